From an optimization exercise on the open Yosys and OpenROAD flow, aimed at small area; shortcuts taken in it are not production practice.
RTL that was checked went through simulation tests only; none was proved equivalent to the original.
Runs are listed by start time; runs that overlapped did not see each other's results, and the first one shown may already differ from the original design.
Not every run is shown, and edits may drop behaviour that the tests do not exercise.
Function not checked in run 8: the RTL went through the layout flow alone.

--- flow/design.v ---
module qam_transmitter (
    input clk,
    input reset,
    input [1:0] syms_in_i,
    input [1:0] syms_in_q,
    output sym_ready,
    output signed [17:0] transmitter_out
);
reg [3:0] c;
always @(posedge clk)
    if (reset) c <= 4'd0;
    else c <= c + 4'd1;
assign sym_ready = (c == 4'd0);
reg [3:0] hold;
always @(posedge clk)
    if (c == 4'd0) hold <= {syms_in_i[1], syms_in_i[1] ~^ syms_in_i[0], syms_in_q[1], syms_in_q[1] ~^ syms_in_q[0]};
wire xfer = (c == 4'd6);
reg [5:0] nv;
always @(posedge clk)
    if (reset) nv <= 6'd0;
    else if (xfer && !nv[5]) nv <= nv + 6'd1;
reg [3:0] R0_0, R0_1, R0_2, R0_3, R1_0, R1_1, R1_2, R1_3, R2_0, R2_1, R2_2, R2_3, R3_0, R3_1, R3_2, R3_3, R4_0, R4_1, R4_2, R4_3, R5_0, R5_1, R5_2, R5_3, R6_0, R6_1, R6_2, R6_3, R7_0, R7_1, R7_2, R7_3;
always @(posedge clk) begin
    R0_0 <= xfer ? hold : R0_1;
    R0_1 <= xfer ? R0_1 : R0_2;
    R0_2 <= xfer ? R1_0 : R0_3;
    R0_3 <= xfer ? R0_3 : R0_0;
    R1_0 <= xfer ? R0_2 : R1_1;
    R1_1 <= xfer ? R1_1 : R1_2;
    R1_2 <= xfer ? R2_0 : R1_3;
    R1_3 <= xfer ? R1_3 : R1_0;
    R2_0 <= xfer ? R1_2 : R2_1;
    R2_1 <= xfer ? R2_1 : R2_2;
    R2_2 <= xfer ? R3_0 : R2_3;
    R2_3 <= xfer ? R2_3 : R2_0;
    R3_0 <= xfer ? R2_2 : R3_1;
    R3_1 <= xfer ? R4_0 : R3_2;
    R3_2 <= xfer ? R3_2 : R3_3;
    R3_3 <= xfer ? R3_3 : R3_0;
    R4_0 <= xfer ? R3_1 : R4_1;
    R4_1 <= xfer ? R4_1 : R4_2;
    R4_2 <= xfer ? R4_2 : R4_3;
    R4_3 <= xfer ? R5_0 : R4_0;
    R5_0 <= xfer ? R4_3 : R5_1;
    R5_1 <= xfer ? R5_1 : R5_2;
    R5_2 <= xfer ? R6_0 : R5_3;
    R5_3 <= xfer ? R5_3 : R5_0;
    R6_0 <= xfer ? R5_2 : R6_1;
    R6_1 <= xfer ? R6_1 : R6_2;
    R6_2 <= xfer ? R7_0 : R6_3;
    R6_3 <= xfer ? R6_3 : R6_0;
    R7_0 <= xfer ? R6_2 : R7_1;
    R7_1 <= xfer ? R7_1 : R7_2;
    R7_2 <= xfer ? R7_2 : R7_3;
    R7_3 <= xfer ? R7_3 : R7_0;
end
wire [3:0] u = c + 4'd1;
wire [1:0] r = u[1:0];    
reg signed [6:0] pa0, pb0;
always @* case (u)
    4'd1: begin pa0 = -10; pb0 = -3; end
    4'd2: begin pa0 = -56; pb0 = -19; end
    4'd3: begin pa0 = 40; pb0 = 13; end
    4'd4: begin pa0 = -19; pb0 = -6; end
    4'd5: begin pa0 = 46; pb0 = 15; end
    4'd6: begin pa0 = -19; pb0 = -6; end
    4'd7: begin pa0 = 0; pb0 = 0; end
    4'd8: begin pa0 = 40; pb0 = 13; end
    4'd9: begin pa0 = -56; pb0 = -19; end
    4'd10: begin pa0 = -10; pb0 = -3; end
    4'd11: begin pa0 = 28; pb0 = 9; end
    4'd12: begin pa0 = 53; pb0 = 18; end
    4'd13: begin pa0 = -54; pb0 = -18; end
    4'd14: begin pa0 = -54; pb0 = -18; end
    4'd15: begin pa0 = 53; pb0 = 18; end
    4'd0: begin pa0 = 28; pb0 = 9; end
endcase
reg v0;
always @* case (r) 2'd0: v0 = nv > 6'd0; 2'd1: v0 = nv > 6'd1; 2'd2: v0 = nv > 6'd30; 2'd3: v0 = nv > 6'd31; endcase
wire signed [6:0] ga0 = v0 ? pa0 : 7'sd0;
wire signed [6:0] gb0 = v0 ? pb0 : 7'sd0;
wire [1:0] si0 = R0_0[3:2];
wire signed [6:0] mi0 = si0[0] ? ga0 : gb0;
wire [6:0] ti0 = mi0 ^ {7{~si0[1]}};
wire [1:0] sq0 = R0_0[1:0];
wire signed [6:0] mq0 = sq0[0] ? ga0 : gb0;
wire [6:0] tq0 = mq0 ^ {7{~sq0[1]}};
reg signed [7:0] pa1, pb1;
always @* case (u)
    4'd1: begin pa1 = 72; pb1 = 24; end
    4'd2: begin pa1 = -86; pb1 = -29; end
    4'd3: begin pa1 = 72; pb1 = 24; end
    4'd4: begin pa1 = -82; pb1 = -27; end
    4'd5: begin pa1 = 127; pb1 = 42; end
    4'd6: begin pa1 = -82; pb1 = -27; end
    4'd7: begin pa1 = 46; pb1 = 15; end
    4'd8: begin pa1 = 72; pb1 = 24; end
    4'd9: begin pa1 = -86; pb1 = -29; end
    4'd10: begin pa1 = 72; pb1 = 24; end
    4'd11: begin pa1 = -22; pb1 = -7; end
    4'd12: begin pa1 = 45; pb1 = 15; end
    4'd13: begin pa1 = -22; pb1 = -7; end
    4'd14: begin pa1 = -22; pb1 = -7; end
    4'd15: begin pa1 = 45; pb1 = 15; end
    4'd0: begin pa1 = -22; pb1 = -7; end
endcase
reg v1;
always @* case (r) 2'd0: v1 = nv > 6'd2; 2'd1: v1 = nv > 6'd3; 2'd2: v1 = nv > 6'd28; 2'd3: v1 = nv > 6'd29; endcase
wire signed [7:0] ga1 = v1 ? pa1 : 8'sd0;
wire signed [7:0] gb1 = v1 ? pb1 : 8'sd0;
wire [1:0] si1 = R1_0[3:2];
wire signed [7:0] mi1 = si1[0] ? ga1 : gb1;
wire [7:0] ti1 = mi1 ^ {8{~si1[1]}};
wire [1:0] sq1 = R1_0[1:0];
wire signed [7:0] mq1 = sq1[0] ? ga1 : gb1;
wire [7:0] tq1 = mq1 ^ {8{~sq1[1]}};
reg signed [8:0] pa2, pb2;
always @* case (u)
    4'd1: begin pa2 = 239; pb2 = 80; end
    4'd2: begin pa2 = -90; pb2 = -30; end
    4'd3: begin pa2 = 93; pb2 = 31; end
    4'd4: begin pa2 = -182; pb2 = -61; end
    4'd5: begin pa2 = 244; pb2 = 81; end
    4'd6: begin pa2 = -182; pb2 = -61; end
    4'd7: begin pa2 = 127; pb2 = 42; end
    4'd8: begin pa2 = 93; pb2 = 31; end
    4'd9: begin pa2 = -90; pb2 = -30; end
    4'd10: begin pa2 = 239; pb2 = 80; end
    4'd11: begin pa2 = -143; pb2 = -48; end
    4'd12: begin pa2 = -21; pb2 = -7; end
    4'd13: begin pa2 = 89; pb2 = 30; end
    4'd14: begin pa2 = 89; pb2 = 30; end
    4'd15: begin pa2 = -21; pb2 = -7; end
    4'd0: begin pa2 = -143; pb2 = -48; end
endcase
reg v2;
always @* case (r) 2'd0: v2 = nv > 6'd4; 2'd1: v2 = nv > 6'd5; 2'd2: v2 = nv > 6'd26; 2'd3: v2 = nv > 6'd27; endcase
wire signed [8:0] ga2 = v2 ? pa2 : 9'sd0;
wire signed [8:0] gb2 = v2 ? pb2 : 9'sd0;
wire [1:0] si2 = R2_0[3:2];
wire signed [8:0] mi2 = si2[0] ? ga2 : gb2;
wire [8:0] ti2 = mi2 ^ {9{~si2[1]}};
wire [1:0] sq2 = R2_0[1:0];
wire signed [8:0] mq2 = sq2[0] ? ga2 : gb2;
wire [8:0] tq2 = mq2 ^ {9{~sq2[1]}};
reg signed [10:0] pa3, pb3;
always @* case (u)
    4'd1: begin pa3 = -49; pb3 = -16; end
    4'd2: begin pa3 = -27; pb3 = -9; end
    4'd3: begin pa3 = 70; pb3 = 23; end
    4'd4: begin pa3 = -313; pb3 = -104; end
    4'd5: begin pa3 = 387; pb3 = 129; end
    4'd6: begin pa3 = -313; pb3 = -104; end
    4'd7: begin pa3 = 244; pb3 = 81; end
    4'd8: begin pa3 = 70; pb3 = 23; end
    4'd9: begin pa3 = -730; pb3 = -243; end
    4'd10: begin pa3 = 527; pb3 = 176; end
    4'd11: begin pa3 = -366; pb3 = -122; end
    4'd12: begin pa3 = -190; pb3 = -63; end
    4'd13: begin pa3 = -530; pb3 = -177; end
    4'd14: begin pa3 = 333; pb3 = 111; end
    4'd15: begin pa3 = -190; pb3 = -63; end
    4'd0: begin pa3 = -366; pb3 = -122; end
endcase
reg v3;
always @* case (r) 2'd0: v3 = nv > 6'd6; 2'd1: v3 = nv > 6'd23; 2'd2: v3 = nv > 6'd24; 2'd3: v3 = nv > 6'd25; endcase
wire signed [10:0] ga3 = v3 ? pa3 : 11'sd0;
wire signed [10:0] gb3 = v3 ? pb3 : 11'sd0;
wire [1:0] si3 = R3_0[3:2];
wire signed [10:0] mi3 = si3[0] ? ga3 : gb3;
wire [10:0] ti3 = mi3 ^ {11{~si3[1]}};
wire [1:0] sq3 = R3_0[1:0];
wire signed [10:0] mq3 = sq3[0] ? ga3 : gb3;
wire [10:0] tq3 = mq3 ^ {11{~sq3[1]}};
reg signed [10:0] pa4, pb4;
always @* case (u)
    4'd1: begin pa4 = -730; pb4 = -243; end
    4'd2: begin pa4 = 988; pb4 = 329; end
    4'd3: begin pa4 = 170; pb4 = 57; end
    4'd4: begin pa4 = 387; pb4 = 129; end
    4'd5: begin pa4 = -463; pb4 = -154; end
    4'd6: begin pa4 = 537; pb4 = 179; end
    4'd7: begin pa4 = -463; pb4 = -154; end
    4'd8: begin pa4 = -27; pb4 = -9; end
    4'd9: begin pa4 = -49; pb4 = -16; end
    4'd10: begin pa4 = 170; pb4 = 57; end
    4'd11: begin pa4 = 988; pb4 = 329; end
    4'd12: begin pa4 = 333; pb4 = 111; end
    4'd13: begin pa4 = -530; pb4 = -177; end
    4'd14: begin pa4 = 797; pb4 = 266; end
    4'd15: begin pa4 = 797; pb4 = 266; end
    4'd0: begin pa4 = 527; pb4 = 176; end
endcase
reg v4;
always @* case (r) 2'd0: v4 = nv > 6'd7; 2'd1: v4 = nv > 6'd8; 2'd2: v4 = nv > 6'd9; 2'd3: v4 = nv > 6'd22; endcase
wire signed [10:0] ga4 = v4 ? pa4 : 11'sd0;
wire signed [10:0] gb4 = v4 ? pb4 : 11'sd0;
wire [1:0] si4 = R4_0[3:2];
wire signed [10:0] mi4 = si4[0] ? ga4 : gb4;
wire [10:0] ti4 = mi4 ^ {11{~si4[1]}};
wire [1:0] sq4 = R4_0[1:0];
wire signed [10:0] mq4 = sq4[0] ? ga4 : gb4;
wire [10:0] tq4 = mq4 ^ {11{~sq4[1]}};
reg signed [11:0] pa5, pb5;
always @* case (u)
    4'd1: begin pa5 = 1762; pb5 = 587; end
    4'd2: begin pa5 = 639; pb5 = 213; end
    4'd3: begin pa5 = -356; pb5 = -119; end
    4'd4: begin pa5 = -608; pb5 = -203; end
    4'd5: begin pa5 = 671; pb5 = 224; end
    4'd6: begin pa5 = -608; pb5 = -203; end
    4'd7: begin pa5 = 537; pb5 = 179; end
    4'd8: begin pa5 = -356; pb5 = -119; end
    4'd9: begin pa5 = 639; pb5 = 213; end
    4'd10: begin pa5 = 1762; pb5 = 587; end
    4'd11: begin pa5 = -1318; pb5 = -439; end
    4'd12: begin pa5 = -1162; pb5 = -387; end
    4'd13: begin pa5 = 1675; pb5 = 558; end
    4'd14: begin pa5 = 1675; pb5 = 558; end
    4'd15: begin pa5 = -1162; pb5 = -387; end
    4'd0: begin pa5 = -1318; pb5 = -439; end
endcase
reg v5;
always @* case (r) 2'd0: v5 = nv > 6'd10; 2'd1: v5 = nv > 6'd11; 2'd2: v5 = nv > 6'd20; 2'd3: v5 = nv > 6'd21; endcase
wire signed [11:0] ga5 = v5 ? pa5 : 12'sd0;
wire signed [11:0] gb5 = v5 ? pb5 : 12'sd0;
wire [1:0] si5 = R5_0[3:2];
wire signed [11:0] mi5 = si5[0] ? ga5 : gb5;
wire [11:0] ti5 = mi5 ^ {12{~si5[1]}};
wire [1:0] sq5 = R5_0[1:0];
wire signed [11:0] mq5 = sq5[0] ? ga5 : gb5;
wire [11:0] tq5 = mq5 ^ {12{~sq5[1]}};
reg signed [12:0] pa6, pb6;
always @* case (u)
    4'd1: begin pa6 = 3533; pb6 = 1178; end
    4'd2: begin pa6 = 1844; pb6 = 615; end
    4'd3: begin pa6 = -1084; pb6 = -361; end
    4'd4: begin pa6 = -723; pb6 = -241; end
    4'd5: begin pa6 = 763; pb6 = 254; end
    4'd6: begin pa6 = -723; pb6 = -241; end
    4'd7: begin pa6 = 671; pb6 = 224; end
    4'd8: begin pa6 = -1084; pb6 = -361; end
    4'd9: begin pa6 = 1844; pb6 = 615; end
    4'd10: begin pa6 = 3533; pb6 = 1178; end
    4'd11: begin pa6 = -2413; pb6 = -804; end
    4'd12: begin pa6 = -2444; pb6 = -815; end
    4'd13: begin pa6 = 3751; pb6 = 1250; end
    4'd14: begin pa6 = 3751; pb6 = 1250; end
    4'd15: begin pa6 = -2444; pb6 = -815; end
    4'd0: begin pa6 = -2413; pb6 = -804; end
endcase
reg v6;
always @* case (r) 2'd0: v6 = nv > 6'd12; 2'd1: v6 = nv > 6'd13; 2'd2: v6 = nv > 6'd18; 2'd3: v6 = nv > 6'd19; endcase
wire signed [12:0] ga6 = v6 ? pa6 : 13'sd0;
wire signed [12:0] gb6 = v6 ? pb6 : 13'sd0;
wire [1:0] si6 = R6_0[3:2];
wire signed [12:0] mi6 = si6[0] ? ga6 : gb6;
wire [12:0] ti6 = mi6 ^ {13{~si6[1]}};
wire [1:0] sq6 = R6_0[1:0];
wire signed [12:0] mq6 = sq6[0] ? ga6 : gb6;
wire [12:0] tq6 = mq6 ^ {13{~sq6[1]}};
reg signed [16:0] pa7, pb7;
always @* case (u)
    4'd1: begin pa7 = 29655; pb7 = 9885; end
    4'd2: begin pa7 = 9067; pb7 = 3022; end
    4'd3: begin pa7 = -3430; pb7 = -1143; end
    4'd4: begin pa7 = -787; pb7 = -262; end
    4'd5: begin pa7 = 33140; pb7 = 11047; end
    4'd6: begin pa7 = -787; pb7 = -262; end
    4'd7: begin pa7 = 763; pb7 = 254; end
    4'd8: begin pa7 = -3430; pb7 = -1143; end
    4'd9: begin pa7 = 9067; pb7 = 3022; end
    4'd10: begin pa7 = 29655; pb7 = 9885; end
    4'd11: begin pa7 = -6244; pb7 = -2081; end
    4'd12: begin pa7 = -6638; pb7 = -2213; end
    4'd13: begin pa7 = 20515; pb7 = 6838; end
    4'd14: begin pa7 = 20515; pb7 = 6838; end
    4'd15: begin pa7 = -6638; pb7 = -2213; end
    4'd0: begin pa7 = -6244; pb7 = -2081; end
endcase
reg v7;
always @* case (r) 2'd0: v7 = nv > 6'd14; 2'd1: v7 = nv > 6'd15; 2'd2: v7 = nv > 6'd16; 2'd3: v7 = nv > 6'd17; endcase
wire signed [16:0] ga7 = v7 ? pa7 : 17'sd0;
wire signed [16:0] gb7 = v7 ? pb7 : 17'sd0;
wire [1:0] si7 = R7_0[3:2];
wire signed [16:0] mi7 = si7[0] ? ga7 : gb7;
wire [16:0] ti7 = mi7 ^ {17{~si7[1]}};
wire [1:0] sq7 = R7_0[1:0];
wire signed [16:0] mq7 = sq7[0] ? ga7 : gb7;
wire [16:0] tq7 = mq7 ^ {17{~sq7[1]}};
reg [17:0] acc_i;
wire [17:0] acc0_i = (r == 2'd0) ? 18'd0 : acc_i;
wire psi_1, psi_2;
FA psi_1_u (.a(~si7[1]), .b(ti7[0]), .c(~si6[1]), .s(psi_1), .co(psi_2));
wire psi_3, psi_4;
FA psi_3_u (.a(ti6[0]), .b(~si5[1]), .c(ti5[0]), .s(psi_3), .co(psi_4));
wire psi_5, psi_6;
FA psi_5_u (.a(~si4[1]), .b(ti4[0]), .c(~si3[1]), .s(psi_5), .co(psi_6));
wire psi_7, psi_8;
FA psi_7_u (.a(ti3[0]), .b(~si2[1]), .c(ti2[0]), .s(psi_7), .co(psi_8));
wire psi_9, psi_10;
FA psi_9_u (.a(ti7[1]), .b(ti6[1]), .c(ti5[1]), .s(psi_9), .co(psi_10));
wire psi_11, psi_12;
FA psi_11_u (.a(ti4[1]), .b(ti3[1]), .c(ti2[1]), .s(psi_11), .co(psi_12));
wire psi_13, psi_14;
FA psi_13_u (.a(ti7[2]), .b(ti6[2]), .c(ti5[2]), .s(psi_13), .co(psi_14));
wire psi_15, psi_16;
HA psi_15_u (.a(ti7[3]), .b(ti6[3]), .s(psi_15), .co(psi_16));
wire psi_17, psi_18;
HA psi_17_u (.a(ti7[4]), .b(ti6[4]), .s(psi_17), .co(psi_18));
wire psi_19, psi_20;
HA psi_19_u (.a(ti7[5]), .b(ti6[5]), .s(psi_19), .co(psi_20));
wire psi_21 = ~(ti7[6] ^ ti6[6]);
wire psi_22 = ti7[6] | ti6[6];
wire psi_23, psi_24;
FA psi_23_u (.a(~si1[1]), .b(ti1[0]), .c(~si0[1]), .s(psi_23), .co(psi_24));
wire psi_25, psi_26;
HA psi_25_u (.a(ti0[0]), .b(acc0_i[0]), .s(psi_25), .co(psi_26));
wire psi_27, psi_28;
FA psi_27_u (.a(ti1[1]), .b(ti0[1]), .c(acc0_i[1]), .s(psi_27), .co(psi_28));
wire psi_29, psi_30;
FA psi_29_u (.a(psi_4), .b(psi_2), .c(psi_11), .s(psi_29), .co(psi_30));
wire psi_31, psi_32;
HA psi_31_u (.a(psi_9), .b(psi_8), .s(psi_31), .co(psi_32));
wire psi_33, psi_34;
FA psi_33_u (.a(ti4[2]), .b(ti3[2]), .c(ti2[2]), .s(psi_33), .co(psi_34));
wire psi_35, psi_36;
FA psi_35_u (.a(ti1[2]), .b(ti0[2]), .c(acc0_i[2]), .s(psi_35), .co(psi_36));
wire psi_37, psi_38;
FA psi_37_u (.a(psi_13), .b(psi_12), .c(psi_10), .s(psi_37), .co(psi_38));
wire psi_39, psi_40;
FA psi_39_u (.a(ti5[3]), .b(ti4[3]), .c(ti3[3]), .s(psi_39), .co(psi_40));
wire psi_41, psi_42;
FA psi_41_u (.a(ti2[3]), .b(ti1[3]), .c(ti0[3]), .s(psi_41), .co(psi_42));
wire psi_43, psi_44;
FA psi_43_u (.a(acc0_i[3]), .b(psi_15), .c(psi_14), .s(psi_43), .co(psi_44));
wire psi_45, psi_46;
FA psi_45_u (.a(ti5[4]), .b(ti4[4]), .c(ti3[4]), .s(psi_45), .co(psi_46));
wire psi_47, psi_48;
FA psi_47_u (.a(ti2[4]), .b(ti1[4]), .c(ti0[4]), .s(psi_47), .co(psi_48));
wire psi_49, psi_50;
FA psi_49_u (.a(acc0_i[4]), .b(psi_17), .c(psi_16), .s(psi_49), .co(psi_50));
wire psi_51, psi_52;
FA psi_51_u (.a(ti5[5]), .b(ti4[5]), .c(ti3[5]), .s(psi_51), .co(psi_52));
wire psi_53, psi_54;
FA psi_53_u (.a(ti2[5]), .b(ti1[5]), .c(ti0[5]), .s(psi_53), .co(psi_54));
wire psi_55, psi_56;
FA psi_55_u (.a(acc0_i[5]), .b(psi_19), .c(psi_18), .s(psi_55), .co(psi_56));
wire psi_57, psi_58;
FA psi_57_u (.a(ti5[6]), .b(ti4[6]), .c(ti3[6]), .s(psi_57), .co(psi_58));
wire psi_59, psi_60;
FA psi_59_u (.a(ti2[6]), .b(ti1[6]), .c(~ti0[6]), .s(psi_59), .co(psi_60));
wire psi_61, psi_62;
FA psi_61_u (.a(acc0_i[6]), .b(psi_21), .c(psi_20), .s(psi_61), .co(psi_62));
wire psi_63, psi_64;
FA psi_63_u (.a(ti7[7]), .b(ti6[7]), .c(ti5[7]), .s(psi_63), .co(psi_64));
wire psi_65, psi_66;
FA psi_65_u (.a(ti4[7]), .b(ti3[7]), .c(ti2[7]), .s(psi_65), .co(psi_66));
wire psi_67, psi_68;
FA psi_67_u (.a(~ti1[7]), .b(acc0_i[7]), .c(psi_22), .s(psi_67), .co(psi_68));
wire psi_69, psi_70;
FA psi_69_u (.a(ti7[8]), .b(ti6[8]), .c(ti5[8]), .s(psi_69), .co(psi_70));
wire psi_71, psi_72;
FA psi_71_u (.a(ti4[8]), .b(ti3[8]), .c(~ti2[8]), .s(psi_71), .co(psi_72));
wire psi_73 = ~(ti7[9] ^ ti6[9]);
wire psi_74 = ti7[9] | ti6[9];
wire psi_75, psi_76;
HA psi_75_u (.a(ti5[9]), .b(ti4[9]), .s(psi_75), .co(psi_76));
wire psi_77 = ~(ti7[10] ^ ti6[10]);
wire psi_78 = ti7[10] | ti6[10];
wire psi_79, psi_80;
HA psi_79_u (.a(ti5[10]), .b(~ti4[10]), .s(psi_79), .co(psi_80));
wire psi_81 = ~ti7[11];
wire psi_82 = ti7[11];
wire psi_83, psi_84;
FA psi_83_u (.a(psi_3), .b(psi_1), .c(psi_7), .s(psi_83), .co(psi_84));
wire psi_85, psi_86;
FA psi_85_u (.a(psi_6), .b(psi_31), .c(psi_29), .s(psi_85), .co(psi_86));
wire psi_87, psi_88;
HA psi_87_u (.a(psi_27), .b(psi_26), .s(psi_87), .co(psi_88));
wire psi_89, psi_90;
FA psi_89_u (.a(psi_37), .b(psi_35), .c(psi_33), .s(psi_89), .co(psi_90));
wire psi_91, psi_92;
FA psi_91_u (.a(psi_32), .b(psi_30), .c(psi_28), .s(psi_91), .co(psi_92));
wire psi_93, psi_94;
FA psi_93_u (.a(psi_43), .b(psi_41), .c(psi_39), .s(psi_93), .co(psi_94));
wire psi_95, psi_96;
FA psi_95_u (.a(psi_38), .b(psi_36), .c(psi_34), .s(psi_95), .co(psi_96));
wire psi_97, psi_98;
FA psi_97_u (.a(psi_49), .b(psi_47), .c(psi_45), .s(psi_97), .co(psi_98));
wire psi_99, psi_100;
FA psi_99_u (.a(psi_44), .b(psi_42), .c(psi_40), .s(psi_99), .co(psi_100));
wire psi_101, psi_102;
FA psi_101_u (.a(psi_55), .b(psi_53), .c(psi_51), .s(psi_101), .co(psi_102));
wire psi_103, psi_104;
FA psi_103_u (.a(psi_50), .b(psi_48), .c(psi_46), .s(psi_103), .co(psi_104));
wire psi_105, psi_106;
FA psi_105_u (.a(psi_61), .b(psi_59), .c(psi_57), .s(psi_105), .co(psi_106));
wire psi_107, psi_108;
FA psi_107_u (.a(psi_56), .b(psi_54), .c(psi_52), .s(psi_107), .co(psi_108));
wire psi_109, psi_110;
FA psi_109_u (.a(psi_67), .b(psi_65), .c(psi_63), .s(psi_109), .co(psi_110));
wire psi_111, psi_112;
FA psi_111_u (.a(psi_62), .b(psi_60), .c(psi_58), .s(psi_111), .co(psi_112));
wire psi_113, psi_114;
FA psi_113_u (.a(acc0_i[8]), .b(psi_71), .c(psi_69), .s(psi_113), .co(psi_114));
wire psi_115, psi_116;
FA psi_115_u (.a(psi_68), .b(psi_66), .c(psi_64), .s(psi_115), .co(psi_116));
wire psi_117, psi_118;
FA psi_117_u (.a(ti3[9]), .b(acc0_i[9]), .c(psi_75), .s(psi_117), .co(psi_118));
wire psi_119, psi_120;
FA psi_119_u (.a(psi_73), .b(psi_72), .c(psi_70), .s(psi_119), .co(psi_120));
wire psi_121, psi_122;
FA psi_121_u (.a(~ti3[10]), .b(acc0_i[10]), .c(psi_79), .s(psi_121), .co(psi_122));
wire psi_123, psi_124;
FA psi_123_u (.a(psi_77), .b(psi_76), .c(psi_74), .s(psi_123), .co(psi_124));
wire psi_125, psi_126;
FA psi_125_u (.a(ti6[11]), .b(~ti5[11]), .c(acc0_i[11]), .s(psi_125), .co(psi_126));
wire psi_127, psi_128;
FA psi_127_u (.a(psi_81), .b(psi_80), .c(psi_78), .s(psi_127), .co(psi_128));
wire psi_129 = ~(ti7[12] ^ ~ti6[12]);
wire psi_130 = ti7[12] | ~ti6[12];
wire psi_131, psi_132;
HA psi_131_u (.a(acc0_i[12]), .b(psi_82), .s(psi_131), .co(psi_132));
wire psi_133, psi_134;
HA psi_133_u (.a(psi_5), .b(psi_25), .s(psi_133), .co(psi_134));
wire psi_135, psi_136;
FA psi_135_u (.a(psi_24), .b(psi_87), .c(psi_85), .s(psi_135), .co(psi_136));
wire psi_137, psi_138;
FA psi_137_u (.a(psi_91), .b(psi_89), .c(psi_88), .s(psi_137), .co(psi_138));
wire psi_139, psi_140;
FA psi_139_u (.a(psi_95), .b(psi_93), .c(psi_92), .s(psi_139), .co(psi_140));
wire psi_141, psi_142;
FA psi_141_u (.a(psi_99), .b(psi_97), .c(psi_96), .s(psi_141), .co(psi_142));
wire psi_143, psi_144;
FA psi_143_u (.a(psi_103), .b(psi_101), .c(psi_100), .s(psi_143), .co(psi_144));
wire psi_145, psi_146;
FA psi_145_u (.a(psi_107), .b(psi_105), .c(psi_104), .s(psi_145), .co(psi_146));
wire psi_147, psi_148;
FA psi_147_u (.a(psi_111), .b(psi_109), .c(psi_108), .s(psi_147), .co(psi_148));
wire psi_149, psi_150;
FA psi_149_u (.a(psi_115), .b(psi_113), .c(psi_112), .s(psi_149), .co(psi_150));
wire psi_151, psi_152;
FA psi_151_u (.a(psi_119), .b(psi_117), .c(psi_116), .s(psi_151), .co(psi_152));
wire psi_153, psi_154;
FA psi_153_u (.a(psi_123), .b(psi_121), .c(psi_120), .s(psi_153), .co(psi_154));
wire psi_155, psi_156;
FA psi_155_u (.a(psi_127), .b(psi_125), .c(psi_124), .s(psi_155), .co(psi_156));
wire psi_157, psi_158;
FA psi_157_u (.a(psi_131), .b(psi_129), .c(psi_128), .s(psi_157), .co(psi_158));
wire psi_159, psi_160;
FA psi_159_u (.a(ti7[13]), .b(acc0_i[13]), .c(psi_132), .s(psi_159), .co(psi_160));
wire psi_161 = ~ti7[14];
wire psi_162 = ti7[14];
wire psi_163 = ~ti7[15];
wire psi_164 = ti7[15];
wire psi_165, psi_166;
HA psi_165_u (.a(psi_23), .b(psi_83), .s(psi_165), .co(psi_166));
wire psi_167, psi_168;
FA psi_167_u (.a(psi_84), .b(psi_135), .c(psi_134), .s(psi_167), .co(psi_168));
wire psi_169, psi_170;
FA psi_169_u (.a(psi_86), .b(psi_137), .c(psi_136), .s(psi_169), .co(psi_170));
wire psi_171, psi_172;
FA psi_171_u (.a(psi_90), .b(psi_139), .c(psi_138), .s(psi_171), .co(psi_172));
wire psi_173, psi_174;
FA psi_173_u (.a(psi_94), .b(psi_141), .c(psi_140), .s(psi_173), .co(psi_174));
wire psi_175, psi_176;
FA psi_175_u (.a(psi_98), .b(psi_143), .c(psi_142), .s(psi_175), .co(psi_176));
wire psi_177, psi_178;
FA psi_177_u (.a(psi_102), .b(psi_145), .c(psi_144), .s(psi_177), .co(psi_178));
wire psi_179, psi_180;
FA psi_179_u (.a(psi_106), .b(psi_147), .c(psi_146), .s(psi_179), .co(psi_180));
wire psi_181, psi_182;
FA psi_181_u (.a(psi_110), .b(psi_149), .c(psi_148), .s(psi_181), .co(psi_182));
wire psi_183, psi_184;
FA psi_183_u (.a(psi_114), .b(psi_151), .c(psi_150), .s(psi_183), .co(psi_184));
wire psi_185, psi_186;
FA psi_185_u (.a(psi_118), .b(psi_153), .c(psi_152), .s(psi_185), .co(psi_186));
wire psi_187, psi_188;
FA psi_187_u (.a(psi_122), .b(psi_155), .c(psi_154), .s(psi_187), .co(psi_188));
wire psi_189, psi_190;
FA psi_189_u (.a(psi_126), .b(psi_157), .c(psi_156), .s(psi_189), .co(psi_190));
wire psi_191, psi_192;
FA psi_191_u (.a(psi_130), .b(psi_159), .c(psi_158), .s(psi_191), .co(psi_192));
wire psi_193, psi_194;
FA psi_193_u (.a(acc0_i[14]), .b(psi_161), .c(psi_160), .s(psi_193), .co(psi_194));
wire psi_195, psi_196;
FA psi_195_u (.a(acc0_i[15]), .b(psi_163), .c(psi_162), .s(psi_195), .co(psi_196));
wire psi_197, psi_198;
FA psi_197_u (.a(~ti7[16]), .b(acc0_i[16]), .c(psi_164), .s(psi_197), .co(psi_198));
wire psi_199 = ~acc0_i[17];
wire psi_200 = acc0_i[17];
wire psi_201, psi_202;
HA psi_201_u (.a(psi_165), .b(psi_133), .s(psi_201), .co(psi_202));
wire psi_203, psi_204;
FA psi_203_u (.a(psi_166), .b(psi_167), .c(psi_202), .s(psi_203), .co(psi_204));
wire psi_205, psi_206;
FA psi_205_u (.a(psi_168), .b(psi_169), .c(psi_204), .s(psi_205), .co(psi_206));
wire psi_207, psi_208;
FA psi_207_u (.a(psi_170), .b(psi_171), .c(psi_206), .s(psi_207), .co(psi_208));
wire psi_209, psi_210;
FA psi_209_u (.a(psi_172), .b(psi_173), .c(psi_208), .s(psi_209), .co(psi_210));
wire psi_211, psi_212;
FA psi_211_u (.a(psi_174), .b(psi_175), .c(psi_210), .s(psi_211), .co(psi_212));
wire psi_213, psi_214;
FA psi_213_u (.a(psi_176), .b(psi_177), .c(psi_212), .s(psi_213), .co(psi_214));
wire psi_215, psi_216;
FA psi_215_u (.a(psi_178), .b(psi_179), .c(psi_214), .s(psi_215), .co(psi_216));
wire psi_217, psi_218;
FA psi_217_u (.a(psi_180), .b(psi_181), .c(psi_216), .s(psi_217), .co(psi_218));
wire psi_219, psi_220;
FA psi_219_u (.a(psi_182), .b(psi_183), .c(psi_218), .s(psi_219), .co(psi_220));
wire psi_221, psi_222;
FA psi_221_u (.a(psi_184), .b(psi_185), .c(psi_220), .s(psi_221), .co(psi_222));
wire psi_223, psi_224;
FA psi_223_u (.a(psi_186), .b(psi_187), .c(psi_222), .s(psi_223), .co(psi_224));
wire psi_225, psi_226;
FA psi_225_u (.a(psi_188), .b(psi_189), .c(psi_224), .s(psi_225), .co(psi_226));
wire psi_227, psi_228;
FA psi_227_u (.a(psi_190), .b(psi_191), .c(psi_226), .s(psi_227), .co(psi_228));
wire psi_229, psi_230;
FA psi_229_u (.a(psi_192), .b(psi_193), .c(psi_228), .s(psi_229), .co(psi_230));
wire psi_231, psi_232;
FA psi_231_u (.a(psi_194), .b(psi_195), .c(psi_230), .s(psi_231), .co(psi_232));
wire psi_233, psi_234;
FA psi_233_u (.a(psi_196), .b(psi_197), .c(psi_232), .s(psi_233), .co(psi_234));
wire psi_235, psi_236;
FA psi_235_u (.a(psi_198), .b(psi_199), .c(psi_234), .s(psi_235), .co(psi_236));
wire [17:0] sum_i = {psi_235, psi_233, psi_231, psi_229, psi_227, psi_225, psi_223, psi_221, psi_219, psi_217, psi_215, psi_213, psi_211, psi_209, psi_207, psi_205, psi_203, psi_201};
always @(posedge clk) acc_i <= reset ? 18'd0 : sum_i;
reg [17:0] acc_q;
wire [17:0] acc0_q = (r == 2'd0) ? 18'd0 : acc_q;
wire psq_1, psq_2;
FA psq_1_u (.a(~sq7[1]), .b(tq7[0]), .c(~sq6[1]), .s(psq_1), .co(psq_2));
wire psq_3, psq_4;
FA psq_3_u (.a(tq6[0]), .b(~sq5[1]), .c(tq5[0]), .s(psq_3), .co(psq_4));
wire psq_5, psq_6;
FA psq_5_u (.a(~sq4[1]), .b(tq4[0]), .c(~sq3[1]), .s(psq_5), .co(psq_6));
wire psq_7, psq_8;
FA psq_7_u (.a(tq3[0]), .b(~sq2[1]), .c(tq2[0]), .s(psq_7), .co(psq_8));
wire psq_9, psq_10;
FA psq_9_u (.a(tq7[1]), .b(tq6[1]), .c(tq5[1]), .s(psq_9), .co(psq_10));
wire psq_11, psq_12;
FA psq_11_u (.a(tq4[1]), .b(tq3[1]), .c(tq2[1]), .s(psq_11), .co(psq_12));
wire psq_13, psq_14;
FA psq_13_u (.a(tq7[2]), .b(tq6[2]), .c(tq5[2]), .s(psq_13), .co(psq_14));
wire psq_15, psq_16;
HA psq_15_u (.a(tq7[3]), .b(tq6[3]), .s(psq_15), .co(psq_16));
wire psq_17, psq_18;
HA psq_17_u (.a(tq7[4]), .b(tq6[4]), .s(psq_17), .co(psq_18));
wire psq_19, psq_20;
HA psq_19_u (.a(tq7[5]), .b(tq6[5]), .s(psq_19), .co(psq_20));
wire psq_21 = ~(tq7[6] ^ tq6[6]);
wire psq_22 = tq7[6] | tq6[6];
wire psq_23, psq_24;
FA psq_23_u (.a(~sq1[1]), .b(tq1[0]), .c(~sq0[1]), .s(psq_23), .co(psq_24));
wire psq_25, psq_26;
HA psq_25_u (.a(tq0[0]), .b(acc0_q[0]), .s(psq_25), .co(psq_26));
wire psq_27, psq_28;
FA psq_27_u (.a(tq1[1]), .b(tq0[1]), .c(acc0_q[1]), .s(psq_27), .co(psq_28));
wire psq_29, psq_30;
FA psq_29_u (.a(psq_4), .b(psq_2), .c(psq_11), .s(psq_29), .co(psq_30));
wire psq_31, psq_32;
HA psq_31_u (.a(psq_9), .b(psq_8), .s(psq_31), .co(psq_32));
wire psq_33, psq_34;
FA psq_33_u (.a(tq4[2]), .b(tq3[2]), .c(tq2[2]), .s(psq_33), .co(psq_34));
wire psq_35, psq_36;
FA psq_35_u (.a(tq1[2]), .b(tq0[2]), .c(acc0_q[2]), .s(psq_35), .co(psq_36));
wire psq_37, psq_38;
FA psq_37_u (.a(psq_13), .b(psq_12), .c(psq_10), .s(psq_37), .co(psq_38));
wire psq_39, psq_40;
FA psq_39_u (.a(tq5[3]), .b(tq4[3]), .c(tq3[3]), .s(psq_39), .co(psq_40));
wire psq_41, psq_42;
FA psq_41_u (.a(tq2[3]), .b(tq1[3]), .c(tq0[3]), .s(psq_41), .co(psq_42));
wire psq_43, psq_44;
FA psq_43_u (.a(acc0_q[3]), .b(psq_15), .c(psq_14), .s(psq_43), .co(psq_44));
wire psq_45, psq_46;
FA psq_45_u (.a(tq5[4]), .b(tq4[4]), .c(tq3[4]), .s(psq_45), .co(psq_46));
wire psq_47, psq_48;
FA psq_47_u (.a(tq2[4]), .b(tq1[4]), .c(tq0[4]), .s(psq_47), .co(psq_48));
wire psq_49, psq_50;
FA psq_49_u (.a(acc0_q[4]), .b(psq_17), .c(psq_16), .s(psq_49), .co(psq_50));
wire psq_51, psq_52;
FA psq_51_u (.a(tq5[5]), .b(tq4[5]), .c(tq3[5]), .s(psq_51), .co(psq_52));
wire psq_53, psq_54;
FA psq_53_u (.a(tq2[5]), .b(tq1[5]), .c(tq0[5]), .s(psq_53), .co(psq_54));
wire psq_55, psq_56;
FA psq_55_u (.a(acc0_q[5]), .b(psq_19), .c(psq_18), .s(psq_55), .co(psq_56));
wire psq_57, psq_58;
FA psq_57_u (.a(tq5[6]), .b(tq4[6]), .c(tq3[6]), .s(psq_57), .co(psq_58));
wire psq_59, psq_60;
FA psq_59_u (.a(tq2[6]), .b(tq1[6]), .c(~tq0[6]), .s(psq_59), .co(psq_60));
wire psq_61, psq_62;
FA psq_61_u (.a(acc0_q[6]), .b(psq_21), .c(psq_20), .s(psq_61), .co(psq_62));
wire psq_63, psq_64;
FA psq_63_u (.a(tq7[7]), .b(tq6[7]), .c(tq5[7]), .s(psq_63), .co(psq_64));
wire psq_65, psq_66;
FA psq_65_u (.a(tq4[7]), .b(tq3[7]), .c(tq2[7]), .s(psq_65), .co(psq_66));
wire psq_67, psq_68;
FA psq_67_u (.a(~tq1[7]), .b(acc0_q[7]), .c(psq_22), .s(psq_67), .co(psq_68));
wire psq_69, psq_70;
FA psq_69_u (.a(tq7[8]), .b(tq6[8]), .c(tq5[8]), .s(psq_69), .co(psq_70));
wire psq_71, psq_72;
FA psq_71_u (.a(tq4[8]), .b(tq3[8]), .c(~tq2[8]), .s(psq_71), .co(psq_72));
wire psq_73 = ~(tq7[9] ^ tq6[9]);
wire psq_74 = tq7[9] | tq6[9];
wire psq_75, psq_76;
HA psq_75_u (.a(tq5[9]), .b(tq4[9]), .s(psq_75), .co(psq_76));
wire psq_77 = ~(tq7[10] ^ tq6[10]);
wire psq_78 = tq7[10] | tq6[10];
wire psq_79, psq_80;
HA psq_79_u (.a(tq5[10]), .b(~tq4[10]), .s(psq_79), .co(psq_80));
wire psq_81 = ~tq7[11];
wire psq_82 = tq7[11];
wire psq_83, psq_84;
FA psq_83_u (.a(psq_3), .b(psq_1), .c(psq_7), .s(psq_83), .co(psq_84));
wire psq_85, psq_86;
FA psq_85_u (.a(psq_6), .b(psq_31), .c(psq_29), .s(psq_85), .co(psq_86));
wire psq_87, psq_88;
HA psq_87_u (.a(psq_27), .b(psq_26), .s(psq_87), .co(psq_88));
wire psq_89, psq_90;
FA psq_89_u (.a(psq_37), .b(psq_35), .c(psq_33), .s(psq_89), .co(psq_90));
wire psq_91, psq_92;
FA psq_91_u (.a(psq_32), .b(psq_30), .c(psq_28), .s(psq_91), .co(psq_92));
wire psq_93, psq_94;
FA psq_93_u (.a(psq_43), .b(psq_41), .c(psq_39), .s(psq_93), .co(psq_94));
wire psq_95, psq_96;
FA psq_95_u (.a(psq_38), .b(psq_36), .c(psq_34), .s(psq_95), .co(psq_96));
wire psq_97, psq_98;
FA psq_97_u (.a(psq_49), .b(psq_47), .c(psq_45), .s(psq_97), .co(psq_98));
wire psq_99, psq_100;
FA psq_99_u (.a(psq_44), .b(psq_42), .c(psq_40), .s(psq_99), .co(psq_100));
wire psq_101, psq_102;
FA psq_101_u (.a(psq_55), .b(psq_53), .c(psq_51), .s(psq_101), .co(psq_102));
wire psq_103, psq_104;
FA psq_103_u (.a(psq_50), .b(psq_48), .c(psq_46), .s(psq_103), .co(psq_104));
wire psq_105, psq_106;
FA psq_105_u (.a(psq_61), .b(psq_59), .c(psq_57), .s(psq_105), .co(psq_106));
wire psq_107, psq_108;
FA psq_107_u (.a(psq_56), .b(psq_54), .c(psq_52), .s(psq_107), .co(psq_108));
wire psq_109, psq_110;
FA psq_109_u (.a(psq_67), .b(psq_65), .c(psq_63), .s(psq_109), .co(psq_110));
wire psq_111, psq_112;
FA psq_111_u (.a(psq_62), .b(psq_60), .c(psq_58), .s(psq_111), .co(psq_112));
wire psq_113, psq_114;
FA psq_113_u (.a(acc0_q[8]), .b(psq_71), .c(psq_69), .s(psq_113), .co(psq_114));
wire psq_115, psq_116;
FA psq_115_u (.a(psq_68), .b(psq_66), .c(psq_64), .s(psq_115), .co(psq_116));
wire psq_117, psq_118;
FA psq_117_u (.a(tq3[9]), .b(acc0_q[9]), .c(psq_75), .s(psq_117), .co(psq_118));
wire psq_119, psq_120;
FA psq_119_u (.a(psq_73), .b(psq_72), .c(psq_70), .s(psq_119), .co(psq_120));
wire psq_121, psq_122;
FA psq_121_u (.a(~tq3[10]), .b(acc0_q[10]), .c(psq_79), .s(psq_121), .co(psq_122));
wire psq_123, psq_124;
FA psq_123_u (.a(psq_77), .b(psq_76), .c(psq_74), .s(psq_123), .co(psq_124));
wire psq_125, psq_126;
FA psq_125_u (.a(tq6[11]), .b(~tq5[11]), .c(acc0_q[11]), .s(psq_125), .co(psq_126));
wire psq_127, psq_128;
FA psq_127_u (.a(psq_81), .b(psq_80), .c(psq_78), .s(psq_127), .co(psq_128));
wire psq_129 = ~(tq7[12] ^ ~tq6[12]);
wire psq_130 = tq7[12] | ~tq6[12];
wire psq_131, psq_132;
HA psq_131_u (.a(acc0_q[12]), .b(psq_82), .s(psq_131), .co(psq_132));
wire psq_133, psq_134;
HA psq_133_u (.a(psq_5), .b(psq_25), .s(psq_133), .co(psq_134));
wire psq_135, psq_136;
FA psq_135_u (.a(psq_24), .b(psq_87), .c(psq_85), .s(psq_135), .co(psq_136));
wire psq_137, psq_138;
FA psq_137_u (.a(psq_91), .b(psq_89), .c(psq_88), .s(psq_137), .co(psq_138));
wire psq_139, psq_140;
FA psq_139_u (.a(psq_95), .b(psq_93), .c(psq_92), .s(psq_139), .co(psq_140));
wire psq_141, psq_142;
FA psq_141_u (.a(psq_99), .b(psq_97), .c(psq_96), .s(psq_141), .co(psq_142));
wire psq_143, psq_144;
FA psq_143_u (.a(psq_103), .b(psq_101), .c(psq_100), .s(psq_143), .co(psq_144));
wire psq_145, psq_146;
FA psq_145_u (.a(psq_107), .b(psq_105), .c(psq_104), .s(psq_145), .co(psq_146));
wire psq_147, psq_148;
FA psq_147_u (.a(psq_111), .b(psq_109), .c(psq_108), .s(psq_147), .co(psq_148));
wire psq_149, psq_150;
FA psq_149_u (.a(psq_115), .b(psq_113), .c(psq_112), .s(psq_149), .co(psq_150));
wire psq_151, psq_152;
FA psq_151_u (.a(psq_119), .b(psq_117), .c(psq_116), .s(psq_151), .co(psq_152));
wire psq_153, psq_154;
FA psq_153_u (.a(psq_123), .b(psq_121), .c(psq_120), .s(psq_153), .co(psq_154));
wire psq_155, psq_156;
FA psq_155_u (.a(psq_127), .b(psq_125), .c(psq_124), .s(psq_155), .co(psq_156));
wire psq_157, psq_158;
FA psq_157_u (.a(psq_131), .b(psq_129), .c(psq_128), .s(psq_157), .co(psq_158));
wire psq_159, psq_160;
FA psq_159_u (.a(tq7[13]), .b(acc0_q[13]), .c(psq_132), .s(psq_159), .co(psq_160));
wire psq_161 = ~tq7[14];
wire psq_162 = tq7[14];
wire psq_163 = ~tq7[15];
wire psq_164 = tq7[15];
wire psq_165, psq_166;
HA psq_165_u (.a(psq_23), .b(psq_83), .s(psq_165), .co(psq_166));
wire psq_167, psq_168;
FA psq_167_u (.a(psq_84), .b(psq_135), .c(psq_134), .s(psq_167), .co(psq_168));
wire psq_169, psq_170;
FA psq_169_u (.a(psq_86), .b(psq_137), .c(psq_136), .s(psq_169), .co(psq_170));
wire psq_171, psq_172;
FA psq_171_u (.a(psq_90), .b(psq_139), .c(psq_138), .s(psq_171), .co(psq_172));
wire psq_173, psq_174;
FA psq_173_u (.a(psq_94), .b(psq_141), .c(psq_140), .s(psq_173), .co(psq_174));
wire psq_175, psq_176;
FA psq_175_u (.a(psq_98), .b(psq_143), .c(psq_142), .s(psq_175), .co(psq_176));
wire psq_177, psq_178;
FA psq_177_u (.a(psq_102), .b(psq_145), .c(psq_144), .s(psq_177), .co(psq_178));
wire psq_179, psq_180;
FA psq_179_u (.a(psq_106), .b(psq_147), .c(psq_146), .s(psq_179), .co(psq_180));
wire psq_181, psq_182;
FA psq_181_u (.a(psq_110), .b(psq_149), .c(psq_148), .s(psq_181), .co(psq_182));
wire psq_183, psq_184;
FA psq_183_u (.a(psq_114), .b(psq_151), .c(psq_150), .s(psq_183), .co(psq_184));
wire psq_185, psq_186;
FA psq_185_u (.a(psq_118), .b(psq_153), .c(psq_152), .s(psq_185), .co(psq_186));
wire psq_187, psq_188;
FA psq_187_u (.a(psq_122), .b(psq_155), .c(psq_154), .s(psq_187), .co(psq_188));
wire psq_189, psq_190;
FA psq_189_u (.a(psq_126), .b(psq_157), .c(psq_156), .s(psq_189), .co(psq_190));
wire psq_191, psq_192;
FA psq_191_u (.a(psq_130), .b(psq_159), .c(psq_158), .s(psq_191), .co(psq_192));
wire psq_193, psq_194;
FA psq_193_u (.a(acc0_q[14]), .b(psq_161), .c(psq_160), .s(psq_193), .co(psq_194));
wire psq_195, psq_196;
FA psq_195_u (.a(acc0_q[15]), .b(psq_163), .c(psq_162), .s(psq_195), .co(psq_196));
wire psq_197, psq_198;
FA psq_197_u (.a(~tq7[16]), .b(acc0_q[16]), .c(psq_164), .s(psq_197), .co(psq_198));
wire psq_199 = ~acc0_q[17];
wire psq_200 = acc0_q[17];
wire psq_201, psq_202;
HA psq_201_u (.a(psq_165), .b(psq_133), .s(psq_201), .co(psq_202));
wire psq_203, psq_204;
FA psq_203_u (.a(psq_166), .b(psq_167), .c(psq_202), .s(psq_203), .co(psq_204));
wire psq_205, psq_206;
FA psq_205_u (.a(psq_168), .b(psq_169), .c(psq_204), .s(psq_205), .co(psq_206));
wire psq_207, psq_208;
FA psq_207_u (.a(psq_170), .b(psq_171), .c(psq_206), .s(psq_207), .co(psq_208));
wire psq_209, psq_210;
FA psq_209_u (.a(psq_172), .b(psq_173), .c(psq_208), .s(psq_209), .co(psq_210));
wire psq_211, psq_212;
FA psq_211_u (.a(psq_174), .b(psq_175), .c(psq_210), .s(psq_211), .co(psq_212));
wire psq_213, psq_214;
FA psq_213_u (.a(psq_176), .b(psq_177), .c(psq_212), .s(psq_213), .co(psq_214));
wire psq_215, psq_216;
FA psq_215_u (.a(psq_178), .b(psq_179), .c(psq_214), .s(psq_215), .co(psq_216));
wire psq_217, psq_218;
FA psq_217_u (.a(psq_180), .b(psq_181), .c(psq_216), .s(psq_217), .co(psq_218));
wire psq_219, psq_220;
FA psq_219_u (.a(psq_182), .b(psq_183), .c(psq_218), .s(psq_219), .co(psq_220));
wire psq_221, psq_222;
FA psq_221_u (.a(psq_184), .b(psq_185), .c(psq_220), .s(psq_221), .co(psq_222));
wire psq_223, psq_224;
FA psq_223_u (.a(psq_186), .b(psq_187), .c(psq_222), .s(psq_223), .co(psq_224));
wire psq_225, psq_226;
FA psq_225_u (.a(psq_188), .b(psq_189), .c(psq_224), .s(psq_225), .co(psq_226));
wire psq_227, psq_228;
FA psq_227_u (.a(psq_190), .b(psq_191), .c(psq_226), .s(psq_227), .co(psq_228));
wire psq_229, psq_230;
FA psq_229_u (.a(psq_192), .b(psq_193), .c(psq_228), .s(psq_229), .co(psq_230));
wire psq_231, psq_232;
FA psq_231_u (.a(psq_194), .b(psq_195), .c(psq_230), .s(psq_231), .co(psq_232));
wire psq_233, psq_234;
FA psq_233_u (.a(psq_196), .b(psq_197), .c(psq_232), .s(psq_233), .co(psq_234));
wire psq_235, psq_236;
FA psq_235_u (.a(psq_198), .b(psq_199), .c(psq_234), .s(psq_235), .co(psq_236));
wire [17:0] sum_q = {psq_235, psq_233, psq_231, psq_229, psq_227, psq_225, psq_223, psq_221, psq_219, psq_217, psq_215, psq_213, psq_211, psq_209, psq_207, psq_205, psq_203, psq_201};
always @(posedge clk) acc_q <= reset ? 18'd0 : sum_q;
wire shift = (c[1:0] == 2'd2);
reg [17:0] L0, L1, L2, L3, L4, N0, N1, N2, N3, N4;
always @(posedge clk) begin
    L0 <= reset ? 18'd0 : shift ? sum_q : N1;
    L1 <= reset ? 18'd0 : shift ? N1 : N0;
    L2 <= reset ? 18'd0 : shift ? N0 : N2;
    L3 <= reset ? 18'd0 : shift ? N2 : N3;
    L4 <= reset ? 18'd0 : shift ? N3 : N4;
    N0 <= reset ? 18'd0 : shift ? L1 : L0;
    N1 <= reset ? 18'd0 : shift ? L2 : L1;
    N2 <= reset ? 18'd0 : shift ? L3 : L2;
    N3 <= reset ? 18'd0 : shift ? L4 : L3;
    N4 <= reset ? 18'd0 : shift ? sum_i : L4;
end
wire [1:0] p = c[1:0] + 2'd1;    
wire [17:0] yo0 = L0 ^ 18'h20000;
reg [17:0] r0_0;
always @* case (p)
    2'd0: r0_0 = ~{18'd0, yo0};
    2'd1: r0_0 = ~{18'd0, yo0};
    2'd2: r0_0 = ~{18'd0, yo0};
    2'd3: r0_0 = ~{18'd0, yo0};
endcase
reg [17:0] r0_1;
always @* case (p)
    2'd0: r0_1 = {18'd0, yo0};
    2'd1: r0_1 = {18'd0, yo0};
    2'd2: r0_1 = {18'd0, yo0};
    2'd3: r0_1 = {18'd0, yo0};
endcase
reg [18:0] r0_2;
always @* case (p)
    2'd0: r0_2 = ~{19'd0, yo0};
    2'd1: r0_2 = ~({19'd0, yo0} << 1);
    2'd2: r0_2 = ~({19'd0, yo0} << 1);
    2'd3: r0_2 = ~{19'd0, yo0};
endcase
reg [17:0] r0_3;
always @* case (p)
    2'd0: r0_3 = 18'd0;
    2'd1: r0_3 = {18'd0, yo0};
    2'd2: r0_3 = {18'd0, yo0};
    2'd3: r0_3 = 18'd0;
endcase
reg [17:0] r0_4;
always @* case (p)
    2'd0: r0_4 = 18'd0;
    2'd1: r0_4 = ~{18'd0, yo0};
    2'd2: r0_4 = ~{18'd0, yo0};
    2'd3: r0_4 = 18'd0;
endcase
wire [17:0] yo1 = L1 ^ 18'h20000;
reg [17:0] r1_0;
always @* case (p)
    2'd0: r1_0 = ~{18'd0, yo1};
    2'd1: r1_0 = {18'd0, yo1};
    2'd2: r1_0 = {18'd0, yo1};
    2'd3: r1_0 = ~{18'd0, yo1};
endcase
reg [17:0] r1_1;
always @* case (p)
    2'd0: r1_1 = ~{18'd0, yo1};
    2'd1: r1_1 = ~{18'd0, yo1};
    2'd2: r1_1 = ~{18'd0, yo1};
    2'd3: r1_1 = ~{18'd0, yo1};
endcase
reg [17:0] r1_2;
always @* case (p)
    2'd0: r1_2 = {18'd0, yo1};
    2'd1: r1_2 = {18'd0, yo1};
    2'd2: r1_2 = {18'd0, yo1};
    2'd3: r1_2 = {18'd0, yo1};
endcase
reg [21:0] r1_3;
always @* case (p)
    2'd0: r1_3 = ~{22'd0, yo1};
    2'd1: r1_3 = ~({22'd0, yo1} << 4);
    2'd2: r1_3 = ~({22'd0, yo1} << 4);
    2'd3: r1_3 = ~{22'd0, yo1};
endcase
reg [21:0] r1_4;
always @* case (p)
    2'd0: r1_4 = ~({22'd0, yo1} << 4);
    2'd1: r1_4 = ~{22'd0, yo1};
    2'd2: r1_4 = ~{22'd0, yo1};
    2'd3: r1_4 = ~({22'd0, yo1} << 4);
endcase
wire [17:0] yo2 = L2 ^ 18'h20000;
reg [17:0] r2_0;
always @* case (p)
    2'd0: r2_0 = {18'd0, yo2};
    2'd1: r2_0 = ~{18'd0, yo2};
    2'd2: r2_0 = ~{18'd0, yo2};
    2'd3: r2_0 = {18'd0, yo2};
endcase
reg [17:0] r2_1;
always @* case (p)
    2'd0: r2_1 = {18'd0, yo2};
    2'd1: r2_1 = {18'd0, yo2};
    2'd2: r2_1 = {18'd0, yo2};
    2'd3: r2_1 = {18'd0, yo2};
endcase
reg [18:0] r2_2;
always @* case (p)
    2'd0: r2_2 = ~({19'd0, yo2} << 1);
    2'd1: r2_2 = {19'd0, yo2};
    2'd2: r2_2 = {19'd0, yo2};
    2'd3: r2_2 = ~({19'd0, yo2} << 1);
endcase
reg [19:0] r2_3;
always @* case (p)
    2'd0: r2_3 = ({20'd0, yo2} << 2);
    2'd1: r2_3 = {20'd0, yo2};
    2'd2: r2_3 = {20'd0, yo2};
    2'd3: r2_3 = ({20'd0, yo2} << 2);
endcase
reg [19:0] r2_4;
always @* case (p)
    2'd0: r2_4 = {20'd0, yo2};
    2'd1: r2_4 = ({20'd0, yo2} << 2);
    2'd2: r2_4 = ({20'd0, yo2} << 2);
    2'd3: r2_4 = {20'd0, yo2};
endcase
reg [17:0] r2_5;
always @* case (p)
    2'd0: r2_5 = ~{18'd0, yo2};
    2'd1: r2_5 = 18'd0;
    2'd2: r2_5 = 18'd0;
    2'd3: r2_5 = ~{18'd0, yo2};
endcase
wire [17:0] yo3 = L3 ^ 18'h20000;
reg [17:0] r3_0;
always @* case (p)
    2'd0: r3_0 = ~{18'd0, yo3};
    2'd1: r3_0 = ~{18'd0, yo3};
    2'd2: r3_0 = ~{18'd0, yo3};
    2'd3: r3_0 = ~{18'd0, yo3};
endcase
reg [17:0] r3_1;
always @* case (p)
    2'd0: r3_1 = {18'd0, yo3};
    2'd1: r3_1 = {18'd0, yo3};
    2'd2: r3_1 = {18'd0, yo3};
    2'd3: r3_1 = {18'd0, yo3};
endcase
reg [17:0] r3_2;
always @* case (p)
    2'd0: r3_2 = {18'd0, yo3};
    2'd1: r3_2 = ~{18'd0, yo3};
    2'd2: r3_2 = ~{18'd0, yo3};
    2'd3: r3_2 = {18'd0, yo3};
endcase
reg [21:0] r3_3;
always @* case (p)
    2'd0: r3_3 = {22'd0, yo3};
    2'd1: r3_3 = ~({22'd0, yo3} << 4);
    2'd2: r3_3 = ~({22'd0, yo3} << 4);
    2'd3: r3_3 = {22'd0, yo3};
endcase
reg [18:0] r3_4;
always @* case (p)
    2'd0: r3_4 = {19'd0, yo3};
    2'd1: r3_4 = ~({19'd0, yo3} << 1);
    2'd2: r3_4 = ~({19'd0, yo3} << 1);
    2'd3: r3_4 = {19'd0, yo3};
endcase
reg [18:0] r3_5;
always @* case (p)
    2'd0: r3_5 = {19'd0, yo3};
    2'd1: r3_5 = ({19'd0, yo3} << 1);
    2'd2: r3_5 = ({19'd0, yo3} << 1);
    2'd3: r3_5 = {19'd0, yo3};
endcase
wire [17:0] yo4 = L4 ^ 18'h20000;
reg [17:0] r4_0;
always @* case (p)
    2'd0: r4_0 = {18'd0, yo4};
    2'd1: r4_0 = {18'd0, yo4};
    2'd2: r4_0 = {18'd0, yo4};
    2'd3: r4_0 = {18'd0, yo4};
endcase
reg [17:0] r4_1;
always @* case (p)
    2'd0: r4_1 = {18'd0, yo4};
    2'd1: r4_1 = {18'd0, yo4};
    2'd2: r4_1 = {18'd0, yo4};
    2'd3: r4_1 = {18'd0, yo4};
endcase
reg [17:0] r4_2;
always @* case (p)
    2'd0: r4_2 = ~{18'd0, yo4};
    2'd1: r4_2 = {18'd0, yo4};
    2'd2: r4_2 = {18'd0, yo4};
    2'd3: r4_2 = ~{18'd0, yo4};
endcase
reg [18:0] r4_3;
always @* case (p)
    2'd0: r4_3 = ({19'd0, yo4} << 1);
    2'd1: r4_3 = ~{19'd0, yo4};
    2'd2: r4_3 = ~{19'd0, yo4};
    2'd3: r4_3 = ({19'd0, yo4} << 1);
endcase
reg [32:0] kc;
always @* case (p)
    2'd0: kc = 33'd908206909;
    2'd1: kc = 33'd644228659;
    2'd2: kc = 33'd644097587;
    2'd3: kc = 33'd908075837;
endcase
wire ups_1 = ~r4_3[8];
wire ups_2 = r4_3[8];
wire ups_3, ups_4;
FA ups_3_u (.a(r4_3[9]), .b(r4_2[1]), .c(r4_1[5]), .s(ups_3), .co(ups_4));
wire ups_5, ups_6;
FA ups_5_u (.a(r4_0[6]), .b(r3_4[2]), .c(r3_3[8]), .s(ups_5), .co(ups_6));
wire ups_7, ups_8;
HA ups_7_u (.a(r3_1[7]), .b(r3_0[10]), .s(ups_7), .co(ups_8));
wire ups_9, ups_10;
FA ups_9_u (.a(r4_3[10]), .b(r4_2[2]), .c(r4_1[6]), .s(ups_9), .co(ups_10));
wire ups_11, ups_12;
FA ups_11_u (.a(r4_0[7]), .b(r3_5[0]), .c(r3_4[3]), .s(ups_11), .co(ups_12));
wire ups_13, ups_14;
FA ups_13_u (.a(r3_3[9]), .b(r3_1[8]), .c(r3_0[11]), .s(ups_13), .co(ups_14));
wire ups_15, ups_16;
HA ups_15_u (.a(r2_4[1]), .b(r2_3[5]), .s(ups_15), .co(ups_16));
wire ups_17, ups_18;
FA ups_17_u (.a(r4_3[11]), .b(r4_2[3]), .c(r4_1[7]), .s(ups_17), .co(ups_18));
wire ups_19, ups_20;
FA ups_19_u (.a(r4_0[8]), .b(r3_5[1]), .c(r3_4[4]), .s(ups_19), .co(ups_20));
wire ups_21, ups_22;
FA ups_21_u (.a(r3_3[10]), .b(r3_1[9]), .c(r3_0[12]), .s(ups_21), .co(ups_22));
wire ups_23, ups_24;
FA ups_23_u (.a(r2_4[2]), .b(r2_3[6]), .c(r2_2[8]), .s(ups_23), .co(ups_24));
wire ups_25 = ~(r4_3[12] ^ r4_2[4]);
wire ups_26 = r4_3[12] | r4_2[4];
wire ups_27, ups_28;
FA ups_27_u (.a(r4_1[8]), .b(r4_0[9]), .c(r3_5[2]), .s(ups_27), .co(ups_28));
wire ups_29, ups_30;
FA ups_29_u (.a(r3_4[5]), .b(r3_3[11]), .c(r3_2[0]), .s(ups_29), .co(ups_30));
wire ups_31, ups_32;
FA ups_31_u (.a(r3_1[10]), .b(r3_0[13]), .c(r2_5[0]), .s(ups_31), .co(ups_32));
wire ups_33, ups_34;
FA ups_33_u (.a(r2_4[3]), .b(r2_3[7]), .c(r2_2[9]), .s(ups_33), .co(ups_34));
wire ups_35, ups_36;
HA ups_35_u (.a(r2_0[12]), .b(r1_4[5]), .s(ups_35), .co(ups_36));
wire ups_37, ups_38;
FA ups_37_u (.a(r4_3[13]), .b(r4_2[5]), .c(r4_1[9]), .s(ups_37), .co(ups_38));
wire ups_39, ups_40;
FA ups_39_u (.a(r4_0[10]), .b(r3_5[3]), .c(r3_4[6]), .s(ups_39), .co(ups_40));
wire ups_41, ups_42;
FA ups_41_u (.a(r3_3[12]), .b(r3_2[1]), .c(r3_1[11]), .s(ups_41), .co(ups_42));
wire ups_43, ups_44;
FA ups_43_u (.a(r3_0[14]), .b(r2_5[1]), .c(r2_4[4]), .s(ups_43), .co(ups_44));
wire ups_45, ups_46;
FA ups_45_u (.a(r2_3[8]), .b(r2_2[10]), .c(r2_0[13]), .s(ups_45), .co(ups_46));
wire ups_47, ups_48;
FA ups_47_u (.a(r1_4[6]), .b(r1_3[14]), .c(r1_2[4]), .s(ups_47), .co(ups_48));
wire ups_49, ups_50;
FA ups_49_u (.a(r4_3[14]), .b(r4_2[6]), .c(r4_1[10]), .s(ups_49), .co(ups_50));
wire ups_51, ups_52;
FA ups_51_u (.a(r4_0[11]), .b(r3_5[4]), .c(r3_4[7]), .s(ups_51), .co(ups_52));
wire ups_53, ups_54;
FA ups_53_u (.a(r3_3[13]), .b(r3_2[2]), .c(r3_1[12]), .s(ups_53), .co(ups_54));
wire ups_55, ups_56;
FA ups_55_u (.a(r3_0[15]), .b(r2_5[2]), .c(r2_4[5]), .s(ups_55), .co(ups_56));
wire ups_57, ups_58;
FA ups_57_u (.a(r2_3[9]), .b(r2_2[11]), .c(r2_1[0]), .s(ups_57), .co(ups_58));
wire ups_59, ups_60;
FA ups_59_u (.a(r2_0[14]), .b(r1_4[7]), .c(r1_3[15]), .s(ups_59), .co(ups_60));
wire ups_61, ups_62;
HA ups_61_u (.a(r1_2[5]), .b(r1_1[10]), .s(ups_61), .co(ups_62));
wire ups_63, ups_64;
FA ups_63_u (.a(r4_3[15]), .b(r4_2[7]), .c(r4_1[11]), .s(ups_63), .co(ups_64));
wire ups_65, ups_66;
FA ups_65_u (.a(r4_0[12]), .b(r3_5[5]), .c(r3_4[8]), .s(ups_65), .co(ups_66));
wire ups_67, ups_68;
FA ups_67_u (.a(r3_3[14]), .b(r3_2[3]), .c(r3_1[13]), .s(ups_67), .co(ups_68));
wire ups_69, ups_70;
FA ups_69_u (.a(r3_0[16]), .b(r2_5[3]), .c(r2_4[6]), .s(ups_69), .co(ups_70));
wire ups_71, ups_72;
FA ups_71_u (.a(r2_3[10]), .b(r2_2[12]), .c(r2_1[1]), .s(ups_71), .co(ups_72));
wire ups_73, ups_74;
FA ups_73_u (.a(r2_0[15]), .b(r1_4[8]), .c(r1_3[16]), .s(ups_73), .co(ups_74));
wire ups_75, ups_76;
FA ups_75_u (.a(r1_2[6]), .b(r1_1[11]), .c(r1_0[15]), .s(ups_75), .co(ups_76));
wire ups_77, ups_78;
FA ups_77_u (.a(r4_3[16]), .b(r4_2[8]), .c(r4_1[12]), .s(ups_77), .co(ups_78));
wire ups_79, ups_80;
FA ups_79_u (.a(r4_0[13]), .b(r3_5[6]), .c(r3_4[9]), .s(ups_79), .co(ups_80));
wire ups_81, ups_82;
FA ups_81_u (.a(r3_3[15]), .b(r3_2[4]), .c(r3_1[14]), .s(ups_81), .co(ups_82));
wire ups_83, ups_84;
FA ups_83_u (.a(r3_0[17]), .b(r2_5[4]), .c(r2_4[7]), .s(ups_83), .co(ups_84));
wire ups_85, ups_86;
FA ups_85_u (.a(r2_3[11]), .b(r2_2[13]), .c(r2_1[2]), .s(ups_85), .co(ups_86));
wire ups_87, ups_88;
FA ups_87_u (.a(r2_0[16]), .b(r1_4[9]), .c(r1_3[17]), .s(ups_87), .co(ups_88));
wire ups_89, ups_90;
FA ups_89_u (.a(r1_2[7]), .b(r1_1[12]), .c(r1_0[16]), .s(ups_89), .co(ups_90));
wire ups_91, ups_92;
HA ups_91_u (.a(r0_4[7]), .b(r0_3[10]), .s(ups_91), .co(ups_92));
wire ups_93, ups_94;
FA ups_93_u (.a(r4_3[17]), .b(r4_2[9]), .c(r4_1[13]), .s(ups_93), .co(ups_94));
wire ups_95, ups_96;
FA ups_95_u (.a(r4_0[14]), .b(r3_5[7]), .c(r3_4[10]), .s(ups_95), .co(ups_96));
wire ups_97, ups_98;
FA ups_97_u (.a(r3_3[16]), .b(r3_2[5]), .c(r3_1[15]), .s(ups_97), .co(ups_98));
wire ups_99, ups_100;
FA ups_99_u (.a(r2_5[5]), .b(r2_4[8]), .c(r2_3[12]), .s(ups_99), .co(ups_100));
wire ups_101, ups_102;
FA ups_101_u (.a(r2_2[14]), .b(r2_1[3]), .c(r2_0[17]), .s(ups_101), .co(ups_102));
wire ups_103, ups_104;
FA ups_103_u (.a(r1_4[10]), .b(r1_3[18]), .c(r1_2[8]), .s(ups_103), .co(ups_104));
wire ups_105, ups_106;
FA ups_105_u (.a(r1_1[13]), .b(r1_0[17]), .c(r0_4[8]), .s(ups_105), .co(ups_106));
wire ups_107, ups_108;
HA ups_107_u (.a(r0_3[11]), .b(r0_2[18]), .s(ups_107), .co(ups_108));
wire ups_109, ups_110;
FA ups_109_u (.a(r4_3[18]), .b(r4_2[10]), .c(r4_1[14]), .s(ups_109), .co(ups_110));
wire ups_111, ups_112;
FA ups_111_u (.a(r4_0[15]), .b(r3_5[8]), .c(r3_4[11]), .s(ups_111), .co(ups_112));
wire ups_113, ups_114;
FA ups_113_u (.a(r3_3[17]), .b(r3_2[6]), .c(r3_1[16]), .s(ups_113), .co(ups_114));
wire ups_115, ups_116;
FA ups_115_u (.a(r2_5[6]), .b(r2_4[9]), .c(r2_3[13]), .s(ups_115), .co(ups_116));
wire ups_117, ups_118;
FA ups_117_u (.a(r2_2[15]), .b(r2_1[4]), .c(r1_4[11]), .s(ups_117), .co(ups_118));
wire ups_119, ups_120;
HA ups_119_u (.a(r1_3[19]), .b(r1_2[9]), .s(ups_119), .co(ups_120));
wire ups_121, ups_122;
FA ups_121_u (.a(r4_2[11]), .b(r4_1[15]), .c(r4_0[16]), .s(ups_121), .co(ups_122));
wire ups_123, ups_124;
FA ups_123_u (.a(r3_5[9]), .b(r3_4[12]), .c(r3_3[18]), .s(ups_123), .co(ups_124));
wire ups_125, ups_126;
FA ups_125_u (.a(r3_2[7]), .b(r3_1[17]), .c(r2_5[7]), .s(ups_125), .co(ups_126));
wire ups_127, ups_128;
FA ups_127_u (.a(r2_4[10]), .b(r2_3[14]), .c(r2_2[16]), .s(ups_127), .co(ups_128));
wire ups_129 = ~(r4_2[12] ^ r4_1[16]);
wire ups_130 = r4_2[12] | r4_1[16];
wire ups_131, ups_132;
FA ups_131_u (.a(r4_0[17]), .b(r3_5[10]), .c(r3_4[13]), .s(ups_131), .co(ups_132));
wire ups_133, ups_134;
HA ups_133_u (.a(r3_3[19]), .b(r3_2[8]), .s(ups_133), .co(ups_134));
wire ups_135, ups_136;
FA ups_135_u (.a(r4_2[13]), .b(r4_1[17]), .c(r3_5[11]), .s(ups_135), .co(ups_136));
wire ups_137 = ~r4_3[4];
wire ups_138 = r4_3[4];
wire ups_139, ups_140;
FA ups_139_u (.a(r4_3[5]), .b(r4_1[1]), .c(r4_0[2]), .s(ups_139), .co(ups_140));
wire ups_141, ups_142;
HA ups_141_u (.a(r3_3[4]), .b(r3_1[3]), .s(ups_141), .co(ups_142));
wire ups_143, ups_144;
FA ups_143_u (.a(r4_3[6]), .b(r4_1[2]), .c(r4_0[3]), .s(ups_143), .co(ups_144));
wire ups_145, ups_146;
FA ups_145_u (.a(r3_3[5]), .b(r3_1[4]), .c(r3_0[7]), .s(ups_145), .co(ups_146));
wire ups_147, ups_148;
HA ups_147_u (.a(r2_3[1]), .b(r2_2[3]), .s(ups_147), .co(ups_148));
wire ups_149, ups_150;
FA ups_149_u (.a(r4_3[7]), .b(r4_1[3]), .c(r4_0[4]), .s(ups_149), .co(ups_150));
wire ups_151, ups_152;
FA ups_151_u (.a(r3_4[0]), .b(r3_3[6]), .c(r3_1[5]), .s(ups_151), .co(ups_152));
wire ups_153, ups_154;
FA ups_153_u (.a(r3_0[8]), .b(r2_3[2]), .c(r2_2[4]), .s(ups_153), .co(ups_154));
wire ups_155, ups_156;
FA ups_155_u (.a(r2_0[7]), .b(r1_4[0]), .c(r1_3[8]), .s(ups_155), .co(ups_156));
wire ups_157, ups_158;
HA ups_157_u (.a(r1_1[3]), .b(r1_0[7]), .s(ups_157), .co(ups_158));
wire ups_159, ups_160;
FA ups_159_u (.a(r4_2[0]), .b(r4_1[4]), .c(r4_0[5]), .s(ups_159), .co(ups_160));
wire ups_161, ups_162;
FA ups_161_u (.a(r3_4[1]), .b(r3_3[7]), .c(r3_1[6]), .s(ups_161), .co(ups_162));
wire ups_163, ups_164;
FA ups_163_u (.a(r3_0[9]), .b(r2_3[3]), .c(r2_2[5]), .s(ups_163), .co(ups_164));
wire ups_165, ups_166;
FA ups_165_u (.a(r2_0[8]), .b(r1_4[1]), .c(r1_3[9]), .s(ups_165), .co(ups_166));
wire ups_167, ups_168;
FA ups_167_u (.a(r1_1[4]), .b(r1_0[8]), .c(r0_3[2]), .s(ups_167), .co(ups_168));
wire ups_169, ups_170;
HA ups_169_u (.a(r0_2[9]), .b(r0_1[3]), .s(ups_169), .co(ups_170));
wire ups_171, ups_172;
FA ups_171_u (.a(r2_4[0]), .b(r2_3[4]), .c(r2_2[6]), .s(ups_171), .co(ups_172));
wire ups_173, ups_174;
FA ups_173_u (.a(r2_0[9]), .b(r1_4[2]), .c(r1_3[10]), .s(ups_173), .co(ups_174));
wire ups_175, ups_176;
FA ups_175_u (.a(r1_2[0]), .b(r1_1[5]), .c(r1_0[9]), .s(ups_175), .co(ups_176));
wire ups_177, ups_178;
FA ups_177_u (.a(r0_4[0]), .b(r0_3[3]), .c(r0_2[10]), .s(ups_177), .co(ups_178));
wire ups_179, ups_180;
FA ups_179_u (.a(r0_1[4]), .b(r0_0[7]), .c(kc[10]), .s(ups_179), .co(ups_180));
wire ups_181, ups_182;
FA ups_181_u (.a(ups_7), .b(ups_5), .c(ups_3), .s(ups_181), .co(ups_182));
wire ups_183, ups_184;
FA ups_183_u (.a(r2_2[7]), .b(r2_0[10]), .c(r1_4[3]), .s(ups_183), .co(ups_184));
wire ups_185, ups_186;
FA ups_185_u (.a(r1_3[11]), .b(r1_2[1]), .c(r1_1[6]), .s(ups_185), .co(ups_186));
wire ups_187, ups_188;
FA ups_187_u (.a(r1_0[10]), .b(r0_4[1]), .c(r0_3[4]), .s(ups_187), .co(ups_188));
wire ups_189, ups_190;
FA ups_189_u (.a(r0_2[11]), .b(r0_1[5]), .c(r0_0[8]), .s(ups_189), .co(ups_190));
wire ups_191, ups_192;
FA ups_191_u (.a(ups_15), .b(ups_13), .c(ups_11), .s(ups_191), .co(ups_192));
wire ups_193, ups_194;
FA ups_193_u (.a(ups_9), .b(ups_8), .c(ups_6), .s(ups_193), .co(ups_194));
wire ups_195, ups_196;
FA ups_195_u (.a(r2_0[11]), .b(r1_4[4]), .c(r1_3[12]), .s(ups_195), .co(ups_196));
wire ups_197, ups_198;
FA ups_197_u (.a(r1_2[2]), .b(r1_1[7]), .c(r1_0[11]), .s(ups_197), .co(ups_198));
wire ups_199, ups_200;
FA ups_199_u (.a(r0_4[2]), .b(r0_3[5]), .c(r0_2[12]), .s(ups_199), .co(ups_200));
wire ups_201, ups_202;
FA ups_201_u (.a(r0_1[6]), .b(r0_0[9]), .c(ups_23), .s(ups_201), .co(ups_202));
wire ups_203, ups_204;
FA ups_203_u (.a(ups_21), .b(ups_19), .c(ups_17), .s(ups_203), .co(ups_204));
wire ups_205, ups_206;
FA ups_205_u (.a(ups_16), .b(ups_14), .c(ups_12), .s(ups_205), .co(ups_206));
wire ups_207, ups_208;
FA ups_207_u (.a(r1_3[13]), .b(r1_2[3]), .c(r1_1[8]), .s(ups_207), .co(ups_208));
wire ups_209, ups_210;
FA ups_209_u (.a(r1_0[12]), .b(r0_4[3]), .c(r0_3[6]), .s(ups_209), .co(ups_210));
wire ups_211, ups_212;
FA ups_211_u (.a(r0_2[13]), .b(r0_1[7]), .c(r0_0[10]), .s(ups_211), .co(ups_212));
wire ups_213, ups_214;
FA ups_213_u (.a(ups_35), .b(ups_33), .c(ups_31), .s(ups_213), .co(ups_214));
wire ups_215, ups_216;
FA ups_215_u (.a(ups_29), .b(ups_27), .c(ups_25), .s(ups_215), .co(ups_216));
wire ups_217, ups_218;
FA ups_217_u (.a(ups_24), .b(ups_22), .c(ups_20), .s(ups_217), .co(ups_218));
wire ups_219, ups_220;
FA ups_219_u (.a(r1_1[9]), .b(r1_0[13]), .c(r0_4[4]), .s(ups_219), .co(ups_220));
wire ups_221, ups_222;
FA ups_221_u (.a(r0_3[7]), .b(r0_2[14]), .c(r0_1[8]), .s(ups_221), .co(ups_222));
wire ups_223, ups_224;
FA ups_223_u (.a(r0_0[11]), .b(ups_47), .c(ups_45), .s(ups_223), .co(ups_224));
wire ups_225, ups_226;
FA ups_225_u (.a(ups_43), .b(ups_41), .c(ups_39), .s(ups_225), .co(ups_226));
wire ups_227, ups_228;
FA ups_227_u (.a(ups_37), .b(ups_36), .c(ups_34), .s(ups_227), .co(ups_228));
wire ups_229, ups_230;
FA ups_229_u (.a(ups_32), .b(ups_30), .c(ups_28), .s(ups_229), .co(ups_230));
wire ups_231, ups_232;
FA ups_231_u (.a(r1_0[14]), .b(r0_4[5]), .c(r0_3[8]), .s(ups_231), .co(ups_232));
wire ups_233, ups_234;
FA ups_233_u (.a(r0_2[15]), .b(r0_1[9]), .c(r0_0[12]), .s(ups_233), .co(ups_234));
wire ups_235, ups_236;
FA ups_235_u (.a(ups_61), .b(ups_59), .c(ups_57), .s(ups_235), .co(ups_236));
wire ups_237, ups_238;
FA ups_237_u (.a(ups_55), .b(ups_53), .c(ups_51), .s(ups_237), .co(ups_238));
wire ups_239, ups_240;
FA ups_239_u (.a(ups_49), .b(ups_48), .c(ups_46), .s(ups_239), .co(ups_240));
wire ups_241, ups_242;
FA ups_241_u (.a(ups_44), .b(ups_42), .c(ups_40), .s(ups_241), .co(ups_242));
wire ups_243, ups_244;
FA ups_243_u (.a(r0_4[6]), .b(r0_3[9]), .c(r0_2[16]), .s(ups_243), .co(ups_244));
wire ups_245, ups_246;
FA ups_245_u (.a(r0_1[10]), .b(r0_0[13]), .c(ups_75), .s(ups_245), .co(ups_246));
wire ups_247, ups_248;
FA ups_247_u (.a(ups_73), .b(ups_71), .c(ups_69), .s(ups_247), .co(ups_248));
wire ups_249, ups_250;
FA ups_249_u (.a(ups_67), .b(ups_65), .c(ups_63), .s(ups_249), .co(ups_250));
wire ups_251, ups_252;
FA ups_251_u (.a(ups_62), .b(ups_60), .c(ups_58), .s(ups_251), .co(ups_252));
wire ups_253, ups_254;
FA ups_253_u (.a(ups_56), .b(ups_54), .c(ups_52), .s(ups_253), .co(ups_254));
wire ups_255, ups_256;
FA ups_255_u (.a(r0_2[17]), .b(r0_1[11]), .c(r0_0[14]), .s(ups_255), .co(ups_256));
wire ups_257, ups_258;
FA ups_257_u (.a(kc[17]), .b(ups_91), .c(ups_89), .s(ups_257), .co(ups_258));
wire ups_259, ups_260;
FA ups_259_u (.a(ups_87), .b(ups_85), .c(ups_83), .s(ups_259), .co(ups_260));
wire ups_261, ups_262;
FA ups_261_u (.a(ups_81), .b(ups_79), .c(ups_77), .s(ups_261), .co(ups_262));
wire ups_263, ups_264;
FA ups_263_u (.a(ups_76), .b(ups_74), .c(ups_72), .s(ups_263), .co(ups_264));
wire ups_265, ups_266;
FA ups_265_u (.a(ups_70), .b(ups_68), .c(ups_66), .s(ups_265), .co(ups_266));
wire ups_267, ups_268;
FA ups_267_u (.a(r0_1[12]), .b(r0_0[15]), .c(kc[18]), .s(ups_267), .co(ups_268));
wire ups_269, ups_270;
FA ups_269_u (.a(ups_107), .b(ups_105), .c(ups_103), .s(ups_269), .co(ups_270));
wire ups_271, ups_272;
FA ups_271_u (.a(ups_101), .b(ups_99), .c(ups_97), .s(ups_271), .co(ups_272));
wire ups_273, ups_274;
FA ups_273_u (.a(ups_95), .b(ups_93), .c(ups_92), .s(ups_273), .co(ups_274));
wire ups_275, ups_276;
FA ups_275_u (.a(ups_90), .b(ups_88), .c(ups_86), .s(ups_275), .co(ups_276));
wire ups_277, ups_278;
FA ups_277_u (.a(ups_84), .b(ups_82), .c(ups_80), .s(ups_277), .co(ups_278));
wire ups_279, ups_280;
FA ups_279_u (.a(r1_1[14]), .b(r0_4[9]), .c(r0_3[12]), .s(ups_279), .co(ups_280));
wire ups_281, ups_282;
FA ups_281_u (.a(r0_1[13]), .b(r0_0[16]), .c(ups_119), .s(ups_281), .co(ups_282));
wire ups_283, ups_284;
FA ups_283_u (.a(ups_117), .b(ups_115), .c(ups_113), .s(ups_283), .co(ups_284));
wire ups_285, ups_286;
FA ups_285_u (.a(ups_111), .b(ups_109), .c(ups_108), .s(ups_285), .co(ups_286));
wire ups_287, ups_288;
FA ups_287_u (.a(ups_106), .b(ups_104), .c(ups_102), .s(ups_287), .co(ups_288));
wire ups_289, ups_290;
FA ups_289_u (.a(ups_100), .b(ups_98), .c(ups_96), .s(ups_289), .co(ups_290));
wire ups_291, ups_292;
FA ups_291_u (.a(r2_1[5]), .b(r1_4[12]), .c(r1_3[20]), .s(ups_291), .co(ups_292));
wire ups_293, ups_294;
FA ups_293_u (.a(r1_2[10]), .b(r1_1[15]), .c(r0_4[10]), .s(ups_293), .co(ups_294));
wire ups_295, ups_296;
FA ups_295_u (.a(r0_3[13]), .b(r0_1[14]), .c(r0_0[17]), .s(ups_295), .co(ups_296));
wire ups_297, ups_298;
FA ups_297_u (.a(ups_127), .b(ups_125), .c(ups_123), .s(ups_297), .co(ups_298));
wire ups_299, ups_300;
FA ups_299_u (.a(ups_121), .b(ups_120), .c(ups_118), .s(ups_299), .co(ups_300));
wire ups_301, ups_302;
FA ups_301_u (.a(ups_116), .b(ups_114), .c(ups_112), .s(ups_301), .co(ups_302));
wire ups_303, ups_304;
FA ups_303_u (.a(r2_5[8]), .b(r2_4[11]), .c(r2_3[15]), .s(ups_303), .co(ups_304));
wire ups_305, ups_306;
FA ups_305_u (.a(r2_2[17]), .b(r2_1[6]), .c(r1_4[13]), .s(ups_305), .co(ups_306));
wire ups_307, ups_308;
FA ups_307_u (.a(r1_3[21]), .b(r1_2[11]), .c(r1_1[16]), .s(ups_307), .co(ups_308));
wire ups_309, ups_310;
FA ups_309_u (.a(r0_4[11]), .b(r0_3[14]), .c(r0_1[15]), .s(ups_309), .co(ups_310));
wire ups_311, ups_312;
FA ups_311_u (.a(ups_133), .b(ups_131), .c(ups_129), .s(ups_311), .co(ups_312));
wire ups_313, ups_314;
FA ups_313_u (.a(ups_128), .b(ups_126), .c(ups_124), .s(ups_313), .co(ups_314));
wire ups_315, ups_316;
FA ups_315_u (.a(r3_4[14]), .b(r3_3[20]), .c(r3_2[9]), .s(ups_315), .co(ups_316));
wire ups_317, ups_318;
FA ups_317_u (.a(r2_5[9]), .b(r2_4[12]), .c(r2_3[16]), .s(ups_317), .co(ups_318));
wire ups_319, ups_320;
FA ups_319_u (.a(r2_2[18]), .b(r2_1[7]), .c(r1_4[14]), .s(ups_319), .co(ups_320));
wire ups_321, ups_322;
FA ups_321_u (.a(r1_2[12]), .b(r1_1[17]), .c(r0_4[12]), .s(ups_321), .co(ups_322));
wire ups_323, ups_324;
FA ups_323_u (.a(r0_3[15]), .b(r0_1[16]), .c(kc[22]), .s(ups_323), .co(ups_324));
wire ups_325, ups_326;
FA ups_325_u (.a(ups_135), .b(ups_134), .c(ups_132), .s(ups_325), .co(ups_326));
wire ups_327, ups_328;
FA ups_327_u (.a(r4_2[14]), .b(r3_5[12]), .c(r3_4[15]), .s(ups_327), .co(ups_328));
wire ups_329, ups_330;
FA ups_329_u (.a(r3_3[21]), .b(r3_2[10]), .c(r2_5[10]), .s(ups_329), .co(ups_330));
wire ups_331, ups_332;
FA ups_331_u (.a(r2_4[13]), .b(r2_3[17]), .c(r2_1[8]), .s(ups_331), .co(ups_332));
wire ups_333, ups_334;
FA ups_333_u (.a(r1_4[15]), .b(r1_2[13]), .c(r0_4[13]), .s(ups_333), .co(ups_334));
wire ups_335, ups_336;
FA ups_335_u (.a(r4_2[15]), .b(r3_5[13]), .c(r3_4[16]), .s(ups_335), .co(ups_336));
wire ups_337, ups_338;
HA ups_337_u (.a(r3_2[11]), .b(r2_5[11]), .s(ups_337), .co(ups_338));
wire ups_339 = ~r4_2[16];
wire ups_340 = r4_2[16];
wire ups_341, ups_342;
HA ups_341_u (.a(r4_3[2]), .b(r3_3[1]), .s(ups_341), .co(ups_342));
wire ups_343 = ~(r4_3[3] ^ r4_0[0]);
wire ups_344 = r4_3[3] | r4_0[0];
wire ups_345, ups_346;
FA ups_345_u (.a(r3_3[2]), .b(r3_1[1]), .c(r3_0[4]), .s(ups_345), .co(ups_346));
wire ups_347, ups_348;
FA ups_347_u (.a(r4_1[0]), .b(r4_0[1]), .c(r3_3[3]), .s(ups_347), .co(ups_348));
wire ups_349, ups_350;
FA ups_349_u (.a(r3_1[2]), .b(r3_0[5]), .c(r2_2[1]), .s(ups_349), .co(ups_350));
wire ups_351, ups_352;
FA ups_351_u (.a(r2_0[4]), .b(r1_3[5]), .c(r1_1[0]), .s(ups_351), .co(ups_352));
wire ups_353, ups_354;
FA ups_353_u (.a(r3_0[6]), .b(r2_3[0]), .c(r2_2[2]), .s(ups_353), .co(ups_354));
wire ups_355, ups_356;
FA ups_355_u (.a(r2_0[5]), .b(r1_3[6]), .c(r1_1[1]), .s(ups_355), .co(ups_356));
wire ups_357, ups_358;
FA ups_357_u (.a(r1_0[5]), .b(r0_2[6]), .c(r0_1[0]), .s(ups_357), .co(ups_358));
wire ups_359, ups_360;
HA ups_359_u (.a(r0_0[3]), .b(ups_141), .s(ups_359), .co(ups_360));
wire ups_361, ups_362;
FA ups_361_u (.a(r2_0[6]), .b(r1_3[7]), .c(r1_1[2]), .s(ups_361), .co(ups_362));
wire ups_363, ups_364;
FA ups_363_u (.a(r1_0[6]), .b(r0_3[0]), .c(r0_2[7]), .s(ups_363), .co(ups_364));
wire ups_365, ups_366;
FA ups_365_u (.a(r0_1[1]), .b(r0_0[4]), .c(ups_147), .s(ups_365), .co(ups_366));
wire ups_367, ups_368;
FA ups_367_u (.a(ups_145), .b(ups_143), .c(ups_142), .s(ups_367), .co(ups_368));
wire ups_369, ups_370;
FA ups_369_u (.a(r0_3[1]), .b(r0_2[8]), .c(r0_1[2]), .s(ups_369), .co(ups_370));
wire ups_371, ups_372;
FA ups_371_u (.a(r0_0[5]), .b(kc[8]), .c(ups_157), .s(ups_371), .co(ups_372));
wire ups_373, ups_374;
FA ups_373_u (.a(ups_155), .b(ups_153), .c(ups_151), .s(ups_373), .co(ups_374));
wire ups_375, ups_376;
FA ups_375_u (.a(ups_149), .b(ups_148), .c(ups_146), .s(ups_375), .co(ups_376));
wire ups_377, ups_378;
FA ups_377_u (.a(r0_0[6]), .b(ups_1), .c(ups_169), .s(ups_377), .co(ups_378));
wire ups_379, ups_380;
FA ups_379_u (.a(ups_167), .b(ups_165), .c(ups_163), .s(ups_379), .co(ups_380));
wire ups_381, ups_382;
FA ups_381_u (.a(ups_161), .b(ups_159), .c(ups_158), .s(ups_381), .co(ups_382));
wire ups_383, ups_384;
FA ups_383_u (.a(ups_156), .b(ups_154), .c(ups_152), .s(ups_383), .co(ups_384));
wire ups_385, ups_386;
FA ups_385_u (.a(ups_2), .b(ups_181), .c(ups_179), .s(ups_385), .co(ups_386));
wire ups_387, ups_388;
FA ups_387_u (.a(ups_177), .b(ups_175), .c(ups_173), .s(ups_387), .co(ups_388));
wire ups_389, ups_390;
FA ups_389_u (.a(ups_171), .b(ups_170), .c(ups_168), .s(ups_389), .co(ups_390));
wire ups_391, ups_392;
FA ups_391_u (.a(ups_166), .b(ups_164), .c(ups_162), .s(ups_391), .co(ups_392));
wire ups_393, ups_394;
FA ups_393_u (.a(ups_4), .b(ups_193), .c(ups_191), .s(ups_393), .co(ups_394));
wire ups_395, ups_396;
FA ups_395_u (.a(ups_189), .b(ups_187), .c(ups_185), .s(ups_395), .co(ups_396));
wire ups_397, ups_398;
FA ups_397_u (.a(ups_183), .b(ups_182), .c(ups_180), .s(ups_397), .co(ups_398));
wire ups_399, ups_400;
FA ups_399_u (.a(ups_178), .b(ups_176), .c(ups_174), .s(ups_399), .co(ups_400));
wire ups_401, ups_402;
FA ups_401_u (.a(ups_10), .b(ups_205), .c(ups_203), .s(ups_401), .co(ups_402));
wire ups_403, ups_404;
FA ups_403_u (.a(ups_201), .b(ups_199), .c(ups_197), .s(ups_403), .co(ups_404));
wire ups_405, ups_406;
FA ups_405_u (.a(ups_195), .b(ups_194), .c(ups_192), .s(ups_405), .co(ups_406));
wire ups_407, ups_408;
FA ups_407_u (.a(ups_190), .b(ups_188), .c(ups_186), .s(ups_407), .co(ups_408));
wire ups_409, ups_410;
FA ups_409_u (.a(ups_18), .b(ups_217), .c(ups_215), .s(ups_409), .co(ups_410));
wire ups_411, ups_412;
FA ups_411_u (.a(ups_213), .b(ups_211), .c(ups_209), .s(ups_411), .co(ups_412));
wire ups_413, ups_414;
FA ups_413_u (.a(ups_207), .b(ups_206), .c(ups_204), .s(ups_413), .co(ups_414));
wire ups_415, ups_416;
FA ups_415_u (.a(ups_202), .b(ups_200), .c(ups_198), .s(ups_415), .co(ups_416));
wire ups_417, ups_418;
FA ups_417_u (.a(ups_26), .b(ups_229), .c(ups_227), .s(ups_417), .co(ups_418));
wire ups_419, ups_420;
FA ups_419_u (.a(ups_225), .b(ups_223), .c(ups_221), .s(ups_419), .co(ups_420));
wire ups_421, ups_422;
FA ups_421_u (.a(ups_219), .b(ups_218), .c(ups_216), .s(ups_421), .co(ups_422));
wire ups_423, ups_424;
FA ups_423_u (.a(ups_214), .b(ups_212), .c(ups_210), .s(ups_423), .co(ups_424));
wire ups_425, ups_426;
FA ups_425_u (.a(ups_38), .b(ups_241), .c(ups_239), .s(ups_425), .co(ups_426));
wire ups_427, ups_428;
FA ups_427_u (.a(ups_237), .b(ups_235), .c(ups_233), .s(ups_427), .co(ups_428));
wire ups_429, ups_430;
FA ups_429_u (.a(ups_231), .b(ups_230), .c(ups_228), .s(ups_429), .co(ups_430));
wire ups_431, ups_432;
FA ups_431_u (.a(ups_226), .b(ups_224), .c(ups_222), .s(ups_431), .co(ups_432));
wire ups_433, ups_434;
FA ups_433_u (.a(ups_50), .b(ups_253), .c(ups_251), .s(ups_433), .co(ups_434));
wire ups_435, ups_436;
FA ups_435_u (.a(ups_249), .b(ups_247), .c(ups_245), .s(ups_435), .co(ups_436));
wire ups_437, ups_438;
FA ups_437_u (.a(ups_243), .b(ups_242), .c(ups_240), .s(ups_437), .co(ups_438));
wire ups_439, ups_440;
FA ups_439_u (.a(ups_238), .b(ups_236), .c(ups_234), .s(ups_439), .co(ups_440));
wire ups_441, ups_442;
FA ups_441_u (.a(ups_64), .b(ups_265), .c(ups_263), .s(ups_441), .co(ups_442));
wire ups_443, ups_444;
FA ups_443_u (.a(ups_261), .b(ups_259), .c(ups_257), .s(ups_443), .co(ups_444));
wire ups_445, ups_446;
FA ups_445_u (.a(ups_255), .b(ups_254), .c(ups_252), .s(ups_445), .co(ups_446));
wire ups_447, ups_448;
FA ups_447_u (.a(ups_250), .b(ups_248), .c(ups_246), .s(ups_447), .co(ups_448));
wire ups_449, ups_450;
FA ups_449_u (.a(ups_78), .b(ups_277), .c(ups_275), .s(ups_449), .co(ups_450));
wire ups_451, ups_452;
FA ups_451_u (.a(ups_273), .b(ups_271), .c(ups_269), .s(ups_451), .co(ups_452));
wire ups_453, ups_454;
FA ups_453_u (.a(ups_267), .b(ups_266), .c(ups_264), .s(ups_453), .co(ups_454));
wire ups_455, ups_456;
FA ups_455_u (.a(ups_262), .b(ups_260), .c(ups_258), .s(ups_455), .co(ups_456));
wire ups_457, ups_458;
FA ups_457_u (.a(ups_94), .b(ups_289), .c(ups_287), .s(ups_457), .co(ups_458));
wire ups_459, ups_460;
FA ups_459_u (.a(ups_285), .b(ups_283), .c(ups_281), .s(ups_459), .co(ups_460));
wire ups_461, ups_462;
FA ups_461_u (.a(ups_279), .b(ups_278), .c(ups_276), .s(ups_461), .co(ups_462));
wire ups_463, ups_464;
FA ups_463_u (.a(ups_274), .b(ups_272), .c(ups_270), .s(ups_463), .co(ups_464));
wire ups_465, ups_466;
FA ups_465_u (.a(ups_110), .b(ups_301), .c(ups_299), .s(ups_465), .co(ups_466));
wire ups_467, ups_468;
FA ups_467_u (.a(ups_297), .b(ups_295), .c(ups_293), .s(ups_467), .co(ups_468));
wire ups_469, ups_470;
FA ups_469_u (.a(ups_291), .b(ups_290), .c(ups_288), .s(ups_469), .co(ups_470));
wire ups_471, ups_472;
FA ups_471_u (.a(ups_286), .b(ups_284), .c(ups_282), .s(ups_471), .co(ups_472));
wire ups_473, ups_474;
FA ups_473_u (.a(ups_122), .b(ups_313), .c(ups_311), .s(ups_473), .co(ups_474));
wire ups_475, ups_476;
FA ups_475_u (.a(ups_309), .b(ups_307), .c(ups_305), .s(ups_475), .co(ups_476));
wire ups_477, ups_478;
FA ups_477_u (.a(ups_303), .b(ups_302), .c(ups_300), .s(ups_477), .co(ups_478));
wire ups_479, ups_480;
FA ups_479_u (.a(ups_298), .b(ups_296), .c(ups_294), .s(ups_479), .co(ups_480));
wire ups_481, ups_482;
FA ups_481_u (.a(ups_130), .b(ups_325), .c(ups_323), .s(ups_481), .co(ups_482));
wire ups_483, ups_484;
FA ups_483_u (.a(ups_321), .b(ups_319), .c(ups_317), .s(ups_483), .co(ups_484));
wire ups_485, ups_486;
FA ups_485_u (.a(ups_315), .b(ups_314), .c(ups_312), .s(ups_485), .co(ups_486));
wire ups_487, ups_488;
FA ups_487_u (.a(ups_310), .b(ups_308), .c(ups_306), .s(ups_487), .co(ups_488));
wire ups_489, ups_490;
FA ups_489_u (.a(r0_3[16]), .b(r0_1[17]), .c(ups_136), .s(ups_489), .co(ups_490));
wire ups_491, ups_492;
FA ups_491_u (.a(ups_333), .b(ups_331), .c(ups_329), .s(ups_491), .co(ups_492));
wire ups_493, ups_494;
FA ups_493_u (.a(ups_327), .b(ups_326), .c(ups_324), .s(ups_493), .co(ups_494));
wire ups_495, ups_496;
FA ups_495_u (.a(ups_322), .b(ups_320), .c(ups_318), .s(ups_495), .co(ups_496));
wire ups_497, ups_498;
FA ups_497_u (.a(r2_4[14]), .b(r2_3[18]), .c(r2_1[9]), .s(ups_497), .co(ups_498));
wire ups_499, ups_500;
FA ups_499_u (.a(r1_4[16]), .b(r1_2[14]), .c(r0_4[14]), .s(ups_499), .co(ups_500));
wire ups_501, ups_502;
FA ups_501_u (.a(r0_3[17]), .b(ups_337), .c(ups_335), .s(ups_501), .co(ups_502));
wire ups_503, ups_504;
FA ups_503_u (.a(ups_334), .b(ups_332), .c(ups_330), .s(ups_503), .co(ups_504));
wire ups_505, ups_506;
FA ups_505_u (.a(r3_5[14]), .b(r3_4[17]), .c(r3_2[12]), .s(ups_505), .co(ups_506));
wire ups_507, ups_508;
FA ups_507_u (.a(r2_5[12]), .b(r2_4[15]), .c(r2_3[19]), .s(ups_507), .co(ups_508));
wire ups_509, ups_510;
FA ups_509_u (.a(r2_1[10]), .b(r1_4[17]), .c(r1_2[15]), .s(ups_509), .co(ups_510));
wire ups_511, ups_512;
FA ups_511_u (.a(r0_4[15]), .b(ups_339), .c(ups_338), .s(ups_511), .co(ups_512));
wire ups_513 = ~(r4_2[17] ^ r3_5[15]);
wire ups_514 = r4_2[17] | r3_5[15];
wire ups_515, ups_516;
FA ups_515_u (.a(r3_4[18]), .b(r3_2[13]), .c(r2_5[13]), .s(ups_515), .co(ups_516));
wire ups_517, ups_518;
FA ups_517_u (.a(r2_4[16]), .b(r2_1[11]), .c(r1_4[18]), .s(ups_517), .co(ups_518));
wire ups_519, ups_520;
HA ups_519_u (.a(r1_2[16]), .b(r0_4[16]), .s(ups_519), .co(ups_520));
wire ups_521, ups_522;
FA ups_521_u (.a(r3_5[16]), .b(r3_2[14]), .c(r2_5[14]), .s(ups_521), .co(ups_522));
wire ups_523, ups_524;
HA ups_523_u (.a(r2_4[17]), .b(r2_1[12]), .s(ups_523), .co(ups_524));
wire ups_525, ups_526;
HA ups_525_u (.a(r4_3[0]), .b(r3_0[1]), .s(ups_525), .co(ups_526));
wire ups_527, ups_528;
FA ups_527_u (.a(r4_3[1]), .b(r3_3[0]), .c(r3_0[2]), .s(ups_527), .co(ups_528));
wire ups_529, ups_530;
HA ups_529_u (.a(r2_0[1]), .b(r1_3[2]), .s(ups_529), .co(ups_530));
wire ups_531, ups_532;
FA ups_531_u (.a(r3_1[0]), .b(r3_0[3]), .c(r2_0[2]), .s(ups_531), .co(ups_532));
wire ups_533, ups_534;
FA ups_533_u (.a(r1_3[3]), .b(r1_0[2]), .c(r0_2[3]), .s(ups_533), .co(ups_534));
wire ups_535, ups_536;
HA ups_535_u (.a(r0_0[0]), .b(kc[3]), .s(ups_535), .co(ups_536));
wire ups_537, ups_538;
FA ups_537_u (.a(r2_2[0]), .b(r2_0[3]), .c(r1_3[4]), .s(ups_537), .co(ups_538));
wire ups_539, ups_540;
FA ups_539_u (.a(r1_0[3]), .b(r0_2[4]), .c(r0_0[1]), .s(ups_539), .co(ups_540));
wire ups_541, ups_542;
FA ups_541_u (.a(ups_345), .b(ups_343), .c(ups_342), .s(ups_541), .co(ups_542));
wire ups_543, ups_544;
FA ups_543_u (.a(r1_0[4]), .b(r0_2[5]), .c(r0_0[2]), .s(ups_543), .co(ups_544));
wire ups_545, ups_546;
FA ups_545_u (.a(ups_137), .b(ups_351), .c(ups_349), .s(ups_545), .co(ups_546));
wire ups_547, ups_548;
FA ups_547_u (.a(ups_347), .b(ups_346), .c(ups_344), .s(ups_547), .co(ups_548));
wire ups_549, ups_550;
FA ups_549_u (.a(ups_139), .b(ups_138), .c(ups_359), .s(ups_549), .co(ups_550));
wire ups_551, ups_552;
FA ups_551_u (.a(ups_357), .b(ups_355), .c(ups_353), .s(ups_551), .co(ups_552));
wire ups_553, ups_554;
FA ups_553_u (.a(ups_352), .b(ups_350), .c(ups_348), .s(ups_553), .co(ups_554));
wire ups_555, ups_556;
FA ups_555_u (.a(ups_140), .b(ups_367), .c(ups_365), .s(ups_555), .co(ups_556));
wire ups_557, ups_558;
FA ups_557_u (.a(ups_363), .b(ups_361), .c(ups_360), .s(ups_557), .co(ups_558));
wire ups_559, ups_560;
FA ups_559_u (.a(ups_358), .b(ups_356), .c(ups_354), .s(ups_559), .co(ups_560));
wire ups_561, ups_562;
FA ups_561_u (.a(ups_144), .b(ups_375), .c(ups_373), .s(ups_561), .co(ups_562));
wire ups_563, ups_564;
FA ups_563_u (.a(ups_371), .b(ups_369), .c(ups_368), .s(ups_563), .co(ups_564));
wire ups_565, ups_566;
FA ups_565_u (.a(ups_366), .b(ups_364), .c(ups_362), .s(ups_565), .co(ups_566));
wire ups_567, ups_568;
FA ups_567_u (.a(ups_150), .b(ups_383), .c(ups_381), .s(ups_567), .co(ups_568));
wire ups_569, ups_570;
FA ups_569_u (.a(ups_379), .b(ups_377), .c(ups_376), .s(ups_569), .co(ups_570));
wire ups_571, ups_572;
FA ups_571_u (.a(ups_374), .b(ups_372), .c(ups_370), .s(ups_571), .co(ups_572));
wire ups_573, ups_574;
FA ups_573_u (.a(ups_160), .b(ups_391), .c(ups_389), .s(ups_573), .co(ups_574));
wire ups_575, ups_576;
FA ups_575_u (.a(ups_387), .b(ups_385), .c(ups_384), .s(ups_575), .co(ups_576));
wire ups_577, ups_578;
FA ups_577_u (.a(ups_382), .b(ups_380), .c(ups_378), .s(ups_577), .co(ups_578));
wire ups_579, ups_580;
FA ups_579_u (.a(ups_172), .b(ups_399), .c(ups_397), .s(ups_579), .co(ups_580));
wire ups_581, ups_582;
FA ups_581_u (.a(ups_395), .b(ups_393), .c(ups_392), .s(ups_581), .co(ups_582));
wire ups_583, ups_584;
FA ups_583_u (.a(ups_390), .b(ups_388), .c(ups_386), .s(ups_583), .co(ups_584));
wire ups_585, ups_586;
FA ups_585_u (.a(ups_184), .b(ups_407), .c(ups_405), .s(ups_585), .co(ups_586));
wire ups_587, ups_588;
FA ups_587_u (.a(ups_403), .b(ups_401), .c(ups_400), .s(ups_587), .co(ups_588));
wire ups_589, ups_590;
FA ups_589_u (.a(ups_398), .b(ups_396), .c(ups_394), .s(ups_589), .co(ups_590));
wire ups_591, ups_592;
FA ups_591_u (.a(ups_196), .b(ups_415), .c(ups_413), .s(ups_591), .co(ups_592));
wire ups_593, ups_594;
FA ups_593_u (.a(ups_411), .b(ups_409), .c(ups_408), .s(ups_593), .co(ups_594));
wire ups_595, ups_596;
FA ups_595_u (.a(ups_406), .b(ups_404), .c(ups_402), .s(ups_595), .co(ups_596));
wire ups_597, ups_598;
FA ups_597_u (.a(ups_208), .b(ups_423), .c(ups_421), .s(ups_597), .co(ups_598));
wire ups_599, ups_600;
FA ups_599_u (.a(ups_419), .b(ups_417), .c(ups_416), .s(ups_599), .co(ups_600));
wire ups_601, ups_602;
FA ups_601_u (.a(ups_414), .b(ups_412), .c(ups_410), .s(ups_601), .co(ups_602));
wire ups_603, ups_604;
FA ups_603_u (.a(ups_220), .b(ups_431), .c(ups_429), .s(ups_603), .co(ups_604));
wire ups_605, ups_606;
FA ups_605_u (.a(ups_427), .b(ups_425), .c(ups_424), .s(ups_605), .co(ups_606));
wire ups_607, ups_608;
FA ups_607_u (.a(ups_422), .b(ups_420), .c(ups_418), .s(ups_607), .co(ups_608));
wire ups_609, ups_610;
FA ups_609_u (.a(ups_232), .b(ups_439), .c(ups_437), .s(ups_609), .co(ups_610));
wire ups_611, ups_612;
FA ups_611_u (.a(ups_435), .b(ups_433), .c(ups_432), .s(ups_611), .co(ups_612));
wire ups_613, ups_614;
FA ups_613_u (.a(ups_430), .b(ups_428), .c(ups_426), .s(ups_613), .co(ups_614));
wire ups_615, ups_616;
FA ups_615_u (.a(ups_244), .b(ups_447), .c(ups_445), .s(ups_615), .co(ups_616));
wire ups_617, ups_618;
FA ups_617_u (.a(ups_443), .b(ups_441), .c(ups_440), .s(ups_617), .co(ups_618));
wire ups_619, ups_620;
FA ups_619_u (.a(ups_438), .b(ups_436), .c(ups_434), .s(ups_619), .co(ups_620));
wire ups_621, ups_622;
FA ups_621_u (.a(ups_256), .b(ups_455), .c(ups_453), .s(ups_621), .co(ups_622));
wire ups_623, ups_624;
FA ups_623_u (.a(ups_451), .b(ups_449), .c(ups_448), .s(ups_623), .co(ups_624));
wire ups_625, ups_626;
FA ups_625_u (.a(ups_446), .b(ups_444), .c(ups_442), .s(ups_625), .co(ups_626));
wire ups_627, ups_628;
FA ups_627_u (.a(ups_268), .b(ups_463), .c(ups_461), .s(ups_627), .co(ups_628));
wire ups_629, ups_630;
FA ups_629_u (.a(ups_459), .b(ups_457), .c(ups_456), .s(ups_629), .co(ups_630));
wire ups_631, ups_632;
FA ups_631_u (.a(ups_454), .b(ups_452), .c(ups_450), .s(ups_631), .co(ups_632));
wire ups_633, ups_634;
FA ups_633_u (.a(ups_280), .b(ups_471), .c(ups_469), .s(ups_633), .co(ups_634));
wire ups_635, ups_636;
FA ups_635_u (.a(ups_467), .b(ups_465), .c(ups_464), .s(ups_635), .co(ups_636));
wire ups_637, ups_638;
FA ups_637_u (.a(ups_462), .b(ups_460), .c(ups_458), .s(ups_637), .co(ups_638));
wire ups_639, ups_640;
FA ups_639_u (.a(ups_292), .b(ups_479), .c(ups_477), .s(ups_639), .co(ups_640));
wire ups_641, ups_642;
FA ups_641_u (.a(ups_475), .b(ups_473), .c(ups_472), .s(ups_641), .co(ups_642));
wire ups_643, ups_644;
FA ups_643_u (.a(ups_470), .b(ups_468), .c(ups_466), .s(ups_643), .co(ups_644));
wire ups_645, ups_646;
FA ups_645_u (.a(ups_304), .b(ups_487), .c(ups_485), .s(ups_645), .co(ups_646));
wire ups_647, ups_648;
FA ups_647_u (.a(ups_483), .b(ups_481), .c(ups_480), .s(ups_647), .co(ups_648));
wire ups_649, ups_650;
FA ups_649_u (.a(ups_478), .b(ups_476), .c(ups_474), .s(ups_649), .co(ups_650));
wire ups_651, ups_652;
FA ups_651_u (.a(ups_316), .b(ups_495), .c(ups_493), .s(ups_651), .co(ups_652));
wire ups_653, ups_654;
FA ups_653_u (.a(ups_491), .b(ups_489), .c(ups_488), .s(ups_653), .co(ups_654));
wire ups_655, ups_656;
FA ups_655_u (.a(ups_486), .b(ups_484), .c(ups_482), .s(ups_655), .co(ups_656));
wire ups_657, ups_658;
FA ups_657_u (.a(ups_328), .b(ups_503), .c(ups_501), .s(ups_657), .co(ups_658));
wire ups_659, ups_660;
FA ups_659_u (.a(ups_499), .b(ups_497), .c(ups_496), .s(ups_659), .co(ups_660));
wire ups_661, ups_662;
FA ups_661_u (.a(ups_494), .b(ups_492), .c(ups_490), .s(ups_661), .co(ups_662));
wire ups_663, ups_664;
FA ups_663_u (.a(ups_336), .b(ups_511), .c(ups_509), .s(ups_663), .co(ups_664));
wire ups_665, ups_666;
FA ups_665_u (.a(ups_507), .b(ups_505), .c(ups_504), .s(ups_665), .co(ups_666));
wire ups_667, ups_668;
FA ups_667_u (.a(ups_502), .b(ups_500), .c(ups_498), .s(ups_667), .co(ups_668));
wire ups_669, ups_670;
FA ups_669_u (.a(ups_340), .b(ups_519), .c(ups_517), .s(ups_669), .co(ups_670));
wire ups_671, ups_672;
FA ups_671_u (.a(ups_515), .b(ups_513), .c(ups_512), .s(ups_671), .co(ups_672));
wire ups_673, ups_674;
FA ups_673_u (.a(ups_510), .b(ups_508), .c(ups_506), .s(ups_673), .co(ups_674));
wire ups_675, ups_676;
FA ups_675_u (.a(r1_4[19]), .b(r1_2[17]), .c(r0_4[17]), .s(ups_675), .co(ups_676));
wire ups_677, ups_678;
FA ups_677_u (.a(ups_523), .b(ups_521), .c(ups_520), .s(ups_677), .co(ups_678));
wire ups_679, ups_680;
FA ups_679_u (.a(ups_518), .b(ups_516), .c(ups_514), .s(ups_679), .co(ups_680));
wire ups_681, ups_682;
FA ups_681_u (.a(r3_5[17]), .b(r3_2[15]), .c(r2_5[15]), .s(ups_681), .co(ups_682));
wire ups_683, ups_684;
FA ups_683_u (.a(r2_4[18]), .b(r2_1[13]), .c(r1_4[20]), .s(ups_683), .co(ups_684));
wire ups_685, ups_686;
FA ups_685_u (.a(kc[28]), .b(ups_524), .c(ups_522), .s(ups_685), .co(ups_686));
wire ups_687 = ~(r3_5[18] ^ r3_2[16]);
wire ups_688 = r3_5[18] | r3_2[16];
wire ups_689, ups_690;
FA ups_689_u (.a(r2_5[16]), .b(r2_4[19]), .c(r2_1[14]), .s(ups_689), .co(ups_690));
wire ups_691, ups_692;
FA ups_691_u (.a(r2_0[0]), .b(r1_3[1]), .c(r1_0[0]), .s(ups_691), .co(ups_692));
wire ups_693, ups_694;
FA ups_693_u (.a(r1_0[1]), .b(r0_2[2]), .c(kc[2]), .s(ups_693), .co(ups_694));
wire ups_695, ups_696;
HA ups_695_u (.a(ups_529), .b(ups_527), .s(ups_695), .co(ups_696));
wire ups_697, ups_698;
FA ups_697_u (.a(ups_341), .b(ups_535), .c(ups_533), .s(ups_697), .co(ups_698));
wire ups_699, ups_700;
FA ups_699_u (.a(ups_531), .b(ups_530), .c(ups_528), .s(ups_699), .co(ups_700));
wire ups_701, ups_702;
FA ups_701_u (.a(ups_541), .b(ups_539), .c(ups_537), .s(ups_701), .co(ups_702));
wire ups_703, ups_704;
FA ups_703_u (.a(ups_536), .b(ups_534), .c(ups_532), .s(ups_703), .co(ups_704));
wire ups_705, ups_706;
FA ups_705_u (.a(ups_547), .b(ups_545), .c(ups_543), .s(ups_705), .co(ups_706));
wire ups_707, ups_708;
FA ups_707_u (.a(ups_542), .b(ups_540), .c(ups_538), .s(ups_707), .co(ups_708));
wire ups_709, ups_710;
FA ups_709_u (.a(ups_553), .b(ups_551), .c(ups_549), .s(ups_709), .co(ups_710));
wire ups_711, ups_712;
FA ups_711_u (.a(ups_548), .b(ups_546), .c(ups_544), .s(ups_711), .co(ups_712));
wire ups_713, ups_714;
FA ups_713_u (.a(ups_559), .b(ups_557), .c(ups_555), .s(ups_713), .co(ups_714));
wire ups_715, ups_716;
FA ups_715_u (.a(ups_554), .b(ups_552), .c(ups_550), .s(ups_715), .co(ups_716));
wire ups_717, ups_718;
FA ups_717_u (.a(ups_565), .b(ups_563), .c(ups_561), .s(ups_717), .co(ups_718));
wire ups_719, ups_720;
FA ups_719_u (.a(ups_560), .b(ups_558), .c(ups_556), .s(ups_719), .co(ups_720));
wire ups_721, ups_722;
FA ups_721_u (.a(ups_571), .b(ups_569), .c(ups_567), .s(ups_721), .co(ups_722));
wire ups_723, ups_724;
FA ups_723_u (.a(ups_566), .b(ups_564), .c(ups_562), .s(ups_723), .co(ups_724));
wire ups_725, ups_726;
FA ups_725_u (.a(ups_577), .b(ups_575), .c(ups_573), .s(ups_725), .co(ups_726));
wire ups_727, ups_728;
FA ups_727_u (.a(ups_572), .b(ups_570), .c(ups_568), .s(ups_727), .co(ups_728));
wire ups_729, ups_730;
FA ups_729_u (.a(ups_583), .b(ups_581), .c(ups_579), .s(ups_729), .co(ups_730));
wire ups_731, ups_732;
FA ups_731_u (.a(ups_578), .b(ups_576), .c(ups_574), .s(ups_731), .co(ups_732));
wire ups_733, ups_734;
FA ups_733_u (.a(ups_589), .b(ups_587), .c(ups_585), .s(ups_733), .co(ups_734));
wire ups_735, ups_736;
FA ups_735_u (.a(ups_584), .b(ups_582), .c(ups_580), .s(ups_735), .co(ups_736));
wire ups_737, ups_738;
FA ups_737_u (.a(ups_595), .b(ups_593), .c(ups_591), .s(ups_737), .co(ups_738));
wire ups_739, ups_740;
FA ups_739_u (.a(ups_590), .b(ups_588), .c(ups_586), .s(ups_739), .co(ups_740));
wire ups_741, ups_742;
FA ups_741_u (.a(ups_601), .b(ups_599), .c(ups_597), .s(ups_741), .co(ups_742));
wire ups_743, ups_744;
FA ups_743_u (.a(ups_596), .b(ups_594), .c(ups_592), .s(ups_743), .co(ups_744));
wire ups_745, ups_746;
FA ups_745_u (.a(ups_607), .b(ups_605), .c(ups_603), .s(ups_745), .co(ups_746));
wire ups_747, ups_748;
FA ups_747_u (.a(ups_602), .b(ups_600), .c(ups_598), .s(ups_747), .co(ups_748));
wire ups_749, ups_750;
FA ups_749_u (.a(ups_613), .b(ups_611), .c(ups_609), .s(ups_749), .co(ups_750));
wire ups_751, ups_752;
FA ups_751_u (.a(ups_608), .b(ups_606), .c(ups_604), .s(ups_751), .co(ups_752));
wire ups_753, ups_754;
FA ups_753_u (.a(ups_619), .b(ups_617), .c(ups_615), .s(ups_753), .co(ups_754));
wire ups_755, ups_756;
FA ups_755_u (.a(ups_614), .b(ups_612), .c(ups_610), .s(ups_755), .co(ups_756));
wire ups_757, ups_758;
FA ups_757_u (.a(ups_625), .b(ups_623), .c(ups_621), .s(ups_757), .co(ups_758));
wire ups_759, ups_760;
FA ups_759_u (.a(ups_620), .b(ups_618), .c(ups_616), .s(ups_759), .co(ups_760));
wire ups_761, ups_762;
FA ups_761_u (.a(ups_631), .b(ups_629), .c(ups_627), .s(ups_761), .co(ups_762));
wire ups_763, ups_764;
FA ups_763_u (.a(ups_626), .b(ups_624), .c(ups_622), .s(ups_763), .co(ups_764));
wire ups_765, ups_766;
FA ups_765_u (.a(ups_637), .b(ups_635), .c(ups_633), .s(ups_765), .co(ups_766));
wire ups_767, ups_768;
FA ups_767_u (.a(ups_632), .b(ups_630), .c(ups_628), .s(ups_767), .co(ups_768));
wire ups_769, ups_770;
FA ups_769_u (.a(ups_643), .b(ups_641), .c(ups_639), .s(ups_769), .co(ups_770));
wire ups_771, ups_772;
FA ups_771_u (.a(ups_638), .b(ups_636), .c(ups_634), .s(ups_771), .co(ups_772));
wire ups_773, ups_774;
FA ups_773_u (.a(ups_649), .b(ups_647), .c(ups_645), .s(ups_773), .co(ups_774));
wire ups_775, ups_776;
FA ups_775_u (.a(ups_644), .b(ups_642), .c(ups_640), .s(ups_775), .co(ups_776));
wire ups_777, ups_778;
FA ups_777_u (.a(ups_655), .b(ups_653), .c(ups_651), .s(ups_777), .co(ups_778));
wire ups_779, ups_780;
FA ups_779_u (.a(ups_650), .b(ups_648), .c(ups_646), .s(ups_779), .co(ups_780));
wire ups_781, ups_782;
FA ups_781_u (.a(ups_661), .b(ups_659), .c(ups_657), .s(ups_781), .co(ups_782));
wire ups_783, ups_784;
FA ups_783_u (.a(ups_656), .b(ups_654), .c(ups_652), .s(ups_783), .co(ups_784));
wire ups_785, ups_786;
FA ups_785_u (.a(ups_667), .b(ups_665), .c(ups_663), .s(ups_785), .co(ups_786));
wire ups_787, ups_788;
FA ups_787_u (.a(ups_662), .b(ups_660), .c(ups_658), .s(ups_787), .co(ups_788));
wire ups_789, ups_790;
FA ups_789_u (.a(ups_673), .b(ups_671), .c(ups_669), .s(ups_789), .co(ups_790));
wire ups_791, ups_792;
FA ups_791_u (.a(ups_668), .b(ups_666), .c(ups_664), .s(ups_791), .co(ups_792));
wire ups_793, ups_794;
FA ups_793_u (.a(ups_679), .b(ups_677), .c(ups_675), .s(ups_793), .co(ups_794));
wire ups_795, ups_796;
FA ups_795_u (.a(ups_674), .b(ups_672), .c(ups_670), .s(ups_795), .co(ups_796));
wire ups_797, ups_798;
FA ups_797_u (.a(ups_685), .b(ups_683), .c(ups_681), .s(ups_797), .co(ups_798));
wire ups_799, ups_800;
FA ups_799_u (.a(ups_680), .b(ups_678), .c(ups_676), .s(ups_799), .co(ups_800));
wire ups_801, ups_802;
FA ups_801_u (.a(r1_4[21]), .b(ups_689), .c(ups_687), .s(ups_801), .co(ups_802));
wire ups_803, ups_804;
FA ups_803_u (.a(ups_686), .b(ups_684), .c(ups_682), .s(ups_803), .co(ups_804));
wire ups_805, ups_806;
FA ups_805_u (.a(r3_2[17]), .b(r2_5[17]), .c(r2_1[15]), .s(ups_805), .co(ups_806));
wire ups_807, ups_808;
HA ups_807_u (.a(ups_690), .b(ups_688), .s(ups_807), .co(ups_808));
wire ups_809 = ~r3_0[0];
wire ups_810 = r3_0[0];
wire ups_811, ups_812;
FA ups_811_u (.a(r0_2[1]), .b(kc[1]), .c(ups_525), .s(ups_811), .co(ups_812));
wire ups_813, ups_814;
FA ups_813_u (.a(ups_526), .b(ups_695), .c(ups_693), .s(ups_813), .co(ups_814));
wire ups_815, ups_816;
FA ups_815_u (.a(ups_699), .b(ups_697), .c(ups_696), .s(ups_815), .co(ups_816));
wire ups_817, ups_818;
FA ups_817_u (.a(ups_703), .b(ups_701), .c(ups_700), .s(ups_817), .co(ups_818));
wire ups_819, ups_820;
FA ups_819_u (.a(ups_707), .b(ups_705), .c(ups_704), .s(ups_819), .co(ups_820));
wire ups_821, ups_822;
FA ups_821_u (.a(ups_711), .b(ups_709), .c(ups_708), .s(ups_821), .co(ups_822));
wire ups_823, ups_824;
FA ups_823_u (.a(ups_715), .b(ups_713), .c(ups_712), .s(ups_823), .co(ups_824));
wire ups_825, ups_826;
FA ups_825_u (.a(ups_719), .b(ups_717), .c(ups_716), .s(ups_825), .co(ups_826));
wire ups_827, ups_828;
FA ups_827_u (.a(ups_723), .b(ups_721), .c(ups_720), .s(ups_827), .co(ups_828));
wire ups_829, ups_830;
FA ups_829_u (.a(ups_727), .b(ups_725), .c(ups_724), .s(ups_829), .co(ups_830));
wire ups_831, ups_832;
FA ups_831_u (.a(ups_731), .b(ups_729), .c(ups_728), .s(ups_831), .co(ups_832));
wire ups_833, ups_834;
FA ups_833_u (.a(ups_735), .b(ups_733), .c(ups_732), .s(ups_833), .co(ups_834));
wire ups_835, ups_836;
FA ups_835_u (.a(ups_739), .b(ups_737), .c(ups_736), .s(ups_835), .co(ups_836));
wire ups_837, ups_838;
FA ups_837_u (.a(ups_743), .b(ups_741), .c(ups_740), .s(ups_837), .co(ups_838));
wire ups_839, ups_840;
FA ups_839_u (.a(ups_747), .b(ups_745), .c(ups_744), .s(ups_839), .co(ups_840));
wire ups_841, ups_842;
FA ups_841_u (.a(ups_751), .b(ups_749), .c(ups_748), .s(ups_841), .co(ups_842));
wire ups_843, ups_844;
FA ups_843_u (.a(ups_755), .b(ups_753), .c(ups_752), .s(ups_843), .co(ups_844));
wire ups_845, ups_846;
FA ups_845_u (.a(ups_759), .b(ups_757), .c(ups_756), .s(ups_845), .co(ups_846));
wire ups_847, ups_848;
FA ups_847_u (.a(ups_763), .b(ups_761), .c(ups_760), .s(ups_847), .co(ups_848));
wire ups_849, ups_850;
FA ups_849_u (.a(ups_767), .b(ups_765), .c(ups_764), .s(ups_849), .co(ups_850));
wire ups_851, ups_852;
FA ups_851_u (.a(ups_771), .b(ups_769), .c(ups_768), .s(ups_851), .co(ups_852));
wire ups_853, ups_854;
FA ups_853_u (.a(ups_775), .b(ups_773), .c(ups_772), .s(ups_853), .co(ups_854));
wire ups_855, ups_856;
FA ups_855_u (.a(ups_779), .b(ups_777), .c(ups_776), .s(ups_855), .co(ups_856));
wire ups_857, ups_858;
FA ups_857_u (.a(ups_783), .b(ups_781), .c(ups_780), .s(ups_857), .co(ups_858));
wire ups_859, ups_860;
FA ups_859_u (.a(ups_787), .b(ups_785), .c(ups_784), .s(ups_859), .co(ups_860));
wire ups_861, ups_862;
FA ups_861_u (.a(ups_791), .b(ups_789), .c(ups_788), .s(ups_861), .co(ups_862));
wire ups_863, ups_864;
FA ups_863_u (.a(ups_795), .b(ups_793), .c(ups_792), .s(ups_863), .co(ups_864));
wire ups_865, ups_866;
FA ups_865_u (.a(ups_799), .b(ups_797), .c(ups_796), .s(ups_865), .co(ups_866));
wire ups_867, ups_868;
FA ups_867_u (.a(ups_803), .b(ups_801), .c(ups_800), .s(ups_867), .co(ups_868));
wire ups_869, ups_870;
FA ups_869_u (.a(ups_807), .b(ups_805), .c(ups_804), .s(ups_869), .co(ups_870));
wire ups_871, ups_872;
HA ups_871_u (.a(r2_1[16]), .b(ups_808), .s(ups_871), .co(ups_872));
wire ups_873, ups_874;
HA ups_873_u (.a(r1_3[0]), .b(r0_2[0]), .s(ups_873), .co(ups_874));
wire ups_875, ups_876;
FA ups_875_u (.a(ups_691), .b(ups_811), .c(ups_810), .s(ups_875), .co(ups_876));
wire ups_877, ups_878;
FA ups_877_u (.a(ups_692), .b(ups_813), .c(ups_812), .s(ups_877), .co(ups_878));
wire ups_879, ups_880;
FA ups_879_u (.a(ups_694), .b(ups_815), .c(ups_814), .s(ups_879), .co(ups_880));
wire ups_881, ups_882;
FA ups_881_u (.a(ups_698), .b(ups_817), .c(ups_816), .s(ups_881), .co(ups_882));
wire ups_883, ups_884;
FA ups_883_u (.a(ups_702), .b(ups_819), .c(ups_818), .s(ups_883), .co(ups_884));
wire ups_885, ups_886;
FA ups_885_u (.a(ups_706), .b(ups_821), .c(ups_820), .s(ups_885), .co(ups_886));
wire ups_887, ups_888;
FA ups_887_u (.a(ups_710), .b(ups_823), .c(ups_822), .s(ups_887), .co(ups_888));
wire ups_889, ups_890;
FA ups_889_u (.a(ups_714), .b(ups_825), .c(ups_824), .s(ups_889), .co(ups_890));
wire ups_891, ups_892;
FA ups_891_u (.a(ups_718), .b(ups_827), .c(ups_826), .s(ups_891), .co(ups_892));
wire ups_893, ups_894;
FA ups_893_u (.a(ups_722), .b(ups_829), .c(ups_828), .s(ups_893), .co(ups_894));
wire ups_895, ups_896;
FA ups_895_u (.a(ups_726), .b(ups_831), .c(ups_830), .s(ups_895), .co(ups_896));
wire ups_897, ups_898;
FA ups_897_u (.a(ups_730), .b(ups_833), .c(ups_832), .s(ups_897), .co(ups_898));
wire ups_899, ups_900;
FA ups_899_u (.a(ups_734), .b(ups_835), .c(ups_834), .s(ups_899), .co(ups_900));
wire ups_901, ups_902;
FA ups_901_u (.a(ups_738), .b(ups_837), .c(ups_836), .s(ups_901), .co(ups_902));
wire ups_903, ups_904;
FA ups_903_u (.a(ups_742), .b(ups_839), .c(ups_838), .s(ups_903), .co(ups_904));
wire ups_905, ups_906;
FA ups_905_u (.a(ups_746), .b(ups_841), .c(ups_840), .s(ups_905), .co(ups_906));
wire ups_907, ups_908;
FA ups_907_u (.a(ups_750), .b(ups_843), .c(ups_842), .s(ups_907), .co(ups_908));
wire ups_909, ups_910;
FA ups_909_u (.a(ups_754), .b(ups_845), .c(ups_844), .s(ups_909), .co(ups_910));
wire ups_911, ups_912;
FA ups_911_u (.a(ups_758), .b(ups_847), .c(ups_846), .s(ups_911), .co(ups_912));
wire ups_913, ups_914;
FA ups_913_u (.a(ups_762), .b(ups_849), .c(ups_848), .s(ups_913), .co(ups_914));
wire ups_915, ups_916;
FA ups_915_u (.a(ups_766), .b(ups_851), .c(ups_850), .s(ups_915), .co(ups_916));
wire ups_917, ups_918;
FA ups_917_u (.a(ups_770), .b(ups_853), .c(ups_852), .s(ups_917), .co(ups_918));
wire ups_919, ups_920;
FA ups_919_u (.a(ups_774), .b(ups_855), .c(ups_854), .s(ups_919), .co(ups_920));
wire ups_921, ups_922;
FA ups_921_u (.a(ups_778), .b(ups_857), .c(ups_856), .s(ups_921), .co(ups_922));
wire ups_923, ups_924;
FA ups_923_u (.a(ups_782), .b(ups_859), .c(ups_858), .s(ups_923), .co(ups_924));
wire ups_925, ups_926;
FA ups_925_u (.a(ups_786), .b(ups_861), .c(ups_860), .s(ups_925), .co(ups_926));
wire ups_927, ups_928;
FA ups_927_u (.a(ups_790), .b(ups_863), .c(ups_862), .s(ups_927), .co(ups_928));
wire ups_929, ups_930;
FA ups_929_u (.a(ups_794), .b(ups_865), .c(ups_864), .s(ups_929), .co(ups_930));
wire ups_931, ups_932;
FA ups_931_u (.a(ups_798), .b(ups_867), .c(ups_866), .s(ups_931), .co(ups_932));
wire ups_933, ups_934;
FA ups_933_u (.a(ups_802), .b(ups_869), .c(ups_868), .s(ups_933), .co(ups_934));
wire ups_935, ups_936;
FA ups_935_u (.a(ups_806), .b(ups_871), .c(ups_870), .s(ups_935), .co(ups_936));
wire ups_937, ups_938;
HA ups_937_u (.a(r2_1[17]), .b(ups_872), .s(ups_937), .co(ups_938));
wire ups_939 = ups_873 & ups_809;
wire ups_940 = (ups_874 & ups_875) | (ups_939 & (ups_874 | ups_875));
wire ups_941 = (ups_876 & ups_877) | (ups_940 & (ups_876 | ups_877));
wire ups_942 = (ups_878 & ups_879) | (ups_941 & (ups_878 | ups_879));
wire ups_943 = (ups_880 & ups_881) | (ups_942 & (ups_880 | ups_881));
wire ups_944 = (ups_882 & ups_883) | (ups_943 & (ups_882 | ups_883));
wire ups_945 = (ups_884 & ups_885) | (ups_944 & (ups_884 | ups_885));
wire ups_946 = (ups_886 & ups_887) | (ups_945 & (ups_886 | ups_887));
wire ups_947 = (ups_888 & ups_889) | (ups_946 & (ups_888 | ups_889));
wire ups_948 = (ups_890 & ups_891) | (ups_947 & (ups_890 | ups_891));
wire ups_949 = (ups_892 & ups_893) | (ups_948 & (ups_892 | ups_893));
wire ups_950 = (ups_894 & ups_895) | (ups_949 & (ups_894 | ups_895));
wire ups_951 = (ups_896 & ups_897) | (ups_950 & (ups_896 | ups_897));
wire ups_952 = (ups_898 & ups_899) | (ups_951 & (ups_898 | ups_899));
wire ups_953 = (ups_900 & ups_901) | (ups_952 & (ups_900 | ups_901));
wire ups_954 = (ups_902 & ups_903) | (ups_953 & (ups_902 | ups_903));
wire ups_955 = (ups_904 & ups_905) | (ups_954 & (ups_904 | ups_905));
wire ups_956, ups_957;
FA ups_956_u (.a(ups_906), .b(ups_907), .c(ups_955), .s(ups_956), .co(ups_957));
wire ups_958, ups_959;
FA ups_958_u (.a(ups_908), .b(ups_909), .c(ups_957), .s(ups_958), .co(ups_959));
wire ups_960, ups_961;
FA ups_960_u (.a(ups_910), .b(ups_911), .c(ups_959), .s(ups_960), .co(ups_961));
wire ups_962, ups_963;
FA ups_962_u (.a(ups_912), .b(ups_913), .c(ups_961), .s(ups_962), .co(ups_963));
wire ups_964, ups_965;
FA ups_964_u (.a(ups_914), .b(ups_915), .c(ups_963), .s(ups_964), .co(ups_965));
wire ups_966, ups_967;
FA ups_966_u (.a(ups_916), .b(ups_917), .c(ups_965), .s(ups_966), .co(ups_967));
wire ups_968, ups_969;
FA ups_968_u (.a(ups_918), .b(ups_919), .c(ups_967), .s(ups_968), .co(ups_969));
wire ups_970, ups_971;
FA ups_970_u (.a(ups_920), .b(ups_921), .c(ups_969), .s(ups_970), .co(ups_971));
wire ups_972, ups_973;
FA ups_972_u (.a(ups_922), .b(ups_923), .c(ups_971), .s(ups_972), .co(ups_973));
wire ups_974, ups_975;
FA ups_974_u (.a(ups_924), .b(ups_925), .c(ups_973), .s(ups_974), .co(ups_975));
wire ups_976, ups_977;
FA ups_976_u (.a(ups_926), .b(ups_927), .c(ups_975), .s(ups_976), .co(ups_977));
wire ups_978, ups_979;
FA ups_978_u (.a(ups_928), .b(ups_929), .c(ups_977), .s(ups_978), .co(ups_979));
wire ups_980, ups_981;
FA ups_980_u (.a(ups_930), .b(ups_931), .c(ups_979), .s(ups_980), .co(ups_981));
wire ups_982, ups_983;
FA ups_982_u (.a(ups_932), .b(ups_933), .c(ups_981), .s(ups_982), .co(ups_983));
wire ups_984, ups_985;
FA ups_984_u (.a(ups_934), .b(ups_935), .c(ups_983), .s(ups_984), .co(ups_985));
wire ups_986, ups_987;
FA ups_986_u (.a(ups_936), .b(ups_937), .c(ups_985), .s(ups_986), .co(ups_987));
wire [32:0] tot = {ups_986, ups_984, ups_982, ups_980, ups_978, ups_976, ups_974, ups_972, ups_970, ups_968, ups_966, ups_964, ups_962, ups_960, ups_958, ups_956, 1'b0, 1'b0, 1'b0, 1'b0, 1'b0, 1'b0, 1'b0, 1'b0, 1'b0, 1'b0, 1'b0, 1'b0, 1'b0, 1'b0, 1'b0, 1'b0, 1'b0};
reg [15:0] yo;
always @(posedge clk) yo <= tot[32:17] ^ {16{p[1]}};
assign transmitter_out = {{2{yo[15]}}, yo};
endmodule
module FA (input a, input b, input c, output s, output co);
assign s = a ^ b ^ c;
assign co = (a & b) | (c & (a ^ b));
endmodule
module HA (input a, input b, output s, output co);
assign s = a ^ b;
assign co = a & b;
endmodule
--- flow/run.sh ---
#!/bin/bash
# synth_recipe.tcl (not shown) runs the flow's synth.tcl, then flattens the netlist and writes it again
# the make line also repeats each setting of config.mk as NAME=value (left out here)
make -C /OpenROAD-flow-scripts/flow DESIGN_CONFIG=/design/flow/config.mk WORK_HOME=/design/flow/orfs CLKGATE_MAP_FILE= SYNTH_SCRIPT=/design/flow/synth_recipe.tcl finish
--- flow/config.mk ---
export PLATFORM = sky130hd
export DESIGN_NAME = qam_transmitter
export DESIGN_NICKNAME = qam_transmitter
export VERILOG_FILES = /design/flow/design.v
export SDC_FILE = /design/flow/constraint.sdc
export NUM_CORES = 4
export LEC_CHECK = 0
export ABC_AREA = 1
export CAP_MARGIN = 20
export CELL_PAD_IN_SITES_DETAIL_PLACEMENT = 1
export CELL_PAD_IN_SITES_GLOBAL_PLACEMENT = 2
export CORE_MARGIN = 2
export CORE_UTILIZATION = 40
export CTS_BUF_LIST = sky130_fd_sc_hd__clkbuf_4 sky130_fd_sc_hd__clkbuf_8
export GPL_ROUTABILITY_DRIVEN = 1
export GPL_TIMING_DRIVEN = 0
export SLEW_MARGIN = 20
export SYNTH_HIERARCHICAL = 1
export SYNTH_MINIMUM_KEEP_SIZE = 0
--- flow/constraint.sdc ---
create_clock -name core_clock -period 16.0 [get_ports {clk}]
set_input_delay 3.2000 -clock core_clock [delete_from_list [all_inputs] [get_ports {clk}]]
set_output_delay 3.2000 -clock core_clock [all_outputs]
set_load 0.01 [all_outputs]
==> out/results.ini, run 1 <==
[place]
place_congestion = 1.074
dp_hpwl_um = 145000
place_ws_ns = 0.7352
place_area_um2 = 36900
io_buffers = 24

[logic_synthesis]
syn_area_um2 = 35120
synth_edf_count = 72
ys_seq_area_share_pct = 23.37
synth_top_cells_by_count = 650 x nand2_1, 647 x fa_1, 414 x o21ai_0
synth.top_cell.area_share_pct = 36.88
synthCells = 3766
async_flop_share_pct = 0
yosysTopAreaCell = fa_1
synth.distinct_cells = 51
synth.most_common_cell = nand2_1
synth.avg_cell_area_um2 = 9.327
synthTopCellsByArea = fa_1 37%, dfxtp_1 17%, nand2_1 6.9%
ys_seq_elements = 374
synth_ff_type = dfxtp_1
yosys_warnings = 7

[final_layout]
fin_nets = 4657
regArea_um2 = 8209
drive_above_1_share_pct = 6.307
areaGrowthSynthToFinish_pct = 9.540
multi_input_area_um2 = 24730
fillCellCount = 9966
design_area_um2 = 38470

[sta]
fmax_mhz = 64.52
maxSlewViolCount = 0
rsz0062_at_grt = false
timing.slew.headroom_pct = 20.96
finalWorstSetupSlack_ns = 0.5012
finalSetupViolCount = 0
whs_ns = 0.4255
final.setup_skew_ns = 0.05580
hold_viol = 0
setup_tns_ns = 0
worst_pin_slew_ns = 1.173
finalCritPeriodShare_pct = 96.87
period_needed_ns = 15.50

[worst_setup_path]
end_kind = register
worstSetupStartpointType = register
critPathArrivalTime_ns = 16.03
worstSetupPathType = reg2reg
max_stage_delay_ns = 0.73
crit_slowest_cell = clkbuf_2
path_common_cell = fa_1
worstPathRequired_ns = 16.54
critical_path.max_fanout = 28

[routing]
avgViaCountPerCell = 5.728
vias = 29070
wl_um = 169500
drt-wirelength-per-cell_um = 33.40
drtPass1Iterations = 5
ant_nets = 0
drt_iter0_drc = 3046
drc = 0

[cts]
clock_path_buffers = 3
numCtsBuffers = 70
clk_latency_ns = 0.69
postCtsHoldBufs = 0
cts_setup_buffers = 0
cts_tree = yes
cts_root_buf = clkbuf_8
clkTransAtPathRegs_ns = 0.07
cts_resized = 0
htree_levels = 3
cts_sinks = 374

[min_path]
hold_path_class = reg2reg

[floorplanning]
die_y_um = 300.3
core_um2 = 86890
die_area_um2 = 90200
ioPinCount = 25
dieWidth_um = 300.3
initial_core_util_pct = 40.42
fp-row-count = 108

[grt]
top_usage_layer = met1
antenna_found_initial = 10
grt_pass1_wl_um = 238200
grt_use_met3_pct = 14.88
grt_max_degree = 52
grtUsageMet1_pct = 55.93
grtUsageMet2_pct = 52.53
grt_use_total_pct = 38.34
grt_pass1_vias = 31290
grt-ovfl-total = 0

[outcome]
status = finished clean

[flow_run]
cap_violations = 0

[cells by family after synthesis]
logic type / after synthesis / synth area share, %
flops: 374 / 23.37
buf+inv: 556 / 6.273
mux: 2 / 0.05700
simple gates: 1161 / 13.14
fa+ha+maj: 785 / 41.79
xor+xnor: 203 / 5.062
compound gates: 685 / 10.30
[critical path, delay by kind of cell (launching register included)]
family	cells	cell delay (ns)
fa+ha+maj	25	11.12
flops	1	0.60
buf+inv	5	2.39
compound gates	1	0.13
xor+xnor	1	0.16
simple gates	5	0.94
[layout by cell type (no fill, tap or decap), drive strengths merged, types with 3 or more instances in the layout]
master         instances
nand2                656
fa                   647
o21ai                464
nor2                 398
inv                  372
dfxtp                302
clkbuf               237
xor2                 201
a21oi                170
ha                   138
edfxtp                72
nand3                 68
buf                   52
clkdlybuf4s50         24
nor3                  19
o211ai                17
clkinv                12
nand4                 10
o31ai                  8
or2                    6
bufinv                 5
diode                  4
nand3b                 4
a31oi                  4
clkinvlp               4
a211oi                 4
o21a                   3
o21bai                 3
o2111ai                3
[final cells by class]
cell class              count  share of cell area [%]
inverters                 375                   3.665
flip-flops and latches    374                   21.34
clock inverters            18                  0.7317
clock buffers             104                   3.330
diodes                      4                 0.02602
multi-input cells        2836                   64.27
repair buffers             28                  0.8065
well taps                1155                   3.756
plain buffers             181                   2.081
[per-module statistics from Yosys (local to each module, per instance)]
module	times used	area, um^2	cells inside	flip-flops and latches
qam_transmitter	1	21560	3070	374
FA	647	20.02	1	0
HA	49	12.51	1	0
[stage by stage]
stage / instances / utilization (%)
finish: 5075 / 44.28
global route: 5073 / 44.27
CTS: 5071 / 44.26
detailed placement: 4949 / 42.46
global placement: 4945 / 42.36
floorplan: 3766 / -
[registers in the layout, indices dropped and copies added (netlist names), 6 cells and up]
| register | cells |
|---|---|
| L2 | 18 |
| nv | 6 |
| acc_i | 18 |
| N1 | 18 |
| N2 | 18 |
| L1 | 18 |
| L3 | 18 |
| yo | 16 |
| acc_q | 18 |
| N3 | 18 |
| N4 | 18 |
| N0 | 18 |
| L4 | 18 |
| L0 | 18 |
[path summary, 6_finish.rpt]
kind	slack (ns)	cells past startpoint	endpoint	startpoint
min	0.43	0	R4_1[3]$_DFFE_PN_	R4_2[3]$_DFFE_PN_
max reg2reg	0.50	37	yo[15]$_DFF_P_	c[0]$_SDFF_PP0_
min reg2reg	0.43	0	R4_1[3]$_DFFE_PN_	R4_2[3]$_DFFE_PN_
max	0.50	37	yo[15]$_DFF_P_	c[0]$_SDFF_PP0_
[routing by layer]
layer	up-vias	routed length [um]
met4	2	4858
met1	15310	76030
li1	12090	-
met2	1460	68050
met3	212	20540
met5	-	7
Power of run 1 is left out: the tool's default activity adds up to more than one toggle a clock period on the data nets, which glitch-free logic cannot reach.
==> run 2: changes to the inputs <==
--- a/flow/config.mk
+++ b/flow/config.mk
@@ -11,7 +11,9 @@
 export CELL_PAD_IN_SITES_GLOBAL_PLACEMENT = 2
 export CORE_MARGIN = 2
 export CORE_UTILIZATION = 40
-export CTS_BUF_LIST = sky130_fd_sc_hd__clkbuf_4 sky130_fd_sc_hd__clkbuf_8
+export CTS_BUF_LIST = sky130_fd_sc_hd__clkbuf_8 sky130_fd_sc_hd__clkbuf_16
+export CTS_CLUSTER_DIAMETER = 50
+export CTS_CLUSTER_SIZE = 12
 export GPL_ROUTABILITY_DRIVEN = 1
 export GPL_TIMING_DRIVEN = 0
 export SLEW_MARGIN = 20
==> run 2 against run 1 <==
Against the previous run: clock skew down 0.035 ns; synthesized cell count unchanged; final cell count down 0.49%; critical path depth did not move; die area stayed put; register-to-register slack worse by 0.11 ns.
==> out/results.ini, run 2 <==
[outcome]
status = finished clean

[logic_synthesis]
ys_seq_area_share_pct = 23.37  ; unchanged
synth-compound-area-share_pct = 10.30  ; unchanged
ys_seq_elements = 374  ; unchanged
yosysTopAreaCell = fa_1
syn_area_um2 = 35120  ; unchanged
synth.distinct_cells = 51  ; unchanged
synth_simple_gate_area_share_pct = 13.14  ; unchanged
async_flop_share_pct = 0  ; unchanged
synth_xor_area_share_pct = 5.062  ; unchanged
synth.most_common_cell = nand2_1
synthAdderAreaFrac_pct = 41.79  ; unchanged
synth_top_family_by_area = adder cells
synth_top_cells_by_count = 650 x nand2_1, 647 x fa_1, 414 x o21ai_0
synth_ff_type = dfxtp_1
synthCells = 3766  ; unchanged
synth.top_cell.area_share_pct = 36.88  ; unchanged
synthMuxAreaShare_pct = 0.05700  ; unchanged
synth.avg_cell_area_um2 = 9.327  ; unchanged
yosys_warnings = 7  ; unchanged
synth_edf_count = 72  ; unchanged
synthTopCellsByArea = fa_1 37%, dfxtp_1 17%, nand2_1 6.9%

[sta]
maxSlewViolCount = 0  ; unchanged
fmax_mhz = 64.07  ; -0.69%
rsz0062_at_grt = false
finalSetupViolCount = 0  ; unchanged
finalCritPeriodShare_pct = 97.54  ; +0.68 points
worst_pin_slew_ns = 1.179  ; +0.005289 ns
hold_viol = 0  ; unchanged
timing.slew.headroom_pct = 21.43  ; +0.47 points
final.setup_skew_ns = 0.02107  ; -0.03474 ns
period_needed_ns = 15.61  ; +0.1083 ns

[cts]
numCtsBuffers = 52  ; -26%
cts_root_buf = clkbuf_16
cts_setup_buffers = 0  ; unchanged
cts_tree = yes
htree_levels = 2  ; -1
cts_resized = 0  ; unchanged
clk_latency_ns = 0.65  ; -0.04 ns
clock_path_buffers = 3  ; unchanged
clkTransAtPathRegs_ns = 0.06  ; about the same
cts_sinks = 374  ; unchanged
postCtsHoldBufs = 0  ; unchanged

[grt]
antenna_found_initial = 6  ; -4
grt_pass1_vias = 31230  ; -0.19%
grt_pass1_wl_um = 239000  ; +0.32%
grt_use_total_pct = 38.41  ; +0.066 points
grt_max_degree = 52  ; unchanged
grt-ovfl-total = 0  ; unchanged

[routing]
drt-wirelength-per-cell_um = 33.63  ; +0.68%
ant_nets = 0  ; unchanged
drt_iter0_drc = 3295  ; +8.2%
drtPass1Iterations = 5  ; unchanged
vias = 29260  ; +0.66%
drc = 0  ; unchanged
avgViaCountPerCell = 5.795  ; +1.2%
wl_um = 169800  ; +0.19%

[final_layout]
final_cell_mix = 650 x nand2_1, 647 x fa_1, 413 x o21ai_0, 388 x nor2_1, 340 x inv_1
fillCellCount = 9944  ; -0.22%
multi_input_area_um2 = 24730  ; unchanged
fin_nets = 4639  ; -0.39%
areaGrowthSynthToFinish_pct = 10.34
drive_above_1_share_pct = 5.551  ; -0.76 points
design_area_um2 = 38760  ; +0.74%
regArea_um2 = 8209  ; unchanged
final_common_cell = nand2_1
final_util_pct = 44.61  ; +0.33 points

[worst_setup_path]
end_kind = register
critical_path.max_fanout = 28  ; unchanged
worst-path-stages = 37  ; unchanged
worstSetupStartpointType = register
max_stage_delay_ns = 0.73  ; about the same
crit_buf_inv = 5  ; unchanged
crit_end = yo[15]$_DFF_P_
path_common_cell = fa_1
critPathArrivalTime_ns = 16.12  ; +0.09 ns
worstSetupPathType = reg2reg
cp-startpoint = c[0]$_SDFF_PP0_
crit_slowest_cell = clkbuf_2
critical_path.top_delay_family = adder cells
worstPathRequired_ns = 16.51  ; -0.03 ns
worstReg2RegEnd = yo[15]$_DFF_P_
ff2ff_setup_slack_ns = 0.39  ; -0.11 ns
r2r-start = c[0]$_SDFF_PP0_
reg2reg_depth = 37  ; unchanged

[floorplanning]
core_um2 = 86890  ; unchanged
die_y_um = 300.3  ; unchanged
dieWidth_um = 300.3  ; unchanged
fp-row-count = 108  ; unchanged
ioPinCount = 25  ; unchanged
die_area_um2 = 90200  ; unchanged
initial_core_util_pct = 40.42  ; unchanged

[place]
place_area_um2 = 36900  ; unchanged
io_buffers = 24  ; unchanged
dp_hpwl_um = 145000  ; unchanged
place_congestion = 1.074  ; unchanged

[min_path]
hold_path_class = reg2reg

[flow_run]
cap_violations = 0  ; unchanged

-- run 2: worst min path at each step --
stage,cells after the start,end,from
after floorplan,0,R3_2[0]$_DFFE_PN_,R3_3[0]$_DFFE_PN_
final,0,R7_1[2]$_DFFE_PN_,R7_2[2]$_DFFE_PN_
after global placement,0,R3_2[3]$_DFFE_PN_,R3_3[3]$_DFFE_PN_
after global routing,0,R2_1[2]$_DFFE_PN_,R2_2[2]$_DFF_P_
after CTS,0,R4_1[3]$_DFFE_PN_,R4_2[3]$_DFFE_PN_
after detailed placement,0,R7_2[2]$_DFFE_PN_,R7_3[2]$_DFFE_PN_
-- run 2: metal layers --
layer  vias to the layer above  part of all wire [%]  wire [um]  track usage (%)
met1                     15490                    45      76350            56.72
met2                      1491                    41      68800            53.21
met5                         -                     0          0                0
li1                      12060                     -          -                -
met3                       220                    12      20080            13.46
met4                         0                   2.7       4579            9.762
-- run 2: kinds of logic after synthesis --
logic type / count (synthesis)
simple gates: 1161
fa+ha+maj: 785
compound gates: 685
buf+inv: 556
flops: 374
xor+xnor: 203
mux: 2
-- run 2: per-stage QoR --
stage               TNS [ns]  cells  worst slack, ns  hold WS (ns)
detailed placement         0   4949           0.7352        0.4077
global placement     -0.3496   4945          -0.3496        0.4028
finish                     0   5050           0.3929        0.4206
global route               0   5046           0.2305        0.4340
CTS                        0   5046           0.6523        0.4249
floorplan                  0   3766            2.775        0.4003
-- run 2: cell type report --
class                   count  area share, %
flip-flops and latches    374          21.18
plain buffers             181          2.069
inverters                 375          3.638
multi-input cells        2836          63.80
clock inverters            41          1.259
diodes                      4        0.02583
repair buffers             28         0.8006
clock buffers              56          3.499
well taps                1155          3.729
-- run 2: Yosys stat by module (local to each module, per instance) --
module,flip-flops and latches,cells
FA,0,1
HA,0,1
qam_transmitter,374,3070
Power of run 2 is left out for the same reason.
==> run 3: changes to the inputs <==
--- a/flow/config.mk
+++ b/flow/config.mk
@@ -11,9 +11,9 @@
 export CELL_PAD_IN_SITES_GLOBAL_PLACEMENT = 2
 export CORE_MARGIN = 2
 export CORE_UTILIZATION = 40
-export CTS_BUF_LIST = sky130_fd_sc_hd__clkbuf_8 sky130_fd_sc_hd__clkbuf_16
-export CTS_CLUSTER_DIAMETER = 50
-export CTS_CLUSTER_SIZE = 12
+export CTS_BUF_LIST = sky130_fd_sc_hd__clkbuf_4 sky130_fd_sc_hd__clkbuf_8
+export CTS_CLUSTER_DIAMETER = 60
+export CTS_CLUSTER_SIZE = 10
 export GPL_ROUTABILITY_DRIVEN = 1
 export GPL_TIMING_DRIVEN = 0
 export SLEW_MARGIN = 20
==> run 3 against run 2 <==
Against the previous run: critical endpoint unchanged; utilization shrank 0.94 points; non-clock buffer count grew 1; synthesized cell count is the same.
==> out/results.ini, run 3 <==
[outcome]
status = finished clean

[worst_setup_path]
crit_buf_inv = 5  ; unchanged
path_common_cell = fa_1
end_kind = register
r2r-start = c[0]$_SDFF_PP0_
worstPathRequired_ns = 16.56  ; +0.05 ns
reg2reg_depth = 37  ; unchanged
ff2ff_setup_slack_ns = 0.45  ; +0.06 ns
critical_path.max_fanout = 28  ; unchanged
worstReg2RegEnd = yo[15]$_DFF_P_
worstSetupStartpointType = register
max_stage_delay_ns = 0.75  ; +0.02 ns
crit_slowest_cell = clkbuf_2
critPathArrivalTime_ns = 16.11  ; about the same
worstSetupPathType = reg2reg
critical_path.top_delay_family = adder cells

[logic_synthesis]
yosysTopAreaCell = fa_1
synth-compound-area-share_pct = 10.30  ; unchanged
synth_top_cells_by_count = 650 x nand2_1, 647 x fa_1, 414 x o21ai_0
synth.avg_cell_area_um2 = 9.327  ; unchanged
synthAdderAreaFrac_pct = 41.79  ; unchanged
synth_ff_type = dfxtp_1
synth.distinct_cells = 51  ; unchanged
ys_seq_elements = 374  ; unchanged
synth_xor_area_share_pct = 5.062  ; unchanged
async_flop_share_pct = 0  ; unchanged
synth_simple_gate_area_share_pct = 13.14  ; unchanged
synthCells = 3766  ; unchanged
synthMuxAreaShare_pct = 0.05700  ; unchanged
synth.top_cell.area_share_pct = 36.88  ; unchanged
ys_seq_area_share_pct = 23.37  ; unchanged
yosys_warnings = 7  ; unchanged
synth_edf_count = 72  ; unchanged
synth_top_family_by_area = adder cells
synthTopCellsByArea = fa_1 37%, dfxtp_1 17%, nand2_1 6.9%
syn_area_um2 = 35120  ; unchanged
synth.most_common_cell = nand2_1

[sta]
fmax_mhz = 64.32  ; +0.38%
period_needed_ns = 15.55  ; -0.05957 ns
whs_ns = 0.4244  ; +0.003816 ns
timing.slew.headroom_pct = 18.96  ; -2.5 points
finalCritPeriodShare_pct = 97.17  ; -0.37 points
hold_viol = 0  ; unchanged
final.setup_skew_ns = 0.05808  ; +0.03702 ns
worst_pin_slew_ns = 1.216  ; +0.03709 ns
finalSetupViolCount = 0  ; unchanged
rsz0062_at_grt = false
maxSlewViolCount = 0  ; unchanged

[place]
place_area_um2 = 36900  ; unchanged
dp_hpwl_um = 145000  ; unchanged
place_congestion = 1.074  ; unchanged
dp_cells = 4949  ; unchanged
io_buffers = 24  ; unchanged

[final_layout]
design_area_um2 = 37940  ; -2.1%
drive_above_1_share_pct = 5.292  ; -0.26 points
final_common_cell = nand2_1
fillCellCount = 9978  ; +0.34%
fin_nets = 4637  ; -0.043%
final_cell_mix = 650 x nand2_1, 647 x fa_1, 413 x o21ai_0, 388 x nor2_1, 334 x inv_1
layout.cells.non_filler = 5033  ; -0.34%
areaGrowthSynthToFinish_pct = 8.008

[grt]
grt_pass1_vias = 31000  ; -0.73%
grt-ovfl-total = 0  ; unchanged
grt_use_total_pct = 38.17  ; -0.23 points
grt_pass1_wl_um = 237700  ; -0.53%
antenna_found_initial = 9  ; +3
grt_max_degree = 52  ; unchanged

[routing]
avgViaCountPerCell = 5.790  ; about the same
vias = 29140  ; -0.41%
drtPass1Iterations = 6  ; +1
drc = 0  ; unchanged
wl_um = 169000  ; -0.49%
drt-wirelength-per-cell_um = 33.57  ; -0.16%
ant_nets = 0  ; unchanged
drt_iter0_drc = 3226  ; -2.1%

[floorplanning]
die_area_um2 = 90200  ; unchanged
ioPinCount = 25  ; unchanged
core_um2 = 86890  ; unchanged
die_y_um = 300.3  ; unchanged
initial_core_util_pct = 40.42  ; unchanged
dieWidth_um = 300.3  ; unchanged
fp-row-count = 108  ; unchanged

[cts]
clk_latency_ns = 0.74  ; +0.09 ns
cts_tree = yes
postCtsHoldBufs = 0  ; unchanged
cts_setup_buffers = 0  ; unchanged
cts_root_buf = clkbuf_8
cts_resized = 0  ; unchanged
clkTransAtPathRegs_ns = 0.08  ; +0.02 ns
clock_path_buffers = 3  ; unchanged
htree_levels = 2  ; unchanged
numCtsBuffers = 49  ; -5.8%
cts_sinks = 374  ; unchanged

[min_path]
hold_depth = 0  ; unchanged
hold_path_class = reg2reg
min_to = R7_1[3]$_DFFE_PN_
min_from = R7_2[3]$_DFFE_PN_

[flow_run]
cap_violations = 0  ; unchanged

[run 3: cell counts after synthesis]
Identical to the previous run, type by type.
[run 3: worst max-delay path by stage]
stage	cells past startpoint	slack, ns	from	endpoint
floorplan	37	2.78	c[0]$_SDFF_PP0_	yo[15]$_DFF_P_
global placement	37	-0.35	c[0]$_SDFF_PP0_	yo[15]$_DFF_P_
detailed placement	37	0.74	c[0]$_SDFF_PP0_	yo[15]$_DFF_P_
CTS	37	0.71	c[0]$_SDFF_PP0_	yo[15]$_DFF_P_
global route	37	0.28	c[0]$_SDFF_PP0_	yo[15]$_DFF_P_
finish	37	0.45	c[0]$_SDFF_PP0_	yo[15]$_DFF_P_
[run 3: cell type report]
class	count	area [um^2]	share of cell area (%)
multi-input cells	2836	24730	65.18
flip-flops and latches	374	8209	21.64
clock inverters	14	212.7	0.5607
diodes	4	10.01	0.02639
repair buffers	29	321.6	0.8476
inverters	375	1410	3.717
clock buffers	65	800.8	2.111
well taps	1155	1445	3.809
plain buffers	181	800.8	2.111
[run 3: cells by family (layout without fill, tap and decap cells)]
logic type               after synthesis  count (layout)
adder cells (fa/ha/maj)              785             785
multiplexers                           2               2
buffers and inverters                556             664
AO/OA/AOI/OAI                        685             685
AND/OR/NAND/NOR                     1161            1161
XOR/XNOR                             203             203
flip-flops                           374             374
other                                  0               4
[run 3: metal layers]
metal / up-vias / part of all wire, % / GRT usage (%)
met1: 15400 / 45 / 56.94
met3: 195 / 12 / 13.03
li1: 12040 / - / -
met5: - / 0 / 0
met2: 1509 / 41 / 52.73
met4: 0 / 2.6 / 9.190
[run 3: metrics by stage]
step	worst slack [ns]	setup TNS [ns]	utilization [%]
floorplan	2.775	0	-
global placement	-0.3496	-0.3496	42.36
detailed placement	0.7352	0	42.46
CTS	0.7126	0	43.63
global route	0.2793	0	43.66
finish	0.4525	0	43.66
[run 3: Yosys stat by module, one instance, submodules excluded]
module | area, um^2 | flip-flops and latches | cells
HA | 12.51 | 0 | 1
FA | 20.02 | 0 | 1
qam_transmitter | 21560 | 374 | 3070
Power of run 3 is left out for the same reason.
==> run 4: changes to the inputs <==
--- a/flow/config.mk
+++ b/flow/config.mk
@@ -11,9 +11,9 @@
 export CELL_PAD_IN_SITES_GLOBAL_PLACEMENT = 2
 export CORE_MARGIN = 2
 export CORE_UTILIZATION = 40
-export CTS_BUF_LIST = sky130_fd_sc_hd__clkbuf_4 sky130_fd_sc_hd__clkbuf_8
+export CTS_BUF_LIST = sky130_fd_sc_hd__clkbuf_2 sky130_fd_sc_hd__clkbuf_4 sky130_fd_sc_hd__clkbuf_8
 export CTS_CLUSTER_DIAMETER = 60
-export CTS_CLUSTER_SIZE = 10
+export CTS_CLUSTER_SIZE = 12
 export GPL_ROUTABILITY_DRIVEN = 1
 export GPL_TIMING_DRIVEN = 0
 export SLEW_MARGIN = 20
==> run 4 against run 3 <==
Against the previous run: still clean on timing, DRC and antenna; first-iteration DRC count shrank 0.74%; design area shrank 0.12%; routed wire length is 0.22% lower; critical path depth unchanged; die area did not move; hold slack got worse by 0.0019 ns; critical path type unchanged; critical endpoint unchanged; largest cell class unchanged; highest routed layer unchanged.
==> out/results.ini, run 4 <==
[cts]
htree_levels = 2  ; unchanged
cts_resized = 0  ; unchanged
cts_root_buf = clkbuf_8
postCtsHoldBufs = 0  ; unchanged
numCtsBuffers = 44  ; -10%
clk_latency_ns = 0.72  ; -0.02 ns
cts_sinks = 374  ; unchanged
cts_setup_buffers = 0  ; unchanged
clkTransAtPathRegs_ns = 0.08  ; about the same
cts_tree = yes
clock_path_buffers = 3  ; unchanged

[sta]
finalCritPeriodShare_pct = 96.55  ; -0.62 points
fmax_mhz = 64.73  ; +0.64%
final.setup_skew_ns = 0.07276  ; +0.01468 ns
worst_pin_slew_ns = 1.201  ; -0.01442 ns
timing.slew.headroom_pct = 19.07  ; +0.11 points
finalSetupViolCount = 0  ; unchanged
hold_viol = 0  ; unchanged
period_needed_ns = 15.45  ; -0.09954 ns
rsz0062_at_grt = false
maxSlewViolCount = 0  ; unchanged

[place]
place_congestion = 1.074  ; unchanged
io_buffers = 24  ; unchanged
place_area_um2 = 36900  ; unchanged
dp_hpwl_um = 145000  ; unchanged

[outcome]
status = finished clean

[floorplanning]
die_area_um2 = 90200  ; unchanged
die_y_um = 300.3  ; unchanged
dieWidth_um = 300.3  ; unchanged
ioPinCount = 25  ; unchanged
fp-row-count = 108  ; unchanged
initial_core_util_pct = 40.42  ; unchanged
core_um2 = 86890  ; unchanged

[routing]
drc = 0  ; unchanged
drt-wirelength-per-cell_um = 33.51  ; -0.18%
drtPass1Iterations = 6  ; unchanged
drt_iter0_drc = 3202  ; -0.74%
vias = 29110  ; -0.11%
wl_um = 168600  ; -0.22%
avgViaCountPerCell = 5.787  ; about the same
ant_nets = 0  ; unchanged

[worst_setup_path]
worstSetupStartpointType = register
critPathArrivalTime_ns = 16.05  ; -0.06 ns
path_common_cell = fa_1
worstSetupPathType = reg2reg
crit_slowest_cell = clkbuf_2
worstPathRequired_ns = 16.60  ; +0.04 ns
end_kind = register
critical_path.max_fanout = 28  ; unchanged
max_stage_delay_ns = 0.73  ; -0.02 ns

[final_layout]
final_common_cell = nand2_1
fin_nets = 4631  ; -0.13%
fillCellCount = 10000  ; +0.26%
drive_above_1_share_pct = 5.218  ; -0.073 points
design_area_um2 = 37890  ; -0.12%
areaGrowthSynthToFinish_pct = 7.876
final_cell_mix = 650 x nand2_1, 647 x fa_1, 413 x o21ai_0, 388 x nor2_1, 334 x inv_1

[grt]
grt_pass1_vias = 30990  ; -0.035%
grtUsageMet2_pct = 52.46  ; -0.26 points
grt_max_degree = 52  ; unchanged
grt_pass1_wl_um = 237300  ; -0.18%
grtUsageMet1_pct = 56.79  ; -0.15 points
grt_use_met3_pct = 13.11  ; +0.079 points
top_usage_layer = met1
antenna_found_initial = 9  ; unchanged
grt-ovfl-total = 0  ; unchanged
grt_use_total_pct = 38.09  ; -0.078 points

[logic_synthesis]
synth_ff_type = dfxtp_1
synth.distinct_cells = 51  ; unchanged
synth.top_cell.area_share_pct = 36.88  ; unchanged
synthCells = 3766  ; unchanged
synth.most_common_cell = nand2_1
yosys_warnings = 7  ; unchanged
synth.avg_cell_area_um2 = 9.327  ; unchanged
yosysTopAreaCell = fa_1
synth_top_cells_by_count = 650 x nand2_1, 647 x fa_1, 414 x o21ai_0
synthTopCellsByArea = fa_1 37%, dfxtp_1 17%, nand2_1 6.9%
async_flop_share_pct = 0  ; unchanged
syn_area_um2 = 35120  ; unchanged
ys_seq_elements = 374  ; unchanged
synth_edf_count = 72  ; unchanged
ys_seq_area_share_pct = 23.37  ; unchanged

[min_path]
hold_path_class = reg2reg

[flow_run]
cap_violations = 0  ; unchanged

-- run 4: cell type report --
type | count | area [um^2] | area share [%]
multi-input cells | 2836 | 24730 | 65.26
flip-flops and latches | 374 | 8209 | 21.67
well taps | 1155 | 1445 | 3.814
inverters | 375 | 1410 | 3.722
plain buffers | 181 | 800.8 | 2.113
clock buffers | 61 | 764.5 | 2.018
repair buffers | 28 | 310.3 | 0.8189
clock inverters | 16 | 211.5 | 0.5581
diodes | 5 | 12.51 | 0.03302
-- run 4: worst max-delay path, delay by kind of cell (launching register included) --
kind                     cells  cell delay [ns]
adder cells (fa/ha/maj)     25            11.11
buffers and inverters        5             2.38
AO/OA/AOI/OAI                1             0.13
AND/OR/NAND/NOR              5             0.93
flip-flops                   1             0.60
XOR/XNOR                     1             0.16
-- run 4: worst paths after layout --
check                    start                end  slack (ns)  cells past startpoint
max            c[0]$_SDFF_PP0_     yo[15]$_DFF_P_        0.55                     37
min          R7_2[2]$_DFFE_PN_  R7_1[2]$_DFFE_PN_        0.42                      0
max reg2reg    c[0]$_SDFF_PP0_     yo[15]$_DFF_P_        0.55                     37
min reg2reg  R7_2[2]$_DFFE_PN_  R7_1[2]$_DFFE_PN_        0.42                      0
-- run 4: cell families after synthesis --
family | share of synthesized area (%)
buffers and inverters | 6.273
AND/OR/NAND/NOR | 13.14
flip-flops | 23.37
multiplexers | 0.05700
AO/OA/AOI/OAI | 10.30
adder cells (fa/ha/maj) | 41.79
XOR/XNOR | 5.062
-- run 4: Yosys stat by module (local to each module, per instance) --
module / cells / area, um^2 / flip-flops and latches
HA: 1 / 12.51 / 0
FA: 1 / 20.02 / 0
qam_transmitter: 3070 / 21560 / 374
-- run 4: routing by layer --
layer / vias up / share of wire [%]
met3: 227 / 12
met2: 1540 / 40
met5: - / 0
met4: 0 / 2.9
li1: 12020 / -
met1: 15320 / 45
-- run 4: through the flow --
stage	hold WS [ns]	utilization (%)	TNS, ns	instances	worst slack (ns)
6_report	0.4226	43.61	0	5031	0.5520
2_1_floorplan	0.4003	-	0	3766	2.775
5_1_grt	0.4378	43.60	0	5028	0.3509
3_5_place_dp	0.4077	42.46	0	4949	0.7352
3_3_place_gp	0.4028	42.36	-0.3496	4945	-0.3496
4_1_cts	0.4224	43.59	0	5026	0.7733
Power of run 4 is left out for the same reason.
==> run 5: changes to the inputs <==
--- a/flow/config.mk
+++ b/flow/config.mk
@@ -11,9 +11,9 @@
 export CELL_PAD_IN_SITES_GLOBAL_PLACEMENT = 2
 export CORE_MARGIN = 2
 export CORE_UTILIZATION = 40
-export CTS_BUF_LIST = sky130_fd_sc_hd__clkbuf_2 sky130_fd_sc_hd__clkbuf_4 sky130_fd_sc_hd__clkbuf_8
-export CTS_CLUSTER_DIAMETER = 60
-export CTS_CLUSTER_SIZE = 12
+export CTS_BUF_LIST = sky130_fd_sc_hd__clkbuf_4 sky130_fd_sc_hd__clkbuf_8
+export CTS_CLUSTER_DIAMETER = 70
+export CTS_CLUSTER_SIZE = 14
 export GPL_ROUTABILITY_DRIVEN = 1
 export GPL_TIMING_DRIVEN = 0
 export SLEW_MARGIN = 20
==> run 5 against run 4 <==
Against the previous run: clock skew shrank 0.031 ns; clock-buffer cell count shrank 16; global-route usage shrank 0.069 points; sequential cell count is the same; final cell count shrank 0.34%; routed wire length is essentially flat; sequential share of layout area grew 0.14 points; area after synthesis is the same; hold slack gained 0.0027 ns; utilization shrank 0.29 points; critical path depth is the same; synthesized cell count is the same; critical path type unchanged; critical endpoint unchanged; largest cell class unchanged; highest routed layer is now met5.
==> out/results.ini, run 5 <==
[floorplanning]
die_y_um = 300.3  ; unchanged
core_um2 = 86890  ; unchanged
fp-row-count = 108  ; unchanged
ioPinCount = 25  ; unchanged
dieWidth_um = 300.3  ; unchanged
die_area_um2 = 90200  ; unchanged
initial_core_util_pct = 40.42  ; unchanged

[min_path]
hold_path_class = reg2reg
min_from = R7_2[2]$_DFFE_PN_
hold_depth = 0  ; unchanged
min_to = R7_1[2]$_DFFE_PN_

[logic_synthesis]
synth_top_cells_by_count = 650 x nand2_1, 647 x fa_1, 414 x o21ai_0
synth.avg_cell_area_um2 = 9.327  ; unchanged
ys_seq_elements = 374  ; unchanged
async_flop_share_pct = 0  ; unchanged
yosysTopAreaCell = fa_1
syn_area_um2 = 35120  ; unchanged
synth_xor_area_share_pct = 5.062  ; unchanged
synthAdderAreaFrac_pct = 41.79  ; unchanged
synth_ff_type = dfxtp_1
synthCells = 3766  ; unchanged
synth-compound-area-share_pct = 10.30  ; unchanged
synth.distinct_cells = 51  ; unchanged
yosys_warnings = 7  ; unchanged
ys_seq_area_share_pct = 23.37  ; unchanged
synth.top_cell.area_share_pct = 36.88  ; unchanged
synth_top_family_by_area = adder cells
synthTopCellsByArea = fa_1 37%, dfxtp_1 17%, nand2_1 6.9%
synthMuxAreaShare_pct = 0.05700  ; unchanged
synth_simple_gate_area_share_pct = 13.14  ; unchanged
synth.most_common_cell = nand2_1
synth_edf_count = 72  ; unchanged

[worst_setup_path]
path_common_cell = fa_1
ff2ff_setup_slack_ns = 0.48  ; -0.07 ns
r2r-start = c[0]$_SDFF_PP0_
worstSetupStartpointType = register
worstPathRequired_ns = 16.57  ; -0.03 ns
critPathArrivalTime_ns = 16.09  ; +0.04 ns
max_stage_delay_ns = 0.73  ; about the same
end_kind = register
worstReg2RegEnd = yo[15]$_DFF_P_
reg2reg_depth = 37  ; unchanged
critical_path.max_fanout = 28  ; unchanged
crit_slowest_cell = clkbuf_2
worstSetupPathType = reg2reg

[sta]
hold_viol = 0  ; unchanged
period_needed_ns = 15.52  ; +0.06910 ns
finalCritPeriodShare_pct = 96.98  ; +0.43 points
timing.slew.headroom_pct = 18.75  ; -0.32 points
fmax_mhz = 64.45  ; -0.45%
finalSetupViolCount = 0  ; unchanged
worst_pin_slew_ns = 1.219  ; +0.01745 ns
maxSlewViolCount = 0  ; unchanged
rsz0062_at_grt = false
final.setup_skew_ns = 0.04128  ; -0.03148 ns

[final_layout]
final_common_cell = nand2_1
drive_above_1_share_pct = 4.751  ; -0.47 points
fin_nets = 4624  ; -0.15%
final_util_pct = 43.32  ; -0.29 points
areaGrowthSynthToFinish_pct = 7.160
multi_input_area_um2 = 24730  ; unchanged
regArea_um2 = 8209  ; unchanged
final_cell_mix = 650 x nand2_1, 647 x fa_1, 413 x o21ai_0, 388 x nor2_1, 334 x inv_1
fillCellCount = 9998  ; -0.060%

[routing]
wl_um = 168600  ; about the same
avgViaCountPerCell = 5.805  ; +0.31%
drtPass1Iterations = 5  ; -1
vias = 29110  ; -0.024%
drc = 0  ; unchanged
ant_nets = 0  ; unchanged
drt-wirelength-per-cell_um = 33.62  ; +0.31%
drt_iter0_drc = 3173  ; -0.91%

[cts]
cts_root_buf = clkbuf_8
cts_setup_buffers = 0  ; unchanged
cts_sinks = 374  ; unchanged
htree_levels = 2  ; unchanged
cts_tree = yes
clock_path_buffers = 3  ; unchanged
clkTransAtPathRegs_ns = 0.09  ; about the same
cts_resized = 0  ; unchanged
numCtsBuffers = 37  ; -16%
postCtsHoldBufs = 0  ; unchanged
clk_latency_ns = 0.69  ; -0.03 ns

[grt]
grt_max_degree = 52  ; unchanged
grt_pass1_vias = 30750  ; -0.79%
antenna_found_initial = 10  ; +1
grt_pass1_wl_um = 236500  ; -0.34%
grt_use_total_pct = 38.03  ; -0.069 points
grt-ovfl-total = 0  ; unchanged

[place]
place_congestion = 1.074  ; unchanged
dp_hpwl_um = 145000  ; unchanged
io_buffers = 24  ; unchanged

[flow_run]
cap_violations = 0  ; unchanged

[outcome]
status = finished clean

## run 5: cell count changes in the layout (fill, tap and decap cells not counted), moves of 2 or more
cell       change
inv_8          -4
clkinv_2       +2
inv_4          -2
bufinv_16      -2
diode_2        +2
clkbuf_4       -5
clkinv_8       +3
clkbuf_8      -11
## run 5: cells by family (layout without fill, tap and decap cells)
group           count (synthesis)  count (layout)
buf+inv                       556             642
compound gates                685             685
other cells                     0               7
flops                         374             374
mux                             2               2
simple gates                 1161            1161
fa+ha+maj                     785             785
xor+xnor                      203             203
## run 5: worst max-delay path, delay by kind of cell (launching register included)
kind,cells,cell delay [ns]
XOR/XNOR,1,0.16
flip-flops,1,0.60
AO/OA/AOI/OAI,1,0.12
AND/OR/NAND/NOR,5,0.93
buffers and inverters,5,2.40
adder cells (fa/ha/maj),25,11.14
## run 5: metal layers
layer | GRT usage [%] | share of wire [%]
met2 | 52.30 | 40
met1 | 56.87 | 45
met5 | 0.3704 | 0.027
met3 | 12.79 | 12
met4 | 9.500 | 2.6
## run 5: how the worst max path moves through the flow
stage / from / end / depth (start not counted)
after global placement: c[0]$_SDFF_PP0_ / yo[15]$_DFF_P_ / 37
after CTS: c[0]$_SDFF_PP0_ / yo[15]$_DFF_P_ / 37
after global routing: c[0]$_SDFF_PP0_ / yo[15]$_DFF_P_ / 37
final: c[0]$_SDFF_PP0_ / yo[15]$_DFF_P_ / 37
after floorplan: c[0]$_SDFF_PP0_ / yo[15]$_DFF_P_ / 37
after detailed placement: c[0]$_SDFF_PP0_ / yo[15]$_DFF_P_ / 37
## run 5: per-stage QoR
step / setup WS, ns / instances / hold WS (ns) / area [um^2] / TNS [ns]
finish: 0.4829 / 5014 / 0.4252 / 37640 / 0
detailed placement: 0.7352 / 4949 / 0.4077 / 36900 / 0
CTS: 0.7406 / 5007 / 0.4270 / 37620 / 0
global placement: -0.3496 / 4945 / 0.4028 / 36810 / -0.3496
global route: 0.3089 / 5008 / 0.4228 / 37620 / 0
floorplan: 2.775 / 3766 / 0.4003 / 35120 / 0
## run 5: final cells by class
class / count / share of cell area (%)
clock inverters: 13 / 0.3823
well taps: 1155 / 3.840
multi-input cells: 2836 / 65.69
diodes: 7 / 0.04654
flip-flops and latches: 374 / 21.81
plain buffers: 181 / 2.128
repair buffers: 28 / 0.8244
clock buffers: 45 / 1.529
inverters: 375 / 3.746
## run 5: Yosys stat by module, one instance, submodules excluded
module | flip-flops and latches | cells | copies in the design
qam_transmitter | 374 | 3070 | 1
FA | 0 | 1 | 647
HA | 0 | 1 | 49
Power of run 5 is left out for the same reason.
==> run 6: changes to the inputs <==
==> flow/flow/run.sh (new file) <==
#!/bin/bash
# Layout flow: the standard flow (standard.sh), with two changes:
#  - synthesis maps logic with an area-only ABC script (flow/abc_area.script)
#    instead of ORFS's abc_area.script; every other ORFS script is used
#    unchanged from a copy of $FLOW_HOME/scripts;
#  - clock tree synthesis runs without dummy loads.
# Each tool's output goes to standard.log (and ORFS's own logs under orfs/).
set -euo pipefail
rm -rf scripts
cp -r "$FLOW_HOME/scripts" scripts
cp flow/abc_area.script scripts/abc_area.script
CTS="-sink_clustering_enable -repair_clock_nets -sink_clustering_size 14 -sink_clustering_max_diameter 70 -buf_list {sky130_fd_sc_hd__clkbuf_4 sky130_fd_sc_hd__clkbuf_8} -dont_use_dummy_load"
bash standard.sh "SCRIPTS_DIR=$PWD/scripts" "CTS_ARGS=$CTS" finish > standard.log 2>&1
==> flow/flow/abc_area.script (new file) <==
strash
dch
map -a -B 0
topo
dnsize -c
==> flow/standard.sh (new file) <==
#!/bin/bash
# synth_recipe.tcl (not shown) runs the flow's synth.tcl, then flattens the netlist and writes it again
# the make line also repeats each setting of config.mk as NAME=value (left out here)
make -C /OpenROAD-flow-scripts/flow DESIGN_CONFIG=/design/flow/config.mk WORK_HOME=/design/flow/orfs CLKGATE_MAP_FILE= SYNTH_SCRIPT=/design/flow/synth_recipe.tcl "${@:-finish}"
removed: flow/run.sh
==> run 6 against run 5 <==
Against the previous run: clock-buffer cell count down 7; final cell count down 6.9%; maximum frequency up 1.3%; via count down 11%; hold slack worse by 0.037 ns; area after synthesis down 3.7%; utilization up 0.71 points; first-iteration DRC count down 45%; sequential share of layout area up 0.48 points; non-clock buffer count down 157.
==> out/results.ini, run 6 <==
[floorplanning]
initial_core_util_pct = 40.40  ; about the same
core_um2 = 83690  ; -3.7%
dieWidth_um = 294.7  ; -1.9%
fp-row-count = 106  ; -1.9%
die_area_um2 = 86870  ; -3.7%
ioPinCount = 25  ; unchanged
die_y_um = 294.7  ; -1.9%

[worst_setup_path]
reg2reg_depth = 38  ; +2.7%
critPathArrivalTime_ns = 15.91  ; -0.18 ns
max_stage_delay_ns = 0.93  ; +0.20 ns
worstPathRequired_ns = 16.59  ; +0.02 ns
crit_slowest_cell = ha_2
path_common_cell = fa_2
critical_path.max_fanout = 41  ; +46%
end_kind = register
worstSetupPathType = reg2reg
worstSetupStartpointType = register

[sta]
maxSlewViolCount = 0  ; unchanged
finalWorstSetupSlack_ns = 0.6812  ; +0.1983 ns
finalCritPeriodShare_pct = 95.74  ; -1.2 points
worst_pin_slew_ns = 1.082  ; -0.1368 ns
period_needed_ns = 15.32  ; -0.1983 ns
final.setup_skew_ns = 0.07638  ; +0.03510 ns
timing.slew.headroom_pct = 27.11  ; +8.4 points
rsz0062_at_grt = false
setup_tns_ns = 0  ; unchanged
hold_viol = 0  ; unchanged
fmax_mhz = 65.28  ; +1.3%
finalSetupViolCount = 0  ; unchanged

[logic_synthesis]
synthTopCellsByArea = fa_1 38%, dfxtp_1 18%, edfxtp_1 6.4%
syn_area_um2 = 33810  ; -3.7%
synth.top_cell.area_share_pct = 38.31  ; +1.4 points
synth.distinct_cells = 32  ; -37%
yosys_warnings = 7  ; unchanged
synthCells = 3440  ; -8.7%
synth.avg_cell_area_um2 = 9.829  ; +5.4%
ys_seq_area_share_pct = 24.27  ; +0.91 points
synth_ff_type = dfxtp_1
synth.most_common_cell = fa_1
synth_top_cells_by_count = 647 x fa_1, 457 x nand2_1, 420 x o21ai_0
async_flop_share_pct = 0  ; unchanged
synth_edf_count = 72  ; unchanged
ys_seq_elements = 374  ; unchanged
yosysTopAreaCell = fa_1

[grt]
grt_use_total_pct = 33.09  ; -4.9 points
grt_pass1_wl_um = 203600  ; -14%
antenna_found_initial = 2  ; -8
grt_max_degree = 123  ; +140%
grt_pass1_vias = 28650  ; -6.8%
grt-ovfl-total = 0  ; unchanged

[place]
io_buffers = 24  ; unchanged
place_ws_ns = -0.3711  ; -1.106 ns
place_congestion = 0.9808  ; -8.7%
dp_cells = 4623  ; -6.6%
dp_hpwl_um = 118200  ; -18%

[routing]
drtPass1Iterations = 5  ; unchanged
ant_nets = 0  ; unchanged
drt-wirelength-per-cell_um = 30.21  ; -10%
drc = 0  ; unchanged
avgViaCountPerCell = 5.557  ; -4.3%
drt_iter0_drc = 1757  ; -45%
vias = 25930  ; -11%
wl_um = 141000  ; -16%

[final_layout]
multi_input_area_um2 = 24460  ; -1.1%
drive_above_1_share_pct = 4.366  ; -0.38 points
areaGrowthSynthToFinish_pct = 8.966
fin_nets = 4320  ; -6.6%
final_common_cell = fa_1
fillCellCount = 9389  ; -6.1%
final_cell_mix = 598 x fa_1, 457 x nand2_1, 419 x o21ai_0, 375 x clkinv_1, 344 x a21oi_1
layout.cells.non_filler = 4667  ; -6.9%
regArea_um2 = 8213  ; about the same

[cts]
numCtsBuffers = 38  ; +2.7%
clkTransAtPathRegs_ns = 0.09  ; about the same
clk_latency_ns = 0.67  ; -0.02 ns
cts_root_buf = clkbuf_8
cts_setup_buffers = 0  ; unchanged
cts_resized = 1  ; +1
htree_levels = 2  ; unchanged
clock_path_buffers = 3  ; unchanged
postCtsHoldBufs = 0  ; unchanged
cts_sinks = 374  ; unchanged
cts_tree = yes

[flow_run]
cap_violations = 0  ; unchanged

[min_path]
hold_path_class = reg2reg
hold_depth = 2  ; +2

[outcome]
status = finished clean

-- run 6: per-module statistics from Yosys, one instance, submodules excluded --
module           cells inside  flops+latches  copies in the design  cell area [um^2]
qam_transmitter          2744            374                     1             20250
HA                          1              0                    49             12.51
FA                          1              0                   647             20.02
-- run 6: path summary, 6_finish.rpt --
check	slack, ns	endpoint	start
hold / removal	0.39	R0_0[3]$_DFF_P_	R0_1[3]$_DFFE_PN_
hold reg to reg	0.39	R0_0[3]$_DFF_P_	R0_1[3]$_DFFE_PN_
setup reg to reg	0.68	L0[17]$_SDFF_PP0_	c[1]$_SDFF_PP0_
setup / recovery	0.68	L0[17]$_SDFF_PP0_	c[1]$_SDFF_PP0_
-- run 6: kinds of logic (layout without fill, tap and decap cells) --
logic type | Yosys count | count (layout) | share of synthesized area [%]
buffers and inverters | 388 | 475 | 4.329
and+or+nand+nor | 851 | 851 | 9.751
xor gates and xnor gates | 206 | 206 | 5.336
AOI/OAI and AO/OA | 836 | 836 | 12.90
DFF | 374 | 374 | 24.27
adders and majority gates | 785 | 785 | 43.41
other | 0 | 6 | 0
-- run 6: critical path: cells and delay by family (launching register included) --
family / cells / cell delay, ns
flip-flops: 1 / 0.77
buffers and inverters: 5 / 1.83
adder cells (fa/ha/maj): 24 / 10.33
AO/OA/AOI/OAI: 2 / 0.30
AND/OR/NAND/NOR: 6 / 1.78
XOR/XNOR: 1 / 0.12
-- run 6: final cells by class --
| type | instances | area share, % |
|---|---|---|
| Antenna cell | 6 | 0.04075 |
| Buffer | 3 | 0.08150 |
| Clock buffer | 38 | 1.420 |
| Inverter | 385 | 4.007 |
| Multi-Input combinational cell | 2678 | 66.40 |
| Sequential cell | 374 | 22.29 |
| Tap cell | 1134 | 3.851 |
| Timing Repair Buffer | 49 | 1.909 |
-- run 6: layer usage --
metal	vias to the layer above	global-route usage, %	part of all wire [%]	wire length, um
met3	261	3.220	4.2	5859
met4	0	15.42	5.5	7810
met1	13500	42.49	42	59110
met5	-	0	0	0
met2	771	56.35	48	68190
li1	11400	-	-	-
-- run 6: per-stage QoR --
step	area [um^2]	hold slack (ns)	utilization [%]
6_report	36840	0.3882	44.03
5_1_grt	36840	0.4257	44.02
4_1_cts	36820	0.3893	44.00
3_5_place_dp	36300	0.4068	43.38
3_3_place_gp	35760	0.4045	42.72
2_1_floorplan	34100	0.4003	-
Power of run 6 is left out for the same reason.
==> run 7: changes to the inputs <==
--- a/flow/config.mk
+++ b/flow/config.mk
@@ -6,7 +6,7 @@
 export NUM_CORES = 4
 export LEC_CHECK = 0
 export ABC_AREA = 1
-export CAP_MARGIN = 20
+export CAP_MARGIN = 5
 export CELL_PAD_IN_SITES_DETAIL_PLACEMENT = 1
 export CELL_PAD_IN_SITES_GLOBAL_PLACEMENT = 2
 export CORE_MARGIN = 2
@@ -16,6 +16,6 @@
 export CTS_CLUSTER_SIZE = 14
 export GPL_ROUTABILITY_DRIVEN = 1
 export GPL_TIMING_DRIVEN = 0
-export SLEW_MARGIN = 20
+export SLEW_MARGIN = 5
 export SYNTH_HIERARCHICAL = 1
 export SYNTH_MINIMUM_KEEP_SIZE = 0
==> run 7 against run 6 <==
Against the previous run: still clean on timing, DRC and antenna; hold slack better by 0.0025 ns; non-clock buffer count down 6; synthesized cell count unchanged; die area unchanged; sequential share of layout area up 0.072 points.
==> out/results.ini, run 7 <==
[cts]
clk_latency_ns = 0.67  ; about the same
postCtsHoldBufs = 0  ; unchanged
numCtsBuffers = 37  ; -2.6%
clkTransAtPathRegs_ns = 0.09  ; about the same
clock_path_buffers = 3  ; unchanged
htree_levels = 2  ; unchanged
cts_sinks = 374  ; unchanged
cts_root_buf = clkbuf_8
cts_tree = yes

[place]
dp_hpwl_um = 117700  ; -0.44%
place_congestion = 0.9808  ; unchanged
io_buffers = 24  ; unchanged

[worst_setup_path]
max_stage_delay_ns = 0.93  ; about the same
crit_slowest_cell = ha_2
worstReg2RegEnd = L0[17]$_SDFF_PP0_
ff2ff_setup_slack_ns = 0.50  ; -0.18 ns
worstPathRequired_ns = 16.59  ; about the same
worstSetupPathType = reg2reg
reg2reg_depth = 37  ; -2.6%
critPathArrivalTime_ns = 16.08  ; +0.17 ns
path_common_cell = fa_2
r2r-start = c[1]$_SDFF_PP0_
end_kind = register
cp-startpoint = c[1]$_SDFF_PP0_
worstSetupStartpointType = register
critical_path.max_fanout = 49  ; +20%

[floorplanning]
ioPinCount = 25  ; unchanged
core_um2 = 83690  ; unchanged
fp-row-count = 106  ; unchanged
initial_core_util_pct = 40.40  ; unchanged
die_y_um = 294.7  ; unchanged
die_area_um2 = 86870  ; unchanged
dieWidth_um = 294.7  ; unchanged

[logic_synthesis]
synthCells = 3440  ; unchanged
syn_area_um2 = 33810  ; unchanged
yosys_warnings = 7  ; unchanged
synth.most_common_cell = fa_1
synth_edf_count = 72  ; unchanged
synth.top_cell.area_share_pct = 38.31  ; unchanged
async_flop_share_pct = 0  ; unchanged
synth.distinct_cells = 32  ; unchanged
ys_seq_area_share_pct = 24.27  ; unchanged
synth_top_cells_by_count = 647 x fa_1, 457 x nand2_1, 420 x o21ai_0
yosysTopAreaCell = fa_1
synthTopCellsByArea = fa_1 38%, dfxtp_1 18%, edfxtp_1 6.4%
synth_ff_type = dfxtp_1
synth.avg_cell_area_um2 = 9.829  ; unchanged
ys_seq_elements = 374  ; unchanged

[grt]
grt-ovfl-total = 0  ; unchanged
grt_pass1_wl_um = 203600  ; about the same
grt_use_total_pct = 33.09  ; about the same
antenna_found_initial = 3  ; +1
grt_max_degree = 148  ; +20%
grt_pass1_vias = 28670  ; +0.052%

[final_layout]
final_common_cell = fa_1
fillCellCount = 9410  ; +0.22%
multi_input_area_um2 = 24450  ; about the same
drive_above_1_share_pct = 4.091  ; -0.28 points
fin_nets = 4313  ; -0.16%
final_util_pct = 43.88  ; -0.14 points
areaGrowthSynthToFinish_pct = 8.614
regArea_um2 = 8213  ; unchanged
final_cell_mix = 598 x fa_1, 457 x nand2_1, 419 x o21ai_0, 375 x clkinv_1, 344 x a21oi_1

[routing]
drt_iter0_drc = 1726  ; -1.8%
vias = 25930  ; -0.012%
drc = 0  ; unchanged
drt-wirelength-per-cell_um = 30.35  ; +0.48%
wl_um = 141400  ; +0.30%
drtPass1Iterations = 5  ; unchanged
avgViaCountPerCell = 5.566  ; +0.16%
ant_nets = 0  ; unchanged

[sta]
timing.slew.headroom_pct = 10.70  ; -16 points
hold_viol = 0  ; unchanged
worst_pin_slew_ns = 1.329  ; +0.2474 ns
fmax_mhz = 64.52  ; -1.2%
rsz0062_at_grt = false
maxSlewViolCount = 0  ; unchanged
finalSetupViolCount = 0  ; unchanged
final.setup_skew_ns = 0.09822  ; +0.02185 ns
period_needed_ns = 15.50  ; +0.1808 ns
finalCritPeriodShare_pct = 96.87  ; +1.1 points

[min_path]
hold_path_class = reg2reg
min_from = N0[8]$_SDFF_PP0_
min_to = L2[8]$_SDFF_PP0_
hold_depth = 2  ; unchanged

[flow_run]
cap_violations = 0  ; unchanged

[outcome]
status = finished clean

-- run 7: worst max-delay path, delay by kind of cell, from the launching register on --
| family | cells | cell delay, ns |
|---|---|---|
| flip-flops | 1 | 0.82 |
| AO/OA/AOI/OAI | 3 | 0.67 |
| AND/OR/NAND/NOR | 4 | 1.70 |
| XOR/XNOR | 1 | 0.20 |
| adder cells (fa/ha/maj) | 24 | 10.26 |
| buffers and inverters | 5 | 1.75 |
-- run 7: what timing repair did --
action	in CTS	in global routing
setup endpoints to repair	9	4
resized for setup	2	0
endpoints found under the hold margin	0	0
buffers inserted	0	1
-- run 7: Yosys stat by module (local to each module, per instance) --
module / copies in the design / flops+latches / cells / cell area, um^2
qam_transmitter: 1 / 374 / 2744 / 20250
FA: 647 / 0 / 1 / 20.02
HA: 49 / 0 / 1 / 12.51
-- run 7: worst max path at each step --
stage                              to  slack (ns)
finish              L0[17]$_SDFF_PP0_        0.50
detailed placement  L0[17]$_SDFF_PP0_       -0.62
global route        L0[17]$_SDFF_PP0_        0.03
global placement       yo[15]$_DFF_P_       -7.78
floorplan              yo[15]$_DFF_P_       -0.59
CTS                 L0[17]$_SDFF_PP0_        0.22
-- run 7: logic make-up after synthesis --
logic type / count (synthesis) / share of synthesized area, %
AND/OR/NAND/NOR: 851 / 9.751
AO/OA/AOI/OAI: 836 / 12.90
adder cells (fa/ha/maj): 785 / 43.41
buffers and inverters: 388 / 4.329
flip-flops: 374 / 24.27
XOR/XNOR: 206 / 5.336
-- run 7: final cells by class --
cell class,count,share of cell area (%)
inverters,385,4.020
diodes,5,0.03407
clock buffers,37,1.387
multi-input cells,2678,66.59
flip-flops and latches,374,22.36
well taps,1134,3.863
repair buffers,43,1.666
plain buffers,3,0.08177
-- run 7: per-layer routing --
layer	share of wire, %	wire length [um]	GRT usage, %
met3	3.9	5522	3.160
met2	48	68410	56.10
met5	0.0092	13	0
met4	5.8	8207	16.20
met1	42	59240	42.43
-- run 7: metrics by stage --
step                      setup slack (ns)  area, um^2  hold slack, ns  instances  setup TNS [ns]
after floorplan                    -0.5895       34100          0.4003       3440          -1.164
after global placement              -7.779       35760          0.4045       4598         -998.32
after detailed placement           -0.6181       36170          0.4068       4616          -3.215
after CTS                           0.2215       36690          0.3917       4653               0
after global routing               0.03232       36720          0.4320       4658               0
final                               0.5004       36730          0.3908       4659               0
Power of run 7 is left out for the same reason.
==> run 8: changes to the inputs <==
--- a/flow/design.v
+++ b/flow/design.v
@@ -56,25 +56,8 @@
 end
 wire [3:0] u = c + 4'd1;
 wire [1:0] r = u[1:0];    
-reg signed [6:0] pa0, pb0;
-always @* case (u)
-    4'd1: begin pa0 = -10; pb0 = -3; end
-    4'd2: begin pa0 = -56; pb0 = -19; end
-    4'd3: begin pa0 = 40; pb0 = 13; end
-    4'd4: begin pa0 = -19; pb0 = -6; end
-    4'd5: begin pa0 = 46; pb0 = 15; end
-    4'd6: begin pa0 = -19; pb0 = -6; end
-    4'd7: begin pa0 = 0; pb0 = 0; end
-    4'd8: begin pa0 = 40; pb0 = 13; end
-    4'd9: begin pa0 = -56; pb0 = -19; end
-    4'd10: begin pa0 = -10; pb0 = -3; end
-    4'd11: begin pa0 = 28; pb0 = 9; end
-    4'd12: begin pa0 = 53; pb0 = 18; end
-    4'd13: begin pa0 = -54; pb0 = -18; end
-    4'd14: begin pa0 = -54; pb0 = -18; end
-    4'd15: begin pa0 = 53; pb0 = 18; end
-    4'd0: begin pa0 = 28; pb0 = 9; end
-endcase
+wire signed [6:0] pa0 = (c == 4'd15) ? 7'sd28 : (c == 4'd14) ? 7'sd53 : (c == 4'd13) ? -7'sd54 : (c == 4'd12) ? -7'sd54 : (c == 4'd11) ? 7'sd53 : (c == 4'd10) ? 7'sd28 : (c == 4'd9) ? -7'sd10 : (c == 4'd8) ? -7'sd56 : (c == 4'd7) ? 7'sd40 : (c == 4'd6) ? 7'sd0 : (c == 4'd5) ? -7'sd19 : (c == 4'd4) ? 7'sd46 : (c == 4'd3) ? -7'sd19 : (c == 4'd2) ? 7'sd40 : (c == 4'd1) ? -7'sd56 : -7'sd10;
+wire signed [6:0] pb0 = (c == 4'd15) ? 7'sd9 : (c == 4'd14) ? 7'sd18 : (c == 4'd13) ? -7'sd18 : (c == 4'd12) ? -7'sd18 : (c == 4'd11) ? 7'sd18 : (c == 4'd10) ? 7'sd9 : (c == 4'd9) ? -7'sd3 : (c == 4'd8) ? -7'sd19 : (c == 4'd7) ? 7'sd13 : (c == 4'd6) ? 7'sd0 : (c == 4'd5) ? -7'sd6 : (c == 4'd4) ? 7'sd15 : (c == 4'd3) ? -7'sd6 : (c == 4'd2) ? 7'sd13 : (c == 4'd1) ? -7'sd19 : -7'sd3;
 reg v0;
 always @* case (r) 2'd0: v0 = nv > 6'd0; 2'd1: v0 = nv > 6'd1; 2'd2: v0 = nv > 6'd30; 2'd3: v0 = nv > 6'd31; endcase
 wire signed [6:0] ga0 = v0 ? pa0 : 7'sd0;
@@ -85,25 +68,8 @@
 wire [1:0] sq0 = R0_0[1:0];
 wire signed [6:0] mq0 = sq0[0] ? ga0 : gb0;
 wire [6:0] tq0 = mq0 ^ {7{~sq0[1]}};
-reg signed [7:0] pa1, pb1;
-always @* case (u)
-    4'd1: begin pa1 = 72; pb1 = 24; end
-    4'd2: begin pa1 = -86; pb1 = -29; end
-    4'd3: begin pa1 = 72; pb1 = 24; end
-    4'd4: begin pa1 = -82; pb1 = -27; end
-    4'd5: begin pa1 = 127; pb1 = 42; end
-    4'd6: begin pa1 = -82; pb1 = -27; end
-    4'd7: begin pa1 = 46; pb1 = 15; end
-    4'd8: begin pa1 = 72; pb1 = 24; end
-    4'd9: begin pa1 = -86; pb1 = -29; end
-    4'd10: begin pa1 = 72; pb1 = 24; end
-    4'd11: begin pa1 = -22; pb1 = -7; end
-    4'd12: begin pa1 = 45; pb1 = 15; end
-    4'd13: begin pa1 = -22; pb1 = -7; end
-    4'd14: begin pa1 = -22; pb1 = -7; end
-    4'd15: begin pa1 = 45; pb1 = 15; end
-    4'd0: begin pa1 = -22; pb1 = -7; end
-endcase
+wire signed [7:0] pa1 = (c == 4'd15) ? -8'sd22 : (c == 4'd14) ? 8'sd45 : (c == 4'd13) ? -8'sd22 : (c == 4'd12) ? -8'sd22 : (c == 4'd11) ? 8'sd45 : (c == 4'd10) ? -8'sd22 : (c == 4'd9) ? 8'sd72 : (c == 4'd8) ? -8'sd86 : (c == 4'd7) ? 8'sd72 : (c == 4'd6) ? 8'sd46 : (c == 4'd5) ? -8'sd82 : (c == 4'd4) ? 8'sd127 : (c == 4'd3) ? -8'sd82 : (c == 4'd2) ? 8'sd72 : (c == 4'd1) ? -8'sd86 : 8'sd72;
+wire signed [7:0] pb1 = (c == 4'd15) ? -8'sd7 : (c == 4'd14) ? 8'sd15 : (c == 4'd13) ? -8'sd7 : (c == 4'd12) ? -8'sd7 : (c == 4'd11) ? 8'sd15 : (c == 4'd10) ? -8'sd7 : (c == 4'd9) ? 8'sd24 : (c == 4'd8) ? -8'sd29 : (c == 4'd7) ? 8'sd24 : (c == 4'd6) ? 8'sd15 : (c == 4'd5) ? -8'sd27 : (c == 4'd4) ? 8'sd42 : (c == 4'd3) ? -8'sd27 : (c == 4'd2) ? 8'sd24 : (c == 4'd1) ? -8'sd29 : 8'sd24;
 reg v1;
 always @* case (r) 2'd0: v1 = nv > 6'd2; 2'd1: v1 = nv > 6'd3; 2'd2: v1 = nv > 6'd28; 2'd3: v1 = nv > 6'd29; endcase
 wire signed [7:0] ga1 = v1 ? pa1 : 8'sd0;
@@ -114,25 +80,8 @@
 wire [1:0] sq1 = R1_0[1:0];
 wire signed [7:0] mq1 = sq1[0] ? ga1 : gb1;
 wire [7:0] tq1 = mq1 ^ {8{~sq1[1]}};
-reg signed [8:0] pa2, pb2;
-always @* case (u)
-    4'd1: begin pa2 = 239; pb2 = 80; end
-    4'd2: begin pa2 = -90; pb2 = -30; end
-    4'd3: begin pa2 = 93; pb2 = 31; end
-    4'd4: begin pa2 = -182; pb2 = -61; end
-    4'd5: begin pa2 = 244; pb2 = 81; end
-    4'd6: begin pa2 = -182; pb2 = -61; end
-    4'd7: begin pa2 = 127; pb2 = 42; end
-    4'd8: begin pa2 = 93; pb2 = 31; end
-    4'd9: begin pa2 = -90; pb2 = -30; end
-    4'd10: begin pa2 = 239; pb2 = 80; end
-    4'd11: begin pa2 = -143; pb2 = -48; end
-    4'd12: begin pa2 = -21; pb2 = -7; end
-    4'd13: begin pa2 = 89; pb2 = 30; end
-    4'd14: begin pa2 = 89; pb2 = 30; end
-    4'd15: begin pa2 = -21; pb2 = -7; end
-    4'd0: begin pa2 = -143; pb2 = -48; end
-endcase
+wire signed [8:0] pa2 = (c == 4'd15) ? -9'sd143 : (c == 4'd14) ? -9'sd21 : (c == 4'd13) ? 9'sd89 : (c == 4'd12) ? 9'sd89 : (c == 4'd11) ? -9'sd21 : (c == 4'd10) ? -9'sd143 : (c == 4'd9) ? 9'sd239 : (c == 4'd8) ? -9'sd90 : (c == 4'd7) ? 9'sd93 : (c == 4'd6) ? 9'sd127 : (c == 4'd5) ? -9'sd182 : (c == 4'd4) ? 9'sd244 : (c == 4'd3) ? -9'sd182 : (c == 4'd2) ? 9'sd93 : (c == 4'd1) ? -9'sd90 : 9'sd239;
+wire signed [8:0] pb2 = (c == 4'd15) ? -9'sd48 : (c == 4'd14) ? -9'sd7 : (c == 4'd13) ? 9'sd30 : (c == 4'd12) ? 9'sd30 : (c == 4'd11) ? -9'sd7 : (c == 4'd10) ? -9'sd48 : (c == 4'd9) ? 9'sd80 : (c == 4'd8) ? -9'sd30 : (c == 4'd7) ? 9'sd31 : (c == 4'd6) ? 9'sd42 : (c == 4'd5) ? -9'sd61 : (c == 4'd4) ? 9'sd81 : (c == 4'd3) ? -9'sd61 : (c == 4'd2) ? 9'sd31 : (c == 4'd1) ? -9'sd30 : 9'sd80;
 reg v2;
 always @* case (r) 2'd0: v2 = nv > 6'd4; 2'd1: v2 = nv > 6'd5; 2'd2: v2 = nv > 6'd26; 2'd3: v2 = nv > 6'd27; endcase
 wire signed [8:0] ga2 = v2 ? pa2 : 9'sd0;
@@ -143,25 +92,8 @@
 wire [1:0] sq2 = R2_0[1:0];
 wire signed [8:0] mq2 = sq2[0] ? ga2 : gb2;
 wire [8:0] tq2 = mq2 ^ {9{~sq2[1]}};
-reg signed [10:0] pa3, pb3;
-always @* case (u)
-    4'd1: begin pa3 = -49; pb3 = -16; end
-    4'd2: begin pa3 = -27; pb3 = -9; end
-    4'd3: begin pa3 = 70; pb3 = 23; end
-    4'd4: begin pa3 = -313; pb3 = -104; end
-    4'd5: begin pa3 = 387; pb3 = 129; end
-    4'd6: begin pa3 = -313; pb3 = -104; end
-    4'd7: begin pa3 = 244; pb3 = 81; end
-    4'd8: begin pa3 = 70; pb3 = 23; end
-    4'd9: begin pa3 = -730; pb3 = -243; end
-    4'd10: begin pa3 = 527; pb3 = 176; end
-    4'd11: begin pa3 = -366; pb3 = -122; end
-    4'd12: begin pa3 = -190; pb3 = -63; end
-    4'd13: begin pa3 = -530; pb3 = -177; end
-    4'd14: begin pa3 = 333; pb3 = 111; end
-    4'd15: begin pa3 = -190; pb3 = -63; end
-    4'd0: begin pa3 = -366; pb3 = -122; end
-endcase
+wire signed [10:0] pa3 = (c == 4'd15) ? -11'sd366 : (c == 4'd14) ? -11'sd190 : (c == 4'd13) ? 11'sd333 : (c == 4'd12) ? -11'sd530 : (c == 4'd11) ? -11'sd190 : (c == 4'd10) ? -11'sd366 : (c == 4'd9) ? 11'sd527 : (c == 4'd8) ? -11'sd730 : (c == 4'd7) ? 11'sd70 : (c == 4'd6) ? 11'sd244 : (c == 4'd5) ? -11'sd313 : (c == 4'd4) ? 11'sd387 : (c == 4'd3) ? -11'sd313 : (c == 4'd2) ? 11'sd70 : (c == 4'd1) ? -11'sd27 : -11'sd49;
+wire signed [10:0] pb3 = (c == 4'd15) ? -11'sd122 : (c == 4'd14) ? -11'sd63 : (c == 4'd13) ? 11'sd111 : (c == 4'd12) ? -11'sd177 : (c == 4'd11) ? -11'sd63 : (c == 4'd10) ? -11'sd122 : (c == 4'd9) ? 11'sd176 : (c == 4'd8) ? -11'sd243 : (c == 4'd7) ? 11'sd23 : (c == 4'd6) ? 11'sd81 : (c == 4'd5) ? -11'sd104 : (c == 4'd4) ? 11'sd129 : (c == 4'd3) ? -11'sd104 : (c == 4'd2) ? 11'sd23 : (c == 4'd1) ? -11'sd9 : -11'sd16;
 reg v3;
 always @* case (r) 2'd0: v3 = nv > 6'd6; 2'd1: v3 = nv > 6'd23; 2'd2: v3 = nv > 6'd24; 2'd3: v3 = nv > 6'd25; endcase
 wire signed [10:0] ga3 = v3 ? pa3 : 11'sd0;
@@ -172,25 +104,8 @@
 wire [1:0] sq3 = R3_0[1:0];
 wire signed [10:0] mq3 = sq3[0] ? ga3 : gb3;
 wire [10:0] tq3 = mq3 ^ {11{~sq3[1]}};
-reg signed [10:0] pa4, pb4;
-always @* case (u)
-    4'd1: begin pa4 = -730; pb4 = -243; end
-    4'd2: begin pa4 = 988; pb4 = 329; end
-    4'd3: begin pa4 = 170; pb4 = 57; end
-    4'd4: begin pa4 = 387; pb4 = 129; end
-    4'd5: begin pa4 = -463; pb4 = -154; end
-    4'd6: begin pa4 = 537; pb4 = 179; end
-    4'd7: begin pa4 = -463; pb4 = -154; end
-    4'd8: begin pa4 = -27; pb4 = -9; end
-    4'd9: begin pa4 = -49; pb4 = -16; end
-    4'd10: begin pa4 = 170; pb4 = 57; end
-    4'd11: begin pa4 = 988; pb4 = 329; end
-    4'd12: begin pa4 = 333; pb4 = 111; end
-    4'd13: begin pa4 = -530; pb4 = -177; end
-    4'd14: begin pa4 = 797; pb4 = 266; end
-    4'd15: begin pa4 = 797; pb4 = 266; end
-    4'd0: begin pa4 = 527; pb4 = 176; end
-endcase
+wire signed [10:0] pa4 = (c == 4'd15) ? 11'sd527 : (c == 4'd14) ? 11'sd797 : (c == 4'd13) ? 11'sd797 : (c == 4'd12) ? -11'sd530 : (c == 4'd11) ? 11'sd333 : (c == 4'd10) ? 11'sd988 : (c == 4'd9) ? 11'sd170 : (c == 4'd8) ? -11'sd49 : (c == 4'd7) ? -11'sd27 : (c == 4'd6) ? -11'sd463 : (c == 4'd5) ? 11'sd537 : (c == 4'd4) ? -11'sd463 : (c == 4'd3) ? 11'sd387 : (c == 4'd2) ? 11'sd170 : (c == 4'd1) ? 11'sd988 : -11'sd730;
+wire signed [10:0] pb4 = (c == 4'd15) ? 11'sd176 : (c == 4'd14) ? 11'sd266 : (c == 4'd13) ? 11'sd266 : (c == 4'd12) ? -11'sd177 : (c == 4'd11) ? 11'sd111 : (c == 4'd10) ? 11'sd329 : (c == 4'd9) ? 11'sd57 : (c == 4'd8) ? -11'sd16 : (c == 4'd7) ? -11'sd9 : (c == 4'd6) ? -11'sd154 : (c == 4'd5) ? 11'sd179 : (c == 4'd4) ? -11'sd154 : (c == 4'd3) ? 11'sd129 : (c == 4'd2) ? 11'sd57 : (c == 4'd1) ? 11'sd329 : -11'sd243;
 reg v4;
 always @* case (r) 2'd0: v4 = nv > 6'd7; 2'd1: v4 = nv > 6'd8; 2'd2: v4 = nv > 6'd9; 2'd3: v4 = nv > 6'd22; endcase
 wire signed [10:0] ga4 = v4 ? pa4 : 11'sd0;
@@ -201,25 +116,8 @@
 wire [1:0] sq4 = R4_0[1:0];
 wire signed [10:0] mq4 = sq4[0] ? ga4 : gb4;
 wire [10:0] tq4 = mq4 ^ {11{~sq4[1]}};
-reg signed [11:0] pa5, pb5;
-always @* case (u)
-    4'd1: begin pa5 = 1762; pb5 = 587; end
-    4'd2: begin pa5 = 639; pb5 = 213; end
-    4'd3: begin pa5 = -356; pb5 = -119; end
-    4'd4: begin pa5 = -608; pb5 = -203; end
-    4'd5: begin pa5 = 671; pb5 = 224; end
-    4'd6: begin pa5 = -608; pb5 = -203; end
-    4'd7: begin pa5 = 537; pb5 = 179; end
-    4'd8: begin pa5 = -356; pb5 = -119; end
-    4'd9: begin pa5 = 639; pb5 = 213; end
-    4'd10: begin pa5 = 1762; pb5 = 587; end
-    4'd11: begin pa5 = -1318; pb5 = -439; end
-    4'd12: begin pa5 = -1162; pb5 = -387; end
-    4'd13: begin pa5 = 1675; pb5 = 558; end
-    4'd14: begin pa5 = 1675; pb5 = 558; end
-    4'd15: begin pa5 = -1162; pb5 = -387; end
-    4'd0: begin pa5 = -1318; pb5 = -439; end
-endcase
+wire signed [11:0] pa5 = (c == 4'd15) ? -12'sd1318 : (c == 4'd14) ? -12'sd1162 : (c == 4'd13) ? 12'sd1675 : (c == 4'd12) ? 12'sd1675 : (c == 4'd11) ? -12'sd1162 : (c == 4'd10) ? -12'sd1318 : (c == 4'd9) ? 12'sd1762 : (c == 4'd8) ? 12'sd639 : (c == 4'd7) ? -12'sd356 : (c == 4'd6) ? 12'sd537 : (c == 4'd5) ? -12'sd608 : (c == 4'd4) ? 12'sd671 : (c == 4'd3) ? -12'sd608 : (c == 4'd2) ? -12'sd356 : (c == 4'd1) ? 12'sd639 : 12'sd1762;
+wire signed [11:0] pb5 = (c == 4'd15) ? -12'sd439 : (c == 4'd14) ? -12'sd387 : (c == 4'd13) ? 12'sd558 : (c == 4'd12) ? 12'sd558 : (c == 4'd11) ? -12'sd387 : (c == 4'd10) ? -12'sd439 : (c == 4'd9) ? 12'sd587 : (c == 4'd8) ? 12'sd213 : (c == 4'd7) ? -12'sd119 : (c == 4'd6) ? 12'sd179 : (c == 4'd5) ? -12'sd203 : (c == 4'd4) ? 12'sd224 : (c == 4'd3) ? -12'sd203 : (c == 4'd2) ? -12'sd119 : (c == 4'd1) ? 12'sd213 : 12'sd587;
 reg v5;
 always @* case (r) 2'd0: v5 = nv > 6'd10; 2'd1: v5 = nv > 6'd11; 2'd2: v5 = nv > 6'd20; 2'd3: v5 = nv > 6'd21; endcase
 wire signed [11:0] ga5 = v5 ? pa5 : 12'sd0;
@@ -230,25 +128,8 @@
 wire [1:0] sq5 = R5_0[1:0];
 wire signed [11:0] mq5 = sq5[0] ? ga5 : gb5;
 wire [11:0] tq5 = mq5 ^ {12{~sq5[1]}};
-reg signed [12:0] pa6, pb6;
-always @* case (u)
-    4'd1: begin pa6 = 3533; pb6 = 1178; end
-    4'd2: begin pa6 = 1844; pb6 = 615; end
-    4'd3: begin pa6 = -1084; pb6 = -361; end
-    4'd4: begin pa6 = -723; pb6 = -241; end
-    4'd5: begin pa6 = 763; pb6 = 254; end
-    4'd6: begin pa6 = -723; pb6 = -241; end
-    4'd7: begin pa6 = 671; pb6 = 224; end
-    4'd8: begin pa6 = -1084; pb6 = -361; end
-    4'd9: begin pa6 = 1844; pb6 = 615; end
-    4'd10: begin pa6 = 3533; pb6 = 1178; end
-    4'd11: begin pa6 = -2413; pb6 = -804; end
-    4'd12: begin pa6 = -2444; pb6 = -815; end
-    4'd13: begin pa6 = 3751; pb6 = 1250; end
-    4'd14: begin pa6 = 3751; pb6 = 1250; end
-    4'd15: begin pa6 = -2444; pb6 = -815; end
-    4'd0: begin pa6 = -2413; pb6 = -804; end
-endcase
+wire signed [12:0] pa6 = (c == 4'd15) ? -13'sd2413 : (c == 4'd14) ? -13'sd2444 : (c == 4'd13) ? 13'sd3751 : (c == 4'd12) ? 13'sd3751 : (c == 4'd11) ? -13'sd2444 : (c == 4'd10) ? -13'sd2413 : (c == 4'd9) ? 13'sd3533 : (c == 4'd8) ? 13'sd1844 : (c == 4'd7) ? -13'sd1084 : (c == 4'd6) ? 13'sd671 : (c == 4'd5) ? -13'sd723 : (c == 4'd4) ? 13'sd763 : (c == 4'd3) ? -13'sd723 : (c == 4'd2) ? -13'sd1084 : (c == 4'd1) ? 13'sd1844 : 13'sd3533;
+wire signed [12:0] pb6 = (c == 4'd15) ? -13'sd804 : (c == 4'd14) ? -13'sd815 : (c == 4'd13) ? 13'sd1250 : (c == 4'd12) ? 13'sd1250 : (c == 4'd11) ? -13'sd815 : (c == 4'd10) ? -13'sd804 : (c == 4'd9) ? 13'sd1178 : (c == 4'd8) ? 13'sd615 : (c == 4'd7) ? -13'sd361 : (c == 4'd6) ? 13'sd224 : (c == 4'd5) ? -13'sd241 : (c == 4'd4) ? 13'sd254 : (c == 4'd3) ? -13'sd241 : (c == 4'd2) ? -13'sd361 : (c == 4'd1) ? 13'sd615 : 13'sd1178;
 reg v6;
 always @* case (r) 2'd0: v6 = nv > 6'd12; 2'd1: v6 = nv > 6'd13; 2'd2: v6 = nv > 6'd18; 2'd3: v6 = nv > 6'd19; endcase
 wire signed [12:0] ga6 = v6 ? pa6 : 13'sd0;
@@ -259,25 +140,8 @@
 wire [1:0] sq6 = R6_0[1:0];
 wire signed [12:0] mq6 = sq6[0] ? ga6 : gb6;
 wire [12:0] tq6 = mq6 ^ {13{~sq6[1]}};
-reg signed [16:0] pa7, pb7;
-always @* case (u)
-    4'd1: begin pa7 = 29655; pb7 = 9885; end
-    4'd2: begin pa7 = 9067; pb7 = 3022; end
-    4'd3: begin pa7 = -3430; pb7 = -1143; end
-    4'd4: begin pa7 = -787; pb7 = -262; end
-    4'd5: begin pa7 = 33140; pb7 = 11047; end
-    4'd6: begin pa7 = -787; pb7 = -262; end
-    4'd7: begin pa7 = 763; pb7 = 254; end
-    4'd8: begin pa7 = -3430; pb7 = -1143; end
-    4'd9: begin pa7 = 9067; pb7 = 3022; end
-    4'd10: begin pa7 = 29655; pb7 = 9885; end
-    4'd11: begin pa7 = -6244; pb7 = -2081; end
-    4'd12: begin pa7 = -6638; pb7 = -2213; end
-    4'd13: begin pa7 = 20515; pb7 = 6838; end
-    4'd14: begin pa7 = 20515; pb7 = 6838; end
-    4'd15: begin pa7 = -6638; pb7 = -2213; end
-    4'd0: begin pa7 = -6244; pb7 = -2081; end
-endcase
+wire signed [16:0] pa7 = (c == 4'd15) ? -17'sd6244 : (c == 4'd14) ? -17'sd6638 : (c == 4'd13) ? 17'sd20515 : (c == 4'd12) ? 17'sd20515 : (c == 4'd11) ? -17'sd6638 : (c == 4'd10) ? -17'sd6244 : (c == 4'd9) ? 17'sd29655 : (c == 4'd8) ? 17'sd9067 : (c == 4'd7) ? -17'sd3430 : (c == 4'd6) ? 17'sd763 : (c == 4'd5) ? -17'sd787 : (c == 4'd4) ? 17'sd33140 : (c == 4'd3) ? -17'sd787 : (c == 4'd2) ? -17'sd3430 : (c == 4'd1) ? 17'sd9067 : 17'sd29655;
+wire signed [16:0] pb7 = (c == 4'd15) ? -17'sd2081 : (c == 4'd14) ? -17'sd2213 : (c == 4'd13) ? 17'sd6838 : (c == 4'd12) ? 17'sd6838 : (c == 4'd11) ? -17'sd2213 : (c == 4'd10) ? -17'sd2081 : (c == 4'd9) ? 17'sd9885 : (c == 4'd8) ? 17'sd3022 : (c == 4'd7) ? -17'sd1143 : (c == 4'd6) ? 17'sd254 : (c == 4'd5) ? -17'sd262 : (c == 4'd4) ? 17'sd11047 : (c == 4'd3) ? -17'sd262 : (c == 4'd2) ? -17'sd1143 : (c == 4'd1) ? 17'sd3022 : 17'sd9885;
 reg v7;
 always @* case (r) 2'd0: v7 = nv > 6'd14; 2'd1: v7 = nv > 6'd15; 2'd2: v7 = nv > 6'd16; 2'd3: v7 = nv > 6'd17; endcase
 wire signed [16:0] ga7 = v7 ? pa7 : 17'sd0;
--- a/flow/config.mk
+++ b/flow/config.mk
@@ -6,7 +6,7 @@
 export NUM_CORES = 4
 export LEC_CHECK = 0
 export ABC_AREA = 1
-export CAP_MARGIN = 5
+export CAP_MARGIN = 20
 export CELL_PAD_IN_SITES_DETAIL_PLACEMENT = 1
 export CELL_PAD_IN_SITES_GLOBAL_PLACEMENT = 2
 export CORE_MARGIN = 2
@@ -16,6 +16,6 @@
 export CTS_CLUSTER_SIZE = 14
 export GPL_ROUTABILITY_DRIVEN = 1
 export GPL_TIMING_DRIVEN = 0
-export SLEW_MARGIN = 5
+export SLEW_MARGIN = 20
 export SYNTH_HIERARCHICAL = 1
 export SYNTH_MINIMUM_KEEP_SIZE = 0
==> run 8 against run 7 <==
Against the previous run: critical path depth increased by 3; area after synthesis increased by 0.88%; routed wire length about the same; clock-buffer cell count increased by 4; first-iteration DRC count increased by 8.0%; die area increased by 0.87%; register-to-register slack improved by 0.23 ns; sequential cell count unchanged; final cell count increased by 2.8%.
==> out/results.ini, run 8 <==
[cts]
cts_tree = yes
cts_sinks = 374  ; unchanged
cts_root_buf = clkbuf_8
clock_path_buffers = 3  ; unchanged
postCtsHoldBufs = 0  ; unchanged
htree_levels = 2  ; unchanged
numCtsBuffers = 41  ; +11%
clk_latency_ns = 0.70  ; +0.03 ns
cts_resized = 0  ; -2
cts_setup_buffers = 0  ; unchanged
clkTransAtPathRegs_ns = 0.10  ; about the same

[sta]
timing.slew.headroom_pct = 24.94  ; +14 points
finalCritPeriodShare_pct = 95.45  ; -1.4 points
finalSetupViolCount = 0  ; unchanged
maxSlewViolCount = 0  ; unchanged
worst_pin_slew_ns = 1.122  ; -0.2075 ns
period_needed_ns = 15.27  ; -0.2283 ns
setup_tns_ns = 0  ; unchanged
final.setup_skew_ns = 0.09810  ; -0.0001226 ns
hold_viol = 0  ; unchanged
fmax_mhz = 65.48  ; +1.5%
rsz0062_at_grt = false

[worst_setup_path]
max_stage_delay_ns = 0.92  ; about the same
worstSetupStartpointType = register
worstSetupPathType = reg2reg
worstReg2RegEnd = N4[17]$_SDFF_PP0_
end_kind = register
ff2ff_setup_slack_ns = 0.73  ; +0.23 ns
critPathArrivalTime_ns = 15.88  ; -0.20 ns
critical_path.max_fanout = 162  ; +230%
crit_slowest_cell = nor3_1
r2r-start = c[0]$_SDFF_PP0_
path_common_cell = fa_1
reg2reg_depth = 40  ; +8.1%
worstPathRequired_ns = 16.61  ; +0.02 ns

[min_path]
min_from = R7_3[3]$_DFFE_PN_
hold_path_class = reg2reg
hold_depth = 0  ; -2
min_to = R7_2[3]$_DFFE_PN_

[routing]
ant_nets = 0  ; unchanged
vias = 26880  ; +3.6%
drc = 0  ; unchanged
avgViaCountPerCell = 5.609  ; +0.78%
drt_iter0_drc = 1864  ; +8.0%
wl_um = 141400  ; about the same
drtPass1Iterations = 6  ; +1
drt-wirelength-per-cell_um = 29.51  ; -2.8%

[logic_synthesis]
ys_seq_elements = 374  ; unchanged
synth.top_cell.area_share_pct = 37.97  ; -0.34 points
synth_top_cells_by_count = 647 x fa_1, 557 x nand2_1, 470 x o21ai_0
synth.most_common_cell = fa_1
syn_area_um2 = 34110  ; +0.88%
yosys_warnings = 7  ; unchanged
synth_ff_type = dfxtp_1
synthTopCellsByArea = fa_1 38%, dfxtp_1 18%, o21ai_0 6.9%
synthCells = 3556  ; +3.4%
yosysTopAreaCell = fa_1
synth.distinct_cells = 34  ; +6.3%
async_flop_share_pct = 0  ; unchanged
synth_edf_count = 72  ; unchanged
ys_seq_area_share_pct = 24.06  ; -0.21 points
synth.avg_cell_area_um2 = 9.593  ; -2.4%

[grt]
grt-ovfl-total = 0  ; unchanged
antenna_found_initial = 2  ; -1
grt_pass1_vias = 29270  ; +2.1%
grt_use_total_pct = 32.81  ; -0.28 points
grt_pass1_wl_um = 205100  ; +0.76%
grt_max_degree = 163  ; +10%

[floorplanning]
initial_core_util_pct = 40.19  ; -0.21 points
ioPinCount = 25  ; unchanged
core_um2 = 84880  ; +1.4%
dieWidth_um = 296.0  ; +0.44%
die_y_um = 296.0  ; +0.44%
fp-row-count = 107  ; +0.94%
die_area_um2 = 87630  ; +0.87%

[flow_run]
cap_violations = 0  ; unchanged

[place]
place_congestion = 0.9968  ; +1.6%
dp_hpwl_um = 116700  ; -0.84%
io_buffers = 24  ; unchanged

[final_layout]
drive_above_1_share_pct = 2.936  ; -1.2 points
final_common_cell = fa_1
fin_nets = 4426  ; +2.6%
final_cell_mix = 632 x fa_1, 557 x nand2_1, 467 x o21ai_0, 388 x clkinv_1, 351 x a21oi_1
fillCellCount = 9733  ; +3.4%
areaGrowthSynthToFinish_pct = 8.634  ; about the same

[outcome]
status = finished clean

-- run 8: worst max path at each step --
stage / slack (ns) / start / endpoint / cells after the start
floorplan: -0.28 / c[0]$_SDFF_PP0_ / yo[15]$_DFF_P_ / 35
global placement: -6.00 / c[1]$_SDFF_PP0_ / yo[15]$_DFF_P_ / 37
detailed placement: 0.73 / c[0]$_SDFF_PP0_ / L0[17]$_SDFF_PP0_ / 40
CTS: 0.74 / c[0]$_SDFF_PP0_ / N4[17]$_SDFF_PP0_ / 40
global route: 0.21 / c[0]$_SDFF_PP0_ / L0[17]$_SDFF_PP0_ / 40
finish: 0.73 / c[0]$_SDFF_PP0_ / N4[17]$_SDFF_PP0_ / 40
-- run 8: per-module statistics from Yosys, one instance, submodules excluded --
module | flip-flops and latches | cells | area, um^2 | times used
FA | 0 | 1 | 20.02 | 647
HA | 0 | 1 | 12.51 | 49
qam_transmitter | 374 | 2860 | 20550 | 1
-- run 8: per-layer routing --
| layer | share of wire, % | track usage, % | vias up |
|---|---|---|---|
| met5 | 0 | 0 | - |
| li1 | - | - | 11760 |
| met4 | 5.4 | 15.72 | 0 |
| met1 | 42 | 42.68 | 14050 |
| met2 | 48 | 55.05 | 811 |
| met3 | 4.2 | 3.335 | 255 |
-- run 8: logic make-up after synthesis --
| kind of cell | after synthesis | synth area share [%] |
|---|---|---|
| adders and majority gates | 773 | 42.59 |
| AOI/OAI and AO/OA | 878 | 13.29 |
| xor gates and xnor gates | 195 | 5.007 |
| buffers and inverters | 396 | 4.380 |
| DFF | 374 | 24.06 |
| muxes | 2 | 0.05869 |
| and+or+nand+nor | 938 | 10.61 |
-- run 8: through the flow --
stage / hold slack [ns] / util, % / worst slack, ns / cells / area [um^2]
finish: 0.4166 / 43.66 / 0.7288 / 4791 / 37060
global route: 0.4168 / 43.66 / 0.2131 / 4791 / 37060
CTS: 0.4210 / 43.65 / 0.7399 / 4789 / 37050
detailed placement: 0.4059 / 42.99 / 0.7316 / 4748 / 36490
global placement: 0.4016 / 42.26 / -5.998 / 4724 / 35870
floorplan: 0.4003 / - / -0.2792 / 3556 / 34200
-- run 8: critical path, delay by kind of cell, from the launching register on --
kind / cells / cell delay (ns)
adders and majority gates: 23 / 9.73
and+or+nand+nor: 6 / 2.55
buffers and inverters: 7 / 1.40
AOI/OAI and AO/OA: 3 / 0.81
DFF: 1 / 0.47
xor gates and xnor gates: 1 / 0.20
-- run 8: layout make-up --
class                   count  area [um^2]  area share (%)
flip-flops and latches    374         8212           22.16
well taps                1144         1431           3.863
plain buffers               3        18.77         0.05065
diodes                      2        5.005         0.01351
repair buffers             48        779.5           2.104
clock buffers              41        564.3           1.523
multi-input cells        2786        24540           66.22
inverters                 393         1508           4.069
Power of run 8 is left out for the same reason.
==> run 9: changes to the inputs <==
--- a/flow/design.v
+++ b/flow/design.v
@@ -13,7 +13,7 @@
 assign sym_ready = (c == 4'd0);
 reg [3:0] hold;
 always @(posedge clk)
-    if (c == 4'd0) hold <= {syms_in_i[1], syms_in_i[1] ~^ syms_in_i[0], syms_in_q[1], syms_in_q[1] ~^ syms_in_q[0]};
+    if (c == 4'd0) hold <= {~syms_in_i[1], syms_in_i[1] ~^ syms_in_i[0], ~syms_in_q[1], syms_in_q[1] ~^ syms_in_q[0]};    
 wire xfer = (c == 4'd6);
 reg [5:0] nv;
 always @(posedge clk)
@@ -56,112 +56,248 @@
 end
 wire [3:0] u = c + 4'd1;
 wire [1:0] r = u[1:0];    
-wire signed [6:0] pa0 = (c == 4'd15) ? 7'sd28 : (c == 4'd14) ? 7'sd53 : (c == 4'd13) ? -7'sd54 : (c == 4'd12) ? -7'sd54 : (c == 4'd11) ? 7'sd53 : (c == 4'd10) ? 7'sd28 : (c == 4'd9) ? -7'sd10 : (c == 4'd8) ? -7'sd56 : (c == 4'd7) ? 7'sd40 : (c == 4'd6) ? 7'sd0 : (c == 4'd5) ? -7'sd19 : (c == 4'd4) ? 7'sd46 : (c == 4'd3) ? -7'sd19 : (c == 4'd2) ? 7'sd40 : (c == 4'd1) ? -7'sd56 : -7'sd10;
-wire signed [6:0] pb0 = (c == 4'd15) ? 7'sd9 : (c == 4'd14) ? 7'sd18 : (c == 4'd13) ? -7'sd18 : (c == 4'd12) ? -7'sd18 : (c == 4'd11) ? 7'sd18 : (c == 4'd10) ? 7'sd9 : (c == 4'd9) ? -7'sd3 : (c == 4'd8) ? -7'sd19 : (c == 4'd7) ? 7'sd13 : (c == 4'd6) ? 7'sd0 : (c == 4'd5) ? -7'sd6 : (c == 4'd4) ? 7'sd15 : (c == 4'd3) ? -7'sd6 : (c == 4'd2) ? 7'sd13 : (c == 4'd1) ? -7'sd19 : -7'sd3;
+reg signed [6:0] pa0, pb0;
+always @* case (u)
+    4'd1: begin pa0 = -10; pb0 = -3; end
+    4'd2: begin pa0 = -56; pb0 = -19; end
+    4'd3: begin pa0 = 40; pb0 = 13; end
+    4'd4: begin pa0 = -19; pb0 = -6; end
+    4'd5: begin pa0 = 46; pb0 = 15; end
+    4'd6: begin pa0 = -19; pb0 = -6; end
+    4'd7: begin pa0 = 0; pb0 = 0; end
+    4'd8: begin pa0 = 40; pb0 = 13; end
+    4'd9: begin pa0 = -56; pb0 = -19; end
+    4'd10: begin pa0 = -10; pb0 = -3; end
+    4'd11: begin pa0 = 28; pb0 = 9; end
+    4'd12: begin pa0 = 53; pb0 = 18; end
+    4'd13: begin pa0 = -54; pb0 = -18; end
+    4'd14: begin pa0 = -54; pb0 = -18; end
+    4'd15: begin pa0 = 53; pb0 = 18; end
+    4'd0: begin pa0 = 28; pb0 = 9; end
+endcase
 reg v0;
 always @* case (r) 2'd0: v0 = nv > 6'd0; 2'd1: v0 = nv > 6'd1; 2'd2: v0 = nv > 6'd30; 2'd3: v0 = nv > 6'd31; endcase
 wire signed [6:0] ga0 = v0 ? pa0 : 7'sd0;
 wire signed [6:0] gb0 = v0 ? pb0 : 7'sd0;
 wire [1:0] si0 = R0_0[3:2];
 wire signed [6:0] mi0 = si0[0] ? ga0 : gb0;
-wire [6:0] ti0 = mi0 ^ {7{~si0[1]}};
+wire [6:0] ti0 = mi0 ^ {7{si0[1]}};
 wire [1:0] sq0 = R0_0[1:0];
 wire signed [6:0] mq0 = sq0[0] ? ga0 : gb0;
-wire [6:0] tq0 = mq0 ^ {7{~sq0[1]}};
-wire signed [7:0] pa1 = (c == 4'd15) ? -8'sd22 : (c == 4'd14) ? 8'sd45 : (c == 4'd13) ? -8'sd22 : (c == 4'd12) ? -8'sd22 : (c == 4'd11) ? 8'sd45 : (c == 4'd10) ? -8'sd22 : (c == 4'd9) ? 8'sd72 : (c == 4'd8) ? -8'sd86 : (c == 4'd7) ? 8'sd72 : (c == 4'd6) ? 8'sd46 : (c == 4'd5) ? -8'sd82 : (c == 4'd4) ? 8'sd127 : (c == 4'd3) ? -8'sd82 : (c == 4'd2) ? 8'sd72 : (c == 4'd1) ? -8'sd86 : 8'sd72;
-wire signed [7:0] pb1 = (c == 4'd15) ? -8'sd7 : (c == 4'd14) ? 8'sd15 : (c == 4'd13) ? -8'sd7 : (c == 4'd12) ? -8'sd7 : (c == 4'd11) ? 8'sd15 : (c == 4'd10) ? -8'sd7 : (c == 4'd9) ? 8'sd24 : (c == 4'd8) ? -8'sd29 : (c == 4'd7) ? 8'sd24 : (c == 4'd6) ? 8'sd15 : (c == 4'd5) ? -8'sd27 : (c == 4'd4) ? 8'sd42 : (c == 4'd3) ? -8'sd27 : (c == 4'd2) ? 8'sd24 : (c == 4'd1) ? -8'sd29 : 8'sd24;
+wire [6:0] tq0 = mq0 ^ {7{sq0[1]}};
+reg signed [7:0] pa1, pb1;
+always @* case (u)
+    4'd1: begin pa1 = 72; pb1 = 24; end
+    4'd2: begin pa1 = -86; pb1 = -29; end
+    4'd3: begin pa1 = 72; pb1 = 24; end
+    4'd4: begin pa1 = -82; pb1 = -27; end
+    4'd5: begin pa1 = 127; pb1 = 42; end
+    4'd6: begin pa1 = -82; pb1 = -27; end
+    4'd7: begin pa1 = 46; pb1 = 15; end
+    4'd8: begin pa1 = 72; pb1 = 24; end
+    4'd9: begin pa1 = -86; pb1 = -29; end
+    4'd10: begin pa1 = 72; pb1 = 24; end
+    4'd11: begin pa1 = -22; pb1 = -7; end
+    4'd12: begin pa1 = 45; pb1 = 15; end
+    4'd13: begin pa1 = -22; pb1 = -7; end
+    4'd14: begin pa1 = -22; pb1 = -7; end
+    4'd15: begin pa1 = 45; pb1 = 15; end
+    4'd0: begin pa1 = -22; pb1 = -7; end
+endcase
 reg v1;
 always @* case (r) 2'd0: v1 = nv > 6'd2; 2'd1: v1 = nv > 6'd3; 2'd2: v1 = nv > 6'd28; 2'd3: v1 = nv > 6'd29; endcase
 wire signed [7:0] ga1 = v1 ? pa1 : 8'sd0;
 wire signed [7:0] gb1 = v1 ? pb1 : 8'sd0;
 wire [1:0] si1 = R1_0[3:2];
 wire signed [7:0] mi1 = si1[0] ? ga1 : gb1;
-wire [7:0] ti1 = mi1 ^ {8{~si1[1]}};
+wire [7:0] ti1 = mi1 ^ {8{si1[1]}};
 wire [1:0] sq1 = R1_0[1:0];
 wire signed [7:0] mq1 = sq1[0] ? ga1 : gb1;
-wire [7:0] tq1 = mq1 ^ {8{~sq1[1]}};
-wire signed [8:0] pa2 = (c == 4'd15) ? -9'sd143 : (c == 4'd14) ? -9'sd21 : (c == 4'd13) ? 9'sd89 : (c == 4'd12) ? 9'sd89 : (c == 4'd11) ? -9'sd21 : (c == 4'd10) ? -9'sd143 : (c == 4'd9) ? 9'sd239 : (c == 4'd8) ? -9'sd90 : (c == 4'd7) ? 9'sd93 : (c == 4'd6) ? 9'sd127 : (c == 4'd5) ? -9'sd182 : (c == 4'd4) ? 9'sd244 : (c == 4'd3) ? -9'sd182 : (c == 4'd2) ? 9'sd93 : (c == 4'd1) ? -9'sd90 : 9'sd239;
-wire signed [8:0] pb2 = (c == 4'd15) ? -9'sd48 : (c == 4'd14) ? -9'sd7 : (c == 4'd13) ? 9'sd30 : (c == 4'd12) ? 9'sd30 : (c == 4'd11) ? -9'sd7 : (c == 4'd10) ? -9'sd48 : (c == 4'd9) ? 9'sd80 : (c == 4'd8) ? -9'sd30 : (c == 4'd7) ? 9'sd31 : (c == 4'd6) ? 9'sd42 : (c == 4'd5) ? -9'sd61 : (c == 4'd4) ? 9'sd81 : (c == 4'd3) ? -9'sd61 : (c == 4'd2) ? 9'sd31 : (c == 4'd1) ? -9'sd30 : 9'sd80;
+wire [7:0] tq1 = mq1 ^ {8{sq1[1]}};
+reg signed [8:0] pa2, pb2;
+always @* case (u)
+    4'd1: begin pa2 = 239; pb2 = 80; end
+    4'd2: begin pa2 = -90; pb2 = -30; end
+    4'd3: begin pa2 = 93; pb2 = 31; end
+    4'd4: begin pa2 = -182; pb2 = -61; end
+    4'd5: begin pa2 = 244; pb2 = 81; end
+    4'd6: begin pa2 = -182; pb2 = -61; end
+    4'd7: begin pa2 = 127; pb2 = 42; end
+    4'd8: begin pa2 = 93; pb2 = 31; end
+    4'd9: begin pa2 = -90; pb2 = -30; end
+    4'd10: begin pa2 = 239; pb2 = 80; end
+    4'd11: begin pa2 = -143; pb2 = -48; end
+    4'd12: begin pa2 = -21; pb2 = -7; end
+    4'd13: begin pa2 = 89; pb2 = 30; end
+    4'd14: begin pa2 = 89; pb2 = 30; end
+    4'd15: begin pa2 = -21; pb2 = -7; end
+    4'd0: begin pa2 = -143; pb2 = -48; end
+endcase
 reg v2;
 always @* case (r) 2'd0: v2 = nv > 6'd4; 2'd1: v2 = nv > 6'd5; 2'd2: v2 = nv > 6'd26; 2'd3: v2 = nv > 6'd27; endcase
 wire signed [8:0] ga2 = v2 ? pa2 : 9'sd0;
 wire signed [8:0] gb2 = v2 ? pb2 : 9'sd0;
 wire [1:0] si2 = R2_0[3:2];
 wire signed [8:0] mi2 = si2[0] ? ga2 : gb2;
-wire [8:0] ti2 = mi2 ^ {9{~si2[1]}};
+wire [8:0] ti2 = mi2 ^ {9{si2[1]}};
 wire [1:0] sq2 = R2_0[1:0];
 wire signed [8:0] mq2 = sq2[0] ? ga2 : gb2;
-wire [8:0] tq2 = mq2 ^ {9{~sq2[1]}};
-wire signed [10:0] pa3 = (c == 4'd15) ? -11'sd366 : (c == 4'd14) ? -11'sd190 : (c == 4'd13) ? 11'sd333 : (c == 4'd12) ? -11'sd530 : (c == 4'd11) ? -11'sd190 : (c == 4'd10) ? -11'sd366 : (c == 4'd9) ? 11'sd527 : (c == 4'd8) ? -11'sd730 : (c == 4'd7) ? 11'sd70 : (c == 4'd6) ? 11'sd244 : (c == 4'd5) ? -11'sd313 : (c == 4'd4) ? 11'sd387 : (c == 4'd3) ? -11'sd313 : (c == 4'd2) ? 11'sd70 : (c == 4'd1) ? -11'sd27 : -11'sd49;
-wire signed [10:0] pb3 = (c == 4'd15) ? -11'sd122 : (c == 4'd14) ? -11'sd63 : (c == 4'd13) ? 11'sd111 : (c == 4'd12) ? -11'sd177 : (c == 4'd11) ? -11'sd63 : (c == 4'd10) ? -11'sd122 : (c == 4'd9) ? 11'sd176 : (c == 4'd8) ? -11'sd243 : (c == 4'd7) ? 11'sd23 : (c == 4'd6) ? 11'sd81 : (c == 4'd5) ? -11'sd104 : (c == 4'd4) ? 11'sd129 : (c == 4'd3) ? -11'sd104 : (c == 4'd2) ? 11'sd23 : (c == 4'd1) ? -11'sd9 : -11'sd16;
+wire [8:0] tq2 = mq2 ^ {9{sq2[1]}};
+reg signed [10:0] pa3, pb3;
+always @* case (u)
+    4'd1: begin pa3 = -49; pb3 = -16; end
+    4'd2: begin pa3 = -27; pb3 = -9; end
+    4'd3: begin pa3 = 70; pb3 = 23; end
+    4'd4: begin pa3 = -313; pb3 = -104; end
+    4'd5: begin pa3 = 387; pb3 = 129; end
+    4'd6: begin pa3 = -313; pb3 = -104; end
+    4'd7: begin pa3 = 244; pb3 = 81; end
+    4'd8: begin pa3 = 70; pb3 = 23; end
+    4'd9: begin pa3 = -730; pb3 = -243; end
+    4'd10: begin pa3 = 527; pb3 = 176; end
+    4'd11: begin pa3 = -366; pb3 = -122; end
+    4'd12: begin pa3 = -190; pb3 = -63; end
+    4'd13: begin pa3 = -530; pb3 = -177; end
+    4'd14: begin pa3 = 333; pb3 = 111; end
+    4'd15: begin pa3 = -190; pb3 = -63; end
+    4'd0: begin pa3 = -366; pb3 = -122; end
+endcase
 reg v3;
 always @* case (r) 2'd0: v3 = nv > 6'd6; 2'd1: v3 = nv > 6'd23; 2'd2: v3 = nv > 6'd24; 2'd3: v3 = nv > 6'd25; endcase
 wire signed [10:0] ga3 = v3 ? pa3 : 11'sd0;
 wire signed [10:0] gb3 = v3 ? pb3 : 11'sd0;
 wire [1:0] si3 = R3_0[3:2];
 wire signed [10:0] mi3 = si3[0] ? ga3 : gb3;
-wire [10:0] ti3 = mi3 ^ {11{~si3[1]}};
+wire [10:0] ti3 = mi3 ^ {11{si3[1]}};
 wire [1:0] sq3 = R3_0[1:0];
 wire signed [10:0] mq3 = sq3[0] ? ga3 : gb3;
-wire [10:0] tq3 = mq3 ^ {11{~sq3[1]}};
-wire signed [10:0] pa4 = (c == 4'd15) ? 11'sd527 : (c == 4'd14) ? 11'sd797 : (c == 4'd13) ? 11'sd797 : (c == 4'd12) ? -11'sd530 : (c == 4'd11) ? 11'sd333 : (c == 4'd10) ? 11'sd988 : (c == 4'd9) ? 11'sd170 : (c == 4'd8) ? -11'sd49 : (c == 4'd7) ? -11'sd27 : (c == 4'd6) ? -11'sd463 : (c == 4'd5) ? 11'sd537 : (c == 4'd4) ? -11'sd463 : (c == 4'd3) ? 11'sd387 : (c == 4'd2) ? 11'sd170 : (c == 4'd1) ? 11'sd988 : -11'sd730;
-wire signed [10:0] pb4 = (c == 4'd15) ? 11'sd176 : (c == 4'd14) ? 11'sd266 : (c == 4'd13) ? 11'sd266 : (c == 4'd12) ? -11'sd177 : (c == 4'd11) ? 11'sd111 : (c == 4'd10) ? 11'sd329 : (c == 4'd9) ? 11'sd57 : (c == 4'd8) ? -11'sd16 : (c == 4'd7) ? -11'sd9 : (c == 4'd6) ? -11'sd154 : (c == 4'd5) ? 11'sd179 : (c == 4'd4) ? -11'sd154 : (c == 4'd3) ? 11'sd129 : (c == 4'd2) ? 11'sd57 : (c == 4'd1) ? 11'sd329 : -11'sd243;
+wire [10:0] tq3 = mq3 ^ {11{sq3[1]}};
+reg signed [10:0] pa4, pb4;
+always @* case (u)
+    4'd1: begin pa4 = -730; pb4 = -243; end
+    4'd2: begin pa4 = 988; pb4 = 329; end
+    4'd3: begin pa4 = 170; pb4 = 57; end
+    4'd4: begin pa4 = 387; pb4 = 129; end
+    4'd5: begin pa4 = -463; pb4 = -154; end
+    4'd6: begin pa4 = 537; pb4 = 179; end
+    4'd7: begin pa4 = -463; pb4 = -154; end
+    4'd8: begin pa4 = -27; pb4 = -9; end
+    4'd9: begin pa4 = -49; pb4 = -16; end
+    4'd10: begin pa4 = 170; pb4 = 57; end
+    4'd11: begin pa4 = 988; pb4 = 329; end
+    4'd12: begin pa4 = 333; pb4 = 111; end
+    4'd13: begin pa4 = -530; pb4 = -177; end
+    4'd14: begin pa4 = 797; pb4 = 266; end
+    4'd15: begin pa4 = 797; pb4 = 266; end
+    4'd0: begin pa4 = 527; pb4 = 176; end
+endcase
 reg v4;
 always @* case (r) 2'd0: v4 = nv > 6'd7; 2'd1: v4 = nv > 6'd8; 2'd2: v4 = nv > 6'd9; 2'd3: v4 = nv > 6'd22; endcase
 wire signed [10:0] ga4 = v4 ? pa4 : 11'sd0;
 wire signed [10:0] gb4 = v4 ? pb4 : 11'sd0;
 wire [1:0] si4 = R4_0[3:2];
 wire signed [10:0] mi4 = si4[0] ? ga4 : gb4;
-wire [10:0] ti4 = mi4 ^ {11{~si4[1]}};
+wire [10:0] ti4 = mi4 ^ {11{si4[1]}};
 wire [1:0] sq4 = R4_0[1:0];
 wire signed [10:0] mq4 = sq4[0] ? ga4 : gb4;
-wire [10:0] tq4 = mq4 ^ {11{~sq4[1]}};
-wire signed [11:0] pa5 = (c == 4'd15) ? -12'sd1318 : (c == 4'd14) ? -12'sd1162 : (c == 4'd13) ? 12'sd1675 : (c == 4'd12) ? 12'sd1675 : (c == 4'd11) ? -12'sd1162 : (c == 4'd10) ? -12'sd1318 : (c == 4'd9) ? 12'sd1762 : (c == 4'd8) ? 12'sd639 : (c == 4'd7) ? -12'sd356 : (c == 4'd6) ? 12'sd537 : (c == 4'd5) ? -12'sd608 : (c == 4'd4) ? 12'sd671 : (c == 4'd3) ? -12'sd608 : (c == 4'd2) ? -12'sd356 : (c == 4'd1) ? 12'sd639 : 12'sd1762;
-wire signed [11:0] pb5 = (c == 4'd15) ? -12'sd439 : (c == 4'd14) ? -12'sd387 : (c == 4'd13) ? 12'sd558 : (c == 4'd12) ? 12'sd558 : (c == 4'd11) ? -12'sd387 : (c == 4'd10) ? -12'sd439 : (c == 4'd9) ? 12'sd587 : (c == 4'd8) ? 12'sd213 : (c == 4'd7) ? -12'sd119 : (c == 4'd6) ? 12'sd179 : (c == 4'd5) ? -12'sd203 : (c == 4'd4) ? 12'sd224 : (c == 4'd3) ? -12'sd203 : (c == 4'd2) ? -12'sd119 : (c == 4'd1) ? 12'sd213 : 12'sd587;
+wire [10:0] tq4 = mq4 ^ {11{sq4[1]}};
+reg signed [11:0] pa5, pb5;
+always @* case (u)
+    4'd1: begin pa5 = 1762; pb5 = 587; end
+    4'd2: begin pa5 = 639; pb5 = 213; end
+    4'd3: begin pa5 = -356; pb5 = -119; end
+    4'd4: begin pa5 = -608; pb5 = -203; end
+    4'd5: begin pa5 = 671; pb5 = 224; end
+    4'd6: begin pa5 = -608; pb5 = -203; end
+    4'd7: begin pa5 = 537; pb5 = 179; end
+    4'd8: begin pa5 = -356; pb5 = -119; end
+    4'd9: begin pa5 = 639; pb5 = 213; end
+    4'd10: begin pa5 = 1762; pb5 = 587; end
+    4'd11: begin pa5 = -1318; pb5 = -439; end
+    4'd12: begin pa5 = -1162; pb5 = -387; end
+    4'd13: begin pa5 = 1675; pb5 = 558; end
+    4'd14: begin pa5 = 1675; pb5 = 558; end
+    4'd15: begin pa5 = -1162; pb5 = -387; end
+    4'd0: begin pa5 = -1318; pb5 = -439; end
+endcase
 reg v5;
 always @* case (r) 2'd0: v5 = nv > 6'd10; 2'd1: v5 = nv > 6'd11; 2'd2: v5 = nv > 6'd20; 2'd3: v5 = nv > 6'd21; endcase
 wire signed [11:0] ga5 = v5 ? pa5 : 12'sd0;
 wire signed [11:0] gb5 = v5 ? pb5 : 12'sd0;
 wire [1:0] si5 = R5_0[3:2];
 wire signed [11:0] mi5 = si5[0] ? ga5 : gb5;
-wire [11:0] ti5 = mi5 ^ {12{~si5[1]}};
+wire [11:0] ti5 = mi5 ^ {12{si5[1]}};
 wire [1:0] sq5 = R5_0[1:0];
 wire signed [11:0] mq5 = sq5[0] ? ga5 : gb5;
-wire [11:0] tq5 = mq5 ^ {12{~sq5[1]}};
-wire signed [12:0] pa6 = (c == 4'd15) ? -13'sd2413 : (c == 4'd14) ? -13'sd2444 : (c == 4'd13) ? 13'sd3751 : (c == 4'd12) ? 13'sd3751 : (c == 4'd11) ? -13'sd2444 : (c == 4'd10) ? -13'sd2413 : (c == 4'd9) ? 13'sd3533 : (c == 4'd8) ? 13'sd1844 : (c == 4'd7) ? -13'sd1084 : (c == 4'd6) ? 13'sd671 : (c == 4'd5) ? -13'sd723 : (c == 4'd4) ? 13'sd763 : (c == 4'd3) ? -13'sd723 : (c == 4'd2) ? -13'sd1084 : (c == 4'd1) ? 13'sd1844 : 13'sd3533;
-wire signed [12:0] pb6 = (c == 4'd15) ? -13'sd804 : (c == 4'd14) ? -13'sd815 : (c == 4'd13) ? 13'sd1250 : (c == 4'd12) ? 13'sd1250 : (c == 4'd11) ? -13'sd815 : (c == 4'd10) ? -13'sd804 : (c == 4'd9) ? 13'sd1178 : (c == 4'd8) ? 13'sd615 : (c == 4'd7) ? -13'sd361 : (c == 4'd6) ? 13'sd224 : (c == 4'd5) ? -13'sd241 : (c == 4'd4) ? 13'sd254 : (c == 4'd3) ? -13'sd241 : (c == 4'd2) ? -13'sd361 : (c == 4'd1) ? 13'sd615 : 13'sd1178;
+wire [11:0] tq5 = mq5 ^ {12{sq5[1]}};
+reg signed [12:0] pa6, pb6;
+always @* case (u)
+    4'd1: begin pa6 = 3533; pb6 = 1178; end
+    4'd2: begin pa6 = 1844; pb6 = 615; end
+    4'd3: begin pa6 = -1084; pb6 = -361; end
+    4'd4: begin pa6 = -723; pb6 = -241; end
+    4'd5: begin pa6 = 763; pb6 = 254; end
+    4'd6: begin pa6 = -723; pb6 = -241; end
+    4'd7: begin pa6 = 671; pb6 = 224; end
+    4'd8: begin pa6 = -1084; pb6 = -361; end
+    4'd9: begin pa6 = 1844; pb6 = 615; end
+    4'd10: begin pa6 = 3533; pb6 = 1178; end
+    4'd11: begin pa6 = -2413; pb6 = -804; end
+    4'd12: begin pa6 = -2444; pb6 = -815; end
+    4'd13: begin pa6 = 3751; pb6 = 1250; end
+    4'd14: begin pa6 = 3751; pb6 = 1250; end
+    4'd15: begin pa6 = -2444; pb6 = -815; end
+    4'd0: begin pa6 = -2413; pb6 = -804; end
+endcase
 reg v6;
 always @* case (r) 2'd0: v6 = nv > 6'd12; 2'd1: v6 = nv > 6'd13; 2'd2: v6 = nv > 6'd18; 2'd3: v6 = nv > 6'd19; endcase
 wire signed [12:0] ga6 = v6 ? pa6 : 13'sd0;
 wire signed [12:0] gb6 = v6 ? pb6 : 13'sd0;
 wire [1:0] si6 = R6_0[3:2];
 wire signed [12:0] mi6 = si6[0] ? ga6 : gb6;
-wire [12:0] ti6 = mi6 ^ {13{~si6[1]}};
+wire [12:0] ti6 = mi6 ^ {13{si6[1]}};
 wire [1:0] sq6 = R6_0[1:0];
 wire signed [12:0] mq6 = sq6[0] ? ga6 : gb6;
-wire [12:0] tq6 = mq6 ^ {13{~sq6[1]}};
-wire signed [16:0] pa7 = (c == 4'd15) ? -17'sd6244 : (c == 4'd14) ? -17'sd6638 : (c == 4'd13) ? 17'sd20515 : (c == 4'd12) ? 17'sd20515 : (c == 4'd11) ? -17'sd6638 : (c == 4'd10) ? -17'sd6244 : (c == 4'd9) ? 17'sd29655 : (c == 4'd8) ? 17'sd9067 : (c == 4'd7) ? -17'sd3430 : (c == 4'd6) ? 17'sd763 : (c == 4'd5) ? -17'sd787 : (c == 4'd4) ? 17'sd33140 : (c == 4'd3) ? -17'sd787 : (c == 4'd2) ? -17'sd3430 : (c == 4'd1) ? 17'sd9067 : 17'sd29655;
-wire signed [16:0] pb7 = (c == 4'd15) ? -17'sd2081 : (c == 4'd14) ? -17'sd2213 : (c == 4'd13) ? 17'sd6838 : (c == 4'd12) ? 17'sd6838 : (c == 4'd11) ? -17'sd2213 : (c == 4'd10) ? -17'sd2081 : (c == 4'd9) ? 17'sd9885 : (c == 4'd8) ? 17'sd3022 : (c == 4'd7) ? -17'sd1143 : (c == 4'd6) ? 17'sd254 : (c == 4'd5) ? -17'sd262 : (c == 4'd4) ? 17'sd11047 : (c == 4'd3) ? -17'sd262 : (c == 4'd2) ? -17'sd1143 : (c == 4'd1) ? 17'sd3022 : 17'sd9885;
+wire [12:0] tq6 = mq6 ^ {13{sq6[1]}};
+reg signed [16:0] pa7, pb7;
+always @* case (u)
+    4'd1: begin pa7 = 29655; pb7 = 9885; end
+    4'd2: begin pa7 = 9067; pb7 = 3022; end
+    4'd3: begin pa7 = -3430; pb7 = -1143; end
+    4'd4: begin pa7 = -787; pb7 = -262; end
+    4'd5: begin pa7 = 33140; pb7 = 11047; end
+    4'd6: begin pa7 = -787; pb7 = -262; end
+    4'd7: begin pa7 = 763; pb7 = 254; end
+    4'd8: begin pa7 = -3430; pb7 = -1143; end
+    4'd9: begin pa7 = 9067; pb7 = 3022; end
+    4'd10: begin pa7 = 29655; pb7 = 9885; end
+    4'd11: begin pa7 = -6244; pb7 = -2081; end
+    4'd12: begin pa7 = -6638; pb7 = -2213; end
+    4'd13: begin pa7 = 20515; pb7 = 6838; end
+    4'd14: begin pa7 = 20515; pb7 = 6838; end
+    4'd15: begin pa7 = -6638; pb7 = -2213; end
+    4'd0: begin pa7 = -6244; pb7 = -2081; end
+endcase
 reg v7;
 always @* case (r) 2'd0: v7 = nv > 6'd14; 2'd1: v7 = nv > 6'd15; 2'd2: v7 = nv > 6'd16; 2'd3: v7 = nv > 6'd17; endcase
 wire signed [16:0] ga7 = v7 ? pa7 : 17'sd0;
 wire signed [16:0] gb7 = v7 ? pb7 : 17'sd0;
 wire [1:0] si7 = R7_0[3:2];
 wire signed [16:0] mi7 = si7[0] ? ga7 : gb7;
-wire [16:0] ti7 = mi7 ^ {17{~si7[1]}};
+wire [16:0] ti7 = mi7 ^ {17{si7[1]}};
 wire [1:0] sq7 = R7_0[1:0];
 wire signed [16:0] mq7 = sq7[0] ? ga7 : gb7;
-wire [16:0] tq7 = mq7 ^ {17{~sq7[1]}};
-reg [17:0] acc_i;
-wire [17:0] acc0_i = (r == 2'd0) ? 18'd0 : acc_i;
+wire [16:0] tq7 = mq7 ^ {17{sq7[1]}};
+reg [17:0] nacc_i;    
+wire [17:0] acc0_i = (r == 2'd0) ? 18'd0 : ~nacc_i;
 wire psi_1, psi_2;
-FA psi_1_u (.a(~si7[1]), .b(ti7[0]), .c(~si6[1]), .s(psi_1), .co(psi_2));
+FA psi_1_u (.a(si7[1]), .b(ti7[0]), .c(si6[1]), .s(psi_1), .co(psi_2));
 wire psi_3, psi_4;
-FA psi_3_u (.a(ti6[0]), .b(~si5[1]), .c(ti5[0]), .s(psi_3), .co(psi_4));
+FA psi_3_u (.a(ti6[0]), .b(si5[1]), .c(ti5[0]), .s(psi_3), .co(psi_4));
 wire psi_5, psi_6;
-FA psi_5_u (.a(~si4[1]), .b(ti4[0]), .c(~si3[1]), .s(psi_5), .co(psi_6));
+FA psi_5_u (.a(si4[1]), .b(ti4[0]), .c(si3[1]), .s(psi_5), .co(psi_6));
 wire psi_7, psi_8;
-FA psi_7_u (.a(ti3[0]), .b(~si2[1]), .c(ti2[0]), .s(psi_7), .co(psi_8));
+FA psi_7_u (.a(ti3[0]), .b(si2[1]), .c(ti2[0]), .s(psi_7), .co(psi_8));
 wire psi_9, psi_10;
 FA psi_9_u (.a(ti7[1]), .b(ti6[1]), .c(ti5[1]), .s(psi_9), .co(psi_10));
 wire psi_11, psi_12;
@@ -177,7 +313,7 @@
 wire psi_21 = ~(ti7[6] ^ ti6[6]);
 wire psi_22 = ti7[6] | ti6[6];
 wire psi_23, psi_24;
-FA psi_23_u (.a(~si1[1]), .b(ti1[0]), .c(~si0[1]), .s(psi_23), .co(psi_24));
+FA psi_23_u (.a(si1[1]), .b(ti1[0]), .c(si0[1]), .s(psi_23), .co(psi_24));
 wire psi_25, psi_26;
 HA psi_25_u (.a(ti0[0]), .b(acc0_i[0]), .s(psi_25), .co(psi_26));
 wire psi_27, psi_28;
@@ -391,17 +527,17 @@
 wire psi_235, psi_236;
 FA psi_235_u (.a(psi_198), .b(psi_199), .c(psi_234), .s(psi_235), .co(psi_236));
 wire [17:0] sum_i = {psi_235, psi_233, psi_231, psi_229, psi_227, psi_225, psi_223, psi_221, psi_219, psi_217, psi_215, psi_213, psi_211, psi_209, psi_207, psi_205, psi_203, psi_201};
-always @(posedge clk) acc_i <= reset ? 18'd0 : sum_i;
-reg [17:0] acc_q;
-wire [17:0] acc0_q = (r == 2'd0) ? 18'd0 : acc_q;
+always @(posedge clk) nacc_i <= reset ? 18'h3ffff : ~sum_i;
+reg [17:0] nacc_q;    
+wire [17:0] acc0_q = (r == 2'd0) ? 18'd0 : ~nacc_q;
 wire psq_1, psq_2;
-FA psq_1_u (.a(~sq7[1]), .b(tq7[0]), .c(~sq6[1]), .s(psq_1), .co(psq_2));
+FA psq_1_u (.a(sq7[1]), .b(tq7[0]), .c(sq6[1]), .s(psq_1), .co(psq_2));
 wire psq_3, psq_4;
-FA psq_3_u (.a(tq6[0]), .b(~sq5[1]), .c(tq5[0]), .s(psq_3), .co(psq_4));
+FA psq_3_u (.a(tq6[0]), .b(sq5[1]), .c(tq5[0]), .s(psq_3), .co(psq_4));
 wire psq_5, psq_6;
-FA psq_5_u (.a(~sq4[1]), .b(tq4[0]), .c(~sq3[1]), .s(psq_5), .co(psq_6));
+FA psq_5_u (.a(sq4[1]), .b(tq4[0]), .c(sq3[1]), .s(psq_5), .co(psq_6));
 wire psq_7, psq_8;
-FA psq_7_u (.a(tq3[0]), .b(~sq2[1]), .c(tq2[0]), .s(psq_7), .co(psq_8));
+FA psq_7_u (.a(tq3[0]), .b(sq2[1]), .c(tq2[0]), .s(psq_7), .co(psq_8));
 wire psq_9, psq_10;
 FA psq_9_u (.a(tq7[1]), .b(tq6[1]), .c(tq5[1]), .s(psq_9), .co(psq_10));
 wire psq_11, psq_12;
@@ -417,7 +553,7 @@
 wire psq_21 = ~(tq7[6] ^ tq6[6]);
 wire psq_22 = tq7[6] | tq6[6];
 wire psq_23, psq_24;
-FA psq_23_u (.a(~sq1[1]), .b(tq1[0]), .c(~sq0[1]), .s(psq_23), .co(psq_24));
+FA psq_23_u (.a(sq1[1]), .b(tq1[0]), .c(sq0[1]), .s(psq_23), .co(psq_24));
 wire psq_25, psq_26;
 HA psq_25_u (.a(tq0[0]), .b(acc0_q[0]), .s(psq_25), .co(psq_26));
 wire psq_27, psq_28;
@@ -631,20 +767,20 @@
 wire psq_235, psq_236;
 FA psq_235_u (.a(psq_198), .b(psq_199), .c(psq_234), .s(psq_235), .co(psq_236));
 wire [17:0] sum_q = {psq_235, psq_233, psq_231, psq_229, psq_227, psq_225, psq_223, psq_221, psq_219, psq_217, psq_215, psq_213, psq_211, psq_209, psq_207, psq_205, psq_203, psq_201};
-always @(posedge clk) acc_q <= reset ? 18'd0 : sum_q;
+always @(posedge clk) nacc_q <= reset ? 18'h3ffff : ~sum_q;
 wire shift = (c[1:0] == 2'd2);
 reg [17:0] L0, L1, L2, L3, L4, N0, N1, N2, N3, N4;
 always @(posedge clk) begin
-    L0 <= reset ? 18'd0 : shift ? sum_q : N1;
-    L1 <= reset ? 18'd0 : shift ? N1 : N0;
-    L2 <= reset ? 18'd0 : shift ? N0 : N2;
-    L3 <= reset ? 18'd0 : shift ? N2 : N3;
-    L4 <= reset ? 18'd0 : shift ? N3 : N4;
-    N0 <= reset ? 18'd0 : shift ? L1 : L0;
-    N1 <= reset ? 18'd0 : shift ? L2 : L1;
-    N2 <= reset ? 18'd0 : shift ? L3 : L2;
-    N3 <= reset ? 18'd0 : shift ? L4 : L3;
-    N4 <= reset ? 18'd0 : shift ? sum_i : L4;
+    L0 <= reset ? 18'd0 : shift ? sum_q : ~N1;
+    L1 <= reset ? 18'd0 : shift ? ~N1 : ~N0;
+    L2 <= reset ? 18'd0 : shift ? ~N0 : ~N2;
+    L3 <= reset ? 18'd0 : shift ? ~N2 : ~N3;
+    L4 <= reset ? 18'd0 : shift ? ~N3 : ~N4;
+    N0 <= reset ? 18'h3ffff : shift ? ~(L1) : ~(L0);
+    N1 <= reset ? 18'h3ffff : shift ? ~(L2) : ~(L1);
+    N2 <= reset ? 18'h3ffff : shift ? ~(L3) : ~(L2);
+    N3 <= reset ? 18'h3ffff : shift ? ~(L4) : ~(L3);
+    N4 <= reset ? 18'h3ffff : shift ? ~(sum_i) : ~(L4);
 end
 wire [1:0] p = c[1:0] + 2'd1;    
 wire [17:0] yo0 = L0 ^ 18'h20000;
==> run 9 against run 8 <==
Against the previous run: via count down 5.9%; clock skew shrank 0.038 ns; die area is 1.8% lower; maximum frequency is 1.2% lower; synthesized cell count decreased by 5.9%; critical path type unchanged; critical endpoint is now L0[17]$_SDFF_PP0_; largest cell class unchanged.
==> out/results.ini, run 9 <==
[min_path]
hold_path_class = reg2reg
min_from = N4[10]$_SDFF_PP1_
min_to = L4[10]$_SDFF_PP0_
hold_depth = 1  ; +1

[cts]
postCtsHoldBufs = 0  ; unchanged
htree_levels = 2  ; unchanged
clk_latency_ns = 0.64  ; -0.06 ns
numCtsBuffers = 39  ; -4.9%
clkTransAtPathRegs_ns = 0.09  ; about the same
clock_path_buffers = 3  ; unchanged
cts_sinks = 374  ; unchanged
cts_root_buf = clkbuf_8
cts_tree = yes

[sta]
worst_pin_slew_ns = 1.174  ; +0.05251 ns
finalWorstSetupSlack_ns = 0.5381  ; -0.1906 ns
fmax_mhz = 64.68  ; -1.2%
timing.slew.headroom_pct = 21.61  ; -3.3 points
finalCritPeriodShare_pct = 96.64  ; +1.2 points
maxSlewViolCount = 0  ; unchanged
whs_ns = 0.3645  ; -0.05211 ns
rsz0062_at_grt = false
hold_viol = 0  ; unchanged
finalSetupViolCount = 0  ; unchanged
final.setup_skew_ns = 0.06042  ; -0.03769 ns
period_needed_ns = 15.46  ; +0.1906 ns

[floorplanning]
ioPinCount = 25  ; unchanged
dieWidth_um = 293.3  ; -0.91%
initial_core_util_pct = 40.20  ; about the same
die_y_um = 293.3  ; -0.91%
die_area_um2 = 86040  ; -1.8%
core_um2 = 83290  ; -1.9%
fp-row-count = 106  ; -0.93%

[worst_setup_path]
reg2reg_depth = 34  ; -15%
critical_path.max_fanout = 50  ; -69%
worstSetupPathType = reg2reg
max_stage_delay_ns = 0.95  ; +0.03 ns
end_kind = register
r2r-start = c[1]$_SDFF_PP0_
path_common_cell = fa_2
ff2ff_setup_slack_ns = 0.54  ; -0.19 ns
crit_slowest_cell = ha_2
worstSetupStartpointType = register
worstPathRequired_ns = 16.51  ; -0.10 ns
critPathArrivalTime_ns = 15.97  ; +0.09 ns
worstReg2RegEnd = L0[17]$_SDFF_PP0_

[final_layout]
fillCellCount = 9311  ; -4.3%
drive_above_1_share_pct = 3.875  ; +0.94 points
fin_nets = 4225  ; -4.5%
design_area_um2 = 36290  ; -2.1%
final_cell_mix = 608 x fa_1, 506 x nand2_1, 403 x o21ai_0, 343 x a21oi_1
final_util_pct = 43.57  ; -0.088 points
areaGrowthSynthToFinish_pct = 8.378
final_common_cell = fa_1

[routing]
ant_nets = 0  ; unchanged
drt_iter0_drc = 1771  ; -5.0%
drt-wirelength-per-cell_um = 30.65  ; +3.9%
avgViaCountPerCell = 5.601  ; -0.15%
wl_um = 138400  ; -2.1%
drtPass1Iterations = 5  ; -1
vias = 25290  ; -5.9%
drc = 0  ; unchanged

[logic_synthesis]
synth_edf_count = 72  ; unchanged
ys_seq_area_share_pct = 24.51  ; +0.45 points
yosysTopAreaCell = fa_1
ys_seq_elements = 374  ; unchanged
syn_area_um2 = 33480  ; -1.8%
async_flop_share_pct = 0  ; unchanged
synth.top_cell.area_share_pct = 38.68  ; +0.71 points
yosys_warnings = 7  ; unchanged
synth.avg_cell_area_um2 = 10.01  ; +4.4%
synthCells = 3345  ; -5.9%
synthTopCellsByArea = fa_1 39%, dfxtp_1 18%, edfxtp_1 6.5%
synth.most_common_cell = fa_1
synth.distinct_cells = 35  ; +2.9%
synth_ff_type = dfxtp_1
synth_top_cells_by_count = 647 x fa_1, 507 x nand2_1, 405 x o21ai_0

[grt]
antenna_found_initial = 1  ; -1
grt_use_total_pct = 32.62  ; -0.19 points
grt_pass1_wl_um = 199900  ; -2.6%
grt_pass1_vias = 28240  ; -3.5%
grt_max_degree = 110  ; -33%
grt-ovfl-total = 0  ; unchanged

[place]
dp_hpwl_um = 116500  ; -0.23%
io_buffers = 24  ; unchanged
place_area_um2 = 35730  ; -2.1%
place_congestion = 0.9962  ; about the same
place_ws_ns = -0.6022  ; -1.334 ns

[flow_run]
cap_violations = 0  ; unchanged

[outcome]
status = finished clean

## run 9: layout make-up
| cell class | count | area, um^2 | area share [%] |
|---|---|---|---|
| Timing Repair Buffer | 48 | 674.4 | 1.858 |
| Tap cell | 1080 | 1351 | 3.724 |
| Sequential cell | 374 | 8213 | 22.63 |
| Antenna cell | 4 | 10.01 | 0.02758 |
| Inverter | 307 | 1187 | 3.272 |
| Multi-Input combinational cell | 2661 | 24300 | 66.96 |
| Buffer | 3 | 18.77 | 0.05172 |
| Clock buffer | 39 | 536.8 | 1.479 |
## run 9: worst max-delay path by stage
| stage | slack [ns] | startpoint | depth (start not counted) | endpoint |
|---|---|---|---|---|
| 3_5_place_dp | -0.60 | c[1]$_SDFF_PP0_ | 34 | L0[17]$_SDFF_PP0_ |
| 4_1_cts | 0.38 | c[1]$_SDFF_PP0_ | 34 | L0[17]$_SDFF_PP0_ |
| 5_1_grt | 0.12 | c[1]$_SDFF_PP0_ | 35 | L0[17]$_SDFF_PP0_ |
| 2_1_floorplan | -0.45 | c[0]$_SDFF_PP0_ | 35 | yo[15]$_DFF_P_ |
| 6_report | 0.54 | c[1]$_SDFF_PP0_ | 34 | L0[17]$_SDFF_PP0_ |
| 3_3_place_gp | -8.28 | c[1]$_SDFF_PP0_ | 10 | nv[3]$_SDFFE_PP0P_ |
## run 9: per-module statistics from Yosys (local to each module, per instance)
module           cells  flip-flops and latches  times used  cell area (um^2)
HA                   1                       0          49             12.51
qam_transmitter   2649                     374           1             19920
FA                   1                       0         647             20.02
## run 9: metal layers
metal | up-vias | share of wire (%) | track usage, %
met5 | - | 0 | 0
met4 | 0 | 6.6 | 18.31
met3 | 249 | 3.7 | 3.124
met2 | 693 | 48 | 54.94
met1 | 13140 | 42 | 41.32
li1 | 11210 | - | -
## run 9: critical path: cells and delay by family (launching register included)
family	cells	cell delay (ns)
buffers and inverters	2	1.28
xor gates and xnor gates	1	0.17
DFF	1	0.66
adders and majority gates	24	10.44
and+or+nand+nor	4	1.69
AOI/OAI and AO/OA	3	1.05
## run 9: kinds of logic after synthesis
| logic type | synth area share, % |
|---|---|
| compound gates | 12.84 |
| mux | 0.1794 |
| buf+inv | 3.497 |
| fa+ha+maj | 43.87 |
| xor+xnor | 5.310 |
| flops | 24.51 |
| simple gates | 9.794 |
## run 9: timing repair
| action | CTS | global route |
|---|---|---|
| resized for setup | 2 | 2 |
| endpoints found under the setup margin | 7 | 1 |
| buffers inserted | 0 | 0 |
| pin swaps | 0 | 0 |
## run 9: through the flow
| stage | setup TNS (ns) | cells |
|---|---|---|
| finish | 0 | 4516 |
| global route | 0 | 4513 |
| CTS | 0 | 4512 |
| detailed placement | -1.822 | 4473 |
| global placement | -1057.08 | 4449 |
| floorplan | -0.5193 | 3345 |
Power of run 9 is left out for the same reason.
==> run 10: changes to the inputs <==
--- a/flow/config.mk
+++ b/flow/config.mk
@@ -16,6 +16,7 @@
 export CTS_CLUSTER_SIZE = 14
 export GPL_ROUTABILITY_DRIVEN = 1
 export GPL_TIMING_DRIVEN = 0
+export SETUP_SLACK_MARGIN = -0.5
 export SLEW_MARGIN = 20
 export SYNTH_HIERARCHICAL = 1
 export SYNTH_MINIMUM_KEEP_SIZE = 0
==> run 10 against run 9 <==
Against the previous run: critical path depth grew 2; maximum frequency is 3.9% lower; setup slack worse by 0.63 ns; clock skew is 0.048 ns higher; critical endpoint unchanged; via count increased by 1.0%; final cell count down 0.11%; global-route usage hardly changed; design area is 0.35% lower; first-iteration DRC count rose by 7.0%; utilization down 0.15 points; the layout now fails its checks (setup timing); sequential cell count did not move.
==> out/results.ini, run 10 <==
[outcome]
status = finished with violations
so_faults = setup timing

[place]
dp_hpwl_um = 116000  ; -0.44%
io_buffers = 24  ; unchanged
place_congestion = 1.039  ; +4.3%
place_ws_ns = -1.183  ; -0.5807 ns
place_area_um2 = 35600  ; -0.36%
dp_cells = 4470  ; -0.067%

[sta]
final.setup_skew_ns = 0.1079  ; +0.04752 ns
finalSetupViolCount = 1  ; +1
fmax_mhz = 62.13  ; -3.9%
maxSlewViolCount = 0  ; unchanged
finalWorstSetupSlack_ns = -0.09606  ; -0.6342 ns
worst_pin_slew_ns = 1.150  ; -0.02398 ns
hold_viol = 0  ; unchanged
period_needed_ns = 16.10  ; +0.6342 ns
finalCritPeriodShare_pct = 100.6  ; +4.0 points
timing.slew.headroom_pct = 22.72  ; +1.1 points

[routing]
drtPass1Iterations = 5  ; unchanged
wl_um = 138300  ; -0.11%
vias = 25550  ; +1.0%
drc = 0  ; unchanged
avgViaCountPerCell = 5.664  ; +1.1%
ant_nets = 0  ; unchanged
drt_iter0_drc = 1895  ; +7.0%
drt-wirelength-per-cell_um = 30.65  ; about the same

[cts]
htree_levels = 2  ; unchanged
clk_latency_ns = 0.70  ; +0.06 ns
cts_root_buf = clkbuf_8
cts_tree = yes
numCtsBuffers = 40  ; +2.6%
clkTransAtPathRegs_ns = 0.09  ; about the same
cts_setup_buffers = 0  ; unchanged
clock_path_buffers = 3  ; unchanged
postCtsHoldBufs = 0  ; unchanged
cts_sinks = 374  ; unchanged

[floorplanning]
dieWidth_um = 293.3  ; unchanged
initial_core_util_pct = 40.20  ; unchanged
fp-row-count = 106  ; unchanged
die_y_um = 293.3  ; unchanged
ioPinCount = 25  ; unchanged
die_area_um2 = 86040  ; unchanged
core_um2 = 83290  ; unchanged

[grt]
grt_pass1_vias = 28290  ; +0.17%
antenna_found_initial = 2  ; +1
grt-ovfl-total = 0  ; unchanged
grt_use_total_pct = 32.63  ; about the same
grt_pass1_wl_um = 199900  ; about the same
grt_max_degree = 109  ; -0.91%

[logic_synthesis]
async_flop_share_pct = 0  ; unchanged
ys_seq_elements = 374  ; unchanged
synthCells = 3345  ; unchanged
synth.distinct_cells = 35  ; unchanged
syn_area_um2 = 33480  ; unchanged
synth.most_common_cell = fa_1
synth_ff_type = dfxtp_1
synth_edf_count = 72  ; unchanged
ys_seq_area_share_pct = 24.51  ; unchanged
synthTopCellsByArea = fa_1 39%, dfxtp_1 18%, edfxtp_1 6.5%
synth.top_cell.area_share_pct = 38.68  ; unchanged
yosysTopAreaCell = fa_1
synth_top_cells_by_count = 647 x fa_1, 507 x nand2_1, 405 x o21ai_0
synth.avg_cell_area_um2 = 10.01  ; unchanged
yosys_warnings = 7  ; unchanged

[worst_setup_path]
worstSetupPathType = reg2reg
critPathArrivalTime_ns = 16.63  ; +0.66 ns
r2r-start = c[1]$_SDFF_PP0_
worstSetupStartpointType = register
worstPathRequired_ns = 16.53  ; +0.02 ns
worstReg2RegEnd = L0[17]$_SDFF_PP0_
reg2reg_depth = 36  ; +5.9%
critical_path.max_fanout = 50  ; unchanged
ff2ff_setup_slack_ns = -0.1  ; -0.63 ns
end_kind = register
max_stage_delay_ns = 0.95  ; about the same
path_common_cell = fa_1
cp-startpoint = c[1]$_SDFF_PP0_
crit_end = L0[17]$_SDFF_PP0_
crit_slowest_cell = ha_2

[final_layout]
fin_nets = 4223  ; -0.047%
drive_above_1_share_pct = 2.741  ; -1.1 points
layout.cells.non_filler = 4511  ; -0.11%
fillCellCount = 9368  ; +0.61%
areaGrowthSynthToFinish_pct = 8.000
design_area_um2 = 36160  ; -0.35%
final_util_pct = 43.42  ; -0.15 points
final_cell_mix = 641 x fa_1, 506 x nand2_1, 403 x o21ai_0, 343 x a21oi_1, 301 x dfxtp_1
final_common_cell = fa_1

[min_path]
hold_path_class = reg2reg

[flow_run]
cap_violations = 0  ; unchanged

run 10: final cells by class:
class | count | area [um^2] | area share, %
flip-flops and latches | 374 | 8212 | 22.71
multi-input cells | 2661 | 24200 | 66.93
well taps | 1080 | 1351 | 3.737
repair buffers | 45 | 636.9 | 1.761
plain buffers | 3 | 18.77 | 0.05190
inverters | 307 | 1187 | 3.283
clock buffers | 40 | 550.5 | 1.522
diodes | 1 | 2.502 | 0.006920
run 10: metal layers:
metal,vias to the layer above,global-route usage (%),part of all wire (%)
li1,11180,-,-
met1,13330,41.24,41
met2,770,54.68,48
met3,274,3.154,3.7
met4,0,19.03,6.9
met5,-,0,0
run 10: cells by family (layout without fill, tap and decap cells):
kind of cell | Yosys count | count (layout) | synth area share (%)
AO/OA/AOI/OAI | 821 | 821 | 12.84
XOR/XNOR | 203 | 203 | 5.310
adder cells (fa/ha/maj) | 786 | 786 | 43.87
buffers and inverters | 310 | 395 | 3.497
flip-flops | 374 | 374 | 24.51
multiplexers | 6 | 6 | 0.1794
other | 0 | 1 | 0
AND/OR/NAND/NOR | 845 | 845 | 9.794
run 10: modules after synthesis, one instance, submodules excluded:
module           cell area (um^2)  cells inside  times used
FA                          20.02             1         647
qam_transmitter             19920          2649           1
HA                          12.51             1          49
run 10: through the flow:
step                       TNS, ns  hold WS (ns)
after global routing        -1.307        0.3732
after detailed placement    -5.700        0.3990
after floorplan             -2.918        0.3890
final                     -0.09606        0.3517
after CTS                   -1.058        0.3574
after global placement    -1073.66        0.3911
run 10: how the worst min path moves through the flow:
stage                      start  slack [ns]                 to  depth (start not counted)
6_report       N4[10]$_SDFF_PP1_        0.35  L4[10]$_SDFF_PP0_                          1
5_1_grt        N4[10]$_SDFF_PP1_        0.37  L4[10]$_SDFF_PP0_                          1
4_1_cts        N4[10]$_SDFF_PP1_        0.36  L4[10]$_SDFF_PP0_                          1
3_5_place_dp    N4[8]$_SDFF_PP1_        0.40   L4[8]$_SDFF_PP0_                          1
3_3_place_gp    N4[7]$_SDFF_PP1_        0.39   L4[7]$_SDFF_PP0_                          1
2_1_floorplan   N4[0]$_SDFF_PP1_        0.39   L4[0]$_SDFF_PP0_                          1
run 10: critical path: cells and delay by family (launching register included):
kind,cells,cell delay (ns)
fa+ha+maj,24,11.04
simple gates,4,1.82
buf+inv,3,1.44
compound gates,4,0.87
flops,1,0.66
xor+xnor,1,0.12
run 10: timing repair:
action | in CTS | in global routing
setup endpoints to repair | 5 | 5
gates resized for setup | 2 | 1
pin swaps | 0 | 0
Power of run 10 is left out for the same reason.
==> run 11: changes to the inputs <==
--- a/flow/flow/run.sh
+++ b/flow/flow/run.sh
@@ -10,4 +10,4 @@
 cp -r "$FLOW_HOME/scripts" scripts
 cp flow/abc_area.script scripts/abc_area.script
 CTS="-sink_clustering_enable -repair_clock_nets -sink_clustering_size 14 -sink_clustering_max_diameter 70 -buf_list {sky130_fd_sc_hd__clkbuf_4 sky130_fd_sc_hd__clkbuf_8} -dont_use_dummy_load"
-bash standard.sh "SCRIPTS_DIR=$PWD/scripts" "CTS_ARGS=$CTS" finish > standard.log 2>&1
+bash standard.sh "SCRIPTS_DIR=$PWD/scripts" "CTS_ARGS=$CTS" REMOVE_ABC_BUFFERS=1 finish > standard.log 2>&1
--- a/flow/config.mk
+++ b/flow/config.mk
@@ -16,7 +16,6 @@
 export CTS_CLUSTER_SIZE = 14
 export GPL_ROUTABILITY_DRIVEN = 1
 export GPL_TIMING_DRIVEN = 0
-export SETUP_SLACK_MARGIN = -0.5
 export SLEW_MARGIN = 20
 export SYNTH_HIERARCHICAL = 1
 export SYNTH_MINIMUM_KEEP_SIZE = 0
==> run 11 against run 10 <==
Against the previous run: the run now finishes clean; final cell count up 0.11%; global-route usage decreased by 0.31 points; non-clock buffer count rose by 5; setup slack improved by 0.57 ns; area after synthesis stayed put; clock-buffer cell count shrank 2; sequential share of layout area about the same; first-iteration DRC count down 8.1%; hold slack worse by 0.023 ns; critical path depth unchanged; critical endpoint unchanged; largest cell class unchanged.
==> out/results.ini, run 11 <==
[outcome]
status = finished clean

[worst_setup_path]
worstSetupStartpointType = register
ff2ff_setup_slack_ns = 0.47  ; +0.57 ns
crit_slowest_cell = nor2_1
max_stage_delay_ns = 0.78  ; -0.17 ns
path_common_cell = fa_1
reg2reg_depth = 36  ; unchanged
critical_path.max_fanout = 43  ; -14%
r2r-start = c[0]$_SDFF_PP0_
end_kind = register
worstPathRequired_ns = 16.51  ; -0.02 ns
cp-startpoint = c[0]$_SDFF_PP0_
critPathArrivalTime_ns = 16.04  ; -0.59 ns
worstSetupPathType = reg2reg
crit_end = L0[17]$_SDFF_PP0_
worstReg2RegEnd = L0[17]$_SDFF_PP0_

[routing]
drt_iter0_drc = 1741  ; -8.1%
drtPass1Iterations = 5  ; unchanged
ant_nets = 0  ; unchanged
wl_um = 137400  ; -0.65%
avgViaCountPerCell = 5.647  ; -0.29%
vias = 25500  ; -0.18%
drt-wirelength-per-cell_um = 30.42  ; -0.76%
drc = 0  ; unchanged

[grt]
grt_pass1_wl_um = 198800  ; -0.58%
antenna_found_initial = 3  ; +1
grt_use_total_pct = 32.32  ; -0.31 points
grt-ovfl-total = 0  ; unchanged
grt_max_degree = 108  ; -0.92%
grt_pass1_vias = 28330  ; +0.17%

[floorplanning]
fp-row-count = 106  ; unchanged
ioPinCount = 25  ; unchanged
initial_core_util_pct = 40.20  ; unchanged
core_um2 = 83290  ; unchanged
die_y_um = 293.3  ; unchanged
dieWidth_um = 293.3  ; unchanged
die_area_um2 = 86040  ; unchanged

[cts]
cts_sinks = 374  ; unchanged
cts_tree = yes
clk_latency_ns = 0.73  ; +0.03 ns
clock_path_buffers = 3  ; unchanged
clkTransAtPathRegs_ns = 0.09  ; about the same
numCtsBuffers = 38  ; -5.0%
cts_root_buf = clkbuf_8
htree_levels = 2  ; unchanged

[logic_synthesis]
ys_seq_area_share_pct = 24.51  ; unchanged
syn_area_um2 = 33480  ; unchanged
yosysTopAreaCell = fa_1
synth.top_cell.area_share_pct = 38.68  ; unchanged
yosys_warnings = 7  ; unchanged
synth.avg_cell_area_um2 = 10.01  ; unchanged
synthTopCellsByArea = fa_1 39%, dfxtp_1 18%, edfxtp_1 6.5%
synth_ff_type = dfxtp_1
ys_seq_elements = 374  ; unchanged
async_flop_share_pct = 0  ; unchanged
synth_edf_count = 72  ; unchanged
synth.most_common_cell = fa_1
synth_simple_gate_area_share_pct = 9.794  ; unchanged
synth_top_cells_by_count = 647 x fa_1, 507 x nand2_1, 405 x o21ai_0
synthAdderAreaFrac_pct = 43.87  ; unchanged
synth.distinct_cells = 35  ; unchanged
synth-compound-area-share_pct = 12.84  ; unchanged
synth_xor_area_share_pct = 5.310  ; unchanged
synthMuxAreaShare_pct = 0.1794  ; unchanged
synthCells = 3345  ; unchanged
synth_top_family_by_area = adder cells

[sta]
finalSetupViolCount = 0  ; -1
fmax_mhz = 64.41  ; +3.7%
maxSlewViolCount = 0  ; unchanged
finalCritPeriodShare_pct = 97.03  ; -3.6 points
worst_pin_slew_ns = 1.126  ; -0.02407 ns
final.setup_skew_ns = 0.1419  ; +0.03393 ns
hold_viol = 0  ; unchanged
rsz0062_at_grt = false
finalWorstSetupSlack_ns = 0.4749  ; +0.5710 ns
setup_tns_ns = 0  ; +0.09606 ns
period_needed_ns = 15.53  ; -0.5710 ns
timing.slew.headroom_pct = 24.73  ; +2.0 points

[final_layout]
fin_nets = 4226  ; +0.071%
final_cell_mix = 647 x fa_1, 506 x nand2_1, 404 x o21ai_0, 343 x a21oi_1, 301 x dfxtp_1
design_area_um2 = 36160  ; unchanged
final_common_cell = fa_1
drive_above_1_share_pct = 2.709  ; -0.032 points
layout.cells.non_filler = 4516  ; +0.11%
areaGrowthSynthToFinish_pct = 8.000  ; unchanged

[place]
place_area_um2 = 35560  ; -0.13%
io_buffers = 24  ; unchanged
dp_hpwl_um = 115200  ; -0.62%
place_congestion = 1.018  ; -2.1%
place_ws_ns = -1.191  ; -0.008030 ns
dp_cells = 4470  ; unchanged

[min_path]
hold_depth = 1  ; unchanged
hold_path_class = reg2reg
min_from = N2[7]$_SDFF_PP1_

[flow_run]
cap_violations = 0  ; unchanged

## run 11: logic make-up after synthesis
kind of cell	after synthesis
buffers and inverters	310
AOI/OAI and AO/OA	821
DFF	374
xor gates and xnor gates	203
muxes	6
and+or+nand+nor	845
adders and majority gates	786
## run 11: critical path: cells and delay by family, from the launching register on
| kind | cells | cell delay, ns |
|---|---|---|
| compound gates | 4 | 0.96 |
| xor+xnor | 1 | 0.23 |
| fa+ha+maj | 24 | 10.48 |
| buf+inv | 4 | 1.44 |
| flops | 1 | 0.63 |
| simple gates | 3 | 1.51 |
## run 11: area by class of cell
| cell class | instances | area [um^2] |
|---|---|---|
| Fill cell | 9389 | 47130 |
| Tap cell | 1080 | 1351 |
| Multi-Input combinational cell | 2661 | 24190 |
| Clock buffer | 38 | 523.0 |
| Antenna cell | 3 | 7.507 |
| Timing Repair Buffer | 53 | 704.4 |
| Sequential cell | 374 | 8209 |
| Inverter | 307 | 1177 |
## run 11: worst min path at each step
stage | endpoint | slack (ns)
final | L2[7]$_SDFF_PP0_ | 0.33
after global routing | L1[7]$_SDFF_PP0_ | 0.33
after CTS | L1[7]$_SDFF_PP0_ | 0.31
after detailed placement | L4[5]$_SDFF_PP0_ | 0.40
after global placement | L4[10]$_SDFF_PP0_ | 0.39
after floorplan | L4[0]$_SDFF_PP0_ | 0.39
## run 11: through the flow
step / utilization [%] / hold slack [ns]
floorplan: - / 0.3890
finish: 43.42 / 0.3291
global route: 43.42 / 0.3332
CTS: 43.34 / 0.3078
detailed placement: 42.69 / 0.3970
global placement: 42.09 / 0.3914
## run 11: Yosys stat by module (local to each module, per instance)
module / flops+latches / area (um^2)
qam_transmitter: 374 / 19920
FA: 0 / 20.02
HA: 0 / 12.51
## run 11: timing repair
item | in CTS | in global routing
setup buffers | 0 | 5
pin swaps | 0 | 1
endpoints found under the setup margin | 10 | 2
gates resized for setup | 6 | 3
hold buffers | 0 | 0
## run 11: routing by layer
| layer | share of wire, % | wire [um] | GRT usage [%] | up-vias |
|---|---|---|---|---|
| met5 | 0 | 0 | 0 | - |
| met4 | 6.9 | 9475 | 18.79 | 0 |
| met3 | 3.6 | 4933 | 3.026 | 263 |
| met2 | 48 | 66080 | 54.72 | 698 |
| met1 | 41 | 56880 | 40.46 | 13350 |
| li1 | - | - | - | 11190 |
Power of run 11 is left out for the same reason.
==> run 12: changes to the inputs <==
--- a/flow/flow/run.sh
+++ b/flow/flow/run.sh
@@ -10,4 +10,4 @@
 cp -r "$FLOW_HOME/scripts" scripts
 cp flow/abc_area.script scripts/abc_area.script
 CTS="-sink_clustering_enable -repair_clock_nets -sink_clustering_size 14 -sink_clustering_max_diameter 70 -buf_list {sky130_fd_sc_hd__clkbuf_4 sky130_fd_sc_hd__clkbuf_8} -dont_use_dummy_load"
-bash standard.sh "SCRIPTS_DIR=$PWD/scripts" "CTS_ARGS=$CTS" REMOVE_ABC_BUFFERS=1 finish > standard.log 2>&1
+bash standard.sh "SCRIPTS_DIR=$PWD/scripts" "CTS_ARGS=$CTS" REMOVE_ABC_BUFFERS=1 "BUFFER_PORTS_ARGS=-buffer_cell sky130_fd_sc_hd__buf_1" finish > standard.log 2>&1
==> run 12 against run 11 <==
Against the previous run: still clean on timing, DRC and antenna; maximum frequency up 0.17%; via count up 0.64%; critical path depth up 6; clock-buffer cell count unchanged; clock skew up 0.0081 ns; hold slack better by 0.020 ns; synthesized cell count unchanged; area after synthesis unchanged; utilization down 0.11 points; sequential share of layout area up 0.058 points; final cell count about the same; register-to-register slack better by 0.03 ns; highest routed layer unchanged.
==> out/results.ini, run 12 <==
[grt]
grt_pass1_vias = 28560  ; +0.82%
antenna_found_initial = 4  ; +1
grt_use_total_pct = 33.14  ; +0.82 points
grt_max_degree = 106  ; -1.9%
grt_pass1_wl_um = 203300  ; +2.3%
grt-ovfl-total = 0  ; unchanged

[final_layout]
areaGrowthSynthToFinish_pct = 7.724
final_util_pct = 43.31  ; -0.11 points
final_cell_mix = 647 x fa_1, 506 x nand2_1, 404 x o21ai_0, 343 x a21oi_1, 301 x dfxtp_1
fin_nets = 4227  ; +0.024%
drive_above_1_share_pct = 2.796  ; +0.087 points
final_common_cell = fa_1

[sta]
fmax_mhz = 64.52  ; +0.17%
final.setup_skew_ns = 0.1499  ; +0.008065 ns
worst_pin_slew_ns = 1.166  ; +0.03941 ns
finalCritPeriodShare_pct = 96.87  ; -0.16 points
rsz0062_at_grt = false
maxSlewViolCount = 0  ; unchanged
timing.slew.headroom_pct = 21.69  ; -3.0 points
whs_ns = 0.3487  ; +0.01967 ns
period_needed_ns = 15.50  ; -0.02582 ns
finalSetupViolCount = 0  ; unchanged
hold_viol = 0  ; unchanged

[place]
io_buffers = 24  ; unchanged
place_congestion = 1.040  ; +2.2%
dp_hpwl_um = 118400  ; +2.8%

[logic_synthesis]
synth.avg_cell_area_um2 = 10.01  ; unchanged
synth.top_cell.area_share_pct = 38.68  ; unchanged
synthCells = 3345  ; unchanged
synth.distinct_cells = 35  ; unchanged
synth_edf_count = 72  ; unchanged
synth.most_common_cell = fa_1
synth_ff_type = dfxtp_1
synth_top_cells_by_count = 647 x fa_1, 507 x nand2_1, 405 x o21ai_0
ys_seq_area_share_pct = 24.51  ; unchanged
yosysTopAreaCell = fa_1
async_flop_share_pct = 0  ; unchanged
syn_area_um2 = 33480  ; unchanged
ys_seq_elements = 374  ; unchanged
yosys_warnings = 7  ; unchanged
synthTopCellsByArea = fa_1 39%, dfxtp_1 18%, edfxtp_1 6.5%

[floorplanning]
dieWidth_um = 293.3  ; unchanged
die_area_um2 = 86040  ; unchanged
initial_core_util_pct = 40.20  ; unchanged
ioPinCount = 25  ; unchanged
core_um2 = 83290  ; unchanged
fp-row-count = 106  ; unchanged
die_y_um = 293.3  ; unchanged

[routing]
avgViaCountPerCell = 5.685  ; +0.66%
ant_nets = 0  ; unchanged
drt-wirelength-per-cell_um = 31.18  ; +2.5%
drt_iter0_drc = 1618  ; -7.1%
top_layer_used = met4
wl_um = 140800  ; +2.5%
drtPass1Iterations = 5  ; unchanged
wl_met3_um = 5757  ; +17%
met1Wirelength_um = 58030  ; +2.0%
vias = 25670  ; +0.64%
wl_met2_um = 67880  ; +2.7%
drc = 0  ; unchanged

[flow_run]
cap_violations = 0  ; unchanged

[cts]
clock_path_buffers = 3  ; unchanged
numCtsBuffers = 38  ; unchanged
cts_tree = yes
cts_root_buf = clkbuf_8
htree_levels = 2  ; unchanged
clk_latency_ns = 0.71  ; -0.02 ns
cts_sinks = 374  ; unchanged
clkTransAtPathRegs_ns = 0.09  ; about the same
postCtsHoldBufs = 0  ; unchanged

[worst_setup_path]
crit_slowest_cell = dfxtp_1
end_kind = register
worstSetupStartpointType = register
critical_path.max_fanout = 75  ; +74%
worstPathRequired_ns = 16.48  ; -0.03 ns
critPathArrivalTime_ns = 15.98  ; -0.06 ns
max_stage_delay_ns = 0.81  ; +0.03 ns
worstSetupPathType = reg2reg
path_common_cell = fa_1

[min_path]
hold_path_class = reg2reg

[outcome]
status = finished clean

## run 12: cell families after synthesis
family / Yosys count / share of synthesized area (%)
AO/OA/AOI/OAI: 821 / 12.84
AND/OR/NAND/NOR: 845 / 9.794
multiplexers: 6 / 0.1794
buffers and inverters: 310 / 3.497
XOR/XNOR: 203 / 5.310
flip-flops: 374 / 24.51
adder cells (fa/ha/maj): 786 / 43.87
## run 12: routing by layer
layer,track usage [%],vias up
li1,-,11200
met3,2.731,259
met1,42.12,13410
met4,18.09,0
met5,0,-
met2,56.18,793
## run 12: path summary, 6_finish.rpt
path	start	endpoint	slack (ns)	cells past startpoint
worst max-delay path	c[0]$_SDFF_PP0_	yo[15]$_DFF_P_	0.50	42
worst min-delay path	N2[7]$_SDFF_PP1_	L2[7]$_SDFF_PP0_	0.35	1
worst max register to register	c[0]$_SDFF_PP0_	yo[15]$_DFF_P_	0.50	42
worst min register to register	N2[7]$_SDFF_PP1_	L2[7]$_SDFF_PP0_	0.35	1
## run 12: critical path: cells and delay by family, from the launching register on
kind                       cells  cell delay (ns)
and+or+nand+nor                4             0.83
DFF                            1             0.81
buffers and inverters          4             1.45
xor gates and xnor gates       1             0.16
AOI/OAI and AO/OA              9             1.29
adders and majority gates     24            10.62
## run 12: area by class of cell
type,instances,area (um^2)
antenna,1,2.502
clock buffer,38,523.0
fill,9326,47220
inverter,307,1176
multi-input combinational,2661,24200
sequential,374,8209
tap,1080,1351
timing repair buffer,54,610.6
## run 12: per-stage QoR
step | setup slack [ns] | cells | instance area, um^2 | setup TNS [ns]
2_1_floorplan | -5.847 | 3342 | 33470 | -372.34
3_3_place_gp | -14.51 | 4446 | 34910 | -2201.51
3_5_place_dp | -1.346 | 4475 | 35500 | -7.860
4_1_cts | 0.3418 | 4513 | 36040 | 0
5_1_grt | 0.05702 | 4515 | 36070 | 0
6_report | 0.5008 | 4515 | 36070 | 0
## run 12: what timing repair did
action                                  CTS  global route
cloned                                    0             0
pin swaps                                 0             1
gates resized for setup                   6             2
endpoints found under the setup margin   12             1
setup buffers                             0             1
## run 12: Yosys stat by module (local to each module, per instance)
module / times used / cell area (um^2) / cells inside / flip-flops and latches
qam_transmitter: 1 / 19920 / 2649 / 374
HA: 49 / 12.51 / 1 / 0
FA: 647 / 20.02 / 1 / 0
Power of run 12 is left out for the same reason.
==> run 13: changes to the inputs <==
--- a/flow/flow/run.sh
+++ b/flow/flow/run.sh
@@ -9,5 +9,5 @@
 rm -rf scripts
 cp -r "$FLOW_HOME/scripts" scripts
 cp flow/abc_area.script scripts/abc_area.script
-CTS="-sink_clustering_enable -repair_clock_nets -sink_clustering_size 14 -sink_clustering_max_diameter 70 -buf_list {sky130_fd_sc_hd__clkbuf_4 sky130_fd_sc_hd__clkbuf_8} -dont_use_dummy_load"
+CTS="-sink_clustering_enable -repair_clock_nets -sink_clustering_size 18 -sink_clustering_max_diameter 90 -buf_list {sky130_fd_sc_hd__clkbuf_4 sky130_fd_sc_hd__clkbuf_8} -dont_use_dummy_load"
 bash standard.sh "SCRIPTS_DIR=$PWD/scripts" "CTS_ARGS=$CTS" REMOVE_ABC_BUFFERS=1 "BUFFER_PORTS_ARGS=-buffer_cell sky130_fd_sc_hd__buf_1" finish > standard.log 2>&1
==> run 13 against run 12 <==
Against the previous run: utilization shrank 0.13 points; register-to-register slack is essentially flat; hold slack gained 0.047 ns; critical path type unchanged; critical endpoint is now L0[17]$_SDFF_PP0_.
==> out/results.ini, run 13 <==
[final_layout]
final_common_cell = fa_1
final_cell_mix = 647 x fa_1, 506 x nand2_1, 404 x o21ai_0, 343 x a21oi_1, 301 x dfxtp_1
areaGrowthSynthToFinish_pct = 7.395
drive_above_1_share_pct = 2.539  ; -0.26 points
fin_nets = 4219  ; -0.19%

[logic_synthesis]
ys_seq_elements = 374  ; unchanged
synth.top_cell.area_share_pct = 38.68  ; unchanged
synth.most_common_cell = fa_1
synth_edf_count = 72  ; unchanged
yosys_warnings = 7  ; unchanged
async_flop_share_pct = 0  ; unchanged
synthCells = 3345  ; unchanged
synth_ff_type = dfxtp_1
synth.distinct_cells = 35  ; unchanged
synth.avg_cell_area_um2 = 10.01  ; unchanged
yosysTopAreaCell = fa_1
synthTopCellsByArea = fa_1 39%, dfxtp_1 18%, edfxtp_1 6.5%
synth_top_cells_by_count = 647 x fa_1, 507 x nand2_1, 405 x o21ai_0
syn_area_um2 = 33480  ; unchanged
ys_seq_area_share_pct = 24.51  ; unchanged

[worst_setup_path]
worstSetupPathType = reg2reg
worstPathRequired_ns = 16.61  ; +0.13 ns
end_kind = register
max_stage_delay_ns = 0.82  ; about the same
critical_path.max_fanout = 26  ; -65%
r2r-start = c[0]$_SDFF_PP0_
critPathArrivalTime_ns = 16.11  ; +0.13 ns
worstReg2RegEnd = L0[17]$_SDFF_PP0_
worstSetupStartpointType = register
ff2ff_setup_slack_ns = 0.50  ; about the same
path_common_cell = fa_1
crit_slowest_cell = dfxtp_1
reg2reg_depth = 35  ; -17%

[min_path]
min_to = L1[15]$_SDFF_PP0_
hold_depth = 1  ; unchanged
min_from = N0[15]$_SDFF_PP1_
hold_path_class = reg2reg

[outcome]
status = finished clean

[cts]
cts_tree = yes
cts_root_buf = clkbuf_8
clk_latency_ns = 0.74  ; +0.03 ns
clkTransAtPathRegs_ns = 0.11  ; +0.02 ns
htree_levels = 1  ; -1
numCtsBuffers = 30  ; -21%
cts_sinks = 374  ; unchanged
clock_path_buffers = 3  ; unchanged

[grt]
antenna_found_initial = 4  ; unchanged
grt_max_degree = 106  ; unchanged
grt-ovfl-total = 0  ; unchanged
grt_pass1_vias = 28450  ; -0.40%
grt_pass1_wl_um = 202500  ; -0.37%
grt_use_total_pct = 32.94  ; -0.20 points

[flow_run]
cap_violations = 0  ; unchanged

[routing]
drt_iter0_drc = 1625  ; +0.43%
avgViaCountPerCell = 5.659  ; -0.45%
drtPass1Iterations = 5  ; unchanged
wl_um = 140400  ; -0.24%
drc = 0  ; unchanged
vias = 25500  ; -0.63%
ant_nets = 0  ; unchanged
drt-wirelength-per-cell_um = 31.16  ; about the same

[floorplanning]
core_um2 = 83290  ; unchanged
ioPinCount = 25  ; unchanged
die_area_um2 = 86040  ; unchanged
fp-row-count = 106  ; unchanged
dieWidth_um = 293.3  ; unchanged
initial_core_util_pct = 40.20  ; unchanged
die_y_um = 293.3  ; unchanged

[place]
place_congestion = 1.040  ; unchanged
dp_hpwl_um = 118400  ; unchanged
place_ws_ns = -1.346  ; unchanged
io_buffers = 24  ; unchanged

[sta]
rsz0062_at_grt = false
finalWorstSetupSlack_ns = 0.4995  ; -0.001253 ns
finalCritPeriodShare_pct = 96.88  ; about the same
maxSlewViolCount = 0  ; unchanged
worst_pin_slew_ns = 1.127  ; -0.03903 ns
finalSetupViolCount = 0  ; unchanged
fmax_mhz = 64.51  ; about the same
setup_tns_ns = 0  ; unchanged
period_needed_ns = 15.50  ; +0.001253 ns
hold_viol = 0  ; unchanged
final.setup_skew_ns = 0.08385  ; -0.06608 ns
timing.slew.headroom_pct = 24.31  ; +2.6 points

-- run 13: cell count changes in the layout (fill, tap and decap cells not counted) --
cell	delta
clkbuf_8	-8
clkinv_2	-1
clkinvlp_4	+1
nor2_1	+1
nor2_2	-1
-- run 13: layer usage --
metal,up-vias,global-route usage (%),routed length (um)
met5,-,0,0
met4,0,16.97,8646
met3,221,2.201,4356
met2,705,56.39,68210
met1,13380,42.14,59210
li1,11200,-,-
-- run 13: cells by family after synthesis --
logic type                 after synthesis  share of synthesized area (%)
AOI/OAI and AO/OA                      821                          12.84
xor gates and xnor gates               203                          5.310
adders and majority gates              786                          43.87
buffers and inverters                  310                          3.497
DFF                                    374                          24.51
muxes                                    6                         0.1794
and+or+nand+nor                        845                          9.794
-- run 13: metrics by stage --
| step | cells | area (um^2) | util [%] | hold WS [ns] |
|---|---|---|---|---|
| after floorplan | 3342 | 33470 | - | 0.3890 |
| after global placement | 4446 | 34910 | 41.91 | 0.3910 |
| after detailed placement | 4475 | 35500 | 42.62 | 0.4007 |
| after CTS | 4505 | 35930 | 43.14 | 0.4020 |
| after global routing | 4507 | 35960 | 43.18 | 0.4202 |
| final | 4507 | 35960 | 43.18 | 0.3955 |
-- run 13: timing repair --
action / in CTS / in global routing
setup endpoints to repair: 12 / 3
resized for setup: 5 / 2
pin swaps: 0 / 1
hold buffers: 0 / 0
buffers inserted: 0 / 1
-- run 13: final cells by class --
cell class	instances	area, um^2
Tap cell	1080	1351
Antenna cell	1	2.502
Timing Repair Buffer	54	610.6
Clock buffer	30	412.9
Sequential cell	374	8209
Fill cell	9326	47330
Multi-Input combinational cell	2661	24200
Inverter	307	1179
-- run 13: critical path, delay by kind of cell, from the launching register on --
| family | cells | cell delay [ns] |
|---|---|---|
| simple gates | 3 | 1.66 |
| flops | 1 | 0.82 |
| buf+inv | 3 | 1.19 |
| fa+ha+maj | 24 | 10.64 |
| xor+xnor | 1 | 0.22 |
| compound gates | 4 | 0.84 |
-- run 13: Yosys stat by module (local to each module, per instance) --
module / cells inside / flip-flops and latches
HA: 1 / 0
FA: 1 / 0
qam_transmitter: 2649 / 374
-- run 13: how the worst max path moves through the flow --
stage                          from                 to  depth (start not counted)
finish              c[0]$_SDFF_PP0_  L0[17]$_SDFF_PP0_                         35
global route        c[0]$_SDFF_PP0_     yo[15]$_DFF_P_                         39
CTS                 c[0]$_SDFF_PP0_  L0[17]$_SDFF_PP0_                         35
detailed placement  c[0]$_SDFF_PP0_  L0[17]$_SDFF_PP0_                         36
global placement    c[0]$_SDFF_PP0_     yo[15]$_DFF_P_                         40
floorplan           c[0]$_SDFF_PP0_     yo[15]$_DFF_P_                         37
Power of run 13 is left out for the same reason.
==> run 14: changes to the inputs <==
--- a/flow/design.v
+++ b/flow/design.v
@@ -81,10 +81,12 @@
 wire signed [6:0] gb0 = v0 ? pb0 : 7'sd0;
 wire [1:0] si0 = R0_0[3:2];
 wire signed [6:0] mi0 = si0[0] ? ga0 : gb0;
-wire [6:0] ti0 = mi0 ^ {7{si0[1]}};
+wire ni0 = v0 & si0[1];    
+wire [6:0] ti0 = mi0 ^ {7{ni0}};
 wire [1:0] sq0 = R0_0[1:0];
 wire signed [6:0] mq0 = sq0[0] ? ga0 : gb0;
-wire [6:0] tq0 = mq0 ^ {7{sq0[1]}};
+wire nq0 = v0 & sq0[1];    
+wire [6:0] tq0 = mq0 ^ {7{nq0}};
 reg signed [7:0] pa1, pb1;
 always @* case (u)
     4'd1: begin pa1 = 72; pb1 = 24; end
@@ -110,10 +112,12 @@
 wire signed [7:0] gb1 = v1 ? pb1 : 8'sd0;
 wire [1:0] si1 = R1_0[3:2];
 wire signed [7:0] mi1 = si1[0] ? ga1 : gb1;
-wire [7:0] ti1 = mi1 ^ {8{si1[1]}};
+wire ni1 = v1 & si1[1];    
+wire [7:0] ti1 = mi1 ^ {8{ni1}};
 wire [1:0] sq1 = R1_0[1:0];
 wire signed [7:0] mq1 = sq1[0] ? ga1 : gb1;
-wire [7:0] tq1 = mq1 ^ {8{sq1[1]}};
+wire nq1 = v1 & sq1[1];    
+wire [7:0] tq1 = mq1 ^ {8{nq1}};
 reg signed [8:0] pa2, pb2;
 always @* case (u)
     4'd1: begin pa2 = 239; pb2 = 80; end
@@ -139,10 +143,12 @@
 wire signed [8:0] gb2 = v2 ? pb2 : 9'sd0;
 wire [1:0] si2 = R2_0[3:2];
 wire signed [8:0] mi2 = si2[0] ? ga2 : gb2;
-wire [8:0] ti2 = mi2 ^ {9{si2[1]}};
+wire ni2 = v2 & si2[1];    
+wire [8:0] ti2 = mi2 ^ {9{ni2}};
 wire [1:0] sq2 = R2_0[1:0];
 wire signed [8:0] mq2 = sq2[0] ? ga2 : gb2;
-wire [8:0] tq2 = mq2 ^ {9{sq2[1]}};
+wire nq2 = v2 & sq2[1];    
+wire [8:0] tq2 = mq2 ^ {9{nq2}};
 reg signed [10:0] pa3, pb3;
 always @* case (u)
     4'd1: begin pa3 = -49; pb3 = -16; end
@@ -168,10 +174,12 @@
 wire signed [10:0] gb3 = v3 ? pb3 : 11'sd0;
 wire [1:0] si3 = R3_0[3:2];
 wire signed [10:0] mi3 = si3[0] ? ga3 : gb3;
-wire [10:0] ti3 = mi3 ^ {11{si3[1]}};
+wire ni3 = v3 & si3[1];    
+wire [10:0] ti3 = mi3 ^ {11{ni3}};
 wire [1:0] sq3 = R3_0[1:0];
 wire signed [10:0] mq3 = sq3[0] ? ga3 : gb3;
-wire [10:0] tq3 = mq3 ^ {11{sq3[1]}};
+wire nq3 = v3 & sq3[1];    
+wire [10:0] tq3 = mq3 ^ {11{nq3}};
 reg signed [10:0] pa4, pb4;
 always @* case (u)
     4'd1: begin pa4 = -730; pb4 = -243; end
@@ -197,10 +205,12 @@
 wire signed [10:0] gb4 = v4 ? pb4 : 11'sd0;
 wire [1:0] si4 = R4_0[3:2];
 wire signed [10:0] mi4 = si4[0] ? ga4 : gb4;
-wire [10:0] ti4 = mi4 ^ {11{si4[1]}};
+wire ni4 = v4 & si4[1];    
+wire [10:0] ti4 = mi4 ^ {11{ni4}};
 wire [1:0] sq4 = R4_0[1:0];
 wire signed [10:0] mq4 = sq4[0] ? ga4 : gb4;
-wire [10:0] tq4 = mq4 ^ {11{sq4[1]}};
+wire nq4 = v4 & sq4[1];    
+wire [10:0] tq4 = mq4 ^ {11{nq4}};
 reg signed [11:0] pa5, pb5;
 always @* case (u)
     4'd1: begin pa5 = 1762; pb5 = 587; end
@@ -226,10 +236,12 @@
 wire signed [11:0] gb5 = v5 ? pb5 : 12'sd0;
 wire [1:0] si5 = R5_0[3:2];
 wire signed [11:0] mi5 = si5[0] ? ga5 : gb5;
-wire [11:0] ti5 = mi5 ^ {12{si5[1]}};
+wire ni5 = v5 & si5[1];    
+wire [11:0] ti5 = mi5 ^ {12{ni5}};
 wire [1:0] sq5 = R5_0[1:0];
 wire signed [11:0] mq5 = sq5[0] ? ga5 : gb5;
-wire [11:0] tq5 = mq5 ^ {12{sq5[1]}};
+wire nq5 = v5 & sq5[1];    
+wire [11:0] tq5 = mq5 ^ {12{nq5}};
 reg signed [12:0] pa6, pb6;
 always @* case (u)
     4'd1: begin pa6 = 3533; pb6 = 1178; end
@@ -255,10 +267,12 @@
 wire signed [12:0] gb6 = v6 ? pb6 : 13'sd0;
 wire [1:0] si6 = R6_0[3:2];
 wire signed [12:0] mi6 = si6[0] ? ga6 : gb6;
-wire [12:0] ti6 = mi6 ^ {13{si6[1]}};
+wire ni6 = v6 & si6[1];    
+wire [12:0] ti6 = mi6 ^ {13{ni6}};
 wire [1:0] sq6 = R6_0[1:0];
 wire signed [12:0] mq6 = sq6[0] ? ga6 : gb6;
-wire [12:0] tq6 = mq6 ^ {13{sq6[1]}};
+wire nq6 = v6 & sq6[1];    
+wire [12:0] tq6 = mq6 ^ {13{nq6}};
 reg signed [16:0] pa7, pb7;
 always @* case (u)
     4'd1: begin pa7 = 29655; pb7 = 9885; end
@@ -284,20 +298,22 @@
 wire signed [16:0] gb7 = v7 ? pb7 : 17'sd0;
 wire [1:0] si7 = R7_0[3:2];
 wire signed [16:0] mi7 = si7[0] ? ga7 : gb7;
-wire [16:0] ti7 = mi7 ^ {17{si7[1]}};
+wire ni7 = v7 & si7[1];    
+wire [16:0] ti7 = mi7 ^ {17{ni7}};
 wire [1:0] sq7 = R7_0[1:0];
 wire signed [16:0] mq7 = sq7[0] ? ga7 : gb7;
-wire [16:0] tq7 = mq7 ^ {17{sq7[1]}};
+wire nq7 = v7 & sq7[1];    
+wire [16:0] tq7 = mq7 ^ {17{nq7}};
 reg [17:0] nacc_i;    
 wire [17:0] acc0_i = (r == 2'd0) ? 18'd0 : ~nacc_i;
 wire psi_1, psi_2;
-FA psi_1_u (.a(si7[1]), .b(ti7[0]), .c(si6[1]), .s(psi_1), .co(psi_2));
+FA psi_1_u (.a(ni7), .b(ti7[0]), .c(ni6), .s(psi_1), .co(psi_2));
 wire psi_3, psi_4;
-FA psi_3_u (.a(ti6[0]), .b(si5[1]), .c(ti5[0]), .s(psi_3), .co(psi_4));
+FA psi_3_u (.a(ti6[0]), .b(ni5), .c(ti5[0]), .s(psi_3), .co(psi_4));
 wire psi_5, psi_6;
-FA psi_5_u (.a(si4[1]), .b(ti4[0]), .c(si3[1]), .s(psi_5), .co(psi_6));
+FA psi_5_u (.a(ni4), .b(ti4[0]), .c(ni3), .s(psi_5), .co(psi_6));
 wire psi_7, psi_8;
-FA psi_7_u (.a(ti3[0]), .b(si2[1]), .c(ti2[0]), .s(psi_7), .co(psi_8));
+FA psi_7_u (.a(ti3[0]), .b(ni2), .c(ti2[0]), .s(psi_7), .co(psi_8));
 wire psi_9, psi_10;
 FA psi_9_u (.a(ti7[1]), .b(ti6[1]), .c(ti5[1]), .s(psi_9), .co(psi_10));
 wire psi_11, psi_12;
@@ -313,7 +329,7 @@
 wire psi_21 = ~(ti7[6] ^ ti6[6]);
 wire psi_22 = ti7[6] | ti6[6];
 wire psi_23, psi_24;
-FA psi_23_u (.a(si1[1]), .b(ti1[0]), .c(si0[1]), .s(psi_23), .co(psi_24));
+FA psi_23_u (.a(ni1), .b(ti1[0]), .c(ni0), .s(psi_23), .co(psi_24));
 wire psi_25, psi_26;
 HA psi_25_u (.a(ti0[0]), .b(acc0_i[0]), .s(psi_25), .co(psi_26));
 wire psi_27, psi_28;
@@ -531,13 +547,13 @@
 reg [17:0] nacc_q;    
 wire [17:0] acc0_q = (r == 2'd0) ? 18'd0 : ~nacc_q;
 wire psq_1, psq_2;
-FA psq_1_u (.a(sq7[1]), .b(tq7[0]), .c(sq6[1]), .s(psq_1), .co(psq_2));
+FA psq_1_u (.a(nq7), .b(tq7[0]), .c(nq6), .s(psq_1), .co(psq_2));
 wire psq_3, psq_4;
-FA psq_3_u (.a(tq6[0]), .b(sq5[1]), .c(tq5[0]), .s(psq_3), .co(psq_4));
+FA psq_3_u (.a(tq6[0]), .b(nq5), .c(tq5[0]), .s(psq_3), .co(psq_4));
 wire psq_5, psq_6;
-FA psq_5_u (.a(sq4[1]), .b(tq4[0]), .c(sq3[1]), .s(psq_5), .co(psq_6));
+FA psq_5_u (.a(nq4), .b(tq4[0]), .c(nq3), .s(psq_5), .co(psq_6));
 wire psq_7, psq_8;
-FA psq_7_u (.a(tq3[0]), .b(sq2[1]), .c(tq2[0]), .s(psq_7), .co(psq_8));
+FA psq_7_u (.a(tq3[0]), .b(nq2), .c(tq2[0]), .s(psq_7), .co(psq_8));
 wire psq_9, psq_10;
 FA psq_9_u (.a(tq7[1]), .b(tq6[1]), .c(tq5[1]), .s(psq_9), .co(psq_10));
 wire psq_11, psq_12;
@@ -553,7 +569,7 @@
 wire psq_21 = ~(tq7[6] ^ tq6[6]);
 wire psq_22 = tq7[6] | tq6[6];
 wire psq_23, psq_24;
-FA psq_23_u (.a(sq1[1]), .b(tq1[0]), .c(sq0[1]), .s(psq_23), .co(psq_24));
+FA psq_23_u (.a(nq1), .b(tq1[0]), .c(nq0), .s(psq_23), .co(psq_24));
 wire psq_25, psq_26;
 HA psq_25_u (.a(tq0[0]), .b(acc0_q[0]), .s(psq_25), .co(psq_26));
 wire psq_27, psq_28;
--- a/flow/flow/run.sh
+++ b/flow/flow/run.sh
@@ -9,5 +9,5 @@
 rm -rf scripts
 cp -r "$FLOW_HOME/scripts" scripts
 cp flow/abc_area.script scripts/abc_area.script
-CTS="-sink_clustering_enable -repair_clock_nets -sink_clustering_size 18 -sink_clustering_max_diameter 90 -buf_list {sky130_fd_sc_hd__clkbuf_4 sky130_fd_sc_hd__clkbuf_8} -dont_use_dummy_load"
+CTS="-sink_clustering_enable -repair_clock_nets -sink_clustering_size 14 -sink_clustering_max_diameter 70 -buf_list {sky130_fd_sc_hd__clkbuf_4 sky130_fd_sc_hd__clkbuf_8} -dont_use_dummy_load"
 bash standard.sh "SCRIPTS_DIR=$PWD/scripts" "CTS_ARGS=$CTS" REMOVE_ABC_BUFFERS=1 "BUFFER_PORTS_ARGS=-buffer_cell sky130_fd_sc_hd__buf_1" finish > standard.log 2>&1
==> run 14 against run 13 <==
Against the previous run: still clean; critical path depth stayed put; synthesized cell count is 1.3% higher; area after synthesis is 0.33% higher; hold slack worse by 0.044 ns; sequential share of layout area is 0.23 points lower; die area is 0.32% higher; non-clock buffer count is 3 higher; register-to-register slack worse by 0.05 ns; utilization is 0.37 points higher; largest cell class unchanged; highest routed layer unchanged.
==> out/results.ini, run 14 <==
[logic_synthesis]
async_flop_share_pct = 0  ; unchanged
ys_seq_area_share_pct = 24.43  ; -0.079 points
synthCells = 3389  ; +1.3%
yosys_warnings = 7  ; unchanged
synth.distinct_cells = 37  ; +5.7%
synth.avg_cell_area_um2 = 9.913  ; -0.98%
yosysTopAreaCell = fa_1
synthTopCellsByArea = fa_1 39%, dfxtp_1 18%, edfxtp_1 6.4%
synth.most_common_cell = fa_1
ys_seq_elements = 374  ; unchanged
synth_ff_type = dfxtp_1
synth_top_cells_by_count = 647 x fa_1, 515 x nand2_1, 416 x o21ai_0
synth.top_cell.area_share_pct = 38.56  ; -0.13 points
syn_area_um2 = 33590  ; +0.33%
synth_edf_count = 72  ; unchanged

[routing]
drtPass1Iterations = 5  ; unchanged
drt_iter0_drc = 1690  ; +4.0%
drt-wirelength-per-cell_um = 30.15  ; -3.2%
drc = 0  ; unchanged
vias = 25740  ; +0.93%
ant_nets = 0  ; unchanged
wl_um = 137600  ; -2.0%
avgViaCountPerCell = 5.640  ; -0.33%

[worst_setup_path]
path_common_cell = fa_1
critPathArrivalTime_ns = 16.05  ; -0.06 ns
end_kind = register
worstPathRequired_ns = 16.50  ; -0.11 ns
max_stage_delay_ns = 0.70  ; -0.12 ns
worstSetupStartpointType = register
worstSetupPathType = reg2reg
critical_path.max_fanout = 27  ; +3.8%
crit_slowest_cell = dfxtp_1

[cts]
numCtsBuffers = 39  ; +30%
clock_path_buffers = 3  ; unchanged
clkTransAtPathRegs_ns = 0.09  ; -0.02 ns
clk_latency_ns = 0.68  ; -0.06 ns
cts_sinks = 374  ; unchanged
cts_root_buf = clkbuf_8
cts_tree = yes
htree_levels = 2  ; +1

[grt]
top_usage_layer = met2
grt-ovfl-total = 0  ; unchanged
antenna_found_initial = 2  ; -2
grt_use_total_pct = 32.49  ; -0.45 points
grt_use_met3_pct = 2.878  ; +0.68 points
grt_pass1_wl_um = 201300  ; -0.62%
grt_max_degree = 110  ; +3.8%
grtUsageMet2_pct = 55.22  ; -1.2 points
grtUsageMet1_pct = 41.83  ; -0.31 points
grt_pass1_vias = 28610  ; +0.57%

[sta]
maxSlewViolCount = 0  ; unchanged
timing.slew.headroom_pct = 17.45  ; -6.9 points
fmax_mhz = 64.29  ; -0.34%
finalCritPeriodShare_pct = 97.21  ; +0.33 points
worst_pin_slew_ns = 1.234  ; +0.1071 ns
period_needed_ns = 15.55  ; +0.05301 ns
finalWorstSetupSlack_ns = 0.4465  ; -0.05301 ns
hold_viol = 0  ; unchanged
finalSetupViolCount = 0  ; unchanged
final.setup_skew_ns = 0.1044  ; +0.02056 ns
rsz0062_at_grt = false

[floorplanning]
die_y_um = 293.8  ; +0.16%
dieWidth_um = 293.8  ; +0.16%
die_area_um2 = 86320  ; +0.32%
initial_core_util_pct = 40.27  ; +0.067 points
ioPinCount = 25  ; unchanged
fp-row-count = 106  ; unchanged
core_um2 = 83420  ; +0.16%

[place]
place_congestion = 1.013  ; -2.6%
place_area_um2 = 35730  ; +0.66%
io_buffers = 24  ; unchanged
place_ws_ns = -1.405  ; -0.05919 ns
dp_hpwl_um = 114500  ; -3.3%

[flow_run]
cap_violations = 0  ; unchanged

[final_layout]
areaGrowthSynthToFinish_pct = 8.145
drive_above_1_share_pct = 3.244  ; +0.70 points
final_cell_mix = 647 x fa_1, 514 x nand2_1, 415 x o21ai_0, 335 x a21oi_1, 310 x clkinv_1
final_common_cell = fa_1
fin_nets = 4276  ; +1.4%
final_util_pct = 43.55  ; +0.37 points
design_area_um2 = 36330  ; +1.0%

[outcome]
status = finished clean

[min_path]
hold_path_class = reg2reg

==> run 14: changes by cell type after synthesis, sizes merged, moves of 4 or more <==
cell and delta:
nand2 +8, mux2i -4, a2111oi -5, nor2 +31, o21ai +11, nand3 +6, a21oi -8, xor2 -48
xnor2 +39, clkinv +11
==> run 14: repair_timing <==
action | in CTS | in global routing
resized for setup | 5 | 2
cloned | 0 | 1
setup buffers | 0 | 1
hold buffers | 0 | 0
endpoints found under the setup margin | 14 | 2
pin swaps | 0 | 2
==> run 14: layer usage <==
| layer | routed length, um | part of all wire [%] |
|---|---|---|
| met5 | 0 | 0 |
| met4 | 7808 | 5.7 |
| met3 | 5025 | 3.7 |
| met2 | 66760 | 49 |
| met1 | 58020 | 42 |
==> run 14: per-stage QoR <==
stage / TNS [ns] / hold slack (ns) / instances
final: 0 / 0.3510 / 4564
after global routing: 0 / 0.3558 / 4564
after CTS: 0 / 0.3517 / 4561
after detailed placement: -8.093 / 0.3988 / 4522
after global placement: -2345.20 / 0.3913 / 4490
after floorplan: -392.62 / 0.3890 / 3386
==> run 14: final timing paths <==
| kind | slack [ns] | endpoint | start | depth (start not counted) |
|---|---|---|---|---|
| worst max-delay path | 0.45 | L0[17]$_SDFF_PP0_ | c[1]$_SDFF_PP0_ | 35 |
| worst min-delay path | 0.35 | L4[14]$_SDFF_PP0_ | N4[14]$_SDFF_PP1_ | 1 |
| worst max register to register | 0.45 | L0[17]$_SDFF_PP0_ | c[1]$_SDFF_PP0_ | 35 |
| worst min register to register | 0.35 | L4[14]$_SDFF_PP0_ | N4[14]$_SDFF_PP1_ | 1 |
==> run 14: per-module statistics from Yosys, one instance, submodules excluded <==
module	times used	flops+latches	cells	cell area, um^2
FA	647	0	1	20.02
HA	49	0	1	12.51
qam_transmitter	1	374	2693	20030
==> run 14: cell type report <==
type	instances	area [um^2]
Antenna cell	1	2.502
Clock buffer	39	536.8
Fill cell	9427	47090
Inverter	318	1224
Multi-Input combinational cell	2695	24310
Sequential cell	374	8210
Tap cell	1080	1351
Timing Repair Buffer	57	699.4
==> run 14: cell families (layout without fill, tap and decap cells) <==
kind of cell | Yosys count | after routing | share of synthesized area [%]
simple gates | 890 | 891 | 10.29
mux | 2 | 2 | 0.05959
fa+ha+maj | 788 | 788 | 43.79
other cells | 0 | 1 | 0
flops | 374 | 374 | 24.43
buf+inv | 321 | 414 | 3.609
xor+xnor | 194 | 194 | 5.058
compound gates | 820 | 820 | 12.76
==> run 14: critical path: cells and delay by family (launching register included) <==
kind | cells | cell delay [ns]
fa+ha+maj | 24 | 10.82
simple gates | 4 | 1.72
buf+inv | 3 | 1.14
compound gates | 3 | 0.79
flops | 1 | 0.70
xor+xnor | 1 | 0.21
Power of run 14 is left out for the same reason.
==> run 15: changes to the inputs <==
==> flow/flow/run.sh (replaced) <==
#!/bin/bash
# Layout flow: the standard flow (standard.sh) with these changes:
#  - synthesis maps logic with an area-only ABC script (flow/abc_area.script)
#    instead of ORFS's abc_area.script; every other ORFS script is used
#    unchanged, from a copy of $FLOW_HOME/scripts;
#  - the floorplan step skips its early (pre-placement) timing repair
#    (REMOVE_ABC_BUFFERS=1; the area-only ABC script inserts no buffers);
#    timing is still repaired after placement, CTS and global routing;
#  - every port still gets a buffer, but a sky130_fd_sc_hd__buf_1;
#  - clock tree synthesis runs without dummy loads.
# standard.sh's output goes to standard.log; ORFS keeps each step's log
# under orfs/logs/.
set -euo pipefail
rm -rf scripts
cp -r "$FLOW_HOME/scripts" scripts
cp flow/abc_area.script scripts/abc_area.script
CTS="-sink_clustering_enable -repair_clock_nets -sink_clustering_size 16 -sink_clustering_max_diameter 80 -buf_list {sky130_fd_sc_hd__clkbuf_4 sky130_fd_sc_hd__clkbuf_8} -dont_use_dummy_load"
bash standard.sh "SCRIPTS_DIR=$PWD/scripts" "CTS_ARGS=$CTS" REMOVE_ABC_BUFFERS=1 \
    "BUFFER_PORTS_ARGS=-buffer_cell sky130_fd_sc_hd__buf_1" finish > standard.log 2>&1
--- a/flow/config.mk
+++ b/flow/config.mk
@@ -6,16 +6,16 @@
 export NUM_CORES = 4
 export LEC_CHECK = 0
 export ABC_AREA = 1
-export CAP_MARGIN = 20
+export CAP_MARGIN = 5
 export CELL_PAD_IN_SITES_DETAIL_PLACEMENT = 1
 export CELL_PAD_IN_SITES_GLOBAL_PLACEMENT = 2
 export CORE_MARGIN = 2
 export CORE_UTILIZATION = 40
 export CTS_BUF_LIST = sky130_fd_sc_hd__clkbuf_4 sky130_fd_sc_hd__clkbuf_8
-export CTS_CLUSTER_DIAMETER = 70
-export CTS_CLUSTER_SIZE = 14
+export CTS_CLUSTER_DIAMETER = 80
+export CTS_CLUSTER_SIZE = 16
 export GPL_ROUTABILITY_DRIVEN = 1
 export GPL_TIMING_DRIVEN = 0
-export SLEW_MARGIN = 20
+export SLEW_MARGIN = 5
 export SYNTH_HIERARCHICAL = 1
 export SYNTH_MINIMUM_KEEP_SIZE = 0
==> run 15 against run 14 <==
Against the previous run: largest cell class unchanged; first-iteration DRC count is 15% higher; synthesized cell count stayed put; sequential share of layout area is 0.11 points higher; sequential cell count stayed put; clock-buffer cell count is 3 lower; die area stayed put; critical path depth is 1 higher.
==> out/results.ini, run 15 <==
[worst_setup_path]
max_stage_delay_ns = 0.75  ; +0.05 ns
worstReg2RegEnd = L0[17]$_SDFF_PP0_
worstPathRequired_ns = 16.50  ; about the same
crit_slowest_cell = ha_4
ff2ff_setup_slack_ns = 0.40  ; -0.05 ns
worstSetupPathType = reg2reg
path_common_cell = fa_1
reg2reg_depth = 36  ; +2.9%
end_kind = register
critPathArrivalTime_ns = 16.10  ; +0.05 ns
critical_path.max_fanout = 22  ; -19%
cp-startpoint = c[1]$_SDFF_PP0_
r2r-start = c[1]$_SDFF_PP0_
worstSetupStartpointType = register

[place]
io_buffers = 24  ; unchanged
dp_hpwl_um = 114600  ; about the same
place_congestion = 1.013  ; unchanged

[sta]
rsz0062_at_grt = false
finalCritPeriodShare_pct = 97.50  ; +0.29 points
final.setup_skew_ns = 0.1095  ; +0.005125 ns
period_needed_ns = 15.60  ; +0.04588 ns
maxSlewViolCount = 0  ; unchanged
timing.slew.headroom_pct = 8.068  ; -9.4 points
finalSetupViolCount = 0  ; unchanged
worst_pin_slew_ns = 1.374  ; +0.1402 ns
fmax_mhz = 64.11  ; -0.29%
hold_viol = 0  ; unchanged

[floorplanning]
dieWidth_um = 293.8  ; unchanged
core_um2 = 83420  ; unchanged
fp-row-count = 106  ; unchanged
die_y_um = 293.8  ; unchanged
die_area_um2 = 86320  ; unchanged
ioPinCount = 25  ; unchanged
initial_core_util_pct = 40.27  ; unchanged

[grt]
grt_pass1_vias = 28520  ; -0.30%
grt_pass1_wl_um = 200900  ; -0.18%
grt_use_total_pct = 32.51  ; about the same
antenna_found_initial = 2  ; unchanged
grt-ovfl-total = 0  ; unchanged
grt_max_degree = 122  ; +11%

[final_layout]
drive_above_1_share_pct = 2.903  ; -0.34 points
final_common_cell = fa_1
areaGrowthSynthToFinish_pct = 7.594
final_cell_mix = 647 x fa_1, 514 x nand2_1, 415 x o21ai_0, 335 x a21oi_1, 311 x clkinv_1
final_util_pct = 43.33  ; -0.22 points
fin_nets = 4272  ; -0.094%

[cts]
clkTransAtPathRegs_ns = 0.10  ; about the same
cts_sinks = 374  ; unchanged
clock_path_buffers = 3  ; unchanged
cts_root_buf = clkbuf_8
cts_tree = yes
htree_levels = 2  ; unchanged
clk_latency_ns = 0.70  ; +0.02 ns
numCtsBuffers = 36  ; -7.7%
postCtsHoldBufs = 0  ; unchanged

[routing]
drt-wirelength-per-cell_um = 30.25  ; +0.33%
drt_iter0_drc = 1947  ; +15%
avgViaCountPerCell = 5.665  ; +0.44%
wl_um = 137900  ; +0.24%
drc = 0  ; unchanged
ant_nets = 0  ; unchanged
vias = 25830  ; +0.35%
drtPass1Iterations = 7  ; +2

[logic_synthesis]
yosys_warnings = 7  ; unchanged
synth_edf_count = 72  ; unchanged
async_flop_share_pct = 0  ; unchanged
ys_seq_elements = 374  ; unchanged
syn_area_um2 = 33590  ; unchanged
synth.avg_cell_area_um2 = 9.913  ; unchanged
synthCells = 3389  ; unchanged
synth_ff_type = dfxtp_1
synth.top_cell.area_share_pct = 38.56  ; unchanged
yosysTopAreaCell = fa_1
synth.distinct_cells = 37  ; unchanged
synth_top_cells_by_count = 647 x fa_1, 515 x nand2_1, 416 x o21ai_0
synth.most_common_cell = fa_1
synthTopCellsByArea = fa_1 39%, dfxtp_1 18%, edfxtp_1 6.4%
ys_seq_area_share_pct = 24.43  ; unchanged

[min_path]
hold_depth = 1  ; unchanged
hold_path_class = reg2reg
min_to = L4[14]$_SDFF_PP0_
min_from = N4[14]$_SDFF_PP1_

[outcome]
status = finished clean

[flow_run]
cap_violations = 0  ; unchanged

[run 15: cell families after synthesis]
kind of cell             synth area share, %
multiplexers                         0.05959
XOR/XNOR                               5.058
AO/OA/AOI/OAI                          12.76
AND/OR/NAND/NOR                        10.29
flip-flops                             24.43
adder cells (fa/ha/maj)                43.79
buffers and inverters                  3.609
[run 15: through the flow]
stage                     worst slack (ns)  area, um^2  setup TNS, ns  hold WS (ns)  std cells
after global placement              -14.44       35020       -2345.20        0.3913       4490
final                               0.4006       36140              0        0.3839       4560
after floorplan                     -6.196       33570        -392.62        0.3890       3386
after detailed placement            -1.072       35590         -4.706        0.3988       4518
after global routing                0.1245       36140              0        0.3866       4560
after CTS                           0.2941       36110              0        0.3881       4555
[run 15: repair_timing]
action | 4_1_cts | 5_1_grt
gates cloned | 1 | 0
setup endpoints to repair | 10 | 2
gates resized for setup | 5 | 2
endpoints found under the hold margin | 0 | 0
setup buffers | 0 | 4
pin swaps | 1 | 1
[run 15: critical path, delay by kind of cell (launching register included)]
| kind | cells | cell delay [ns] |
|---|---|---|
| DFF | 1 | 0.67 |
| buffers and inverters | 3 | 1.36 |
| and+or+nand+nor | 5 | 1.47 |
| AOI/OAI and AO/OA | 3 | 0.89 |
| xor gates and xnor gates | 1 | 0.14 |
| adders and majority gates | 24 | 10.94 |
[run 15: area by class of cell]
class                   count  area [um^2]
fillers                  9389        47280
multi-input cells        2695        24260
flip-flops and latches    374         8209
well taps                1080         1351
inverters                 318         1221
repair buffers             56        601.8
clock buffers              36        495.5
diodes                      1        2.502
[run 15: worst max path at each step]
stage / endpoint / slack, ns / cells after the start
2_1_floorplan: yo[15]$_DFF_P_ / -6.20 / 35
3_3_place_gp: L0[17]$_SDFF_PP0_ / -14.44 / 35
3_5_place_dp: L0[17]$_SDFF_PP0_ / -1.07 / 35
4_1_cts: yo[15]$_DFF_P_ / 0.29 / 40
5_1_grt: L0[17]$_SDFF_PP0_ / 0.12 / 35
6_report: L0[17]$_SDFF_PP0_ / 0.40 / 36
[run 15: layer usage]
| metal | vias to the layer above | GRT usage [%] | share of wire (%) |
|---|---|---|---|
| met5 | - | 0 | 0 |
| met1 | 13510 | 41.57 | 42 |
| li1 | 11330 | - | - |
| met4 | 0 | 16.33 | 5.9 |
| met3 | 251 | 3.263 | 4.2 |
| met2 | 741 | 55.02 | 48 |
[run 15: modules after synthesis, one instance, submodules excluded]
module,flops+latches,cells inside
FA,0,1
HA,0,1
qam_transmitter,374,2693
Power of run 15 is left out for the same reason.
==> run 16: changes to the inputs <==
==> flow/flow/abc_area.script (replaced) <==
strash
dch
amap
topo
dnsize -c
==> run 16 against run 15 <==
Against the previous run: via count grew 0.57%; setup slack improved by 0.063 ns; sequential share of layout area grew 0.56 points; global-route usage shrank 0.45 points; critical path type unchanged; critical endpoint unchanged; largest cell class unchanged; highest routed layer unchanged.
==> out/results.ini, run 16 <==
[cts]
cts_root_buf = clkbuf_8
clk_latency_ns = 0.66  ; -0.04 ns
cts_tree = yes
clkTransAtPathRegs_ns = 0.10  ; about the same
clock_path_buffers = 3  ; unchanged
htree_levels = 2  ; unchanged
cts_sinks = 374  ; unchanged
numCtsBuffers = 35  ; -2.8%

[sta]
period_needed_ns = 15.54  ; -0.06308 ns
timing.slew.headroom_pct = 5.010  ; -3.1 points
maxSlewViolCount = 0  ; unchanged
whs_ns = 0.3740  ; -0.009864 ns
finalCritPeriodShare_pct = 97.10  ; -0.39 points
hold_viol = 0  ; unchanged
final.setup_skew_ns = 0.1103  ; +0.0007380 ns
finalSetupViolCount = 0  ; unchanged
fmax_mhz = 64.37  ; +0.41%
rsz0062_at_grt = false
worst_pin_slew_ns = 1.420  ; +0.04570 ns

[final_layout]
fillCellCount = 8912  ; -5.1%
layout.cells.non_filler = 4245  ; -6.9%
design_area_um2 = 35280  ; -2.4%
fin_nets = 3977  ; -6.9%
final_common_cell = fa_1
final_cell_mix = 647 x fa_1, 491 x nor2_1, 301 x dfxtp_1, 263 x clkinv_1, 242 x o22ai_1
areaGrowthSynthToFinish_pct = 7.935
drive_above_1_share_pct = 2.889  ; -0.014 points

[worst_setup_path]
end_kind = register
worstSetupStartpointType = register
r2r-start = c[1]$_SDFF_PP0_
max_stage_delay_ns = 0.69  ; -0.06 ns
crit_slowest_cell = nor2_1
critPathArrivalTime_ns = 16.06  ; -0.04 ns
path_common_cell = fa_1
critical_path.max_fanout = 28  ; +27%
worstSetupPathType = reg2reg
cp-startpoint = c[1]$_SDFF_PP0_
worstPathRequired_ns = 16.53  ; +0.03 ns

[routing]
ant_nets = 0  ; unchanged
drt_iter0_drc = 1902  ; -2.3%
drt-wirelength-per-cell_um = 31.73  ; +4.9%
vias = 25980  ; +0.57%
avgViaCountPerCell = 6.120  ; +8.0%
drc = 0  ; unchanged
drtPass1Iterations = 5  ; -2
wl_um = 134700  ; -2.4%

[place]
place_area_um2 = 34740  ; -2.4%
io_buffers = 24  ; unchanged
place_congestion = 1.019  ; +0.59%
dp_hpwl_um = 111600  ; -2.7%
dp_cells = 4208  ; -6.9%

[floorplanning]
dieWidth_um = 289.9  ; -1.3%
die_y_um = 289.9  ; -1.3%
core_um2 = 80680  ; -3.3%
die_area_um2 = 84020  ; -2.7%
initial_core_util_pct = 40.52  ; +0.25 points
fp-row-count = 104  ; -1.9%
ioPinCount = 25  ; unchanged

[logic_synthesis]
yosysTopAreaCell = fa_1
synth_ff_type = dfxtp_1
yosys_warnings = 7  ; unchanged
synth.distinct_cells = 41  ; +11%
ys_seq_area_share_pct = 25.11  ; +0.68 points
syn_area_um2 = 32690  ; -2.7%
synth.most_common_cell = fa_1
synth_top_cells_by_count = 647 x fa_1, 495 x nor2_1, 302 x dfxtp_1
async_flop_share_pct = 0  ; unchanged
ys_seq_elements = 374  ; unchanged
synth_edf_count = 72  ; unchanged
synthCells = 3100  ; -8.5%
synth.top_cell.area_share_pct = 39.62  ; +1.1 points
synthTopCellsByArea = fa_1 40%, dfxtp_1 18%, edfxtp_1 6.6%
synth.avg_cell_area_um2 = 10.54  ; +6.4%

[grt]
grt_max_degree = 144  ; +18%
grt-ovfl-total = 0  ; unchanged
grt_pass1_vias = 28130  ; -1.4%
grt_use_total_pct = 32.06  ; -0.45 points
grt_pass1_wl_um = 195900  ; -2.5%
antenna_found_initial = 2  ; unchanged

[outcome]
status = finished clean

[min_path]
min_from = N4[9]$_SDFF_PP1_
hold_path_class = reg2reg

[flow_run]
cap_violations = 0  ; unchanged

-- run 16: final timing paths --
check                 endpoint  slack [ns]  depth (start not counted)
min           L4[9]$_SDFF_PP0_        0.37                          1
min reg2reg   L4[9]$_SDFF_PP0_        0.37                          1
max          L0[17]$_SDFF_PP0_        0.46                         35
max reg2reg  L0[17]$_SDFF_PP0_        0.46                         35
-- run 16: modules after synthesis (local to each module, per instance) --
module | cells | flops+latches
HA | 1 | 0
FA | 1 | 0
qam_transmitter | 2404 | 374
-- run 16: timing repair --
action,CTS,global route
gates resized for setup,6,6
hold buffers,0,0
endpoints found under the hold margin,0,0
endpoints found under the setup margin,20,6
pin swaps,1,1
setup buffers,1,0
-- run 16: per-layer routing --
layer  vias to the layer above  wire (um)  global-route usage (%)
met5                         -          0                       0
met4                         0       8289                   17.05
met3                       281       6005                   3.577
met2                       798      65520                   54.31
met1                     13720      54860                   40.46
li1                      11180          -                       -
-- run 16: cells by family after synthesis --
logic type,share of synthesized area (%)
buf+inv,3.169
flops,25.11
simple gates,9.263
compound gates,17.55
fa+ha+maj,44.91
-- run 16: critical path: cells and delay by family (launching register included) --
family	cells	cell delay [ns]
AO/OA/AOI/OAI	5	1.54
adder cells (fa/ha/maj)	24	10.55
buffers and inverters	3	1.22
flip-flops	1	0.58
AND/OR/NAND/NOR	3	1.43
-- run 16: per-stage QoR --
step           setup slack [ns]  setup TNS [ns]  util (%)
2_1_floorplan            -7.033         -259.44         -
3_3_place_gp             -16.93        -2001.08     42.25
3_5_place_dp             -1.903          -18.38     43.07
4_1_cts                 0.04317               0     43.70
5_1_grt                0.001110               0     43.73
6_report                 0.4637               0     43.73
-- run 16: cell type report --
type	count	area [um^2]	area share (%)
diodes	1	2.502	0.007093
well taps	1060	1326	3.759
multi-input cells	2452	23610	66.92
clock buffers	35	481.7	1.365
flip-flops and latches	374	8212	23.27
repair buffers	52	603.1	1.709
inverters	271	1045	2.961
Power of run 16 is left out for the same reason.
==> run 17: changes to the inputs <==
--- a/flow/config.mk
+++ b/flow/config.mk
@@ -16,6 +16,7 @@
 export CTS_CLUSTER_SIZE = 16
 export GPL_ROUTABILITY_DRIVEN = 1
 export GPL_TIMING_DRIVEN = 0
+export PLACE_DENSITY = 0.7
 export SLEW_MARGIN = 5
 export SYNTH_HIERARCHICAL = 1
 export SYNTH_MINIMUM_KEEP_SIZE = 0
==> run 17 against run 16 <==
Against the previous run: maximum frequency up 0.65%; global-route usage down 0.085 points; highest routed layer unchanged; first-iteration DRC count up 2.0%.
==> out/results.ini, run 17 <==
[worst_setup_path]
worstSetupStartpointType = register
critical_path.max_fanout = 28  ; unchanged
crit_slowest_cell = ha_2
worstSetupPathType = reg2reg
path_common_cell = fa_1
max_stage_delay_ns = 0.89  ; +0.20 ns
crit_buf_inv = 4  ; +1
end_kind = register
critPathArrivalTime_ns = 15.96  ; -0.10 ns
critical_path.top_delay_family = adder cells
worstPathRequired_ns = 16.52  ; about the same

[sta]
whs_ns = 0.3989  ; +0.02490 ns
maxSlewViolCount = 0  ; unchanged
worst_pin_slew_ns = 1.377  ; -0.04232 ns
fmax_mhz = 64.78  ; +0.65%
hold_viol = 0  ; unchanged
period_needed_ns = 15.44  ; -0.1004 ns
final.setup_skew_ns = 0.08838  ; -0.02190 ns
rsz0062_at_grt = false
finalSetupViolCount = 0  ; unchanged
timing.slew.headroom_pct = 7.842  ; +2.8 points
finalCritPeriodShare_pct = 96.47  ; -0.63 points

[cts]
cts_sinks = 374  ; unchanged
clkTransAtPathRegs_ns = 0.10  ; about the same
clk_latency_ns = 0.65  ; about the same
postCtsHoldBufs = 0  ; unchanged
cts_root_buf = clkbuf_8
htree_levels = 2  ; unchanged
cts_tree = yes
numCtsBuffers = 34  ; -2.9%
clock_path_buffers = 3  ; unchanged

[final_layout]
final_common_cell = fa_1
final_util_pct = 43.74  ; about the same
areaGrowthSynthToFinish_pct = 7.958  ; about the same
multi_input_area_um2 = 23600  ; about the same
fillCellCount = 8983  ; +0.80%
regArea_um2 = 8212  ; unchanged
design_area_um2 = 35290  ; about the same
drive_above_1_share_pct = 3.105  ; +0.22 points
final_cell_mix = 647 x fa_1, 490 x nor2_1, 301 x dfxtp_1, 263 x clkinv_1, 242 x o22ai_1
fin_nets = 3981  ; +0.10%

[floorplanning]
initial_core_util_pct = 40.52  ; unchanged
core_um2 = 80680  ; unchanged
fp-row-count = 104  ; unchanged
dieWidth_um = 289.9  ; unchanged
die_area_um2 = 84020  ; unchanged
die_y_um = 289.9  ; unchanged
ioPinCount = 25  ; unchanged

[min_path]
hold_path_class = reg2reg

[logic_synthesis]
syn_area_um2 = 32690  ; unchanged
ys_seq_elements = 374  ; unchanged
yosysTopAreaCell = fa_1
synth.most_common_cell = fa_1
synth_edf_count = 72  ; unchanged
ys_seq_area_share_pct = 25.11  ; unchanged
synth_top_cells_by_count = 647 x fa_1, 495 x nor2_1, 302 x dfxtp_1
yosys_warnings = 7  ; unchanged
synthTopCellsByArea = fa_1 40%, dfxtp_1 18%, edfxtp_1 6.6%
synth.top_cell.area_share_pct = 39.62  ; unchanged
synthCells = 3100  ; unchanged
synth.distinct_cells = 41  ; unchanged
async_flop_share_pct = 0  ; unchanged
synth_ff_type = dfxtp_1
synth.avg_cell_area_um2 = 10.54  ; unchanged

[routing]
avgViaCountPerCell = 6.119  ; about the same
drt-wirelength-per-cell_um = 31.60  ; -0.39%
drt_iter0_drc = 1940  ; +2.0%
wl_um = 134300  ; -0.27%
ant_nets = 0  ; unchanged
drtPass1Iterations = 5  ; unchanged
vias = 26010  ; +0.10%
drc = 0  ; unchanged

[outcome]
status = finished clean

[place]
dp_hpwl_um = 110700  ; -0.79%
place_area_um2 = 34740  ; about the same
place_congestion = 1.007  ; -1.1%
io_buffers = 24  ; unchanged

[grt]
grt_pass1_vias = 28020  ; -0.38%
grt_pass1_wl_um = 195500  ; -0.20%
antenna_found_initial = 1  ; -1
grt_use_total_pct = 31.97  ; -0.085 points
grt-ovfl-total = 0  ; unchanged
grt_max_degree = 139  ; -3.5%

[flow_run]
cap_violations = 0  ; unchanged

==> run 17: logic make-up after synthesis <==
| family | count (synthesis) | share of synthesized area (%) |
|---|---|---|
| compound gates | 907 | 17.55 |
| fa+ha+maj | 785 | 44.91 |
| buf+inv | 274 | 3.169 |
| flops | 374 | 25.11 |
| simple gates | 760 | 9.263 |
==> run 17: path summary, 6_finish.rpt <==
check                          from                 to  slack [ns]  cells past startpoint
hold / removal    R4_2[0]$_DFFE_PN_  R4_1[0]$_DFFE_PN_        0.40                      0
hold reg to reg   R4_2[0]$_DFFE_PN_  R4_1[0]$_DFFE_PN_        0.40                      0
setup / recovery    c[1]$_SDFF_PP0_  L0[17]$_SDFF_PP0_        0.56                     37
setup reg to reg    c[1]$_SDFF_PP0_  L0[17]$_SDFF_PP0_        0.56                     37
==> run 17: repair_timing <==
action / in CTS / in global routing
resized for setup: 7 / 6
pin swaps: 1 / 1
buffers inserted: 1 / 1
endpoints found under the setup margin: 16 / 7
==> run 17: final cells by class <==
type,instances,share of cell area [%]
tap,1060,3.758
clock buffer,34,1.326
sequential,374,23.27
multi-input combinational,2452,66.87
antenna,2,0.01418
timing repair buffer,57,1.776
inverter,271,2.982
==> run 17: layer usage <==
metal	track usage (%)	share of wire (%)	routed length, um	up-vias
met1	40.99	41	55220	13650
met3	3.745	4.7	6347	279
li1	-	-	-	11200
met5	0	0	0	-
met4	15.40	6.0	8005	0
met2	54.03	48	64740	877
==> run 17: per-stage QoR <==
step / setup TNS, ns / setup slack (ns) / instances
floorplan: -259.44 / -7.033 / 3097
global placement: -1921.22 / -16.46 / 4181
detailed placement: -12.32 / -1.385 / 4211
CTS: 0 / 0.03891 / 4246
global route: 0 / 0.06995 / 4250
finish: 0 / 0.5641 / 4250
==> run 17: per-module statistics from Yosys (local to each module, per instance) <==
| module | copies in the design | flops+latches |
|---|---|---|
| FA | 647 | 0 |
| qam_transmitter | 1 | 374 |
| HA | 49 | 0 |
Power of run 17 is left out for the same reason.
==> run 18: changes to the inputs <==
--- a/flow/config.mk
+++ b/flow/config.mk
@@ -15,8 +15,7 @@
 export CTS_CLUSTER_DIAMETER = 80
 export CTS_CLUSTER_SIZE = 16
 export GPL_ROUTABILITY_DRIVEN = 1
-export GPL_TIMING_DRIVEN = 0
-export PLACE_DENSITY = 0.7
+export GPL_TIMING_DRIVEN = 1
 export SLEW_MARGIN = 5
 export SYNTH_HIERARCHICAL = 1
 export SYNTH_MINIMUM_KEEP_SIZE = 0
==> run 18 against run 17 <==
Against the previous run: critical path type unchanged; design area decreased by 0.17%; clock-buffer cell count increased by 2; critical endpoint is now yo[15]$_DFF_P_; largest cell class unchanged; die area unchanged.
==> out/results.ini, run 18 <==
[outcome]
status = finished clean

[logic_synthesis]
synthCells = 3100  ; unchanged
synth.avg_cell_area_um2 = 10.54  ; unchanged
syn_area_um2 = 32690  ; unchanged
synth_edf_count = 72  ; unchanged
synth_top_cells_by_count = 647 x fa_1, 495 x nor2_1, 302 x dfxtp_1
async_flop_share_pct = 0  ; unchanged
ys_seq_elements = 374  ; unchanged
ys_seq_area_share_pct = 25.11  ; unchanged
synth.distinct_cells = 41  ; unchanged
yosysTopAreaCell = fa_1
synth.top_cell.area_share_pct = 39.62  ; unchanged
synth.most_common_cell = fa_1
synthTopCellsByArea = fa_1 40%, dfxtp_1 18%, edfxtp_1 6.6%
yosys_warnings = 7  ; unchanged
synth_ff_type = dfxtp_1

[worst_setup_path]
crit_end = yo[15]$_DFF_P_
worstSetupStartpointType = register
crit_slowest_cell = dfxtp_1
worstSetupPathType = reg2reg
ff2ff_setup_slack_ns = 1.20  ; +0.63 ns
critPathArrivalTime_ns = 15.30  ; -0.66 ns
reg2reg_depth = 40  ; +8.1%
end_kind = register
worstPathRequired_ns = 16.50  ; -0.02 ns
cp-startpoint = c[0]$_SDFF_PP0_
critical_path.max_fanout = 68  ; +140%
path_common_cell = fa_1
max_stage_delay_ns = 0.74  ; -0.15 ns
r2r-start = c[0]$_SDFF_PP0_
worstReg2RegEnd = yo[15]$_DFF_P_

[sta]
final.setup_skew_ns = 0.09358  ; +0.005201 ns
finalCritPeriodShare_pct = 92.52  ; -4.0 points
finalSetupViolCount = 0  ; unchanged
whs_ns = 0.3932  ; -0.005717 ns
maxSlewViolCount = 0  ; unchanged
setup_tns_ns = 0  ; unchanged
period_needed_ns = 14.80  ; -0.6331 ns
fmax_mhz = 67.55  ; +4.3%
timing.slew.headroom_pct = 29.57  ; +22 points
rsz0062_at_grt = false
worst_pin_slew_ns = 1.056  ; -0.3208 ns
hold_viol = 0  ; unchanged

[routing]
drt_iter0_drc = 2165  ; +12%
drc = 0  ; unchanged
avgViaCountPerCell = 6.143  ; +0.39%
ant_nets = 0  ; unchanged
drtPass1Iterations = 7  ; +2
wl_um = 141600  ; +5.4%
vias = 26350  ; +1.3%
drt-wirelength-per-cell_um = 33.00  ; +4.4%

[flow_run]
cap_violations = 0  ; unchanged

[cts]
cts_sinks = 374  ; unchanged
clkTransAtPathRegs_ns = 0.10  ; about the same
numCtsBuffers = 36  ; +5.9%
htree_levels = 2  ; unchanged
cts_tree = yes
clock_path_buffers = 3  ; unchanged
cts_root_buf = clkbuf_8
clk_latency_ns = 0.66  ; about the same
cts_resized = 0  ; -7
postCtsHoldBufs = 0  ; unchanged
cts_setup_buffers = 0  ; -1

[grt]
grt-ovfl-total = 0  ; unchanged
grt_pass1_vias = 28670  ; +2.3%
antenna_found_initial = 2  ; +1
grt_max_degree = 143  ; +2.9%
grt_pass1_wl_um = 205400  ; +5.0%
grt_use_total_pct = 33.74  ; +1.8 points

[floorplanning]
fp-row-count = 104  ; unchanged
ioPinCount = 25  ; unchanged
die_y_um = 289.9  ; unchanged
die_area_um2 = 84020  ; unchanged
core_um2 = 80680  ; unchanged
dieWidth_um = 289.9  ; unchanged
initial_core_util_pct = 40.52  ; unchanged

[final_layout]
drive_above_1_share_pct = 3.779  ; +0.67 points
areaGrowthSynthToFinish_pct = 7.774
fin_nets = 4021  ; +1.0%
final_common_cell = fa_1
final_cell_mix = 647 x fa_1, 494 x nor2_1, 302 x dfxtp_1, 267 x clkinv_1, 243 x o22ai_1

[min_path]
min_from = R2_2[2]$_DFF_P_
hold_path_class = reg2reg

[place]
dp_hpwl_um = 116700  ; +5.4%
io_buffers = 24  ; unchanged
place_congestion = 1.010  ; +0.24%

==> run 18: worst min-delay path by stage <==
stage                                    to  slack (ns)  cells past startpoint
after floorplan           R3_2[0]$_DFFE_PN_        0.40                      0
after global placement    R7_2[2]$_DFFE_PN_        0.40                      0
after detailed placement  R7_2[2]$_DFFE_PN_        0.41                      0
after CTS                 R2_1[2]$_DFFE_PN_        0.38                      0
after global routing      R2_1[2]$_DFFE_PN_        0.39                      0
final                     R2_1[2]$_DFFE_PN_        0.39                      0
==> run 18: modules after synthesis (local to each module, per instance) <==
| module | area (um^2) | cells inside |
|---|---|---|
| HA | 12.51 | 1 |
| FA | 20.02 | 1 |
| qam_transmitter | 19120 | 2404 |
==> run 18: cell families after synthesis <==
group | count (synthesis) | share of synthesized area [%]
flip-flops | 374 | 25.11
buffers and inverters | 274 | 3.169
AND/OR/NAND/NOR | 760 | 9.263
AO/OA/AOI/OAI | 907 | 17.55
adder cells (fa/ha/maj) | 785 | 44.91
==> run 18: worst max-delay path, delay by kind of cell (launching register included) <==
kind / cells / cell delay (ns)
AOI/OAI and AO/OA: 6 / 0.76
adders and majority gates: 24 / 10.61
buffers and inverters: 3 / 1.83
DFF: 1 / 0.74
and+or+nand+nor: 7 / 0.67
==> run 18: per-layer routing <==
layer	wire length, um	track usage (%)
met1	57560	42.84
met2	69220	57.41
met3	6408	3.692
met4	8375	16.92
met5	11	0
==> run 18: layout make-up <==
class | instances | area, um^2
sequential | 374 | 8208
multi-input combinational | 2452 | 23530
antenna | 2 | 5.005
inverter | 271 | 1035
tap | 1060 | 1326
timing repair buffer | 95 | 626.9
fill | 8934 | 45450
clock buffer | 36 | 495.5
==> run 18: per-stage QoR <==
| step | utilization, % | area, um^2 | worst slack (ns) | cells |
|---|---|---|---|---|
| after floorplan | - | 32670 | -7.033 | 3097 |
| after global placement | 43.05 | 34730 | 1.457 | 4252 |
| after detailed placement | 43.05 | 34730 | 1.274 | 4252 |
| after CTS | 43.66 | 35220 | 1.250 | 4288 |
| after global routing | 43.67 | 35230 | 0.6092 | 4290 |
| final | 43.67 | 35230 | 1.197 | 4290 |
Power of run 18 is left out for the same reason.
==> run 19: changes to the inputs <==
--- a/flow/config.mk
+++ b/flow/config.mk
@@ -6,7 +6,7 @@
 export NUM_CORES = 4
 export LEC_CHECK = 0
 export ABC_AREA = 1
-export CAP_MARGIN = 5
+export CAP_MARGIN = 0
 export CELL_PAD_IN_SITES_DETAIL_PLACEMENT = 1
 export CELL_PAD_IN_SITES_GLOBAL_PLACEMENT = 2
 export CORE_MARGIN = 2
@@ -16,6 +16,6 @@
 export CTS_CLUSTER_SIZE = 16
 export GPL_ROUTABILITY_DRIVEN = 1
 export GPL_TIMING_DRIVEN = 1
-export SLEW_MARGIN = 5
+export SLEW_MARGIN = 0
 export SYNTH_HIERARCHICAL = 1
 export SYNTH_MINIMUM_KEEP_SIZE = 0
==> run 19 against run 18 <==
Against the previous run: highest routed layer unchanged; sequential share of layout area is the same; die area unchanged; non-clock buffer count unchanged; clock-buffer cell count did not move; first-iteration DRC count stayed put; global-route usage unchanged; clock skew unchanged; critical path depth unchanged; setup slack did not move; maximum frequency stayed put; final cell count stayed put.
==> out/results.ini, run 19 <==
[outcome]
status = finished clean

[cts]
clkTransAtPathRegs_ns = 0.10  ; about the same
cts_sinks = 374  ; unchanged
cts_setup_buffers = 0  ; unchanged
cts_tree = yes
clock_path_buffers = 3  ; unchanged
postCtsHoldBufs = 0  ; unchanged
htree_levels = 2  ; unchanged
cts_root_buf = clkbuf_8
clk_latency_ns = 0.66  ; about the same
numCtsBuffers = 36  ; unchanged
cts_resized = 0  ; unchanged

[worst_setup_path]
critPathArrivalTime_ns = 15.30  ; about the same
worstReg2RegEnd = yo[15]$_DFF_P_
critical_path.max_fanout = 68  ; unchanged
end_kind = register
worst-path-stages = 40  ; unchanged
crit_buf_inv = 3  ; unchanged
r2r-start = c[0]$_SDFF_PP0_
worstPathRequired_ns = 16.50  ; about the same
reg2reg_depth = 40  ; unchanged
path_common_cell = fa_1
max_stage_delay_ns = 0.74  ; about the same
crit_slowest_cell = dfxtp_1
worstSetupPathType = reg2reg
worstSetupStartpointType = register
critical_path.top_delay_family = adder cells
ff2ff_setup_slack_ns = 1.20  ; about the same

[logic_synthesis]
synth-compound-area-share_pct = 17.55  ; unchanged
synth.most_common_cell = fa_1
synth.top_cell.area_share_pct = 39.62  ; unchanged
synthAdderAreaFrac_pct = 44.91  ; unchanged
synth_simple_gate_area_share_pct = 9.263  ; unchanged
synth_edf_count = 72  ; unchanged
yosys_warnings = 7  ; unchanged
synthCells = 3100  ; unchanged
synthMuxAreaShare_pct = 0  ; unchanged
ys_seq_elements = 374  ; unchanged
synth.avg_cell_area_um2 = 10.54  ; unchanged
synth_ff_type = dfxtp_1
ys_seq_area_share_pct = 25.11  ; unchanged
synth_top_cells_by_count = 647 x fa_1, 495 x nor2_1, 302 x dfxtp_1
synth_top_family_by_area = adder cells
yosysTopAreaCell = fa_1
synth_xor_area_share_pct = 0  ; unchanged
synthTopCellsByArea = fa_1 40%, dfxtp_1 18%, edfxtp_1 6.6%
synth.distinct_cells = 41  ; unchanged
syn_area_um2 = 32690  ; unchanged
async_flop_share_pct = 0  ; unchanged

[routing]
ant_nets = 0  ; unchanged
drt_iter0_drc = 2165  ; unchanged
drt-wirelength-per-cell_um = 33.00  ; unchanged
vias = 26350  ; unchanged
wl_um = 141600  ; unchanged
avgViaCountPerCell = 6.143  ; unchanged
drc = 0  ; unchanged
drtPass1Iterations = 7  ; unchanged

[sta]
hold_viol = 0  ; unchanged
final.setup_skew_ns = 0.09358  ; unchanged
whs_ns = 0.3932  ; unchanged
period_needed_ns = 14.80  ; unchanged
worst_pin_slew_ns = 1.056  ; unchanged
finalCritPeriodShare_pct = 92.52  ; unchanged
finalSetupViolCount = 0  ; unchanged
fmax_mhz = 67.55  ; unchanged
maxSlewViolCount = 0  ; unchanged
finalWorstSetupSlack_ns = 1.197  ; unchanged
rsz0062_at_grt = false
timing.slew.headroom_pct = 29.57  ; unchanged

[min_path]
min_from = R2_2[2]$_DFF_P_
min_to = R2_1[2]$_DFFE_PN_
hold_depth = 0  ; unchanged
hold_path_class = reg2reg

[place]
place_ws_ns = 1.274  ; unchanged
io_buffers = 24  ; unchanged
dp_hpwl_um = 116700  ; unchanged
place_congestion = 1.010  ; unchanged
dp_cells = 4252  ; unchanged

[floorplanning]
dieWidth_um = 289.9  ; unchanged
ioPinCount = 25  ; unchanged
die_y_um = 289.9  ; unchanged
die_area_um2 = 84020  ; unchanged
core_um2 = 80680  ; unchanged
initial_core_util_pct = 40.52  ; unchanged
fp-row-count = 104  ; unchanged

[final_layout]
final_cell_mix = 647 x fa_1, 494 x nor2_1, 302 x dfxtp_1, 267 x clkinv_1, 243 x o22ai_1
areaGrowthSynthToFinish_pct = 7.774  ; unchanged
final_util_pct = 43.67  ; unchanged
fin_nets = 4021  ; unchanged
layout.cells.non_filler = 4290  ; unchanged
final_common_cell = fa_1
drive_above_1_share_pct = 3.779  ; unchanged

[flow_run]
cap_violations = 0  ; unchanged

[grt]
grt_max_degree = 143  ; unchanged
grt_use_total_pct = 33.74  ; unchanged
antenna_found_initial = 2  ; unchanged
grt_pass1_wl_um = 205400  ; unchanged
grt_pass1_vias = 28670  ; unchanged
grt-ovfl-total = 0  ; unchanged

==> run 19: through the flow <==
stage	instance area (um^2)	setup TNS [ns]
after floorplan	32670	-259.44
after CTS	35220	0
after detailed placement	34730	0
after global placement	34730	0
after global routing	35230	0
final	35230	0
==> run 19: how the worst max path moves through the flow <==
| stage | startpoint | endpoint | slack, ns |
|---|---|---|---|
| global route | c[0]$_SDFF_PP0_ | yo[15]$_DFF_P_ | 0.61 |
| detailed placement | c[0]$_SDFF_PP0_ | yo[15]$_DFF_P_ | 1.27 |
| global placement | c[0]$_SDFF_PP0_ | yo[15]$_DFF_P_ | 1.46 |
| CTS | c[0]$_SDFF_PP0_ | yo[15]$_DFF_P_ | 1.25 |
| floorplan | c[0]$_SDFF_PP0_ | yo[15]$_DFF_P_ | -7.03 |
| finish | c[0]$_SDFF_PP0_ | yo[15]$_DFF_P_ | 1.20 |
==> run 19: routing by layer <==
| layer | global-route usage, % | part of all wire [%] | vias up |
|---|---|---|---|
| met2 | 57.41 | 49 | 901 |
| met1 | 42.84 | 41 | 13920 |
| li1 | - | - | 11270 |
| met3 | 3.692 | 4.5 | 262 |
| met5 | 0 | 0.0078 | - |
| met4 | 16.92 | 5.9 | 2 |
==> run 19: cells by family (layout without fill, tap and decap cells) <==
kind of cell / count (synthesis) / in the layout
AO/OA/AOI/OAI: 907 / 907
adder cells (fa/ha/maj): 785 / 785
buffers and inverters: 274 / 402
flip-flops: 374 / 374
other: 0 / 2
AND/OR/NAND/NOR: 760 / 760
==> run 19: final cells by class <==
type                    instances  area, um^2
fillers                      8934       45450
multi-input cells            2452       23530
flip-flops and latches        374        8208
well taps                    1060        1326
inverters                     271        1035
repair buffers                 95       626.9
clock buffers                  36       495.5
diodes                          2       5.005
==> run 19: per-module statistics from Yosys (local to each module, per instance) <==
module | area [um^2] | copies in the design | flip-flops and latches | cells inside
qam_transmitter | 19120 | 1 | 374 | 2404
FA | 20.02 | 647 | 0 | 1
HA | 12.51 | 49 | 0 | 1
Power of run 19 is left out for the same reason.

==> separate check: timing with driven ports <==
The results above use ideal ports. As a check the final layouts listed here were re-extracted and re-timed, cells and wires unchanged. Step 1: set_driving_cell puts a clkbuf_16 on clk and a buf_2 on each other input, an assumption about the parent block. Step 2 adds t to the input delays and takes it off the output delays; t is the mean of the earliest and latest rising clock arrival at the registers after step 1. Input paths then give back, and output paths get back, about the clock's delay inside the block. Slacks: no drivers / after step 1 / after step 2; pairs: no drivers / after step 1.
run | t (ns) | setup slack, ns | worst setup path after step 2
run 1 | 0.720 | 0.501 / 0.501 / 0.501 | register to register
run 2 | 0.714 | 0.393 / 0.393 / 0.393 | register to register
run 3 | 0.766 | 0.452 / 0.452 / 0.452 | register to register
run 4 | 0.754 | 0.552 / 0.552 / 0.552 | register to register
run 5 | 0.736 | 0.483 / 0.483 / 0.483 | register to register
run 6 | 0.705 | 0.681 / 0.681 / 0.681 | register to register
run 7 | 0.692 | 0.500 / 0.500 / 0.500 | register to register
run 8 | 0.721 | 0.729 / 0.729 / 0.729 | register to register
run 9 | 0.676 | 0.538 / 0.538 / 0.538 | register to register
run 10 | 0.722 | -0.096 / -0.096 / -0.096 | register to register
run 11 | 0.724 | 0.475 / 0.475 / 0.475 | register to register
run 12 | 0.698 | 0.501 / 0.501 / 0.501 | register to register
run 13 | 0.764 | 0.500 / 0.500 / 0.500 | register to register
run 14 | 0.697 | 0.446 / 0.446 / 0.446 | register to register
run 15 | 0.706 | 0.401 / 0.401 / 0.401 | register to register
run 16 | 0.665 | 0.464 / 0.464 / 0.464 | register to register
run 17 | 0.674 | 0.564 / 0.564 / 0.564 | register to register
run 18 | 0.678 | 1.197 / 1.197 / 1.197 | register to register
run 19 | 0.678 | 1.197 / 1.197 / 1.197 | register to register
